This design comes from an exercise in tuning for small area and a short achievable clock period on the open sky130 flow, not from production work.
RTL that was checked went through simulation tests only; none was proved equivalent to the original.
The runs stand in the order in which they began. Some may have run side by side, so a run need not build on the results above it, and the first need not be the original design.
Not every run is shown, and edits may drop behaviour that the tests do not exercise.
Function not checked in runs 8 to 11, 16, 21 to 25, 27 to 34, 40 to 44, 52 and 53: the RTL went through the layout flow alone.
Power and IR drop assume default switching activity.

[flow/design.v]
module mul8(
    input clk,
    input logic[7:0] a,
    input logic[7:0] b,
    output logic[15:0] r
);
    logic[15:0] r_temp;
    always @(*) begin
        r_temp = a*b;
    end
    always_ff  @(posedge clk) begin
        r <= r_temp;
    end
endmodule
module mul16(
    input clk,
    input logic[15:0] a,
    input logic[15:0] b,
    output logic[31:0] r
);
    logic [15:0] aLow_bLow, aHigh_bLow, aLow_bHigh, aHigh_bHigh;
    logic [16:0] aHbL_add;
    logic [31:0] temp_r, temp1, temp2;
    assign aHbL_add=aHigh_bLow + aLow_bHigh;
    always @(*) begin
        temp_r = { 16'h0000, aLow_bLow } + {7'b0000000,aHbL_add,8'h00} + {aHigh_bHigh,16'h0000};
    end
    mul8 mul1(.clk(clk), .a(a[7:0]), .b(b[7:0]), .r(aLow_bLow));
    mul8 mul2(.clk(clk), .a(a[15:8]), .b(b[7:0]), .r(aHigh_bLow));
    mul8 mul3(.clk(clk), .a(a[7:0]), .b(b[15:8]), .r(aLow_bHigh));
    mul8 mul4(.clk(clk), .a(a[15:8]), .b(b[15:8]), .r(aHigh_bHigh));
    always_ff  @(posedge clk) begin
        r <= temp_r;
    end
endmodule
[flow/run.sh]
#!/bin/bash
# synth_recipe.tcl (not shown) runs the flow's synth.tcl, then flattens the netlist and writes it again
# the make line also repeats each setting of config.mk as NAME=value (left out here)
make -C /OpenROAD-flow-scripts/flow DESIGN_CONFIG=/design/flow/config.mk WORK_HOME=/design/flow/orfs CLKGATE_MAP_FILE= SYNTH_SCRIPT=/design/flow/synth_recipe.tcl finish
[flow/config.mk]
export PLATFORM = sky130hd
export DESIGN_NAME = mul16
export DESIGN_NICKNAME = mul16
export VERILOG_FILES = /design/flow/design.v
export SDC_FILE = /design/flow/constraint.sdc
export NUM_CORES = 4
export LEC_CHECK = 0
export CAP_MARGIN = 20
export CORE_MARGIN = 2
export CORE_UTILIZATION = 40
export SLEW_MARGIN = 20
[flow/constraint.sdc]
create_clock -name core_clock -period 5.5 [get_ports {clk}]
set_input_delay 1.1000 -clock core_clock [delete_from_list [all_inputs] [get_ports {clk}]]
set_output_delay 1.1000 -clock core_clock [all_outputs]
set_load 0.01 [all_outputs]
==> impl_metrics.toml, run 1 <==
[die]
dieHeight_um = 177
start_util = 0.404
rows = 63
design.core.area_sq_mm = 0.0295
fp.dieW_um = 177
dieArea_sq_mm = 0.0312
ios = 65

[sta]
finClkSkew_ns = 0.0133
hold_viol_final = 0
min_period_ns = 5.29
setup_viol = 0
worst_pin_slew_ns = 0.567
fmax_mhz = 189
maxSlewViolCount = 0
max_slew_margin = 0.616
period_share = 0.962
rsz0062_at_grt = "false"

[power]
peakVddDrop_mv = 0.250
power.leakage_nw = 7.14
power_density_mw_per_mm2 = 515

[global_routing]
grt_pass1_vias = 9290
overflow = 0
grt_pass1_wl_um = 45100
grt_util_all_layers = 0.181
grt_max_degree = 19
grt_antenna_before_repair = 2

[logic_synthesis]
syn_area_per_cell_sq_um = 9.10
synthArstFlopShare = 0
ys_seq_area_frac = 0.161
ys_ff_latch = 96
synth-main-ff-cell = "dfxtp_1"
postSynthCellCount = 1309
synth_area_sq_mm = 0.0119
synth-edff-count = 0
yosysTopAreaCellShare = 0.245
ys_top_cells_by_count = "220 x inv_1, 215 x and2_1, 177 x ha_1"
yosysUniqueCellTypes = 49
synth_top_area_cell = "fa_1"
synth.most_common_cell = "inv_1"
ys_warn_count = 2
yosys-top-cells-area = "fa_1 25%, ha_1 19%, dfxtp_1 16%, and2_1 11%, inv_1 6.9%"

[finish]
drive_gt1_frac = 0.101
fin_util = 0.481
multi_input_area_sq_mm = 0.00904
nets = 1827
seq_area_sq_mm = 0.00192
num-fill-cells = 2822
stdcell_count = 1866
syn_to_final_growth_pct = 19.1
diodes = 0

[clock_tree]
clockBufferDepth = 2
cts.sinks = 96
clk_pin_slew_ns = 0.07
cts_tree = "yes"
cts_setup_buffers = 0
cts_buffers = 9
cts.htree.levels = 3
clock-root-buffer = "clkbuf_16"
clock_latency_ns = 0.36

[place]
place_congestion = 0.875
placed_cells = 1850
io_buffers = 64
hpwlAfterDp_um = 22400

[outcome]
outcome = "no timing/DRC/antenna violations"

[critical_path]
criticalPathCategory = "in -> reg"
critPathMaxFanout = 8
required_ns = 5.80
cp-end-kind = "register"
reg2regPathDepth = 17
critPathLaunchType = "primary input"
reg2reg_slack_ns = 1.46
r2r-end = "r[31]"
regToRegStartpoint = "mul2.r[0]"
arrival_ns = 5.59

[detailed_routing]
vias = 8813
drc_errors = 0
drt_pass1_iterations = 5
drtIter0Drc = 297
wl_per_cell_um = 13.9
via_per_inst = 4.72
routed_wirelength_um = 25900
antenna_left = 0

[min_path]
min_delay_worst_endpoint = "r[7]"
hold_start = "mul1.r[7]"
holdPathStages = 0
min_path_type = "reg -> reg"

[job]
maxCapViolCount = 0
## repair_timing
action | in CTS | in global routing
hold endpoints to repair | 0 | 0
hold buffers | 0 | 0
resized for setup | 0 | 6
setup endpoints to repair | 0 | 7
## layout make-up
cell class	instances	area share
flip-flops and latches	96	0.135
clock buffers	9	0.0159
multi-input cells	958	0.637
well taps	390	0.0344
repair buffers	186	0.113
inverters	220	0.0582
clock inverters	7	0.00617
## how the worst max path moves through the flow
stage	cells past startpoint	endpoint	start	slack, ns
6_report	15	mul3.r[14]	a[3]	0.21
5_1_grt	18	mul1.r[15]	a[1]	0.01
4_1_cts	18	mul1.r[15]	a[1]	0.17
3_5_place_dp	18	mul1.r[15]	a[1]	-0.20
3_3_place_gp	18	mul1.r[15]	a[1]	-0.12
2_1_floorplan	16	mul3.r[14]	b[13]	0.52
## cell families after synthesis
| logic type | Yosys count | share of synthesized area |
|---|---|---|
| compound gates | 148 | 0.0825 |
| xor+xnor | 68 | 0.0500 |
| fa+ha+maj | 323 | 0.431 |
| buf+inv | 255 | 0.0806 |
| flops | 96 | 0.161 |
| mux | 2 | 0.00168 |
| simple gates | 417 | 0.193 |
## state kept, by name, indices dropped and copies added, names as in the netlist
signal	cells
r	32
mul1.r	16
mul2.r	16
mul3.r	16
mul4.r	16
## where the power goes
part	total [W]	switching, W	internal (W)
logic	0.00545	0.00279	0.00266
clock network	0.000663	0.000301	0.000362
registers	0.00120	0.000124	0.00108
## per-layer routing
metal	wire, um	up-vias	track usage
li1	-	4480	-
met1	13000	4201	0.249
met2	11700	104	0.298
met3	719	28	0.0243
met4	470	0	0.0513
met5	0	-	0
## layout by cell type, fill, tap and decap left out, drive strengths merged, types with 14 or more instances in the layout
| master | count |
|---|---|
| a211oi | 14 |
| a21o | 19 |
| a21oi | 42 |
| and2 | 215 |
| buf | 122 |
| clkdlybuf4s50 | 64 |
| dfxtp | 96 |
| fa | 146 |
| ha | 177 |
| inv | 223 |
| nand2 | 74 |
| nor2 | 43 |
| nor2b | 27 |
| nor3 | 18 |
| o21ai | 30 |
| xnor2 | 55 |
## critical path: stages
cell             delay (ns)
clkdlybuf4s50_1        0.63
and2_1                 0.21
fa_1                   0.46
fa_1                   0.53
fa_1                   0.54
inv_1                  0.05
fa_1                   0.52
inv_1                  0.05
ha_1                   0.30
or2_2                  0.29
o31ai_1                0.07
a21oi_1                0.08
a41o_1                 0.25
o41ai_1                0.33
xnor2_1                0.16
## per-stage QoR
stage	setup TNS (ns)	hold slack, ns	instance area [sq um]	power (W)	setup slack, ns
after floorplan	0	0.310	11900	0.00508	0.517
after CTS	0	0.331	14200	0.00737	0.168
after global routing	0	0.335	14200	0.00817	0.0140
after global placement	-0.962	0.313	13900	0.00658	-0.124
after detailed placement	-1.49	0.314	13900	0.00665	-0.204
final	0	0.328	14200	0.00731	0.209
==> run 2: too many edits to list; what changed since run 1 <==
flow/design.v: 35 -> 1270 lines; modules unchanged: 1
  mul16: edited, 21 -> 1105 lines, shown in part
  mul16_fa: new, 4 lines
  mul16_cpa: new, 147 lines, not shown
==> module mul16, changes in run 2, first 12 of 1116 lines <==
@@ -4,18 +4,1102 @@
     input logic[15:0] b,
     output logic[31:0] r
 );
-    logic [15:0] aLow_bLow, aHigh_bLow, aLow_bHigh, aHigh_bHigh;
-    logic [16:0] aHbL_add;
-    logic [31:0] temp_r, temp1, temp2;
-    assign aHbL_add=aHigh_bLow + aLow_bHigh;
-    always @(*) begin
-        temp_r = { 16'h0000, aLow_bLow } + {7'b0000000,aHbL_add,8'h00} + {aHigh_bHigh,16'h0000};
-    end
-    mul8 mul1(.clk(clk), .a(a[7:0]), .b(b[7:0]), .r(aLow_bLow));
==> module mul16_fa as of run 2 <==
module mul16_fa(input x, input y, input z, output s, output c);
    assign s = x ^ y ^ z;
    assign c = (x & y) | (x & z) | (y & z);
endmodule
--- a/flow/config.mk
+++ b/flow/config.mk
@@ -9,3 +9,5 @@
 export CORE_MARGIN = 2
 export CORE_UTILIZATION = 40
 export SLEW_MARGIN = 20
+export SYNTH_HIERARCHICAL = 1
+export SYNTH_MINIMUM_KEEP_SIZE = 0
==> run 2 against run 1 <==
Against the previous run: cell count fell by 39%; global-route usage increased by 0.12 points; combinational power shrank 39%; worst setup slack improved by 1.2 ns; still clean; sequential share of layout area increased by 8.8 points; clock skew is 0.0025 ns lower; synthesized cell count down 37%; power fell by 27%; routed wire length shrank 22%; sequential power up 12%.
==> impl_metrics.toml, run 2 <==
[outcome]
outcome = "no timing/DRC/antenna violations"

[logic_synthesis]
ys_seq_area_frac = 0.243
yosysUniqueCellTypes = 36
synth-main-ff-cell = "dfxtp_1"
synth-edff-count = 0
yosys-top-cells-area = "fa_1 44%, dfxtp_1 24%, nand2_1 11%, ha_1 7.4%, buf_6 3.9%"
postSynthCellCount = 830
synthArstFlopShare = 0
syn_area_per_cell_sq_um = 11.0
yosysTopAreaCellShare = 0.435
synth.most_common_cell = "nand2_1"
synth_area_sq_mm = 0.00915
ys_top_cells_by_count = "262 x nand2_1, 199 x fa_1, 111 x dfxtp_1"
synth_top_area_cell = "fa_1"
ys_ff_latch = 111
ys_warn_count = 7

[critical_path]
critPathLaunchType = "primary input"
arrival_ns = 4.33
required_ns = 5.73
regToRegStartpoint = "q[33]"
cp-end-kind = "register"
r2r-end = "r[28]"
criticalPathCategory = "in -> reg"
reg2reg_slack_ns = 1.65
crit_path_end = "q[34]"
reg2regPathDepth = 14
critPathMaxFanout = 16
timing.critical_path.from = "a[8]"

[place]
hpwlAfterDp_um = 15200
io_buffers = 64
place_congestion = 0.855
place_ws_ns = 1.05

[min_path]
min_path_type = "reg -> reg"

[sta]
setup_slack_ns = 1.40
fmax_mhz = 244
setup_viol = 0
max_slew_margin = 0.395
min_period_ns = 4.10
hold_slack_ns = 0.358
hold_viol_final = 0
setup_tns_ns = 0
period_share = 0.745
maxSlewViolCount = 0
rsz0062_at_grt = "false"
worst_pin_slew_ns = 0.905
finClkSkew_ns = 0.0108

[global_routing]
grt_pass1_wl_um = 33500
grt_antenna_before_repair = 0
overflow = 0
grt_pass1_vias = 6268
grt_max_degree = 19
grt_util_all_layers = 0.182

[finish]
top_register = "q"
diodes = 0
largest_reg_flops = 79
final_common_cell = "nand2_1"
drive_gt1_frac = 0.0352
nets = 1134
syn_to_final_growth_pct = 8.83
final_cell_mix = "262 x nand2_1, 199 x fa_1, 111 x dfxtp_1"
top_regs = "q (79), r (32)"

[clock_tree]
cts_buffers = 9
cts.sinks = 111
hold_buffers = 0
cts_tree = "yes"
cts_setup_buffers = 0
cts-resized-gates = 0
clk_pin_slew_ns = 0.08
clock-root-buffer = "clkbuf_16"
cts.htree.levels = 3
clockBufferDepth = 2
clock_latency_ns = 0.36

[detailed_routing]
vias = 5643
drtIter0Drc = 289
drc_errors = 0
routed_wirelength_um = 20100
drt_pass1_iterations = 5
wl_per_cell_um = 17.7
via_per_inst = 4.96
antenna_left = 0

[die]
dieArea_sq_mm = 0.0241
dieHeight_um = 155
design.core.area_sq_mm = 0.0226
fp.dieW_um = 155
start_util = 0.405
ios = 65
rows = 55

[power]
power.leakage_nw = 4.07
peakVddDrop_mv = 0.313
power_w = 0.00533
power_density_mw_per_mm2 = 535

[job]
maxCapViolCount = 0
[run 2: layout make-up]
class,count,area (sq um)
clock inverter,5,65.1
fill,2158,12600
clock buffer,10,239
multi-input combinational,588,6140
sequential,111,2220
timing repair buffer,68,671
tap,285,357
inverter,70,263
[run 2: modules after synthesis (local to each module, per instance)]
module	cells	area, sq um
mul16	534	4470
mul16_cpa	97	696
mul16_fa	1	20.0
[run 2: worst max-delay path, cell delays in order]
cell and delay, ns:
clkdlybuf4s50_1 1.06, nand2_1 0.20, fa_1 0.60, fa_1 0.45
fa_1 0.44, fa_1 0.47
[run 2: how the worst min path moves through the flow]
stage                     startpoint  endpoint  slack (ns)  depth (start not counted)
after floorplan                 q[0]      r[0]        0.34                          1
after global routing            q[3]      r[3]        0.38                          1
after global placement          q[1]      r[1]        0.34                          1
after detailed placement        q[1]      r[1]        0.34                          1
after CTS                       q[1]      r[1]        0.35                          1
final                           q[1]      r[1]        0.36                          1
[run 2: cell families (layout without fill, tap and decap cells)]
| kind of cell | after synthesis | after routing | share of synthesized area |
|---|---|---|---|
| xor+xnor | 13 | 13 | 0.0124 |
| flops | 111 | 111 | 0.243 |
| buf+inv | 131 | 153 | 0.0859 |
| simple gates | 291 | 291 | 0.124 |
| compound gates | 30 | 30 | 0.0250 |
| fa+ha+maj | 253 | 253 | 0.509 |
| other cells | 1 | 1 | 0.000410 |
[run 2: where the power goes]
group	switching [W]	internal (W)	total (W)	leakage [nW]
combinational	0.00178	0.00153	0.00331	2.99
clock	0.000308	0.000368	0.000677	0.143
sequential	0.000126	0.00121	0.00134	0.933
total	0.00222	0.00311	0.00533	4.07
[run 2: through the flow]
stage	instances	utilization	cell area [sq um]
final	1137	0.441	9960
after global routing	1137	0.441	9960
after CTS	1137	0.441	9960
after detailed placement	1122	0.428	9650
after global placement	1122	0.428	9650
after floorplan	830	-	9150
[run 2: metal layers]
metal  global-route usage  up-vias  wire (um)
met3               0.0376       20       1530
met4               0.0594        0        462
li1                     -     2513          -
met2                0.294      235       9310
met1                0.249     2875       8770
met5                    0        -          0
==> inputs of run 3 (changes only) <==
--- a/flow/config.mk
+++ b/flow/config.mk
@@ -8,6 +8,7 @@
 export CAP_MARGIN = 20
 export CORE_MARGIN = 2
 export CORE_UTILIZATION = 40
+export SETUP_SLACK_MARGIN = 2.0
 export SLEW_MARGIN = 20
 export SYNTH_HIERARCHICAL = 1
 export SYNTH_MINIMUM_KEEP_SIZE = 0
==> run 3 against run 2 <==
Against the previous run: via count rose by 1.7%; synthesized area unchanged; combinational power grew 13%; still clean; clock skew is 0.00085 ns lower; sequential share of layout area fell by 0.17 points; largest power group unchanged; critical path depth unchanged; register-to-register slack improved by 0.40 ns.
==> impl_metrics.toml, run 3 <==
[die]
ios = 65
start_util = 0.405
fp.dieW_um = 155
dieHeight_um = 155
dieArea_sq_mm = 0.0241
rows = 55
design.core.area_sq_mm = 0.0226

[min_path]
holdPathStages = 1
min_delay_worst_endpoint = "r[4]"
hold_start = "q[4]"
min_path_type = "reg -> reg"

[finish]
final_common_cell = "nand2_1"
multi_input_area_sq_mm = 0.00622
num-fill-cells = 2157
final_cell_mix = "262 x nand2_1, 197 x fa_1, 109 x dfxtp_1"
top_regs = "q (79), r (32)"
drive_gt1_frac = 0.0942
diodes = 0
seq_area_sq_mm = 0.00222
largest_reg_flops = 79
top_register = "q"
nets = 1142
syn_to_final_growth_pct = 9.80

[sta]
setup_tns_ns = 0
fmax_mhz = 289
min_period_ns = 3.46
hold_viol_final = 0
rsz0062_at_grt = "true"
hold_slack_ns = 0.360
maxSlewViolCount = 0
max_slew_margin = 0.408
worst_pin_slew_ns = 0.888
setup_viol = 0
finClkSkew_ns = 0.00996
period_share = 0.630

[global_routing]
busiest_layer = "met2"
grtUsageMet3 = 0.0412
grt_pass1_vias = 6301
use_met2 = 0.294
grt_util_all_layers = 0.183
overflow = 0
grt_antenna_before_repair = 0
use_met1 = 0.247
grt_pass1_wl_um = 33600
grt_max_degree = 19

[clock_tree]
cts.htree.levels = 3
clockBufferDepth = 2
cts_buffers = 9
clock-root-buffer = "clkbuf_16"
clock_latency_ns = 0.36
cts.sinks = 111
cts_tree = "yes"
clk_pin_slew_ns = 0.08

[critical_path]
reg2reg_slack_ns = 2.05
critPathLaunchType = "primary input"
critPathMaxFanout = 16
regToRegStartpoint = "q[32]"
arrival_ns = 3.76
criticalPathCategory = "in -> reg"
r2r-end = "r[30]"
cp-end-kind = "register"
reg2regPathDepth = 15
required_ns = 5.80

[detailed_routing]
wl_met3_um = 1890
drt_pass1_iterations = 6
drtIter0Drc = 320
wl_per_cell_um = 17.8
dr.max_layer_used = "met4"
via_per_inst = 5.01
m1WireLength_um = 8530
vias = 5739
antenna_left = 0
drc_errors = 0
routed_wirelength_um = 20400
met2_wirelength_um = 9400

[power]
power.leakage_nw = 4.13
power_density_mw_per_mm2 = 573
peakVddDrop_mv = 0.340

[job]
maxCapViolCount = 0

[place]
io_buffers = 64
place_congestion = 0.855
hpwlAfterDp_um = 15200

[logic_synthesis]
ys_warn_count = 7
syn_area_per_cell_sq_um = 11.0
synth.most_common_cell = "nand2_1"
synth-edff-count = 0
ys_seq_area_frac = 0.243
synth_top_area_cell = "fa_1"
yosys-top-cells-area = "fa_1 44%, dfxtp_1 24%, nand2_1 11%, ha_1 7.4%, buf_6 3.9%"
yosysTopAreaCellShare = 0.435
synth-main-ff-cell = "dfxtp_1"
ys_top_cells_by_count = "262 x nand2_1, 199 x fa_1, 111 x dfxtp_1"
postSynthCellCount = 830
ys_ff_latch = 111
synth_area_sq_mm = 0.00915
yosysUniqueCellTypes = 36
synthArstFlopShare = 0

[outcome]
outcome = "no timing/DRC/antenna violations"
[run 3: cell counts after synthesis]
Identical to the previous run, type by type.
[run 3: layout make-up]
class / instances / share of cell area
clock buffers: 10 / 0.0238
inverters: 70 / 0.0262
well taps: 285 / 0.0355
multi-input cells: 588 / 0.619
repair buffers: 76 / 0.0675
clock inverters: 5 / 0.00648
flip-flops and latches: 111 / 0.221
[run 3: worst max-delay path, stage by stage]
cell	delay [ns]
clkdlybuf4s15_2	0.42
nand2_1	0.13
fa_1	0.51
fa_1	0.58
fa_1	0.48
fa_1	0.53
[run 3: worst max path at each step]
stage	startpoint	to	slack (ns)
3_3_place_gp	a[1]	q[34]	1.07
2_1_floorplan	a[10]	q[34]	2.03
5_1_grt	q[32]	r[26]	1.91
3_5_place_dp	a[7]	q[34]	1.05
4_1_cts	a[1]	q[34]	2.00
6_report	b[12]	q[34]	2.04
[run 3: cells by family after synthesis]
kind of cell    Yosys count  synth area share
simple gates            291             0.124
fa+ha+maj               253             0.509
buf+inv                 131            0.0859
flops                   111             0.243
compound gates           30            0.0250
xor+xnor                 13            0.0124
other cells               1          0.000410
[run 3: repair_timing]
action                     in CTS  in global routing
pin swaps                       6                  1
setup endpoints to repair      70                 23
buffers inserted                4                  4
hold buffers                    0                  0
resized for setup             103                 37
[run 3: power breakdown]
group	internal (W)	switching [W]	total (W)
logic	0.00180	0.00193	0.00374
registers	0.00121	0.000129	0.00134
clock network	0.000368	0.000310	0.000679
[run 3: per-stage QoR]
| stage | util | std cells | setup slack [ns] | cell area [sq um] | total power (W) |
|---|---|---|---|---|---|
| 3_3_place_gp | 0.428 | 1122 | 1.07 | 9650 | 0.00470 |
| 3_5_place_dp | 0.428 | 1122 | 1.05 | 9650 | 0.00473 |
| 4_1_cts | 0.446 | 1141 | 2.00 | 10100 | 0.00566 |
| 6_report | 0.445 | 1145 | 2.04 | 10000 | 0.00576 |
| 5_1_grt | 0.445 | 1145 | 1.91 | 10000 | 0.00643 |
| 2_1_floorplan | - | 830 | 2.03 | 9150 | 0.00380 |
[run 3: per-module statistics from Yosys, one instance, submodules excluded]
| module | flops+latches | times used | cells |
|---|---|---|---|
| mul16 | 111 | 1 | 534 |
| mul16_cpa | 0 | 1 | 97 |
| mul16_fa | 0 | 199 | 1 |
==> inputs of run 4 (changes only) <==
--- a/flow/config.mk
+++ b/flow/config.mk
@@ -8,7 +8,7 @@
 export CAP_MARGIN = 20
 export CORE_MARGIN = 2
 export CORE_UTILIZATION = 40
-export SETUP_SLACK_MARGIN = 2.0
+export SETUP_SLACK_MARGIN = 2.6
 export SLEW_MARGIN = 20
 export SYNTH_HIERARCHICAL = 1
 export SYNTH_MINIMUM_KEEP_SIZE = 0
==> run 4 against run 3 <==
Against the previous run: first-iteration DRC count down 4.7%; non-clock buffer count up 48; clock skew is 0.0030 ns higher; synthesized cell count stayed put; combinational power rose by 14%; synthesized area unchanged; cell count up 4.3%; sequential power about the same; clock power up 11%; die area unchanged; critical endpoint is now r[30]; largest cell class unchanged.
==> impl_metrics.toml, run 4 <==
[logic_synthesis]
synthAdderAreaFrac = 0.509
synth_area_sq_mm = 0.00915
synth_top_family_by_area = "adder cells"
yosys-top-cells-area = "fa_1 44%, dfxtp_1 24%, nand2_1 11%, ha_1 7.4%, buf_6 3.9%"
synth.most_common_cell = "nand2_1"
yosysTopAreaCellShare = 0.435
ys_ff_latch = 111
synth-simple-area-share = 0.124
ys_warn_count = 7
synthXorXnorAreaFrac = 0.0124
synth_top_area_cell = "fa_1"
synthArstFlopShare = 0
syn_area_per_cell_sq_um = 11.0
synth-main-ff-cell = "dfxtp_1"
synthMuxAreaShare = 0
ys_seq_area_frac = 0.243
postSynthCellCount = 830
ys_top_cells_by_count = "262 x nand2_1, 199 x fa_1, 111 x dfxtp_1"
synth-compound-area-share = 0.0250
yosysUniqueCellTypes = 36
synth-edff-count = 0

[sta]
worst_pin_slew_ns = 0.706
fmax_mhz = 289
maxSlewViolCount = 0
max_slew_margin = 0.529
setup_tns_ns = 0
setup_viol = 0
hold_viol_final = 0
rsz0062_at_grt = "true"
min_period_ns = 3.46
finClkSkew_ns = 0.0129
period_share = 0.629

[clock_tree]
clock-root-buffer = "clkbuf_16"
cts.htree.levels = 3
clk_pin_slew_ns = 0.08
hold_buffers = 0
cts.sinks = 111
clockBufferDepth = 2
cts_buffers = 9
cts-resized-gates = 333
cts_tree = "yes"
clock_latency_ns = 0.37
cts_setup_buffers = 39

[place]
hpwlAfterDp_um = 16300
place_congestion = 0.869
io_buffers = 64

[outcome]
outcome = "no timing/DRC/antenna violations"

[critical_path]
critPathMaxFanout = 3
path_cells = "fa_2, fa_2, fa_1, inv_2, ha_4, nand4_1, nor2_2, a221oi_4, a2111oi_4, buf_4, nand2b_1, ha_1, nor2_1, xnor2_1"
cp_slowest_stage_delay_ns = 0.51
criticalPathCategory = "reg -> reg"
cp_common_cell = "fa_2"
required_ns = 5.80
cp_top_family = "adder cells"
critPathLaunchType = "register"
cp-end-kind = "register"
crit_slowest_cell = "fa_1"
arrival_ns = 3.75
critPathBufInv = 2

[finish]
diodes = 0
fin_util = 0.515
top_regs = "q (79), r (32)"
largest_reg_flops = 79
top_register = "q"
syn_to_final_growth_pct = 27.2
final_cell_mix = "213 x nand2_1, 121 x fa_2, 106 x dfxtp_1"
final_common_cell = "nand2_1"
drive_gt1_frac = 0.356
nets = 1190

[detailed_routing]
drt_pass1_iterations = 5
antenna_left = 0
drc_errors = 0
via_per_inst = 5.01
routed_wirelength_um = 22200
wl_per_cell_um = 18.6
drtIter0Drc = 305
vias = 5986

[die]
dieHeight_um = 155
start_util = 0.405
fp.dieW_um = 155
design.core.area_sq_mm = 0.0226
dieArea_sq_mm = 0.0241
rows = 55
ios = 65

[global_routing]
grt_util_all_layers = 0.199
grt_pass1_wl_um = 35900
grt_max_degree = 21
grt_pass1_vias = 6553
overflow = 0
grt_antenna_before_repair = 0

[power]
peakVddDrop_mv = 0.368
power_density_mw_per_mm2 = 547
power.leakage_nw = 4.67

[min_path]
min_path_type = "reg -> reg"

[job]
maxCapViolCount = 0
==> run 4: where the power goes <==
| group | total, W | internal (W) | switching, W |
|---|---|---|---|
| clock | 0.000751 | 0.000411 | 0.000340 |
| combinational | 0.00426 | 0.00207 | 0.00219 |
| sequential | 0.00135 | 0.00122 | 0.000138 |
==> run 4: path summary, 6_finish.rpt <==
path | depth (start not counted) | slack (ns) | startpoint | endpoint
max | 14 | 2.04 | q[32] | r[30]
max reg2reg | 14 | 2.04 | q[32] | r[30]
min reg2reg | 1 | 0.36 | q[4] | r[4]
min | 1 | 0.36 | q[4] | r[4]
==> run 4: area by class of cell <==
type	instances	area [sq um]
fill	1959	10900
multi-input combinational	588	6930
sequential	111	2230
tap	285	357
clock buffer	9	225
clock inverter	7	114
inverter	70	263
timing repair buffer	124	1520
==> run 4: cell families after synthesis <==
kind of cell | Yosys count
xor gates and xnor gates | 13
other | 1
DFF | 111
AOI/OAI and AO/OA | 30
buffers and inverters | 131
and+or+nand+nor | 291
adders and majority gates | 253
==> run 4: per-module statistics from Yosys, one instance, submodules excluded <==
module / cells / copies in the design / flip-flops and latches
mul16_cpa: 97 / 1 / 0
mul16_fa: 1 / 199 / 0
mul16: 534 / 1 / 111
==> run 4: stage by stage <==
| stage | std cells | total power [W] | cell area (sq um) | setup slack, ns | hold slack (ns) |
|---|---|---|---|---|---|
| finish | 1194 | 0.00637 | 11600 | 2.04 | 0.355 |
| global route | 1194 | 0.00709 | 11600 | 1.91 | 0.376 |
| CTS | 1192 | 0.00641 | 11500 | 2.02 | 0.358 |
| detailed placement | 1134 | 0.00517 | 10200 | 1.14 | 0.344 |
| global placement | 1134 | 0.00512 | 10200 | 1.17 | 0.340 |
| floorplan | 830 | 0.00412 | 9860 | 2.13 | 0.338 |
==> run 4: routing by layer <==
layer  vias to the layer above  track usage  routed length (um)
met1                      3093        0.267                9390
met4                         0       0.0730                 586
met5                         -            0                   0
met2                       225        0.316               10600
met3                        35       0.0476                1690
li1                       2633            -                   -
==> run 4: worst reg2reg max path: stages, from the launching register on <==
cell	delay, ns
dfxtp_2	0.33
fa_2	0.38
fa_2	0.35
fa_1	0.51
inv_2	0.05
ha_4	0.22
nand4_1	0.10
nor2_2	0.07
a221oi_4	0.47
a2111oi_4	0.13
buf_4	0.18
nand2b_1	0.14
ha_1	0.20
nor2_1	0.13
xnor2_1	0.14
==> inputs of run 5 (changes only) <==
--- a/flow/design.v
+++ b/flow/design.v
@@ -826,19 +826,19 @@
     assign pp15_13 = ~(a[15] & b[13]);
     assign pp15_14 = ~(a[15] & b[14]);
     assign pp15_15 = ~(a[15] & b[15]);
-    assign s1 = ~(pp0_1 ^ pp1_0);
+    mul16_xnor us1 (.x(pp0_1), .y(pp1_0), .s(s1));
     assign c2 = pp0_1 | pp1_0;
     mul16_fa us3 (.x(pp0_2), .y(pp1_1), .z(pp2_0), .s(s3), .c(c4));
-    assign s5 = ~(c2 ^ s3);
+    mul16_xnor us5 (.x(c2), .y(s3), .s(s5));
     assign c6 = c2 | s3;
     mul16_fa us7 (.x(pp0_3), .y(pp1_2), .z(pp2_1), .s(s7), .c(c8));
     mul16_fa us9 (.x(pp3_0), .y(c4), .z(s7), .s(s9), .c(c10));
-    assign s11 = ~(c6 ^ s9);
+    mul16_xnor us11 (.x(c6), .y(s9), .s(s11));
     assign c12 = c6 | s9;
     mul16_fa us13 (.x(pp0_4), .y(pp1_3), .z(pp2_2), .s(s13), .c(c14));
     mul16_fa us15 (.x(pp3_1), .y(pp4_0), .z(c8), .s(s15), .c(c16));
     mul16_fa us17 (.x(s13), .y(s15), .z(c10), .s(s17), .c(c18));
-    assign s19 = ~(c12 ^ s17);
+    mul16_xnor us19 (.x(c12), .y(s17), .s(s19));
     assign c20 = c12 | s17;
     mul16_fa us21 (.x(pp0_5), .y(pp1_4), .z(pp2_3), .s(s21), .c(c22));
     mul16_fa us23 (.x(pp3_2), .y(pp4_1), .z(pp5_0), .s(s23), .c(c24));
@@ -1011,35 +1011,35 @@
     mul16_fa us357 (.x(pp13_15), .y(pp14_14), .z(pp15_13), .s(s357), .c(c358));
     mul16_fa us359 (.x(c352), .y(s357), .z(c354), .s(s359), .c(c360));
     mul16_fa us361 (.x(pp14_15), .y(pp15_14), .z(c358), .s(s361), .c(c362));
-    assign s442 = ~(q370 ^ q371);
+    mul16_xnor us442 (.x(q370), .y(q371), .s(s442));
     assign c443 = q370 | q371;
-    assign s444 = ~(q373 ^ q374);
+    mul16_xnor us444 (.x(q373), .y(q374), .s(s444));
     assign c445 = q373 | q374;
-    assign s446 = ~(q375 ^ q376);
+    mul16_xnor us446 (.x(q375), .y(q376), .s(s446));
     assign c447 = q375 | q376;
-    assign s448 = ~(q377 ^ q378);
+    mul16_xnor us448 (.x(q377), .y(q378), .s(s448));
     assign c449 = q377 | q378;
     mul16_fa us450 (.x(q379), .y(q380), .z(q381), .s(s450), .c(c451));
-    assign s452 = ~(q382 ^ c449);
+    mul16_xnor us452 (.x(q382), .y(c449), .s(s452));
     assign c453 = q382 | c449;
     mul16_fa us454 (.x(q383), .y(q384), .z(q385), .s(s454), .c(c455));
-    assign s456 = ~(c451 ^ s454);
+    mul16_xnor us456 (.x(c451), .y(s454), .s(s456));
     assign c457 = c451 | s454;
     mul16_fa us458 (.x(q386), .y(q387), .z(q388), .s(s458), .c(c459));
-    assign s460 = ~(c455 ^ s458);
+    mul16_xnor us460 (.x(c455), .y(s458), .s(s460));
     assign c461 = c455 | s458;
     mul16_fa us462 (.x(q389), .y(q390), .z(q391), .s(s462), .c(c463));
-    assign s464 = ~(c459 ^ s462);
+    mul16_xnor us464 (.x(c459), .y(s462), .s(s464));
     assign c465 = c459 | s462;
     mul16_fa us466 (.x(q392), .y(q393), .z(q394), .s(s466), .c(c467));
-    assign s468 = ~(c463 ^ s466);
+    mul16_xnor us468 (.x(c463), .y(s466), .s(s468));
     assign c469 = c463 | s466;
     mul16_fa us470 (.x(q395), .y(q396), .z(q397), .s(s470), .c(c471));
-    assign s472 = ~(c467 ^ s470);
+    mul16_xnor us472 (.x(c467), .y(s470), .s(s472));
     assign c473 = c467 | s470;
     mul16_fa us474 (.x(q398), .y(q399), .z(q400), .s(s474), .c(c475));
     mul16_fa us476 (.x(q401), .y(q402), .z(c471), .s(s476), .c(c477));
-    assign s478 = ~(s474 ^ c473);
+    mul16_xnor us478 (.x(s474), .y(c473), .s(s478));
     assign c479 = s474 | c473;
     mul16_fa us480 (.x(q403), .y(q404), .z(q405), .s(s480), .c(c481));
     mul16_fa us482 (.x(c475), .y(s480), .z(c477), .s(s482), .c(c483));
@@ -1056,59 +1056,59 @@
     mul16_fa us504 (.x(q427), .y(q428), .z(q429), .s(s504), .c(c505));
     mul16_fa us506 (.x(q430), .y(q431), .z(q432), .s(s506), .c(c507));
     wire [26:0] cg, cp, cs;
-    assign cg[0] = ~(xn[5] | yn[5]);
+    assign cg[0] = xn[5] & yn[5];
     assign cp[0] = xn[5] ^ yn[5];
-    assign cg[1] = ~(xn[6] | yn[6]);
+    assign cg[1] = xn[6] & yn[6];
     assign cp[1] = xn[6] ^ yn[6];
-    assign cg[2] = ~(xn[7] | yn[7]);
+    assign cg[2] = xn[7] & yn[7];
     assign cp[2] = xn[7] ^ yn[7];
-    assign cg[3] = ~(xn[8] | yn[8]);
+    assign cg[3] = xn[8] & yn[8];
     assign cp[3] = xn[8] ^ yn[8];
-    assign cg[4] = ~(xn[9] | yn[9]);
+    assign cg[4] = xn[9] & yn[9];
     assign cp[4] = xn[9] ^ yn[9];
-    assign cg[5] = ~(xn[10] | yn[10]);
+    assign cg[5] = xn[10] & yn[10];
     assign cp[5] = xn[10] ^ yn[10];
-    assign cg[6] = ~(xn[11] | yn[11]);
+    assign cg[6] = xn[11] & yn[11];
     assign cp[6] = xn[11] ^ yn[11];
-    assign cg[7] = ~(xn[12] | yn[12]);
+    assign cg[7] = xn[12] & yn[12];
     assign cp[7] = xn[12] ^ yn[12];
-    assign cg[8] = ~(xn[13] | yn[13]);
+    assign cg[8] = xn[13] & yn[13];
     assign cp[8] = xn[13] ^ yn[13];
-    assign cg[9] = ~(xn[14] | yn[14]);
+    assign cg[9] = xn[14] & yn[14];
     assign cp[9] = xn[14] ^ yn[14];
-    assign cg[10] = ~(xn[15] | yn[15]);
+    assign cg[10] = xn[15] & yn[15];
     assign cp[10] = xn[15] ^ yn[15];
-    assign cg[11] = ~(xn[16] | yn[16]);
+    assign cg[11] = xn[16] & yn[16];
     assign cp[11] = xn[16] ^ yn[16];
-    assign cg[12] = ~(xn[17] | yn[17]);
+    assign cg[12] = xn[17] & yn[17];
     assign cp[12] = xn[17] ^ yn[17];
-    assign cg[13] = ~(xn[18] | yn[18]);
+    assign cg[13] = xn[18] & yn[18];
     assign cp[13] = xn[18] ^ yn[18];
-    assign cg[14] = ~(xn[19] | yn[19]);
+    assign cg[14] = xn[19] & yn[19];
     assign cp[14] = xn[19] ^ yn[19];
-    assign cg[15] = ~(xn[20] | yn[20]);
+    assign cg[15] = xn[20] & yn[20];
     assign cp[15] = xn[20] ^ yn[20];
-    assign cg[16] = ~(xn[21] | yn[21]);
+    assign cg[16] = xn[21] & yn[21];
     assign cp[16] = xn[21] ^ yn[21];
-    assign cg[17] = ~(xn[22] | yn[22]);
+    assign cg[17] = xn[22] & yn[22];
     assign cp[17] = xn[22] ^ yn[22];
-    assign cg[18] = ~(xn[23] | yn[23]);
+    assign cg[18] = xn[23] & yn[23];
     assign cp[18] = xn[23] ^ yn[23];
-    assign cg[19] = ~(xn[24] | yn[24]);
+    assign cg[19] = xn[24] & yn[24];
     assign cp[19] = xn[24] ^ yn[24];
-    assign cg[20] = ~(xn[25] | yn[25]);
+    assign cg[20] = xn[25] & yn[25];
     assign cp[20] = xn[25] ^ yn[25];
-    assign cg[21] = ~(xn[26] | yn[26]);
+    assign cg[21] = xn[26] & yn[26];
     assign cp[21] = xn[26] ^ yn[26];
-    assign cg[22] = ~(xn[27] | yn[27]);
+    assign cg[22] = xn[27] & yn[27];
     assign cp[22] = xn[27] ^ yn[27];
-    assign cg[23] = ~(xn[28] | yn[28]);
+    assign cg[23] = xn[28] & yn[28];
     assign cp[23] = xn[28] ^ yn[28];
-    assign cg[24] = ~(xn[29] | yn[29]);
+    assign cg[24] = xn[29] & yn[29];
     assign cp[24] = xn[29] ^ yn[29];
-    assign cg[25] = ~(xn[30] | yn[30]);
+    assign cg[25] = xn[30] & yn[30];
     assign cp[25] = xn[30] ^ yn[30];
-    assign cg[26] = ~(xn[31] | yn[31]);
+    assign cg[26] = xn[31] & yn[31];
     assign cp[26] = xn[31] ^ yn[31];
     mul16_cpa ucpa (.gi(cg), .pi(cp), .s(cs));
     wire [31:0] sum = {cs, ~xn[4], ~xn[3], ~xn[2], ~xn[1], ~xn[0]};
@@ -1122,7 +1122,7 @@
     assign c = (x & y) | (x & z) | (y & z);
 endmodule
 module mul16_cpa(input [26:0] gi, input [26:0] pi, output [26:0] s);
-    wire g0 = gi[0];
+    wire g0 = gi[0] | pi[0];
     wire p0 = pi[0];
     wire g1 = gi[1];
     wire p1 = pi[1];
@@ -1266,5 +1266,8 @@
     wire P44 = p24 & P24;
     wire G45 = g26 | (p26 & G32);
     wire P45 = p26 & P32;
-    assign s = {p26 ^ G32, p25 ^ G44, p24 ^ G24, p23 ^ G43, p22 ^ G31, p21 ^ G42, p20 ^ G26, p19 ^ G41, p18 ^ G30, p17 ^ G40, p16 ^ G23, p15 ^ G39, p14 ^ G29, p13 ^ G38, p12 ^ G25, p11 ^ G37, p10 ^ G28, p9 ^ G36, p8 ^ G20, p7 ^ G35, p6 ^ G27, p5 ^ G34, p4 ^ G14, p3 ^ G33, p2 ^ G1, p1 ^ g0, p0};
+    assign s = {~(p26 ^ G32), ~(p25 ^ G44), ~(p24 ^ G24), ~(p23 ^ G43), ~(p22 ^ G31), ~(p21 ^ G42), ~(p20 ^ G26), ~(p19 ^ G41), ~(p18 ^ G30), ~(p17 ^ G40), ~(p16 ^ G23), ~(p15 ^ G39), ~(p14 ^ G29), ~(p13 ^ G38), ~(p12 ^ G25), ~(p11 ^ G37), ~(p10 ^ G28), ~(p9 ^ G36), ~(p8 ^ G20), ~(p7 ^ G35), ~(p6 ^ G27), ~(p5 ^ G34), ~(p4 ^ G14), ~(p3 ^ G33), ~(p2 ^ G1), ~(p1 ^ g0), p0};
+endmodule
+module mul16_xnor(input x, input y, output s);
+    assign s = ~(x ^ y);
 endmodule
--- a/flow/config.mk
+++ b/flow/config.mk
@@ -8,7 +8,7 @@
 export CAP_MARGIN = 20
 export CORE_MARGIN = 2
 export CORE_UTILIZATION = 40
-export SETUP_SLACK_MARGIN = 2.6
+export SETUP_SLACK_MARGIN = 2.0
 export SLEW_MARGIN = 20
 export SYNTH_HIERARCHICAL = 1
 export SYNTH_MINIMUM_KEEP_SIZE = 0
==> run 5 against run 4 <==
Against the previous run: via count down 5.9%; worst hold slack better by 0.0099 ns; critical path depth fell by 7; worst setup slack worse by 0.010 ns; cell count fell by 7.1%; first-iteration DRC count rose by 18%.
==> impl_metrics.toml, run 5 <==
[clock_tree]
cts_tree = "yes"
clock-root-buffer = "clkbuf_16"
clock_latency_ns = 0.37
cts.sinks = 111
hold_buffers = 0
clk_pin_slew_ns = 0.08
cts.htree.levels = 3
cts_buffers = 9
clockBufferDepth = 2

[critical_path]
cp-end-kind = "register"
critPathLaunchType = "primary input"
required_ns = 5.74
crit_path_end = "q[60]"
reg2regPathDepth = 12
criticalPathCategory = "in -> reg"
arrival_ns = 3.71
critPathMaxFanout = 16
reg2reg_slack_ns = 2.12
r2r-end = "r[28]"
timing.critical_path.from = "a[15]"
regToRegStartpoint = "q[33]"

[finish]
stdcell_count = 1109
num-fill-cells = 1997
drive_gt1_frac = 0.115
top_regs = "q (79), r (32)"
final_common_cell = "nand2_1"
nets = 1095
syn_to_final_growth_pct = 13.0
diodes = 0
top_register = "q"
largest_reg_flops = 79
seq_area_sq_mm = 0.00222
final_cell_mix = "264 x nand2_1, 192 x fa_1, 111 x dfxtp_1"
multi_input_area_sq_mm = 0.00626

[logic_synthesis]
ys_warn_count = 7
syn_area_per_cell_sq_um = 11.0
postSynthCellCount = 800
synth_area_sq_mm = 0.00878

[die]
ios = 65
dieArea_sq_mm = 0.0232
dieHeight_um = 152
fp.dieW_um = 152
rows = 54
start_util = 0.405
design.core.area_sq_mm = 0.0217

[sta]
maxSlewViolCount = 0
hold_viol_final = 0
min_period_ns = 3.47
setup_viol = 0
rsz0062_at_grt = "true"
setup_tns_ns = 0
finClkSkew_ns = 0.0134
worst_pin_slew_ns = 0.512
max_slew_margin = 0.659
period_share = 0.630
fmax_mhz = 288

[detailed_routing]
via_per_inst = 5.08
wl_met3_um = 1210
met2_wirelength_um = 10300
m1WireLength_um = 8020
wl_per_cell_um = 18.1
antenna_left = 0
vias = 5630
dr.max_layer_used = "met4"
drt_pass1_iterations = 7
drtIter0Drc = 360
drc_errors = 0
routed_wirelength_um = 20100

[global_routing]
grt_pass1_vias = 6300
grt_pass1_wl_um = 32800
overflow = 0
grt_util_all_layers = 0.182
grt_max_degree = 22
grt_antenna_before_repair = 0

[min_path]
holdPathStages = 1
hold_start = "q[4]"
min_path_type = "reg -> reg"

[place]
hpwlAfterDp_um = 14800
placed_cells = 1087
io_buffers = 64
place_congestion = 0.834

[power]
peakVddDrop_mv = 0.409
power_density_mw_per_mm2 = 644
power_w = 0.00639
power.leakage_nw = 3.73

[job]
maxCapViolCount = 0

[outcome]
outcome = "no timing/DRC/antenna violations"
-- run 5: cell type report --
class,instances,share of cell area
multi-input cells,603,0.631
flip-flops and latches,111,0.224
repair buffers,78,0.0720
well taps,280,0.0353
clock buffers,9,0.0227
inverters,21,0.00794
clock inverters,7,0.00757
-- run 5: worst max-delay path, stage by stage --
cell and delay, ns:
clkdlybuf4s50_1 0.49, buf_8 0.17, nand2_1 0.09, fa_1 0.43
fa_1 0.48, fa_1 0.46, fa_1 0.48
-- run 5: power by group --
| part | internal [W] | switching [W] |
|---|---|---|
| registers | 0.00123 | 0.000139 |
| logic | 0.00203 | 0.00233 |
| clock network | 0.000322 | 0.000335 |
-- run 5: per-stage QoR --
step | instance area, sq um | worst slack [ns] | util | hold WS, ns
2_1_floorplan | 8890 | 1.98 | - | 0.338
3_3_place_gp | 9530 | 1.08 | 0.440 | 0.342
3_5_place_dp | 9530 | 1.04 | 0.440 | 0.344
4_1_cts | 9940 | 1.99 | 0.458 | 0.369
5_1_grt | 9920 | 1.99 | 0.458 | 0.387
6_report | 9920 | 2.03 | 0.458 | 0.365
-- run 5: worst min-delay path by stage --
stage	end	slack [ns]
6_report	r[4]	0.37
5_1_grt	r[1]	0.39
4_1_cts	r[4]	0.37
3_5_place_dp	r[2]	0.34
3_3_place_gp	r[4]	0.34
2_1_floorplan	r[0]	0.34
-- run 5: repair_timing --
| item | in CTS | in global routing |
|---|---|---|
| buffers inserted | 5 | 0 |
| pin swaps | 4 | 4 |
| setup endpoints to repair | 71 | 21 |
| resized for setup | 97 | 44 |
| cloned | 0 | 1 |
-- run 5: routing by layer --
layer / vias to the layer above / GRT usage
li1: 2470 / -
met1: 2937 / 0.224
met2: 186 / 0.313
met3: 37 / 0.0415
met4: 0 / 0.0699
met5: - / 0
==> inputs of run 6 (changes only) <==
==> flow/flow/run.sh (new file) <==
#!/bin/bash
# The standard layout (standard.sh, standard synthesis unchanged), except that
# the port buffers are sky130_fd_sc_hd__buf_1 cells instead of the resizer's default pick
# (a clkdlybuf4s50_1 delay cell). Every input and output port still gets its buffer.
set -uo pipefail
export BUFFER_PORTS_ARGS="-buffer_cell sky130_fd_sc_hd__buf_1"
bash standard.sh > standard.log 2>&1
==> flow/standard.sh (new file) <==
#!/bin/bash
# synth_recipe.tcl (not shown) runs the flow's synth.tcl, then flattens the netlist and writes it again
# the make line also repeats each setting of config.mk as NAME=value (left out here)
make -C /OpenROAD-flow-scripts/flow DESIGN_CONFIG=/design/flow/config.mk WORK_HOME=/design/flow/orfs CLKGATE_MAP_FILE= SYNTH_SCRIPT=/design/flow/synth_recipe.tcl "${@:-finish}"
removed: flow/run.sh
==> run 6 against run 5 <==
Against the previous run: worst hold slack got worse by 0.0086 ns; critical path depth fell by 1; global-route usage fell by 0.60 points; non-clock buffer count fell by 5; maximum frequency rose by 0.95%; clock skew fell by 0.0037 ns; critical path type unchanged; cell count fell by 0.36%; power fell by 5.1%.
==> impl_metrics.toml, run 6 <==
[outcome]
outcome = "no timing/DRC/antenna violations"

[die]
ios = 65
dieArea_sq_mm = 0.0232
design.core.area_sq_mm = 0.0217
fp.dieW_um = 152
start_util = 0.405
rows = 54
dieHeight_um = 152

[detailed_routing]
drt_pass1_iterations = 5
via_per_inst = 5.03
drc_errors = 0
drtIter0Drc = 274
antenna_left = 0
wl_per_cell_um = 17.5
vias = 5560
routed_wirelength_um = 19400

[clock_tree]
cts_buffers = 9
cts_tree = "yes"
hold_buffers = 0
clk_pin_slew_ns = 0.07
cts.sinks = 111
cts.htree.levels = 3
clock-root-buffer = "clkbuf_16"
clock_latency_ns = 0.36
clockBufferDepth = 2

[critical_path]
cp_top_family = "adder cells"
reg2regPathDepth = 12
regToRegStartpoint = "q[52]"
path_cells = "clkdlybuf4s18_2, nand2_1, fa_1, fa_1, fa_1, fa_1"
cp_common_cell = "fa_1"
reg2reg_slack_ns = 2.15
cp-end-kind = "register"
critPathLaunchType = "primary input"
r2r-end = "r[28]"
crit_slowest_cell = "fa_1"
critPathBufInv = 1
cp_slowest_stage_delay_ns = 0.54
arrival_ns = 3.73
criticalPathCategory = "in -> reg"
required_ns = 5.80
critPathMaxFanout = 16
timing.critical_path.from = "b[5]"

[power]
power_density_mw_per_mm2 = 633
power.leakage_nw = 3.58
peakVddDrop_mv = 0.341

[finish]
final_area_sq_mm = 0.00959
drive_gt1_frac = 0.104
top_register = "q"
top_regs = "q (79), r (32)"
final_common_cell = "nand2_1"
largest_reg_flops = 79
syn_to_final_growth_pct = 9.12
num-fill-cells = 2032
nets = 1090
final_cell_mix = "264 x nand2_1, 196 x fa_1, 111 x dfxtp_1"

[global_routing]
overflow = 0
grt_pass1_vias = 6129
grt_pass1_wl_um = 32000
grtUsageMet3 = 0.0307
use_met2 = 0.295
use_met1 = 0.238
grt_util_all_layers = 0.176
grt_max_degree = 20
grt_antenna_before_repair = 1
busiest_layer = "met2"

[min_path]
hold_start = "q[4]"
min_path_type = "reg -> reg"
holdPathStages = 1
min_delay_worst_endpoint = "r[4]"

[sta]
setup_viol = 0
rsz0062_at_grt = "true"
hold_viol_final = 0
finClkSkew_ns = 0.00973
maxSlewViolCount = 0
fmax_mhz = 291
setup_slack_ns = 2.07
period_share = 0.625
setup_tns_ns = 0
min_period_ns = 3.43

[logic_synthesis]
postSynthCellCount = 800
syn_area_per_cell_sq_um = 11.0
synth_area_sq_mm = 0.00878
ys_warn_count = 7

[place]
io_buffers = 64
placed_area_sq_mm = 0.00913
place_ws_ns = 1.37
place_congestion = 0.838
hpwlAfterDp_um = 14600

[job]
maxCapViolCount = 0
run 6: changes by cell type in the layout (fill, tap and decap cells not counted), moves of 4 or more:
| cell | delta |
|---|---|
| clkdlybuf4s15_2 | -6 |
| fa_1 | +4 |
| buf_2 | +4 |
| buf_1 | +33 |
| clkdlybuf4s50_1 | -33 |
| fa_2 | -4 |
run 6: how the worst max path moves through the flow:
stage / slack [ns] / cells after the start / end
floorplan: 1.98 / 7 / q[34]
global placement: 1.37 / 6 / q[15]
detailed placement: 1.37 / 6 / q[70]
CTS: 2.01 / 6 / q[34]
global route: 1.99 / 12 / r[28]
finish: 2.07 / 6 / q[31]
run 6: metal layers:
metal  up-vias  share of wire
met3        25          0.056
met1      2889           0.41
met2       189           0.51
met4         0          0.018
met5         -              0
li1       2457              -
run 6: area by class of cell:
type                            count  area [sq um]  share of cell area
Sequential cell                   111          2220               0.232
Antenna cell                        1          2.50            0.000261
Timing Repair Buffer               73           420              0.0439
Inverter                           21          78.8             0.00822
Clock buffer                       10           229              0.0239
Clock inverter                      6          52.6             0.00548
Multi-Input combinational cell    603          6230               0.650
Tap cell                          280           350              0.0365
run 6: power by group:
part / internal [W] / total, W / switching [W]
sequential: 0.00123 / 0.00137 / 0.000138
clock: 0.000315 / 0.000629 / 0.000314
combinational: 0.00184 / 0.00407 / 0.00223
run 6: per-stage QoR:
step | cells | utilization | total power (W) | hold WS [ns]
floorplan | 800 | - | 0.00433 | 0.338
global placement | 1086 | 0.421 | 0.00524 | 0.340
detailed placement | 1086 | 0.421 | 0.00528 | 0.345
CTS | 1104 | 0.443 | 0.00610 | 0.362
global route | 1105 | 0.442 | 0.00684 | 0.375
finish | 1105 | 0.442 | 0.00607 | 0.356
run 6: timing repair:
action	CTS	global route
pin swaps	4	7
buffers inserted	2	0
gates resized for setup	54	23
setup endpoints to repair	48	16
run 6: worst register-to-register path, stage by stage, from the launching register on:
cell	delay (ns)
dfxtp_1	0.32
fa_1	0.61
fa_1	0.47
ha_1	0.37
nand4_1	0.14
nor2_1	0.07
a211oi_2	0.25
o31ai_4	0.19
a31oi_2	0.28
o21ai_1	0.10
ha_1	0.20
nor2_2	0.11
xor2_1	0.16
==> inputs of run 7 (changes only) <==
==> flow/flow/run.sh (replaced) <==
#!/bin/bash
# The standard layout (standard.sh, standard synthesis unchanged), except that
# the port buffers are sky130_fd_sc_hd__buf_2 cells instead of the resizer's default pick
# (a clkdlybuf4s50_1 delay cell). Every input and output port still gets its buffer.
set -uo pipefail
export BUFFER_PORTS_ARGS="-buffer_cell sky130_fd_sc_hd__buf_2"
bash standard.sh > standard.log 2>&1
==> run 7 against run 6 <==
Against the previous run: still clean on timing, DRC and antenna; worst hold slack improved by 0.0037 ns; flip-flop and latch count unchanged; clock-buffer cell count unchanged; largest cell class unchanged; combinational power about the same; routed wire length about the same; maximum frequency increased by 2.4%; power rose by 0.30%; synthesized area unchanged; highest routed layer unchanged; register-to-register slack improved by 0.05 ns; design area fell by 0.80%.
==> impl_metrics.toml, run 7 <==
[critical_path]
criticalPathCategory = "in -> reg"
cp-end-kind = "register"
critPathMaxFanout = 17
reg2regPathDepth = 13
critPathLaunchType = "primary input"
required_ns = 5.74
cp_slowest_stage_delay_ns = 0.57
path_cells = "buf_2, nand2_1, fa_1, fa_1, fa_1, fa_1"
crit_slowest_cell = "fa_1"
cp_common_cell = "fa_1"
arrival_ns = 3.59

[logic_synthesis]
ys_warn_count = 7
postSynthCellCount = 800
synth_area_sq_mm = 0.00878
syn_area_per_cell_sq_um = 11.0

[global_routing]
grt_antenna_before_repair = 1
use_met1 = 0.234
grtUsageMet3 = 0.0324
grt_pass1_vias = 6233
use_met2 = 0.307
overflow = 0
grt_util_all_layers = 0.180
grt_max_degree = 21
busiest_layer = "met2"
grt_pass1_wl_um = 32700

[min_path]
holdPathStages = 1
min_path_type = "reg -> reg"

[finish]
top_regs = "q (79), r (32)"
final_common_cell = "nand2_1"
top_register = "q"
final_cell_mix = "264 x nand2_1, 196 x fa_1, 111 x dfxtp_1"
largest_reg_flops = 79
drive_gt1_frac = 0.136
syn_to_final_growth_pct = 8.25
nets = 1083

[sta]
setup_tns_ns = 0
min_period_ns = 3.35
period_share = 0.610
hold_viol_final = 0
rsz0062_at_grt = "false"
finClkSkew_ns = 0.0102
fmax_mhz = 298
maxSlewViolCount = 0
setup_viol = 0

[detailed_routing]
routed_wirelength_um = 19400
drt_pass1_iterations = 7
drtIter0Drc = 409
vias = 5537
drc_errors = 0
via_per_inst = 5.04
wl_per_cell_um = 17.7
antenna_left = 0

[outcome]
outcome = "no timing/DRC/antenna violations"

[clock_tree]
cts_tree = "yes"
clock_latency_ns = 0.37
cts.sinks = 111
hold_buffers = 0
cts_buffers = 9
clk_pin_slew_ns = 0.08
cts.htree.levels = 3
clockBufferDepth = 2
clock-root-buffer = "clkbuf_16"

[place]
io_buffers = 64
hpwlAfterDp_um = 14400
place_congestion = 0.818

[die]
rows = 54
fp.dieW_um = 152
dieHeight_um = 152
ios = 65
dieArea_sq_mm = 0.0232
start_util = 0.405
design.core.area_sq_mm = 0.0217

[power]
power_w = 0.00609
power.leakage_nw = 3.63
power_density_mw_per_mm2 = 640
peakVddDrop_mv = 0.441

[job]
maxCapViolCount = 0
## run 7: per-stage QoR
step	hold WS, ns	util	cell area [sq um]	worst slack, ns	std cells
2_1_floorplan	0.338	-	8890	1.98	800
3_3_place_gp	0.340	0.422	9150	1.80	1079
3_5_place_dp	0.342	0.422	9150	1.77	1079
4_1_cts	0.362	0.438	9490	2.02	1097
5_1_grt	0.360	0.438	9510	2.00	1098
6_report	0.360	0.438	9510	2.15	1098
## run 7: worst max-delay path, delay by kind of cell
kind                       cells  cell delay, ns
and+or+nand+nor                1            0.14
buffers and inverters          1            0.34
adders and majority gates      4            1.99
## run 7: area by class of cell
cell class	count	area (sq um)
tap	280	350
fill	2040	12200
sequential	111	2220
inverter	21	78.8
clock inverter	6	67.6
clock buffer	10	229
antenna	1	2.50
multi-input combinational	603	6220
timing repair buffer	66	335
## run 7: what timing repair did
action | in CTS | in global routing
setup endpoints to repair | 8 | 4
pin swaps | 3 | 6
setup buffers | 2 | 0
resized for setup | 4 | 5
## run 7: where the power goes
group | total [W] | internal (W) | switching, W
clock network | 0.000651 | 0.000321 | 0.000330
logic | 0.00407 | 0.00183 | 0.00224
registers | 0.00137 | 0.00123 | 0.000138
total | 0.00609 | 0.00338 | 0.00271
## run 7: layer usage
| metal | part of all wire | wire length, um | vias to the layer above |
|---|---|---|---|
| li1 | - | - | 2443 |
| met1 | 0.41 | 7970 | 2853 |
| met2 | 0.50 | 9680 | 211 |
| met3 | 0.069 | 1340 | 30 |
| met4 | 0.021 | 414 | 0 |
| met5 | 0 | 0 | - |
## run 7: final timing paths
check | startpoint | end | slack (ns)
max | a[1] | q[34] | 2.15
min | q[1] | r[1] | 0.36
max reg2reg | q[33] | r[28] | 2.20
min reg2reg | q[1] | r[1] | 0.36
## Run 8: large edit since run 7, in outline
flow/design.v: 1273 -> 1286 lines; modules unchanged: 4
  mul16: edited, 1105 -> 1118 lines, shown in part
==> module mul16 as of run 8, first 55 of 1118 lines <==
module mul16(
    input clk,
    input logic[15:0] a,
    input logic[15:0] b,
    output logic[31:0] r
);
    wire pp0_0;
    wire pp0_1;
    wire pp0_2;
    wire pp0_3;
    wire pp0_4;
    wire pp0_5;
    wire pp0_6;
    wire pp0_7;
    wire pp0_8;
    wire pp0_9;
    wire pp0_10;
    wire pp0_11;
    wire pp0_12;
    wire pp0_13;
    wire pp0_14;
    wire pp0_15;
    wire pp1_0;
    wire pp1_1;
    wire pp1_2;
    wire pp1_3;
    wire pp1_4;
    wire pp1_5;
    wire pp1_6;
    wire pp1_7;
    wire pp1_8;
    wire pp1_9;
    wire pp1_10;
    wire pp1_11;
    wire pp1_12;
    wire pp1_13;
    wire pp1_14;
    wire pp1_15;
    wire pp2_0;
    wire pp2_1;
    wire pp2_2;
    wire pp2_3;
    wire pp2_4;
    wire pp2_5;
    wire pp2_6;
    wire pp2_7;
    wire pp2_8;
    wire pp2_9;
    wire pp2_10;
    wire pp2_11;
    wire pp2_12;
    wire pp2_13;
    wire pp2_14;
    wire pp2_15;
    wire pp3_0;
==> run 8 against run 7 <==
Against the previous run: synthesized cell count is 1.6% higher; clock skew down 0.0017 ns; sequential power up 8%; synthesized area up 3.0%; die area up 2.9%; register-to-register slack worse by 0.43 ns; cell count up 3.3%; combinational power grew 23%; flip-flop and latch count grew 13; utilization grew 1.4 points; global-route usage is 0.86 points higher; clock power grew 71%.
==> impl_metrics.toml, run 8 <==
[outcome]
outcome = "no timing/DRC/antenna violations"

[sta]
maxSlewViolCount = 0
finClkSkew_ns = 0.00851
hold_slack_ns = 0.355
rsz0062_at_grt = "true"
setup_slack_ns = 1.77
hold_viol_final = 0
fmax_mhz = 268
setup_tns_ns = 0
min_period_ns = 3.73
setup_viol = 0
period_share = 0.678

[place]
io_buffers = 64
place_ws_ns = 1.73
place_congestion = 0.797
hpwlAfterDp_um = 15000

[critical_path]
criticalPathCategory = "reg -> reg"
critPathMaxFanout = 4
required_ns = 5.85
arrival_ns = 4.08
cp-end-kind = "register"
critPathLaunchType = "register"

[finish]
largest_reg_flops = 92
final_cell_mix = "264 x nand2_1, 196 x fa_1, 123 x dfxtp_1"
syn_to_final_growth_pct = 12.1
drive_gt1_frac = 0.164
top_regs = "q (92), r (32)"
nets = 1106
seq_area_sq_mm = 0.00248
top_register = "q"
multi_input_area_sq_mm = 0.00629
fin_util = 0.452
num-fill-cells = 2100
final_common_cell = "nand2_1"

[detailed_routing]
drc_errors = 0
antenna_left = 0
via_per_inst = 5.07
drt_pass1_iterations = 5
drtIter0Drc = 320
vias = 5746
routed_wirelength_um = 20900
wl_per_cell_um = 18.4

[logic_synthesis]
synth_area_sq_mm = 0.00904
ys_warn_count = 7
postSynthCellCount = 813
syn_area_per_cell_sq_um = 11.1

[power]
power_density_mw_per_mm2 = 748
power.leakage_nw = 3.89
peakVddDrop_mv = 0.492

[clock_tree]
cts.htree.levels = 4
cts.sinks = 124
clockBufferDepth = 2
clk_pin_slew_ns = 0.06
cts_buffers = 17
cts_tree = "yes"
hold_buffers = 0
clock_latency_ns = 0.42
clock-root-buffer = "clkbuf_16"

[die]
start_util = 0.403
fp.dieW_um = 154
rows = 55
ios = 65
dieArea_sq_mm = 0.0238
design.core.area_sq_mm = 0.0224
dieHeight_um = 154

[global_routing]
grt_antenna_before_repair = 0
grt_pass1_wl_um = 34200
grt_util_all_layers = 0.189
overflow = 0
grt_max_degree = 18
grt_pass1_vias = 6389

[min_path]
min_path_type = "reg -> reg"

[job]
maxCapViolCount = 0
## run 8: timing repair
item | in CTS | in global routing
pin swaps | 8 | 4
gates resized for setup | 6 | 4
endpoints found under the setup margin | 9 | 11
buffers inserted | 3 | 1
## run 8: critical path, cell delays in order, from the launching register on
cell	delay [ns]
dfxtp_2	0.32
fa_2	0.39
fa_1	0.46
fa_2	0.36
fa_2	0.37
ha_4	0.26
a21oi_2	0.13
o21bai_1	0.10
a211oi_2	0.27
o31ai_4	0.18
a31oi_4	0.25
o21ai_1	0.10
ha_2	0.21
nor2_2	0.11
xor2_1	0.14
## run 8: final timing paths
path          from  endpoint  slack (ns)  cells after the start
min reg2reg   q[2]      r[2]        0.35                      1
min           q[2]      r[2]        0.35                      1
max          q[37]     r[30]        1.77                     14
max reg2reg  q[37]     r[30]        1.77                     14
## run 8: cell type report
cell class	count	area share
diodes	1	0.000247
clock buffers	19	0.0437
clock inverters	13	0.0138
inverters	21	0.00777
multi-input cells	603	0.620
flip-flops and latches	124	0.245
well taps	285	0.0352
repair buffers	68	0.0345
## run 8: per-layer routing
metal | GRT usage | up-vias | wire length, um
met5 | 0 | - | 0
li1 | - | 2511 | -
met4 | 0.0564 | 0 | 484
met2 | 0.305 | 235 | 10200
met1 | 0.252 | 2962 | 8690
met3 | 0.0499 | 38 | 1530
## run 8: where the power goes
| group | internal (W) | total, W | switching, W |
|---|---|---|---|
| Clock | 0.000681 | 0.00111 | 0.000430 |
| Combinational | 0.00232 | 0.00500 | 0.00268 |
| Sequential | 0.00134 | 0.00148 | 0.000144 |
| Total | 0.00434 | 0.00759 | 0.00325 |
## run 8: stage by stage
step                      std cells  area [sq um]  power, W
after floorplan                 813          9120   0.00503
after global placement         1097          9480   0.00607
after detailed placement       1097          9480   0.00612
after CTS                      1132         10100   0.00755
after global routing           1133         10100   0.00852
final                          1134         10100   0.00759
## Run 9: large edit since run 8, in outline
flow/design.v: 1286 -> 1266 lines; modules unchanged: 3
  mul16: edited, 1118 -> 1102 lines, shown in part
  mul16_cpa: edited, 147 -> 143 lines, not shown
==> module mul16, changes in run 9, first 40 of 767 lines <==
@@ -428,15 +428,23 @@
     wire s331, c332;
     wire s333, c334;
     wire s335, c336;
-    wire s429, c430;
-    wire s431, c432;
-    wire s433, c434;
-    wire s435, c436;
-    wire s437, c438;
-    wire s439, c440;
-    wire s441, c442;
-    wire s443, c444;
-    wire s445, c446;
+    wire s337, c338;
+    wire s339, c340;
+    wire s341, c342;
+    wire s343, c344;
+    wire s345, c346;
+    wire s347, c348;
+    wire s349, c350;
+    wire s351, c352;
+    wire s353, c354;
+    wire s355, c356;
+    wire s357, c358;
+    wire s359, c360;
+    wire s361, c362;
+    wire s363, c364;
+    wire s365, c366;
+    wire s367, c368;
+    wire s369, c370;
     wire s447, c448;
     wire s449, c450;
     wire s451, c452;
@@ -467,108 +475,85 @@
     wire s501, c502;
     wire s503, c504;
     wire s505, c506;
-    wire s507, c508;
-    wire s509, c510;
-    wire s511, c512;
==> run 9 against run 8 <==
Against the previous run: die area decreased by 3.2%; sequential power fell by 9%; first-iteration DRC count increased by 7.8%; global-route usage down 0.26 points; still clean.
==> impl_metrics.toml, run 9 <==
[min_path]
min_path_type = "reg -> reg"
hold_start = "q[1]"
min_delay_worst_endpoint = "r[1]"
holdPathStages = 1

[detailed_routing]
via_per_inst = 5.08
wl_met3_um = 1720
vias = 5563
wl_per_cell_um = 18.5
drt_pass1_iterations = 4
drtIter0Drc = 345
dr.max_layer_used = "met4"
drc_errors = 0
met2_wirelength_um = 9480
m1WireLength_um = 8810
routed_wirelength_um = 20300
antenna_left = 0

[die]
ios = 65
dieHeight_um = 152
design.core.area_sq_mm = 0.0216
fp.dieW_um = 152
rows = 54
start_util = 0.405
dieArea_sq_mm = 0.0231

[sta]
setup_viol = 0
max_slew_margin = 0.670
min_period_ns = 3.45
finClkSkew_ns = 0.00728
hold_viol_final = 0
maxSlewViolCount = 0
rsz0062_at_grt = "false"
setup_slack_ns = 2.05
period_share = 0.627
setup_tns_ns = 0
worst_pin_slew_ns = 0.492
fmax_mhz = 290

[global_routing]
grt_antenna_before_repair = 0
grt_util_all_layers = 0.186
grt_max_degree = 20
overflow = 0
grt_pass1_vias = 6052
grt_pass1_wl_um = 33300

[clock_tree]
cts_buffers = 9
clockBufferDepth = 2
cts_tree = "yes"
clock-root-buffer = "clkbuf_16"
cts.htree.levels = 3
cts.sinks = 108
clock_latency_ns = 0.36
clk_pin_slew_ns = 0.08

[critical_path]
critPathMaxFanout = 16
r2r-end = "r[27]"
required_ns = 5.73
arrival_ns = 3.68
critPathLaunchType = "primary input"
reg2reg_slack_ns = 2.17
cp-end-kind = "register"
criticalPathCategory = "in -> reg"
regToRegStartpoint = "q[32]"
reg2regPathDepth = 13

[outcome]
outcome = "no timing/DRC/antenna violations"

[logic_synthesis]
ys_warn_count = 7
postSynthCellCount = 799
synth_area_sq_mm = 0.00875
syn_area_per_cell_sq_um = 10.9

[power]
peakVddDrop_mv = 0.333
power_density_mw_per_mm2 = 651
power.leakage_nw = 3.65
power_w = 0.00620

[finish]
top_regs = "q (76), r (32)"
final_common_cell = "nand2_1"
diodes = 0
syn_to_final_growth_pct = 9.00
largest_reg_flops = 76
drive_gt1_frac = 0.159
num-fill-cells = 2058
top_register = "q"
final_cell_mix = "261 x nand2_1, 186 x fa_1, 107 x dfxtp_1"
nets = 1082

[place]
place_ws_ns = 1.67
hpwlAfterDp_um = 15300
place_congestion = 0.877
io_buffers = 64

[job]
maxCapViolCount = 0
run 9: routing by layer:
| metal | track usage | up-vias |
|---|---|---|
| met1 | 0.269 | 2902 |
| met5 | 0 | - |
| met3 | 0.0513 | 15 |
| li1 | - | 2432 |
| met2 | 0.283 | 214 |
| met4 | 0.0409 | 0 |
run 9: power by group:
| part | switching, W | internal [W] |
|---|---|---|
| clock network | 0.000316 | 0.000328 |
| registers | 0.000138 | 0.00121 |
| logic | 0.00236 | 0.00185 |
run 9: worst max-delay path, cell delays in order:
cell,delay [ns]
buf_2,0.35
nand2_1,0.15
fa_2,0.42
fa_2,0.38
fa_2,0.40
fa_2,0.37
fa_1,0.49
run 9: worst max-delay path by stage:
stage	slack, ns	start	depth (start not counted)	endpoint
floorplan	1.97	a[14]	8	q[65]
global placement	1.71	b[14]	7	q[65]
detailed placement	1.67	a[13]	7	q[65]
CTS	2.02	q[32]	13	r[29]
global route	2.00	a[13]	7	q[65]
finish	2.05	a[13]	7	q[65]
run 9: area by class of cell:
type / instances / area [sq um] / area share
multi-input cells: 601 / 6290 / 0.660
repair buffers: 66 / 340 / 0.0357
inverters: 25 / 93.8 / 0.00984
clock inverters: 6 / 52.6 / 0.00551
flip-flops and latches: 108 / 2160 / 0.227
clock buffers: 10 / 239 / 0.0251
well taps: 280 / 350 / 0.0367
run 9: repair_timing:
item                       in CTS  in global routing
gates resized for setup         5                 11
setup buffers                   0                  2
setup endpoints to repair       7                 10
pin swaps                       2                  7
hold buffers                    0                  0
run 9: through the flow:
step	instances	hold WS, ns	utilization	area (sq um)
global route	1096	0.374	0.441	9530
finish	1096	0.359	0.441	9530
detailed placement	1078	0.344	0.424	9160
global placement	1078	0.343	0.424	9160
floorplan	799	0.338	-	9010
CTS	1094	0.361	0.438	9480
## Run 10: large edit since run 9, in outline
flow/design.v: 1266 -> 1257 lines; modules unchanged: 4
  mul16: edited, 1102 -> 1093 lines, shown in part
==> module mul16 as of run 10, first 37 of 1093 lines <==
module mul16(
    input clk,
    input logic[15:0] a,
    input logic[15:0] b,
    output logic[31:0] r
);
    wire pp0_0;
    wire pp0_1;
    wire pp0_2;
    wire pp0_3;
    wire pp0_4;
    wire pp0_5;
    wire pp0_6;
    wire pp0_7;
    wire pp0_8;
    wire pp0_9;
    wire pp0_10;
    wire pp0_11;
    wire pp0_12;
    wire pp0_13;
    wire pp0_14;
    wire pp0_15;
    wire pp1_0;
    wire pp1_1;
    wire pp1_2;
    wire pp1_3;
    wire pp1_4;
    wire pp1_5;
    wire pp1_6;
    wire pp1_7;
    wire pp1_8;
    wire pp1_9;
    wire pp1_10;
    wire pp1_11;
    wire pp1_12;
    wire pp1_13;
    wire pp1_14;
--- a/flow/config.mk
+++ b/flow/config.mk
@@ -8,7 +8,7 @@
 export CAP_MARGIN = 20
 export CORE_MARGIN = 2
 export CORE_UTILIZATION = 40
-export SETUP_SLACK_MARGIN = 2.0
+export SETUP_SLACK_MARGIN = 1.8
 export SLEW_MARGIN = 20
 export SYNTH_HIERARCHICAL = 1
 export SYNTH_MINIMUM_KEEP_SIZE = 0
==> run 10 against run 9 <==
Against the previous run: maximum frequency fell by 4.6%; power fell by 14%; die area decreased by 2.0%; combinational power down 18%; utilization grew 0.32 points; largest power group unchanged.
==> impl_metrics.toml, run 10 <==
[die]
start_util = 0.408
design.core.area_sq_mm = 0.0210
dieHeight_um = 150
ios = 65
fp.dieW_um = 150
rows = 53
dieArea_sq_mm = 0.0226

[critical_path]
cp_top_family = "adder cells"
arrival_ns = 3.85
cp_slowest_stage_delay_ns = 0.53
crit_slowest_cell = "fa_1"
criticalPathCategory = "in -> reg"
path_cells = "buf_2, nand2_1, fa_2, fa_1, fa_2, fa_2, fa_1"
cp-end-kind = "register"
required_ns = 5.73
critPathBufInv = 1
critPathLaunchType = "primary input"
critPathMaxFanout = 17
cp_common_cell = "fa_2"

[power]
power.leakage_nw = 3.55
power_density_mw_per_mm2 = 571
peakVddDrop_mv = 0.319

[clock_tree]
cts.htree.levels = 3
clock_latency_ns = 0.36
cts_buffers = 9
clk_pin_slew_ns = 0.07
hold_buffers = 0
clockBufferDepth = 2
cts.sinks = 99
clock-root-buffer = "clkbuf_16"
cts_tree = "yes"

[logic_synthesis]
postSynthCellCount = 790
syn_area_per_cell_sq_um = 10.8
synth_area_sq_mm = 0.00857
ys_warn_count = 7

[global_routing]
grt_pass1_vias = 6185
grt_antenna_before_repair = 0
grt_util_all_layers = 0.196
grt_max_degree = 18
grt_pass1_wl_um = 33300
overflow = 0

[min_path]
min_path_type = "reg -> reg"

[finish]
final_cell_mix = "263 x nand2_1, 161 x fa_1, 99 x dfxtp_1"
drive_gt1_frac = 0.181
stdcell_count = 1080
largest_reg_flops = 67
diodes = 0
syn_to_final_growth_pct = 9.00
num-fill-cells = 1970
fin_util = 0.444
top_register = "q"
final_area_sq_mm = 0.00934
nets = 1071
final_common_cell = "nand2_1"
top_regs = "q (67), r (32)"

[detailed_routing]
wl_per_cell_um = 18.5
via_per_inst = 5.09
routed_wirelength_um = 20000
vias = 5497
antenna_left = 0
drc_errors = 0
drtIter0Drc = 304
drt_pass1_iterations = 5

[place]
place_congestion = 0.919
placed_cells = 1064
io_buffers = 64
hpwlAfterDp_um = 14900
placed_area_sq_mm = 0.00903

[outcome]
outcome = "no timing/DRC/antenna violations"

[sta]
min_period_ns = 3.61
finClkSkew_ns = 0.00659
worst_pin_slew_ns = 0.499
fmax_mhz = 277
max_slew_margin = 0.665
rsz0062_at_grt = "false"
maxSlewViolCount = 0
hold_viol_final = 0
period_share = 0.657
setup_viol = 0
setup_tns_ns = 0

[job]
maxCapViolCount = 0
run 10: changes by cell type in the layout (fill, tap and decap cells not counted), sizes merged:
cell | before | now
or2 | 11 | 12
clkinvlp | 2 | 0
dfxtp | 108 | 99
or3 | 3 | 2
buf | 64 | 62
inv | 29 | 26
clkinv | 0 | 4
bufinv | 0 | 1
run 10: repair_timing:
action                                 4_1_cts  5_1_grt
setup endpoints to repair                    0        2
resized for setup                            0        2
endpoints found under the hold margin        0        0
buffers inserted                             0        0
run 10: worst paths after layout:
| check | start | end | slack [ns] | cells past startpoint |
|---|---|---|---|---|
| max | a[1] | q[39] | 1.89 | 7 |
| max reg2reg | q[35] | r[31] | 2.10 | 12 |
| min reg2reg | q[5] | r[5] | 0.36 | 1 |
| min | q[5] | r[5] | 0.36 | 1 |
run 10: area by class of cell:
| class | instances | area (sq um) | share of cell area |
|---|---|---|---|
| clock buffer | 10 | 229 | 0.0245 |
| tap | 275 | 344 | 0.0368 |
| inverter | 25 | 93.8 | 0.0100 |
| multi-input combinational | 601 | 6290 | 0.674 |
| clock inverter | 6 | 73.8 | 0.00791 |
| sequential | 99 | 1980 | 0.212 |
| timing repair buffer | 64 | 325 | 0.0348 |
run 10: stage by stage:
step                worst slack [ns]  hold slack (ns)  total power (W)
floorplan                       1.77            0.338          0.00387
global placement                1.54            0.342          0.00473
detailed placement              1.51            0.345          0.00477
CTS                             1.90            0.360          0.00546
global route                    1.81            0.364          0.00600
finish                          1.89            0.361          0.00533
run 10: per-layer routing:
layer / global-route usage / wire length [um] / up-vias
met5: 0 / 0 / -
li1: - / - / 2400
met3: 0.0436 / 1470 / 32
met1: 0.264 / 8420 / 2842
met4: 0.0642 / 504 / 0
met2: 0.317 / 9590 / 223
run 10: power by group:
group,internal [W],switching (W)
Sequential,0.00112,0.000122
Combinational,0.00150,0.00194
Clock,0.000358,0.000291
Total,0.00298,0.00235
run 10: worst reg2reg max path: cells and delay by family, from the launching register on:
family	cells	cell delay, ns
simple gates	3	0.44
fa+ha+maj	4	1.58
flops	1	0.32
xor+xnor	1	0.13
compound gates	4	0.83
## Run 11: large edit since run 10, in outline
flow/design.v: 1257 -> 1303 lines; modules unchanged: 3
  mul16: edited, 1093 -> 1105 lines, shown in part
  mul16_cpa: edited, 143 -> 177 lines, not shown
==> module mul16, changes in run 11, first 26 of 735 lines <==
@@ -441,19 +441,13 @@
     wire s357, c358;
     wire s359, c360;
     wire s361, c362;
-    wire s363, c364;
-    wire s365, c366;
-    wire s367, c368;
-    wire s369, c370;
-    wire s371, c372;
-    wire s373, c374;
-    wire s375, c376;
-    wire s377, c378;
-    wire s379, c380;
-    wire s381, c382;
-    wire s383, c384;
-    wire s385, c386;
-    wire s387, c388;
+    wire s442, c443;
+    wire s444, c445;
+    wire s446, c447;
+    wire s448, c449;
+    wire s450, c451;
+    wire s452, c453;
+    wire s454, c455;
     wire s456, c457;
     wire s458, c459;
--- a/flow/config.mk
+++ b/flow/config.mk
@@ -8,7 +8,7 @@
 export CAP_MARGIN = 20
 export CORE_MARGIN = 2
 export CORE_UTILIZATION = 40
-export SETUP_SLACK_MARGIN = 1.8
+export SETUP_SLACK_MARGIN = 2.0
 export SLEW_MARGIN = 20
 export SYNTH_HIERARCHICAL = 1
 export SYNTH_MINIMUM_KEEP_SIZE = 0
==> run 11 against run 10 <==
Against the previous run: non-clock buffer count increased by 1; power grew 16%; design area rose by 1.5%; critical path depth decreased by 1; utilization shrank 0.58 points; via count up 1.7%; sequential share of layout area rose by 2.2 points; largest power group unchanged; critical endpoint is now q[15]; die area up 2.1%; still clean on timing, DRC and antenna.
==> impl_metrics.toml, run 11 <==
[logic_synthesis]
postSynthCellCount = 797
synth_area_sq_mm = 0.00876
syn_area_per_cell_sq_um = 11.0
ys_warn_count = 7

[global_routing]
grt_pass1_vias = 6166
overflow = 0
grt_util_all_layers = 0.183
grt_max_degree = 21
grt_antenna_before_repair = 0
grt_pass1_wl_um = 32900

[finish]
nets = 1071
diodes = 0
top_regs = "q (79), r (32)"
final_cell_mix = "265 x nand2_1, 197 x fa_1, 111 x dfxtp_1"
final_area_sq_mm = 0.00948
syn_to_final_growth_pct = 8.25
largest_reg_flops = 79
drive_gt1_frac = 0.129
top_register = "q"
final_common_cell = "nand2_1"

[detailed_routing]
via_per_inst = 5.12
drtIter0Drc = 299
routed_wirelength_um = 20100
vias = 5593
wl_per_cell_um = 18.4
drc_errors = 0
antenna_left = 0
drt_pass1_iterations = 4

[sta]
worst_pin_slew_ns = 0.492
setup_viol = 0
rsz0062_at_grt = "false"
hold_viol_final = 0
max_slew_margin = 0.669
min_period_ns = 3.40
finClkSkew_ns = 0.0120
maxSlewViolCount = 0
setup_slack_ns = 2.10
period_share = 0.618
fmax_mhz = 294
setup_tns_ns = 0

[power]
power.leakage_nw = 3.57
power_density_mw_per_mm2 = 655
peakVddDrop_mv = 0.440

[critical_path]
cp-end-kind = "register"
reg2regPathDepth = 11
criticalPathCategory = "in -> reg"
critPathMaxFanout = 16
arrival_ns = 3.62
reg2reg_slack_ns = 2.12
critPathLaunchType = "primary input"
required_ns = 5.72

[clock_tree]
clock-root-buffer = "clkbuf_16"
cts_tree = "yes"
cts.htree.levels = 3
cts.sinks = 111
clock_latency_ns = 0.36
cts_buffers = 9
clockBufferDepth = 2
clk_pin_slew_ns = 0.08

[outcome]
outcome = "no timing/DRC/antenna violations"

[place]
io_buffers = 64
place_ws_ns = 1.72
place_congestion = 0.817
placed_area_sq_mm = 0.00913
hpwlAfterDp_um = 15100

[job]
maxCapViolCount = 0

[die]
design.core.area_sq_mm = 0.0216
dieArea_sq_mm = 0.0231
rows = 54
start_util = 0.405
ios = 65
dieHeight_um = 152
fp.dieW_um = 152

[min_path]
min_path_type = "reg -> reg"
holdPathStages = 1
[run 11: report_power, final]
| group | internal, W | leakage (nW) | total, W | switching, W |
|---|---|---|---|---|
| sequential | 0.00123 | 0.933 | 0.00137 | 0.000142 |
| clock | 0.000321 | 0.143 | 0.000643 | 0.000323 |
| combinational | 0.00191 | 2.49 | 0.00419 | 0.00227 |
| total | 0.00346 | 3.57 | 0.00620 | 0.00274 |
[run 11: final cells by class]
class                   instances  area, sq um
clock buffers                  10          229
inverters                      14         52.6
fillers                      2085        12100
repair buffers                 65          328
flip-flops and latches        111         2220
well taps                     280          350
clock inverters                 6         62.6
multi-input cells             607         6230
[run 11: what timing repair did]
action / 4_1_cts / 5_1_grt
hold buffers: 0 / 0
setup endpoints to repair: 9 / 1
setup buffers: 0 / 1
pin swaps: 3 / 5
resized for setup: 5 / 3
endpoints found under the hold margin: 0 / 0
[run 11: through the flow]
stage / utilization / hold slack, ns / total power (W) / instances
2_1_floorplan: - / 0.338 / 0.00442 / 797
3_3_place_gp: 0.422 / 0.339 / 0.00532 / 1076
3_5_place_dp: 0.422 / 0.345 / 0.00540 / 1076
4_1_cts: 0.438 / 0.365 / 0.00630 / 1092
5_1_grt: 0.438 / 0.381 / 0.00691 / 1093
6_report: 0.438 / 0.366 / 0.00620 / 1093
[run 11: per-layer routing]
layer	track usage	vias to the layer above	part of all wire
met5	0	-	0
met2	0.299	203	0.49
met1	0.247	2918	0.43
met4	0.0481	0	0.014
met3	0.0434	21	0.069
li1	-	2451	-
[run 11: worst max-delay path: stages]
cell and delay [ns]:
buf_2 0.35, nand2_1 0.14, fa_1 0.46, fa_1 0.59, fa_1 0.44, fa_1 0.52
[run 11: final timing paths]
| check | from | to |
|---|---|---|
| setup / recovery | b[7] | q[15] |
| hold / removal | q[2] | r[2] |
| setup reg to reg | q[32] | r[28] |
| hold reg to reg | q[2] | r[2] |
==> inputs of run 12 (changes only) <==
==> flow/design.v: back to that of run 5 <==
--- a/flow/config.mk
+++ b/flow/config.mk
@@ -8,7 +8,9 @@
 export CAP_MARGIN = 20
 export CORE_MARGIN = 2
 export CORE_UTILIZATION = 40
-export SETUP_SLACK_MARGIN = 2.0
+export CTS_BUF_LIST = sky130_fd_sc_hd__clkbuf_8
+export CTS_CLUSTER_SIZE = 10
+export SETUP_SLACK_MARGIN = 2.2
 export SLEW_MARGIN = 20
 export SYNTH_HIERARCHICAL = 1
 export SYNTH_MINIMUM_KEEP_SIZE = 0
==> run 12 against run 11 <==
Against the previous run: non-clock buffer count grew 2; flip-flop and latch count unchanged; via count increased by 0.46%; clock skew grew 0.0053 ns; largest cell class unchanged; maximum frequency rose by 2.7%; routed wire length shrank 2.5%; critical path type is now reg -> reg; highest routed layer unchanged.
==> impl_metrics.toml, run 12 <==
[die]
ios = 65
fp.dieW_um = 152
start_util = 0.405
design.core.area_sq_mm = 0.0217
dieHeight_um = 152
rows = 54
dieArea_sq_mm = 0.0232

[clock_tree]
clock-root-buffer = "clkbuf_8"
cts_tree = "yes"
hold_buffers = 0
clk_pin_slew_ns = 0.12
clock_latency_ns = 0.41
cts_buffers = 9
cts.sinks = 111
cts.htree.levels = 3
clockBufferDepth = 2

[finish]
drive_gt1_frac = 0.226
final_area_sq_mm = 0.00964
largest_reg_flops = 79
multi_input_area_sq_mm = 0.00645
num-fill-cells = 2026
top_regs = "q (79), r (32)"
top_register = "q"
final_common_cell = "nand2_1"
stdcell_count = 1098
nets = 1084
final_cell_mix = "253 x nand2_1, 145 x fa_1, 110 x dfxtp_1"
seq_area_sq_mm = 0.00222
diodes = 0
syn_to_final_growth_pct = 9.78

[logic_synthesis]
syn_area_per_cell_sq_um = 11.0
ys_warn_count = 7
postSynthCellCount = 800
synth_area_sq_mm = 0.00878

[sta]
fmax_mhz = 302
setup_tns_ns = 0
setup_viol = 0
finClkSkew_ns = 0.0173
rsz0062_at_grt = "true"
hold_viol_final = 0
hold_slack_ns = 0.367
min_period_ns = 3.31
period_share = 0.602
maxSlewViolCount = 0

[detailed_routing]
wl_met3_um = 1280
met2_wirelength_um = 9950
drc_errors = 0
routed_wirelength_um = 19600
drt_pass1_iterations = 5
drtIter0Drc = 378
antenna_left = 0
m1WireLength_um = 8080
vias = 5619
via_per_inst = 5.12
wl_per_cell_um = 17.9
dr.max_layer_used = "met4"

[global_routing]
grt_util_all_layers = 0.180
grt_pass1_vias = 6179
overflow = 0
grt_pass1_wl_um = 32600
grt_antenna_before_repair = 0
grt_max_degree = 21

[critical_path]
cp-end-kind = "register"
critPathLaunchType = "register"
r2r-end = "r[30]"
reg2reg_slack_ns = 2.19
criticalPathCategory = "reg -> reg"
regToRegStartpoint = "q[52]"
arrival_ns = 3.63
reg2regPathDepth = 11
required_ns = 5.81
critPathMaxFanout = 4

[place]
hpwlAfterDp_um = 14600
io_buffers = 64
place_congestion = 0.812
placed_area_sq_mm = 0.00933
placed_cells = 1079

[min_path]
holdPathStages = 1
min_delay_worst_endpoint = "r[4]"
min_path_type = "reg -> reg"
hold_start = "q[4]"

[power]
power_frac_clock = 0.080
p_sw_w = 0.00279
pwr-share-comb = 0.699
power_w = 0.00622
internal_power_w = 0.00342
power_density_mw_per_mm2 = 645
peakVddDrop_mv = 0.463
swShare = 0.449
seqPwrFrac = 0.221
power.leakage_nw = 3.60

[job]
maxCapViolCount = 0

[outcome]
outcome = "no timing/DRC/antenna violations"
[run 12: what timing repair did]
action | 4_1_cts | 5_1_grt
endpoints found under the setup margin | 8 | 7
resized for setup | 7 | 14
pin swaps | 10 | 8
buffers inserted | 2 | 1
[run 12: per-stage QoR]
step,setup slack [ns],util
after floorplan,2.14,-
after global placement,1.86,0.430
after detailed placement,1.85,0.430
after CTS,2.20,0.442
after global routing,2.01,0.445
final,2.19,0.445
[run 12: layout make-up]
cell class              instances  area share
well taps                     280      0.0363
repair buffers                 67      0.0358
flip-flops and latches        111       0.231
multi-input cells             603       0.669
clock buffers                  10      0.0143
clock inverters                 6     0.00623
inverters                      21     0.00817
[run 12: how the worst max path moves through the flow]
| stage | start | end |
|---|---|---|
| after floorplan | b[5] | q[34] |
| after global placement | q[33] | r[30] |
| after detailed placement | b[2] | q[34] |
| after CTS | q[33] | r[30] |
| after global routing | q[33] | r[24] |
| final | q[52] | r[30] |
[run 12: routing by layer]
layer  global-route usage  vias up
li1                     -     2444
met5                    0        -
met3               0.0299       30
met2                0.308      228
met1                0.240     2917
met4               0.0485        0
[run 12: worst max-delay path, stage by stage, from the launching register on]
cell and delay, ns:
dfxtp_1 0.34, fa_1 0.56, fa_1 0.47, ha_1 0.38, nand4_1 0.13, buf_4 0.16, o31ai_4 0.42, a31oi_4 0.17
o21ai_2 0.19, ha_2 0.20, nor2_2 0.04, xor2_1 0.15
[run 12: power groups by stage]
stage | Combinational [W] | Clock [W] | Sequential [W]
6_report | 0.00435 | 0.000498 | 0.00137
2_1_floorplan | 0.00303 | 0 | 0.00143
3_5_place_dp | 0.00398 | 0 | 0.00140
3_3_place_gp | 0.00395 | 0 | 0.00139
4_1_cts | 0.00420 | 0.000527 | 0.00138
5_1_grt | 0.00501 | 0.000555 | 0.00141
==> inputs of run 13 (changes only) <==
--- a/flow/config.mk
+++ b/flow/config.mk
@@ -10,7 +10,7 @@
 export CORE_UTILIZATION = 40
 export CTS_BUF_LIST = sky130_fd_sc_hd__clkbuf_8
 export CTS_CLUSTER_SIZE = 10
-export SETUP_SLACK_MARGIN = 2.2
+export SETUP_SLACK_MARGIN = 2.4
 export SLEW_MARGIN = 20
 export SYNTH_HIERARCHICAL = 1
 export SYNTH_MINIMUM_KEEP_SIZE = 0
==> run 13 against run 12 <==
Against the previous run: design area rose by 3.3%; non-clock buffer count rose by 2; cell count rose by 0.18%; synthesized cell count did not move; synthesized area did not move; worst setup slack improved by 0.019 ns; routed wire length fell by 1.8%; register-to-register slack improved by 0.02 ns; critical path type unchanged; critical endpoint is now r[24]; largest cell class unchanged; highest routed layer unchanged.
==> impl_metrics.toml, run 13 <==
[finish]
nets = 1086
final_common_cell = "nand2_1"
syn_to_final_growth_pct = 13.5
final_cell_mix = "242 x nand2_1, 112 x fa_1, 110 x dfxtp_1"
diodes = 0
top_regs = "q (79), r (32)"
largest_reg_flops = 79
top_register = "q"
drive_gt1_frac = 0.287

[detailed_routing]
drc_errors = 0
routed_wirelength_um = 19300
drt_pass1_iterations = 5
via_per_inst = 5.08
drtIter0Drc = 335
vias = 5583
antenna_left = 0
wl_per_cell_um = 17.5

[critical_path]
cp_top_family = "adder cells"
regToRegStartpoint = "q[32]"
critPathLaunchType = "register"
critPathMaxFanout = 4
timing.critical_path.from = "q[32]"
criticalPathCategory = "reg -> reg"
arrival_ns = 3.63
crit_slowest_cell = "fa_2"
cp-end-kind = "register"
cp_common_cell = "fa_2"
required_ns = 5.84
critPathBufInv = 0
cp_slowest_stage_delay_ns = 0.55
path_cells = "fa_2, fa_2, fa_2, ha_4, nand4_1, nor2_1, a211oi_2, o31ai_4, a21o_1, a21o_1, ha_4, nor2_2, xor2_1"

[die]
fp.dieW_um = 152
rows = 54
start_util = 0.405
ios = 65
dieHeight_um = 152
design.core.area_sq_mm = 0.0217
dieArea_sq_mm = 0.0232

[sta]
setup_viol = 0
min_period_ns = 3.29
finClkSkew_ns = 0.0211
rsz0062_at_grt = "true"
fmax_mhz = 304
hold_viol_final = 0
maxSlewViolCount = 0
setup_tns_ns = 0
period_share = 0.598

[clock_tree]
cts.sinks = 111
cts_tree = "yes"
cts.htree.levels = 3
clock_latency_ns = 0.41
clk_pin_slew_ns = 0.11
clockBufferDepth = 2
cts_buffers = 9
clock-root-buffer = "clkbuf_8"

[min_path]
hold_start = "q[1]"
min_path_type = "reg -> reg"

[outcome]
outcome = "no timing/DRC/antenna violations"

[global_routing]
overflow = 0
grt_util_all_layers = 0.175
grt_pass1_wl_um = 32000
grt_max_degree = 21
grt_pass1_vias = 6165
grt_antenna_before_repair = 0

[power]
power_density_mw_per_mm2 = 669
peakVddDrop_mv = 0.386
power.leakage_nw = 3.69
power_w = 0.00667

[place]
hpwlAfterDp_um = 14500
io_buffers = 64
place_congestion = 0.804

[job]
maxCapViolCount = 0

[logic_synthesis]
synth_area_sq_mm = 0.00878
syn_area_per_cell_sq_um = 11.0
postSynthCellCount = 800
ys_warn_count = 7
run 13: cell types whose count changed in the layout (fill, tap and decap cells not counted), sizes merged:
cell,delta
clkinv,-1
inv,+2
buf,-1
clkbuf,+2
run 13: worst paths after layout:
kind / endpoint / slack, ns / cells past startpoint
max: r[24] / 2.21 / 13
min: r[1] / 0.37 / 1
max reg2reg: r[24] / 2.21 / 13
min reg2reg: r[1] / 0.37 / 1
run 13: repair_timing:
action	CTS	global route
setup buffers	4	1
pin swaps	7	11
resized for setup	34	26
hold buffers	0	0
setup endpoints to repair	24	23
run 13: area by class of cell:
type,instances,area [sq um]
inverter,21,78.8
sequential,111,2220
multi-input combinational,603,6670
fill,1972,11700
clock buffer,9,124
tap,280,350
clock inverter,7,61.3
timing repair buffer,69,460
run 13: metrics by stage:
step / area [sq um] / setup WS (ns) / instances / utilization / hold slack, ns
after floorplan: 9670 / 2.14 / 800 / - / 0.338
after global placement: 9500 / 1.89 / 1079 / 0.438 / 0.339
after detailed placement: 9500 / 1.85 / 1079 / 0.438 / 0.343
after CTS: 9830 / 2.24 / 1099 / 0.453 / 0.370
after global routing: 9970 / 2.09 / 1100 / 0.460 / 0.387
final: 9970 / 2.21 / 1100 / 0.460 / 0.368
run 13: where the power goes:
group	leakage, nW	switching, W	internal, W
clock	0.0998	0.000307	0.000176
combinational	2.66	0.00251	0.00231
sequential	0.933	0.000132	0.00123
total	3.69	0.00295	0.00372
run 13: worst register-to-register path: stages (launching register included):
cell and delay [ns]:
dfxtp_2 0.34, fa_2 0.38, fa_2 0.35, fa_2 0.55, ha_4 0.20, nand4_1 0.09, nor2_1 0.07, a211oi_2 0.27
o31ai_4 0.18, a21o_1 0.22, a21o_1 0.21, ha_4 0.16, nor2_2 0.09, xor2_1 0.14
run 13: layer usage:
metal	up-vias	GRT usage	routed length, um
li1	2448	-	-
met1	2905	0.239	8180
met2	205	0.292	9640
met3	25	0.0310	1110
met4	0	0.0463	342
met5	-	0	0
==> inputs of run 14 (changes only) <==
--- a/flow/config.mk
+++ b/flow/config.mk
@@ -9,8 +9,8 @@
 export CORE_MARGIN = 2
 export CORE_UTILIZATION = 40
 export CTS_BUF_LIST = sky130_fd_sc_hd__clkbuf_8
-export CTS_CLUSTER_SIZE = 10
-export SETUP_SLACK_MARGIN = 2.4
+export CTS_CLUSTER_SIZE = 12
+export SETUP_SLACK_MARGIN = 1.5
 export SLEW_MARGIN = 20
 export SYNTH_HIERARCHICAL = 1
 export SYNTH_MINIMUM_KEEP_SIZE = 0
==> run 14 against run 13 <==
Against the previous run: register-to-register slack worse by 0.46 ns; critical path type unchanged; clock power rose by 11%; utilization is 2.8 points lower; sequential share of layout area is 1.4 points higher; still clean on timing, DRC and antenna; design area decreased by 6.1%; non-clock buffer count decreased by 5; flip-flop and latch count stayed put; worst hold slack worse by 0.0046 ns.
==> impl_metrics.toml, run 14 <==
[finish]
top_register = "q"
diodes = 0
final_common_cell = "nand2_1"
final_cell_mix = "264 x nand2_1, 199 x fa_1, 111 x dfxtp_1"
final_area_sq_mm = 0.00936
num-fill-cells = 2075
top_regs = "q (79), r (32)"
drive_gt1_frac = 0.125
largest_reg_flops = 79
fin_util = 0.432
syn_to_final_growth_pct = 6.59
nets = 1081

[detailed_routing]
drc_errors = 0
m1WireLength_um = 8510
antenna_left = 0
vias = 5470
routed_wirelength_um = 19500
drt_pass1_iterations = 5
via_per_inst = 5.00
met2_wirelength_um = 9580
drtIter0Drc = 444
dr.max_layer_used = "met4"
wl_met3_um = 1180
wl_per_cell_um = 17.8

[global_routing]
grt_antenna_before_repair = 0
grt_pass1_vias = 5966
grt_max_degree = 21
grt_pass1_wl_um = 32300
overflow = 0
grt_util_all_layers = 0.178

[die]
dieArea_sq_mm = 0.0232
ios = 65
design.core.area_sq_mm = 0.0217
dieHeight_um = 152
start_util = 0.405
fp.dieW_um = 152
rows = 54

[place]
place_ws_ns = 1.75
hpwlAfterDp_um = 14500
io_buffers = 64
place_congestion = 0.804
placed_area_sq_mm = 0.00915

[critical_path]
cp_slowest_stage_delay_ns = 0.44
arrival_ns = 4.10
critPathMaxFanout = 4
required_ns = 5.85
critPathLaunchType = "register"
criticalPathCategory = "reg -> reg"
cp-end-kind = "register"
crit_slowest_cell = "fa_1"
cp_common_cell = "fa_1"
path_cells = "fa_1, fa_1, fa_1, ha_1, a21oi_1, o21bai_1, a211oi_2, o31ai_4, a31oi_1, o21ai_1, ha_1, nor2_1, xor2_1"
reg2reg_slack_ns = 1.74

[sta]
min_period_ns = 3.76
setup_viol = 0
fmax_mhz = 266
setup_slack_ns = 1.74
period_share = 0.683
setup_tns_ns = 0
finClkSkew_ns = 0.0145
maxSlewViolCount = 0
hold_viol_final = 0
rsz0062_at_grt = "false"

[clock_tree]
clockBufferDepth = 2
cts.htree.levels = 3
cts_tree = "yes"
cts_setup_buffers = 0
cts.sinks = 111
hold_buffers = 0
clk_pin_slew_ns = 0.11
cts_buffers = 9
clock-root-buffer = "clkbuf_8"
clock_latency_ns = 0.41
cts-resized-gates = 0

[power]
pwr-share-comb = 0.674
power.leakage_nw = 3.59
swShare = 0.458
seqPwrFrac = 0.234
power_density_mw_per_mm2 = 625
p_sw_w = 0.00268
power_frac_clock = 0.091
internal_power_w = 0.00318
peakVddDrop_mv = 0.465

[outcome]
outcome = "no timing/DRC/antenna violations"

[min_path]
min_path_type = "reg -> reg"

[job]
maxCapViolCount = 0

[logic_synthesis]
postSynthCellCount = 800
ys_warn_count = 7
syn_area_per_cell_sq_um = 11.0
synth_area_sq_mm = 0.00878
run 14: changes by cell type in the layout (fill, tap and decap cells not counted), moves of 7 or more:
cell     before  now
ha_4          9    0
fa_2         87    0
nand2_1     242  264
nand2_2      15    0
fa_1        112  199
ha_1         30   39
buf_2        32   64
buf_4        27    0
nand2_4       7    0
run 14: power groups by stage:
stage | Clock, W | Sequential, W | Combinational, W
finish | 0.000535 | 0.00137 | 0.00395
detailed placement | 0 | 0.00140 | 0.00399
global placement | 0 | 0.00139 | 0.00394
CTS | 0.000553 | 0.00138 | 0.00404
global route | 0.000586 | 0.00141 | 0.00459
floorplan | 0 | 0.00143 | 0.00289
run 14: final cells by class:
cell class	instances	area (sq um)	area share
sequential	111	2220	0.237
timing repair buffer	64	320	0.0342
clock buffer	9	124	0.0132
multi-input combinational	603	6180	0.660
tap	280	350	0.0374
inverter	21	78.8	0.00842
clock inverter	7	86.3	0.00922
run 14: stage by stage:
step / power (W) / hold slack, ns / cells
after floorplan: 0.00432 / 0.338 / 800
after global placement: 0.00533 / 0.338 / 1079
after detailed placement: 0.00538 / 0.342 / 1079
after CTS: 0.00597 / 0.362 / 1095
after global routing: 0.00659 / 0.366 / 1095
final: 0.00585 / 0.363 / 1095
run 14: path summary, 6_finish.rpt:
| path | start | to | depth (start not counted) |
|---|---|---|---|
| max | q[33] | r[30] | 13 |
| min reg2reg | q[4] | r[4] | 1 |
| min | q[4] | r[4] | 1 |
| max reg2reg | q[33] | r[30] | 13 |
run 14: critical path, delay by kind of cell (launching register included):
kind | cells | cell delay [ns]
adder cells (fa/ha/maj) | 5 | 1.85
AND/OR/NAND/NOR | 1 | 0.12
flip-flops | 1 | 0.33
AO/OA/AOI/OAI | 6 | 1.25
XOR/XNOR | 1 | 0.15
run 14: layer usage:
metal  GRT usage  vias up
met5           0        -
met4      0.0498        0
met3      0.0421       23
met2       0.285      177
met1       0.243     2837
li1            -     2433
==> inputs of run 15 (changes only) <==
--- a/flow/config.mk
+++ b/flow/config.mk
@@ -9,8 +9,8 @@
 export CORE_MARGIN = 2
 export CORE_UTILIZATION = 40
 export CTS_BUF_LIST = sky130_fd_sc_hd__clkbuf_8
-export CTS_CLUSTER_SIZE = 12
-export SETUP_SLACK_MARGIN = 1.5
+export CTS_CLUSTER_SIZE = 8
+export SETUP_SLACK_MARGIN = 2.0
 export SLEW_MARGIN = 20
 export SYNTH_HIERARCHICAL = 1
 export SYNTH_MINIMUM_KEEP_SIZE = 0
==> run 15 against run 14 <==
Against the previous run: die area is the same; sequential share of layout area decreased by 0.10 points; synthesized cell count is the same; design area increased by 0.43%; highest routed layer unchanged; clock skew shrank 0.00068 ns; via count grew 0.82%; flip-flop and latch count is the same; non-clock buffer count increased by 2; worst setup slack gained 0.44 ns; first-iteration DRC count shrank 25%; power increased by 0.89%; critical path depth down 7.
==> impl_metrics.toml, run 15 <==
[outcome]
outcome = "no timing/DRC/antenna violations"

[detailed_routing]
routed_wirelength_um = 19300
antenna_left = 0
drt_pass1_iterations = 5
wl_per_cell_um = 17.6
drtIter0Drc = 332
vias = 5515
drc_errors = 0
via_per_inst = 5.02

[clock_tree]
cts_tree = "yes"
cts_buffers = 9
cts.htree.levels = 3
clk_pin_slew_ns = 0.11
clockBufferDepth = 2
clock_latency_ns = 0.40
hold_buffers = 0
cts.sinks = 111
clock-root-buffer = "clkbuf_8"

[power]
internal_power_w = 0.00322
power.leakage_nw = 3.59
power_density_mw_per_mm2 = 628
seqPwrFrac = 0.232
swShare = 0.454
power_frac_clock = 0.082
p_sw_w = 0.00268
peakVddDrop_mv = 0.442
power_w = 0.00591
pwr-share-comb = 0.686

[sta]
finClkSkew_ns = 0.0138
rsz0062_at_grt = "false"
min_period_ns = 3.32
maxSlewViolCount = 0
setup_viol = 0
max_slew_margin = 0.655
hold_viol_final = 0
fmax_mhz = 302
period_share = 0.603
setup_slack_ns = 2.18
setup_tns_ns = 0
worst_pin_slew_ns = 0.515

[place]
place_congestion = 0.818
hpwlAfterDp_um = 14400
io_buffers = 64
placed_area_sq_mm = 0.00915
placed_cells = 1079
place_ws_ns = 1.77

[global_routing]
grt_util_all_layers = 0.179
grt_pass1_vias = 6204
grt_max_degree = 21
overflow = 0
grt_antenna_before_repair = 1
grt_pass1_wl_um = 32600

[die]
dieArea_sq_mm = 0.0232
ios = 65
design.core.area_sq_mm = 0.0217
dieHeight_um = 152
start_util = 0.405
rows = 54
fp.dieW_um = 152

[finish]
largest_reg_flops = 79
final_common_cell = "nand2_1"
top_regs = "q (79), r (32)"
nets = 1083
top_register = "q"
final_cell_mix = "264 x nand2_1, 196 x fa_1, 111 x dfxtp_1"
final_area_sq_mm = 0.00940
drive_gt1_frac = 0.137
stdcell_count = 1098
syn_to_final_growth_pct = 7.05

[critical_path]
cp_slowest_stage_delay_ns = 0.58
critPathBufInv = 1
cp_top_family = "adder cells"
path_cells = "buf_2, nand2_1, fa_1, fa_1, fa_1, fa_1"
arrival_ns = 3.59
criticalPathCategory = "in -> reg"
critPathMaxFanout = 17
required_ns = 5.78
cp-end-kind = "register"
cp_common_cell = "fa_1"
crit_slowest_cell = "fa_1"
critPathLaunchType = "primary input"

[job]
maxCapViolCount = 0

[logic_synthesis]
ys_warn_count = 7
synth_area_sq_mm = 0.00878
syn_area_per_cell_sq_um = 11.0
postSynthCellCount = 800

[min_path]
min_path_type = "reg -> reg"
## run 15: power groups by stage
stage | Sequential, W | Clock (W) | Combinational [W]
2_1_floorplan | 0.00143 | 0 | 0.00290
3_3_place_gp | 0.00139 | 0 | 0.00387
3_5_place_dp | 0.00139 | 0 | 0.00390
4_1_cts | 0.00137 | 0.000506 | 0.00410
5_1_grt | 0.00141 | 0.000535 | 0.00473
6_report | 0.00137 | 0.000487 | 0.00405
## run 15: final timing paths
check | start | slack [ns] | cells after the start | endpoint
setup reg to reg | q[33] | 2.18 | 13 | r[28]
setup / recovery | a[1] | 2.18 | 6 | q[34]
hold reg to reg | q[1] | 0.37 | 1 | r[1]
hold / removal | q[1] | 0.37 | 1 | r[1]
## run 15: metal layers
layer | vias up | part of all wire | routed length (um) | GRT usage
met5 | - | 0 | 0 | 0
met4 | 0 | 0.022 | 422 | 0.0605
met3 | 26 | 0.065 | 1250 | 0.0299
met2 | 212 | 0.50 | 9580 | 0.303
met1 | 2837 | 0.42 | 8050 | 0.236
li1 | 2440 | - | - | -
## run 15: area by class of cell
type | count | area [sq um]
Sequential cell | 111 | 2220
Timing Repair Buffer | 66 | 335
Clock buffer | 9 | 124
Antenna cell | 1 | 2.50
Multi-Input combinational cell | 603 | 6220
Inverter | 21 | 78.8
Fill cell | 2052 | 12300
Clock inverter | 7 | 71.3
Tap cell | 280 | 350
## run 15: per-stage QoR
stage / hold WS [ns] / utilization
2_1_floorplan: 0.338 / -
3_3_place_gp: 0.340 / 0.422
3_5_place_dp: 0.342 / 0.422
4_1_cts: 0.365 / 0.433
5_1_grt: 0.368 / 0.434
6_report: 0.371 / 0.434
## run 15: worst register-to-register path, stage by stage (launching register included)
cell and delay [ns]:
dfxtp_1 0.33, fa_2 0.38, fa_2 0.35, fa_2 0.53, ha_1 0.25, nand4_1 0.11, nor2_1 0.06, a211oi_2 0.22
o31ai_4 0.18, a31oi_2 0.27, o21ai_1 0.11, ha_1 0.19, nor2_2 0.11, xor2_1 0.15
## run 15: timing repair
action	4_1_cts	5_1_grt
endpoints found under the setup margin	8	5
resized for setup	4	5
buffers inserted	2	0
pin swaps	3	6
endpoints found under the hold margin	0	0
## Run 16: large edit since run 15, in outline
flow/design.v: 1273 -> 1263 lines; modules unchanged: 3
  mul16: edited, 1105 -> 1105 lines, shown in part
  mul16_cpa: edited, 147 -> 137 lines, not shown
==> module mul16, changes in run 16, first 14 of 218 lines <==
@@ -474,6 +474,8 @@
     wire s502, c503;
     wire s504, c505;
     wire s506, c507;
+    wire s508, c509;
+    wire s510, c511;
     logic [78:0] q;
     wire q363 = q[0];
     wire q364 = q[1];
@@ -554,8 +556,8 @@
     wire q439 = q[76];
     wire q440 = q[77];
     wire q441 = q[78];
-    wire [31:0] xn = {1'b1, q440, q438, q436, q434, q433, c505, c503, s502, s500, c495, c491, c487, s486, c479, s476, s472, s468, s464, s460, c453, s452, s448, s446, s444, q372, q368, q367, q366, q365, q364, q363};
--- a/flow/config.mk
+++ b/flow/config.mk
@@ -9,7 +9,7 @@
 export CORE_MARGIN = 2
 export CORE_UTILIZATION = 40
 export CTS_BUF_LIST = sky130_fd_sc_hd__clkbuf_8
-export CTS_CLUSTER_SIZE = 8
+export CTS_CLUSTER_SIZE = 12
 export SETUP_SLACK_MARGIN = 2.0
 export SLEW_MARGIN = 20
 export SYNTH_HIERARCHICAL = 1
==> run 16 against run 15 <==
Against the previous run: cell count up 0.36%; die area down 0.25%; critical path depth up 9; worst hold slack worse by 0.0012 ns; synthesized cell count up 0.25%; design area up 0.85%; combinational power up 3%; sequential share of layout area down 0.17 points; largest cell class unchanged.
==> impl_metrics.toml, run 16 <==
[finish]
final_cell_mix = "265 x nand2_1, 199 x fa_1, 109 x dfxtp_1"
seq_area_sq_mm = 0.00222
drive_gt1_frac = 0.136
nets = 1087
top_register = "q"
largest_reg_flops = 79
multi_input_area_sq_mm = 0.00626
diodes = 0
num-fill-cells = 2031
syn_to_final_growth_pct = 8.24
top_regs = "q (79), r (32)"
final_common_cell = "nand2_1"

[sta]
min_period_ns = 3.50
finClkSkew_ns = 0.0154
rsz0062_at_grt = "true"
fmax_mhz = 285
period_share = 0.637
maxSlewViolCount = 0
setup_tns_ns = 0
hold_slack_ns = 0.370
hold_viol_final = 0
setup_viol = 0

[critical_path]
cp_top_family = "adder cells"
critPathLaunchType = "register"
crit_cells = 15
critPathBufInv = 1
cp_slowest_stage_delay_ns = 0.49
cp_common_cell = "ha_4"
path_cells = "fa_2, fa_1, ha_4, or2_4, ha_4, o211ai_1, a21o_1, a211o_1, o31a_1, buf_6, o21ai_4, a31o_1, ha_4, nor2_2, xor2_1"
crit_slowest_cell = "fa_1"
critPathMaxFanout = 3
criticalPathCategory = "reg -> reg"
required_ns = 5.80
reg2regPathDepth = 15
cp-end-kind = "register"
arrival_ns = 3.80

[clock_tree]
cts.sinks = 111
clockBufferDepth = 2
clk_pin_slew_ns = 0.12
clock-root-buffer = "clkbuf_8"
cts_tree = "yes"
cts.htree.levels = 3
cts_buffers = 9
clock_latency_ns = 0.39

[global_routing]
grt_pass1_wl_um = 32600
grt_antenna_before_repair = 0
grt_max_degree = 21
grt_util_all_layers = 0.180
grt_pass1_vias = 6252
overflow = 0

[outcome]
outcome = "no timing/DRC/antenna violations"

[logic_synthesis]
syn_area_per_cell_sq_um = 10.9
ys_warn_count = 7
synth_area_sq_mm = 0.00876
postSynthCellCount = 802

[die]
rows = 54
start_util = 0.404
design.core.area_sq_mm = 0.0217
dieHeight_um = 152
dieArea_sq_mm = 0.0231
ios = 65
fp.dieW_um = 152

[power]
power.leakage_nw = 3.62
power_density_mw_per_mm2 = 640
peakVddDrop_mv = 0.364

[min_path]
holdPathStages = 1
min_path_type = "reg -> reg"

[detailed_routing]
wl_per_cell_um = 18.0
drt_pass1_iterations = 5
antenna_left = 0
routed_wirelength_um = 19800
drtIter0Drc = 357
drc_errors = 0
vias = 5634
via_per_inst = 5.11

[place]
hpwlAfterDp_um = 14500
io_buffers = 64
place_congestion = 0.857

[job]
maxCapViolCount = 0
==> run 16: metrics by stage <==
step | area [sq um] | std cells | setup slack, ns | utilization | total power, W
3_5_place_dp | 9140 | 1082 | 1.60 | 0.421 | 0.00518
3_3_place_gp | 9140 | 1082 | 1.69 | 0.421 | 0.00514
2_1_floorplan | 8870 | 803 | 1.98 | - | 0.00427
5_1_grt | 9480 | 1102 | 1.86 | 0.437 | 0.00684
4_1_cts | 9440 | 1100 | 1.98 | 0.435 | 0.00606
6_report | 9480 | 1102 | 2.00 | 0.437 | 0.00607
==> run 16: worst paths after layout <==
path | slack [ns] | from | endpoint
worst max-delay path | 2.00 | q[7] | r[30]
worst min-delay path | 0.37 | q[0] | r[0]
worst max register to register | 2.00 | q[7] | r[30]
worst min register to register | 0.37 | q[0] | r[0]
==> run 16: area by class of cell <==
type	count	share of cell area
timing repair buffer	68	0.0373
inverter	23	0.00937
multi-input combinational	604	0.660
clock buffer	9	0.0131
tap	280	0.0369
sequential	111	0.235
clock inverter	7	0.00910
==> run 16: timing repair <==
item                                    in CTS  in global routing
pin swaps                                   13                  6
endpoints found under the setup margin      12                  9
buffers inserted                             2                  2
hold buffers                                 0                  0
resized for setup                           19                  4
gates cloned                                 0                  0
==> run 16: metal layers <==
metal | GRT usage | up-vias | wire length (um)
met4 | 0.0512 | 0 | 277
met3 | 0.0516 | 23 | 1760
met2 | 0.278 | 247 | 8990
met5 | 0 | - | 0
met1 | 0.250 | 2905 | 8760
li1 | - | 2459 | -
==> run 16: where the power goes <==
part	switching, W	internal [W]	leakage, nW	total [W]
clock	0.000311	0.000221	0.104	0.000533
combinational	0.00220	0.00196	2.58	0.00416
sequential	0.000140	0.00123	0.933	0.00137
total	0.00266	0.00341	3.62	0.00607
==> inputs of run 17 (changes only) <==
==> flow/design.v: back to that of run 5 <==
--- a/flow/config.mk
+++ b/flow/config.mk
@@ -8,8 +8,8 @@
 export CAP_MARGIN = 20
 export CORE_MARGIN = 2
 export CORE_UTILIZATION = 40
-export CTS_BUF_LIST = sky130_fd_sc_hd__clkbuf_8
-export CTS_CLUSTER_SIZE = 12
+export CTS_BUF_LIST = sky130_fd_sc_hd__clkbuf_4 sky130_fd_sc_hd__clkbuf_8
+export CTS_CLUSTER_SIZE = 10
 export SETUP_SLACK_MARGIN = 2.0
 export SLEW_MARGIN = 20
 export SYNTH_HIERARCHICAL = 1
==> run 17 against run 16 <==
Against the previous run: non-clock buffer count decreased by 2; critical path depth decreased by 2; sequential share of layout area grew 0.16 points; design area shrank 0.80%; synthesized cell count decreased by 0.25%; utilization down 0.35 points.
==> impl_metrics.toml, run 17 <==
[clock_tree]
clock_latency_ns = 0.41
cts_buffers = 9
clk_pin_slew_ns = 0.11
cts.htree.levels = 3
cts_tree = "yes"
cts.sinks = 111
hold_buffers = 0
clock-root-buffer = "clkbuf_8"
clockBufferDepth = 2

[detailed_routing]
vias = 5503
drc_errors = 0
drtIter0Drc = 327
wl_per_cell_um = 17.6
drt_pass1_iterations = 5
routed_wirelength_um = 19300
via_per_inst = 5.01
antenna_left = 0

[min_path]
hold_start = "q[1]"
holdPathStages = 1
min_path_type = "reg -> reg"
min_delay_worst_endpoint = "r[1]"

[finish]
final_area_sq_mm = 0.00941
nets = 1083
final_cell_mix = "264 x nand2_1, 196 x fa_1, 111 x dfxtp_1"
top_regs = "q (79), r (32)"
largest_reg_flops = 79
drive_gt1_frac = 0.138
num-fill-cells = 2054
syn_to_final_growth_pct = 7.09
top_register = "q"
final_common_cell = "nand2_1"
stdcell_count = 1098

[power]
seqPwrFrac = 0.232
power.leakage_nw = 3.59
peakVddDrop_mv = 0.441
swShare = 0.453
power_density_mw_per_mm2 = 628
pwr-share-comb = 0.685
internal_power_w = 0.00323
p_sw_w = 0.00268
power_w = 0.00591
power_frac_clock = 0.084

[critical_path]
criticalPathCategory = "reg -> reg"
cp-end-kind = "register"
path_cells = "fa_2, fa_2, fa_2, ha_1, nand4_1, nor2_1, a211oi_2, o31ai_4, a31oi_2, o21ai_1, ha_1, nor2_2, xor2_1"
reg2reg_slack_ns = 2.19
required_ns = 5.84
reg2regPathDepth = 13
critPathMaxFanout = 3
regToRegStartpoint = "q[33]"
critPathLaunchType = "register"
r2r-end = "r[28]"
cp_common_cell = "fa_2"
arrival_ns = 3.65
crit_slowest_cell = "fa_2"
timing.critical_path.from = "q[33]"
cp_slowest_stage_delay_ns = 0.53

[logic_synthesis]
syn_area_per_cell_sq_um = 11.0
postSynthCellCount = 800
synth_area_sq_mm = 0.00878
ys_warn_count = 7

[place]
placed_area_sq_mm = 0.00915
hpwlAfterDp_um = 14400
placed_cells = 1079
io_buffers = 64
place_congestion = 0.818

[global_routing]
grt_util_all_layers = 0.179
grt_max_degree = 21
grt_antenna_before_repair = 1
grt_pass1_wl_um = 32600
overflow = 0
grt_pass1_vias = 6206

[sta]
max_slew_margin = 0.655
finClkSkew_ns = 0.0130
setup_tns_ns = 0
fmax_mhz = 302
period_share = 0.602
min_period_ns = 3.31
worst_pin_slew_ns = 0.515
setup_viol = 0
hold_viol_final = 0
maxSlewViolCount = 0
rsz0062_at_grt = "false"

[die]
dieArea_sq_mm = 0.0232
dieHeight_um = 152
start_util = 0.405
rows = 54
fp.dieW_um = 152
design.core.area_sq_mm = 0.0217
ios = 65

[job]
maxCapViolCount = 0

[outcome]
outcome = "no timing/DRC/antenna violations"
## run 17: cell types whose count changed in the layout (fill, tap and decap cells not counted), sizes merged, moves of 3 or more
cell / delta
inv: -4
nor2: +4
a21o: -3
clkinv: +3
ha: +3
## run 17: repair_timing
item,4_1_cts,5_1_grt
buffers inserted,2,0
endpoints found under the setup margin,8,5
endpoints found under the hold margin,0,0
pin swaps,3,6
resized for setup,4,5
## run 17: per-stage QoR
stage / utilization / hold slack (ns) / setup slack (ns)
floorplan: - / 0.338 / 1.98
global placement: 0.422 / 0.340 / 1.80
detailed placement: 0.422 / 0.342 / 1.77
CTS: 0.433 / 0.365 / 2.01
global route: 0.434 / 0.368 / 2.01
finish: 0.434 / 0.371 / 2.19
## run 17: power by group through the flow
| stage | combinational [W] | clock, W | sequential (W) |
|---|---|---|---|
| finish | 0.00405 | 0.000495 | 0.00137 |
| global route | 0.00473 | 0.000542 | 0.00141 |
| CTS | 0.00410 | 0.000514 | 0.00137 |
| detailed placement | 0.00390 | 0 | 0.00139 |
| global placement | 0.00387 | 0 | 0.00139 |
| floorplan | 0.00290 | 0 | 0.00143 |
## run 17: cell type report
| cell class | count | area (sq um) | share of cell area |
|---|---|---|---|
| sequential | 111 | 2220 | 0.236 |
| inverter | 21 | 78.8 | 0.00838 |
| antenna | 1 | 2.50 | 0.000266 |
| timing repair buffer | 66 | 335 | 0.0356 |
| tap | 280 | 350 | 0.0372 |
| multi-input combinational | 603 | 6220 | 0.661 |
| clock buffer | 10 | 131 | 0.0140 |
| clock inverter | 6 | 67.6 | 0.00718 |
## run 17: metal layers
layer | GRT usage | vias up | wire length [um]
met4 | 0.0605 | 0 | 392
met2 | 0.303 | 194 | 9640
met3 | 0.0299 | 23 | 1140
met5 | 0 | - | 0
li1 | - | 2439 | -
met1 | 0.236 | 2847 | 8130
## run 17: worst max path at each step
stage                        to  slack [ns]  cells past startpoint
final                     r[28]        2.19                     13
after global routing      r[30]        2.01                     12
after CTS                 r[30]        2.01                     13
after detailed placement  q[34]        1.77                      6
after global placement    r[28]        1.80                     13
after floorplan           q[34]        1.98                      7
## run 17: critical path, delay by kind of cell (launching register included)
family | cells | cell delay, ns
AOI/OAI and AO/OA | 4 | 0.77
xor gates and xnor gates | 1 | 0.15
adders and majority gates | 5 | 1.70
DFF | 1 | 0.33
and+or+nand+nor | 3 | 0.28
==> inputs of run 18 (changes only) <==
--- a/flow/config.mk
+++ b/flow/config.mk
@@ -7,9 +7,9 @@
 export LEC_CHECK = 0
 export CAP_MARGIN = 20
 export CORE_MARGIN = 2
-export CORE_UTILIZATION = 40
-export CTS_BUF_LIST = sky130_fd_sc_hd__clkbuf_4 sky130_fd_sc_hd__clkbuf_8
-export CTS_CLUSTER_SIZE = 10
+export CORE_UTILIZATION = 60
+export CTS_BUF_LIST = sky130_fd_sc_hd__clkbuf_8
+export CTS_CLUSTER_SIZE = 12
 export SETUP_SLACK_MARGIN = 2.0
 export SLEW_MARGIN = 20
 export SYNTH_HIERARCHICAL = 1
==> run 18 against run 17 <==
Against the previous run: routed wire length rose by 1.0%; sequential power barely moved; sequential share of layout area rose by 0.22 points; utilization rose by 21 points; worst setup slack got worse by 0.028 ns; clock skew barely moved; combinational power rose by 1%; synthesized area did not move; non-clock buffer count did not move; clock-buffer cell count did not move; clock power rose by 12%; critical endpoint unchanged; highest routed layer unchanged.
==> impl_metrics.toml, run 18 <==
[outcome]
outcome = "no timing/DRC/antenna violations"

[clock_tree]
cts_tree = "yes"
clock_latency_ns = 0.40
clockBufferDepth = 2
hold_buffers = 0
cts.htree.levels = 3
clock-root-buffer = "clkbuf_8"
cts.sinks = 111
cts_buffers = 9
clk_pin_slew_ns = 0.10

[die]
dieArea_sq_mm = 0.0156
rows = 44
design.core.area_sq_mm = 0.0144
dieHeight_um = 125
fp.dieW_um = 125
ios = 65
start_util = 0.609

[critical_path]
regToRegStartpoint = "q[33]"
critPathLaunchType = "register"
arrival_ns = 3.66
criticalPathCategory = "reg -> reg"
r2r-end = "r[28]"
reg2reg_slack_ns = 2.16
required_ns = 5.82
reg2regPathDepth = 13
critPathMaxFanout = 3
cp-end-kind = "register"

[place]
placed_cells = 983
place_congestion = 0.856
hpwlAfterDp_um = 14400
io_buffers = 64
placed_area_sq_mm = 0.00903

[logic_synthesis]
syn_area_per_cell_sq_um = 11.0
postSynthCellCount = 800
ys_warn_count = 7
synth_area_sq_mm = 0.00878

[power]
internal_power_w = 0.00337
seqPwrFrac = 0.228
pwr-share-comb = 0.680
power_density_mw_per_mm2 = 647
peakVddDrop_mv = 0.417
p_sw_w = 0.00266
power_frac_clock = 0.092
power.leakage_nw = 3.61
swShare = 0.441

[min_path]
hold_start = "q[0]"
min_delay_worst_endpoint = "r[0]"
holdPathStages = 1
min_path_type = "reg -> reg"

[detailed_routing]
antenna_left = 0
drc_errors = 0
drt_pass1_iterations = 4
via_per_inst = 5.69
drtIter0Drc = 350
vias = 5692
routed_wirelength_um = 19500
wl_per_cell_um = 19.5

[finish]
top_regs = "q (79), r (32)"
drive_gt1_frac = 0.140
diodes = 0
stdcell_count = 1001
final_cell_mix = "264 x nand2_1, 196 x fa_1, 110 x dfxtp_1"
final_area_sq_mm = 0.00933
nets = 1083
num-fill-cells = 1155
largest_reg_flops = 79
syn_to_final_growth_pct = 6.15
final_common_cell = "nand2_1"
top_register = "q"

[sta]
setup_tns_ns = 0
rsz0062_at_grt = "true"
min_period_ns = 3.34
maxSlewViolCount = 0
period_share = 0.607
finClkSkew_ns = 0.0127
hold_viol_final = 0
setup_viol = 0
fmax_mhz = 299

[global_routing]
grt_pass1_wl_um = 32300
grt_util_all_layers = 0.268
grt_max_degree = 19
grt_antenna_before_repair = 0
overflow = 0
grt_pass1_vias = 6370

[job]
maxCapViolCount = 0
run 18: layout make-up:
| class | count | area [sq um] | area share |
|---|---|---|---|
| clock inverters | 6 | 90.1 | 0.00966 |
| flip-flops and latches | 111 | 2220 | 0.238 |
| clock buffers | 10 | 138 | 0.0148 |
| multi-input cells | 603 | 6230 | 0.668 |
| well taps | 184 | 230 | 0.0247 |
| inverters | 21 | 78.8 | 0.00845 |
| repair buffers | 66 | 335 | 0.0360 |
run 18: how the worst max path moves through the flow:
stage,cells past startpoint,slack [ns],to,from
2_1_floorplan,7,1.98,q[34],b[13]
3_3_place_gp,13,1.76,r[28],q[33]
3_5_place_dp,13,1.75,r[30],q[33]
4_1_cts,13,2.01,r[28],q[33]
5_1_grt,13,1.99,r[28],q[33]
6_report,13,2.16,r[28],q[33]
run 18: worst max-delay path, cell delays in order (launching register included):
cell and delay [ns]:
dfxtp_2 0.34, fa_2 0.39, fa_2 0.35, fa_2 0.55, ha_4 0.21, nand4_1 0.10, nor2_1 0.06, a211oi_2 0.24
o31ai_4 0.17, a31oi_2 0.27, o21ai_1 0.09, ha_1 0.19, nor2_2 0.11, xor2_1 0.18
run 18: power groups by stage:
stage / clock network [W] / logic, W / registers [W]
3_5_place_dp: 0 / 0.00388 / 0.00140
4_1_cts: 0.000574 / 0.00410 / 0.00138
6_report: 0.000556 / 0.00410 / 0.00138
5_1_grt: 0.000605 / 0.00474 / 0.00142
2_1_floorplan: 0 / 0.00290 / 0.00143
3_3_place_gp: 0 / 0.00378 / 0.00139
run 18: what timing repair did:
action	CTS	global route
gates resized for setup	7	3
pin swaps	5	9
setup endpoints to repair	8	4
setup buffers	2	0
run 18: per-layer routing:
| metal | GRT usage | vias to the layer above | wire length [um] |
|---|---|---|---|
| met5 | 0 | - | 0 |
| met4 | 0.0837 | 0 | 453 |
| met3 | 0.0595 | 32 | 1690 |
| met2 | 0.435 | 292 | 9390 |
| met1 | 0.368 | 2927 | 7970 |
| li1 | - | 2441 | - |
run 18: metrics by stage:
stage,total power (W),hold slack [ns],worst slack [ns],utilization
global placement,0.00517,0.346,1.76,0.626
finish,0.00604,0.368,2.16,0.647
floorplan,0.00433,0.338,1.98,-
CTS,0.00606,0.374,2.01,0.645
detailed placement,0.00528,0.342,1.75,0.626
global route,0.00676,0.389,1.99,0.647
==> inputs of run 19 (changes only) <==
--- a/flow/config.mk
+++ b/flow/config.mk
@@ -7,7 +7,7 @@
 export LEC_CHECK = 0
 export CAP_MARGIN = 20
 export CORE_MARGIN = 2
-export CORE_UTILIZATION = 60
+export CORE_UTILIZATION = 75
 export CTS_BUF_LIST = sky130_fd_sc_hd__clkbuf_8
 export CTS_CLUSTER_SIZE = 12
 export SETUP_SLACK_MARGIN = 2.0
==> run 19 against run 18 <==
Against the previous run: maximum frequency fell by 5.9%; combinational power rose by 6.1%; die area fell by 19%; flip-flop and latch count did not move; design area fell by 0.78%; synthesized cell count did not move; synthesized area did not move; clock-buffer cell count did not move; register-to-register slack got worse by 0.21 ns; first-iteration DRC count rose by 52%; sequential share of layout area rose by 0.20 points.
==> impl_metrics.toml, run 19 <==
[die]
fp.dieW_um = 112
design.core.area_sq_mm = 0.0114
dieHeight_um = 112
ios = 65
rows = 39
dieArea_sq_mm = 0.0126
start_util = 0.769

[job]
maxCapViolCount = 0

[finish]
top_register = "q"
num-fill-cells = 693
diodes = 0
fin_util = 0.810
final_common_cell = "nand2_1"
multi_input_area_sq_mm = 0.00623
nets = 1085
largest_reg_flops = 79
syn_to_final_growth_pct = 5.33
seq_area_sq_mm = 0.00222
final_cell_mix = "264 x nand2_1, 196 x fa_1, 109 x dfxtp_1"
drive_gt1_frac = 0.143
top_regs = "q (79), r (32)"

[detailed_routing]
vias = 5890
wl_per_cell_um = 20.2
antenna_left = 0
via_per_inst = 6.12
routed_wirelength_um = 19400
drtIter0Drc = 532
drc_errors = 0
drt_pass1_iterations = 6

[critical_path]
cp-end-kind = "register"
criticalPathCategory = "reg -> reg"
required_ns = 5.78
cp_slowest_stage_delay_ns = 0.47
arrival_ns = 3.83
critPathBufInv = 2
cp_top_family = "adder cells"
critPathMaxFanout = 3
reg2reg_slack_ns = 1.95
path_cells = "fa_2, fa_2, fa_2, ha_4, nand4_1, buf_4, buf_6, o31ai_4, a31oi_2, o21ai_1, ha_2, nor2_2, xor2_1"
crit_slowest_cell = "o31ai_4"
cp_common_cell = "fa_2"
critPathLaunchType = "register"

[global_routing]
grt_antenna_before_repair = 1
overflow = 0
grt_util_all_layers = 0.338
grt_pass1_vias = 6643
grt_pass1_wl_um = 32300
grt_max_degree = 19

[clock_tree]
clockBufferDepth = 2
clock-root-buffer = "clkbuf_8"
cts.htree.levels = 3
clock_latency_ns = 0.39
cts_tree = "yes"
cts_buffers = 9
clk_pin_slew_ns = 0.10
cts.sinks = 111

[logic_synthesis]
ys_warn_count = 7
postSynthCellCount = 800
synth_area_sq_mm = 0.00878
syn_area_per_cell_sq_um = 11.0

[sta]
period_share = 0.645
finClkSkew_ns = 0.00568
setup_tns_ns = 0
fmax_mhz = 282
maxSlewViolCount = 0
rsz0062_at_grt = "true"
hold_viol_final = 0
setup_slack_ns = 1.95
setup_viol = 0
max_slew_margin = 0.654
worst_pin_slew_ns = 0.518
min_period_ns = 3.55

[power]
power_density_mw_per_mm2 = 668
power.leakage_nw = 3.59
peakVddDrop_mv = 1.35

[min_path]
min_path_type = "reg -> reg"

[place]
place_congestion = 0.945
place_ws_ns = 1.73
hpwlAfterDp_um = 14400
io_buffers = 64

[outcome]
outcome = "no timing/DRC/antenna violations"
[run 19: layout make-up]
| cell class | instances | area share |
|---|---|---|
| clock buffers | 10 | 0.0149 |
| clock inverters | 6 | 0.00500 |
| inverters | 21 | 0.00852 |
| multi-input cells | 603 | 0.674 |
| flip-flops and latches | 111 | 0.240 |
| well taps | 143 | 0.0193 |
| repair buffers | 68 | 0.0383 |
[run 19: worst reg2reg max path, delay by kind of cell (launching register included)]
kind / cells / cell delay [ns]
flip-flops: 1 / 0.34
buffers and inverters: 2 / 0.27
AO/OA/AOI/OAI: 3 / 0.85
adder cells (fa/ha/maj): 5 / 1.69
XOR/XNOR: 1 / 0.14
AND/OR/NAND/NOR: 2 / 0.14
[run 19: timing repair]
action,in CTS,in global routing
cloned,0,0
pin swaps,7,12
hold buffers,0,0
endpoints found under the setup margin,8,5
setup buffers,2,2
endpoints found under the hold margin,0,0
gates resized for setup,6,7
[run 19: power breakdown]
group / internal (W) / switching, W
Sequential: 0.00123 / 0.000138
Combinational: 0.00194 / 0.00241
Clock: 0.000179 / 0.000280
[run 19: metal layers]
metal	part of all wire	GRT usage	vias up
met2	0.48	0.531	428
met4	0.055	0.207	0
met3	0.11	0.0853	92
li1	-	-	2443
met5	0	0.0118	-
met1	0.35	0.430	2927
[run 19: worst paths after layout]
path,endpoint,from,depth (start not counted)
setup reg to reg,r[28],q[32],13
hold reg to reg,r[1],q[1],1
setup / recovery,r[28],q[32],13
hold / removal,r[1],q[1],1
[run 19: stage by stage]
step / std cells / instance area, sq um / total power, W / hold slack [ns]
finish: 962 / 9250 / 0.00618 / 0.370
global route: 962 / 9250 / 0.00682 / 0.389
CTS: 960 / 9210 / 0.00606 / 0.375
detailed placement: 942 / 8980 / 0.00535 / 0.350
global placement: 942 / 8980 / 0.00514 / 0.341
floorplan: 800 / 8890 / 0.00433 / 0.338
==> inputs of run 20 (changes only) <==
--- a/flow/config.mk
+++ b/flow/config.mk
@@ -7,7 +7,7 @@
 export LEC_CHECK = 0
 export CAP_MARGIN = 20
 export CORE_MARGIN = 2
-export CORE_UTILIZATION = 75
+export CORE_UTILIZATION = 40
 export CTS_BUF_LIST = sky130_fd_sc_hd__clkbuf_8
 export CTS_CLUSTER_SIZE = 12
 export SETUP_SLACK_MARGIN = 2.0
==> run 20 against run 19 <==
Against the previous run: still clean on timing, DRC and antenna; die area grew 84%; clock skew grew 0.0081 ns; non-clock buffer count shrank 2; critical path type is now in -> reg.
==> impl_metrics.toml, run 20 <==
[outcome]
outcome = "no timing/DRC/antenna violations"

[place]
placed_area_sq_mm = 0.00915
place_congestion = 0.818
hpwlAfterDp_um = 14400
place_ws_ns = 1.77
io_buffers = 64

[finish]
final_common_cell = "nand2_1"
final_cell_mix = "264 x nand2_1, 196 x fa_1, 111 x dfxtp_1"
final_area_sq_mm = 0.00940
largest_reg_flops = 79
drive_gt1_frac = 0.137
nets = 1083
syn_to_final_growth_pct = 7.05
top_register = "q"
top_regs = "q (79), r (32)"

[sta]
period_share = 0.603
setup_slack_ns = 2.18
worst_pin_slew_ns = 0.515
maxSlewViolCount = 0
fmax_mhz = 302
max_slew_margin = 0.655
hold_slack_ns = 0.371
setup_viol = 0
finClkSkew_ns = 0.0138
hold_viol_final = 0
setup_tns_ns = 0
min_period_ns = 3.32
rsz0062_at_grt = "false"

[power]
p_sw_w = 0.00268
peakVddDrop_mv = 0.442
power.leakage_nw = 3.59
power_density_mw_per_mm2 = 628
pwr-share-comb = 0.686
internal_power_w = 0.00322
seqPwrFrac = 0.232
swShare = 0.454
power_w = 0.00591
power_frac_clock = 0.082

[die]
dieHeight_um = 152
rows = 54
dieArea_sq_mm = 0.0232
ios = 65
fp.dieW_um = 152
design.core.area_sq_mm = 0.0217
start_util = 0.405

[clock_tree]
clock_latency_ns = 0.40
clk_pin_slew_ns = 0.11
cts.htree.levels = 3
clock-root-buffer = "clkbuf_8"
clockBufferDepth = 2
cts_tree = "yes"
hold_buffers = 0
cts.sinks = 111
cts_buffers = 9

[critical_path]
cp-end-kind = "register"
arrival_ns = 3.59
reg2reg_slack_ns = 2.18
reg2regPathDepth = 13
r2r-end = "r[28]"
crit_path_end = "q[34]"
required_ns = 5.78
critPathMaxFanout = 17
criticalPathCategory = "in -> reg"
critPathLaunchType = "primary input"
timing.critical_path.from = "a[1]"
regToRegStartpoint = "q[33]"

[detailed_routing]
drt_pass1_iterations = 5
via_per_inst = 5.02
vias = 5515
drc_errors = 0
drtIter0Drc = 332
antenna_left = 0
wl_per_cell_um = 17.6
routed_wirelength_um = 19300

[global_routing]
grt_pass1_vias = 6204
grt_pass1_wl_um = 32600
grt_antenna_before_repair = 1
grt_util_all_layers = 0.179
grt_max_degree = 21
overflow = 0

[logic_synthesis]
synth_area_sq_mm = 0.00878
syn_area_per_cell_sq_um = 11.0
postSynthCellCount = 800
ys_warn_count = 7

[min_path]
min_path_type = "reg -> reg"

[job]
maxCapViolCount = 0
[run 20: changes by cell type in the layout (fill, tap and decap cells not counted), sizes merged]
cell / change
inv: +1
clkinvlp: -3
diode: +1
clkbuf: -1
buf: -2
clkinv: +3
[run 20: metal layers]
layer,track usage,part of all wire
met5,0,0
met4,0.0605,0.022
met3,0.0299,0.065
met2,0.303,0.50
met1,0.236,0.42
[run 20: timing repair]
action,in CTS,in global routing
cloned,0,0
pin swaps,3,6
endpoints found under the setup margin,8,5
gates resized for setup,4,5
buffers inserted,2,0
[run 20: final cells by class]
cell class	instances	area [sq um]
antenna	1	2.50
clock buffer	9	124
clock inverter	7	71.3
fill	2052	12300
inverter	21	78.8
multi-input combinational	603	6220
sequential	111	2220
tap	280	350
timing repair buffer	66	335
[run 20: power groups by stage]
stage	registers, W	clock network [W]	logic (W)
after CTS	0.00137	0.000506	0.00410
final	0.00137	0.000487	0.00405
after global routing	0.00141	0.000535	0.00473
after global placement	0.00139	0	0.00387
after detailed placement	0.00139	0	0.00390
after floorplan	0.00143	0	0.00290
[run 20: worst max-delay path, stage by stage]
cell	delay, ns
buf_2	0.33
nand2_1	0.14
fa_1	0.47
fa_1	0.54
fa_1	0.58
fa_1	0.42
[run 20: worst min-delay path by stage]
stage,from,end,slack (ns),cells past startpoint
detailed placement,q[1],r[1],0.34,1
global placement,q[3],r[3],0.34,1
CTS,q[1],r[1],0.37,1
global route,q[1],r[1],0.37,1
finish,q[1],r[1],0.37,1
floorplan,q[0],r[0],0.34,1
[run 20: metrics by stage]
step | utilization | instances
floorplan | - | 800
global placement | 0.422 | 1079
detailed placement | 0.422 | 1079
CTS | 0.433 | 1097
global route | 0.434 | 1098
finish | 0.434 | 1098
==> inputs of run 21 (changes only) <==
--- a/flow/design.v
+++ b/flow/design.v
@@ -1110,7 +1110,9 @@
     assign cp[25] = xn[30] ^ yn[30];
     assign cg[26] = xn[31] & yn[31];
     assign cp[26] = xn[31] ^ yn[31];
-    mul16_cpa ucpa (.gi(cg), .pi(cp), .s(cs));
+    mul16_cpa ucpa (.gi(cg), .pi(cp), .co(cco));
+    wire [25:0] cco;
+    assign cs = {~(cp[26] ^ cco[25]), ~(cp[25] ^ cco[24]), ~(cp[24] ^ cco[23]), ~(cp[23] ^ cco[22]), ~(cp[22] ^ cco[21]), ~(cp[21] ^ cco[20]), ~(cp[20] ^ cco[19]), ~(cp[19] ^ cco[18]), ~(cp[18] ^ cco[17]), ~(cp[17] ^ cco[16]), ~(cp[16] ^ cco[15]), ~(cp[15] ^ cco[14]), ~(cp[14] ^ cco[13]), ~(cp[13] ^ cco[12]), ~(cp[12] ^ cco[11]), ~(cp[11] ^ cco[10]), ~(cp[10] ^ cco[9]), ~(cp[9] ^ cco[8]), ~(cp[8] ^ cco[7]), ~(cp[7] ^ cco[6]), ~(cp[6] ^ cco[5]), ~(cp[5] ^ cco[4]), ~(cp[4] ^ cco[3]), ~(cp[3] ^ cco[2]), ~(cp[2] ^ cco[1]), ~(cp[1] ^ cco[0]), cp[0]};
     wire [31:0] sum = {cs, ~xn[4], ~xn[3], ~xn[2], ~xn[1], ~xn[0]};
     always_ff @(posedge clk) begin
         q <= {c362, pp15_15, c360, s361, c356, s359, c350, s355, s349, c334, s341, c332, s333, c324, s331, s323, c312, s321, s311, s309, c284, s297, s295, c282, c268, s283, s281, c266, s267, c250, s265, c248, s249, c230, c228, s247, s229, s227, c208, c186, s207, c184, s205, c182, s185, c162, s183, s161, c140, s159, s139, c120, s137, s119, c102, s117, s101, s99, c86, c72, s85, c70, s83, s71, c58, s57, c46, s45, c36, c28, s35, s33, s27, c20, s19, s11, s5, s1, pp0_0};
@@ -1121,7 +1123,7 @@
     assign s = x ^ y ^ z;
     assign c = (x & y) | (x & z) | (y & z);
 endmodule
-module mul16_cpa(input [26:0] gi, input [26:0] pi, output [26:0] s);
+module mul16_cpa(input [26:0] gi, input [26:0] pi, output [25:0] co);
     wire g0 = gi[0] | pi[0];
     wire p0 = pi[0];
     wire g1 = gi[1];
@@ -1178,95 +1180,121 @@
     wire p26 = pi[26];
     wire G1 = g1 | (p1 & g0);
     wire P1 = p1 & p0;
-    wire G2 = g3 | (p3 & g2);
-    wire P2 = p3 & p2;
-    wire G3 = g5 | (p5 & g4);
-    wire P3 = p5 & p4;
-    wire G4 = g7 | (p7 & g6);
-    wire P4 = p7 & p6;
-    wire G5 = g9 | (p9 & g8);
-    wire P5 = p9 & p8;
-    wire G6 = g11 | (p11 & g10);
-    wire P6 = p11 & p10;
-    wire G7 = g13 | (p13 & g12);
-    wire P7 = p13 & p12;
-    wire G8 = g15 | (p15 & g14);
-    wire P8 = p15 & p14;
-    wire G9 = g17 | (p17 & g16);
-    wire P9 = p17 & p16;
-    wire G10 = g19 | (p19 & g18);
-    wire P10 = p19 & p18;
-    wire G11 = g21 | (p21 & g20);
-    wire P11 = p21 & p20;
-    wire G12 = g23 | (p23 & g22);
-    wire P12 = p23 & p22;
-    wire G13 = g25 | (p25 & g24);
-    wire P13 = p25 & p24;
-    wire G14 = G2 | (P2 & G1);
-    wire P14 = P2 & P1;
-    wire G15 = G4 | (P4 & G3);
-    wire P15 = P4 & P3;
-    wire G16 = G6 | (P6 & G5);
-    wire P16 = P6 & P5;
-    wire G17 = G8 | (P8 & G7);
-    wire P17 = P8 & P7;
-    wire G18 = G10 | (P10 & G9);
-    wire P18 = P10 & P9;
-    wire G19 = G12 | (P12 & G11);
-    wire P19 = P12 & P11;
-    wire G20 = G15 | (P15 & G14);
-    wire P20 = P15 & P14;
-    wire G21 = G17 | (P17 & G16);
-    wire P21 = P17 & P16;
-    wire G22 = G19 | (P19 & G18);
-    wire P22 = P19 & P18;
-    wire G23 = G21 | (P21 & G20);
-    wire P23 = P21 & P20;
-    wire G24 = G22 | (P22 & G23);
-    wire P24 = P22 & P23;
-    wire G25 = G16 | (P16 & G20);
-    wire P25 = P16 & P20;
-    wire G26 = G18 | (P18 & G23);
-    wire P26 = P18 & P23;
-    wire G27 = G3 | (P3 & G14);
-    wire P27 = P3 & P14;
-    wire G28 = G5 | (P5 & G20);
-    wire P28 = P5 & P20;
-    wire G29 = G7 | (P7 & G25);
-    wire P29 = P7 & P25;
-    wire G30 = G9 | (P9 & G23);
-    wire P30 = P9 & P23;
-    wire G31 = G11 | (P11 & G26);
-    wire P31 = P11 & P26;
-    wire G32 = G13 | (P13 & G24);
-    wire P32 = P13 & P24;
-    wire G33 = g2 | (p2 & G1);
-    wire P33 = p2 & P1;
-    wire G34 = g4 | (p4 & G14);
-    wire P34 = p4 & P14;
-    wire G35 = g6 | (p6 & G27);
-    wire P35 = p6 & P27;
-    wire G36 = g8 | (p8 & G20);
-    wire P36 = p8 & P20;
-    wire G37 = g10 | (p10 & G28);
-    wire P37 = p10 & P28;
-    wire G38 = g12 | (p12 & G25);
-    wire P38 = p12 & P25;
-    wire G39 = g14 | (p14 & G29);
-    wire P39 = p14 & P29;
-    wire G40 = g16 | (p16 & G23);
-    wire P40 = p16 & P23;
-    wire G41 = g18 | (p18 & G30);
-    wire P41 = p18 & P30;
-    wire G42 = g20 | (p20 & G26);
-    wire P42 = p20 & P26;
-    wire G43 = g22 | (p22 & G31);
-    wire P43 = p22 & P31;
-    wire G44 = g24 | (p24 & G24);
-    wire P44 = p24 & P24;
-    wire G45 = g26 | (p26 & G32);
-    wire P45 = p26 & P32;
-    assign s = {~(p26 ^ G32), ~(p25 ^ G44), ~(p24 ^ G24), ~(p23 ^ G43), ~(p22 ^ G31), ~(p21 ^ G42), ~(p20 ^ G26), ~(p19 ^ G41), ~(p18 ^ G30), ~(p17 ^ G40), ~(p16 ^ G23), ~(p15 ^ G39), ~(p14 ^ G29), ~(p13 ^ G38), ~(p12 ^ G25), ~(p11 ^ G37), ~(p10 ^ G28), ~(p9 ^ G36), ~(p8 ^ G20), ~(p7 ^ G35), ~(p6 ^ G27), ~(p5 ^ G34), ~(p4 ^ G14), ~(p3 ^ G33), ~(p2 ^ G1), ~(p1 ^ g0), p0};
+    wire G2 = g2 | (p2 & G1);
+    wire P2 = p2 & P1;
+    wire G3 = g4 | (p4 & g3);
+    wire P3 = p4 & p3;
+    wire G4 = g5 | (p5 & G3);
+    wire P4 = p5 & P3;
+    wire G5 = g3 | (p3 & G2);
+    wire P5 = p3 & P2;
+    wire G6 = G3 | (P3 & G2);
+    wire P6 = P3 & P2;
+    wire G7 = G4 | (P4 & G2);
+    wire P7 = P4 & P2;
+    wire G8 = g6 | (p6 & G7);
+    wire P8 = p6 & P7;
+    wire G9 = g8 | (p8 & g7);
+    wire P9 = p8 & p7;
+    wire G10 = g7 | (p7 & G8);
+    wire P10 = p7 & P8;
+    wire G11 = G9 | (P9 & G8);
+    wire P11 = P9 & P8;
+    wire G12 = g10 | (p10 & g9);
+    wire P12 = p10 & p9;
+    wire G13 = g11 | (p11 & G12);
+    wire P13 = p11 & P12;
+    wire G14 = g9 | (p9 & G11);
+    wire P14 = p9 & P11;
+    wire G15 = G12 | (P12 & G11);
+    wire P15 = P12 & P11;
+    wire G16 = G13 | (P13 & G11);
+    wire P16 = P13 & P11;
+    wire G17 = g12 | (p12 & G16);
+    wire P17 = p12 & P16;
+    wire G18 = g15 | (p15 & g14);
+    wire P18 = p15 & p14;
+    wire G19 = g18 | (p18 & g17);
+    wire P19 = p18 & p17;
+    wire G20 = g17 | (p17 & g16);
+    wire P20 = p17 & p16;
+    wire G21 = G19 | (P19 & g16);
+    wire P21 = P19 & p16;
+    wire G22 = g16 | (p16 & G18);
+    wire P22 = p16 & P18;
+    wire G23 = G20 | (P20 & G18);
+    wire P23 = P20 & P18;
+    wire G24 = G21 | (P21 & G18);
+    wire P24 = P21 & P18;
+    wire G25 = g14 | (p14 & g13);
+    wire P25 = p14 & p13;
+    wire G26 = G18 | (P18 & g13);
+    wire P26 = P18 & p13;
+    wire G27 = G22 | (P22 & g13);
+    wire P27 = P22 & p13;
+    wire G28 = G23 | (P23 & g13);
+    wire P28 = P23 & p13;
+    wire G29 = G24 | (P24 & g13);
+    wire P29 = P24 & p13;
+    wire G30 = g20 | (p20 & g19);
+    wire P30 = p20 & p19;
+    wire G31 = g21 | (p21 & G30);
+    wire P31 = p21 & P30;
+    wire G32 = g22 | (p22 & G31);
+    wire P32 = p22 & P31;
+    wire G33 = g23 | (p23 & G32);
+    wire P33 = p23 & P32;
+    wire G34 = g24 | (p24 & G33);
+    wire P34 = p24 & P33;
+    wire G35 = g25 | (p25 & G34);
+    wire P35 = p25 & P34;
+    wire G36 = g26 | (p26 & G35);
+    wire P36 = p26 & P35;
+    wire G37 = g19 | (p19 & G29);
+    wire P37 = p19 & P29;
+    wire G38 = G30 | (P30 & G29);
+    wire P38 = P30 & P29;
+    wire G39 = G31 | (P31 & G29);
+    wire P39 = P31 & P29;
+    wire G40 = G32 | (P32 & G29);
+    wire P40 = P32 & P29;
+    wire G41 = G33 | (P33 & G29);
+    wire P41 = P33 & P29;
+    wire G42 = G34 | (P34 & G29);
+    wire P42 = P34 & P29;
+    wire G43 = G35 | (P35 & G29);
+    wire P43 = P35 & P29;
+    wire G44 = G36 | (P36 & G29);
+    wire P44 = P36 & P29;
+    wire G45 = g13 | (p13 & G17);
+    wire P45 = p13 & P17;
+    wire G46 = G25 | (P25 & G17);
+    wire P46 = P25 & P17;
+    wire G47 = G26 | (P26 & G17);
+    wire P47 = P26 & P17;
+    wire G48 = G27 | (P27 & G17);
+    wire P48 = P27 & P17;
+    wire G49 = G28 | (P28 & G17);
+    wire P49 = P28 & P17;
+    wire G50 = G29 | (P29 & G17);
+    wire P50 = P29 & P17;
+    wire G51 = G37 | (P37 & G17);
+    wire P51 = P37 & P17;
+    wire G52 = G38 | (P38 & G17);
+    wire P52 = P38 & P17;
+    wire G53 = G39 | (P39 & G17);
+    wire P53 = P39 & P17;
+    wire G54 = G40 | (P40 & G17);
+    wire P54 = P40 & P17;
+    wire G55 = G41 | (P41 & G17);
+    wire P55 = P41 & P17;
+    wire G56 = G42 | (P42 & G17);
+    wire P56 = P42 & P17;
+    wire G57 = G43 | (P43 & G17);
+    wire P57 = P43 & P17;
+    wire G58 = G44 | (P44 & G17);
+    wire P58 = P44 & P17;
+    assign co = {G57, G56, G55, G54, G53, G52, G51, G50, G49, G48, G47, G46, G45, G17, G16, G15, G14, G11, G10, G8, G7, G6, G5, G2, G1, g0};
 endmodule
 module mul16_xnor(input x, input y, output s);
     assign s = ~(x ^ y);
--- a/flow/config.mk
+++ b/flow/config.mk
@@ -10,7 +10,7 @@
 export CORE_UTILIZATION = 40
 export CTS_BUF_LIST = sky130_fd_sc_hd__clkbuf_8
 export CTS_CLUSTER_SIZE = 12
-export SETUP_SLACK_MARGIN = 2.0
+export SETUP_SLACK_MARGIN = 2.2
 export SLEW_MARGIN = 20
 export SYNTH_HIERARCHICAL = 1
 export SYNTH_MINIMUM_KEEP_SIZE = 0
==> run 21 against run 20 <==
Against the previous run: routed wire length rose by 6.0%; critical endpoint is now q[31]; flip-flop and latch count did not move; register-to-register slack improved by 0.13 ns; critical path depth did not move; cell count rose by 0.46%; synthesized area rose by 2.5%; still clean.
==> impl_metrics.toml, run 21 <==
[sta]
period_share = 0.590
rsz0062_at_grt = "true"
maxSlewViolCount = 0
max_slew_margin = 0.692
setup_tns_ns = 0
hold_viol_final = 0
finClkSkew_ns = 0.00915
hold_slack_ns = 0.365
setup_viol = 0
min_period_ns = 3.25
worst_pin_slew_ns = 0.460
fmax_mhz = 308

[global_routing]
grt_pass1_wl_um = 33200
grt_max_degree = 18
grt_pass1_vias = 6159
grt_antenna_before_repair = 0
grt_util_all_layers = 0.182
overflow = 0

[detailed_routing]
dr.max_layer_used = "met4"
vias = 5646
m1WireLength_um = 9390
antenna_left = 0
met2_wirelength_um = 9160
wl_met3_um = 1530
drc_errors = 0
wl_per_cell_um = 18.5
routed_wirelength_um = 20400
drt_pass1_iterations = 5
drtIter0Drc = 344
via_per_inst = 5.12

[place]
io_buffers = 64
hpwlAfterDp_um = 15400
place_congestion = 0.894

[power]
peakVddDrop_mv = 0.351
power.leakage_nw = 3.52
power_density_mw_per_mm2 = 672
power_w = 0.00647

[finish]
final_common_cell = "nand2_1"
final_cell_mix = "253 x nand2_1, 147 x fa_1, 111 x dfxtp_1"
drive_gt1_frac = 0.205
top_register = "q"
diodes = 0
top_regs = "q (79), r (32)"
nets = 1076
largest_reg_flops = 79
syn_to_final_growth_pct = 6.87
num-fill-cells = 2045
seq_area_sq_mm = 0.00222
multi_input_area_sq_mm = 0.00646

[logic_synthesis]
postSynthCellCount = 831
synth_area_sq_mm = 0.00900
ys_warn_count = 7
syn_area_per_cell_sq_um = 10.8

[die]
fp.dieW_um = 154
start_util = 0.410
design.core.area_sq_mm = 0.0220
ios = 65
dieArea_sq_mm = 0.0237
rows = 54
dieHeight_um = 154

[outcome]
outcome = "no timing/DRC/antenna violations"

[critical_path]
critPathMaxFanout = 17
arrival_ns = 3.51
criticalPathCategory = "in -> reg"
cp-end-kind = "register"
required_ns = 5.77
critPathLaunchType = "primary input"

[clock_tree]
clk_pin_slew_ns = 0.10
cts.sinks = 111
clock_latency_ns = 0.39
cts.htree.levels = 3
cts_buffers = 9
cts_tree = "yes"
clock-root-buffer = "clkbuf_8"
clockBufferDepth = 2

[min_path]
min_path_type = "reg -> reg"

[job]
maxCapViolCount = 0
run 21: through the flow:
step                      setup slack [ns]  area (sq um)   util  cells
after CTS                             2.16          9570  0.436   1101
after detailed placement              1.84          9340  0.425   1085
after global placement                1.85          9340  0.425   1085
after floorplan                       2.14          9630      -    831
after global routing                  2.20          9620  0.438   1103
final                                 2.25          9620  0.438   1103
run 21: report_power, final:
group	internal (W)	switching (W)	leakage (nW)
Combinational	0.00217	0.00239	2.47
Clock	0.000236	0.000289	0.111
Sequential	0.00123	0.000141	0.933
Total	0.00364	0.00282	3.52
run 21: worst paths after layout:
path | startpoint | to | cells past startpoint | slack [ns]
min | q[2] | r[2] | 1 | 0.37
min reg2reg | q[2] | r[2] | 1 | 0.37
max | a[0] | q[31] | 6 | 2.25
max reg2reg | q[33] | r[30] | 10 | 2.31
run 21: final cells by class:
type	count	share of cell area
sequential	111	0.231
inverter	8	0.00312
multi-input combinational	622	0.671
tap	280	0.0364
clock buffer	11	0.0157
clock inverter	5	0.00585
timing repair buffer	66	0.0364
run 21: critical path, cell delays in order:
cell     delay [ns]
buf_2          0.34
nand2_1        0.15
fa_1           0.55
fa_2           0.41
fa_1           0.53
fa_1           0.43
run 21: timing repair:
| action | CTS | global route |
|---|---|---|
| hold buffers | 0 | 0 |
| pin swaps | 1 | 4 |
| buffers inserted | 0 | 2 |
| resized for setup | 2 | 11 |
| endpoints found under the setup margin | 3 | 7 |
| gates cloned | 0 | 0 |
run 21: routing by layer:
layer	global-route usage	vias up
met4	0.0485	0
li1	-	2486
met1	0.259	2902
met2	0.286	230
met3	0.0375	28
met5	0	-
==> run 22: too many edits to list; what changed since run 21 <==
flow/design.v: 1301 -> 1336 lines; modules unchanged: 3
  mul16: edited, 1107 -> 1114 lines, shown in part
  mul16_cpa: edited, 173 -> 201 lines, not shown
==> module mul16 as of run 22, first 53 of 1114 lines <==
module mul16(
    input clk,
    input logic[15:0] a,
    input logic[15:0] b,
    output logic[31:0] r
);
    wire pp0_0;
    wire pp0_1;
    wire pp0_2;
    wire pp0_3;
    wire pp0_4;
    wire pp0_5;
    wire pp0_6;
    wire pp0_7;
    wire pp0_8;
    wire pp0_9;
    wire pp0_10;
    wire pp0_11;
    wire pp0_12;
    wire pp0_13;
    wire pp0_14;
    wire pp0_15;
    wire pp1_0;
    wire pp1_1;
    wire pp1_2;
    wire pp1_3;
    wire pp1_4;
    wire pp1_5;
    wire pp1_6;
    wire pp1_7;
    wire pp1_8;
    wire pp1_9;
    wire pp1_10;
    wire pp1_11;
    wire pp1_12;
    wire pp1_13;
    wire pp1_14;
    wire pp1_15;
    wire pp2_0;
    wire pp2_1;
    wire pp2_2;
    wire pp2_3;
    wire pp2_4;
    wire pp2_5;
    wire pp2_6;
    wire pp2_7;
    wire pp2_8;
    wire pp2_9;
    wire pp2_10;
    wire pp2_11;
    wire pp2_12;
    wire pp2_13;
    wire pp2_14;
==> run 22 against run 21 <==
Against the previous run: largest cell class unchanged; clock power is 56% higher; still clean on timing, DRC and antenna; register-to-register slack worse by 0.41 ns; critical path depth is 5 higher; clock skew is 0.0055 ns higher.
==> impl_metrics.toml, run 22 <==
[sta]
finClkSkew_ns = 0.0147
hold_viol_final = 0
fmax_mhz = 278
max_slew_margin = 0.704
hold_slack_ns = 0.359
maxSlewViolCount = 0
min_period_ns = 3.60
worst_pin_slew_ns = 0.444
period_share = 0.655
setup_tns_ns = 0
rsz0062_at_grt = "true"
setup_viol = 0

[global_routing]
grt_pass1_vias = 6355
grt_util_all_layers = 0.186
use_met1 = 0.245
busiest_layer = "met2"
grt_pass1_wl_um = 33500
use_met2 = 0.297
grt_antenna_before_repair = 1
grtUsageMet3 = 0.0519
overflow = 0
grt_max_degree = 18

[detailed_routing]
drtIter0Drc = 358
antenna_left = 0
drc_errors = 0
via_per_inst = 5.14
routed_wirelength_um = 20300
drt_pass1_iterations = 5
vias = 5685
wl_per_cell_um = 18.4

[critical_path]
path_cells = "fa_2, fa_1, fa_1, ha_4, a21oi_2, o21ai_2, a221o_1, a221o_1, o31a_1, a21o_1, xnor2_1"
critPathBufInv = 0
cp_slowest_stage_delay_ns = 0.51
criticalPathCategory = "reg -> reg"
crit_slowest_cell = "fa_1"
cp_top_family = "adder cells"
critPathMaxFanout = 3
cp-end-kind = "register"
arrival_ns = 3.94
required_ns = 5.84
critPathLaunchType = "register"

[logic_synthesis]
synth_area_sq_mm = 0.00901
syn_area_per_cell_sq_um = 11.1
ys_warn_count = 7
postSynthCellCount = 813

[power]
power_frac_clock = 0.112
p_sw_w = 0.00306
pwr-share-comb = 0.692
seqPwrFrac = 0.196
internal_power_w = 0.00424
power_density_mw_per_mm2 = 744
peakVddDrop_mv = 0.506
swShare = 0.419
power.leakage_nw = 3.69

[die]
dieArea_sq_mm = 0.0237
design.core.area_sq_mm = 0.0220
ios = 65
start_util = 0.410
dieHeight_um = 154
rows = 54
fp.dieW_um = 154

[clock_tree]
cts.sinks = 118
cts_buffers = 17
hold_buffers = 0
cts.htree.levels = 4
clockBufferDepth = 2
cts_tree = "yes"
clock-root-buffer = "clkbuf_8"
clk_pin_slew_ns = 0.08
clock_latency_ns = 0.45

[finish]
nets = 1070
final_cell_mix = "261 x nand2_1, 163 x fa_1, 117 x dfxtp_1"
syn_to_final_growth_pct = 9.00
largest_reg_flops = 86
drive_gt1_frac = 0.201
top_register = "q"
diodes = 0
top_regs = "q (86), r (32)"
final_common_cell = "nand2_1"

[place]
io_buffers = 64
hpwlAfterDp_um = 14800
place_congestion = 0.800

[min_path]
min_path_type = "reg -> reg"

[outcome]
outcome = "no timing/DRC/antenna violations"

[job]
maxCapViolCount = 0
run 22: metrics by stage:
stage | instance area, sq um | utilization | instances | setup slack [ns] | power, W
2_1_floorplan | 9420 | - | 813 | 1.99 | 0.00570
3_3_place_gp | 9300 | 0.424 | 1067 | 1.84 | 0.00600
3_5_place_dp | 9300 | 0.424 | 1067 | 1.80 | 0.00607
4_1_cts | 9770 | 0.445 | 1102 | 1.87 | 0.00726
5_1_grt | 9820 | 0.447 | 1105 | 1.81 | 0.00815
6_report | 9820 | 0.447 | 1105 | 1.90 | 0.00731
run 22: area by class of cell:
| cell class | instances | area, sq um |
|---|---|---|
| Clock buffer | 17 | 234 |
| Clock inverter | 15 | 166 |
| Fill cell | 2038 | 12100 |
| Inverter | 9 | 33.8 |
| Multi-Input combinational cell | 596 | 6300 |
| Sequential cell | 118 | 2360 |
| Tap cell | 280 | 350 |
| Timing Repair Buffer | 70 | 373 |
run 22: final timing paths:
check | startpoint | endpoint | slack (ns) | cells after the start
worst max register to register | q[43] | r[30] | 1.90 | 11
worst min register to register | q[1] | r[1] | 0.36 | 1
worst max-delay path | q[43] | r[30] | 1.90 | 11
worst min-delay path | q[1] | r[1] | 0.36 | 1
run 22: routing by layer:
layer	vias to the layer above	routed length [um]
met1	2990	8690
met5	-	0
met4	0	298
li1	2453	-
met2	222	9630
met3	20	1680
run 22: what timing repair did:
| action | CTS | global route |
|---|---|---|
| pin swaps | 4 | 6 |
| buffers inserted | 3 | 3 |
| setup endpoints to repair | 13 | 11 |
| gates resized for setup | 8 | 6 |
run 22: power by group through the flow:
stage	Sequential [W]	Clock [W]	Combinational, W
6_report	0.00143	0.000820	0.00506
5_1_grt	0.00147	0.000885	0.00579
4_1_cts	0.00144	0.000846	0.00497
3_5_place_dp	0.00146	0	0.00461
3_3_place_gp	0.00145	0	0.00455
2_1_floorplan	0.00149	0	0.00421
--- run 23: outline of the changes from run 22 ---
flow/design.v: 1336 -> 1312 lines; modules unchanged: 3
  mul16: edited, 1114 -> 1120 lines, shown in part
  mul16_cpa: edited, 201 -> 171 lines, not shown
==> module mul16 as of run 23, first 53 of 1120 lines <==
module mul16(
    input clk,
    input logic[15:0] a,
    input logic[15:0] b,
    output logic[31:0] r
);
    wire pp0_0;
    wire pp0_1;
    wire pp0_2;
    wire pp0_3;
    wire pp0_4;
    wire pp0_5;
    wire pp0_6;
    wire pp0_7;
    wire pp0_8;
    wire pp0_9;
    wire pp0_10;
    wire pp0_11;
    wire pp0_12;
    wire pp0_13;
    wire pp0_14;
    wire pp0_15;
    wire pp1_0;
    wire pp1_1;
    wire pp1_2;
    wire pp1_3;
    wire pp1_4;
    wire pp1_5;
    wire pp1_6;
    wire pp1_7;
    wire pp1_8;
    wire pp1_9;
    wire pp1_10;
    wire pp1_11;
    wire pp1_12;
    wire pp1_13;
    wire pp1_14;
    wire pp1_15;
    wire pp2_0;
    wire pp2_1;
    wire pp2_2;
    wire pp2_3;
    wire pp2_4;
    wire pp2_5;
    wire pp2_6;
    wire pp2_7;
    wire pp2_8;
    wire pp2_9;
    wire pp2_10;
    wire pp2_11;
    wire pp2_12;
    wire pp2_13;
    wire pp2_14;
==> run 23 against run 22 <==
Against the previous run: non-clock buffer count shrank 4; cell count increased by 1.5%; via count rose by 0.40%; sequential share of layout area rose by 0.80 points; first-iteration DRC count down 5.3%; still clean on timing, DRC and antenna; power grew 4.5%; synthesized area up 2.1%; sequential power up 3%; register-to-register slack got worse by 0.03 ns.
==> impl_metrics.toml, run 23 <==
[critical_path]
critPathLaunchType = "register"
r2r-end = "r[29]"
crit_path_end = "r[29]"
criticalPathCategory = "reg -> reg"
regToRegStartpoint = "q[37]"
critPathMaxFanout = 3
timing.critical_path.from = "q[37]"
reg2reg_slack_ns = 1.87
required_ns = 5.84
cp-end-kind = "register"
arrival_ns = 3.97
reg2regPathDepth = 11

[min_path]
min_path_type = "reg -> reg"

[finish]
seq_area_sq_mm = 0.00248
diodes = 0
final_cell_mix = "258 x nand2_1, 180 x fa_1, 123 x dfxtp_1"
drive_gt1_frac = 0.173
top_register = "q"
syn_to_final_growth_pct = 8.63
final_common_cell = "nand2_1"
nets = 1082
num-fill-cells = 2109
multi_input_area_sq_mm = 0.00633
top_regs = "q (92), r (32)"
largest_reg_flops = 92

[detailed_routing]
antenna_left = 0
vias = 5708
wl_per_cell_um = 18.3
via_per_inst = 5.09
drc_errors = 0
drt_pass1_iterations = 5
routed_wirelength_um = 20500
drtIter0Drc = 339

[die]
dieArea_sq_mm = 0.0242
design.core.area_sq_mm = 0.0226
rows = 55
start_util = 0.407
dieHeight_um = 156
ios = 65
fp.dieW_um = 156

[clock_tree]
clk_pin_slew_ns = 0.08
cts_buffers = 17
clock_latency_ns = 0.45
clockBufferDepth = 2
clock-root-buffer = "clkbuf_8"
cts.htree.levels = 4
hold_buffers = 0
cts_tree = "yes"
cts.sinks = 124

[sta]
finClkSkew_ns = 0.0161
worst_pin_slew_ns = 0.894
rsz0062_at_grt = "true"
setup_slack_ns = 1.87
setup_viol = 0
maxSlewViolCount = 0
min_period_ns = 3.63
fmax_mhz = 276
setup_tns_ns = 0
hold_viol_final = 0
period_share = 0.660
max_slew_margin = 0.389

[global_routing]
grt_max_degree = 18
overflow = 0
grt_pass1_vias = 6145
grt_antenna_before_repair = 0
grt_util_all_layers = 0.179
grt_pass1_wl_um = 33000

[power]
power_w = 0.00764
power_density_mw_per_mm2 = 765
peakVddDrop_mv = 0.448
power.leakage_nw = 3.74

[logic_synthesis]
syn_area_per_cell_sq_um = 11.1
ys_warn_count = 7
postSynthCellCount = 829
synth_area_sq_mm = 0.00920

[place]
hpwlAfterDp_um = 15000
place_congestion = 0.785
io_buffers = 64
place_ws_ns = 1.82

[outcome]
outcome = "no timing/DRC/antenna violations"

[job]
maxCapViolCount = 0
## run 23: what timing repair did
action | in CTS | in global routing
buffers inserted | 0 | 2
resized for setup | 6 | 3
pin swaps | 5 | 2
endpoints found under the setup margin | 13 | 15
## run 23: power breakdown
group	switching (W)	leakage (nW)	internal [W]
registers	0.000142	1.04	0.00133
clock network	0.000400	0.229	0.000516
logic	0.00265	2.47	0.00259
## run 23: through the flow
step	hold WS (ns)	utilization	std cells	area, sq um
4_1_cts	0.362	0.441	1120	9950
5_1_grt	0.368	0.443	1122	9990
3_5_place_dp	0.343	0.420	1088	9480
3_3_place_gp	0.342	0.420	1088	9480
6_report	0.361	0.443	1122	9990
2_1_floorplan	0.338	-	829	9470
## run 23: worst min path at each step
stage                     start   end  slack, ns  cells after the start
final                      q[1]  r[1]       0.36                      1
after global routing       q[2]  r[2]       0.37                      1
after CTS                  q[2]  r[2]       0.36                      1
after detailed placement   q[2]  r[2]       0.34                      1
after global placement     q[1]  r[1]       0.34                      1
after floorplan            q[0]  r[0]       0.34                      1
## run 23: per-layer routing
| layer | wire length (um) | up-vias | GRT usage |
|---|---|---|---|
| met4 | 390 | 0 | 0.0612 |
| met1 | 8700 | 2934 | 0.248 |
| li1 | - | 2502 | - |
| met2 | 9740 | 248 | 0.280 |
| met3 | 1660 | 24 | 0.0392 |
| met5 | 0 | - | 0 |
## run 23: area by class of cell
| cell class | instances | share of cell area |
|---|---|---|
| multi-input combinational | 606 | 0.634 |
| sequential | 124 | 0.249 |
| tap | 285 | 0.0357 |
| timing repair buffer | 66 | 0.0336 |
| clock buffer | 18 | 0.0248 |
| clock inverter | 14 | 0.0204 |
| inverter | 9 | 0.00338 |
## run 23: worst max-delay path, cell delays in order (launching register included)
cell and delay [ns]:
dfxtp_2 0.33, fa_2 0.38, fa_1 0.45, fa_2 0.35, fa_2 0.55, ha_4 0.22
a21oi_4 0.15, nor3b_4 0.33, a211o_1 0.18, o211ai_1 0.20, a31o_1 0.26, xnor2_1 0.12
==> inputs of run 24 (changes only) <==
==> flow/design.v: back to that of run 21 <==
--- a/flow/config.mk
+++ b/flow/config.mk
@@ -10,7 +10,7 @@
 export CORE_UTILIZATION = 40
 export CTS_BUF_LIST = sky130_fd_sc_hd__clkbuf_8
 export CTS_CLUSTER_SIZE = 12
-export SETUP_SLACK_MARGIN = 2.2
+export SETUP_SLACK_MARGIN = 2.0
 export SLEW_MARGIN = 20
 export SYNTH_HIERARCHICAL = 1
 export SYNTH_MINIMUM_KEEP_SIZE = 0
==> run 24 against run 23 <==
Against the previous run: global-route usage is 0.18 points lower; largest cell class unchanged; flip-flop and latch count is 13 lower; clock-buffer cell count is 8 lower; die area is 2.1% lower; design area is 6.3% lower; sequential power is 7% lower; cell count is 1.9% lower.
==> impl_metrics.toml, run 24 <==
[outcome]
outcome = "no timing/DRC/antenna violations"

[finish]
final_common_cell = "nand2_1"
syn_to_final_growth_pct = 4.00
num-fill-cells = 2102
final_area_sq_mm = 0.00936
top_regs = "q (79), r (32)"
final_cell_mix = "264 x nand2_1, 199 x fa_1, 111 x dfxtp_1"
top_register = "q"
fin_util = 0.426
largest_reg_flops = 79
drive_gt1_frac = 0.123
nets = 1074
diodes = 0

[die]
start_util = 0.410
ios = 65
dieArea_sq_mm = 0.0237
rows = 54
design.core.area_sq_mm = 0.0220
dieHeight_um = 154
fp.dieW_um = 154

[critical_path]
critPathLaunchType = "register"
cp_slowest_stage_delay_ns = 0.45
arrival_ns = 3.63
crit_slowest_cell = "fa_1"
criticalPathCategory = "reg -> reg"
path_cells = "fa_1, fa_1, fa_1, ha_1, a211o_1, a21oi_4, o21ai_2, a221oi_2, a31oi_1, xnor2_1"
cp_common_cell = "fa_1"
required_ns = 5.78
cp-end-kind = "register"
critPathMaxFanout = 6

[clock_tree]
clock-root-buffer = "clkbuf_8"
cts-resized-gates = 0
hold_buffers = 0
cts_setup_buffers = 0
clockBufferDepth = 2
cts.sinks = 111
cts.htree.levels = 3
cts_buffers = 9
cts_tree = "yes"
clock_latency_ns = 0.39
clk_pin_slew_ns = 0.10

[job]
maxCapViolCount = 0

[sta]
rsz0062_at_grt = "false"
maxSlewViolCount = 0
period_share = 0.608
fmax_mhz = 299
min_period_ns = 3.34
finClkSkew_ns = 0.00583
setup_viol = 0
worst_pin_slew_ns = 0.437
hold_viol_final = 0
max_slew_margin = 0.707
hold_slack_ns = 0.363
setup_tns_ns = 0

[detailed_routing]
drtIter0Drc = 438
routed_wirelength_um = 19700
vias = 5626
antenna_left = 0
via_per_inst = 5.11
wl_per_cell_um = 17.9
drt_pass1_iterations = 5
drc_errors = 0

[logic_synthesis]
postSynthCellCount = 831
syn_area_per_cell_sq_um = 10.8
synth_area_sq_mm = 0.00900
ys_warn_count = 7

[global_routing]
grt_antenna_before_repair = 0
grt_pass1_wl_um = 32400
grt_max_degree = 18
overflow = 0
grt_util_all_layers = 0.177
grt_pass1_vias = 6105

[power]
power.leakage_nw = 3.48
peakVddDrop_mv = 0.401
power_w = 0.00624
power_density_mw_per_mm2 = 667

[place]
hpwlAfterDp_um = 14800
placed_area_sq_mm = 0.00918
place_congestion = 0.866
io_buffers = 64

[min_path]
min_path_type = "reg -> reg"
==> run 24: cell count changes in the layout (fill, tap and decap cells not counted), sizes merged, moves of 4 or more <==
| cell | before | now |
|---|---|---|
| and3 | 0 | 4 |
| nor2 | 6 | 14 |
| bufinv | 4 | 0 |
| a21o | 16 | 9 |
| clkbuf | 18 | 10 |
| a21oi | 8 | 13 |
| dfxtp | 124 | 111 |
| inv | 15 | 10 |
==> run 24: final timing paths <==
path	start	to	slack (ns)	cells past startpoint
setup / recovery	q[33]	r[30]	2.16	10
hold / removal	q[3]	r[3]	0.36	1
setup reg to reg	q[33]	r[30]	2.16	10
hold reg to reg	q[3]	r[3]	0.36	1
==> run 24: layer usage <==
| layer | track usage | wire [um] | part of all wire | up-vias |
|---|---|---|---|---|
| met3 | 0.0392 | 1370 | 0.070 | 23 |
| met5 | 0 | 0 | 0 | - |
| li1 | - | - | - | 2483 |
| met4 | 0.0485 | 294 | 0.015 | 0 |
| met2 | 0.282 | 9110 | 0.46 | 210 |
| met1 | 0.246 | 8910 | 0.45 | 2910 |
==> run 24: where the power goes <==
part / internal (W) / leakage (nW) / switching, W
sequential: 0.00123 / 0.933 / 0.000146
combinational: 0.00209 / 2.46 / 0.00232
clock: 0.000175 / 0.0936 / 0.000279
==> run 24: layout make-up <==
type	instances	area [sq um]	area share
multi-input combinational	622	6270	0.669
clock inverter	6	35.0	0.00374
inverter	8	30.0	0.00321
tap	280	350	0.0374
clock buffer	10	138	0.0147
timing repair buffer	64	320	0.0342
sequential	111	2220	0.237
==> run 24: per-stage QoR <==
step	setup WS (ns)	cells
2_1_floorplan	1.98	831
3_3_place_gp	1.78	1085
3_5_place_dp	1.77	1085
4_1_cts	2.08	1101
5_1_grt	2.01	1101
6_report	2.16	1101
==> run 24: critical path: cells and delay by family (launching register included) <==
kind                       cells  cell delay (ns)
DFF                            1             0.33
adders and majority gates      4             1.55
AOI/OAI and AO/OA              5             1.21
xor gates and xnor gates       1             0.15
==> inputs of run 25 (changes only) <==
==> flow/flow/run.sh (replaced) <==
#!/bin/bash
set -uo pipefail
here=$(pwd)
export PRE_GLOBAL_PLACE_TCL="$here/flow/inbuf.tcl"
export BUFFER_PORTS_ARGS="-outputs -buffer_cell sky130_fd_sc_hd__buf_1"
bash standard.sh > standard.log 2>&1
==> flow/flow/inbuf.tcl (new file) <==
# Sourced by ORFS's global_place.tcl just before its buffer_ports call (which then buffers
# the outputs only): buffer the input ports with buf_4 cells.
buffer_ports -inputs -buffer_cell sky130_fd_sc_hd__buf_4
==> run 25 against run 24 <==
Against the previous run: synthesized area is the same; sequential share of layout area grew 0.45 points; sequential power is essentially flat; clock power grew 12%; global-route usage grew 0.37 points; utilization shrank 0.79 points; clock skew grew 0.0080 ns; register-to-register slack gained 0.05 ns; critical path depth is the same; largest power group unchanged; highest routed layer unchanged.
==> impl_metrics.toml, run 25 <==
[outcome]
outcome = "no timing/DRC/antenna violations"

[die]
start_util = 0.410
design.core.area_sq_mm = 0.0220
dieHeight_um = 154
rows = 54
ios = 65
fp.dieW_um = 154
dieArea_sq_mm = 0.0237

[detailed_routing]
via_per_inst = 5.13
antenna_left = 0
drc_errors = 0
vias = 5486
drtIter0Drc = 380
wl_per_cell_um = 18.6
routed_wirelength_um = 19900
drt_pass1_iterations = 5

[critical_path]
critPathMaxFanout = 6
regToRegStartpoint = "q[33]"
criticalPathCategory = "reg -> reg"
reg2regPathDepth = 10
critPathLaunchType = "register"
cp-end-kind = "register"
reg2reg_slack_ns = 2.21
arrival_ns = 3.58
required_ns = 5.79
r2r-end = "r[30]"

[sta]
min_period_ns = 3.29
finClkSkew_ns = 0.0138
period_share = 0.599
setup_viol = 0
max_slew_margin = 0.668
rsz0062_at_grt = "false"
worst_pin_slew_ns = 0.497
fmax_mhz = 304
maxSlewViolCount = 0
hold_viol_final = 0
setup_tns_ns = 0

[power]
peakVddDrop_mv = 0.354
power_frac_clock = 0.081
power_w = 0.00624
power.leakage_nw = 3.28
internal_power_w = 0.00352
swShare = 0.436
seqPwrFrac = 0.221
pwr-share-comb = 0.698
p_sw_w = 0.00272
power_density_mw_per_mm2 = 679

[global_routing]
use_met2 = 0.285
use_met1 = 0.243
grt_util_all_layers = 0.181
grtUsageMet3 = 0.0609
grt_antenna_before_repair = 0
busiest_layer = "met2"
grt_max_degree = 19
grt_pass1_wl_um = 32900
overflow = 0
grt_pass1_vias = 5971

[min_path]
min_delay_worst_endpoint = "r[0]"
holdPathStages = 1
hold_start = "q[0]"
min_path_type = "reg -> reg"

[logic_synthesis]
ys_warn_count = 7
synth_area_sq_mm = 0.00900
syn_area_per_cell_sq_um = 10.8
postSynthCellCount = 831

[finish]
nets = 1042
largest_reg_flops = 79
top_register = "q"
num-fill-cells = 2085
final_cell_mix = "264 x nand2_1, 199 x fa_1, 111 x dfxtp_1"
final_common_cell = "nand2_1"
drive_gt1_frac = 0.0456
syn_to_final_growth_pct = 2.09
diodes = 0
top_regs = "q (79), r (32)"

[place]
place_congestion = 0.850
io_buffers = 32
hpwlAfterDp_um = 14900

[clock_tree]
cts_buffers = 9
cts_setup_buffers = 0
clockBufferDepth = 2
cts.htree.levels = 3
clock_latency_ns = 0.39
hold_buffers = 0
cts.sinks = 111
clock-root-buffer = "clkbuf_8"
clk_pin_slew_ns = 0.11
cts-resized-gates = 0
cts_tree = "yes"

[job]
maxCapViolCount = 0
[run 25: per-layer routing]
metal  vias to the layer above  part of all wire
li1                       2427                 -
met1                      2808              0.43
met2                       228              0.46
met3                        23              0.10
met4                         0             0.011
met5                         -                 0
[run 25: power by group through the flow]
stage | clock network (W) | logic [W] | registers (W)
4_1_cts | 0.000538 | 0.00443 | 0.00139
5_1_grt | 0.000564 | 0.00497 | 0.00142
3_5_place_dp | 0 | 0.00442 | 0.00141
2_1_floorplan | 0 | 0.00415 | 0.00143
3_3_place_gp | 0 | 0.00435 | 0.00141
6_report | 0.000508 | 0.00436 | 0.00138
[run 25: worst max-delay path: stages (launching register included)]
cell,delay (ns)
dfxtp_1,0.33
fa_1,0.45
fa_1,0.44
fa_1,0.41
ha_1,0.24
a211o_1,0.30
a21oi_4,0.17
o21ai_2,0.16
a221oi_2,0.39
a31oi_1,0.16
xnor2_1,0.15
[run 25: through the flow]
stage	worst slack (ns)	utilization	instance area (sq um)	cells	hold WS (ns)
after floorplan	1.98	-	9100	831	0.338
after CTS	2.18	0.418	9190	1069	0.376
after global routing	2.05	0.418	9190	1069	0.381
after global placement	2.16	0.409	8980	1053	0.343
after detailed placement	2.11	0.409	8980	1053	0.344
final	2.21	0.418	9190	1069	0.372
[run 25: layout make-up]
cell class	instances	area, sq um	area share
inverters	8	30.0	0.00327
well taps	280	350	0.0381
flip-flops and latches	111	2220	0.242
repair buffers	32	120	0.0131
multi-input cells	622	6260	0.681
clock inverters	6	68.8	0.00749
clock buffers	10	138	0.0150
[run 25: worst max path at each step]
stage	from	to	slack, ns	depth (start not counted)
after floorplan	b[13]	q[34]	1.98	7
after global placement	a[1]	q[34]	2.16	5
after detailed placement	a[1]	q[34]	2.11	5
after CTS	q[33]	r[30]	2.18	10
after global routing	q[33]	r[30]	2.05	10
final	q[33]	r[30]	2.21	10
==> inputs of run 26 (changes only) <==
==> flow/design.v: back to that of run 5 <==
==> run 26 against run 25 <==
Against the previous run: sequential share of layout area is 0.053 points lower; worst hold slack got worse by 0.0023 ns; clock skew rose by 0.0038 ns; clock power decreased by 6.7%; critical endpoint unchanged; largest cell class unchanged.
==> impl_metrics.toml, run 26 <==
[min_path]
holdPathStages = 1
min_path_type = "reg -> reg"
hold_start = "q[3]"
min_delay_worst_endpoint = "r[3]"

[critical_path]
path_cells = "fa_2, fa_2, fa_2, ha_4, a21oi_2, o21bai_1, a211oi_2, o31ai_4, a31oi_2, o21ai_1, ha_1, nor2_1, xor2_1"
crit_slowest_cell = "fa_2"
reg2regPathDepth = 13
reg2reg_slack_ns = 2.16
required_ns = 5.83
critPathLaunchType = "register"
cp_common_cell = "fa_2"
cp_slowest_stage_delay_ns = 0.39
regToRegStartpoint = "q[33]"
r2r-end = "r[30]"
cp-end-kind = "register"
arrival_ns = 3.67
criticalPathCategory = "reg -> reg"
critPathMaxFanout = 4

[sta]
rsz0062_at_grt = "false"
finClkSkew_ns = 0.0176
setup_tns_ns = 0
setup_viol = 0
hold_viol_final = 0
maxSlewViolCount = 0
fmax_mhz = 300
period_share = 0.607
min_period_ns = 3.34
hold_slack_ns = 0.369

[clock_tree]
clock-root-buffer = "clkbuf_8"
cts_buffers = 9
cts.sinks = 111
cts_tree = "yes"
cts.htree.levels = 3
clockBufferDepth = 2
clk_pin_slew_ns = 0.11
clock_latency_ns = 0.40

[die]
start_util = 0.405
dieHeight_um = 152
ios = 65
dieArea_sq_mm = 0.0232
design.core.area_sq_mm = 0.0217
rows = 54
fp.dieW_um = 152

[place]
place_congestion = 0.790
hpwlAfterDp_um = 14500
io_buffers = 32

[global_routing]
grt_util_all_layers = 0.181
use_met1 = 0.225
grtUsageMet3 = 0.0449
grt_pass1_vias = 6191
grt_pass1_wl_um = 32600
grt_max_degree = 20
grt_antenna_before_repair = 0
busiest_layer = "met2"
overflow = 0
use_met2 = 0.306

[logic_synthesis]
ys_warn_count = 7
synth_area_sq_mm = 0.00878
syn_area_per_cell_sq_um = 11.0
postSynthCellCount = 800

[finish]
top_register = "q"
syn_to_final_growth_pct = 4.83
final_common_cell = "nand2_1"
final_cell_mix = "264 x nand2_1, 196 x fa_1, 111 x dfxtp_1"
drive_gt1_frac = 0.0623
top_regs = "q (79), r (32)"
largest_reg_flops = 79
diodes = 0
nets = 1053

[job]
maxCapViolCount = 0

[detailed_routing]
wl_per_cell_um = 18.5
drt_pass1_iterations = 5
via_per_inst = 5.10
routed_wirelength_um = 19800
antenna_left = 0
vias = 5445
drtIter0Drc = 335
drc_errors = 0

[power]
power_w = 0.00598
power_density_mw_per_mm2 = 649
power.leakage_nw = 3.38
peakVddDrop_mv = 0.386

[outcome]
outcome = "no timing/DRC/antenna violations"
## run 26: through the flow
stage / instance area [sq um] / std cells / util / setup WS (ns)
after global placement: 8950 / 1047 / 0.413 / 1.89
final: 9210 / 1067 / 0.425 / 2.16
after global routing: 9210 / 1067 / 0.425 / 2.00
after CTS: 9190 / 1066 / 0.424 / 2.01
after floorplan: 8890 / 800 / - / 1.98
after detailed placement: 8950 / 1047 / 0.413 / 1.84
## run 26: timing repair
action                                 4_1_cts  5_1_grt
endpoints found under the hold margin        0        0
pin swaps                                    4        4
setup buffers                                3        1
setup endpoints to repair                    8        7
resized for setup                            5        3
hold buffers                                 0        0
## run 26: worst max path at each step
| stage | from | endpoint | slack [ns] |
|---|---|---|---|
| finish | q[33] | r[30] | 2.16 |
| global route | q[33] | r[30] | 2.00 |
| floorplan | b[13] | q[34] | 1.98 |
| detailed placement | q[33] | r[28] | 1.84 |
| CTS | q[33] | r[30] | 2.01 |
| global placement | q[33] | r[30] | 1.89 |
## run 26: metal layers
metal  vias to the layer above  wire (um)
met5                         -          0
met4                         0        597
met3                        36       1300
met2                       181       9930
met1                      2849       7960
li1                       2379          -
## run 26: report_power, final
part	internal, W	leakage, nW	switching [W]
Clock	0.000171	0.0948	0.000302
Combinational	0.00191	2.35	0.00222
Sequential	0.00123	0.933	0.000137
Total	0.00332	3.38	0.00266
## run 26: critical path: cells and delay by family (launching register included)
kind / cells / cell delay, ns
AO/OA/AOI/OAI: 6 / 1.09
XOR/XNOR: 1 / 0.16
flip-flops: 1 / 0.33
AND/OR/NAND/NOR: 1 / 0.11
adder cells (fa/ha/maj): 5 / 1.59
## run 26: cell type report
type                            instances  area [sq um]
Clock buffer                            9           124
Clock inverter                          7          56.3
Fill cell                            2071         12500
Inverter                               21          78.8
Multi-Input combinational cell        603          6230
Sequential cell                       111          2220
Tap cell                              280           350
Timing Repair Buffer                   36           150
==> inputs of run 27 (changes only) <==
==> flow/design.v: back to that of run 21 <==
==> flow/flow/run.sh (replaced) <==
#!/bin/bash
set -uo pipefail
here=$(pwd)
export BUFFER_PORTS_ARGS="-buffer_cell sky130_fd_sc_hd__buf_4"
export PRE_RESIZE_TCL="$here/flow/outbuf.tcl"
bash standard.sh > standard.log 2>&1
==> flow/flow/outbuf.tcl (new file) <==
# Sourced by ORFS's resize.tcl before repair_design: the buffer that buffer_ports put on
# each output port becomes a sky130_fd_sc_hd__buf_1.
set n 0
foreach port [get_ports -filter "direction==output"] {
  set net [get_nets [get_full_name $port]]
  foreach pin [get_pins -of_objects $net -filter "direction==output"] {
    set inst [get_cells -of_objects $pin]
    if {[get_property $inst ref_name] eq "sky130_fd_sc_hd__buf_4"} {
      replace_cell $inst sky130_fd_sc_hd__buf_1
      incr n
    }
  }
}
puts "outbuf.tcl: $n output buffers made buf_1"
removed: flow/flow/inbuf.tcl
==> run 27 against run 26 <==
Against the previous run: design area up 2.3%; non-clock buffer count up 28; register-to-register slack worse by 0.04 ns; via count up 3.6%; combinational power up 6.3%; sequential power about the same; worst hold slack worse by 0.0026 ns.
==> impl_metrics.toml, run 27 <==
[detailed_routing]
drtIter0Drc = 354
via_per_inst = 5.12
routed_wirelength_um = 19800
drt_pass1_iterations = 6
vias = 5641
antenna_left = 0
drc_errors = 0
wl_per_cell_um = 17.9

[finish]
fin_util = 0.429
syn_to_final_growth_pct = 4.66
top_register = "q"
final_common_cell = "nand2_1"
largest_reg_flops = 79
top_regs = "q (79), r (32)"
diodes = 0
final_area_sq_mm = 0.00942
final_cell_mix = "264 x nand2_1, 199 x fa_1, 111 x dfxtp_1"
num-fill-cells = 2082
drive_gt1_frac = 0.0853
nets = 1074

[clock_tree]
clock_latency_ns = 0.40
cts_tree = "yes"
cts.htree.levels = 3
hold_buffers = 0
clock-root-buffer = "clkbuf_8"
cts.sinks = 111
cts_buffers = 9
clockBufferDepth = 2
clk_pin_slew_ns = 0.12

[global_routing]
busiest_layer = "met2"
grt_antenna_before_repair = 0
grt_util_all_layers = 0.180
grt_max_degree = 20
grt_pass1_vias = 6137
grtUsageMet3 = 0.0536
use_met1 = 0.255
use_met2 = 0.271
overflow = 0
grt_pass1_wl_um = 33000

[power]
power_density_mw_per_mm2 = 664
peakVddDrop_mv = 0.351
power.leakage_nw = 3.42

[sta]
setup_viol = 0
hold_viol_final = 0
max_slew_margin = 0.710
rsz0062_at_grt = "false"
worst_pin_slew_ns = 0.435
min_period_ns = 3.38
maxSlewViolCount = 0
fmax_mhz = 296
period_share = 0.614
finClkSkew_ns = 0.0156
setup_tns_ns = 0

[logic_synthesis]
postSynthCellCount = 831
syn_area_per_cell_sq_um = 10.8
synth_area_sq_mm = 0.00900
ys_warn_count = 7

[die]
fp.dieW_um = 154
start_util = 0.410
dieArea_sq_mm = 0.0237
dieHeight_um = 154
rows = 54
ios = 65
design.core.area_sq_mm = 0.0220

[place]
place_congestion = 0.842
placed_area_sq_mm = 0.00922
hpwlAfterDp_um = 15100
io_buffers = 64

[job]
maxCapViolCount = 0

[outcome]
outcome = "no timing/DRC/antenna violations"

[critical_path]
path_cells = "fa_1, fa_1, fa_1, ha_1, a211o_1, a21oi_4, o21ai_2, a221oi_2, a31oi_1, xnor2_1"
required_ns = 5.80
cp_common_cell = "fa_1"
cp-end-kind = "register"
critPathBufInv = 0
critPathMaxFanout = 6
criticalPathCategory = "reg -> reg"
crit_slowest_cell = "fa_1"
cp_slowest_stage_delay_ns = 0.44
critPathLaunchType = "register"
cp_top_family = "adder cells"
arrival_ns = 3.68

[min_path]
min_path_type = "reg -> reg"
## run 27: cell types whose count changed in the layout (fill, tap and decap cells not counted), sizes merged, moves of 3 or more
| cell | delta |
|---|---|
| ha | -13 |
| buf | +28 |
| xor2 | -13 |
| a21o | +5 |
| inv | -15 |
| xnor2 | +25 |
| and3 | +3 |
| a21oi | +4 |
## run 27: cell type report
type,count,area (sq um),share of cell area
Clock buffer,10,138,0.0146
Clock inverter,6,53.8,0.00571
Inverter,8,30.0,0.00319
Multi-Input combinational cell,622,6270,0.665
Sequential cell,111,2220,0.236
Tap cell,280,350,0.0372
Timing Repair Buffer,64,360,0.0383
## run 27: per-stage QoR
| step | cells | hold slack (ns) | worst slack (ns) | power (W) |
|---|---|---|---|---|
| 2_1_floorplan | 831 | 0.338 | 1.98 | 0.00558 |
| 3_3_place_gp | 1085 | 0.343 | 1.94 | 0.00585 |
| 3_5_place_dp | 1085 | 0.343 | 1.93 | 0.00584 |
| 4_1_cts | 1101 | 0.368 | 2.04 | 0.00636 |
| 5_1_grt | 1101 | 0.388 | 2.02 | 0.00698 |
| 6_report | 1101 | 0.367 | 2.12 | 0.00626 |
## run 27: path summary, 6_finish.rpt
kind,start,endpoint,slack (ns),depth (start not counted)
worst max-delay path,q[34],r[30],2.12,10
worst min-delay path,q[4],r[4],0.37,1
worst max register to register,q[34],r[30],2.12,10
worst min register to register,q[4],r[4],0.37,1
## run 27: power breakdown
group / switching, W / internal [W] / leakage [nW] / total, W
registers: 0.000143 / 0.00123 / 0.933 / 0.00138
clock network: 0.000307 / 0.000185 / 0.0950 / 0.000491
logic: 0.00232 / 0.00207 / 2.39 / 0.00439
total: 0.00277 / 0.00349 / 3.42 / 0.00626
## run 27: metal layers
| metal | wire, um | vias to the layer above |
|---|---|---|
| met5 | 0 | - |
| met4 | 288 | 0 |
| met3 | 1650 | 18 |
| met2 | 8900 | 199 |
| met1 | 8920 | 2938 |
| li1 | - | 2486 |
## run 27: timing repair
item	in CTS	in global routing
resized for setup	0	1
endpoints found under the setup margin	0	2
setup buffers	0	0
--- run 28: outline of the changes from run 27 ---
flow/design.v: 1301 -> 1301 lines; modules unchanged: 3
  mul16: edited, 1107 -> 1105 lines, shown in part
  mul16_cpa: edited, 173 -> 175 lines, not shown
==> module mul16 as of run 28, first 53 of 1105 lines <==
module mul16(
    input clk,
    input logic[15:0] a,
    input logic[15:0] b,
    output logic[31:0] r
);
    wire pp0_0;
    wire pp0_1;
    wire pp0_2;
    wire pp0_3;
    wire pp0_4;
    wire pp0_5;
    wire pp0_6;
    wire pp0_7;
    wire pp0_8;
    wire pp0_9;
    wire pp0_10;
    wire pp0_11;
    wire pp0_12;
    wire pp0_13;
    wire pp0_14;
    wire pp0_15;
    wire pp1_0;
    wire pp1_1;
    wire pp1_2;
    wire pp1_3;
    wire pp1_4;
    wire pp1_5;
    wire pp1_6;
    wire pp1_7;
    wire pp1_8;
    wire pp1_9;
    wire pp1_10;
    wire pp1_11;
    wire pp1_12;
    wire pp1_13;
    wire pp1_14;
    wire pp1_15;
    wire pp2_0;
    wire pp2_1;
    wire pp2_2;
    wire pp2_3;
    wire pp2_4;
    wire pp2_5;
    wire pp2_6;
    wire pp2_7;
    wire pp2_8;
    wire pp2_9;
    wire pp2_10;
    wire pp2_11;
    wire pp2_12;
    wire pp2_13;
    wire pp2_14;
==> run 28 against run 27 <==
Against the previous run: via count shrank 0.92%; clock power rose by 2%; largest cell class unchanged; largest power group unchanged; still clean on timing, DRC and antenna; highest routed layer unchanged; combinational power up 2%.
==> impl_metrics.toml, run 28 <==
[critical_path]
required_ns = 5.79
critPathLaunchType = "register"
criticalPathCategory = "reg -> reg"
arrival_ns = 3.63
critPathMaxFanout = 4
cp-end-kind = "register"

[detailed_routing]
via_per_inst = 5.15
drtIter0Drc = 262
wl_per_cell_um = 17.9
antenna_left = 0
drt_pass1_iterations = 6
vias = 5589
routed_wirelength_um = 19400
drc_errors = 0

[sta]
hold_slack_ns = 0.366
rsz0062_at_grt = "false"
fmax_mhz = 300
period_share = 0.607
maxSlewViolCount = 0
worst_pin_slew_ns = 0.506
min_period_ns = 3.34
setup_viol = 0
finClkSkew_ns = 0.0161
hold_viol_final = 0
max_slew_margin = 0.659
setup_tns_ns = 0

[die]
dieHeight_um = 153
dieArea_sq_mm = 0.0235
rows = 54
design.core.area_sq_mm = 0.0219
ios = 65
fp.dieW_um = 153
start_util = 0.408

[min_path]
min_path_type = "reg -> reg"

[finish]
final_common_cell = "nand2_1"
final_cell_mix = "265 x nand2_1, 193 x fa_1, 109 x dfxtp_1"
seq_area_sq_mm = 0.00218
nets = 1060
largest_reg_flops = 77
drive_gt1_frac = 0.108
multi_input_area_sq_mm = 0.00630
stdcell_count = 1086
top_regs = "q (77), r (32)"
diodes = 0
num-fill-cells = 2084
top_register = "q"
syn_to_final_growth_pct = 5.49

[clock_tree]
clk_pin_slew_ns = 0.11
clock_latency_ns = 0.39
cts_tree = "yes"
cts_buffers = 9
clock-root-buffer = "clkbuf_8"
cts.sinks = 109
cts.htree.levels = 3
clockBufferDepth = 2

[job]
maxCapViolCount = 0

[global_routing]
grt_pass1_wl_um = 31900
grt_util_all_layers = 0.176
grt_pass1_vias = 5975
grt_max_degree = 19
overflow = 0
grt_antenna_before_repair = 0

[place]
placed_cells = 1070
io_buffers = 64
place_congestion = 0.859
hpwlAfterDp_um = 14900

[logic_synthesis]
synth_area_sq_mm = 0.00893
syn_area_per_cell_sq_um = 11.0
postSynthCellCount = 815
ys_warn_count = 7

[outcome]
outcome = "no timing/DRC/antenna violations"

[power]
power.leakage_nw = 3.40
power_density_mw_per_mm2 = 672
peakVddDrop_mv = 0.452
-- run 28: layout make-up --
type / count / area share
clock buffers: 9 / 0.0131
inverters: 7 / 0.00279
flip-flops and latches: 109 / 0.232
multi-input cells: 610 / 0.669
repair buffers: 65 / 0.0390
clock inverters: 6 / 0.00770
well taps: 280 / 0.0372
-- run 28: where the power goes --
group	total, W	internal (W)	switching [W]
Clock	0.000500	0.000213	0.000287
Sequential	0.00135	0.00121	0.000138
Combinational	0.00448	0.00212	0.00236
-- run 28: metrics by stage --
step                      setup slack, ns  cell area, sq um  power (W)   util
after floorplan                      1.97              9130    0.00528      -
after global placement               1.90              9300    0.00576  0.425
after detailed placement             1.87              9180    0.00569  0.419
after CTS                            2.01              9390    0.00627  0.429
after global routing                 2.03              9420    0.00699  0.430
final                                2.16              9420    0.00634  0.430
-- run 28: repair_timing --
| action | in CTS | in global routing |
|---|---|---|
| resized for setup | 2 | 5 |
| buffers inserted | 0 | 1 |
| endpoints found under the setup margin | 4 | 4 |
| pin swaps | 0 | 4 |
| hold endpoints to repair | 0 | 0 |
| hold buffers | 0 | 0 |
-- run 28: critical path: stages (launching register included) --
cell,delay (ns)
dfxtp_1,0.33
fa_1,0.44
fa_2,0.37
fa_1,0.56
ha_4,0.24
o21a_1,0.18
o31a_1,0.18
a22oi_2,0.33
nand3_2,0.16
a221o_1,0.33
xnor2_1,0.13
-- run 28: worst paths after layout --
path	from	end	slack [ns]	depth (start not counted)
worst max-delay path	q[32]	r[29]	2.16	10
worst min-delay path	q[1]	r[1]	0.37	1
worst max register to register	q[32]	r[29]	2.16	10
worst min register to register	q[1]	r[1]	0.37	1
-- run 28: per-layer routing --
metal,up-vias,routed length (um),GRT usage
met5,-,0,0
met4,0,395,0.0498
met3,29,1550,0.0428
met2,228,9220,0.277
met1,2899,8270,0.243
li1,2433,-,-
==> run 29: too many edits to list; what changed since run 28 <==
flow/design.v: 1301 -> 1300 lines; modules unchanged: 4
  mul16: edited, 1105 -> 1104 lines, shown in part
==> module mul16, changes in run 29, first 41 of 346 lines <==
@@ -444,117 +444,116 @@
     wire s363, c364;
     wire s365, c366;
     wire s367, c368;
-    wire s446, c447;
-    wire s448, c449;
-    wire s450, c451;
-    wire s452, c453;
-    wire s454, c455;
-    wire s456, c457;
-    wire s458, c459;
-    wire s460, c461;
-    wire s462, c463;
-    wire s464, c465;
-    wire s466, c467;
-    wire s468, c469;
-    wire s470, c471;
-    wire s472, c473;
-    wire s474, c475;
-    wire s476, c477;
-    wire s478, c479;
-    wire s480, c481;
-    wire s482, c483;
-    wire s484, c485;
-    wire s486, c487;
-    wire s488, c489;
-    wire s490, c491;
-    wire s492, c493;
-    wire s494, c495;
-    wire s496, c497;
-    wire s498, c499;
-    wire s500, c501;
-    wire s502, c503;
-    wire s504, c505;
-    wire s506, c507;
-    logic [76:0] q;
-    wire q369 = q[0];
-    wire q370 = q[1];
-    wire q371 = q[2];
-    wire q372 = q[3];
-    wire q373 = q[4];
==> run 29 against run 28 <==
Against the previous run: still clean on timing, DRC and antenna; clock power about the same; worst setup slack got worse by 0.056 ns; register-to-register slack got worse by 0.06 ns; via count decreased by 1.8%; critical endpoint unchanged.
==> impl_metrics.toml, run 29 <==
[critical_path]
required_ns = 5.81
criticalPathCategory = "reg -> reg"
arrival_ns = 3.70
critPathMaxFanout = 4
reg2reg_slack_ns = 2.10
cp-end-kind = "register"
reg2regPathDepth = 10
critPathLaunchType = "register"
regToRegStartpoint = "q[32]"
r2r-end = "r[29]"

[logic_synthesis]
syn_area_per_cell_sq_um = 10.9
synth_area_sq_mm = 0.00891
ys_warn_count = 7
postSynthCellCount = 814

[place]
placed_area_sq_mm = 0.00918
hpwlAfterDp_um = 15100
place_congestion = 0.873
io_buffers = 64
placed_cells = 1069

[global_routing]
grt_antenna_before_repair = 0
grt_pass1_wl_um = 32300
grt_max_degree = 22
overflow = 0
grt_util_all_layers = 0.178
grt_pass1_vias = 5988

[finish]
diodes = 0
final_area_sq_mm = 0.00944
final_cell_mix = "263 x nand2_1, 188 x fa_1, 108 x dfxtp_1"
top_regs = "q (76), r (32)"
drive_gt1_frac = 0.119
syn_to_final_growth_pct = 5.87
top_register = "q"
final_common_cell = "nand2_1"
stdcell_count = 1087
largest_reg_flops = 76
nets = 1060

[detailed_routing]
via_per_inst = 5.05
antenna_left = 0
drc_errors = 0
drtIter0Drc = 311
wl_per_cell_um = 18.2
routed_wirelength_um = 19800
drt_pass1_iterations = 4
vias = 5486

[power]
p_sw_w = 0.00277
swShare = 0.443
pwr-share-comb = 0.705
seqPwrFrac = 0.215
power.leakage_nw = 3.41
peakVddDrop_mv = 0.372
power_frac_clock = 0.080
power_density_mw_per_mm2 = 664
internal_power_w = 0.00349

[die]
start_util = 0.408
rows = 54
design.core.area_sq_mm = 0.0218
dieArea_sq_mm = 0.0235
fp.dieW_um = 153
dieHeight_um = 153
ios = 65

[min_path]
hold_start = "q[2]"
min_path_type = "reg -> reg"
min_delay_worst_endpoint = "r[2]"
holdPathStages = 1

[outcome]
outcome = "no timing/DRC/antenna violations"

[sta]
hold_viol_final = 0
maxSlewViolCount = 0
rsz0062_at_grt = "true"
max_slew_margin = 0.645
setup_viol = 0
period_share = 0.617
worst_pin_slew_ns = 0.526
finClkSkew_ns = 0.0158
setup_tns_ns = 0
fmax_mhz = 295
min_period_ns = 3.40

[clock_tree]
cts.sinks = 108
clock_latency_ns = 0.41
cts_buffers = 9
cts.htree.levels = 3
clock-root-buffer = "clkbuf_8"
clockBufferDepth = 2
hold_buffers = 0
cts_tree = "yes"
clk_pin_slew_ns = 0.12

[job]
maxCapViolCount = 0
-- run 29: area by class of cell --
type / count / area [sq um]
inverters: 7 / 26.3
repair buffers: 66 / 375
well taps: 280 / 350
multi-input cells: 610 / 6320
fillers: 2120 / 12400
clock inverters: 7 / 80.1
clock buffers: 9 / 124
flip-flops and latches: 108 / 2160
-- run 29: metal layers --
metal  share of wire  vias up  track usage
li1                -     2433            -
met1            0.43     2824        0.243
met5               0        -            0
met2            0.47      205        0.277
met4           0.023        0       0.0714
met3           0.077       24       0.0391
-- run 29: repair_timing --
item / 4_1_cts / 5_1_grt
buffers inserted: 0 / 2
resized for setup: 1 / 4
pin swaps: 0 / 3
setup endpoints to repair: 1 / 5
-- run 29: worst max path at each step --
stage | to | slack (ns) | cells after the start | start
6_report | r[29] | 2.10 | 10 | q[32]
5_1_grt | r[29] | 1.96 | 10 | q[32]
2_1_floorplan | q[65] | 1.97 | 8 | a[14]
3_3_place_gp | q[65] | 1.87 | 7 | a[8]
4_1_cts | r[30] | 2.01 | 11 | q[32]
3_5_place_dp | q[65] | 1.83 | 7 | a[8]
-- run 29: metrics by stage --
stage                     setup slack [ns]  power [W]  hold slack (ns)  utilization
after floorplan                       1.97    0.00526            0.338            -
after global placement                1.87    0.00570            0.339        0.426
after detailed placement              1.83    0.00563            0.344        0.421
after CTS                             2.01    0.00620            0.363        0.431
after global routing                  1.96    0.00691            0.394        0.432
final                                 2.10    0.00626            0.367        0.432
-- run 29: critical path, cell delays in order (launching register included) --
cell	delay (ns)
dfxtp_1	0.33
fa_1	0.44
fa_1	0.42
fa_1	0.55
ha_4	0.23
o21a_1	0.18
o31a_1	0.14
a22oi_2	0.40
nand3_2	0.16
a221o_1	0.33
xnor2_1	0.12
-- run 29: power by group through the flow --
stage / Combinational (W) / Sequential (W) / Clock, W
after floorplan: 0.00386 / 0.00140 / 0
after global placement: 0.00433 / 0.00137 / 0
after detailed placement: 0.00426 / 0.00137 / 0
after CTS: 0.00432 / 0.00135 / 0.000527
after global routing: 0.00498 / 0.00139 / 0.000550
final: 0.00441 / 0.00135 / 0.000500
==> inputs of run 30 (changes only) <==
--- a/flow/design.v
+++ b/flow/design.v
@@ -1173,127 +1173,95 @@
     wire p24 = pi[24];
     wire g25 = gi[25];
     wire p25 = pi[25];
-    wire G1 = g2 | (p2 & g1);
-    wire P1 = p2 & p1;
-    wire G2 = g4 | (p4 & g3);
-    wire P2 = p4 & p3;
-    wire G3 = g5 | (p5 & G2);
-    wire P3 = p5 & P2;
-    wire G4 = g3 | (p3 & G1);
-    wire P4 = p3 & P1;
-    wire G5 = G2 | (P2 & G1);
-    wire P5 = P2 & P1;
-    wire G6 = G3 | (P3 & G1);
-    wire P6 = P3 & P1;
-    wire G7 = g1 | (p1 & g0);
-    wire P7 = p1 & p0;
-    wire G8 = G1 | (P1 & g0);
-    wire P8 = P1 & p0;
-    wire G9 = G4 | (P4 & g0);
-    wire P9 = P4 & p0;
-    wire G10 = G5 | (P5 & g0);
-    wire P10 = P5 & p0;
-    wire G11 = G6 | (P6 & g0);
-    wire P11 = P6 & p0;
-    wire G12 = g7 | (p7 & g6);
-    wire P12 = p7 & p6;
-    wire G13 = g6 | (p6 & G11);
-    wire P13 = p6 & P11;
-    wire G14 = G12 | (P12 & G11);
-    wire P14 = P12 & P11;
-    wire G15 = g9 | (p9 & g8);
-    wire P15 = p9 & p8;
-    wire G16 = g10 | (p10 & G15);
-    wire P16 = p10 & P15;
-    wire G17 = g8 | (p8 & G14);
-    wire P17 = p8 & P14;
-    wire G18 = G15 | (P15 & G14);
-    wire P18 = P15 & P14;
-    wire G19 = G16 | (P16 & G14);
-    wire P19 = P16 & P14;
-    wire G20 = g11 | (p11 & G19);
-    wire P20 = p11 & P19;
-    wire G21 = g14 | (p14 & g13);
-    wire P21 = p14 & p13;
-    wire G22 = g16 | (p16 & g15);
-    wire P22 = p16 & p15;
-    wire G23 = g17 | (p17 & G22);
-    wire P23 = p17 & P22;
-    wire G24 = g15 | (p15 & G21);
-    wire P24 = p15 & P21;
-    wire G25 = G22 | (P22 & G21);
-    wire P25 = P22 & P21;
-    wire G26 = G23 | (P23 & G21);
-    wire P26 = P23 & P21;
-    wire G27 = g13 | (p13 & g12);
-    wire P27 = p13 & p12;
-    wire G28 = G21 | (P21 & g12);
-    wire P28 = P21 & p12;
-    wire G29 = G24 | (P24 & g12);
-    wire P29 = P24 & p12;
-    wire G30 = G25 | (P25 & g12);
-    wire P30 = P25 & p12;
-    wire G31 = G26 | (P26 & g12);
-    wire P31 = P26 & p12;
-    wire G32 = g19 | (p19 & g18);
-    wire P32 = p19 & p18;
-    wire G33 = g20 | (p20 & G32);
-    wire P33 = p20 & P32;
-    wire G34 = g21 | (p21 & G33);
-    wire P34 = p21 & P33;
-    wire G35 = g22 | (p22 & G34);
-    wire P35 = p22 & P34;
-    wire G36 = g23 | (p23 & G35);
-    wire P36 = p23 & P35;
-    wire G37 = g24 | (p24 & G36);
-    wire P37 = p24 & P36;
-    wire G38 = g25 | (p25 & G37);
-    wire P38 = p25 & P37;
-    wire G39 = g18 | (p18 & G31);
-    wire P39 = p18 & P31;
-    wire G40 = G32 | (P32 & G31);
-    wire P40 = P32 & P31;
-    wire G41 = G33 | (P33 & G31);
-    wire P41 = P33 & P31;
-    wire G42 = G34 | (P34 & G31);
-    wire P42 = P34 & P31;
-    wire G43 = G35 | (P35 & G31);
-    wire P43 = P35 & P31;
-    wire G44 = G36 | (P36 & G31);
-    wire P44 = P36 & P31;
-    wire G45 = G37 | (P37 & G31);
-    wire P45 = P37 & P31;
-    wire G46 = G38 | (P38 & G31);
-    wire P46 = P38 & P31;
-    wire G47 = g12 | (p12 & G20);
-    wire P47 = p12 & P20;
-    wire G48 = G27 | (P27 & G20);
-    wire P48 = P27 & P20;
-    wire G49 = G28 | (P28 & G20);
-    wire P49 = P28 & P20;
-    wire G50 = G29 | (P29 & G20);
-    wire P50 = P29 & P20;
-    wire G51 = G30 | (P30 & G20);
-    wire P51 = P30 & P20;
-    wire G52 = G31 | (P31 & G20);
-    wire P52 = P31 & P20;
-    wire G53 = G39 | (P39 & G20);
-    wire P53 = P39 & P20;
-    wire G54 = G40 | (P40 & G20);
-    wire P54 = P40 & P20;
-    wire G55 = G41 | (P41 & G20);
-    wire P55 = P41 & P20;
-    wire G56 = G42 | (P42 & G20);
-    wire P56 = P42 & P20;
-    wire G57 = G43 | (P43 & G20);
-    wire P57 = P43 & P20;
-    wire G58 = G44 | (P44 & G20);
-    wire P58 = P44 & P20;
-    wire G59 = G45 | (P45 & G20);
-    wire P59 = P45 & P20;
-    wire G60 = G46 | (P46 & G20);
-    wire P60 = P46 & P20;
-    assign co = {G59, G58, G57, G56, G55, G54, G53, G52, G51, G50, G49, G48, G47, G20, G19, G18, G17, G14, G13, G11, G10, G9, G8, G7, g0};
+    wire G1 = g1 | (p1 & g0);
+    wire P1 = p1 & p0;
+    wire G2 = g3 | (p3 & g2);
+    wire P2 = p3 & p2;
+    wire G3 = g5 | (p5 & g4);
+    wire P3 = p5 & p4;
+    wire G4 = g7 | (p7 & g6);
+    wire P4 = p7 & p6;
+    wire G5 = g9 | (p9 & g8);
+    wire P5 = p9 & p8;
+    wire G6 = g11 | (p11 & g10);
+    wire P6 = p11 & p10;
+    wire G7 = g13 | (p13 & g12);
+    wire P7 = p13 & p12;
+    wire G8 = g15 | (p15 & g14);
+    wire P8 = p15 & p14;
+    wire G9 = g17 | (p17 & g16);
+    wire P9 = p17 & p16;
+    wire G10 = g19 | (p19 & g18);
+    wire P10 = p19 & p18;
+    wire G11 = g21 | (p21 & g20);
+    wire P11 = p21 & p20;
+    wire G12 = g23 | (p23 & g22);
+    wire P12 = p23 & p22;
+    wire G13 = g25 | (p25 & g24);
+    wire P13 = p25 & p24;
+    wire G14 = G2 | (P2 & G1);
+    wire P14 = P2 & P1;
+    wire G15 = G4 | (P4 & G3);
+    wire P15 = P4 & P3;
+    wire G16 = G6 | (P6 & G5);
+    wire P16 = P6 & P5;
+    wire G17 = G8 | (P8 & G7);
+    wire P17 = P8 & P7;
+    wire G18 = G10 | (P10 & G9);
+    wire P18 = P10 & P9;
+    wire G19 = G12 | (P12 & G11);
+    wire P19 = P12 & P11;
+    wire G20 = G15 | (P15 & G14);
+    wire P20 = P15 & P14;
+    wire G21 = G17 | (P17 & G16);
+    wire P21 = P17 & P16;
+    wire G22 = G19 | (P19 & G18);
+    wire P22 = P19 & P18;
+    wire G23 = G21 | (P21 & G20);
+    wire P23 = P21 & P20;
+    wire G24 = G22 | (P22 & G23);
+    wire P24 = P22 & P23;
+    wire G25 = G16 | (P16 & G20);
+    wire P25 = P16 & P20;
+    wire G26 = G18 | (P18 & G23);
+    wire P26 = P18 & P23;
+    wire G27 = G3 | (P3 & G14);
+    wire P27 = P3 & P14;
+    wire G28 = G5 | (P5 & G20);
+    wire P28 = P5 & P20;
+    wire G29 = G7 | (P7 & G25);
+    wire P29 = P7 & P25;
+    wire G30 = G9 | (P9 & G23);
+    wire P30 = P9 & P23;
+    wire G31 = G11 | (P11 & G26);
+    wire P31 = P11 & P26;
+    wire G32 = G13 | (P13 & G24);
+    wire P32 = P13 & P24;
+    wire G33 = g2 | (p2 & G1);
+    wire P33 = p2 & P1;
+    wire G34 = g4 | (p4 & G14);
+    wire P34 = p4 & P14;
+    wire G35 = g6 | (p6 & G27);
+    wire P35 = p6 & P27;
+    wire G36 = g8 | (p8 & G20);
+    wire P36 = p8 & P20;
+    wire G37 = g10 | (p10 & G28);
+    wire P37 = p10 & P28;
+    wire G38 = g12 | (p12 & G25);
+    wire P38 = p12 & P25;
+    wire G39 = g14 | (p14 & G29);
+    wire P39 = p14 & P29;
+    wire G40 = g16 | (p16 & G23);
+    wire P40 = p16 & P23;
+    wire G41 = g18 | (p18 & G30);
+    wire P41 = p18 & P30;
+    wire G42 = g20 | (p20 & G26);
+    wire P42 = p20 & P26;
+    wire G43 = g22 | (p22 & G31);
+    wire P43 = p22 & P31;
+    wire G44 = g24 | (p24 & G24);
+    wire P44 = p24 & P24;
+    assign co = {G44, G24, G43, G31, G42, G26, G41, G30, G40, G23, G39, G29, G38, G25, G37, G28, G36, G20, G35, G27, G34, G14, G33, G1, g0};
 endmodule
 module mul16_xnor(input x, input y, output s);
     assign s = ~(x ^ y);
==> run 30 against run 29 <==
Against the previous run: worst setup slack better by 0.078 ns; clock power is 7.4% lower; via count is 2.0% higher; design area hardly changed; flip-flop and latch count stayed put; worst hold slack worse by 0.0010 ns; clock skew is 0.00085 ns higher; cell count stayed put; critical endpoint is now r[30].
==> impl_metrics.toml, run 30 <==
[critical_path]
critPathLaunchType = "register"
cp_top_family = "adder cells"
critPathBufInv = 1
cp-end-kind = "register"
required_ns = 5.83
cp_common_cell = "fa_2"
crit_slowest_cell = "fa_1"
criticalPathCategory = "reg -> reg"
arrival_ns = 3.64
critPathMaxFanout = 5
cp_slowest_stage_delay_ns = 0.44
path_cells = "fa_2, fa_2, fa_1, ha_4, nand4_1, buf_4, nor4_4, a32oi_2, a21o_4, o21ai_2, a21o_1, xnor2_1"

[logic_synthesis]
syn_area_per_cell_sq_um = 10.9
synth_area_sq_mm = 0.00891
ys_warn_count = 7
postSynthCellCount = 814

[min_path]
min_path_type = "reg -> reg"

[clock_tree]
clk_pin_slew_ns = 0.11
clock-root-buffer = "clkbuf_8"
cts.sinks = 108
cts_tree = "yes"
clock_latency_ns = 0.40
clockBufferDepth = 2
cts_buffers = 9
cts.htree.levels = 3

[place]
placed_cells = 1069
hpwlAfterDp_um = 14500
place_congestion = 0.809
io_buffers = 64
place_ws_ns = 1.57

[die]
dieHeight_um = 153
design.core.area_sq_mm = 0.0218
ios = 65
rows = 54
fp.dieW_um = 153
start_util = 0.408
dieArea_sq_mm = 0.0235

[finish]
fin_util = 0.433
stdcell_count = 1087
final_common_cell = "nand2_1"
largest_reg_flops = 76
syn_to_final_growth_pct = 5.97
top_regs = "q (76), r (32)"
diodes = 0
nets = 1060
top_register = "q"
drive_gt1_frac = 0.121
num-fill-cells = 2043
final_cell_mix = "258 x nand2_1, 186 x fa_1, 108 x dfxtp_1"

[sta]
hold_viol_final = 0
worst_pin_slew_ns = 0.401
maxSlewViolCount = 0
setup_slack_ns = 2.18
period_share = 0.603
finClkSkew_ns = 0.0167
setup_viol = 0
rsz0062_at_grt = "false"
max_slew_margin = 0.732
min_period_ns = 3.32
setup_tns_ns = 0
fmax_mhz = 301

[global_routing]
grt_pass1_wl_um = 31900
grt_util_all_layers = 0.175
overflow = 0
grt_antenna_before_repair = 0
grt_max_degree = 20
grt_pass1_vias = 5977

[power]
peakVddDrop_mv = 0.418
power_w = 0.00624
power.leakage_nw = 3.41
power_density_mw_per_mm2 = 661

[detailed_routing]
wl_per_cell_um = 18.1
routed_wirelength_um = 19700
drtIter0Drc = 377
via_per_inst = 5.15
drc_errors = 0
drt_pass1_iterations = 5
antenna_left = 0
vias = 5597

[job]
maxCapViolCount = 0

[outcome]
outcome = "no timing/DRC/antenna violations"
## run 30: layout make-up
| class | instances | area, sq um | share of cell area |
|---|---|---|---|
| clock buffers | 9 | 124 | 0.0131 |
| clock inverters | 7 | 57.6 | 0.00610 |
| flip-flops and latches | 108 | 2160 | 0.229 |
| repair buffers | 66 | 375 | 0.0398 |
| multi-input cells | 605 | 6330 | 0.670 |
| inverters | 12 | 45.0 | 0.00477 |
| well taps | 280 | 350 | 0.0371 |
## run 30: worst paths after layout
check	start	to	slack [ns]	cells after the start
hold reg to reg	q[3]	r[3]	0.37	1
setup reg to reg	q[32]	r[30]	2.18	12
setup / recovery	q[32]	r[30]	2.18	12
hold / removal	q[3]	r[3]	0.37	1
## run 30: per-stage QoR
stage | hold slack (ns) | cell area (sq um)
after detailed placement | 0.342 | 9180
after CTS | 0.369 | 9410
after global placement | 0.338 | 9300
after global routing | 0.382 | 9440
after floorplan | 0.338 | 9170
final | 0.366 | 9440
## run 30: timing repair
action / CTS / global route
hold buffers: 0 / 0
setup buffers: 2 / 0
setup endpoints to repair: 10 / 9
gates cloned: 0 / 0
pin swaps: 2 / 2
resized for setup: 6 / 6
## run 30: metal layers
layer | vias up | track usage | wire length [um]
li1 | 2433 | - | -
met1 | 2900 | 0.234 | 8200
met2 | 229 | 0.279 | 9520
met3 | 35 | 0.0499 | 1540
met4 | 0 | 0.0538 | 402
met5 | - | 0 | 0
## run 30: report_power, final
group / switching (W) / internal [W]
Combinational: 0.00234 / 0.00209
Clock: 0.000292 / 0.000171
Sequential: 0.000138 / 0.00121
Total: 0.00277 / 0.00347
==> run 31: too many edits to list; what changed since run 30 <==
flow/design.v: 1268 -> 1301 lines; modules unchanged: 3
  mul16: edited, 1104 -> 1095 lines, shown in part
  mul16_cpa: edited, 143 -> 185 lines, not shown
==> module mul16 as of run 31, first 53 of 1095 lines <==
module mul16(
    input clk,
    input logic[15:0] a,
    input logic[15:0] b,
    output logic[31:0] r
);
    wire pp0_0;
    wire pp0_1;
    wire pp0_2;
    wire pp0_3;
    wire pp0_4;
    wire pp0_5;
    wire pp0_6;
    wire pp0_7;
    wire pp0_8;
    wire pp0_9;
    wire pp0_10;
    wire pp0_11;
    wire pp0_12;
    wire pp0_13;
    wire pp0_14;
    wire pp0_15;
    wire pp1_0;
    wire pp1_1;
    wire pp1_2;
    wire pp1_3;
    wire pp1_4;
    wire pp1_5;
    wire pp1_6;
    wire pp1_7;
    wire pp1_8;
    wire pp1_9;
    wire pp1_10;
    wire pp1_11;
    wire pp1_12;
    wire pp1_13;
    wire pp1_14;
    wire pp1_15;
    wire pp2_0;
    wire pp2_1;
    wire pp2_2;
    wire pp2_3;
    wire pp2_4;
    wire pp2_5;
    wire pp2_6;
    wire pp2_7;
    wire pp2_8;
    wire pp2_9;
    wire pp2_10;
    wire pp2_11;
    wire pp2_12;
    wire pp2_13;
    wire pp2_14;
==> run 31 against run 30 <==
Against the previous run: first-iteration DRC count down 19%; register-to-register slack better by 0.02 ns; power fell by 10%; cell count fell by 0.64%; combinational power is 16% lower; design area down 0.29%; clock-buffer cell count did not move; utilization grew 0.28 points; clock skew up 0.0039 ns; routed wire length rose by 1.3%; largest cell class unchanged; largest power group unchanged.
==> impl_metrics.toml, run 31 <==
[outcome]
outcome = "no timing/DRC/antenna violations"

[detailed_routing]
antenna_left = 0
routed_wirelength_um = 19900
m1WireLength_um = 8900
via_per_inst = 5.06
drtIter0Drc = 304
drc_errors = 0
vias = 5470
dr.max_layer_used = "met5"
drt_pass1_iterations = 4
met2_wirelength_um = 9060
wl_per_cell_um = 18.4
wl_met3_um = 1530

[clock_tree]
clock-root-buffer = "clkbuf_8"
clk_pin_slew_ns = 0.11
hold_buffers = 0
clockBufferDepth = 2
clock_latency_ns = 0.41
cts-resized-gates = 0
cts_buffers = 9
cts_tree = "yes"
cts.sinks = 99
cts.htree.levels = 3
cts_setup_buffers = 0

[sta]
fmax_mhz = 296
max_slew_margin = 0.743
setup_tns_ns = 0
worst_pin_slew_ns = 0.383
min_period_ns = 3.38
period_share = 0.614
maxSlewViolCount = 0
finClkSkew_ns = 0.0206
setup_viol = 0
hold_viol_final = 0
hold_slack_ns = 0.366
rsz0062_at_grt = "false"

[place]
io_buffers = 64
place_congestion = 0.852
hpwlAfterDp_um = 14800

[power]
internal_power_w = 0.00317
power_density_mw_per_mm2 = 594
power_frac_clock = 0.109
swShare = 0.432
p_sw_w = 0.00242
seqPwrFrac = 0.223
pwr-share-comb = 0.668
power.leakage_nw = 3.36
peakVddDrop_mv = 0.323

[job]
maxCapViolCount = 0

[die]
start_util = 0.403
dieHeight_um = 152
design.core.area_sq_mm = 0.0216
ios = 65
dieArea_sq_mm = 0.0230
rows = 54
fp.dieW_um = 152

[logic_synthesis]
postSynthCellCount = 809
synth_area_sq_mm = 0.00872
ys_warn_count = 7
syn_area_per_cell_sq_um = 10.8

[finish]
largest_reg_flops = 67
diodes = 0
final_cell_mix = "251 x nand2_1, 136 x fa_1, 99 x dfxtp_1"
syn_to_final_growth_pct = 7.95
top_register = "q"
nets = 1053
final_common_cell = "nand2_1"
drive_gt1_frac = 0.188
top_regs = "q (67), r (32)"

[global_routing]
grt_pass1_wl_um = 32300
grt_antenna_before_repair = 1
overflow = 0
grt_pass1_vias = 5974
grt_util_all_layers = 0.189
grt_max_degree = 19

[critical_path]
critPathLaunchType = "primary input"
critPathMaxFanout = 17
criticalPathCategory = "in -> reg"
arrival_ns = 3.66
required_ns = 5.78
cp-end-kind = "register"

[min_path]
min_path_type = "reg -> reg"
run 31: worst max-delay path: stages:
cell and delay (ns):
buf_4 0.24, nand2_1 0.13, fa_2 0.41, fa_1 0.45, fa_1 0.50, fa_2 0.38
fa_1 0.43
run 31: per-stage QoR:
stage               setup WS, ns  utilization  cells  total power [W]  instance area, sq um
floorplan                   1.83            -    809          0.00474                  9410
global placement            1.74        0.429   1064          0.00509                  9280
detailed placement          1.70        0.424   1064          0.00505                  9160
CTS                         2.12        0.435   1080          0.00568                  9410
global route                2.05        0.435   1080          0.00618                  9410
finish                      2.12        0.435   1080          0.00559                  9410
run 31: path summary, 6_finish.rpt:
kind,startpoint,end,slack [ns],depth (start not counted)
min,q[4],r[4],0.37,1
max,a[1],q[39],2.12,7
min reg2reg,q[4],r[4],0.37,1
max reg2reg,q[22],r[30],2.20,11
run 31: power by group through the flow:
stage	combinational [W]	sequential (W)	clock, W
floorplan	0.00344	0.00130	0
global placement	0.00382	0.00127	0
detailed placement	0.00378	0.00127	0
CTS	0.00380	0.00125	0.000630
global route	0.00424	0.00129	0.000653
finish	0.00373	0.00125	0.000609
run 31: final cells by class:
cell class	instances	area, sq um
Clock buffer	9	124
Clock inverter	7	128
Fill cell	2057	12200
Inverter	10	37.5
Multi-Input combinational cell	611	6430
Sequential cell	99	1980
Tap cell	280	350
Timing Repair Buffer	64	360
run 31: layer usage:
layer / global-route usage / vias up
met4: 0.0704 / 2
li1: - / 2403
met2: 0.296 / 213
met3: 0.0440 / 31
met1: 0.259 / 2821
met5: 0 / -
==> run 32: too many edits to list; what changed since run 31 <==
flow/design.v: 1301 -> 1261 lines; modules unchanged: 3
  mul16: edited, 1095 -> 1091 lines, shown in part
  mul16_cpa: edited, 185 -> 149 lines, not shown
==> module mul16, changes in run 32, first 39 of 471 lines <==
@@ -454,8 +454,10 @@
     wire s383, c384;
     wire s385, c386;
     wire s387, c388;
-    wire s456, c457;
-    wire s458, c459;
+    wire s389, c390;
+    wire s391, c392;
+    wire s393, c394;
+    wire s395, c396;
     wire s460, c461;
     wire s462, c463;
     wire s464, c465;
@@ -473,78 +475,72 @@
     wire s488, c489;
     wire s490, c491;
     wire s492, c493;
-    wire s494, c495;
-    wire s496, c497;
-    logic [66:0] q;
-    wire q389 = q[0];
-    wire q390 = q[1];
-    wire q391 = q[2];
-    wire q392 = q[3];
-    wire q393 = q[4];
-    wire q394 = q[5];
-    wire q395 = q[6];
-    wire q396 = q[7];
-    wire q397 = q[8];
-    wire q398 = q[9];
-    wire q399 = q[10];
-    wire q400 = q[11];
-    wire q401 = q[12];
-    wire q402 = q[13];
-    wire q403 = q[14];
-    wire q404 = q[15];
-    wire q405 = q[16];
-    wire q406 = q[17];
-    wire q407 = q[18];
==> run 32 against run 31 <==
Against the previous run: clock-buffer cell count unchanged; synthesized cell count decreased by 0.87%; clock power decreased by 22%; design area decreased by 0.33%; sequential share of layout area decreased by 0.78 points; global-route usage decreased by 0.31 points; die area decreased by 1.1%; combinational power decreased by 15%; worst setup slack got worse by 0.069 ns; worst hold slack got worse by 0.015 ns; highest routed layer is now met4.
==> impl_metrics.toml, run 32 <==
[power]
peakVddDrop_mv = 0.382
power_density_mw_per_mm2 = 517
power.leakage_nw = 3.36

[critical_path]
arrival_ns = 3.72
path_cells = "buf_4, nand2_1, fa_1, fa_2, fa_2, fa_1, fa_2"
cp-end-kind = "register"
critPathBufInv = 1
critPathLaunchType = "primary input"
cp_slowest_stage_delay_ns = 0.56
critPathMaxFanout = 16
required_ns = 5.77
cp_top_family = "adder cells"
reg2reg_slack_ns = 2.33
criticalPathCategory = "in -> reg"
crit_slowest_cell = "fa_1"
cp_common_cell = "fa_2"

[sta]
max_slew_margin = 0.669
setup_viol = 0
rsz0062_at_grt = "true"
hold_viol_final = 0
setup_tns_ns = 0
period_share = 0.627
worst_pin_slew_ns = 0.494
maxSlewViolCount = 0
hold_slack_ns = 0.351
min_period_ns = 3.45
setup_slack_ns = 2.05
finClkSkew_ns = 0.0212
fmax_mhz = 290

[die]
dieHeight_um = 151
fp.dieW_um = 151
ios = 65
dieArea_sq_mm = 0.0227
start_util = 0.409
rows = 53
design.core.area_sq_mm = 0.0211

[detailed_routing]
antenna_left = 0
wl_per_cell_um = 18.1
drc_errors = 0
drt_pass1_iterations = 4
via_per_inst = 5.09
drtIter0Drc = 323
routed_wirelength_um = 19400
vias = 5438

[finish]
num-fill-cells = 2002
drive_gt1_frac = 0.194
stdcell_count = 1068
multi_input_area_sq_mm = 0.00644
largest_reg_flops = 63
top_regs = "q (63), r (32)"
diodes = 0
final_area_sq_mm = 0.00938
nets = 1046
final_cell_mix = "244 x nand2_1, 130 x fa_1, 95 x dfxtp_1"
seq_area_sq_mm = 0.00190
syn_to_final_growth_pct = 8.86
top_register = "q"
final_common_cell = "nand2_1"

[clock_tree]
clk_pin_slew_ns = 0.11
cts.htree.levels = 3
clock_latency_ns = 0.40
cts_setup_buffers = 0
cts_buffers = 9
clockBufferDepth = 2
cts_tree = "yes"
clock-root-buffer = "clkbuf_8"
hold_buffers = 0
cts.sinks = 95

[place]
place_ws_ns = 1.57
placed_cells = 1052
io_buffers = 64
hpwlAfterDp_um = 14700
place_congestion = 0.830
placed_area_sq_mm = 0.00908

[logic_synthesis]
ys_warn_count = 7
syn_area_per_cell_sq_um = 10.7
synth_area_sq_mm = 0.00862
postSynthCellCount = 802

[job]
maxCapViolCount = 0

[global_routing]
grt_pass1_vias = 5950
overflow = 0
grt_pass1_wl_um = 31700
grt_antenna_before_repair = 0
grt_max_degree = 20
grt_util_all_layers = 0.186

[min_path]
min_path_type = "reg -> reg"

[outcome]
outcome = "no timing/DRC/antenna violations"
[run 32: area by class of cell]
| cell class | instances | area share |
|---|---|---|
| inverter | 9 | 0.00360 |
| clock buffer | 9 | 0.0132 |
| clock inverter | 7 | 0.00774 |
| timing repair buffer | 64 | 0.0492 |
| sequential | 95 | 0.203 |
| tap | 275 | 0.0367 |
| multi-input combinational | 609 | 0.687 |
[run 32: power by group]
group | internal, W | leakage, nW | switching [W]
registers | 0.00107 | 0.799 | 0.000124
clock network | 0.000179 | 0.102 | 0.000293
logic | 0.00154 | 2.46 | 0.00164
[run 32: worst paths after layout]
| check | end | start | cells past startpoint |
|---|---|---|---|
| hold / removal | r[4] | q[4] | 1 |
| hold reg to reg | r[4] | q[4] | 1 |
| setup / recovery | q[24] | b[7] | 7 |
| setup reg to reg | r[27] | q[30] | 10 |
[run 32: worst register-to-register path, stage by stage, from the launching register on]
cell	delay [ns]
dfxtp_1	0.33
fa_1	0.44
fa_1	0.40
ha_1	0.37
a21o_1	0.22
a211o_1	0.30
a21oi_2	0.17
o211ai_2	0.19
o311ai_2	0.36
a211oi_1	0.14
xnor2_1	0.15
[run 32: timing repair]
| item | 4_1_cts | 5_1_grt |
|---|---|---|
| gates resized for setup | 1 | 27 |
| cloned | 0 | 0 |
| endpoints found under the setup margin | 1 | 9 |
[run 32: metrics by stage]
stage          total power, W   util
2_1_floorplan         0.00415      -
3_3_place_gp          0.00448  0.436
3_5_place_dp          0.00445  0.431
4_1_cts               0.00494  0.440
5_1_grt               0.00538  0.445
6_report              0.00485  0.445
[run 32: routing by layer]
metal	GRT usage	share of wire	up-vias
met5	0	0	-
met4	0.0771	0.035	0
met3	0.0461	0.078	39
met2	0.303	0.48	214
met1	0.239	0.41	2790
li1	-	-	2395
==> run 33: too many edits to list; what changed since run 32 <==
flow/design.v: 1261 -> 1268 lines; modules unchanged: 3
  mul16: edited, 1091 -> 1090 lines, shown in part
  mul16_cpa: edited, 149 -> 157 lines, not shown
==> module mul16 as of run 33, first 53 of 1090 lines <==
module mul16(
    input clk,
    input logic[15:0] a,
    input logic[15:0] b,
    output logic[31:0] r
);
    wire pp0_0;
    wire pp0_1;
    wire pp0_2;
    wire pp0_3;
    wire pp0_4;
    wire pp0_5;
    wire pp0_6;
    wire pp0_7;
    wire pp0_8;
    wire pp0_9;
    wire pp0_10;
    wire pp0_11;
    wire pp0_12;
    wire pp0_13;
    wire pp0_14;
    wire pp0_15;
    wire pp1_0;
    wire pp1_1;
    wire pp1_2;
    wire pp1_3;
    wire pp1_4;
    wire pp1_5;
    wire pp1_6;
    wire pp1_7;
    wire pp1_8;
    wire pp1_9;
    wire pp1_10;
    wire pp1_11;
    wire pp1_12;
    wire pp1_13;
    wire pp1_14;
    wire pp1_15;
    wire pp2_0;
    wire pp2_1;
    wire pp2_2;
    wire pp2_3;
    wire pp2_4;
    wire pp2_5;
    wire pp2_6;
    wire pp2_7;
    wire pp2_8;
    wire pp2_9;
    wire pp2_10;
    wire pp2_11;
    wire pp2_12;
    wire pp2_13;
    wire pp2_14;
==> run 33 against run 32 <==
Against the previous run: clock skew down 0.011 ns; clock-buffer cell count up 1; utilization up 1.3 points; cell count down 0.37%; synthesized area down 1.4%; maximum frequency down 1.4%; worst hold slack better by 0.013 ns.
==> impl_metrics.toml, run 33 <==
[outcome]
outcome = "no timing/DRC/antenna violations"

[sta]
min_period_ns = 3.49
rsz0062_at_grt = "true"
hold_viol_final = 0
finClkSkew_ns = 0.0103
fmax_mhz = 286
period_share = 0.635
setup_tns_ns = 0
worst_pin_slew_ns = 0.664
maxSlewViolCount = 0
max_slew_margin = 0.553
setup_viol = 0

[critical_path]
required_ns = 5.77
reg2regPathDepth = 11
critPathMaxFanout = 16
arrival_ns = 3.77
r2r-end = "r[21]"
criticalPathCategory = "in -> reg"
cp-end-kind = "register"
reg2reg_slack_ns = 2.47
critPathLaunchType = "primary input"
regToRegStartpoint = "q[8]"

[die]
start_util = 0.406
ios = 65
fp.dieW_um = 150
rows = 53
dieHeight_um = 150
dieArea_sq_mm = 0.0224
design.core.area_sq_mm = 0.0210

[finish]
syn_to_final_growth_pct = 13.0
final_cell_mix = "228 x nand2_1, 105 x fa_1, 96 x fa_2"
final_common_cell = "nand2_1"
diodes = 0
drive_gt1_frac = 0.253
largest_reg_flops = 62
nets = 1042
top_regs = "q (62), r (32)"
top_register = "q"

[clock_tree]
clk_pin_slew_ns = 0.10
hold_buffers = 0
cts_tree = "yes"
cts_buffers = 9
clock-root-buffer = "clkbuf_8"
cts.sinks = 94
clockBufferDepth = 2
cts.htree.levels = 3
clock_latency_ns = 0.39

[min_path]
min_delay_worst_endpoint = "r[3]"
holdPathStages = 1
hold_start = "q[3]"
min_path_type = "reg -> reg"

[global_routing]
grt_antenna_before_repair = 0
grt_pass1_vias = 5912
grt_util_all_layers = 0.190
grt_max_degree = 18
overflow = 0
grt_pass1_wl_um = 31900

[detailed_routing]
vias = 5358
via_per_inst = 5.04
wl_per_cell_um = 18.7
drc_errors = 0
drtIter0Drc = 330
drt_pass1_iterations = 5
antenna_left = 0
routed_wirelength_um = 19900

[place]
hpwlAfterDp_um = 15200
place_congestion = 0.838
io_buffers = 64

[power]
pwr-share-comb = 0.664
peakVddDrop_mv = 0.282
seqPwrFrac = 0.245
p_sw_w = 0.00206
power.leakage_nw = 3.42
power_w = 0.00480
swShare = 0.430
power_frac_clock = 0.091
internal_power_w = 0.00274
power_density_mw_per_mm2 = 500

[logic_synthesis]
postSynthCellCount = 794
ys_warn_count = 7
synth_area_sq_mm = 0.00850
syn_area_per_cell_sq_um = 10.7

[job]
maxCapViolCount = 0
-- run 33: metrics by stage --
stage / instance area (sq um) / hold slack [ns] / std cells / util / setup WS, ns
2_1_floorplan: 9640 / 0.338 / 794 / - / 1.63
3_3_place_gp: 9260 / 0.344 / 1045 / 0.442 / 1.55
3_5_place_dp: 9140 / 0.345 / 1045 / 0.436 / 1.52
4_1_cts: 9360 / 0.367 / 1061 / 0.447 / 1.98
5_1_grt: 9600 / 0.383 / 1064 / 0.458 / 1.98
6_report: 9600 / 0.365 / 1064 / 0.458 / 2.01
-- run 33: metal layers --
| layer | GRT usage | vias up | part of all wire |
|---|---|---|---|
| met5 | 0 | - | 0 |
| met4 | 0.0542 | 0 | 0.015 |
| met3 | 0.0448 | 20 | 0.078 |
| met2 | 0.295 | 201 | 0.46 |
| met1 | 0.269 | 2770 | 0.44 |
| li1 | - | 2367 | - |
-- run 33: final cells by class --
class                      count  area (sq um)
inverter                      12          45.0
tap                          275           344
clock inverter                 6          36.3
multi-input combinational    600          6530
timing repair buffer          67           632
clock buffer                  10           138
sequential                    94          1880
fill                        2009         11400
-- run 33: how the worst max path moves through the flow --
stage | startpoint | end | slack, ns | cells after the start
6_report | b[15] | q[32] | 2.01 | 7
5_1_grt | a[2] | q[26] | 1.98 | 7
4_1_cts | b[11] | q[26] | 1.98 | 7
3_5_place_dp | a[2] | q[32] | 1.52 | 7
3_3_place_gp | a[1] | q[26] | 1.55 | 7
2_1_floorplan | b[6] | q[26] | 1.63 | 8
-- run 33: critical path, cell delays in order --
cell and delay (ns):
buf_6 0.17, nand2_1 0.11, fa_2 0.41, fa_1 0.48, fa_1 0.52, fa_2 0.57
fa_1 0.40
-- run 33: what timing repair did --
item | 4_1_cts | 5_1_grt
endpoints found under the setup margin | 5 | 10
endpoints found under the hold margin | 0 | 0
resized for setup | 13 | 52
pin swaps | 0 | 8
setup buffers | 0 | 3
-- run 33: power groups by stage --
| stage | combinational, W | sequential (W) | clock [W] |
|---|---|---|---|
| after global routing | 0.00366 | 0.00121 | 0.000479 |
| after global placement | 0.00324 | 0.00119 | 0 |
| after CTS | 0.00322 | 0.00118 | 0.000450 |
| after detailed placement | 0.00321 | 0.00120 | 0 |
| after floorplan | 0.00284 | 0.00123 | 0 |
| final | 0.00319 | 0.00117 | 0.000436 |
--- run 34: outline of the changes from run 33 ---
flow/design.v: 1268 -> 1259 lines; modules unchanged: 3
  mul16: edited, 1090 -> 1095 lines, shown in part
  mul16_cpa: edited, 157 -> 143 lines, not shown
==> module mul16 as of run 34, first 53 of 1095 lines <==
module mul16(
    input clk,
    input logic[15:0] a,
    input logic[15:0] b,
    output logic[31:0] r
);
    wire pp0_0;
    wire pp0_1;
    wire pp0_2;
    wire pp0_3;
    wire pp0_4;
    wire pp0_5;
    wire pp0_6;
    wire pp0_7;
    wire pp0_8;
    wire pp0_9;
    wire pp0_10;
    wire pp0_11;
    wire pp0_12;
    wire pp0_13;
    wire pp0_14;
    wire pp0_15;
    wire pp1_0;
    wire pp1_1;
    wire pp1_2;
    wire pp1_3;
    wire pp1_4;
    wire pp1_5;
    wire pp1_6;
    wire pp1_7;
    wire pp1_8;
    wire pp1_9;
    wire pp1_10;
    wire pp1_11;
    wire pp1_12;
    wire pp1_13;
    wire pp1_14;
    wire pp1_15;
    wire pp2_0;
    wire pp2_1;
    wire pp2_2;
    wire pp2_3;
    wire pp2_4;
    wire pp2_5;
    wire pp2_6;
    wire pp2_7;
    wire pp2_8;
    wire pp2_9;
    wire pp2_10;
    wire pp2_11;
    wire pp2_12;
    wire pp2_13;
    wire pp2_14;
==> run 34 against run 33 <==
Against the previous run: still clean on timing, DRC and antenna; register-to-register slack got worse by 0.23 ns; cell count up 1.2%; worst hold slack lost 0.0031 ns; clock skew rose by 0.0059 ns; power is 13% higher; worst setup slack better by 0.12 ns; maximum frequency increased by 3.5%; sequential share of layout area increased by 1.5 points; clock power up 1%; critical path depth is the same; die area rose by 2.6%; non-clock buffer count is 2 lower; critical endpoint is now q[39].
==> impl_metrics.toml, run 34 <==
[outcome]
outcome = "no timing/DRC/antenna violations"

[power]
seqPwrFrac = 0.230
power.leakage_nw = 3.33
swShare = 0.435
pwr-share-comb = 0.689
power_density_mw_per_mm2 = 578
p_sw_w = 0.00236
power_w = 0.00542
internal_power_w = 0.00306
power_frac_clock = 0.081
peakVddDrop_mv = 0.348

[finish]
largest_reg_flops = 67
final_area_sq_mm = 0.00938
final_common_cell = "nand2_1"
num-fill-cells = 2063
nets = 1050
final_cell_mix = "248 x nand2_1, 136 x fa_1, 99 x dfxtp_1"
drive_gt1_frac = 0.191
top_regs = "q (67), r (32)"
fin_util = 0.434
top_register = "q"
syn_to_final_growth_pct = 7.43
diodes = 0

[die]
ios = 65
design.core.area_sq_mm = 0.0216
start_util = 0.404
fp.dieW_um = 152
dieArea_sq_mm = 0.0230
dieHeight_um = 152
rows = 54

[detailed_routing]
drtIter0Drc = 296
drc_errors = 0
antenna_left = 0
routed_wirelength_um = 19600
vias = 5434
wl_per_cell_um = 18.2
drt_pass1_iterations = 5
via_per_inst = 5.05

[job]
maxCapViolCount = 0

[clock_tree]
cts_buffers = 9
cts.htree.levels = 3
cts_tree = "yes"
clockBufferDepth = 2
clk_pin_slew_ns = 0.09
cts.sinks = 99
clock-root-buffer = "clkbuf_8"
clock_latency_ns = 0.39

[logic_synthesis]
syn_area_per_cell_sq_um = 10.8
ys_warn_count = 7
postSynthCellCount = 805
synth_area_sq_mm = 0.00873

[critical_path]
critPathMaxFanout = 17
required_ns = 5.77
arrival_ns = 3.65
criticalPathCategory = "in -> reg"
critPathLaunchType = "primary input"
cp-end-kind = "register"

[global_routing]
grt_util_all_layers = 0.187
overflow = 0
grt_pass1_wl_um = 32100
grt_antenna_before_repair = 0
grt_max_degree = 18
grt_pass1_vias = 5974

[sta]
max_slew_margin = 0.710
finClkSkew_ns = 0.0163
period_share = 0.614
setup_tns_ns = 0
hold_viol_final = 0
worst_pin_slew_ns = 0.435
fmax_mhz = 296
maxSlewViolCount = 0
min_period_ns = 3.38
setup_viol = 0
rsz0062_at_grt = "false"

[place]
io_buffers = 64
hpwlAfterDp_um = 15000
placed_area_sq_mm = 0.00917
place_congestion = 0.859

[min_path]
min_path_type = "reg -> reg"
==> run 34: metrics by stage <==
stage / setup slack, ns / cells / hold slack [ns]
floorplan: 1.83 / 805 / 0.338
detailed placement: 1.70 / 1060 / 0.342
global placement: 1.74 / 1060 / 0.338
finish: 2.12 / 1077 / 0.362
global route: 2.06 / 1077 / 0.375
CTS: 2.12 / 1076 / 0.364
==> run 34: repair_timing <==
| action | CTS | global route |
|---|---|---|
| setup endpoints to repair | 1 | 1 |
| gates resized for setup | 1 | 2 |
| hold buffers | 0 | 0 |
| setup buffers | 0 | 1 |
| pin swaps | 0 | 1 |
==> run 34: worst paths after layout <==
kind                            startpoint  endpoint  slack [ns]  cells after the start
worst min-delay path                  q[5]      r[5]        0.36                      1
worst min register to register        q[5]      r[5]        0.36                      1
worst max-delay path                  a[1]     q[39]        2.12                      7
worst max register to register       q[35]     r[30]        2.24                     10
==> run 34: critical path, cell delays in order <==
cell and delay, ns:
buf_4 0.23, nand2_1 0.14, fa_2 0.41, fa_1 0.46
fa_1 0.50, fa_2 0.38, fa_1 0.42
==> run 34: final cells by class <==
type / instances / area (sq um) / area share
Multi-Input combinational cell: 605 / 6450 / 0.688
Sequential cell: 99 / 1980 / 0.211
Timing Repair Buffer: 65 / 368 / 0.0392
Tap cell: 280 / 350 / 0.0374
Clock buffer: 10 / 138 / 0.0147
Inverter: 12 / 45.0 / 0.00480
Clock inverter: 6 / 41.3 / 0.00440
==> run 34: per-layer routing <==
metal  share of wire  track usage
met5               0            0
met4           0.024       0.0634
met3           0.065       0.0347
met2            0.48        0.307
met1            0.43        0.252
==> run 34: power groups by stage <==
stage	sequential, W	clock [W]	combinational [W]
after floorplan	0.00130	0	0.00340
after global placement	0.00127	0	0.00377
after detailed placement	0.00127	0	0.00373
after CTS	0.00125	0.000463	0.00376
after global routing	0.00128	0.000487	0.00429
final	0.00125	0.000441	0.00373
==> run 35: too many edits to list; what changed since run 34 <==
flow/design.v: 1259 -> 1286 lines; modules unchanged: 3
  mul16: edited, 1095 -> 1100 lines, shown in part
  mul16_cpa: edited, 143 -> 165 lines, not shown
==> module mul16 as of run 35, first 33 of 1100 lines <==
module mul16(
    input clk,
    input logic[15:0] a,
    input logic[15:0] b,
    output logic[31:0] r
);
    wire pp0_0;
    wire pp0_1;
    wire pp0_2;
    wire pp0_3;
    wire pp0_4;
    wire pp0_5;
    wire pp0_6;
    wire pp0_7;
    wire pp0_8;
    wire pp0_9;
    wire pp0_10;
    wire pp0_11;
    wire pp0_12;
    wire pp0_13;
    wire pp0_14;
    wire pp0_15;
    wire pp1_0;
    wire pp1_1;
    wire pp1_2;
    wire pp1_3;
    wire pp1_4;
    wire pp1_5;
    wire pp1_6;
    wire pp1_7;
    wire pp1_8;
    wire pp1_9;
    wire pp1_10;
--- a/flow/config.mk
+++ b/flow/config.mk
@@ -10,7 +10,7 @@
 export CORE_UTILIZATION = 40
 export CTS_BUF_LIST = sky130_fd_sc_hd__clkbuf_8
 export CTS_CLUSTER_SIZE = 12
-export SETUP_SLACK_MARGIN = 2.0
+export SETUP_SLACK_MARGIN = 2.25
 export SLEW_MARGIN = 20
 export SYNTH_HIERARCHICAL = 1
 export SYNTH_MINIMUM_KEEP_SIZE = 0
==> run 35 against run 34 <==
Against the previous run: cell count did not move; worst setup slack improved by 0.17 ns; maximum frequency rose by 5.4%; flip-flop and latch count rose by 5; synthesized area rose by 0.34%; global-route usage fell by 0.36 points; sequential power rose by 5%; via count rose by 0.26%; clock power rose by 18%; critical endpoint is now q[48]; largest cell class unchanged; highest routed layer unchanged.
==> impl_metrics.toml, run 35 <==
[sta]
rsz0062_at_grt = "true"
fmax_mhz = 312
period_share = 0.582
worst_pin_slew_ns = 0.623
finClkSkew_ns = 0.0165
hold_viol_final = 0
max_slew_margin = 0.583
min_period_ns = 3.20
setup_viol = 0
setup_tns_ns = 0
maxSlewViolCount = 0

[finish]
drive_gt1_frac = 0.212
final_cell_mix = "243 x nand2_1, 126 x fa_1, 103 x dfxtp_1"
top_register = "q"
final_common_cell = "nand2_1"
top_regs = "q (72), r (32)"
largest_reg_flops = 72
diodes = 0
stdcell_count = 1077
num-fill-cells = 2034
syn_to_final_growth_pct = 8.77
nets = 1050

[critical_path]
cp_top_family = "adder cells"
crit_slowest_cell = "fa_1"
required_ns = 5.78
critPathLaunchType = "primary input"
critPathMaxFanout = 16
critPathBufInv = 1
arrival_ns = 3.48
cp-end-kind = "register"
timing.critical_path.from = "a[2]"
cp_slowest_stage_delay_ns = 0.50
cp_common_cell = "fa_2"
regToRegStartpoint = "q[35]"
path_cells = "buf_4, nand2_1, fa_2, fa_2, fa_2, fa_1, fa_1"
criticalPathCategory = "in -> reg"

[clock_tree]
cts.htree.levels = 3
clock-root-buffer = "clkbuf_8"
clockBufferDepth = 2
clock_latency_ns = 0.40
clk_pin_slew_ns = 0.11
cts_buffers = 9
cts.sinks = 104
cts_tree = "yes"

[die]
ios = 65
rows = 54
fp.dieW_um = 152
dieHeight_um = 152
dieArea_sq_mm = 0.0231
design.core.area_sq_mm = 0.0217
start_util = 0.404

[logic_synthesis]
synth_area_sq_mm = 0.00876
postSynthCellCount = 805
ys_warn_count = 7
syn_area_per_cell_sq_um = 10.9

[power]
power_density_mw_per_mm2 = 607
peakVddDrop_mv = 0.352
swShare = 0.427
power.leakage_nw = 3.39
p_sw_w = 0.00247
power_frac_clock = 0.090
pwr-share-comb = 0.685
seqPwrFrac = 0.226
internal_power_w = 0.00331

[global_routing]
use_met2 = 0.291
grtUsageMet3 = 0.0471
grt_max_degree = 20
grt_util_all_layers = 0.184
grt_pass1_vias = 6075
grt_pass1_wl_um = 32800
overflow = 0
grt_antenna_before_repair = 0
use_met1 = 0.252
busiest_layer = "met2"

[detailed_routing]
drc_errors = 0
drt_pass1_iterations = 4
wl_per_cell_um = 18.5
via_per_inst = 5.06
vias = 5448
drtIter0Drc = 366
routed_wirelength_um = 19900
antenna_left = 0

[min_path]
hold_start = "q[5]"
min_path_type = "reg -> reg"

[place]
hpwlAfterDp_um = 14700
placed_cells = 1060
place_congestion = 0.836
io_buffers = 64

[outcome]
outcome = "no timing/DRC/antenna violations"

[job]
maxCapViolCount = 0
[run 35: area by class of cell]
| cell class | count | area, sq um | area share |
|---|---|---|---|
| well taps | 280 | 350 | 0.0368 |
| inverters | 10 | 37.5 | 0.00394 |
| clock inverters | 7 | 83.8 | 0.00880 |
| clock buffers | 9 | 124 | 0.0130 |
| flip-flops and latches | 104 | 2080 | 0.219 |
| repair buffers | 65 | 390 | 0.0410 |
| multi-input cells | 602 | 6460 | 0.678 |
[run 35: repair_timing]
action                     CTS  global route
hold buffers                 0             0
setup endpoints to repair    1             5
pin swaps                    2             9
gates resized for setup      3             9
buffers inserted             0             1
[run 35: metrics by stage]
stage                     power [W]  setup WS [ns]  utilization  hold slack (ns)  area, sq um
after floorplan             0.00490           2.01            -            0.338         9560
after global placement      0.00518           1.88        0.432            0.341         9370
after detailed placement    0.00515           1.88        0.427            0.344         9250
after CTS                   0.00581           2.27        0.437            0.372         9490
after global routing        0.00643           2.15        0.439            0.379         9530
final                       0.00578           2.30        0.439            0.366         9530
[run 35: power by group through the flow]
stage	sequential [W]	combinational, W	clock (W)
floorplan	0.00136	0.00353	0
global placement	0.00133	0.00385	0
global route	0.00135	0.00452	0.000564
detailed placement	0.00133	0.00382	0
CTS	0.00131	0.00397	0.000536
finish	0.00131	0.00396	0.000519
[run 35: layer usage]
metal / part of all wire / routed length [um] / vias to the layer above
met3: 0.069 / 1380 / 26
met4: 0.016 / 323 / 0
met2: 0.47 / 9360 / 190
met1: 0.44 / 8830 / 2831
li1: - / - / 2401
met5: 0 / 0 / -
[run 35: worst paths after layout]
path	to	slack [ns]	depth (start not counted)
hold / removal	r[5]	0.37	1
setup / recovery	q[48]	2.30	7
setup reg to reg	r[30]	2.33	10
hold reg to reg	r[5]	0.37	1
==> inputs of run 36 (changes only) <==
--- a/flow/config.mk
+++ b/flow/config.mk
@@ -10,7 +10,7 @@
 export CORE_UTILIZATION = 40
 export CTS_BUF_LIST = sky130_fd_sc_hd__clkbuf_8
 export CTS_CLUSTER_SIZE = 12
-export SETUP_SLACK_MARGIN = 2.25
+export SETUP_SLACK_MARGIN = 2.0
 export SLEW_MARGIN = 20
 export SYNTH_HIERARCHICAL = 1
 export SYNTH_MINIMUM_KEEP_SIZE = 0
==> run 36 against run 35 <==
Against the previous run: routed wire length is 3.8% lower; worst setup slack worse by 0.10 ns; critical path depth is 3 higher; die area unchanged; sequential power about the same; non-clock buffer count decreased by 1; register-to-register slack got worse by 0.13 ns; critical path type is now reg -> reg; largest cell class unchanged.
==> impl_metrics.toml, run 36 <==
[clock_tree]
clock-root-buffer = "clkbuf_8"
cts.sinks = 104
cts-resized-gates = 0
clockBufferDepth = 2
hold_buffers = 0
cts_buffers = 9
cts_setup_buffers = 0
clock_latency_ns = 0.39
cts_tree = "yes"
clk_pin_slew_ns = 0.11
cts.htree.levels = 3

[sta]
hold_viol_final = 0
rsz0062_at_grt = "false"
worst_pin_slew_ns = 0.573
period_share = 0.600
maxSlewViolCount = 0
fmax_mhz = 303
min_period_ns = 3.30
finClkSkew_ns = 0.0114
max_slew_margin = 0.617
setup_slack_ns = 2.20
setup_viol = 0
setup_tns_ns = 0

[die]
rows = 54
dieArea_sq_mm = 0.0231
fp.dieW_um = 152
dieHeight_um = 152
ios = 65
start_util = 0.404
design.core.area_sq_mm = 0.0217

[global_routing]
overflow = 0
grt_pass1_wl_um = 31400
grt_pass1_vias = 5967
grt_antenna_before_repair = 0
grt_max_degree = 20
grt_util_all_layers = 0.174

[power]
pwr-share-comb = 0.673
internal_power_w = 0.00317
seqPwrFrac = 0.234
peakVddDrop_mv = 0.331
power.leakage_nw = 3.36
power_density_mw_per_mm2 = 598
power_frac_clock = 0.092
swShare = 0.428
p_sw_w = 0.00238

[critical_path]
crit_cells = 10
critPathLaunchType = "register"
arrival_ns = 3.60
cp_common_cell = "fa_1"
regToRegStartpoint = "q[36]"
cp_slowest_stage_delay_ns = 0.56
timing.critical_path.from = "q[36]"
required_ns = 5.79
path_cells = "fa_1, fa_1, ha_1, a21oi_1, o211ai_1, a22oi_1, o21ai_1, a31o_2, a221o_1, xnor2_1"
cp-end-kind = "register"
cp_top_family = "compound AO/OA/AOI/OAI gates"
crit_path_end = "r[30]"
crit_slowest_cell = "fa_1"
reg2regPathDepth = 10
critPathBufInv = 0
criticalPathCategory = "reg -> reg"
r2r-end = "r[30]"
reg2reg_slack_ns = 2.20
critPathMaxFanout = 4

[finish]
seq_area_sq_mm = 0.00208
top_regs = "q (72), r (32)"
syn_to_final_growth_pct = 5.87
nets = 1049
multi_input_area_sq_mm = 0.00623
final_common_cell = "nand2_1"
diodes = 0
drive_gt1_frac = 0.122
top_register = "q"
final_cell_mix = "259 x nand2_1, 175 x fa_1, 104 x dfxtp_1"
num-fill-cells = 2069
largest_reg_flops = 72

[place]
hpwlAfterDp_um = 14300
place_congestion = 0.810
io_buffers = 64
place_ws_ns = 1.82

[detailed_routing]
vias = 5382
wl_per_cell_um = 17.8
drc_errors = 0
drt_pass1_iterations = 5
routed_wirelength_um = 19100
drtIter0Drc = 304
antenna_left = 0
via_per_inst = 5.00

[job]
maxCapViolCount = 0

[logic_synthesis]
postSynthCellCount = 805
synth_area_sq_mm = 0.00876
syn_area_per_cell_sq_um = 10.9
ys_warn_count = 7

[outcome]
outcome = "no timing/DRC/antenna violations"

[min_path]
min_path_type = "reg -> reg"
run 36: power groups by stage:
stage                     Sequential [W]  Combinational (W)  Clock (W)
final                            0.00130            0.00373   0.000513
after global routing             0.00134            0.00429   0.000569
after CTS                        0.00131            0.00381   0.000538
after detailed placement         0.00133            0.00379          0
after global placement           0.00133            0.00381          0
after floorplan                  0.00136            0.00350          0
run 36: worst min path at each step:
stage | startpoint | end | slack [ns] | cells past startpoint
after floorplan | q[0] | r[0] | 0.34 | 1
after global placement | q[2] | r[2] | 0.34 | 1
after detailed placement | q[5] | r[5] | 0.34 | 1
after CTS | q[5] | r[5] | 0.37 | 1
after global routing | q[3] | r[3] | 0.38 | 1
final | q[5] | r[5] | 0.37 | 1
run 36: area by class of cell:
cell class / instances / share of cell area
timing repair buffer: 64 / 0.0389
inverter: 10 / 0.00405
tap: 280 / 0.0378
clock buffer: 9 / 0.0134
multi-input combinational: 602 / 0.672
clock inverter: 7 / 0.00931
sequential: 104 / 0.225
run 36: worst reg2reg max path, cell delays in order (launching register included):
cell and delay (ns):
dfxtp_1 0.33, fa_1 0.56, fa_1 0.42, ha_1 0.36, a21oi_1 0.16, o211ai_1 0.19
a22oi_1 0.31, o21ai_1 0.12, a31o_2 0.30, a221o_1 0.33, xnor2_1 0.13
run 36: through the flow:
step / util / hold WS (ns) / instance area, sq um / total power [W] / instances
after CTS: 0.428 / 0.367 / 9270 / 0.00565 / 1076
final: 0.428 / 0.366 / 9270 / 0.00555 / 1076
after floorplan: - / 0.338 / 9260 / 0.00486 / 805
after detailed placement: 0.418 / 0.341 / 9060 / 0.00512 / 1060
after global routing: 0.428 / 0.380 / 9270 / 0.00620 / 1076
after global placement: 0.423 / 0.340 / 9180 / 0.00514 / 1060
run 36: metal layers:
layer | global-route usage | up-vias | part of all wire
li1 | - | 2402 | -
met3 | 0.0428 | 28 | 0.071
met2 | 0.274 | 195 | 0.46
met5 | 0 | - | 0
met4 | 0.0610 | 0 | 0.023
met1 | 0.237 | 2757 | 0.45
==> inputs of run 37 (changes only) <==
--- a/flow/config.mk
+++ b/flow/config.mk
@@ -10,7 +10,7 @@
 export CORE_UTILIZATION = 40
 export CTS_BUF_LIST = sky130_fd_sc_hd__clkbuf_8
 export CTS_CLUSTER_SIZE = 12
-export SETUP_SLACK_MARGIN = 2.0
+export SETUP_SLACK_MARGIN = 2.5
 export SLEW_MARGIN = 20
 export SYNTH_HIERARCHICAL = 1
 export SYNTH_MINIMUM_KEEP_SIZE = 0
==> run 37 against run 36 <==
Against the previous run: still clean on timing, DRC and antenna; critical path depth unchanged; global-route usage up 0.85 points; sequential share of layout area shrank 3.0 points; highest routed layer unchanged.
==> impl_metrics.toml, run 37 <==
[sta]
min_period_ns = 3.16
rsz0062_at_grt = "true"
hold_viol_final = 0
setup_viol = 0
finClkSkew_ns = 0.0209
maxSlewViolCount = 0
period_share = 0.574
max_slew_margin = 0.706
setup_tns_ns = 0
worst_pin_slew_ns = 0.439
fmax_mhz = 317

[clock_tree]
clockBufferDepth = 2
clock-root-buffer = "clkbuf_8"
clock_latency_ns = 0.40
cts_buffers = 9
cts.sinks = 104
cts.htree.levels = 3
clk_pin_slew_ns = 0.12
cts_tree = "yes"

[power]
power.leakage_nw = 3.91
power_w = 0.00604
p_sw_w = 0.00253
seqPwrFrac = 0.217
power_frac_clock = 0.087
swShare = 0.419
power_density_mw_per_mm2 = 565
internal_power_w = 0.00351
peakVddDrop_mv = 0.364
pwr-share-comb = 0.696

[finish]
diodes = 0
top_regs = "q (72), r (32)"
nets = 1095
largest_reg_flops = 72
top_register = "q"
final_cell_mix = "219 x nand2_1, 103 x fa_2, 103 x dfxtp_1"
drive_gt1_frac = 0.327
final_common_cell = "nand2_1"
multi_input_area_sq_mm = 0.00668
stdcell_count = 1122
seq_area_sq_mm = 0.00208
syn_to_final_growth_pct = 22.0
num-fill-cells = 1900

[critical_path]
critPathLaunchType = "register"
criticalPathCategory = "reg -> reg"
arrival_ns = 3.45
critPathMaxFanout = 4
cp-end-kind = "register"
required_ns = 5.79

[place]
place_congestion = 0.829
io_buffers = 64
hpwlAfterDp_um = 14700
placed_cells = 1060

[die]
rows = 54
start_util = 0.404
ios = 65
dieHeight_um = 152
dieArea_sq_mm = 0.0231
design.core.area_sq_mm = 0.0217
fp.dieW_um = 152

[logic_synthesis]
ys_warn_count = 7
synth_area_sq_mm = 0.00876
syn_area_per_cell_sq_um = 10.9
postSynthCellCount = 805

[global_routing]
overflow = 0
grt_pass1_vias = 6023
grt_pass1_wl_um = 32700
grt_util_all_layers = 0.183
grt_max_degree = 19
grt_antenna_before_repair = 0

[job]
maxCapViolCount = 0

[detailed_routing]
routed_wirelength_um = 21400
antenna_left = 0
drtIter0Drc = 376
drc_errors = 0
wl_per_cell_um = 19.1
vias = 5750
via_per_inst = 5.12
drt_pass1_iterations = 4

[outcome]
outcome = "no timing/DRC/antenna violations"

[min_path]
min_path_type = "reg -> reg"
run 37: cell types whose count changed in the layout (fill, tap and decap cells not counted), moves of 3 or more:
cell     change
nand2_2     +27
nand2_1     -40
buf_16      +16
fa_1        -78
nand2_4     +13
xnor2_2      +3
buf_4        +4
buf_8        +3
buf_12      +19
fa_2        +78
xnor2_1      -3
run 37: critical path, stage by stage (launching register included):
cell	delay (ns)
dfxtp_2	0.33
fa_1	0.49
fa_1	0.57
ha_4	0.23
a21oi_2	0.13
o211ai_1	0.20
a22oi_2	0.23
o21ai_1	0.09
a31o_2	0.28
a221o_1	0.34
xnor2_2	0.16
run 37: per-layer routing:
layer / routed length [um] / GRT usage
met2: 10500 / 0.297
met5: 0 / 0
met1: 9040 / 0.248
met3: 1510 / 0.0408
met4: 381 / 0.0512
run 37: power groups by stage:
| stage | clock network, W | logic, W | registers [W] |
|---|---|---|---|
| finish | 0.000525 | 0.00421 | 0.00131 |
| floorplan | 0 | 0.00360 | 0.00136 |
| global placement | 0 | 0.00392 | 0.00133 |
| detailed placement | 0 | 0.00388 | 0.00133 |
| CTS | 0.000541 | 0.00407 | 0.00132 |
| global route | 0.000575 | 0.00478 | 0.00135 |
run 37: what timing repair did:
| action | in CTS | in global routing |
|---|---|---|
| setup endpoints to repair | 33 | 27 |
| hold buffers | 0 | 0 |
| resized for setup | 95 | 57 |
| cloned | 0 | 2 |
| pin swaps | 10 | 36 |
| setup buffers | 5 | 39 |
run 37: path summary, 6_finish.rpt:
check	to	depth (start not counted)	from	slack, ns
max reg2reg	r[30]	10	q[36]	2.34
min	r[4]	1	q[4]	0.37
min reg2reg	r[4]	1	q[4]	0.37
max	r[30]	10	q[36]	2.34
run 37: cell type report:
type | count | area share
clock buffer | 10 | 0.0129
clock inverter | 6 | 0.00702
inverter | 10 | 0.00351
multi-input combinational | 602 | 0.625
sequential | 104 | 0.195
tap | 280 | 0.0328
timing repair buffer | 110 | 0.124
run 37: stage by stage:
step	cell area, sq um	hold slack, ns	util	worst slack (ns)
2_1_floorplan	9730	0.338	-	2.01
6_report	10700	0.368	0.493	2.34
4_1_cts	10000	0.371	0.462	2.37
3_5_place_dp	9370	0.343	0.432	1.80
3_3_place_gp	9490	0.340	0.437	1.84
5_1_grt	10700	0.387	0.493	2.19
==> inputs of run 38 (changes only) <==
--- a/flow/config.mk
+++ b/flow/config.mk
@@ -7,10 +7,10 @@
 export LEC_CHECK = 0
 export CAP_MARGIN = 20
 export CORE_MARGIN = 2
-export CORE_UTILIZATION = 40
+export CORE_UTILIZATION = 45
 export CTS_BUF_LIST = sky130_fd_sc_hd__clkbuf_8
 export CTS_CLUSTER_SIZE = 12
-export SETUP_SLACK_MARGIN = 2.5
+export SETUP_SLACK_MARGIN = 2.0
 export SLEW_MARGIN = 20
 export SYNTH_HIERARCHICAL = 1
 export SYNTH_MINIMUM_KEEP_SIZE = 0
==> run 38 against run 37 <==
Against the previous run: non-clock buffer count fell by 46; utilization decreased by 1.3 points; synthesized area stayed put; clock skew down 0.0095 ns; cell count decreased by 5.4%; combinational power down about 10%; worst setup slack worse by 0.12 ns; via count shrank 4.8%; clock power decreased by 5.5%; first-iteration DRC count is 13% lower; routed wire length is 8.1% lower; critical endpoint is now q[18].
==> impl_metrics.toml, run 38 <==
[power]
seqPwrFrac = 0.233
power_frac_clock = 0.089
power.leakage_nw = 3.36
pwr-share-comb = 0.678
internal_power_w = 0.00319
peakVddDrop_mv = 0.407
p_sw_w = 0.00239
power_w = 0.00558
swShare = 0.428
power_density_mw_per_mm2 = 603

[finish]
syn_to_final_growth_pct = 5.64
fin_util = 0.480
final_cell_mix = "259 x nand2_1, 175 x fa_1, 104 x dfxtp_1"
drive_gt1_frac = 0.123
num-fill-cells = 1807
diodes = 0
final_common_cell = "nand2_1"
final_area_sq_mm = 0.00925
nets = 1049
top_register = "q"
top_regs = "q (72), r (32)"
largest_reg_flops = 72

[clock_tree]
cts_tree = "yes"
clockBufferDepth = 2
hold_buffers = 0
cts.sinks = 104
cts_setup_buffers = 0
clock-root-buffer = "clkbuf_8"
cts_buffers = 9
cts.htree.levels = 3
cts-resized-gates = 0
clk_pin_slew_ns = 0.10
clock_latency_ns = 0.38

[detailed_routing]
antenna_left = 0
via_per_inst = 5.16
wl_per_cell_um = 18.6
drt_pass1_iterations = 5
vias = 5473
drtIter0Drc = 326
drc_errors = 0
routed_wirelength_um = 19700

[die]
design.core.area_sq_mm = 0.0193
rows = 51
ios = 65
dieHeight_um = 144
start_util = 0.454
fp.dieW_um = 144
dieArea_sq_mm = 0.0206

[place]
hpwlAfterDp_um = 15000
place_congestion = 0.865
placed_area_sq_mm = 0.00904
io_buffers = 64

[global_routing]
grt_pass1_wl_um = 32600
grt_antenna_before_repair = 0
grt_pass1_vias = 6086
overflow = 0
grt_max_degree = 18
grt_util_all_layers = 0.211

[critical_path]
arrival_ns = 3.53
critPathLaunchType = "primary input"
timing.critical_path.from = "a[3]"
cp-end-kind = "register"
regToRegStartpoint = "q[36]"
criticalPathCategory = "in -> reg"
reg2regPathDepth = 10
required_ns = 5.76
critPathMaxFanout = 16

[sta]
period_share = 0.595
fmax_mhz = 305
setup_viol = 0
min_period_ns = 3.27
setup_tns_ns = 0
finClkSkew_ns = 0.0114
worst_pin_slew_ns = 0.635
maxSlewViolCount = 0
rsz0062_at_grt = "false"
max_slew_margin = 0.575
hold_viol_final = 0

[logic_synthesis]
postSynthCellCount = 805
ys_warn_count = 7
synth_area_sq_mm = 0.00876
syn_area_per_cell_sq_um = 10.9

[min_path]
holdPathStages = 1
hold_start = "q[2]"
min_path_type = "reg -> reg"

[job]
maxCapViolCount = 0

[outcome]
outcome = "no timing/DRC/antenna violations"
==> run 38: stage by stage <==
step / hold WS, ns / worst slack (ns) / cells
2_1_floorplan: 0.338 / 1.96 / 805
3_3_place_gp: 0.342 / 1.86 / 1045
3_5_place_dp: 0.342 / 1.84 / 1045
4_1_cts: 0.367 / 2.12 / 1061
5_1_grt: 0.380 / 2.05 / 1061
6_report: 0.365 / 2.23 / 1061
==> run 38: path summary, 6_finish.rpt <==
kind	slack, ns	end
max	2.23	q[18]
max reg2reg	2.24	r[30]
min reg2reg	0.37	r[2]
min	0.37	r[2]
==> run 38: power groups by stage <==
stage                     registers [W]  logic [W]  clock network [W]
after floorplan                 0.00136    0.00350                  0
after global placement          0.00132    0.00379                  0
after detailed placement        0.00132    0.00380                  0
after CTS                       0.00131    0.00382           0.000517
after global routing            0.00134    0.00432           0.000549
final                           0.00130    0.00379           0.000496
==> run 38: cell type report <==
class                   count  area, sq um  area share
clock buffers              10          138      0.0149
inverters                  10         37.5     0.00406
well taps                 265          332      0.0358
clock inverters             6         66.3     0.00717
flip-flops and latches    104         2080       0.225
repair buffers             64          360      0.0389
multi-input cells         602         6240       0.674
==> run 38: metal layers <==
| layer | part of all wire | wire [um] | GRT usage | up-vias |
|---|---|---|---|---|
| li1 | - | - | - | 2400 |
| met1 | 0.43 | 8540 | 0.292 | 2843 |
| met2 | 0.47 | 9320 | 0.332 | 209 |
| met3 | 0.076 | 1490 | 0.0536 | 21 |
| met4 | 0.018 | 357 | 0.0599 | 0 |
| met5 | 0 | 0 | 0 | - |
==> run 38: worst max-delay path, cell delays in order <==
cell,delay (ns)
buf_4,0.22
nand2_1,0.12
fa_2,0.42
fa_2,0.40
fa_2,0.35
fa_1,0.51
fa_1,0.41
==> inputs of run 39 (changes only) <==
--- a/flow/config.mk
+++ b/flow/config.mk
@@ -7,7 +7,7 @@
 export LEC_CHECK = 0
 export CAP_MARGIN = 20
 export CORE_MARGIN = 2
-export CORE_UTILIZATION = 45
+export CORE_UTILIZATION = 35
 export CTS_BUF_LIST = sky130_fd_sc_hd__clkbuf_8
 export CTS_CLUSTER_SIZE = 12
 export SETUP_SLACK_MARGIN = 2.0
==> run 39 against run 38 <==
Against the previous run: non-clock buffer count stayed put; highest routed layer unchanged; largest cell class unchanged; clock-buffer cell count did not move; flip-flop and latch count unchanged; sequential power about the same; critical endpoint is now q[48].
==> impl_metrics.toml, run 39 <==
[die]
ios = 65
dieHeight_um = 162
dieArea_sq_mm = 0.0263
start_util = 0.358
fp.dieW_um = 162
rows = 57
design.core.area_sq_mm = 0.0245

[job]
maxCapViolCount = 0

[detailed_routing]
drt_pass1_iterations = 5
drc_errors = 0
drtIter0Drc = 380
via_per_inst = 4.87
wl_per_cell_um = 17.8
antenna_left = 0
routed_wirelength_um = 20000
vias = 5449

[clock_tree]
clock-root-buffer = "clkbuf_8"
clock_latency_ns = 0.39
clk_pin_slew_ns = 0.10
cts_buffers = 9
cts_tree = "yes"
clockBufferDepth = 2
cts.htree.levels = 3
cts.sinks = 104
cts_setup_buffers = 0
hold_buffers = 0

[critical_path]
critPathMaxFanout = 16
reg2regPathDepth = 10
cp-end-kind = "register"
critPathLaunchType = "primary input"
required_ns = 5.77
arrival_ns = 3.53
criticalPathCategory = "in -> reg"

[sta]
maxSlewViolCount = 0
max_slew_margin = 0.619
min_period_ns = 3.26
fmax_mhz = 307
worst_pin_slew_ns = 0.569
setup_tns_ns = 0
finClkSkew_ns = 0.0166
period_share = 0.592
setup_viol = 0
hold_viol_final = 0
rsz0062_at_grt = "false"

[logic_synthesis]
synth_area_sq_mm = 0.00876
ys_warn_count = 7
syn_area_per_cell_sq_um = 10.9
postSynthCellCount = 805

[outcome]
outcome = "no timing/DRC/antenna violations"

[place]
io_buffers = 64
hpwlAfterDp_um = 15000
placed_cells = 1104
place_congestion = 0.831

[global_routing]
grt_max_degree = 19
grt_util_all_layers = 0.164
grt_pass1_vias = 5995
grt_pass1_wl_um = 32800
overflow = 0
grt_antenna_before_repair = 0

[power]
power.leakage_nw = 3.36
power_density_mw_per_mm2 = 599
peakVddDrop_mv = 0.452
power_w = 0.00559

[finish]
diodes = 0
syn_to_final_growth_pct = 6.60
fin_util = 0.382
stdcell_count = 1120
drive_gt1_frac = 0.123
top_register = "q"
top_regs = "q (72), r (32)"
final_common_cell = "nand2_1"
largest_reg_flops = 72
nets = 1049
final_cell_mix = "259 x nand2_1, 175 x fa_1, 104 x dfxtp_1"

[min_path]
holdPathStages = 1
min_path_type = "reg -> reg"
==> run 39: timing repair <==
| item | in CTS | in global routing |
|---|---|---|
| hold endpoints to repair | 0 | 0 |
| setup endpoints to repair | 0 | 1 |
| gates resized for setup | 0 | 1 |
==> run 39: worst paths after layout <==
path / startpoint / slack [ns] / to
max: a[2] / 2.24 / q[48]
min: q[4] / 0.35 / r[4]
max reg2reg: q[44] / 2.29 / r[30]
min reg2reg: q[4] / 0.35 / r[4]
==> run 39: final cells by class <==
class	count	area [sq um]
clock buffer	10	138
clock inverter	6	76.3
fill	2408	15100
inverter	10	37.5
multi-input combinational	602	6240
sequential	104	2080
tap	324	405
timing repair buffer	64	360
==> run 39: worst max-delay path, cell delays in order <==
cell and delay [ns]:
buf_4 0.22, nand2_1 0.12, fa_2 0.41, fa_2 0.38
fa_2 0.35, fa_1 0.51, fa_1 0.43
==> run 39: metrics by stage <==
| step | hold slack, ns | setup WS (ns) | cell area, sq um |
|---|---|---|---|
| finish | 0.354 | 2.24 | 9340 |
| global route | 0.367 | 2.08 | 9340 |
| CTS | 0.351 | 2.15 | 9330 |
| detailed placement | 0.341 | 1.81 | 9120 |
| global placement | 0.341 | 1.87 | 9240 |
| floorplan | 0.338 | 1.96 | 9260 |
==> run 39: power breakdown <==
group	switching, W	internal [W]	leakage (nW)
Sequential	0.000147	0.00117	0.875
Clock	0.000286	0.000230	0.103
Combinational	0.00197	0.00179	2.38
==> run 39: per-layer routing <==
layer / vias to the layer above / global-route usage / part of all wire
li1: 2398 / - / -
met1: 2801 / 0.230 / 0.44
met4: 0 / 0.0451 / 0.013
met2: 228 / 0.258 / 0.46
met5: - / 0 / 0
met3: 22 / 0.0380 / 0.086
--- run 40: outline of the changes from run 39 ---
flow/design.v: 1286 -> 1278 lines; modules unchanged: 3
  mul16: edited, 1100 -> 1100 lines, shown in part
  mul16_cpa: edited, 165 -> 151 lines, not shown
  mul16_fsum: new, 3 lines
  mul16_fcar: new, 3 lines
==> module mul16, changes in run 40, first 14 of 514 lines <==
@@ -449,9 +449,12 @@
     wire s373, c374;
     wire s375, c376;
     wire s377, c378;
-    wire s451, c452;
-    wire s453, c454;
-    wire s455, c456;
+    wire s379, c380;
+    wire s381, c382;
+    wire s383, c384;
+    wire s385, c386;
+    wire s387, c388;
+    wire s389, c390;
     wire s457, c458;
==> module mul16_fsum as of run 40 <==
module mul16_fsum(input x, input y, input z, output s);
    assign s = (x ^ y) ^ z;
endmodule
==> module mul16_fcar as of run 40 <==
module mul16_fcar(input x, input y, input z, output c);
    assign c = (x & y) | (z & (x | y));
endmodule
--- a/flow/config.mk
+++ b/flow/config.mk
@@ -7,7 +7,7 @@
 export LEC_CHECK = 0
 export CAP_MARGIN = 20
 export CORE_MARGIN = 2
-export CORE_UTILIZATION = 35
+export CORE_UTILIZATION = 40
 export CTS_BUF_LIST = sky130_fd_sc_hd__clkbuf_8
 export CTS_CLUSTER_SIZE = 12
 export SETUP_SLACK_MARGIN = 2.0
==> run 40 against run 39 <==
Against the previous run: maximum frequency down 3.1%; flip-flop and latch count down 6; largest power group unchanged; worst hold slack better by 0.010 ns; largest cell class unchanged; synthesized cell count grew 2.4%; power shrank 5.5%; routed wire length down 3.2%; clock skew grew 0.00079 ns; die area fell by 12%.
==> impl_metrics.toml, run 40 <==
[sta]
setup_viol = 0
period_share = 0.611
maxSlewViolCount = 0
min_period_ns = 3.36
worst_pin_slew_ns = 0.410
finClkSkew_ns = 0.0173
rsz0062_at_grt = "false"
fmax_mhz = 298
hold_viol_final = 0
hold_slack_ns = 0.365
max_slew_margin = 0.720
setup_tns_ns = 0

[job]
maxCapViolCount = 0

[min_path]
min_path_type = "reg -> reg"

[clock_tree]
cts_buffers = 9
cts.sinks = 98
clk_pin_slew_ns = 0.09
hold_buffers = 0
cts-resized-gates = 0
cts_setup_buffers = 0
cts_tree = "yes"
clockBufferDepth = 2
clock-root-buffer = "clkbuf_8"
cts.htree.levels = 3
clock_latency_ns = 0.39

[finish]
final_cell_mix = "255 x nand2_1, 132 x fa_1, 98 x dfxtp_1"
nets = 1062
diodes = 0
multi_input_area_sq_mm = 0.00650
seq_area_sq_mm = 0.00196
top_regs = "q (66), r (32)"
final_common_cell = "nand2_1"
top_register = "q"
largest_reg_flops = 66
drive_gt1_frac = 0.174
num-fill-cells = 2053
syn_to_final_growth_pct = 6.96

[critical_path]
cp_common_cell = "fa_1"
cp-end-kind = "register"
crit_slowest_cell = "fa_1"
critPathLaunchType = "primary input"
cp_slowest_stage_delay_ns = 0.54
required_ns = 5.78
path_cells = "buf_4, nand2_1, fa_2, fa_1, fa_1, fa_1, maj3_2"
arrival_ns = 3.64
critPathMaxFanout = 17
criticalPathCategory = "in -> reg"

[logic_synthesis]
synth_area_sq_mm = 0.00880
postSynthCellCount = 824
syn_area_per_cell_sq_um = 10.7
ys_warn_count = 7

[die]
dieArea_sq_mm = 0.0232
fp.dieW_um = 152
dieHeight_um = 152
design.core.area_sq_mm = 0.0217
rows = 54
ios = 65
start_util = 0.406

[power]
peakVddDrop_mv = 0.282
power_density_mw_per_mm2 = 561
power.leakage_nw = 3.38

[detailed_routing]
drtIter0Drc = 289
drt_pass1_iterations = 4
vias = 5529
drc_errors = 0
routed_wirelength_um = 19300
antenna_left = 0
via_per_inst = 5.05
wl_per_cell_um = 17.6

[global_routing]
grt_pass1_wl_um = 32600
grt_max_degree = 18
grt_antenna_before_repair = 0
grt_util_all_layers = 0.180
grt_pass1_vias = 6134
overflow = 0

[outcome]
outcome = "no timing/DRC/antenna violations"

[place]
hpwlAfterDp_um = 14800
io_buffers = 64
place_congestion = 0.901
[run 40: stage by stage]
| step | power, W | utilization | setup slack, ns | instances | instance area (sq um) |
|---|---|---|---|---|---|
| final | 0.00528 | 0.434 | 2.14 | 1095 | 9420 |
| after detailed placement | 0.00487 | 0.425 | 1.74 | 1079 | 9220 |
| after global placement | 0.00493 | 0.430 | 1.76 | 1079 | 9340 |
| after floorplan | 0.00463 | - | 1.92 | 824 | 9440 |
| after global routing | 0.00586 | 0.434 | 2.09 | 1095 | 9420 |
| after CTS | 0.00538 | 0.434 | 2.17 | 1095 | 9420 |
[run 40: layout make-up]
cell class | instances | share of cell area
clock buffers | 9 | 0.0132
clock inverters | 7 | 0.00824
inverters | 11 | 0.00438
multi-input cells | 626 | 0.690
flip-flops and latches | 98 | 0.208
well taps | 280 | 0.0372
repair buffers | 64 | 0.0383
[run 40: path summary, 6_finish.rpt]
kind / from / end / slack [ns] / cells past startpoint
worst max register to register: q[34] / r[27] / 2.50 / 10
worst min register to register: q[3] / r[3] / 0.36 / 1
worst max-delay path: a[0] / q[26] / 2.14 / 7
worst min-delay path: q[3] / r[3] / 0.36 / 1
[run 40: routing by layer]
metal | routed length [um] | GRT usage | up-vias
li1 | - | - | 2478
met1 | 8610 | 0.254 | 2830
met2 | 9090 | 0.284 | 206
met3 | 1380 | 0.0404 | 15
met4 | 238 | 0.0467 | 0
met5 | 0 | 0 | -
[run 40: critical path: cells and delay by family]
kind                     cells  cell delay [ns]
adder cells (fa/ha/maj)      5             2.22
AND/OR/NAND/NOR              1             0.12
buffers and inverters        1             0.21
[run 40: where the power goes]
part           internal (W)  leakage, nW  switching [W]  total (W)
Combinational       0.00175         2.45        0.00183    0.00357
Sequential          0.00111        0.825       0.000123    0.00123
Clock              0.000214       0.0992       0.000267   0.000481
Total               0.00307         3.38        0.00222    0.00528
--- run 41: outline of the changes from run 40 ---
flow/design.v: 1278 -> 1263 lines; modules unchanged: 5
  mul16: edited, 1100 -> 1095 lines, shown in part
  mul16_cpa: edited, 151 -> 141 lines, not shown
==> module mul16, changes in run 41, first 39 of 465 lines <==
@@ -455,8 +455,10 @@
     wire s385, c386;
     wire s387, c388;
     wire s389, c390;
-    wire s457, c458;
-    wire s459, c460;
+    wire s391, c392;
+    wire s393, c394;
+    wire s395, c396;
+    wire s397, c398;
     wire s461, c462;
     wire s463, c464;
     wire s465, c466;
@@ -473,77 +475,71 @@
     wire s487, c488;
     wire s489, c490;
     wire s491, c492;
-    wire s493, c494;
-    wire s495, c496;
-    logic [65:0] q;
-    wire q391 = q[0];
-    wire q392 = q[1];
-    wire q393 = q[2];
-    wire q394 = q[3];
-    wire q395 = q[4];
-    wire q396 = q[5];
-    wire q397 = q[6];
-    wire q398 = q[7];
-    wire q399 = q[8];
-    wire q400 = q[9];
-    wire q401 = q[10];
-    wire q402 = q[11];
-    wire q403 = q[12];
-    wire q404 = q[13];
-    wire q405 = q[14];
-    wire q406 = q[15];
-    wire q407 = q[16];
-    wire q408 = q[17];
-    wire q409 = q[18];
==> run 41 against run 40 <==
Against the previous run: synthesized cell count shrank 0.85%; synthesized area shrank 0.77%; design area about the same; combinational power decreased by 4%; still clean on timing, DRC and antenna; worst hold slack better by 0.0027 ns.
==> impl_metrics.toml, run 41 <==
[sta]
setup_tns_ns = 0
max_slew_margin = 0.657
setup_slack_ns = 2.07
maxSlewViolCount = 0
min_period_ns = 3.43
setup_viol = 0
period_share = 0.624
worst_pin_slew_ns = 0.511
hold_viol_final = 0
fmax_mhz = 291
finClkSkew_ns = 0.0141
rsz0062_at_grt = "false"

[critical_path]
crit_slowest_cell = "fa_2"
critPathMaxFanout = 16
path_cells = "buf_4, nand2_1, fa_1, fa_2, fa_1, fa_1, maj3_2"
reg2regPathDepth = 9
reg2reg_slack_ns = 2.22
critPathBufInv = 1
required_ns = 5.78
cp_common_cell = "fa_1"
r2r-end = "r[30]"
cp_top_family = "adder cells"
regToRegStartpoint = "q[28]"
cp_slowest_stage_delay_ns = 0.56
critPathLaunchType = "primary input"
criticalPathCategory = "in -> reg"
cp-end-kind = "register"
arrival_ns = 3.71

[place]
placed_area_sq_mm = 0.00922
hpwlAfterDp_um = 14800
place_congestion = 0.838
place_ws_ns = 1.65
io_buffers = 64

[die]
rows = 54
ios = 65
fp.dieW_um = 152
design.core.area_sq_mm = 0.0216
dieHeight_um = 152
dieArea_sq_mm = 0.0230
start_util = 0.404

[power]
power_density_mw_per_mm2 = 538
power_frac_clock = 0.093
pwr-share-comb = 0.674
seqPwrFrac = 0.233
power_w = 0.00507
internal_power_w = 0.00291
peakVddDrop_mv = 0.293
swShare = 0.425
power.leakage_nw = 3.38
p_sw_w = 0.00215

[global_routing]
busiest_layer = "met2"
overflow = 0
use_met2 = 0.312
use_met1 = 0.266
grt_antenna_before_repair = 0
grt_pass1_vias = 6195
grtUsageMet3 = 0.0377
grt_pass1_wl_um = 33200
grt_max_degree = 18
grt_util_all_layers = 0.193

[finish]
nets = 1056
final_cell_mix = "249 x nand2_1, 119 x fa_1, 94 x dfxtp_1"
drive_gt1_frac = 0.204
final_area_sq_mm = 0.00943
top_register = "q"
final_common_cell = "nand2_1"
largest_reg_flops = 62
syn_to_final_growth_pct = 7.89
diodes = 0
top_regs = "q (62), r (32)"

[outcome]
outcome = "no timing/DRC/antenna violations"

[min_path]
min_delay_worst_endpoint = "r[1]"
min_path_type = "reg -> reg"
holdPathStages = 1
hold_start = "q[1]"

[clock_tree]
cts.htree.levels = 3
cts.sinks = 94
clock-root-buffer = "clkbuf_8"
clk_pin_slew_ns = 0.11
cts_tree = "yes"
clockBufferDepth = 2
cts_buffers = 9
hold_buffers = 0
clock_latency_ns = 0.39

[detailed_routing]
antenna_left = 0
via_per_inst = 5.07
routed_wirelength_um = 19800
drt_pass1_iterations = 5
vias = 5512
wl_per_cell_um = 18.2
drc_errors = 0
drtIter0Drc = 284

[logic_synthesis]
synth_area_sq_mm = 0.00874
ys_warn_count = 7
syn_area_per_cell_sq_um = 10.7
postSynthCellCount = 817

[job]
maxCapViolCount = 0
[run 41: what timing repair did]
action,4_1_cts,5_1_grt
endpoints found under the hold margin,0,0
setup endpoints to repair,0,4
gates resized for setup,0,3
buffers inserted,0,0
[run 41: how the worst max path moves through the flow]
stage	slack [ns]	end	cells after the start	startpoint
6_report	2.07	q[30]	7	b[12]
5_1_grt	2.01	q[35]	7	b[8]
4_1_cts	2.06	q[35]	7	a[4]
3_5_place_dp	1.65	q[30]	7	a[0]
3_3_place_gp	1.67	q[47]	7	b[10]
2_1_floorplan	1.82	q[30]	8	b[7]
[run 41: through the flow]
step | util | instances | hold WS [ns]
2_1_floorplan | - | 817 | 0.338
3_3_place_gp | 0.432 | 1072 | 0.339
3_5_place_dp | 0.426 | 1072 | 0.344
4_1_cts | 0.435 | 1088 | 0.368
5_1_grt | 0.436 | 1088 | 0.376
6_report | 0.436 | 1088 | 0.367
[run 41: cell type report]
type	count	area [sq um]
timing repair buffer	64	368
clock buffer	11	151
clock inverter	5	41.3
fill	2060	12200
multi-input combinational	623	6590
sequential	94	1880
tap	280	350
inverter	11	41.3
[run 41: metal layers]
layer | routed length (um) | part of all wire
met5 | 0 | 0
met1 | 8570 | 0.43
met4 | 427 | 0.022
met2 | 9410 | 0.48
met3 | 1360 | 0.069
[run 41: worst reg2reg max path: stages (launching register included)]
cell	delay, ns
dfxtp_1	0.33
fa_1	0.44
fa_1	0.47
ha_1	0.38
and4_1	0.28
a211oi_4	0.40
nor4_1	0.12
a211oi_1	0.43
a31oi_1	0.18
xnor2_1	0.15
[run 41: power by group through the flow]
stage | Combinational (W) | Clock [W] | Sequential (W)
final | 0.00342 | 0.000470 | 0.00118
after global routing | 0.00387 | 0.000516 | 0.00122
after CTS | 0.00346 | 0.000490 | 0.00119
after detailed placement | 0.00344 | 0 | 0.00120
after global placement | 0.00350 | 0 | 0.00120
after floorplan | 0.00308 | 0 | 0.00124
--- run 42: outline of the changes from run 41 ---
flow/design.v: 1263 -> 1278 lines; modules unchanged: 5
  mul16: edited, 1095 -> 1110 lines, shown in part
  mul16_cpa: edited, 141 -> 141 lines, not shown
==> module mul16, changes in run 42, first 38 of 475 lines <==
@@ -455,10 +455,8 @@
     wire s385, c386;
     wire s387, c388;
     wire s389, c390;
-    wire s391, c392;
-    wire s393, c394;
-    wire s395, c396;
-    wire s397, c398;
+    wire s457, c458;
+    wire s459, c460;
     wire s461, c462;
     wire s463, c464;
     wire s465, c466;
@@ -475,71 +473,77 @@
     wire s487, c488;
     wire s489, c490;
     wire s491, c492;
-    logic [61:0] q;
-    wire q399 = q[0];
-    wire q400 = q[1];
-    wire q401 = q[2];
-    wire q402 = q[3];
-    wire q403 = q[4];
-    wire q404 = q[5];
-    wire q405 = q[6];
-    wire q406 = q[7];
-    wire q407 = q[8];
-    wire q408 = q[9];
-    wire q409 = q[10];
-    wire q410 = q[11];
-    wire q411 = q[12];
-    wire q412 = q[13];
-    wire q413 = q[14];
-    wire q414 = q[15];
-    wire q415 = q[16];
-    wire q416 = q[17];
-    wire q417 = q[18];
-    wire q418 = q[19];
==> run 42 against run 41 <==
Against the previous run: first-iteration DRC count up 13%; utilization is 0.10 points higher; flip-flop and latch count is 4 higher; routed wire length increased by 4.1%; non-clock buffer count up 3; critical endpoint is now r[30]; largest cell class unchanged; highest routed layer unchanged.
==> impl_metrics.toml, run 42 <==
[die]
dieArea_sq_mm = 0.0233
start_util = 0.407
dieHeight_um = 153
ios = 65
design.core.area_sq_mm = 0.0218
rows = 54
fp.dieW_um = 153

[clock_tree]
cts.sinks = 98
hold_buffers = 0
clock_latency_ns = 0.41
cts.htree.levels = 3
cts_buffers = 9
clockBufferDepth = 2
clock-root-buffer = "clkbuf_8"
cts_tree = "yes"
clk_pin_slew_ns = 0.10

[detailed_routing]
antenna_left = 0
drtIter0Drc = 320
wl_per_cell_um = 19.0
drc_errors = 0
routed_wirelength_um = 20600
vias = 5585
drt_pass1_iterations = 5
via_per_inst = 5.16

[critical_path]
critPathLaunchType = "register"
cp_common_cell = "buf_4"
path_cells = "xor3_1, maj3_2, ha_1, and3_4, nand2_1, nor4b_4, a21oi_2, buf_4, a311oi_4, o41ai_2, buf_4, o21bai_1, xnor2_1"
reg2reg_slack_ns = 2.14
regToRegStartpoint = "q[34]"
arrival_ns = 3.70
critPathMaxFanout = 4
required_ns = 5.84
r2r-end = "r[30]"
cp_slowest_stage_delay_ns = 0.45
crit_slowest_cell = "xor3_1"
cp-end-kind = "register"
criticalPathCategory = "reg -> reg"
reg2regPathDepth = 13

[min_path]
min_delay_worst_endpoint = "r[1]"
holdPathStages = 1
min_path_type = "reg -> reg"
hold_start = "q[1]"

[finish]
drive_gt1_frac = 0.196
top_register = "q"
top_regs = "q (66), r (32)"
final_common_cell = "nand2_1"
syn_to_final_growth_pct = 7.35
diodes = 0
largest_reg_flops = 66
num-fill-cells = 2085
nets = 1039
final_cell_mix = "252 x nand2_1, 122 x fa_1, 98 x dfxtp_1"

[global_routing]
grt_pass1_wl_um = 33600
grt_max_degree = 19
overflow = 0
grt_pass1_vias = 6127
grt_util_all_layers = 0.186
grt_antenna_before_repair = 0

[sta]
min_period_ns = 3.36
fmax_mhz = 297
setup_tns_ns = 0
period_share = 0.612
finClkSkew_ns = 0.0191
maxSlewViolCount = 0
max_slew_margin = 0.462
worst_pin_slew_ns = 0.802
setup_viol = 0
hold_viol_final = 0
hold_slack_ns = 0.366
rsz0062_at_grt = "false"

[logic_synthesis]
syn_area_per_cell_sq_um = 11.0
synth_area_sq_mm = 0.00886
postSynthCellCount = 808
ys_warn_count = 7

[job]
maxCapViolCount = 0

[place]
io_buffers = 64
hpwlAfterDp_um = 15000
place_congestion = 0.861

[outcome]
outcome = "no timing/DRC/antenna violations"

[power]
power_density_mw_per_mm2 = 573
peakVddDrop_mv = 0.322
power.leakage_nw = 3.51
## run 42: how the worst max path moves through the flow
stage                     start    end  slack (ns)  cells after the start
final                     q[34]  r[30]        2.14                     13
after CTS                 q[31]  r[30]        2.08                     11
after global routing      q[34]  r[30]        1.95                     13
after global placement     a[0]  q[26]        1.80                      7
after detailed placement  b[11]  q[26]        1.76                      7
after floorplan            b[9]  q[26]        1.92                      8
## run 42: layer usage
layer	vias up	GRT usage	wire length, um
met4	0	0.0591	449
met3	36	0.0429	1550
met2	231	0.291	9450
met5	-	0	0
li1	2439	-	-
met1	2879	0.260	9140
## run 42: layout make-up
cell class / count / area (sq um) / share of cell area
Multi-Input combinational cell: 612 / 6600 / 0.694
Timing Repair Buffer: 67 / 383 / 0.0403
Clock inverter: 7 / 57.6 / 0.00605
Clock buffer: 9 / 124 / 0.0130
Sequential cell: 98 / 1960 / 0.206
Tap cell: 280 / 350 / 0.0368
Inverter: 9 / 33.8 / 0.00355
## run 42: critical path, delay by kind of cell, from the launching register on
family / cells / cell delay, ns
and+or+nand+nor: 3 / 0.57
AOI/OAI and AO/OA: 4 / 0.79
buffers and inverters: 2 / 0.33
xor gates and xnor gates: 2 / 0.58
adders and majority gates: 2 / 0.67
DFF: 1 / 0.35
## run 42: report_power, final
part	internal [W]	leakage, nW	switching (W)
clock	0.000172	0.0886	0.000294
sequential	0.00111	0.825	0.000150
combinational	0.00194	2.60	0.00178
total	0.00322	3.51	0.00223
## run 42: through the flow
step                      instance area [sq um]   util  worst slack (ns)  power, W  instances
after floorplan                            9490      -              1.92   0.00467        808
after global placement                     9390  0.432              1.80   0.00495       1063
after detailed placement                   9270  0.426              1.76   0.00490       1063
after CTS                                  9450  0.435              2.08   0.00540       1079
after global routing                       9510  0.437              1.95   0.00600       1082
final                                      9510  0.437              2.14   0.00545       1082
## run 42: what timing repair did
action                     CTS  global route
setup endpoints to repair    3             3
setup buffers                0             3
pin swaps                    0             2
gates resized for setup      1             4
==> run 43: too many edits to list; what changed since run 42 <==
flow/design.v: 1278 -> 1262 lines; modules unchanged: 3
  mul16: edited, 1110 -> 1100 lines, shown in part
  mul16_cpa: edited, 141 -> 141 lines, not shown
  removed: mul16_fsum, mul16_fcar
==> module mul16 as of run 43, first 35 of 1100 lines <==
module mul16(
    input clk,
    input logic[15:0] a,
    input logic[15:0] b,
    output logic[31:0] r
);
    wire pp0_0;
    wire pp0_1;
    wire pp0_2;
    wire pp0_3;
    wire pp0_4;
    wire pp0_5;
    wire pp0_6;
    wire pp0_7;
    wire pp0_8;
    wire pp0_9;
    wire pp0_10;
    wire pp0_11;
    wire pp0_12;
    wire pp0_13;
    wire pp0_14;
    wire pp0_15;
    wire pp1_0;
    wire pp1_1;
    wire pp1_2;
    wire pp1_3;
    wire pp1_4;
    wire pp1_5;
    wire pp1_6;
    wire pp1_7;
    wire pp1_8;
    wire pp1_9;
    wire pp1_10;
    wire pp1_11;
    wire pp1_12;
--- a/flow/config.mk
+++ b/flow/config.mk
@@ -7,7 +7,7 @@
 export LEC_CHECK = 0
 export CAP_MARGIN = 20
 export CORE_MARGIN = 2
-export CORE_UTILIZATION = 40
+export CORE_UTILIZATION = 35
 export CTS_BUF_LIST = sky130_fd_sc_hd__clkbuf_8
 export CTS_CLUSTER_SIZE = 12
 export SETUP_SLACK_MARGIN = 2.0
==> run 43 against run 42 <==
Against the previous run: global-route usage is 3.3 points lower; combinational power up 8.1%; clock-buffer cell count did not move; cell count grew 3.1%; first-iteration DRC count up 23%; via count shrank 2.7%; critical path type unchanged; critical endpoint unchanged; largest power group unchanged.
==> impl_metrics.toml, run 43 <==
[power]
power_density_mw_per_mm2 = 616
power_w = 0.00577
power.leakage_nw = 3.37
peakVddDrop_mv = 0.488

[detailed_routing]
vias = 5435
routed_wirelength_um = 19100
drc_errors = 0
via_per_inst = 4.87
drt_pass1_iterations = 5
drtIter0Drc = 393
antenna_left = 0
wl_per_cell_um = 17.1

[die]
ios = 65
design.core.area_sq_mm = 0.0245
dieArea_sq_mm = 0.0263
dieHeight_um = 162
start_util = 0.358
rows = 57
fp.dieW_um = 162

[place]
hpwlAfterDp_um = 14500
place_congestion = 0.824
io_buffers = 64

[clock_tree]
clk_pin_slew_ns = 0.10
clockBufferDepth = 2
cts.htree.levels = 3
hold_buffers = 0
clock_latency_ns = 0.39
clock-root-buffer = "clkbuf_8"
cts_tree = "yes"
cts_buffers = 9
cts.sinks = 104

[sta]
rsz0062_at_grt = "false"
min_period_ns = 3.39
period_share = 0.616
maxSlewViolCount = 0
worst_pin_slew_ns = 0.414
setup_viol = 0
setup_tns_ns = 0
hold_viol_final = 0
max_slew_margin = 0.721
fmax_mhz = 295
finClkSkew_ns = 0.0132

[finish]
nets = 1045
drive_gt1_frac = 0.134
final_common_cell = "nand2_1"
multi_input_area_sq_mm = 0.00628
num-fill-cells = 2424
final_cell_mix = "259 x nand2_1, 174 x fa_1, 103 x dfxtp_1"
diodes = 0
top_register = "q"
syn_to_final_growth_pct = 7.02
seq_area_sq_mm = 0.00208
top_regs = "q (72), r (32)"
largest_reg_flops = 72

[global_routing]
grt_max_degree = 18
grt_util_all_layers = 0.153
grt_pass1_vias = 5835
overflow = 0
grt_antenna_before_repair = 0
grt_pass1_wl_um = 30900

[logic_synthesis]
syn_area_per_cell_sq_um = 11.0
ys_warn_count = 7
synth_area_sq_mm = 0.00875
postSynthCellCount = 797

[outcome]
outcome = "no timing/DRC/antenna violations"

[job]
maxCapViolCount = 0

[min_path]
min_path_type = "reg -> reg"

[critical_path]
criticalPathCategory = "reg -> reg"
required_ns = 5.79
cp-end-kind = "register"
critPathLaunchType = "register"
arrival_ns = 3.68
critPathMaxFanout = 3
## run 43: worst paths after layout
path | start | to | slack (ns) | cells past startpoint
worst min register to register | q[3] | r[3] | 0.36 | 1
worst max-delay path | q[35] | r[30] | 2.11 | 12
worst max register to register | q[35] | r[30] | 2.11 | 12
worst min-delay path | q[3] | r[3] | 0.36 | 1
## run 43: worst max-delay path, cell delays in order, from the launching register on
cell and delay [ns]:
dfxtp_2 0.34, fa_1 0.50, fa_2 0.58, ha_4 0.21
and3_4 0.18, a221oi_4 0.30, nand4b_1 0.16, buf_6 0.13
nand2_2 0.07, a21bo_4 0.25, a31o_4 0.26, a21o_1 0.19
xnor2_1 0.12
## run 43: area by class of cell
cell class | instances | share of cell area
clock buffers | 9 | 0.0132
clock inverters | 7 | 0.00535
inverters | 7 | 0.00281
multi-input cells | 597 | 0.671
flip-flops and latches | 104 | 0.223
well taps | 324 | 0.0433
repair buffers | 68 | 0.0421
## run 43: through the flow
| step | worst slack (ns) | cell area (sq um) | utilization | hold WS (ns) | cells |
|---|---|---|---|---|---|
| floorplan | 1.96 | 9250 | - | 0.338 | 797 |
| global placement | 1.87 | 9230 | 0.377 | 0.341 | 1096 |
| detailed placement | 1.83 | 9110 | 0.372 | 0.343 | 1096 |
| CTS | 2.01 | 9300 | 0.380 | 0.356 | 1112 |
| global route | 2.01 | 9360 | 0.383 | 0.372 | 1116 |
| finish | 2.11 | 9360 | 0.383 | 0.362 | 1116 |
## run 43: power breakdown
part	total [W]	internal, W	switching [W]
clock network	0.000447	0.000165	0.000281
registers	0.00130	0.00117	0.000134
logic	0.00402	0.00198	0.00204
## run 43: routing by layer
layer  wire (um)  global-route usage
met5           0                   0
met4         518              0.0595
met3        1320              0.0345
met2        9430               0.252
met1        7780               0.197
## run 43: timing repair
item | in CTS | in global routing
pin swaps | 0 | 6
setup buffers | 0 | 4
endpoints found under the setup margin | 1 | 4
gates resized for setup | 2 | 7
--- run 44: outline of the changes from run 43 ---
flow/design.v: 1262 -> 1275 lines; modules unchanged: 3
  mul16: edited, 1100 -> 1097 lines, shown in part
  mul16_cpa: edited, 141 -> 157 lines, not shown
==> module mul16 as of run 44, first 53 of 1097 lines <==
module mul16(
    input clk,
    input logic[15:0] a,
    input logic[15:0] b,
    output logic[31:0] r
);
    wire pp0_0;
    wire pp0_1;
    wire pp0_2;
    wire pp0_3;
    wire pp0_4;
    wire pp0_5;
    wire pp0_6;
    wire pp0_7;
    wire pp0_8;
    wire pp0_9;
    wire pp0_10;
    wire pp0_11;
    wire pp0_12;
    wire pp0_13;
    wire pp0_14;
    wire pp0_15;
    wire pp1_0;
    wire pp1_1;
    wire pp1_2;
    wire pp1_3;
    wire pp1_4;
    wire pp1_5;
    wire pp1_6;
    wire pp1_7;
    wire pp1_8;
    wire pp1_9;
    wire pp1_10;
    wire pp1_11;
    wire pp1_12;
    wire pp1_13;
    wire pp1_14;
    wire pp1_15;
    wire pp2_0;
    wire pp2_1;
    wire pp2_2;
    wire pp2_3;
    wire pp2_4;
    wire pp2_5;
    wire pp2_6;
    wire pp2_7;
    wire pp2_8;
    wire pp2_9;
    wire pp2_10;
    wire pp2_11;
    wire pp2_12;
    wire pp2_13;
    wire pp2_14;
==> run 44 against run 43 <==
Against the previous run: utilization rose by 0.13 points; synthesized cell count rose by 0.38%; first-iteration DRC count fell by 23%; register-to-register slack improved by 0.21 ns; still clean; clock power rose by 9.4%; sequential share of layout area fell by 0.60 points; clock-buffer cell count did not move; design area fell by 0.24%; flip-flop and latch count fell by 3; largest power group unchanged; clock skew rose by 0.011 ns; maximum frequency rose by 1.4%; worst hold slack improved by 0.0024 ns.
==> impl_metrics.toml, run 44 <==
[die]
fp.dieW_um = 162
ios = 65
dieHeight_um = 162
start_util = 0.357
design.core.area_sq_mm = 0.0243
dieArea_sq_mm = 0.0261
rows = 57

[finish]
drive_gt1_frac = 0.169
top_register = "q"
top_regs = "q (69), r (32)"
fin_util = 0.384
syn_to_final_growth_pct = 7.56
largest_reg_flops = 69
diodes = 0
nets = 1044
num-fill-cells = 2336
final_cell_mix = "249 x nand2_1, 148 x fa_1, 101 x dfxtp_1"
final_common_cell = "nand2_1"

[global_routing]
overflow = 0
grt_antenna_before_repair = 0
grt_pass1_wl_um = 32000
grt_max_degree = 18
grt_util_all_layers = 0.161
grt_pass1_vias = 5991

[min_path]
hold_start = "q[4]"
holdPathStages = 1
min_delay_worst_endpoint = "r[4]"
min_path_type = "reg -> reg"

[critical_path]
cp-end-kind = "register"
crit_slowest_cell = "fa_1"
path_cells = "buf_4, nand2_1, fa_2, fa_2, fa_1, fa_2, fa_1"
arrival_ns = 3.59
cp_slowest_stage_delay_ns = 0.52
critPathMaxFanout = 16
criticalPathCategory = "in -> reg"
r2r-end = "r[26]"
cp_common_cell = "fa_2"
critPathLaunchType = "primary input"
reg2regPathDepth = 10
regToRegStartpoint = "q[39]"
required_ns = 5.76
reg2reg_slack_ns = 2.32

[detailed_routing]
drtIter0Drc = 301
antenna_left = 0
routed_wirelength_um = 19700
drt_pass1_iterations = 5
wl_per_cell_um = 17.7
via_per_inst = 4.89
drc_errors = 0
vias = 5450

[place]
hpwlAfterDp_um = 14900
place_congestion = 0.853
io_buffers = 64

[job]
maxCapViolCount = 0

[clock_tree]
clockBufferDepth = 2
cts_setup_buffers = 0
cts_tree = "yes"
cts_buffers = 9
cts-resized-gates = 0
clock-root-buffer = "clkbuf_8"
cts.htree.levels = 3
clock_latency_ns = 0.39
cts.sinks = 101
clk_pin_slew_ns = 0.09
hold_buffers = 0

[sta]
fmax_mhz = 299
maxSlewViolCount = 0
setup_tns_ns = 0
max_slew_margin = 0.729
hold_viol_final = 0
period_share = 0.607
worst_pin_slew_ns = 0.402
rsz0062_at_grt = "false"
finClkSkew_ns = 0.0243
min_period_ns = 3.34
setup_viol = 0

[power]
peakVddDrop_mv = 0.346
power_density_mw_per_mm2 = 569
power.leakage_nw = 3.34

[outcome]
outcome = "no timing/DRC/antenna violations"

[logic_synthesis]
synth_area_sq_mm = 0.00868
ys_warn_count = 7
postSynthCellCount = 800
syn_area_per_cell_sq_um = 10.9
## run 44: metrics by stage
stage / power, W / area, sq um / hold slack [ns] / std cells / setup WS [ns]
5_1_grt: 0.00595 / 9340 / 0.381 / 1115 / 2.13
3_5_place_dp: 0.00490 / 9140 / 0.343 / 1099 / 1.75
4_1_cts: 0.00541 / 9340 / 0.366 / 1115 / 2.21
2_1_floorplan: 0.00464 / 9330 / 0.338 / 800 / 1.92
3_3_place_gp: 0.00493 / 9260 / 0.338 / 1099 / 1.80
6_report: 0.00532 / 9340 / 0.364 / 1115 / 2.16
## run 44: metal layers
metal / wire length (um) / up-vias / track usage
li1: - / 2376 / -
met1: 8710 / 2792 / 0.221
met2: 8940 / 247 / 0.252
met3: 1610 / 35 / 0.0352
met4: 470 / 0 / 0.0605
met5: 0 / - / 0
## run 44: worst max-delay path by stage
stage | start | to | slack, ns | depth (start not counted)
3_3_place_gp | a[2] | q[20] | 1.80 | 7
3_5_place_dp | a[2] | q[20] | 1.75 | 7
2_1_floorplan | b[15] | q[56] | 1.92 | 8
6_report | a[6] | q[43] | 2.16 | 7
4_1_cts | a[2] | q[20] | 2.21 | 7
5_1_grt | b[1] | q[43] | 2.13 | 7
## run 44: final cells by class
type / instances / area [sq um] / share of cell area
clock buffer: 9 / 124 / 0.0133
clock inverter: 7 / 73.8 / 0.00790
inverter: 14 / 52.6 / 0.00563
multi-input combinational: 596 / 6300 / 0.675
sequential: 101 / 2020 / 0.216
tap: 324 / 405 / 0.0434
timing repair buffer: 64 / 360 / 0.0386
## run 44: critical path, delay by kind of cell
| kind | cells | cell delay [ns] |
|---|---|---|
| adder cells (fa/ha/maj) | 5 | 2.10 |
| buffers and inverters | 1 | 0.25 |
| AND/OR/NAND/NOR | 1 | 0.13 |
## run 44: power breakdown
part	switching, W	internal (W)	total (W)
combinational	0.00187	0.00168	0.00355
sequential	0.000142	0.00114	0.00128
clock	0.000275	0.000214	0.000489
==> inputs of run 45 (changes only) <==
==> flow/design.v: back to that of run 35 <==
--- a/flow/config.mk
+++ b/flow/config.mk
@@ -8,8 +8,8 @@
 export CAP_MARGIN = 20
 export CORE_MARGIN = 2
 export CORE_UTILIZATION = 35
-export CTS_BUF_LIST = sky130_fd_sc_hd__clkbuf_8
-export CTS_CLUSTER_SIZE = 12
+export CTS_BUF_LIST = sky130_fd_sc_hd__clkbuf_4 sky130_fd_sc_hd__clkbuf_8
+export CTS_CLUSTER_SIZE = 8
 export SETUP_SLACK_MARGIN = 2.0
 export SLEW_MARGIN = 20
 export SYNTH_HIERARCHICAL = 1
==> run 45 against run 44 <==
Against the previous run: design area about the same; first-iteration DRC count increased by 26%; sequential share of layout area increased by 0.65 points; routed wire length increased by 1.2%; critical endpoint is now q[48]; clock power increased by 5.5%; non-clock buffer count unchanged; combinational power increased by 5.9%; still clean on timing, DRC and antenna.
==> impl_metrics.toml, run 45 <==
[outcome]
outcome = "no timing/DRC/antenna violations"

[job]
maxCapViolCount = 0

[min_path]
min_path_type = "reg -> reg"
min_delay_worst_endpoint = "r[4]"
hold_start = "q[4]"
holdPathStages = 1

[detailed_routing]
wl_met3_um = 1730
drc_errors = 0
dr.max_layer_used = "met4"
via_per_inst = 4.87
wl_per_cell_um = 17.8
routed_wirelength_um = 20000
drt_pass1_iterations = 5
drtIter0Drc = 380
met2_wirelength_um = 9210
m1WireLength_um = 8760
antenna_left = 0
vias = 5449

[global_routing]
overflow = 0
grt_max_degree = 19
grt_pass1_vias = 5995
grt_antenna_before_repair = 0
grt_pass1_wl_um = 32800
grt_util_all_layers = 0.164

[place]
hpwlAfterDp_um = 15000
io_buffers = 64
placed_cells = 1104
place_congestion = 0.831
placed_area_sq_mm = 0.00912

[critical_path]
reg2regPathDepth = 10
criticalPathCategory = "in -> reg"
critPathLaunchType = "primary input"
reg2reg_slack_ns = 2.29
r2r-end = "r[30]"
critPathMaxFanout = 16
regToRegStartpoint = "q[44]"
required_ns = 5.77
arrival_ns = 3.53
cp-end-kind = "register"

[clock_tree]
hold_buffers = 0
clockBufferDepth = 2
cts.htree.levels = 3
cts_setup_buffers = 0
cts_tree = "yes"
clock-root-buffer = "clkbuf_8"
cts.sinks = 104
clock_latency_ns = 0.39
clk_pin_slew_ns = 0.10
cts_buffers = 9
cts-resized-gates = 0

[die]
start_util = 0.358
dieArea_sq_mm = 0.0263
dieHeight_um = 162
design.core.area_sq_mm = 0.0245
rows = 57
fp.dieW_um = 162
ios = 65

[finish]
final_cell_mix = "259 x nand2_1, 175 x fa_1, 104 x dfxtp_1"
num-fill-cells = 2408
largest_reg_flops = 72
diodes = 0
syn_to_final_growth_pct = 6.60
stdcell_count = 1120
final_area_sq_mm = 0.00934
drive_gt1_frac = 0.123
nets = 1049
top_regs = "q (72), r (32)"
final_common_cell = "nand2_1"
top_register = "q"

[logic_synthesis]
ys_warn_count = 7
postSynthCellCount = 805
synth_area_sq_mm = 0.00876
syn_area_per_cell_sq_um = 10.9

[sta]
max_slew_margin = 0.619
setup_viol = 0
hold_slack_ns = 0.354
finClkSkew_ns = 0.0166
fmax_mhz = 307
period_share = 0.592
min_period_ns = 3.26
rsz0062_at_grt = "false"
maxSlewViolCount = 0
hold_viol_final = 0
setup_tns_ns = 0
worst_pin_slew_ns = 0.569

[power]
power_density_mw_per_mm2 = 599
power.leakage_nw = 3.36
power_w = 0.00559
peakVddDrop_mv = 0.452
## run 45: changes by cell type in the layout (fill, tap and decap cells not counted), sizes merged, moves of 3 or more
cell | previous run | this run
inv | 16 | 12
a21o | 12 | 15
o21ai | 7 | 4
o21a | 3 | 0
clkinv | 4 | 1
dfxtp | 101 | 104
## run 45: worst max path at each step
stage,cells past startpoint,startpoint,endpoint,slack (ns)
CTS,10,q[36],r[30],2.15
detailed placement,7,b[13],q[34],1.81
global placement,7,a[2],q[48],1.87
finish,7,a[2],q[48],2.24
floorplan,8,a[3],q[18],1.96
global route,10,q[36],r[30],2.08
## run 45: cell type report
| class | instances | area, sq um | share of cell area |
|---|---|---|---|
| Timing Repair Buffer | 64 | 360 | 0.0386 |
| Clock inverter | 6 | 76.3 | 0.00817 |
| Multi-Input combinational cell | 602 | 6240 | 0.668 |
| Tap cell | 324 | 405 | 0.0434 |
| Inverter | 10 | 37.5 | 0.00402 |
| Clock buffer | 10 | 138 | 0.0147 |
| Sequential cell | 104 | 2080 | 0.223 |
## run 45: worst max-delay path, cell delays in order
cell and delay [ns]:
buf_4 0.22, nand2_1 0.12, fa_2 0.41, fa_2 0.38, fa_2 0.35, fa_1 0.51, fa_1 0.43
## run 45: power by group
part | total, W | leakage (nW) | switching, W | internal [W]
combinational | 0.00376 | 2.38 | 0.00197 | 0.00179
sequential | 0.00132 | 0.875 | 0.000147 | 0.00117
clock | 0.000516 | 0.103 | 0.000286 | 0.000230
## run 45: routing by layer
layer	track usage	up-vias
li1	-	2398
met1	0.230	2801
met2	0.258	228
met3	0.0380	22
met4	0.0451	0
met5	0	-
## run 45: metrics by stage
step | setup WS [ns] | utilization
2_1_floorplan | 1.96 | -
3_3_place_gp | 1.87 | 0.378
3_5_place_dp | 1.81 | 0.373
4_1_cts | 2.15 | 0.381
5_1_grt | 2.08 | 0.382
6_report | 2.24 | 0.382
==> inputs of run 46 (changes only) <==
--- a/flow/config.mk
+++ b/flow/config.mk
@@ -8,8 +8,8 @@
 export CAP_MARGIN = 20
 export CORE_MARGIN = 2
 export CORE_UTILIZATION = 35
-export CTS_BUF_LIST = sky130_fd_sc_hd__clkbuf_4 sky130_fd_sc_hd__clkbuf_8
-export CTS_CLUSTER_SIZE = 8
+export CTS_BUF_LIST = sky130_fd_sc_hd__clkbuf_16
+export CTS_CLUSTER_SIZE = 30
 export SETUP_SLACK_MARGIN = 2.0
 export SLEW_MARGIN = 20
 export SYNTH_HIERARCHICAL = 1
==> run 46 against run 45 <==
Against the previous run: power is 2.5% higher; register-to-register slack hardly changed; clock skew fell by 0.0065 ns; critical path type unchanged; critical endpoint unchanged; largest power group unchanged.
==> impl_metrics.toml, run 46 <==
[global_routing]
grt_pass1_wl_um = 32800
overflow = 0
grt_max_degree = 19
grt_antenna_before_repair = 0
grt_util_all_layers = 0.164
grt_pass1_vias = 5987

[clock_tree]
clockBufferDepth = 2
cts_setup_buffers = 0
cts_tree = "yes"
cts.sinks = 104
cts.htree.levels = 3
clock-root-buffer = "clkbuf_16"
cts_buffers = 9
clk_pin_slew_ns = 0.07
clock_latency_ns = 0.36

[detailed_routing]
routed_wirelength_um = 19900
vias = 5468
drtIter0Drc = 334
drt_pass1_iterations = 5
antenna_left = 0
via_per_inst = 4.88
drc_errors = 0
wl_per_cell_um = 17.8

[finish]
nets = 1049
diodes = 0
final_cell_mix = "259 x nand2_1, 175 x fa_1, 104 x dfxtp_1"
fin_util = 0.385
top_register = "q"
drive_gt1_frac = 0.122
syn_to_final_growth_pct = 7.64
top_regs = "q (72), r (32)"
final_common_cell = "nand2_1"
stdcell_count = 1120
largest_reg_flops = 72

[sta]
min_period_ns = 3.30
fmax_mhz = 303
setup_slack_ns = 2.20
period_share = 0.599
hold_viol_final = 0
worst_pin_slew_ns = 0.571
rsz0062_at_grt = "false"
finClkSkew_ns = 0.0101
setup_tns_ns = 0
max_slew_margin = 0.618
maxSlewViolCount = 0
setup_viol = 0

[power]
seqPwrFrac = 0.230
pwr-share-comb = 0.655
power_frac_clock = 0.115
swShare = 0.422
internal_power_w = 0.00332
p_sw_w = 0.00242
power.leakage_nw = 3.40
power_density_mw_per_mm2 = 608
peakVddDrop_mv = 0.454

[logic_synthesis]
syn_area_per_cell_sq_um = 10.9
synth_area_sq_mm = 0.00876
ys_warn_count = 7
postSynthCellCount = 805

[critical_path]
arrival_ns = 3.53
criticalPathCategory = "in -> reg"
cp_slowest_stage_delay_ns = 0.51
required_ns = 5.73
cp_common_cell = "fa_2"
crit_slowest_cell = "fa_1"
critPathMaxFanout = 16
path_cells = "buf_4, nand2_1, fa_2, fa_2, fa_2, fa_1, fa_1"
critPathLaunchType = "primary input"
cp-end-kind = "register"

[place]
hpwlAfterDp_um = 15000
placed_cells = 1104
io_buffers = 64
place_ws_ns = 1.81
place_congestion = 0.831

[die]
dieHeight_um = 162
ios = 65
fp.dieW_um = 162
dieArea_sq_mm = 0.0263
rows = 57
start_util = 0.358
design.core.area_sq_mm = 0.0245

[outcome]
outcome = "no timing/DRC/antenna violations"

[min_path]
min_path_type = "reg -> reg"

[job]
maxCapViolCount = 0
run 46: path summary, 6_finish.rpt:
check | start | to | slack [ns] | cells past startpoint
worst min-delay path | q[4] | r[4] | 0.35 | 1
worst min register to register | q[4] | r[4] | 0.35 | 1
worst max-delay path | a[2] | q[48] | 2.20 | 7
worst max register to register | q[44] | r[30] | 2.30 | 10
run 46: timing repair:
action                                  4_1_cts  5_1_grt
endpoints found under the setup margin        0        1
gates resized for setup                       0        1
hold buffers                                  0        0
run 46: layer usage:
layer  vias up  global-route usage  routed length [um]
met5         -                   0                   0
met1      2813               0.231                8810
met2       228               0.257                9290
li1       2400                   -                   -
met4         0              0.0459                 280
met3        27              0.0368                1560
run 46: critical path, delay by kind of cell:
kind | cells | cell delay [ns]
adder cells (fa/ha/maj) | 5 | 2.07
buffers and inverters | 1 | 0.22
AND/OR/NAND/NOR | 1 | 0.12
run 46: cell type report:
class                           instances  area [sq um]
Fill cell                            2405         15000
Clock inverter                          7          80.1
Sequential cell                       104          2080
Clock buffer                            9           225
Inverter                               10          37.5
Multi-Input combinational cell        602          6240
Timing Repair Buffer                   64           360
Tap cell                              324           405
run 46: metrics by stage:
| step | area (sq um) | total power, W | hold slack (ns) |
|---|---|---|---|
| after global routing | 9430 | 0.00641 | 0.365 |
| after floorplan | 9260 | 0.00486 | 0.338 |
| final | 9430 | 0.00574 | 0.354 |
| after CTS | 9420 | 0.00585 | 0.351 |
| after global placement | 9240 | 0.00519 | 0.341 |
| after detailed placement | 9120 | 0.00516 | 0.341 |
run 46: power groups by stage:
stage          sequential [W]  combinational, W  clock [W]
2_1_floorplan         0.00136           0.00350          0
3_3_place_gp          0.00134           0.00385          0
3_5_place_dp          0.00134           0.00382          0
4_1_cts               0.00132           0.00384   0.000687
5_1_grt               0.00136           0.00435   0.000712
6_report              0.00132           0.00376   0.000661
==> inputs of run 47 (changes only) <==
--- a/flow/design.v
+++ b/flow/design.v
@@ -1185,101 +1185,201 @@
     wire P7 = P4 & P3;
     wire G8 = G5 | (P5 & G3);
     wire P8 = P5 & P3;
-    wire G9 = g8 | (p8 & g7);
-    wire P9 = p8 & p7;
-    wire G10 = g7 | (p7 & G8);
-    wire P10 = p7 & P8;
-    wire G11 = G9 | (P9 & G8);
-    wire P11 = P9 & P8;
-    wire G12 = g10 | (p10 & g9);
-    wire P12 = p10 & p9;
-    wire G13 = g11 | (p11 & G12);
-    wire P13 = p11 & P12;
-    wire G14 = g9 | (p9 & G11);
-    wire P14 = p9 & P11;
-    wire G15 = G12 | (P12 & G11);
-    wire P15 = P12 & P11;
-    wire G16 = G13 | (P13 & G11);
-    wire P16 = P13 & P11;
-    wire G17 = g13 | (p13 & g12);
-    wire P17 = p13 & p12;
-    wire G18 = g15 | (p15 & g14);
-    wire P18 = p15 & p14;
-    wire G19 = g16 | (p16 & G18);
-    wire P19 = p16 & P18;
-    wire G20 = g14 | (p14 & G17);
-    wire P20 = p14 & P17;
-    wire G21 = G18 | (P18 & G17);
-    wire P21 = P18 & P17;
-    wire G22 = G19 | (P19 & G17);
-    wire P22 = P19 & P17;
-    wire G23 = g18 | (p18 & g17);
-    wire P23 = p18 & p17;
-    wire G24 = g19 | (p19 & G23);
-    wire P24 = p19 & P23;
-    wire G25 = g20 | (p20 & G24);
-    wire P25 = p20 & P24;
-    wire G26 = g21 | (p21 & G25);
-    wire P26 = p21 & P25;
-    wire G27 = g23 | (p23 & g22);
-    wire P27 = p23 & p22;
-    wire G28 = g22 | (p22 & G26);
-    wire P28 = p22 & P26;
-    wire G29 = G27 | (P27 & G26);
-    wire P29 = P27 & P26;
-    wire G30 = g25 | (p25 & g24);
-    wire P30 = p25 & p24;
-    wire G31 = g24 | (p24 & G29);
-    wire P31 = p24 & P29;
-    wire G32 = G30 | (P30 & G29);
-    wire P32 = P30 & P29;
-    wire G33 = g17 | (p17 & G22);
-    wire P33 = p17 & P22;
-    wire G34 = G23 | (P23 & G22);
-    wire P34 = P23 & P22;
-    wire G35 = G24 | (P24 & G22);
-    wire P35 = P24 & P22;
-    wire G36 = G25 | (P25 & G22);
-    wire P36 = P25 & P22;
-    wire G37 = G26 | (P26 & G22);
-    wire P37 = P26 & P22;
-    wire G38 = G28 | (P28 & G22);
-    wire P38 = P28 & P22;
-    wire G39 = G29 | (P29 & G22);
-    wire P39 = P29 & P22;
-    wire G40 = G31 | (P31 & G22);
-    wire P40 = P31 & P22;
-    wire G41 = G32 | (P32 & G22);
-    wire P41 = P32 & P22;
-    wire G42 = g12 | (p12 & G16);
-    wire P42 = p12 & P16;
-    wire G43 = G17 | (P17 & G16);
-    wire P43 = P17 & P16;
-    wire G44 = G20 | (P20 & G16);
-    wire P44 = P20 & P16;
-    wire G45 = G21 | (P21 & G16);
-    wire P45 = P21 & P16;
-    wire G46 = G22 | (P22 & G16);
-    wire P46 = P22 & P16;
-    wire G47 = G33 | (P33 & G16);
-    wire P47 = P33 & P16;
-    wire G48 = G34 | (P34 & G16);
-    wire P48 = P34 & P16;
-    wire G49 = G35 | (P35 & G16);
-    wire P49 = P35 & P16;
-    wire G50 = G36 | (P36 & G16);
-    wire P50 = P36 & P16;
-    wire G51 = G37 | (P37 & G16);
-    wire P51 = P37 & P16;
-    wire G52 = G38 | (P38 & G16);
-    wire P52 = P38 & P16;
-    wire G53 = G39 | (P39 & G16);
-    wire P53 = P39 & P16;
-    wire G54 = G40 | (P40 & G16);
-    wire P54 = P40 & P16;
-    wire G55 = G41 | (P41 & G16);
-    wire P55 = P41 & P16;
-    assign co = {G54, G53, G52, G51, G50, G49, G48, G47, G46, G45, G44, G43, G42, G16, G15, G14, G11, G10, G8, G7, G6, G3, G2, G1, g0};
+    wire G9 = g7 | (p7 & G8);
+    wire P9 = p7 & P8;
+    wire G10 = g9 | (p9 & g8);
+    wire P10 = p9 & p8;
+    wire G11 = g10 | (p10 & G10);
+    wire P11 = p10 & P10;
+    wire G12 = g8 | (p8 & G9);
+    wire P12 = p8 & P9;
+    wire G13 = G10 | (P10 & G9);
+    wire P13 = P10 & P9;
+    wire G14 = G11 | (P11 & G9);
+    wire P14 = P11 & P9;
+    wire G15 = g12 | (p12 & g11);
+    wire P15 = p12 & p11;
+    wire G16 = g17 | (p17 & g16);
+    wire P16 = p17 & p16;
+    wire G17 = g21 | (p21 & g20);
+    wire P17 = p21 & p20;
+    wire G18 = g22 | (p22 & G17);
+    wire P18 = p22 & P17;
+    wire G19 = g24 | (p24 & g23);
+    wire P19 = p24 & p23;
+    wire G20 = g25 | (p25 & G19);
+    wire P20 = p25 & P19;
+    wire G21 = g23 | (p23 & G18);
+    wire P21 = p23 & P18;
+    wire G22 = G19 | (P19 & G18);
+    wire P22 = P19 & P18;
+    wire G23 = G20 | (P20 & G18);
+    wire P23 = P20 & P18;
+    wire G24 = g20 | (p20 & g19);
+    wire P24 = p20 & p19;
+    wire G25 = G17 | (P17 & g19);
+    wire P25 = P17 & p19;
+    wire G26 = G18 | (P18 & g19);
+    wire P26 = P18 & p19;
+    wire G27 = G21 | (P21 & g19);
+    wire P27 = P21 & p19;
+    wire G28 = G22 | (P22 & g19);
+    wire P28 = P22 & p19;
+    wire G29 = G23 | (P23 & g19);
+    wire P29 = P23 & p19;
+    wire G30 = g19 | (p19 & g18);
+    wire P30 = p19 & p18;
+    wire G31 = G24 | (P24 & g18);
+    wire P31 = P24 & p18;
+    wire G32 = G25 | (P25 & g18);
+    wire P32 = P25 & p18;
+    wire G33 = G26 | (P26 & g18);
+    wire P33 = P26 & p18;
+    wire G34 = G27 | (P27 & g18);
+    wire P34 = P27 & p18;
+    wire G35 = G28 | (P28 & g18);
+    wire P35 = P28 & p18;
+    wire G36 = G29 | (P29 & g18);
+    wire P36 = P29 & p18;
+    wire G37 = g18 | (p18 & G16);
+    wire P37 = p18 & P16;
+    wire G38 = G30 | (P30 & G16);
+    wire P38 = P30 & P16;
+    wire G39 = G31 | (P31 & G16);
+    wire P39 = P31 & P16;
+    wire G40 = G32 | (P32 & G16);
+    wire P40 = P32 & P16;
+    wire G41 = G33 | (P33 & G16);
+    wire P41 = P33 & P16;
+    wire G42 = G34 | (P34 & G16);
+    wire P42 = P34 & P16;
+    wire G43 = G35 | (P35 & G16);
+    wire P43 = P35 & P16;
+    wire G44 = G36 | (P36 & G16);
+    wire P44 = P36 & P16;
+    wire G45 = g16 | (p16 & g15);
+    wire P45 = p16 & p15;
+    wire G46 = G16 | (P16 & g15);
+    wire P46 = P16 & p15;
+    wire G47 = G37 | (P37 & g15);
+    wire P47 = P37 & p15;
+    wire G48 = G38 | (P38 & g15);
+    wire P48 = P38 & p15;
+    wire G49 = G39 | (P39 & g15);
+    wire P49 = P39 & p15;
+    wire G50 = G40 | (P40 & g15);
+    wire P50 = P40 & p15;
+    wire G51 = G41 | (P41 & g15);
+    wire P51 = P41 & p15;
+    wire G52 = G42 | (P42 & g15);
+    wire P52 = P42 & p15;
+    wire G53 = G43 | (P43 & g15);
+    wire P53 = P43 & p15;
+    wire G54 = G44 | (P44 & g15);
+    wire P54 = P44 & p15;
+    wire G55 = g15 | (p15 & g14);
+    wire P55 = p15 & p14;
+    wire G56 = G45 | (P45 & g14);
+    wire P56 = P45 & p14;
+    wire G57 = G46 | (P46 & g14);
+    wire P57 = P46 & p14;
+    wire G58 = G47 | (P47 & g14);
+    wire P58 = P47 & p14;
+    wire G59 = G48 | (P48 & g14);
+    wire P59 = P48 & p14;
+    wire G60 = G49 | (P49 & g14);
+    wire P60 = P49 & p14;
+    wire G61 = G50 | (P50 & g14);
+    wire P61 = P50 & p14;
+    wire G62 = G51 | (P51 & g14);
+    wire P62 = P51 & p14;
+    wire G63 = G52 | (P52 & g14);
+    wire P63 = P52 & p14;
+    wire G64 = G53 | (P53 & g14);
+    wire P64 = P53 & p14;
+    wire G65 = G54 | (P54 & g14);
+    wire P65 = P54 & p14;
+    wire G66 = g14 | (p14 & g13);
+    wire P66 = p14 & p13;
+    wire G67 = G55 | (P55 & g13);
+    wire P67 = P55 & p13;
+    wire G68 = G56 | (P56 & g13);
+    wire P68 = P56 & p13;
+    wire G69 = G57 | (P57 & g13);
+    wire P69 = P57 & p13;
+    wire G70 = G58 | (P58 & g13);
+    wire P70 = P58 & p13;
+    wire G71 = G59 | (P59 & g13);
+    wire P71 = P59 & p13;
+    wire G72 = G60 | (P60 & g13);
+    wire P72 = P60 & p13;
+    wire G73 = G61 | (P61 & g13);
+    wire P73 = P61 & p13;
+    wire G74 = G62 | (P62 & g13);
+    wire P74 = P62 & p13;
+    wire G75 = G63 | (P63 & g13);
+    wire P75 = P63 & p13;
+    wire G76 = G64 | (P64 & g13);
+    wire P76 = P64 & p13;
+    wire G77 = G65 | (P65 & g13);
+    wire P77 = P65 & p13;
+    wire G78 = g13 | (p13 & G15);
+    wire P78 = p13 & P15;
+    wire G79 = G66 | (P66 & G15);
+    wire P79 = P66 & P15;
+    wire G80 = G67 | (P67 & G15);
+    wire P80 = P67 & P15;
+    wire G81 = G68 | (P68 & G15);
+    wire P81 = P68 & P15;
+    wire G82 = G69 | (P69 & G15);
+    wire P82 = P69 & P15;
+    wire G83 = G70 | (P70 & G15);
+    wire P83 = P70 & P15;
+    wire G84 = G71 | (P71 & G15);
+    wire P84 = P71 & P15;
+    wire G85 = G72 | (P72 & G15);
+    wire P85 = P72 & P15;
+    wire G86 = G73 | (P73 & G15);
+    wire P86 = P73 & P15;
+    wire G87 = G74 | (P74 & G15);
+    wire P87 = P74 & P15;
+    wire G88 = G75 | (P75 & G15);
+    wire P88 = P75 & P15;
+    wire G89 = G76 | (P76 & G15);
+    wire P89 = P76 & P15;
+    wire G90 = G77 | (P77 & G15);
+    wire P90 = P77 & P15;
+    wire G91 = g11 | (p11 & G14);
+    wire P91 = p11 & P14;
+    wire G92 = G15 | (P15 & G14);
+    wire P92 = P15 & P14;
+    wire G93 = G78 | (P78 & G14);
+    wire P93 = P78 & P14;
+    wire G94 = G79 | (P79 & G14);
+    wire P94 = P79 & P14;
+    wire G95 = G80 | (P80 & G14);
+    wire P95 = P80 & P14;
+    wire G96 = G81 | (P81 & G14);
+    wire P96 = P81 & P14;
+    wire G97 = G82 | (P82 & G14);
+    wire P97 = P82 & P14;
+    wire G98 = G83 | (P83 & G14);
+    wire P98 = P83 & P14;
+    wire G99 = G84 | (P84 & G14);
+    wire P99 = P84 & P14;
+    wire G100 = G85 | (P85 & G14);
+    wire P100 = P85 & P14;
+    wire G101 = G86 | (P86 & G14);
+    wire P101 = P86 & P14;
+    wire G102 = G87 | (P87 & G14);
+    wire P102 = P87 & P14;
+    wire G103 = G88 | (P88 & G14);
+    wire P103 = P88 & P14;
+    wire G104 = G89 | (P89 & G14);
+    wire P104 = P89 & P14;
+    wire G105 = G90 | (P90 & G14);
+    wire P105 = P90 & P14;
+    assign co = {G104, G103, G102, G101, G100, G99, G98, G97, G96, G95, G94, G93, G92, G91, G14, G13, G12, G9, G8, G7, G6, G3, G2, G1, g0};
 endmodule
 module mul16_xnor(input x, input y, output s);
     assign s = ~(x ^ y);
--- a/flow/config.mk
+++ b/flow/config.mk
@@ -8,9 +8,9 @@
 export CAP_MARGIN = 20
 export CORE_MARGIN = 2
 export CORE_UTILIZATION = 35
-export CTS_BUF_LIST = sky130_fd_sc_hd__clkbuf_16
-export CTS_CLUSTER_SIZE = 30
-export SETUP_SLACK_MARGIN = 2.0
+export CTS_BUF_LIST = sky130_fd_sc_hd__clkbuf_8
+export CTS_CLUSTER_SIZE = 12
+export SETUP_SLACK_MARGIN = 1.0
 export SLEW_MARGIN = 20
 export SYNTH_HIERARCHICAL = 1
 export SYNTH_MINIMUM_KEEP_SIZE = 0
==> run 47 against run 46 <==
Against the previous run: highest routed layer unchanged; critical path type unchanged; sequential share of layout area is 0.21 points higher; worst setup slack worse by 0.22 ns; non-clock buffer count stayed put; still clean.
==> impl_metrics.toml, run 47 <==
[finish]
drive_gt1_frac = 0.0856
stdcell_count = 1136
syn_to_final_growth_pct = 5.89
final_common_cell = "nand2_1"
diodes = 0
top_register = "q"
final_cell_mix = "266 x nand2_1, 200 x fa_1, 104 x dfxtp_1"
top_regs = "q (72), r (32)"
final_area_sq_mm = 0.00934
nets = 1059
largest_reg_flops = 72

[logic_synthesis]
syn_area_per_cell_sq_um = 10.8
synth_area_sq_mm = 0.00882
ys_warn_count = 7
postSynthCellCount = 815

[power]
power_frac_clock = 0.093
internal_power_w = 0.00332
pwr-share-comb = 0.684
peakVddDrop_mv = 0.307
swShare = 0.437
power.leakage_nw = 3.37
power_density_mw_per_mm2 = 633
p_sw_w = 0.00258
seqPwrFrac = 0.223

[sta]
setup_slack_ns = 1.98
rsz0062_at_grt = "false"
maxSlewViolCount = 0
max_slew_margin = 0.703
min_period_ns = 3.52
finClkSkew_ns = 0.0127
period_share = 0.640
fmax_mhz = 284
setup_viol = 0
hold_viol_final = 0
worst_pin_slew_ns = 0.445
setup_tns_ns = 0
hold_slack_ns = 0.363

[critical_path]
cp-end-kind = "register"
reg2reg_slack_ns = 2.34
arrival_ns = 3.78
r2r-end = "r[30]"
regToRegStartpoint = "q[40]"
critPathLaunchType = "primary input"
reg2regPathDepth = 10
criticalPathCategory = "in -> reg"
critPathMaxFanout = 16
required_ns = 5.76
timing.critical_path.from = "b[9]"

[clock_tree]
clock_latency_ns = 0.39
clock-root-buffer = "clkbuf_8"
clockBufferDepth = 2
cts.sinks = 104
cts-resized-gates = 0
cts_setup_buffers = 0
cts_tree = "yes"
clk_pin_slew_ns = 0.10
cts.htree.levels = 3
cts_buffers = 9
hold_buffers = 0

[min_path]
min_path_type = "reg -> reg"
min_delay_worst_endpoint = "r[4]"
hold_start = "q[4]"
holdPathStages = 1

[detailed_routing]
drt_pass1_iterations = 5
wl_per_cell_um = 17.5
drtIter0Drc = 401
routed_wirelength_um = 19900
via_per_inst = 4.83
antenna_left = 0
drc_errors = 0
vias = 5487

[global_routing]
grt_pass1_vias = 5986
grt_util_all_layers = 0.159
grt_antenna_before_repair = 0
grt_max_degree = 18
grt_pass1_wl_um = 32000
overflow = 0

[die]
ios = 65
start_util = 0.353
fp.dieW_um = 163
dieHeight_um = 163
dieArea_sq_mm = 0.0265
design.core.area_sq_mm = 0.0250
rows = 58

[place]
place_ws_ns = 1.60
place_congestion = 0.868
placed_area_sq_mm = 0.00911
hpwlAfterDp_um = 15100
placed_cells = 1120
io_buffers = 64

[outcome]
outcome = "no timing/DRC/antenna violations"

[job]
maxCapViolCount = 0
-- run 47: per-layer routing --
layer | GRT usage | vias to the layer above | part of all wire
met5 | 0 | - | 0
met4 | 0.0426 | 0 | 0.017
met3 | 0.0364 | 22 | 0.071
met2 | 0.243 | 218 | 0.46
met1 | 0.227 | 2809 | 0.45
li1 | - | 2438 | -
-- run 47: final cells by class --
type / count / area (sq um)
Timing Repair Buffer: 64 / 360
Fill cell: 2493 / 15600
Clock inverter: 6 / 90.1
Tap cell: 330 / 413
Inverter: 12 / 45.0
Sequential cell: 104 / 2080
Multi-Input combinational cell: 610 / 6210
Clock buffer: 10 / 138
-- run 47: critical path: stages --
cell	delay (ns)
buf_4	0.21
nand2_1	0.12
fa_1	0.47
fa_1	0.47
fa_1	0.52
fa_1	0.44
fa_1	0.45
-- run 47: worst max path at each step --
| stage | to | depth (start not counted) |
|---|---|---|
| finish | q[34] | 7 |
| global route | q[48] | 7 |
| CTS | q[34] | 7 |
| detailed placement | q[34] | 7 |
| global placement | q[34] | 7 |
| floorplan | q[18] | 8 |
-- run 47: power groups by stage --
stage                     combinational (W)  clock [W]  sequential, W
after detailed placement            0.00407          0        0.00134
after global placement              0.00412          0        0.00134
final                               0.00404   0.000551        0.00132
after global routing                0.00457   0.000601        0.00136
after floorplan                     0.00372          0        0.00136
after CTS                           0.00410   0.000576        0.00133
-- run 47: per-stage QoR --
step,power [W],utilization
final,0.00591,0.374
after global routing,0.00654,0.374
after CTS,0.00600,0.374
after detailed placement,0.00542,0.365
after global placement,0.00546,0.370
after floorplan,0.00508,-
==> inputs of run 48 (changes only) <==
--- a/flow/config.mk
+++ b/flow/config.mk
@@ -10,7 +10,7 @@
 export CORE_UTILIZATION = 35
 export CTS_BUF_LIST = sky130_fd_sc_hd__clkbuf_8
 export CTS_CLUSTER_SIZE = 12
-export SETUP_SLACK_MARGIN = 1.0
+export SETUP_SLACK_MARGIN = 2.15
 export SLEW_MARGIN = 20
 export SYNTH_HIERARCHICAL = 1
 export SYNTH_MINIMUM_KEEP_SIZE = 0
==> run 48 against run 47 <==
Against the previous run: maximum frequency grew 7.6%; synthesized area unchanged; non-clock buffer count stayed put; worst setup slack better by 0.25 ns; flip-flop and latch count did not move; power hardly changed; register-to-register slack better by 0.05 ns; combinational power is 1% higher; worst hold slack gained 0.0057 ns; utilization up 0.67 points; critical path type unchanged; critical endpoint is now q[18].
==> impl_metrics.toml, run 48 <==
[outcome]
outcome = "no timing/DRC/antenna violations"

[critical_path]
regToRegStartpoint = "q[40]"
r2r-end = "r[28]"
reg2reg_slack_ns = 2.39
critPathMaxFanout = 17
arrival_ns = 3.54
required_ns = 5.77
reg2regPathDepth = 10
timing.critical_path.from = "a[0]"
cp-end-kind = "register"
criticalPathCategory = "in -> reg"
critPathLaunchType = "primary input"

[detailed_routing]
drtIter0Drc = 378
drt_pass1_iterations = 5
wl_per_cell_um = 18.4
via_per_inst = 4.94
vias = 5612
drc_errors = 0
routed_wirelength_um = 20900
antenna_left = 0

[min_path]
holdPathStages = 1
hold_start = "q[0]"
min_path_type = "reg -> reg"
min_delay_worst_endpoint = "r[0]"

[finish]
syn_to_final_growth_pct = 7.78
drive_gt1_frac = 0.170
nets = 1059
top_register = "q"
final_common_cell = "nand2_1"
top_regs = "q (72), r (32)"
diodes = 0
final_cell_mix = "249 x nand2_1, 148 x fa_1, 104 x dfxtp_1"
largest_reg_flops = 72

[sta]
hold_viol_final = 0
setup_tns_ns = 0
period_share = 0.594
setup_viol = 0
min_period_ns = 3.27
fmax_mhz = 306
setup_slack_ns = 2.23
rsz0062_at_grt = "false"
worst_pin_slew_ns = 0.392
max_slew_margin = 0.739
maxSlewViolCount = 0
finClkSkew_ns = 0.0201

[clock_tree]
cts.sinks = 104
cts.htree.levels = 3
cts_setup_buffers = 0
clk_pin_slew_ns = 0.11
hold_buffers = 0
clock-root-buffer = "clkbuf_8"
clock_latency_ns = 0.39
cts_buffers = 9
cts_tree = "yes"
cts-resized-gates = 0
clockBufferDepth = 2

[global_routing]
grt_util_all_layers = 0.169
grt_antenna_before_repair = 0
overflow = 0
grt_pass1_vias = 6335
grt_max_degree = 18
grt_pass1_wl_um = 33900

[power]
power_density_mw_per_mm2 = 621
power.leakage_nw = 3.38
peakVddDrop_mv = 0.290

[die]
dieHeight_um = 163
ios = 65
dieArea_sq_mm = 0.0265
fp.dieW_um = 163
rows = 58
start_util = 0.353
design.core.area_sq_mm = 0.0250

[place]
place_ws_ns = 1.84
hpwlAfterDp_um = 15600
place_congestion = 0.793
io_buffers = 64

[logic_synthesis]
synth_area_sq_mm = 0.00882
ys_warn_count = 7
syn_area_per_cell_sq_um = 10.8
postSynthCellCount = 815

[job]
maxCapViolCount = 0
==> run 48: metrics by stage <==
step                      power, W  instance area, sq um   util  cells  hold WS, ns
after floorplan            0.00515                  9530      -    815        0.338
after global placement     0.00547                  9430  0.378   1120        0.341
after detailed placement   0.00547                  9310  0.373   1120        0.345
after CTS                  0.00598                  9500  0.381   1135        0.370
after global routing       0.00651                  9500  0.381   1135        0.375
final                      0.00590                  9500  0.381   1135        0.369
==> run 48: final cells by class <==
cell class / instances / area [sq um]
inverters: 12 / 45.0
clock buffers: 9 / 124
repair buffers: 64 / 360
fillers: 2500 / 15500
multi-input cells: 610 / 6410
flip-flops and latches: 104 / 2080
well taps: 330 / 413
clock inverters: 6 / 67.6
==> run 48: metal layers <==
metal / share of wire / track usage / vias to the layer above
met4: 0.012 / 0.0527 / 0
met3: 0.074 / 0.0359 / 26
met1: 0.44 / 0.227 / 2926
met2: 0.47 / 0.274 / 225
met5: 0 / 0 / -
li1: - / - / 2435
==> run 48: worst max-delay path, stage by stage <==
cell and delay, ns:
buf_4 0.24, nand2_1 0.13, fa_1 0.53, fa_1 0.53, fa_1 0.58, fa_1 0.42
==> run 48: report_power, final <==
group	internal (W)	total, W	switching, W
logic	0.00191	0.00409	0.00219
registers	0.00117	0.00131	0.000141
clock network	0.000211	0.000496	0.000285
total	0.00329	0.00590	0.00261
==> run 48: worst max-delay path by stage <==
stage,cells past startpoint,to,slack [ns]
3_3_place_gp,7,q[34],1.87
5_1_grt,10,r[28],2.20
6_report,6,q[18],2.23
4_1_cts,6,q[18],2.27
2_1_floorplan,8,q[18],2.01
3_5_place_dp,7,q[48],1.84
==> inputs of run 49 (changes only) <==
--- a/flow/config.mk
+++ b/flow/config.mk
@@ -10,7 +10,7 @@
 export CORE_UTILIZATION = 35
 export CTS_BUF_LIST = sky130_fd_sc_hd__clkbuf_8
 export CTS_CLUSTER_SIZE = 12
-export SETUP_SLACK_MARGIN = 2.15
+export SETUP_SLACK_MARGIN = 2.0
 export SLEW_MARGIN = 20
 export SYNTH_HIERARCHICAL = 1
 export SYNTH_MINIMUM_KEEP_SIZE = 0
==> run 49 against run 48 <==
Against the previous run: worst hold slack lost 0.0036 ns; cell count is the same; clock skew shrank 0.0025 ns; critical path depth grew 1; largest cell class unchanged.
==> impl_metrics.toml, run 49 <==
[die]
dieHeight_um = 163
start_util = 0.353
fp.dieW_um = 163
rows = 58
design.core.area_sq_mm = 0.0250
dieArea_sq_mm = 0.0265
ios = 65

[global_routing]
grt_pass1_vias = 6152
grt_pass1_wl_um = 33100
grt_antenna_before_repair = 0
overflow = 0
grt_max_degree = 19
grt_util_all_layers = 0.165

[power]
power.leakage_nw = 3.36
peakVddDrop_mv = 0.323
power_density_mw_per_mm2 = 629

[detailed_routing]
wl_per_cell_um = 17.9
drt_pass1_iterations = 5
drtIter0Drc = 370
drc_errors = 0
routed_wirelength_um = 20400
vias = 5540
via_per_inst = 4.88
antenna_left = 0

[clock_tree]
cts_tree = "yes"
cts-resized-gates = 0
clockBufferDepth = 2
cts_buffers = 9
clk_pin_slew_ns = 0.11
hold_buffers = 0
clock-root-buffer = "clkbuf_8"
cts.sinks = 104
cts.htree.levels = 3
cts_setup_buffers = 0
clock_latency_ns = 0.40

[job]
maxCapViolCount = 0

[finish]
top_regs = "q (72), r (32)"
seq_area_sq_mm = 0.00208
diodes = 0
final_common_cell = "nand2_1"
syn_to_final_growth_pct = 6.41
nets = 1059
multi_input_area_sq_mm = 0.00628
drive_gt1_frac = 0.119
largest_reg_flops = 72
top_register = "q"
num-fill-cells = 2492
final_cell_mix = "263 x nand2_1, 175 x fa_1, 104 x dfxtp_1"
fin_util = 0.376
stdcell_count = 1135

[critical_path]
reg2regPathDepth = 10
criticalPathCategory = "in -> reg"
cp-end-kind = "register"
crit_slowest_cell = "fa_1"
required_ns = 5.78
arrival_ns = 3.52
critPathMaxFanout = 16
critPathLaunchType = "primary input"
cp_common_cell = "fa_2"
cp_top_family = "adder cells"
crit_cells = 7
path_cells = "buf_4, nand2_1, fa_2, fa_2, fa_2, fa_1, fa_1"
critPathBufInv = 1
cp_slowest_stage_delay_ns = 0.52

[sta]
max_slew_margin = 0.744
worst_pin_slew_ns = 0.384
setup_tns_ns = 0
setup_slack_ns = 2.26
hold_viol_final = 0
maxSlewViolCount = 0
fmax_mhz = 309
period_share = 0.589
finClkSkew_ns = 0.0177
rsz0062_at_grt = "false"
min_period_ns = 3.24
setup_viol = 0

[outcome]
outcome = "no timing/DRC/antenna violations"

[logic_synthesis]
syn_area_per_cell_sq_um = 10.8
synth_area_sq_mm = 0.00882
postSynthCellCount = 815
ys_warn_count = 7

[place]
hpwlAfterDp_um = 15500
placed_cells = 1120
place_ws_ns = 1.81
io_buffers = 64
place_congestion = 0.821

[min_path]
min_path_type = "reg -> reg"
holdPathStages = 1
-- run 49: final timing paths --
check / start / to / slack, ns
worst min register to register: q[0] / r[0] / 0.37
worst max-delay path: b[10] / q[48] / 2.26
worst max register to register: q[40] / r[28] / 2.31
worst min-delay path: q[0] / r[0] / 0.37
-- run 49: where the power goes --
part	leakage, nW	internal [W]	switching, W
Sequential	0.875	0.00117	0.000147
Clock	0.0982	0.000215	0.000287
Combinational	2.39	0.00189	0.00219
-- run 49: worst reg2reg max path, delay by kind of cell (launching register included) --
family	cells	cell delay, ns
flip-flops	1	0.33
AO/OA/AOI/OAI	5	1.06
adder cells (fa/ha/maj)	3	1.35
XOR/XNOR	1	0.18
AND/OR/NAND/NOR	1	0.21
-- run 49: layer usage --
layer	vias to the layer above	track usage	share of wire
met5	-	0	0
met4	0	0.0507	0.017
met3	28	0.0420	0.081
met2	210	0.258	0.46
met1	2857	0.227	0.44
li1	2445	-	-
-- run 49: through the flow --
stage / power (W) / hold slack (ns) / instance area, sq um
5_1_grt: 0.00653 / 0.371 / 9380
3_5_place_dp: 0.00545 / 0.342 / 9190
6_report: 0.00590 / 0.365 / 9380
4_1_cts: 0.00598 / 0.364 / 9380
2_1_floorplan: 0.00513 / 0.338 / 9320
3_3_place_gp: 0.00547 / 0.338 / 9310
-- run 49: layout make-up --
type / instances / area share
Clock inverter: 6 / 0.00800
Inverter: 12 / 0.00480
Timing Repair Buffer: 64 / 0.0384
Sequential cell: 104 / 0.222
Tap cell: 330 / 0.0440
Clock buffer: 9 / 0.0132
Multi-Input combinational cell: 610 / 0.670
==> inputs of run 50 (changes only) <==
--- a/flow/config.mk
+++ b/flow/config.mk
@@ -7,7 +7,7 @@
 export LEC_CHECK = 0
 export CAP_MARGIN = 20
 export CORE_MARGIN = 2
-export CORE_UTILIZATION = 35
+export CORE_UTILIZATION = 30
 export CTS_BUF_LIST = sky130_fd_sc_hd__clkbuf_8
 export CTS_CLUSTER_SIZE = 12
 export SETUP_SLACK_MARGIN = 2.0
==> run 50 against run 49 <==
Against the previous run: maximum frequency is 1.3% lower; worst hold slack better by 0.0088 ns; critical path depth stayed put; utilization is 4.8 points lower; global-route usage is 2.5 points lower; first-iteration DRC count is 7.8% higher; largest power group unchanged; highest routed layer unchanged.
==> impl_metrics.toml, run 50 <==
[critical_path]
arrival_ns = 3.55
critPathMaxFanout = 17
path_cells = "buf_4, nand2_1, fa_2, fa_1, fa_2, fa_2, fa_1"
critPathLaunchType = "primary input"
crit_slowest_cell = "fa_1"
cp_top_family = "adder cells"
critPathBufInv = 1
cp_slowest_stage_delay_ns = 0.50
cp_common_cell = "fa_2"
timing.critical_path.from = "a[0]"
criticalPathCategory = "in -> reg"
regToRegStartpoint = "q[40]"
cp-end-kind = "register"
required_ns = 5.77
reg2reg_slack_ns = 2.36

[finish]
drive_gt1_frac = 0.120
diodes = 0
largest_reg_flops = 72
nets = 1059
top_register = "q"
final_area_sq_mm = 0.00946
final_cell_mix = "263 x nand2_1, 175 x fa_1, 104 x dfxtp_1"
top_regs = "q (72), r (32)"
final_common_cell = "nand2_1"
syn_to_final_growth_pct = 7.31

[power]
power_density_mw_per_mm2 = 627
peakVddDrop_mv = 0.406
power.leakage_nw = 3.37

[sta]
finClkSkew_ns = 0.0180
hold_viol_final = 0
setup_tns_ns = 0
rsz0062_at_grt = "false"
period_share = 0.597
setup_slack_ns = 2.22
hold_slack_ns = 0.374
setup_viol = 0
worst_pin_slew_ns = 0.386
min_period_ns = 3.28
max_slew_margin = 0.743
maxSlewViolCount = 0
fmax_mhz = 305

[clock_tree]
hold_buffers = 0
cts_setup_buffers = 0
clk_pin_slew_ns = 0.10
cts.sinks = 104
clock_latency_ns = 0.40
clock-root-buffer = "clkbuf_8"
cts_tree = "yes"
cts-resized-gates = 0
clockBufferDepth = 2
cts_buffers = 9
cts.htree.levels = 3

[detailed_routing]
drt_pass1_iterations = 5
routed_wirelength_um = 20600
vias = 5572
antenna_left = 0
wl_per_cell_um = 17.3
via_per_inst = 4.68
drc_errors = 0
drtIter0Drc = 399

[logic_synthesis]
ys_warn_count = 7
synth_area_sq_mm = 0.00882
syn_area_per_cell_sq_um = 10.8
postSynthCellCount = 815

[global_routing]
grt_max_degree = 19
grt_antenna_before_repair = 0
grt_pass1_vias = 6150
grt_util_all_layers = 0.140
overflow = 0
grt_pass1_wl_um = 33200

[place]
place_congestion = 0.831
placed_area_sq_mm = 0.00925
place_ws_ns = 1.84
io_buffers = 64
hpwlAfterDp_um = 15900

[min_path]
hold_start = "q[1]"
min_path_type = "reg -> reg"

[die]
ios = 65
design.core.area_sq_mm = 0.0289
dieArea_sq_mm = 0.0308
dieHeight_um = 175
rows = 62
start_util = 0.306
fp.dieW_um = 175

[outcome]
outcome = "no timing/DRC/antenna violations"

[job]
maxCapViolCount = 0
==> run 50: final cells by class <==
cell class	instances	area [sq um]
clock buffers	10	138
clock inverters	6	72.6
fillers	2959	19400
inverters	12	45.0
multi-input cells	610	6280
flip-flops and latches	104	2080
well taps	384	480
repair buffers	64	360
==> run 50: path summary, 6_finish.rpt <==
check | cells past startpoint | end
max | 7 | q[7]
min | 1 | r[1]
max reg2reg | 10 | r[30]
min reg2reg | 1 | r[1]
==> run 50: per-stage QoR <==
stage	util	std cells	power, W
floorplan	-	815	0.00513
global placement	0.325	1174	0.00548
detailed placement	0.321	1174	0.00548
CTS	0.328	1190	0.00602
global route	0.328	1190	0.00654
finish	0.328	1190	0.00593
==> run 50: report_power, final <==
group          total, W  leakage [nW]  internal [W]  switching (W)
registers       0.00133         0.875       0.00117       0.000159
clock network  0.000525         0.104      0.000229       0.000296
logic           0.00408          2.39       0.00190        0.00218
total           0.00593          3.37       0.00330        0.00264
==> run 50: routing by layer <==
layer	GRT usage	wire length, um
met2	0.220	9490
met3	0.0411	1750
met1	0.189	9070
met5	0	0
met4	0.0386	340
==> inputs of run 51 (changes only) <==
--- a/flow/config.mk
+++ b/flow/config.mk
@@ -7,9 +7,10 @@
 export LEC_CHECK = 0
 export CAP_MARGIN = 20
 export CORE_MARGIN = 2
-export CORE_UTILIZATION = 30
+export CORE_UTILIZATION = 35
 export CTS_BUF_LIST = sky130_fd_sc_hd__clkbuf_8
 export CTS_CLUSTER_SIZE = 12
+export PLACE_DENSITY = 0.5
 export SETUP_SLACK_MARGIN = 2.0
 export SLEW_MARGIN = 20
 export SYNTH_HIERARCHICAL = 1
==> run 51 against run 50 <==
Against the previous run: worst hold slack got worse by 0.0081 ns; highest routed layer unchanged; clock skew fell by 0.0048 ns; combinational power barely moved; still clean; via count fell by 1.3%; critical path depth stayed put.
==> impl_metrics.toml, run 51 <==
[die]
ios = 65
start_util = 0.353
fp.dieW_um = 163
design.core.area_sq_mm = 0.0250
rows = 58
dieArea_sq_mm = 0.0265
dieHeight_um = 163

[critical_path]
critPathLaunchType = "primary input"
criticalPathCategory = "in -> reg"
arrival_ns = 3.55
cp_common_cell = "fa_2"
critPathMaxFanout = 17
r2r-end = "r[27]"
required_ns = 5.77
timing.critical_path.from = "a[0]"
crit_slowest_cell = "fa_1"
reg2reg_slack_ns = 2.38
path_cells = "buf_4, nand2_1, fa_2, fa_2, fa_1, fa_2, fa_1"
reg2regPathDepth = 10
regToRegStartpoint = "q[40]"
cp_slowest_stage_delay_ns = 0.47
cp-end-kind = "register"

[global_routing]
grt_pass1_vias = 5855
grt_pass1_wl_um = 32900
overflow = 0
grt_max_degree = 20
grt_util_all_layers = 0.165
grt_antenna_before_repair = 0

[clock_tree]
cts_tree = "yes"
cts-resized-gates = 0
cts.htree.levels = 3
clockBufferDepth = 2
clk_pin_slew_ns = 0.11
cts_buffers = 9
clock-root-buffer = "clkbuf_8"
cts_setup_buffers = 0
hold_buffers = 0
cts.sinks = 104
clock_latency_ns = 0.39

[place]
io_buffers = 64
placed_cells = 1120
hpwlAfterDp_um = 15500
place_congestion = 0.805

[power]
peakVddDrop_mv = 0.364
power_density_mw_per_mm2 = 622
seqPwrFrac = 0.223
pwr-share-comb = 0.697
internal_power_w = 0.00324
power_frac_clock = 0.080
power.leakage_nw = 3.35
swShare = 0.444
p_sw_w = 0.00259

[outcome]
outcome = "no timing/DRC/antenna violations"

[sta]
maxSlewViolCount = 0
setup_tns_ns = 0
finClkSkew_ns = 0.0133
setup_viol = 0
hold_slack_ns = 0.366
hold_viol_final = 0
rsz0062_at_grt = "false"
fmax_mhz = 305
min_period_ns = 3.28
max_slew_margin = 0.782
worst_pin_slew_ns = 0.326
period_share = 0.597

[finish]
top_regs = "q (72), r (32)"
drive_gt1_frac = 0.120
diodes = 0
top_register = "q"
largest_reg_flops = 72
stdcell_count = 1136
syn_to_final_growth_pct = 6.33
nets = 1059
final_common_cell = "nand2_1"
final_cell_mix = "263 x nand2_1, 175 x fa_1, 104 x dfxtp_1"

[logic_synthesis]
ys_warn_count = 7
syn_area_per_cell_sq_um = 10.8
synth_area_sq_mm = 0.00882
postSynthCellCount = 815

[detailed_routing]
drc_errors = 0
drt_pass1_iterations = 5
via_per_inst = 4.84
vias = 5497
routed_wirelength_um = 20700
drtIter0Drc = 262
antenna_left = 0
wl_per_cell_um = 18.2

[min_path]
holdPathStages = 1
min_path_type = "reg -> reg"
min_delay_worst_endpoint = "r[0]"
hold_start = "q[0]"

[job]
maxCapViolCount = 0
## run 51: metal layers
metal,track usage,part of all wire,vias up
li1,-,-,2436
met1,0.229,0.46,2857
met2,0.259,0.46,185
met3,0.0362,0.063,19
met4,0.0511,0.015,0
met5,0,0,-
## run 51: layout make-up
class / instances / area (sq um)
Inverter: 12 / 45.0
Tap cell: 330 / 413
Clock buffer: 9 / 124
Clock inverter: 7 / 67.6
Fill cell: 2496 / 15600
Multi-Input combinational cell: 610 / 6280
Timing Repair Buffer: 64 / 360
Sequential cell: 104 / 2080
## run 51: per-stage QoR
stage,setup slack [ns],util,total power [W],cell area (sq um)
2_1_floorplan,1.96,-,0.00513,9320
3_3_place_gp,1.83,0.373,0.00552,9310
3_5_place_dp,1.81,0.368,0.00545,9190
4_1_cts,2.23,0.376,0.00595,9380
5_1_grt,2.13,0.376,0.00647,9380
6_report,2.22,0.376,0.00583,9380
## run 51: power groups by stage
stage / Sequential (W) / Clock (W) / Combinational [W]
after global routing: 0.00134 / 0.000519 / 0.00461
after global placement: 0.00133 / 0 / 0.00418
after detailed placement: 0.00133 / 0 / 0.00413
after floorplan: 0.00136 / 0 / 0.00376
after CTS: 0.00131 / 0.000497 / 0.00414
final: 0.00130 / 0.000464 / 0.00407
## run 51: worst max path at each step
stage | endpoint | slack, ns | depth (start not counted)
after floorplan | q[18] | 1.96 | 8
after global placement | q[38] | 1.83 | 7
after detailed placement | q[34] | 1.81 | 7
after CTS | q[48] | 2.23 | 7
after global routing | r[26] | 2.13 | 10
final | q[34] | 2.22 | 7
## run 51: critical path: cells and delay by family
| family | cells | cell delay [ns] |
|---|---|---|
| simple gates | 1 | 0.12 |
| fa+ha+maj | 5 | 2.10 |
| buf+inv | 1 | 0.21 |
--- run 52: outline of the changes from run 51 ---
flow/design.v: 1386 -> 1388 lines; modules unchanged: 4
  mul16_cpa: edited, 265 -> 267 lines, not shown
--- a/flow/config.mk
+++ b/flow/config.mk
@@ -10,7 +10,6 @@
 export CORE_UTILIZATION = 35
 export CTS_BUF_LIST = sky130_fd_sc_hd__clkbuf_8
 export CTS_CLUSTER_SIZE = 12
-export PLACE_DENSITY = 0.5
 export SETUP_SLACK_MARGIN = 2.0
 export SLEW_MARGIN = 20
 export SYNTH_HIERARCHICAL = 1
==> run 52 against run 51 <==
Against the previous run: still clean on timing, DRC and antenna; worst hold slack lost 0.0035 ns; maximum frequency shrank 1.2%; flip-flop and latch count stayed put; combinational power shrank 3%; synthesized cell count down 1.5%; worst setup slack lost 0.041 ns; sequential share of layout area grew 0.074 points; power fell by 1.8%; critical path type unchanged.
==> impl_metrics.toml, run 52 <==
[critical_path]
reg2regPathDepth = 10
cp_common_cell = "fa_2"
reg2reg_slack_ns = 2.30
regToRegStartpoint = "q[44]"
cp_top_family = "adder cells"
cp-end-kind = "register"
critPathBufInv = 1
criticalPathCategory = "in -> reg"
critPathLaunchType = "primary input"
required_ns = 5.77
path_cells = "buf_4, nand2_1, fa_2, fa_2, fa_1, fa_2, fa_1"
r2r-end = "r[24]"
arrival_ns = 3.59
crit_slowest_cell = "fa_1"
critPathMaxFanout = 17
cp_slowest_stage_delay_ns = 0.51

[min_path]
min_path_type = "reg -> reg"
holdPathStages = 1
min_delay_worst_endpoint = "r[5]"
hold_start = "q[5]"

[die]
start_util = 0.352
ios = 65
dieHeight_um = 163
fp.dieW_um = 163
dieArea_sq_mm = 0.0264
rows = 58
design.core.area_sq_mm = 0.0250

[sta]
fmax_mhz = 301
hold_slack_ns = 0.363
rsz0062_at_grt = "false"
setup_tns_ns = 0
setup_viol = 0
finClkSkew_ns = 0.0234
setup_slack_ns = 2.18
period_share = 0.604
hold_viol_final = 0
max_slew_margin = 0.623
maxSlewViolCount = 0
min_period_ns = 3.32
worst_pin_slew_ns = 0.561

[place]
hpwlAfterDp_um = 15000
place_ws_ns = 1.78
io_buffers = 64
place_congestion = 0.831
placed_cells = 1108

[finish]
top_register = "q"
stdcell_count = 1124
drive_gt1_frac = 0.123
nets = 1047
diodes = 0
largest_reg_flops = 72
final_cell_mix = "262 x nand2_1, 175 x fa_1, 104 x dfxtp_1"
syn_to_final_growth_pct = 6.20
top_regs = "q (72), r (32)"
num-fill-cells = 2487
final_common_cell = "nand2_1"

[detailed_routing]
wl_per_cell_um = 17.7
antenna_left = 0
drc_errors = 0
routed_wirelength_um = 19900
drt_pass1_iterations = 5
drtIter0Drc = 336
via_per_inst = 4.81
vias = 5410

[clock_tree]
cts.sinks = 104
hold_buffers = 0
clock-root-buffer = "clkbuf_8"
cts.htree.levels = 3
cts-resized-gates = 0
clockBufferDepth = 2
cts_buffers = 9
cts_tree = "yes"
clk_pin_slew_ns = 0.10
cts_setup_buffers = 0
clock_latency_ns = 0.39

[power]
power_w = 0.00572
peakVddDrop_mv = 0.315
power_density_mw_per_mm2 = 612
power.leakage_nw = 3.36

[logic_synthesis]
synth_area_sq_mm = 0.00880
syn_area_per_cell_sq_um = 11.0
postSynthCellCount = 803
ys_warn_count = 7

[outcome]
outcome = "no timing/DRC/antenna violations"

[job]
maxCapViolCount = 0

[global_routing]
grt_util_all_layers = 0.163
grt_pass1_vias = 5940
grt_max_degree = 19
overflow = 0
grt_antenna_before_repair = 1
grt_pass1_wl_um = 32300
[run 52: area by class of cell]
cell class                      count  area (sq um)  area share
Tap cell                          330           413      0.0442
Multi-Input combinational cell    602          6280       0.672
Clock buffer                        9           124      0.0133
Clock inverter                      7          55.1     0.00589
Inverter                            8          30.0     0.00321
Timing Repair Buffer               64           360      0.0386
Sequential cell                   104          2080       0.223
[run 52: per-layer routing]
metal  part of all wire  global-route usage  vias to the layer above
met2               0.48               0.263                      177
li1                   -                   -                     2393
met4              0.013              0.0406                        0
met1               0.44               0.222                     2825
met5                  0                   0                        -
met3              0.074              0.0392                       15
[run 52: power breakdown]
group,switching [W],internal [W]
registers,0.000142,0.00117
logic,0.00205,0.00191
clock network,0.000279,0.000169
[run 52: how the worst max path moves through the flow]
stage	startpoint	end	slack, ns	cells after the start
2_1_floorplan	a[3]	q[18]	1.96	8
3_3_place_gp	a[0]	q[34]	1.83	7
3_5_place_dp	a[0]	q[34]	1.78	7
4_1_cts	a[0]	q[34]	2.22	7
5_1_grt	q[44]	r[24]	2.09	10
6_report	a[0]	q[34]	2.18	7
[run 52: through the flow]
step	area, sq um	util
finish	9350	0.374
global route	9350	0.374
CTS	9350	0.374
detailed placement	9170	0.367
global placement	9290	0.372
floorplan	9300	-
--- run 53: outline of the changes from run 52 ---
flow/design.v: 1388 -> 1384 lines; modules unchanged: 4
  mul16_cpa: edited, 267 -> 263 lines, shown in part
==> module mul16_cpa, changes in run 53, first 32 of 341 lines <==
@@ -53,66 +53,66 @@
     wire p25 = pi[25];
     wire G1 = g1 | (p1 & g0);
     wire P1 = p1 & p0;
-    wire G2 = g3 | (p3 & g2);
-    wire P2 = p3 & p2;
-    wire G3 = g2 | (p2 & G1);
-    wire P3 = p2 & P1;
-    wire G4 = G2 | (P2 & G1);
-    wire P4 = P2 & P1;
-    wire G5 = g5 | (p5 & g4);
-    wire P5 = p5 & p4;
-    wire G6 = g6 | (p6 & G5);
-    wire P6 = p6 & P5;
-    wire G7 = g4 | (p4 & G4);
-    wire P7 = p4 & P4;
-    wire G8 = G5 | (P5 & G4);
-    wire P8 = P5 & P4;
-    wire G9 = G6 | (P6 & G4);
-    wire P9 = P6 & P4;
-    wire G10 = g7 | (p7 & G9);
-    wire P10 = p7 & P9;
-    wire G11 = g9 | (p9 & g8);
-    wire P11 = p9 & p8;
-    wire G12 = g10 | (p10 & G11);
-    wire P12 = p10 & P11;
-    wire G13 = g8 | (p8 & G10);
-    wire P13 = p8 & P10;
-    wire G14 = G11 | (P11 & G10);
-    wire P14 = P11 & P10;
-    wire G15 = G12 | (P12 & G10);
-    wire P15 = P12 & P10;
==> run 53 against run 52 <==
Against the previous run: critical path depth increased by 3; sequential power about the same; utilization rose by 0.17 points; maximum frequency grew 2.1%; still clean on timing, DRC and antenna; clock power increased by 6.9%; non-clock buffer count stayed put; worst hold slack worse by 0.012 ns; combinational power increased by 4%; synthesized cell count grew 1.9%; clock-buffer cell count increased by 3.
==> impl_metrics.toml, run 53 <==
[critical_path]
cp-end-kind = "register"
cp_top_family = "adder cells"
criticalPathCategory = "reg -> reg"
crit_path_end = "r[28]"
regToRegStartpoint = "q[40]"
reg2regPathDepth = 10
critPathBufInv = 0
critPathLaunchType = "register"
crit_cells = 10
reg2reg_slack_ns = 2.25
required_ns = 5.81
path_cells = "fa_1, fa_1, ha_1, and3_1, and4_1, o211ai_1, nand4b_1, a21o_1, a21o_1, xnor2_1"
cp_slowest_stage_delay_ns = 0.56
critPathMaxFanout = 5
r2r-end = "r[28]"
crit_slowest_cell = "fa_1"
timing.critical_path.from = "q[40]"
arrival_ns = 3.56

[sta]
rsz0062_at_grt = "false"
period_share = 0.591
setup_tns_ns = 0
fmax_mhz = 307
max_slew_margin = 0.706
maxSlewViolCount = 0
worst_pin_slew_ns = 0.441
setup_slack_ns = 2.25
finClkSkew_ns = 0.0174
min_period_ns = 3.25
hold_viol_final = 0
setup_viol = 0

[power]
power_density_mw_per_mm2 = 627
swShare = 0.445
power_frac_clock = 0.081
pwr-share-comb = 0.695
seqPwrFrac = 0.223
p_sw_w = 0.00262
internal_power_w = 0.00328
peakVddDrop_mv = 0.399
power.leakage_nw = 3.38

[die]
dieArea_sq_mm = 0.0266
rows = 58
dieHeight_um = 163
design.core.area_sq_mm = 0.0250
start_util = 0.353
ios = 65
fp.dieW_um = 163

[finish]
largest_reg_flops = 72
diodes = 0
top_regs = "q (72), r (32)"
top_register = "q"
num-fill-cells = 2528
drive_gt1_frac = 0.117
nets = 1062
final_common_cell = "nand2_1"
syn_to_final_growth_pct = 6.39
final_cell_mix = "260 x nand2_1, 175 x fa_1, 104 x dfxtp_1"

[global_routing]
grt_util_all_layers = 0.165
overflow = 0
grtUsageMet3 = 0.0415
busiest_layer = "met2"
use_met2 = 0.270
use_met1 = 0.220
grt_antenna_before_repair = 0
grt_max_degree = 18
grt_pass1_vias = 6239
grt_pass1_wl_um = 33100

[outcome]
outcome = "no timing/DRC/antenna violations"

[clock_tree]
cts.htree.levels = 3
clock_latency_ns = 0.38
cts_tree = "yes"
clk_pin_slew_ns = 0.10
hold_buffers = 0
clock-root-buffer = "clkbuf_8"
cts_setup_buffers = 0
cts.sinks = 104
cts_buffers = 9
cts-resized-gates = 0
clockBufferDepth = 2

[place]
io_buffers = 64
hpwlAfterDp_um = 15600
place_congestion = 0.852
place_ws_ns = 1.86

[detailed_routing]
vias = 5475
via_per_inst = 4.81
drt_pass1_iterations = 4
wl_per_cell_um = 17.7
drc_errors = 0
antenna_left = 0
routed_wirelength_um = 20200
drtIter0Drc = 288

[job]
maxCapViolCount = 0

[logic_synthesis]
postSynthCellCount = 818
synth_area_sq_mm = 0.00885
ys_warn_count = 7
syn_area_per_cell_sq_um = 10.8

[min_path]
min_path_type = "reg -> reg"
run 53: layer usage:
metal | share of wire | vias up
met5 | 0 | -
met4 | 0.012 | 0
met3 | 0.081 | 17
met2 | 0.47 | 181
met1 | 0.43 | 2826
li1 | - | 2451
run 53: power by group through the flow:
stage	registers, W	clock network [W]	logic, W
floorplan	0.00136	0	0.00381
global placement	0.00135	0	0.00419
detailed placement	0.00134	0	0.00417
CTS	0.00133	0.000511	0.00419
global route	0.00136	0.000537	0.00469
finish	0.00132	0.000480	0.00410
run 53: worst reg2reg max path, stage by stage (launching register included):
cell and delay, ns:
dfxtp_1 0.33, fa_1 0.56, fa_1 0.43, ha_1 0.36, and3_1 0.22, and4_1 0.24
o211ai_1 0.18, nand4b_1 0.26, a21o_1 0.26, a21o_1 0.18, xnor2_1 0.17
run 53: worst min path at each step:
stage,startpoint,cells past startpoint,end,slack [ns]
5_1_grt,q[4],1,r[4],0.36
4_1_cts,q[4],1,r[4],0.35
3_3_place_gp,q[2],1,r[2],0.34
3_5_place_dp,q[0],1,r[0],0.34
2_1_floorplan,q[0],1,r[0],0.34
6_report,q[4],1,r[4],0.35
run 53: final cells by class:
type	count	area, sq um	share of cell area
multi-input combinational	615	6320	0.672
clock buffer	12	165	0.0175
clock inverter	4	33.8	0.00359
tap	330	413	0.0439
inverter	10	37.5	0.00399
sequential	104	2080	0.221
timing repair buffer	64	360	0.0383
run 53: stage by stage:
stage               cells  cell area, sq um  power [W]  hold WS, ns   util
global route         1139              9410    0.00658        0.360  0.376
detailed placement   1123              9220    0.00551        0.343  0.368
floorplan             818              9350    0.00517        0.338      -
finish               1139              9410    0.00590        0.351  0.376
global placement     1123              9340    0.00554        0.340  0.373
CTS                  1139              9410    0.00603        0.346  0.376

-- afterwards: timing with drivers on the ports --
How much do the figures lean on ideal ports? The routed layouts below were timed once more, with nothing changed but the port constraints. Step 1 (the two cells are an assumption about what drives the block):
set clk [get_ports {clk}]
set_driving_cell -lib_cell sky130_fd_sc_hd__clkbuf_16 $clk
set_driving_cell -lib_cell sky130_fd_sc_hd__buf_2 [delete_from_list [all_inputs] $clk]
Step 2, shift: input delay + t, output delay - t, t = (earliest + latest rising clock arrival at the registers) / 2. This alone moves slack from input paths to output paths. Slacks: ideal / step 1 / step 2; pairs: ideal / step 1.
run	t (ns)	slack for setup (ns)	cell pins on the clock port's net
run 1	0.402	0.209 / 0.223 / -0.180	1
run 2	0.398	1.403 / 1.424 / 1.026	1
run 3	0.400	2.037 / 2.048 / 1.662	1
run 4	0.407	2.043 / 2.043 / 1.990	1
run 5	0.403	2.033 / 2.052 / 1.649	1
run 6	0.395	2.065 / 2.070 / 1.675	1
run 7	0.407	2.147 / 2.147 / 1.740	1
run 8	0.460	1.772 / 1.772 / 1.772	1
run 9	0.400	2.052 / 2.074 / 1.674	1
run 10	0.399	1.885 / 1.897 / 1.498	1
run 11	0.402	2.099 / 2.115 / 1.713	1
run 12	0.442	2.189 / 2.189 / 1.875	1
run 13	0.438	2.208 / 2.208 / 2.034	1
run 14	0.439	1.744 / 1.744 / 1.744	1
run 15	0.434	2.185 / 2.168 / 1.734	1
run 16	0.426	1.997 / 1.997 / 1.719	1
run 17	0.436	2.189 / 2.170 / 1.734	1
run 18	0.435	2.161 / 2.161 / 1.752	1
run 19	0.423	1.950 / 1.950 / 1.778	1
run 20	0.434	2.185 / 2.168 / 1.734	1
run 21	0.424	2.254 / 2.275 / 1.851	1
run 22	0.491	1.898 / 1.898 / 1.876	1
run 23	0.484	1.872 / 1.872 / 1.872	1
run 24	0.428	2.156 / 2.156 / 1.784	1
run 25	0.423	2.206 / 2.183 / 1.759	1
run 26	0.432	2.162 / 2.162 / 1.774	1
run 27	0.437	2.125 / 2.124 / 1.913	1
run 28	0.427	2.161 / 2.161 / 1.866	1
run 29	0.443	2.105 / 2.105 / 1.847	1
run 30	0.434	2.183 / 2.183 / 1.806	1
run 31	0.440	2.122 / 2.138 / 1.698	1
run 32	0.427	2.053 / 2.065 / 1.637	1
run 33	0.427	2.005 / 1.988 / 1.561	1
run 34	0.424	2.124 / 2.133 / 1.709	1
run 35	0.429	2.298 / 2.300 / 1.871	1
run 36	0.429	2.198 / 2.198 / 1.821	1
run 37	0.427	2.344 / 2.256 / 1.829	1
run 38	0.415	2.226 / 2.229 / 1.814	1
run 39	0.426	2.242 / 2.252 / 1.826	1
run 40	0.420	2.140 / 2.153 / 1.733	1
run 41	0.426	2.067 / 2.070 / 1.644	1
run 42	0.440	2.135 / 2.135 / 1.766	1
run 43	0.420	2.113 / 2.113 / 1.817	1
run 44	0.423	2.161 / 2.178 / 1.755	1
run 45	0.426	2.242 / 2.252 / 1.826	1
run 46	0.397	2.204 / 2.224 / 1.827	1
run 47	0.421	1.981 / 1.983 / 1.562	1
run 48	0.422	2.231 / 2.246 / 1.823	1
run 49	0.430	2.260 / 2.269 / 1.839	1
run 50	0.426	2.217 / 2.216 / 1.790	1
run 51	0.425	2.219 / 2.233 / 1.808	1
run 52	0.419	2.178 / 2.202 / 1.782	1
run 53	0.408	2.248 / 2.248 / 1.872	1
With both steps, setup timing fails in run 1, where it was met with ideal ports. For run 37, which loses most, drivers alone change the setup slack by -0.088 ns; drivers and shift together by -0.515 ns.
